This design comes from an exercise in tuning for small area, a short achievable clock period and few clock cycles per item on the open sky130 flow, not from production work. Where RTL was checked, it was by simulation tests only, not by an equivalence proof against the original. Order is by start time. A run may have started before the one above it ended, and the first run may already hold edits. Not every run is shown, and edits may drop behaviour that the tests do not exercise. The RTL of runs 2, 3, 5 and 6 was laid out without a check of its function. Power and IR drop assume default switching activity.

`flow/config.mk`:
```
export PLATFORM = sky130hd
export DESIGN_NAME = fpu_arith
export DESIGN_NICKNAME = fpu_arith
export VERILOG_FILES = /design/flow/design.v
export SDC_FILE = /design/flow/constraint.sdc
export NUM_CORES = 4
export LEC_CHECK = 0
export CAP_MARGIN = 20
export CORE_MARGIN = 2
export CORE_UTILIZATION = 35
export SLEW_MARGIN = 20
```
`flow/run.sh`:
```
#!/bin/bash
# synth_recipe.tcl (not shown) runs the flow's synth.tcl, then flattens the netlist and writes it again
# the make line also repeats each setting of config.mk as NAME=value (left out here)
make -C /OpenROAD-flow-scripts/flow DESIGN_CONFIG=/design/flow/config.mk WORK_HOME=/design/flow/orfs CLKGATE_MAP_FILE= SYNTH_SCRIPT=/design/flow/synth_recipe.tcl finish
```
`flow/design.v`:
```
module fpu_pre_norm_addsub (
			    clk,
 			    rst,
			    opa_i,		
			    opb_i,		
			    fracta_28_o, 
			    fractb_28_o,
			    exp_o
			    );
   parameter FP_WIDTH = 32;
   parameter MUL_SERIAL = 0;  
   parameter MUL_COUNT = 11;  
   parameter FRAC_WIDTH = 23;
   parameter EXP_WIDTH = 8;
   parameter ZERO_VECTOR = 31'd0;
   parameter INF = 31'b1111111100000000000000000000000;
   parameter QNAN = 31'b1111111110000000000000000000000;
   parameter SNAN = 31'b1111111100000000000000000000001;
   input clk;
   input rst;
   input [FP_WIDTH-1:0] opa_i;
   input [FP_WIDTH-1:0] opb_i;
   output reg [FRAC_WIDTH+4:0] fracta_28_o;
   output reg [FRAC_WIDTH+4:0] fractb_28_o;
   output reg [EXP_WIDTH-1:0]  exp_o;
   reg [EXP_WIDTH-1 : 0]       s_exp_o ;
   wire [FRAC_WIDTH+4 : 0]     s_fracta_28_o, s_fractb_28_o ;
   wire [EXP_WIDTH-1 : 0]      s_expa;
   wire [EXP_WIDTH-1 : 0]      s_expb ;
   wire [FRAC_WIDTH-1 : 0]     s_fracta;
   wire [FRAC_WIDTH-1 : 0]     s_fractb ;
   wire [FRAC_WIDTH+4 : 0]     s_fracta_28;
   wire [FRAC_WIDTH+4 : 0]     s_fractb_28 ;
   wire [FRAC_WIDTH+4 : 0]     s_fract_sm_28;
   wire [FRAC_WIDTH+4 : 0]     s_fract_shr_28 ;
   reg [EXP_WIDTH-1 : 0]       s_exp_diff ;
   reg [5 : 0] 		       s_rzeros ;
   wire 		       s_expa_eq_expb;
   wire 		       s_expa_gt_expb;
   wire 		       s_fracta_1;
   wire 		       s_fractb_1;
   wire 		       s_op_dn,s_opa_dn, s_opb_dn;
   wire [1 : 0] 	       s_mux_diff ;
   wire 		       s_mux_exp;
   wire 		       s_sticky;
   assign s_expa = opa_i[30:23];
   assign s_expb = opb_i[30:23];
   assign s_fracta = opa_i[22:0];
   assign s_fractb = opb_i[22:0];
   always @(posedge clk or posedge rst)
     if (rst)
       begin
	  exp_o <= 'd0;
	  fracta_28_o <= 'd0;
	  fractb_28_o <= 'd0;
       end
     else
       begin
	  exp_o <= s_exp_o;
	  fracta_28_o <= s_fracta_28_o;
	  fractb_28_o <= s_fractb_28_o;	
       end
   assign s_expa_eq_expb = (s_expa == s_expb);
   assign s_expa_gt_expb = (s_expa > s_expb);
   assign s_fracta_1 = |s_fracta;
   assign s_fractb_1 = |s_fractb; 
   assign s_opa_dn = !(|s_expa);
   assign s_opb_dn = !(|s_expb);
   assign s_op_dn = s_opa_dn | s_opb_dn; 
   assign s_mux_exp = s_expa_gt_expb;
   always @(posedge clk or posedge rst)
     if (rst)
       s_exp_o <= 'd0;
     else
       s_exp_o <= s_mux_exp ? s_expa : s_expb;
   assign s_fracta_28 = s_opa_dn ? 
			{2'b00, s_fracta, 3'b000} : {2'b01, s_fracta, 3'b000};
   assign s_fractb_28 = s_opb_dn ? 
			{2'b00, s_fractb, 3'b000} : {2'b01, s_fractb, 3'b000};
   assign s_mux_diff = {s_expa_gt_expb, s_opa_dn ^ s_opb_dn};
   always @(posedge clk or posedge rst)
     if (rst)
       s_exp_diff <= 'd0;
     else
       begin
	  case(s_mux_diff)
	    2'b00: s_exp_diff <= s_expb - s_expa;
	    2'b01: s_exp_diff <= s_expb - (s_expa + 8'd1);
	    2'b10: s_exp_diff <= s_expa - s_expb;
	    2'b11: s_exp_diff <= s_expa - (s_expb + 8'd1);
	  endcase
       end
   assign s_fract_sm_28 =  s_expa_gt_expb ? s_fractb_28 : s_fracta_28;
   assign s_fract_shr_28 = s_fract_sm_28 >> s_exp_diff;
   always @(s_fract_sm_28)
     casez(s_fract_sm_28)
       28'b???????????????????????????1: s_rzeros = 0;
       28'b??????????????????????????10: s_rzeros = 1;
       28'b?????????????????????????100: s_rzeros = 2;
       28'b????????????????????????1000: s_rzeros = 3;
       28'b???????????????????????10000: s_rzeros = 4;
       28'b??????????????????????100000: s_rzeros = 5;
       28'b?????????????????????1000000: s_rzeros = 6;
       28'b????????????????????10000000: s_rzeros = 7;
       28'b???????????????????100000000: s_rzeros = 8;
       28'b??????????????????1000000000: s_rzeros = 9;
       28'b?????????????????10000000000: s_rzeros = 10;
       28'b????????????????100000000000: s_rzeros = 11;
       28'b???????????????1000000000000: s_rzeros = 12;
       28'b??????????????10000000000000: s_rzeros = 13;
       28'b?????????????100000000000000: s_rzeros = 14;
       28'b????????????1000000000000000: s_rzeros = 15;
       28'b???????????10000000000000000: s_rzeros = 16;
       28'b??????????100000000000000000: s_rzeros = 17;
       28'b?????????1000000000000000000: s_rzeros = 18;
       28'b????????10000000000000000000: s_rzeros = 19;
       28'b???????100000000000000000000: s_rzeros = 20;
       28'b??????1000000000000000000000: s_rzeros = 21;
       28'b?????10000000000000000000000: s_rzeros = 22;
       28'b????100000000000000000000000: s_rzeros = 23;
       28'b???1000000000000000000000000: s_rzeros = 24;
       28'b??10000000000000000000000000: s_rzeros = 25;
       28'b?100000000000000000000000000: s_rzeros = 26;
       28'b1000000000000000000000000000: s_rzeros = 27;
       28'b0000000000000000000000000000: s_rzeros = 28;
     endcase  
   assign s_sticky = (s_exp_diff > {2'b00,s_rzeros}) & (|s_fract_sm_28);
   assign s_fracta_28_o = s_expa_gt_expb ?
			  s_fracta_28 :
			  {s_fract_shr_28[27:1],(s_sticky|s_fract_shr_28[0])};
   assign s_fractb_28_o =  s_expa_gt_expb ? 
			   {s_fract_shr_28[27:1],(s_sticky|s_fract_shr_28[0])} :
			   s_fractb_28;
endmodule  
module fpu_addsub(
		  clk,
		  rst,
		  fpu_op_i,
		  fracta_i,
		  fractb_i,
		  signa_i,
		  signb_i,
		  fract_o,
		  sign_o);
   parameter FP_WIDTH = 32;
   parameter MUL_SERIAL = 0;  
   parameter MUL_COUNT = 11;  
   parameter FRAC_WIDTH = 23;
   parameter EXP_WIDTH = 8;
   parameter ZERO_VECTOR = 31'd0;
   parameter INF = 31'b1111111100000000000000000000000;
   parameter QNAN = 31'b1111111110000000000000000000000;
   parameter SNAN = 31'b1111111100000000000000000000001;
   input clk;
   input rst;
   input fpu_op_i;   
   input [FRAC_WIDTH+4:0] fracta_i;
   input [FRAC_WIDTH+4:0] fractb_i;
   input 		  signa_i;
   input 		  signb_i;
   output reg [FRAC_WIDTH+4:0] fract_o;
   output reg 		       sign_o;
   wire [FRAC_WIDTH+4:0]       s_fracta_i;
   wire [FRAC_WIDTH+4:0]       s_fractb_i;
   wire [FRAC_WIDTH+4:0]       s_fract_o;
   wire 		       s_signa_i, s_signb_i, s_sign_o;   
   wire 		       s_fpu_op_i;
   wire 		       fracta_gt_fractb;
   wire 		       s_addop;
   assign s_fracta_i = fracta_i;
   assign s_fractb_i = fractb_i;
   assign s_signa_i  = signa_i;
   assign s_signb_i  = signb_i;
   assign s_fpu_op_i = fpu_op_i;
   always @(posedge clk or posedge rst)
     if (rst)
       begin
	  fract_o <= 'd0;
	  sign_o <= 1'b0;
       end
     else
       begin
	  fract_o <= s_fract_o;
	  sign_o <= s_sign_o;	
       end
   assign fracta_gt_fractb = s_fracta_i > s_fractb_i;
   assign s_addop = ((s_signa_i ^ s_signb_i) & !s_fpu_op_i) |
		    ((s_signa_i ^~ s_signb_i) & s_fpu_op_i);
   assign s_sign_o = ((s_fract_o == 28'd0) & !(s_signa_i & s_signb_i)) ? 1'b0 :
		     (!s_signa_i & (!fracta_gt_fractb & (fpu_op_i^s_signb_i)))|
		     (s_signa_i & (fracta_gt_fractb | (fpu_op_i^s_signb_i)));
   assign s_fract_o = s_addop ?
		      (fracta_gt_fractb ? s_fracta_i - s_fractb_i :
		       s_fractb_i - s_fracta_i) :
		      s_fracta_i + s_fractb_i;
endmodule  
module fpu_post_norm_addsub
  (
   clk,
   rst,
   opa_i,
   opb_i,
   fract_28_i,
   exp_i,
   sign_i,
   fpu_op_i,
   rmode_i,
   output_o,
   ine_o
   );
   parameter FP_WIDTH = 32;
   parameter MUL_SERIAL = 0;  
   parameter MUL_COUNT = 11;  
   parameter FRAC_WIDTH = 23;
   parameter EXP_WIDTH = 8;
   parameter ZERO_VECTOR = 31'd0;
   parameter INF = 31'b1111111100000000000000000000000;
   parameter QNAN = 31'b1111111110000000000000000000000;
   parameter SNAN = 31'b1111111100000000000000000000001;
   input     clk;
   input     rst;
   input [FP_WIDTH-1:0] opa_i;   
   input [FP_WIDTH-1:0] opb_i;
   input [FRAC_WIDTH+4:0] fract_28_i;   
   input [EXP_WIDTH-1:0]  exp_i;
   input 		  sign_i;
   input 		  fpu_op_i;
   input [1:0] 		  rmode_i;
   output reg [FP_WIDTH-1:0] output_o;
   output reg 		     ine_o;
   wire [FP_WIDTH-1:0] 	     s_opa_i;   
   wire [FP_WIDTH-1:0] 	     s_opb_i;
   wire [FRAC_WIDTH+4:0]     s_fract_28_i;	
   wire [EXP_WIDTH-1:0]      s_exp_i;
   wire 		     s_sign_i;
   wire 		     s_fpu_op_i;
   wire [1:0] 		     s_rmode_i;   
   wire [FP_WIDTH-1:0] 	     s_output_o;
   wire 		     s_ine_o;
   wire 		     s_overflow;
   wire [5:0] 		     s_zeros;
   reg [5:0] 		     s_shr1;
   reg [5:0] 		     s_shl1;
   wire 		     s_shr2, s_carry;
   wire [9:0] 		     s_exp10;
   reg [EXP_WIDTH:0] 	     s_expo9_1;
   wire [EXP_WIDTH:0] 	     s_expo9_2;
   wire [EXP_WIDTH:0] 	     s_expo9_3;
   reg [FRAC_WIDTH+4:0]      s_fracto28_1;
   wire [FRAC_WIDTH+4:0]     s_fracto28_2;
   wire [FRAC_WIDTH+4:0]     s_fracto28_rnd;
   wire 		     s_roundup;
   wire 		     s_sticky;
   wire 		     s_zero_fract;	
   wire 		     s_lost;
   wire 		     s_infa, s_infb;
   wire 		     s_nan_in, s_nan_op, s_nan_a, s_nan_b, s_nan_sign;
   assign s_opa_i = opa_i;
   assign s_opb_i = opb_i;
   assign s_fract_28_i = fract_28_i;
   assign s_exp_i = exp_i;
   assign s_sign_i = sign_i;
   assign s_fpu_op_i = fpu_op_i;
   assign s_rmode_i = rmode_i;
   always @(posedge clk or posedge rst)
     if (rst)
       begin
	  output_o <= 'd0;
	  ine_o <= 1'b0;
       end
     else
       begin
	  output_o <= s_output_o;
	  ine_o <= s_ine_o;
       end
   assign s_carry = s_fract_28_i[27];
   reg [5:0] lzeroes;
   always @(s_fract_28_i)
     casez(s_fract_28_i[26:0])
       27'b1??????????????????????????: lzeroes = 0;
       27'b01?????????????????????????: lzeroes = 1;
       27'b001????????????????????????: lzeroes = 2;
       27'b0001???????????????????????: lzeroes = 3;
       27'b00001??????????????????????: lzeroes = 4;
       27'b000001?????????????????????: lzeroes = 5;
       27'b0000001????????????????????: lzeroes = 6;
       27'b00000001???????????????????: lzeroes = 7;
       27'b000000001??????????????????: lzeroes = 8;
       27'b0000000001?????????????????: lzeroes = 9;
       27'b00000000001????????????????: lzeroes = 10;
       27'b000000000001???????????????: lzeroes = 11;
       27'b0000000000001??????????????: lzeroes = 12;
       27'b00000000000001?????????????: lzeroes = 13;
       27'b000000000000001????????????: lzeroes = 14;
       27'b0000000000000001???????????: lzeroes = 15;
       27'b00000000000000001??????????: lzeroes = 16;
       27'b000000000000000001?????????: lzeroes = 17;
       27'b0000000000000000001????????: lzeroes = 18;
       27'b00000000000000000001???????: lzeroes = 19;
       27'b000000000000000000001??????: lzeroes = 20;
       27'b0000000000000000000001?????: lzeroes = 21;
       27'b00000000000000000000001????: lzeroes = 22;
       27'b000000000000000000000001???: lzeroes = 23;
       27'b0000000000000000000000001??: lzeroes = 24;
       27'b00000000000000000000000001?: lzeroes = 25;
       27'b000000000000000000000000001: lzeroes = 26;
       27'b000000000000000000000000000: lzeroes = 27;
     endcase
   assign s_zeros = s_fract_28_i[27] ? 6'd0 : lzeroes;
   assign s_exp10 = {2'd0,s_exp_i} + {9'd0,s_carry} - {4'd0,s_zeros}; 
   always @(posedge clk or posedge rst)
     if (rst)
       begin
	  s_shr1 <= 0;
	  s_shl1 <= 0;
	  s_expo9_1 <= 'd0;
       end
     else
       begin
	  if (s_exp10[9] | !(|s_exp10))
	    begin
	       s_shr1 <= 0;
	       s_expo9_1 <= 9'd1;
	       if (|s_exp_i)
		 s_shl1 <= s_exp_i[5:0] - 6'd1;
	       else
		 s_shl1 <= 0;
	    end
	  else if (s_exp10[8])
	    begin
	       s_shr1 <= 0;
	       s_shl1 <= 0;
	       s_expo9_1 <= 9'b011111111;
	    end
	  else
	    begin
	       s_shr1 <= {5'd0,s_carry};
	       s_shl1 <= s_zeros;
	       s_expo9_1 <= s_exp10[8:0];
	    end  
       end  
   always @(posedge clk or posedge rst)
     if (rst)
       s_fracto28_1 <= 'd0;
     else
       if (|s_shr1)
	 s_fracto28_1 <= s_fract_28_i >> s_shr1;
       else 
	 s_fracto28_1 <= s_fract_28_i << s_shl1; 
   assign s_expo9_2 = (s_fracto28_1[27:26]==2'b00) ? 
		      s_expo9_1 - 9'd1 : s_expo9_1;
   assign s_sticky = s_fracto28_1[0] | (s_fract_28_i[0] & s_fract_28_i[27]); 
   assign s_roundup = s_rmode_i==2'b00 ?
		      s_fracto28_1[2] & ((s_fracto28_1[1] | s_sticky) | 
					 s_fracto28_1[3]) :
		      s_rmode_i==2'b10 ?
		      (s_fracto28_1[2] | s_fracto28_1[1] | s_sticky) & !s_sign_i:
		      s_rmode_i==2'b11 ?
		      (s_fracto28_1[2] | s_fracto28_1[1] | s_sticky) & s_sign_i :
		      1'b0;
   assign s_fracto28_rnd = s_roundup ? 
			   s_fracto28_1+28'b0000_0000_0000_0000_0000_0000_1000 :
			   s_fracto28_1;
   assign s_shr2 = s_fracto28_rnd[27]; 
   assign s_expo9_3 = (s_shr2 &  s_expo9_2!=9'b011111111) ?
		      s_expo9_2 + 9'b000000001 : s_expo9_2;
   assign s_fracto28_2 = s_shr2 ? {1'b0,s_fracto28_rnd[27:1]} : s_fracto28_rnd;
   assign s_infa = &s_opa_i[30:23];
   assign s_infb = &s_opb_i[30:23];
   assign s_nan_a = s_infa &  (|s_opa_i[22:0]);
   assign s_nan_b = s_infb &  (|s_opb_i[22:0]);
   assign s_nan_in = s_nan_a | s_nan_b;
   assign s_nan_op = (s_infa & s_infb) & 
		     (s_opa_i[31] ^ (s_fpu_op_i ^ s_opb_i[31]));
   assign s_nan_sign = (s_nan_a & s_nan_b) ? s_sign_i :
		       s_nan_a ? 
		       s_opa_i[31] : s_opb_i[31];
   assign s_lost = (s_shr1[0] & s_fract_28_i[0]) | 
		   (s_shr2 & s_fracto28_rnd[0]) | (|s_fracto28_2[2:0]);
   assign s_ine_o = (s_lost | s_overflow) & !(s_infa | s_infb);
   assign s_overflow = s_expo9_3==9'b011111111 & !(s_infa | s_infb);
   assign s_zero_fract = s_zeros==27 & !s_fract_28_i[27];
   assign s_output_o = (s_nan_in | s_nan_op) ?
		       {s_nan_sign,QNAN} :
		       (s_infa | s_infb) | s_overflow ?
		       {s_sign_i,INF} :
		       s_zero_fract ?
		       {s_sign_i,ZERO_VECTOR} :
		       {s_sign_i,s_expo9_3[7:0],s_fracto28_2[25:3]};
endmodule  
module fpu_pre_norm_mul (
			 clk,
			 rst,
			 opa_i,
			 opb_i,
			 exp_10_o,
			 fracta_24_o,
			 fractb_24_o
			 );
   parameter FP_WIDTH = 32;
   parameter MUL_SERIAL = 0;  
   parameter MUL_COUNT = 11;  
   parameter FRAC_WIDTH = 23;
   parameter EXP_WIDTH = 8;
   parameter ZERO_VECTOR = 31'd0;
   parameter INF = 31'b1111111100000000000000000000000;
   parameter QNAN = 31'b1111111110000000000000000000000;
   parameter SNAN = 31'b1111111100000000000000000000001;
   input clk;
   input rst;
   input [FP_WIDTH-1:0] opa_i;
   input [FP_WIDTH-1:0] opb_i;
   output reg [EXP_WIDTH+1:0] exp_10_o;
   output [FRAC_WIDTH:0]      fracta_24_o;
   output [FRAC_WIDTH:0]      fractb_24_o; 
   wire [EXP_WIDTH-1:0]       s_expa;
   wire [EXP_WIDTH-1:0]       s_expb;
   wire [FRAC_WIDTH-1:0]      s_fracta;
   wire [FRAC_WIDTH-1:0]      s_fractb;
   wire [EXP_WIDTH+1:0]       s_exp_10_o;
   wire [EXP_WIDTH+1:0]       s_expa_in;
   wire [EXP_WIDTH+1:0]       s_expb_in;
   wire 		      s_opa_dn, s_opb_dn;
   assign s_expa = opa_i[30:23];
   assign s_expb = opb_i[30:23];
   assign s_fracta = opa_i[22:0];
   assign s_fractb = opb_i[22:0];
   always @(posedge clk or posedge rst)
     if (rst)
       exp_10_o <= 'd0;
     else
       exp_10_o <= s_exp_10_o;
   assign s_opa_dn = !(|s_expa);
   assign s_opb_dn = !(|s_expb);
   assign fracta_24_o = {!s_opa_dn, s_fracta};
   assign fractb_24_o = {!s_opb_dn, s_fractb};
   assign s_expa_in = {2'd0, s_expa} + {9'd0, s_opa_dn};
   assign s_expb_in = {2'd0, s_expb} + {9'd0, s_opb_dn};
   assign s_exp_10_o = s_expa_in + s_expb_in - 10'b0001111111;		
endmodule  
module fpu_mul 
  (  
     clk,
     rst,
     fracta_i,
     fractb_i,
     signa_i,
     signb_i,
     start_i,
     fract_o,
     sign_o,
     ready_o
     );
   parameter FP_WIDTH = 32;
   parameter MUL_SERIAL = 0;  
   parameter MUL_COUNT = 11;  
   parameter FRAC_WIDTH = 23;
   parameter EXP_WIDTH = 8;
   parameter ZERO_VECTOR = 31'd0;
   parameter INF = 31'b1111111100000000000000000000000;
   parameter QNAN = 31'b1111111110000000000000000000000;
   parameter SNAN = 31'b1111111100000000000000000000001;
   input clk;
   input rst;
   input [FRAC_WIDTH:0] fracta_i;   
   input [FRAC_WIDTH:0] fractb_i;   
   input 		signa_i;
   input 		signb_i;
   input 		start_i;
   output reg [2*FRAC_WIDTH+1:0] fract_o;
   output reg 			 sign_o;
   output reg 			 ready_o;
   parameter t_state_waiting = 1'b0,
	       t_state_busy = 1'b1;
   reg [47:0] 			 s_fract_o;
   reg [23:0] 			 s_fracta_i;
   reg [23:0] 			 s_fractb_i;
   reg 				 s_signa_i, s_signb_i;
   wire 			 s_sign_o;
   reg 				 s_start_i;
   reg 				 s_ready_o;
   reg 				 s_state;
   reg [4:0] 			 s_count;
   wire [23:0] 			 s_tem_prod;
   always @(posedge clk or posedge rst) 
     if (rst)
       begin 
	  s_fracta_i <= 'd0;
	  s_fractb_i <= 'd0;
	  s_signa_i <= 1'b0;
	  s_signb_i <= 1'b0;
	  s_start_i <= 1'b0;
       end
     else 
       begin
	  s_fracta_i <= fracta_i;
	  s_fractb_i <= fractb_i;
	  s_signa_i<= signa_i;
	  s_signb_i<= signb_i;
	  s_start_i <= start_i;
       end
   always @(posedge clk or posedge rst) 
     if (rst) 
       begin
	  fract_o <= 'd0;
	  sign_o <= 1'b0;
	  ready_o <= 1'b0;
       end
     else 
       begin
	  fract_o <= s_fract_o;
	  sign_o <= s_sign_o;	
	  ready_o <= s_ready_o;
       end
   assign s_sign_o = signa_i ^ signb_i;
   always @(posedge clk or posedge rst) 
     if (rst)
       begin
	  s_state <= t_state_waiting;
	  s_count <= 0;
       end
     else 
       if (s_start_i)
	 begin
	    s_state <= t_state_busy;
	    s_count <= 0;
	 end
       else if (s_count==23)
	 begin
	    s_state <= t_state_waiting;
	    s_ready_o <= 1;
	    s_count <=0;
	 end
       else if (s_state==t_state_busy)
	 s_count <= s_count + 1;
       else
	 begin
	    s_state <= t_state_waiting;
	    s_ready_o <= 0;
	 end
   assign s_tem_prod[0] = s_fracta_i[0] & s_fractb_i[s_count];
   assign s_tem_prod[1] = s_fracta_i[1] & s_fractb_i[s_count];
   assign s_tem_prod[2] = s_fracta_i[2] & s_fractb_i[s_count];
   assign s_tem_prod[3] = s_fracta_i[3] & s_fractb_i[s_count];
   assign s_tem_prod[4] = s_fracta_i[4] & s_fractb_i[s_count];
   assign s_tem_prod[5] = s_fracta_i[5] & s_fractb_i[s_count];
   assign s_tem_prod[6] = s_fracta_i[6] & s_fractb_i[s_count];
   assign s_tem_prod[7] = s_fracta_i[7] & s_fractb_i[s_count];
   assign s_tem_prod[8] = s_fracta_i[8] & s_fractb_i[s_count];
   assign s_tem_prod[9] = s_fracta_i[9] & s_fractb_i[s_count];
   assign s_tem_prod[10] = s_fracta_i[10] & s_fractb_i[s_count];
   assign s_tem_prod[11] = s_fracta_i[11] & s_fractb_i[s_count];
   assign s_tem_prod[12] = s_fracta_i[12] & s_fractb_i[s_count];
   assign s_tem_prod[13] = s_fracta_i[13] & s_fractb_i[s_count];
   assign s_tem_prod[14] = s_fracta_i[14] & s_fractb_i[s_count];
   assign s_tem_prod[15] = s_fracta_i[15] & s_fractb_i[s_count];
   assign s_tem_prod[16] = s_fracta_i[16] & s_fractb_i[s_count];
   assign s_tem_prod[17] = s_fracta_i[17] & s_fractb_i[s_count];
   assign s_tem_prod[18] = s_fracta_i[18] & s_fractb_i[s_count];
   assign s_tem_prod[19] = s_fracta_i[19] & s_fractb_i[s_count];
   assign s_tem_prod[20] = s_fracta_i[20] & s_fractb_i[s_count];
   assign s_tem_prod[21] = s_fracta_i[21] & s_fractb_i[s_count];
   assign s_tem_prod[22] = s_fracta_i[22] & s_fractb_i[s_count];
   assign s_tem_prod[23] = s_fracta_i[23] & s_fractb_i[s_count];
   wire [47:0] v_prod_shl;
   assign v_prod_shl = {24'd0,s_tem_prod} << s_count[4:0];
   always @(posedge clk or posedge rst) 
     if (rst)
       s_fract_o <= 'd0; 
     else
       if (s_state==t_state_busy)
	 begin
	    if (|s_count)
	      s_fract_o <= v_prod_shl + s_fract_o;
	    else
	      s_fract_o <= v_prod_shl;
	 end
endmodule  
module fpu_post_norm_mul(
			 clk,
			 rst,
			 opa_i,
			 opb_i,
			 exp_10_i,
			 fract_48_i,
			 sign_i,
			 rmode_i,
			 output_o,
			 ine_o
			 );
   parameter FP_WIDTH = 32;
   parameter MUL_SERIAL = 0;  
   parameter MUL_COUNT = 11;  
   parameter FRAC_WIDTH = 23;
   parameter EXP_WIDTH = 8;
   parameter ZERO_VECTOR = 31'd0;
   parameter INF = 31'b1111111100000000000000000000000;
   parameter QNAN = 31'b1111111110000000000000000000000;
   parameter SNAN = 31'b1111111100000000000000000000001;
   input clk;
   input rst;
   input [FP_WIDTH-1:0] opa_i;
   input [FP_WIDTH-1:0] opb_i;
   input [EXP_WIDTH+1:0] exp_10_i;
   input [2*FRAC_WIDTH+1:0] fract_48_i;
   input 		    sign_i;
   input [1:0] 		    rmode_i;
   output reg [FP_WIDTH-1:0] output_o;
   output reg 		     ine_o;
   reg [EXP_WIDTH-1:0] 	     s_expa;
   reg [EXP_WIDTH-1:0] 	     s_expb;
   reg [EXP_WIDTH+1:0] 	     s_exp_10_i;
   reg [2*FRAC_WIDTH+1:0]    s_fract_48_i;
   reg 			     s_sign_i;   
   wire [FP_WIDTH-1:0] 	     s_output_o;
   wire 		     s_ine_o;
   wire 		     s_overflow;   
   reg [FP_WIDTH-1:0] 	     s_opa_i;
   reg [FP_WIDTH-1:0] 	     s_opb_i;
   reg [1:0] 		     s_rmode_i;
   reg [5:0] 		     s_zeros;
   wire 		     s_carry;   
   reg [5:0] 		     s_shr2;
   reg [5:0] 		     s_shl2;
   reg [8:0] 		     s_expo1;
   wire [8:0] 		     s_expo2b;
   wire [9:0] 		     s_exp_10a;
   wire [9:0] 		     s_exp_10b;
   reg [47:0] 		     s_frac2a;
   wire 		     s_sticky, s_guard, s_round;   
   wire 		     s_roundup;   
   reg [24:0] 		     s_frac_rnd;
   wire [24:0] 		     s_frac3;
   wire 		     s_shr3;   
   reg [5:0] 		     s_r_zeros;
   wire 		     s_lost;   
   wire 		     s_op_0;   
   wire [8:0] 		     s_expo3;
   wire 		     s_infa, s_infb;   
   wire 		     s_nan_in, s_nan_op, s_nan_a, s_nan_b;   
   always @(posedge clk or posedge rst)
     if (rst)
       begin
	  s_opa_i <= 'd0;
	  s_opb_i <= 'd0;
	  s_expa <= 'd0;
	  s_expb <= 'd0;
	  s_exp_10_i <= 1'b0;
	  s_fract_48_i <= 1'b0;
	  s_sign_i <= 1'b0;
	  s_rmode_i <= 2'b0;
       end
     else
       begin
	  s_opa_i <= opa_i;
	  s_opb_i <= opb_i;	
	  s_expa <= opa_i[30:23];
	  s_expb <= opb_i[30:23];
	  s_exp_10_i <= exp_10_i;
	  s_fract_48_i <= fract_48_i;
	  s_sign_i <= sign_i;
	  s_rmode_i <= rmode_i;
       end
   always @(posedge clk or posedge rst)
     if (rst)
       begin
	  output_o <= 'd0;
	  ine_o <= 1'b0;
       end
     else
       begin
	  output_o <= s_output_o;
	  ine_o	<= s_ine_o;
       end
   assign s_carry = s_fract_48_i[47];
   always @(posedge clk or posedge rst)
     if (rst)
       s_zeros <= 0;
     else
       if (!s_fract_48_i[47])
	 casez(s_fract_48_i[46:1])
	   46'b1?????????????????????????????????????????????: s_zeros <=  0;
	   46'b01????????????????????????????????????????????: s_zeros <=  1;
	   46'b001???????????????????????????????????????????: s_zeros <=  2;
	   46'b0001??????????????????????????????????????????: s_zeros <=  3;
	   46'b00001?????????????????????????????????????????: s_zeros <=  4;
	   46'b000001????????????????????????????????????????: s_zeros <=  5;
	   46'b0000001???????????????????????????????????????: s_zeros <=  6;
	   46'b00000001??????????????????????????????????????: s_zeros <=  7;
	   46'b000000001?????????????????????????????????????: s_zeros <=  8;
	   46'b0000000001????????????????????????????????????: s_zeros <=  9;
	   46'b00000000001???????????????????????????????????: s_zeros <=  10;
	   46'b000000000001??????????????????????????????????: s_zeros <=  11;
	   46'b0000000000001?????????????????????????????????: s_zeros <=  12;
	   46'b00000000000001????????????????????????????????: s_zeros <=  13;
	   46'b000000000000001???????????????????????????????: s_zeros <=  14;
	   46'b0000000000000001??????????????????????????????: s_zeros <=  15;
	   46'b00000000000000001?????????????????????????????: s_zeros <=  16;
	   46'b000000000000000001????????????????????????????: s_zeros <=  17;
	   46'b0000000000000000001???????????????????????????: s_zeros <=  18;
	   46'b00000000000000000001??????????????????????????: s_zeros <=  19;
	   46'b000000000000000000001?????????????????????????: s_zeros <=  20;
	   46'b0000000000000000000001????????????????????????: s_zeros <=  21;
	   46'b00000000000000000000001???????????????????????: s_zeros <=  22;
	   46'b000000000000000000000001??????????????????????: s_zeros <=  23;
	   46'b0000000000000000000000001?????????????????????: s_zeros <=  24;
	   46'b00000000000000000000000001????????????????????: s_zeros <=  25;
	   46'b000000000000000000000000001???????????????????: s_zeros <=  26;
	   46'b0000000000000000000000000001??????????????????: s_zeros <=  27;
	   46'b00000000000000000000000000001?????????????????: s_zeros <=  28;
	   46'b000000000000000000000000000001????????????????: s_zeros <=  29;
	   46'b0000000000000000000000000000001???????????????: s_zeros <=  30;
	   46'b00000000000000000000000000000001??????????????: s_zeros <=  31;
	   46'b000000000000000000000000000000001?????????????: s_zeros <=  32;
	   46'b0000000000000000000000000000000001????????????: s_zeros <=  33;
	   46'b00000000000000000000000000000000001???????????: s_zeros <=  34;
	   46'b000000000000000000000000000000000001??????????: s_zeros <=  35;
	   46'b0000000000000000000000000000000000001?????????: s_zeros <=  36;
	   46'b00000000000000000000000000000000000001????????: s_zeros <=  37;
	   46'b000000000000000000000000000000000000001???????: s_zeros <=  38;
	   46'b0000000000000000000000000000000000000001??????: s_zeros <=  39;
	   46'b00000000000000000000000000000000000000001?????: s_zeros <=  40;
	   46'b000000000000000000000000000000000000000001????: s_zeros <=  41;
	   46'b0000000000000000000000000000000000000000001???: s_zeros <=  42;
	   46'b00000000000000000000000000000000000000000001??: s_zeros <=  43;
	   46'b000000000000000000000000000000000000000000001?: s_zeros <=  44;
	   46'b0000000000000000000000000000000000000000000001: s_zeros <=  45;
	   46'b0000000000000000000000000000000000000000000000: s_zeros <=  46;
	 endcase  
       else
	 s_zeros <= 0;
   always @(posedge clk or posedge rst)
     if (rst)
       s_r_zeros <= 0;
     else
       casez(s_fract_48_i)
	 48'b???????????????????????????????????????????????1: s_r_zeros <=  0;
	 48'b??????????????????????????????????????????????10: s_r_zeros <=  1;
	 48'b?????????????????????????????????????????????100: s_r_zeros <=  2;
	 48'b????????????????????????????????????????????1000: s_r_zeros <=  3;
	 48'b???????????????????????????????????????????10000: s_r_zeros <=  4;
	 48'b??????????????????????????????????????????100000: s_r_zeros <=  5;
	 48'b?????????????????????????????????????????1000000: s_r_zeros <=  6;
	 48'b????????????????????????????????????????10000000: s_r_zeros <=  7;
	 48'b???????????????????????????????????????100000000: s_r_zeros <=  8;
	 48'b??????????????????????????????????????1000000000: s_r_zeros <=  9;
	 48'b?????????????????????????????????????10000000000: s_r_zeros <=  10;
	 48'b????????????????????????????????????100000000000: s_r_zeros <=  11;
	 48'b???????????????????????????????????1000000000000: s_r_zeros <=  12;
	 48'b??????????????????????????????????10000000000000: s_r_zeros <=  13;
	 48'b?????????????????????????????????100000000000000: s_r_zeros <=  14;
	 48'b????????????????????????????????1000000000000000: s_r_zeros <=  15;
	 48'b???????????????????????????????10000000000000000: s_r_zeros <=  16;
	 48'b??????????????????????????????100000000000000000: s_r_zeros <=  17;
	 48'b?????????????????????????????1000000000000000000: s_r_zeros <=  18;
	 48'b????????????????????????????10000000000000000000: s_r_zeros <=  19;
	 48'b???????????????????????????100000000000000000000: s_r_zeros <=  20;
	 48'b??????????????????????????1000000000000000000000: s_r_zeros <=  21;
	 48'b?????????????????????????10000000000000000000000: s_r_zeros <=  22;
	 48'b????????????????????????100000000000000000000000: s_r_zeros <=  23;
	 48'b???????????????????????1000000000000000000000000: s_r_zeros <=  24;
	 48'b??????????????????????10000000000000000000000000: s_r_zeros <=  25;
	 48'b?????????????????????100000000000000000000000000: s_r_zeros <=  26;
	 48'b????????????????????1000000000000000000000000000: s_r_zeros <=  27;
	 48'b???????????????????10000000000000000000000000000: s_r_zeros <=  28;
	 48'b??????????????????100000000000000000000000000000: s_r_zeros <=  29;
	 48'b?????????????????1000000000000000000000000000000: s_r_zeros <=  30;
	 48'b????????????????10000000000000000000000000000000: s_r_zeros <=  31;
	 48'b???????????????100000000000000000000000000000000: s_r_zeros <=  32;
	 48'b??????????????1000000000000000000000000000000000: s_r_zeros <=  33;
	 48'b?????????????10000000000000000000000000000000000: s_r_zeros <=  34;
	 48'b????????????100000000000000000000000000000000000: s_r_zeros <=  35;
	 48'b???????????1000000000000000000000000000000000000: s_r_zeros <=  36;
	 48'b??????????10000000000000000000000000000000000000: s_r_zeros <=  37;
	 48'b?????????100000000000000000000000000000000000000: s_r_zeros <=  38;
	 48'b????????1000000000000000000000000000000000000000: s_r_zeros <=  39;
	 48'b???????10000000000000000000000000000000000000000: s_r_zeros <=  40;
	 48'b??????100000000000000000000000000000000000000000: s_r_zeros <=  41;
	 48'b?????1000000000000000000000000000000000000000000: s_r_zeros <=  42;
	 48'b????10000000000000000000000000000000000000000000: s_r_zeros <=  43;
	 48'b???100000000000000000000000000000000000000000000: s_r_zeros <=  44;
	 48'b??1000000000000000000000000000000000000000000000: s_r_zeros <=  45;
	 48'b?10000000000000000000000000000000000000000000000: s_r_zeros <=  46;
	 48'b100000000000000000000000000000000000000000000000: s_r_zeros <=  47;
	 48'b000000000000000000000000000000000000000000000000: s_r_zeros <=  48;
       endcase  
   assign s_exp_10a = s_exp_10_i + {9'd0,s_carry};		
   assign s_exp_10b = s_exp_10a - {4'd0,s_zeros};
   wire [9:0] v_shr1;
   wire [9:0] v_shl1;
   assign v_shr1 = (s_exp_10a[9] | !(|s_exp_10a)) ?
		   10'd1 - s_exp_10a + {9'd0,s_carry} :
		   (s_exp_10b[9] | !(|s_exp_10b)) ?
		   1'b0 :
		   s_exp_10b[8] ?
		   1'b0 : {9'd0,s_carry};
   assign v_shl1 = (s_exp_10a[9] | !(|s_exp_10a)) ?
		   1'b0 :
		   (s_exp_10b[9] | !(|s_exp_10b)) ?
		   {4'd0,s_zeros} - s_exp_10a :
		   s_exp_10b[8] ?
		   1'b0 : {4'd0,s_zeros};
   always @(posedge clk or posedge rst)
     if (rst)
       s_expo1 <= 'd0;
     else
       begin
	  if ((s_exp_10a[9] | !(|s_exp_10a)))
	    s_expo1 <= 9'd1;
	  else if (s_exp_10b[9] | !(|s_exp_10b))
	    s_expo1 <= 9'd1;
	  else if (s_exp_10b[8])
	    s_expo1 <= 9'b011111111;
	  else
	    s_expo1 <= s_exp_10b[8:0];
	  if (v_shr1[6])
	    s_shr2 <= {6{1'b1}};
	  else
	    s_shr2 <= v_shr1[5:0];
	  s_shl2 <= v_shl1[5:0];
       end  
   always @(posedge clk or posedge rst)
     if (rst)
       s_frac2a <= 'd0;
     else
       if (|s_shr2)
	 s_frac2a <= s_fract_48_i >> s_shr2;
       else 
	 s_frac2a <= s_fract_48_i << s_shl2; 
   assign s_expo2b = s_frac2a[46] ? s_expo1 : s_expo1 - 9'd1;
   assign s_lost = s_shr2 > s_r_zeros;
   assign s_guard = s_frac2a[22];
   assign s_round = s_frac2a[21];
   assign s_sticky = (|s_frac2a[20:0]) | s_lost;
   assign s_roundup = s_rmode_i==2'b00 ?  
		      s_guard & ((s_round | s_sticky) | s_frac2a[23]) :
		      s_rmode_i==2'b10 ?  
		      (s_guard | s_round | s_sticky) & !s_sign_i :
		      s_rmode_i==2'b11 ?  
		      (s_guard | s_round | s_sticky) & s_sign_i : 
		      1'b0;  
   always @(posedge clk or posedge rst)
     if (rst)
       s_frac_rnd <= 'd0;
     else
       if (s_roundup)
	 s_frac_rnd <= s_frac2a[47:23] + 1; 
       else 
	 s_frac_rnd <= s_frac2a[47:23];
   assign s_shr3 = s_frac_rnd[24];
   assign s_expo3 = (s_shr3 & (s_expo2b!=9'b011111111)) ? 
		    s_expo2b + 1'b1 : s_expo2b;
   assign s_frac3 = (s_shr3 & (s_expo2b!=9'b011111111)) ? 
		    {1'b0,s_frac_rnd[24:1]} : s_frac_rnd; 
   assign s_op_0 = !((|s_opa_i[30:0]) & (|s_opb_i[30:0]));
   assign s_infa = &s_expa;
   assign s_infb = &s_expb;
   assign s_nan_a = s_infa & (|s_opa_i[22:0]);
   assign s_nan_b = s_infb & (|s_opb_i[22:0]);
   assign s_nan_in = s_nan_a | s_nan_b;
   assign s_nan_op = (s_infa | s_infb) & s_op_0;  
   assign s_overflow = (s_expo3==9'b011111111) & !(s_infa | s_infb);
   assign s_ine_o = !s_op_0 & (s_lost | (|s_frac2a[22:0]) | s_overflow);
   assign s_output_o = (s_nan_in | s_nan_op) ?
		       {s_sign_i,QNAN} :
		       (s_infa | s_infb) | s_overflow ?
		       {s_sign_i,INF} :
		       s_r_zeros==48 ?
		       {s_sign_i,ZERO_VECTOR} :
		       {s_sign_i,s_expo3[7:0],s_frac3[22:0]};
endmodule  
module fpu_pre_norm_div
  (
   clk,
   rst,
   opa_i,
   opb_i,
   exp_10_o,
   dvdnd_50_o,
   dvsor_27_o
   );
   parameter FP_WIDTH = 32;
   parameter MUL_SERIAL = 0;  
   parameter MUL_COUNT = 11;  
   parameter FRAC_WIDTH = 23;
   parameter EXP_WIDTH = 8;
   parameter ZERO_VECTOR = 31'd0;
   parameter INF = 31'b1111111100000000000000000000000;
   parameter QNAN = 31'b1111111110000000000000000000000;
   parameter SNAN = 31'b1111111100000000000000000000001;
   input clk;
   input rst;
   input [FP_WIDTH-1:0] opa_i;
   input [FP_WIDTH-1:0] opb_i;
   output reg [EXP_WIDTH+1:0] exp_10_o;
   output [2*(FRAC_WIDTH+2)-1:0] dvdnd_50_o;
   output [FRAC_WIDTH+3:0] 	 dvsor_27_o;
   wire [EXP_WIDTH-1:0] 	 s_expa;
   wire [EXP_WIDTH-1:0] 	 s_expb;
   wire [FRAC_WIDTH-1:0] 	 s_fracta;
   wire [FRAC_WIDTH-1:0] 	 s_fractb;
   wire [2*(FRAC_WIDTH+2)-1:0] 	 s_dvdnd_50_o;
   wire [FRAC_WIDTH+3:0] 	 s_dvsor_27_o;
   reg [5:0] 			 s_dvd_zeros;
   reg [5:0] 			 s_div_zeros;
   reg [EXP_WIDTH+1:0] 		 s_exp_10_o;
   reg [EXP_WIDTH+1:0] 		 s_expa_in;
   reg [EXP_WIDTH+1:0] 		 s_expb_in;
   wire 			 s_opa_dn, s_opb_dn;
   wire [FRAC_WIDTH:0] 		 s_fracta_24;
   wire [FRAC_WIDTH:0] 		 s_fractb_24;
   assign s_expa = opa_i[30:23];
   assign s_expb = opb_i[30:23];
   assign s_fracta = opa_i[22:0];
   assign s_fractb = opb_i[22:0];
   assign dvdnd_50_o = s_dvdnd_50_o;
   assign dvsor_27_o	= s_dvsor_27_o;
   always @(posedge clk or posedge rst)
     if (rst)
       exp_10_o <= 'd0;
     else
       exp_10_o <= s_exp_10_o;
   assign s_opa_dn = !(|s_expa);
   assign s_opb_dn = !(|s_expb);
   assign s_fracta_24 = {!s_opa_dn,s_fracta};
   assign s_fractb_24 = {!s_opb_dn,s_fractb};
   always @(s_fracta_24)
     casez(s_fracta_24)
       24'b1???????????????????????: s_dvd_zeros = 0;
       24'b01??????????????????????: s_dvd_zeros = 1;
       24'b001?????????????????????: s_dvd_zeros = 2;
       24'b0001????????????????????: s_dvd_zeros = 3;
       24'b00001???????????????????: s_dvd_zeros = 4;
       24'b000001??????????????????: s_dvd_zeros = 5;
       24'b0000001?????????????????: s_dvd_zeros = 6;
       24'b00000001????????????????: s_dvd_zeros = 7;
       24'b000000001???????????????: s_dvd_zeros = 8;
       24'b0000000001??????????????: s_dvd_zeros = 9;
       24'b00000000001?????????????: s_dvd_zeros = 10;
       24'b000000000001????????????: s_dvd_zeros = 11;
       24'b0000000000001???????????: s_dvd_zeros = 12;
       24'b00000000000001??????????: s_dvd_zeros = 13;
       24'b000000000000001?????????: s_dvd_zeros = 14;
       24'b0000000000000001????????: s_dvd_zeros = 15;
       24'b00000000000000001???????: s_dvd_zeros = 16;
       24'b000000000000000001??????: s_dvd_zeros = 17;
       24'b0000000000000000001?????: s_dvd_zeros = 18;
       24'b00000000000000000001????: s_dvd_zeros = 19;
       24'b000000000000000000001???: s_dvd_zeros = 20;
       24'b0000000000000000000001??: s_dvd_zeros = 21;
       24'b00000000000000000000001?: s_dvd_zeros = 22;
       24'b000000000000000000000001: s_dvd_zeros = 23;
       24'b000000000000000000000000: s_dvd_zeros = 24;
     endcase
   always @(s_fractb_24)
     casez(s_fractb_24)
       24'b1???????????????????????: s_div_zeros = 0;
       24'b01??????????????????????: s_div_zeros = 1;
       24'b001?????????????????????: s_div_zeros = 2;
       24'b0001????????????????????: s_div_zeros = 3;
       24'b00001???????????????????: s_div_zeros = 4;
       24'b000001??????????????????: s_div_zeros = 5;
       24'b0000001?????????????????: s_div_zeros = 6;
       24'b00000001????????????????: s_div_zeros = 7;
       24'b000000001???????????????: s_div_zeros = 8;
       24'b0000000001??????????????: s_div_zeros = 9;
       24'b00000000001?????????????: s_div_zeros = 10;
       24'b000000000001????????????: s_div_zeros = 11;
       24'b0000000000001???????????: s_div_zeros = 12;
       24'b00000000000001??????????: s_div_zeros = 13;
       24'b000000000000001?????????: s_div_zeros = 14;
       24'b0000000000000001????????: s_div_zeros = 15;
       24'b00000000000000001???????: s_div_zeros = 16;
       24'b000000000000000001??????: s_div_zeros = 17;
       24'b0000000000000000001?????: s_div_zeros = 18;
       24'b00000000000000000001????: s_div_zeros = 19;
       24'b000000000000000000001???: s_div_zeros = 20;
       24'b0000000000000000000001??: s_div_zeros = 21;
       24'b00000000000000000000001?: s_div_zeros = 22;
       24'b000000000000000000000001: s_div_zeros = 23;
       24'b000000000000000000000000: s_div_zeros = 24;
     endcase
   wire [FRAC_WIDTH:0] 		 fracta_lshift_intermediate;
   wire [FRAC_WIDTH:0] 		 fractb_lshift_intermediate;
   assign fracta_lshift_intermediate = s_fracta_24 << s_dvd_zeros;
   assign fractb_lshift_intermediate = s_fractb_24 << s_div_zeros;
   assign s_dvdnd_50_o = {fracta_lshift_intermediate,26'd0};
   assign s_dvsor_27_o = {3'd0,fractb_lshift_intermediate};
   always @(posedge clk or posedge rst)
     if (rst)
       begin
	  s_expa_in <= 'd0;
	  s_expb_in <= 'd0;
	  s_exp_10_o <= 'd0;
       end
     else
       begin
	  s_expa_in <= {2'd0,s_expa} + {9'd0,s_opa_dn};
	  s_expb_in <= {2'd0,s_expb} + {9'd0,s_opb_dn};	
	  s_exp_10_o <= s_expa_in - s_expb_in + 10'b0001111111 - 
			{4'd0,s_dvd_zeros} + {4'd0,s_div_zeros};
       end
endmodule  
module fpu_div
  (
   clk,
   rst,
   dvdnd_i,
   dvsor_i,
   sign_dvd_i,
   sign_div_i,
   start_i,
   ready_o,
   qutnt_o,
   rmndr_o,
   sign_o,
   div_zero_o
   );
   parameter FP_WIDTH = 32;
   parameter MUL_SERIAL = 0;  
   parameter MUL_COUNT = 11;  
   parameter FRAC_WIDTH = 23;
   parameter EXP_WIDTH = 8;
   parameter ZERO_VECTOR = 31'd0;
   parameter INF = 31'b1111111100000000000000000000000;
   parameter QNAN = 31'b1111111110000000000000000000000;
   parameter SNAN = 31'b1111111100000000000000000000001;
   input clk;
   input rst;
   input [2*(FRAC_WIDTH+2)-1:0] dvdnd_i;
   input [FRAC_WIDTH+3:0] 	dvsor_i;
   input 			sign_dvd_i;
   input 			sign_div_i;
   input 			start_i;
   output 			ready_o;
   output [FRAC_WIDTH+3:0] 	qutnt_o;
   output [FRAC_WIDTH+3:0] 	rmndr_o;
   output 			sign_o;
   output 			div_zero_o;
   parameter t_state_waiting = 1'b0,
	       t_state_busy = 1'b1;
   reg [FRAC_WIDTH+3:0] 	s_qutnt_o;
   reg [FRAC_WIDTH+3:0] 	s_rmndr_o;   
   reg [2*(FRAC_WIDTH+2)-1:0] 	s_dvdnd_i;   
   reg [FRAC_WIDTH+3:0] 	s_dvsor_i;
   reg 				s_sign_dvd_i, s_sign_div_i;
   wire 			s_sign_o;
   wire 			s_div_zero_o;
   reg 				s_start_i;
   reg 				s_ready_o;
   reg 				s_state;
   reg [4:0] 			s_count;
   reg [FRAC_WIDTH+3:0] 	s_dvd;
   always @(posedge clk or posedge rst)
     if (rst)
       begin
          s_dvdnd_i <= 'd0;
	  s_dvsor_i <= 'd0;
	  s_sign_dvd_i<= 1'b0;
	  s_sign_div_i<= 1'b0;
	  s_start_i <= 1'b0;
       end
     else
       begin
	  s_dvdnd_i <= dvdnd_i;
	  s_dvsor_i <= dvsor_i;
	  s_sign_dvd_i<= sign_dvd_i;
	  s_sign_div_i<= sign_div_i;
	  s_start_i <= start_i;
       end
   assign qutnt_o = s_qutnt_o;
   assign rmndr_o = s_rmndr_o;
   assign sign_o = s_sign_o;	
   assign ready_o = s_ready_o;
   assign div_zero_o = s_div_zero_o;
   assign s_sign_o = sign_dvd_i ^ sign_div_i;
   assign s_div_zero_o = !(|s_dvsor_i) & (|s_dvdnd_i);
   always @(posedge clk or posedge rst)
     if (rst)
       begin
	  s_state <= t_state_waiting;
	  s_count <= 0;
	  s_ready_o <= 0;
       end
     else
       if (s_start_i)
	 begin
	    s_state <= t_state_busy;
	    s_count <= 26;
	 end
       else if (!(|s_count) & s_state==t_state_busy)
	 begin
	    s_state <= t_state_waiting;
	    s_ready_o <= 1;
	    s_count <=26;
	 end
       else if (s_state==t_state_busy)
	 s_count <= s_count - 1;
       else
	 begin
	    s_state <= t_state_waiting;
	    s_ready_o <= 0;
	 end
   wire [26:0] v_div;
   assign v_div = (s_count==26) ? {3'd0,s_dvdnd_i[49:26]} : s_dvd;
   wire [26:0] v_div_minus_s_dvsor_i;
   assign v_div_minus_s_dvsor_i = v_div - s_dvsor_i;
   always @(posedge clk or posedge rst)
     begin
	if (rst)
	  begin
	     s_qutnt_o <= 0;
	     s_rmndr_o <= 0;
	  end
	else
	  if (s_start_i)
	    begin
	       s_qutnt_o <= 0;
	       s_rmndr_o <= 0;
	    end
	  else if (s_state==t_state_busy)
	    begin
	       if (v_div < s_dvsor_i)
		 begin
		    s_qutnt_o[s_count] <= 1'b0;
		    s_dvd <= {v_div[25:0],1'b0};		  
		 end
	       else
		 begin
		    s_qutnt_o[s_count] <= 1'b1;
		    s_dvd <= {v_div_minus_s_dvsor_i[25:0],1'b0};		  
		 end
	       s_rmndr_o <= v_div;
	    end  
     end  
endmodule  
module fpu_post_norm_div
  (
   clk,
   rst,
   opa_i,
   opb_i,
   qutnt_i,
   rmndr_i,
   exp_10_i,
   sign_i,
   rmode_i,
   output_o,
   ine_o
   );
   parameter FP_WIDTH = 32;
   parameter MUL_SERIAL = 0;  
   parameter MUL_COUNT = 11;  
   parameter FRAC_WIDTH = 23;
   parameter EXP_WIDTH = 8;
   parameter ZERO_VECTOR = 31'd0;
   parameter INF = 31'b1111111100000000000000000000000;
   parameter QNAN = 31'b1111111110000000000000000000000;
   parameter SNAN = 31'b1111111100000000000000000000001;
   input clk;
   input rst;
   input [FP_WIDTH-1:0] opa_i;
   input [FP_WIDTH-1:0] opb_i;
   input [FRAC_WIDTH+3:0] qutnt_i;
   input [FRAC_WIDTH+3:0] rmndr_i;
   input [EXP_WIDTH+1:0]  exp_10_i;
   input 		  sign_i;
   input [1:0] 		  rmode_i;
   output reg [FP_WIDTH-1:0] output_o;
   output reg 		     ine_o;
   reg [FP_WIDTH-1:0] 	     s_opa_i;
   reg [FP_WIDTH-1:0] 	     s_opb_i;
   reg [EXP_WIDTH-1:0] 	     s_expa;
   reg [EXP_WIDTH-1:0] 	     s_expb;
   reg [FRAC_WIDTH+3:0]      s_qutnt_i;
   reg [FRAC_WIDTH+3:0]      s_rmndr_i;
   reg [5:0] 		     s_r_zeros;
   reg [EXP_WIDTH+1:0] 	     s_exp_10_i;
   reg 			     s_sign_i;
   reg [1:0] 		     s_rmode_i;
   wire [FP_WIDTH-1:0] 	     s_output_o;
   wire 		     s_ine_o, s_overflow;
   wire 		     s_opa_dn, s_opb_dn;
   wire 		     s_qutdn;
   wire [9:0] 		     s_exp_10b;
   reg [5:0] 		     s_shr1;
   reg [5:0] 		     s_shl1;
   wire 		     s_shr2;
   reg [8:0] 		     s_expo1;
   wire [8:0] 		     s_expo2;
   reg [8:0] 		     s_expo3;
   reg [26:0] 		     s_fraco1;
   wire [24:0] 		     s_frac_rnd;
   reg [24:0] 		     s_fraco2;
   wire 		     s_guard, s_round, s_sticky, s_roundup;
   wire 		     s_lost;
   wire 		     s_op_0, s_opab_0, s_opb_0;
   wire 		     s_infa, s_infb;
   wire 		     s_nan_in, s_nan_op, s_nan_a, s_nan_b;
   wire 		     s_inf_result;
   always @(posedge clk or posedge rst)
     if (rst)
       begin
	  s_opa_i <= 'd0;
	  s_opb_i <= 'd0;
	  s_expa <= 'd0;
	  s_expb <= 'd0;
	  s_qutnt_i <= 1'b0;
	  s_rmndr_i <= 1'b0;
	  s_exp_10_i <= 1'b0;
	  s_sign_i <= 1'b0;
	  s_rmode_i <= 1'b0;
       end
     else
       begin
	  s_opa_i <= opa_i;
	  s_opb_i <= opb_i;	
	  s_expa <= opa_i[30:23];
	  s_expb <= opb_i[30:23];
	  s_qutnt_i <= qutnt_i;
	  s_rmndr_i <= rmndr_i;
	  s_exp_10_i <= exp_10_i;			
	  s_sign_i <= sign_i;
	  s_rmode_i <= rmode_i;
       end
   always @(posedge clk or posedge rst)
     if (rst)
       begin
	  output_o <= 'd0;
	  ine_o <= 1'b0;
       end
     else
       begin
	  output_o <= s_output_o;
	  ine_o	<= s_ine_o;
       end
   assign s_opa_dn = !(|s_expa) & (|opa_i[22:0]);
   assign s_opb_dn = !(|s_expb) & (|opb_i[22:0]);
   assign s_qutdn =  !s_qutnt_i[26];
   assign s_exp_10b = s_exp_10_i - {9'd0,s_qutdn};
   wire [9:0] v_shr;
   wire [9:0] v_shl;
   assign v_shr = (s_exp_10b[9] | !(|s_exp_10b)) ?
		  (10'd1 - s_exp_10b) - {9'd0,s_qutdn} : 6'd0;
   assign v_shl = (s_exp_10b[9] | !(|s_exp_10b)) ?
		  10'd0 :
		  s_exp_10b[8] ?   
		  10'd0 : {9'd0,s_qutdn};
   always @(posedge clk or posedge rst)
     if (rst)
       s_expo1 <= 'd0;
     else
       if (s_exp_10b[9] | !(|s_exp_10b))
	 s_expo1 <= 9'd1;
       else
	 s_expo1 <= s_exp_10b[8:0];
   always @(posedge clk or posedge rst)
     if (rst)
       s_shr1 <= 'd0;
     else
       s_shr1 <= v_shr[6] ? 6'b111111 : v_shr[5:0];
   always @(posedge clk or posedge rst)
     if (rst)
       s_shl1 <= 'd0;
     else
       s_shl1 <= v_shl[5:0];
   always @(posedge clk or posedge rst)
     if (rst)
       s_fraco1 <= 'd0;
     else
       if (|s_shr1)
	 s_fraco1 <= s_qutnt_i >> s_shr1;
       else
	 s_fraco1 <= s_qutnt_i << s_shl1;
   assign s_expo2 = s_fraco1[26] ? s_expo1 : s_expo1 - 9'd1;
   always @(s_qutnt_i)
     casez(s_qutnt_i)
       27'b??????????????????????????1: s_r_zeros = 0;
       27'b?????????????????????????10: s_r_zeros = 1;
       27'b????????????????????????100: s_r_zeros = 2;
       27'b???????????????????????1000: s_r_zeros = 3;
       27'b??????????????????????10000: s_r_zeros = 4;
       27'b?????????????????????100000: s_r_zeros = 5;
       27'b????????????????????1000000: s_r_zeros = 6;
       27'b???????????????????10000000: s_r_zeros = 7;
       27'b??????????????????100000000: s_r_zeros = 8;
       27'b?????????????????1000000000: s_r_zeros = 9;
       27'b????????????????10000000000: s_r_zeros = 10;
       27'b???????????????100000000000: s_r_zeros = 11;
       27'b??????????????1000000000000: s_r_zeros = 12;
       27'b?????????????10000000000000: s_r_zeros = 13;
       27'b????????????100000000000000: s_r_zeros = 14;
       27'b???????????1000000000000000: s_r_zeros = 15;
       27'b??????????10000000000000000: s_r_zeros = 16;
       27'b?????????100000000000000000: s_r_zeros = 17;
       27'b????????1000000000000000000: s_r_zeros = 18;
       27'b???????10000000000000000000: s_r_zeros = 19;
       27'b??????100000000000000000000: s_r_zeros = 20;
       27'b?????1000000000000000000000: s_r_zeros = 21;
       27'b????10000000000000000000000: s_r_zeros = 22;
       27'b???100000000000000000000000: s_r_zeros = 23;
       27'b??1000000000000000000000000: s_r_zeros = 24;
       27'b?10000000000000000000000000: s_r_zeros = 25;
       27'b100000000000000000000000000: s_r_zeros = 26;
       27'b000000000000000000000000000: s_r_zeros = 27;
     endcase  
   assign s_lost = (s_shr1+{5'd0,s_shr2}) > s_r_zeros;
   assign s_guard = s_fraco1[2];
   assign s_round = s_fraco1[1];
   assign s_sticky = s_fraco1[0] | (|s_rmndr_i);
   assign s_roundup = s_rmode_i==2'b00 ?  
		      s_guard & ((s_round | s_sticky) | s_fraco1[3]) :
		      s_rmode_i==2'b10 ?  
		      (s_guard | s_round | s_sticky) & !s_sign_i :
		      s_rmode_i==2'b11 ?  
		      (s_guard | s_round | s_sticky) & s_sign_i : 
		      1'b0;  
   assign s_frac_rnd = s_roundup ?{1'b0,s_fraco1[26:3]} + 25'd1 : 
		       {1'b0,s_fraco1[26:3]};
   assign s_shr2 = s_frac_rnd[24];
   always @(posedge clk or posedge rst)
     if (rst)
       begin
	  s_expo3 <= 1'b0;
	  s_fraco2 <= 'd0;
       end
     else
       begin
	  s_expo3 <= s_shr2 ? s_expo2 + 9'd1 : s_expo2;
	  s_fraco2 <= s_shr2 ? {1'b0,s_frac_rnd[24:1]} : s_frac_rnd;
       end
   assign s_op_0 = !((|s_opa_i[30:0]) & (|s_opb_i[30:0]));
   assign s_opab_0 = !((|s_opa_i[30:0]) | (|s_opb_i[30:0]));
   assign s_opb_0 = !(|s_opb_i[30:0]);
   assign s_infa = &s_expa;
   assign s_infb = &s_expb;
   assign s_nan_a = s_infa & (|s_opa_i[22:0]);
   assign s_nan_b = s_infb & (|s_opb_i[22:0]);
   assign s_nan_in = s_nan_a | s_nan_b;
   assign s_nan_op = (s_infa & s_infb) | s_opab_0;  
   assign s_inf_result = (&s_expo3[7:0]) | s_expo3[8] | s_opb_0;
   assign s_overflow =  s_inf_result & !(s_infa) & !s_opb_0;
   assign s_ine_o =  !s_op_0 & 
		     (s_lost | (|s_fraco1[2:0]) | s_overflow | (|s_rmndr_i));
   assign s_output_o = (s_nan_in | s_nan_op) ?
		       {s_sign_i,QNAN} :
		       s_infa  | s_overflow | s_inf_result ?
		       {s_sign_i,INF} :
		       s_op_0 | s_infb ?
		       {s_sign_i,ZERO_VECTOR} :
		       {s_sign_i,s_expo3[7:0],s_fraco2[22:0]};
endmodule  
module fpu_post_norm_intfloat_conv 
  ( 
    clk, rst, fpu_op, opas, sign, rmode, fract_in, 
    exp_in, opa_dn, opa_nan, opa_inf, opb_dn,  out,
    ine, inv, overflow, underflow, f2i_out_sign
    );
   input		clk;
   input 		rst;
   input [2:0] 		fpu_op;
   input		opas;
   input		sign;
   input [1:0] 		rmode;
   input [47:0] 	fract_in;
   input [7:0] 		exp_in;
   input		opa_dn, opb_dn;
   input 		opa_nan, opa_inf;
   output [30:0] 	out;
   output		ine, inv;
   output		overflow, underflow;
   output		f2i_out_sign;
     reg [22:0] 		fract_out;
    reg [7:0] 		exp_out;
   wire [30:0] 		out;
   wire 		exp_out1_co, overflow, underflow;
   wire [22:0] 		fract_out_final;
   reg [22:0] 		fract_out_rnd;
   wire [8:0] 		exp_next_mi;
   wire 		dn;
   wire 		exp_rnd_adj;
   wire [7:0] 		exp_out_final;
   reg [7:0] 		exp_out_rnd;
   wire 		op_dn = opa_dn | opb_dn;
   wire 		op_mul = fpu_op[2:0]==3'b010;
   wire 		op_div = fpu_op[2:0]==3'b011;
   wire 		op_i2f = fpu_op[2:0]==3'b100;
   wire 		op_f2i = fpu_op[2:0]==3'b101;
   reg [5:0] 		fi_ldz;
   wire 		g, r, s;
   wire 		round, round2, round2a, round2_fasu, round2_fmul;
   wire [7:0] 		exp_out_rnd0, exp_out_rnd1, exp_out_rnd2, exp_out_rnd2a;
   wire [22:0] 		fract_out_rnd0, fract_out_rnd1, fract_out_rnd2, 
			fract_out_rnd2a;
   wire 		exp_rnd_adj0, exp_rnd_adj2a;
   wire 		r_sign;
   wire 		ovf0, ovf1;
   wire [23:0] 		fract_out_pl1;
   wire [7:0] 		exp_out_pl1, exp_out_mi1;
   wire 		exp_out_00, exp_out_fe, exp_out_ff, exp_in_00, 
			exp_in_ff;
   wire 		exp_out_final_ff, fract_out_7fffff;
    reg [24:0] 		fract_trunc;
   wire [7:0] 		exp_out1;
   wire 		grs_sel;
   wire 		fract_out_00;
   reg 			fract_in_00;
   wire 		shft_co;
   wire [8:0] 		exp_in_pl1, exp_in_mi1;
   wire [47:0] 		fract_in_shftr;
   wire [47:0] 		fract_in_shftl;
   wire [7:0] 		shft2;
   wire [7:0] 		exp_out1_mi1;
   wire [6:0] 		fi_ldz_2a;
   wire [7:0] 		fi_ldz_2;
   wire 		left_right;   
   wire [7:0] 		shift_right;
   wire [7:0] 		shift_left;   
   wire [7:0] 		fasu_shift;
   wire [5:0] 		fi_ldz_mi1;
   wire [5:0] 		fi_ldz_mi22;
   wire [6:0] 		ldz_all;
   wire [7:0] 		f2i_shft;
   wire [55:0] 		exp_f2i_1;
   wire 		f2i_zero, f2i_max;
   wire [7:0] 		f2i_emin;
   wire 		f2i_exp_gt_max ,f2i_exp_lt_min;
   wire [7:0] 		conv_shft;
   wire [7:0] 		exp_i2f, exp_f2i, conv_exp;
   wire 		round2_f2i;
   always @(  posedge clk or posedge rst)
     if (rst)
       fi_ldz <= 0;
     else
       casez(fract_in)
	 48'b1???????????????????????????????????????????????: fi_ldz <=  1;
	 48'b01??????????????????????????????????????????????: fi_ldz <=  2;
	 48'b001?????????????????????????????????????????????: fi_ldz <=  3;
	 48'b0001????????????????????????????????????????????: fi_ldz <=  4;
	 48'b00001???????????????????????????????????????????: fi_ldz <=  5;
	 48'b000001??????????????????????????????????????????: fi_ldz <=  6;
	 48'b0000001?????????????????????????????????????????: fi_ldz <=  7;
	 48'b00000001????????????????????????????????????????: fi_ldz <=  8;
	 48'b000000001???????????????????????????????????????: fi_ldz <=  9;
	 48'b0000000001??????????????????????????????????????: fi_ldz <=  10;
	 48'b00000000001?????????????????????????????????????: fi_ldz <=  11;
	 48'b000000000001????????????????????????????????????: fi_ldz <=  12;
	 48'b0000000000001???????????????????????????????????: fi_ldz <=  13;
	 48'b00000000000001??????????????????????????????????: fi_ldz <=  14;
	 48'b000000000000001?????????????????????????????????: fi_ldz <=  15;
	 48'b0000000000000001????????????????????????????????: fi_ldz <=  16;
	 48'b00000000000000001???????????????????????????????: fi_ldz <=  17;
	 48'b000000000000000001??????????????????????????????: fi_ldz <=  18;
	 48'b0000000000000000001?????????????????????????????: fi_ldz <=  19;
	 48'b00000000000000000001????????????????????????????: fi_ldz <=  20;
	 48'b000000000000000000001???????????????????????????: fi_ldz <=  21;
	 48'b0000000000000000000001??????????????????????????: fi_ldz <=  22;
	 48'b00000000000000000000001?????????????????????????: fi_ldz <=  23;
	 48'b000000000000000000000001????????????????????????: fi_ldz <=  24;
	 48'b0000000000000000000000001???????????????????????: fi_ldz <=  25;
	 48'b00000000000000000000000001??????????????????????: fi_ldz <=  26;
	 48'b000000000000000000000000001?????????????????????: fi_ldz <=  27;
	 48'b0000000000000000000000000001????????????????????: fi_ldz <=  28;
	 48'b00000000000000000000000000001???????????????????: fi_ldz <=  29;
	 48'b000000000000000000000000000001??????????????????: fi_ldz <=  30;
	 48'b0000000000000000000000000000001?????????????????: fi_ldz <=  31;
	 48'b00000000000000000000000000000001????????????????: fi_ldz <=  32;
	 48'b000000000000000000000000000000001???????????????: fi_ldz <=  33;
	 48'b0000000000000000000000000000000001??????????????: fi_ldz <=  34;
	 48'b00000000000000000000000000000000001?????????????: fi_ldz <=  35;
	 48'b000000000000000000000000000000000001????????????: fi_ldz <=  36;
	 48'b0000000000000000000000000000000000001???????????: fi_ldz <=  37;
	 48'b00000000000000000000000000000000000001??????????: fi_ldz <=  38;
	 48'b000000000000000000000000000000000000001?????????: fi_ldz <=  39;
	 48'b0000000000000000000000000000000000000001????????: fi_ldz <=  40;
	 48'b00000000000000000000000000000000000000001???????: fi_ldz <=  41;
	 48'b000000000000000000000000000000000000000001??????: fi_ldz <=  42;
	 48'b0000000000000000000000000000000000000000001?????: fi_ldz <=  43;
	 48'b00000000000000000000000000000000000000000001????: fi_ldz <=  44;
	 48'b000000000000000000000000000000000000000000001???: fi_ldz <=  45;
	 48'b0000000000000000000000000000000000000000000001??: fi_ldz <=  46;
	 48'b00000000000000000000000000000000000000000000001?: fi_ldz <=  47;
	 48'b00000000000000000000000000000000000000000000000?: fi_ldz <=  48;
       endcase
   wire 		exp_in_80;
   wire 		rmode_00, rmode_01, rmode_10, rmode_11;
   assign exp_in_ff        = &exp_in;
   assign exp_in_00        = !(|exp_in);
   assign exp_in_80	= exp_in[7] & !(|exp_in[6:0]);
   assign exp_out_ff       = &exp_out;
   assign exp_out_00       = !(|exp_out);
   assign exp_out_fe       = &exp_out[7:1] & !exp_out[0];
   assign exp_out_final_ff = &exp_out_final;
   assign fract_out_7fffff = &fract_out;
   assign fract_out_00     = !(|fract_out);
   always @(posedge clk or posedge rst)
     if (rst)
       fract_in_00 <= 1'b0;
     else
       fract_in_00  <= !(|fract_in);
   assign rmode_00 = (rmode==2'b00);
   assign rmode_01 = (rmode==2'b01);
   assign rmode_10 = (rmode==2'b10);
   assign rmode_11 = (rmode==2'b11);
   assign dn = !op_mul & !op_div & 
	       (exp_in_00 | (exp_next_mi[8] & !fract_in[47]) );
   parameter	f2i_emax = 8'h9d;
   assign f2i_emin = rmode_00 ? 8'h7e : 8'h7f;
   assign f2i_exp_gt_max = (exp_in > f2i_emax);
   assign f2i_exp_lt_min = (exp_in < f2i_emin);
   assign fract_out_pl1 = fract_out + 24'd1;
   assign f2i_zero = (
		      ( (f2i_exp_lt_min & (opas & (!rmode_11 | fract_in_00))) |
			(f2i_exp_lt_min & !opas) |
			(f2i_exp_gt_max & opas) )
		      & !(&exp_in)
		      ) |
		     (opa_inf & opas) |
		       (fract_in_00 & exp_in_00);
   assign f2i_max = (
		     ( ((!opas & f2i_exp_gt_max) | 
			(f2i_exp_lt_min & !fract_in_00 & rmode_11 & opas)) 
		       & !(&exp_in)) |
		     (opa_nan | (opa_inf & !opas))) &
                    !(opas & fract_in_00 & exp_in_00);
   assign f2i_shft  = exp_in-8'h7d;
   assign conv_shft = op_f2i ? f2i_shft : {2'h0, fi_ldz};
   assign fract_in_shftl   = (|conv_shft[7:6] | (f2i_zero & op_f2i)) ? 
			     0 : fract_in<<conv_shft[5:0];
   always @(posedge clk or posedge rst)
     if (rst)
       begin
	  fract_out <= 1'b0;
	  fract_trunc <= 'd0;
       end
     else
       {fract_out,fract_trunc} <= fract_in_shftl;
   assign fi_ldz_mi1    = fi_ldz - 6'd1;
   assign fi_ldz_mi22   = fi_ldz - 6'd22;
   assign exp_out_pl1   = exp_out + 8'd1;
   assign exp_out_mi1   = exp_out - 8'd1;
   assign exp_in_pl1    = exp_in  + 9'd1;	 
   assign exp_in_mi1    = exp_in  - 9'd1;	 
   assign exp_out1_mi1  = exp_out1 - 8'd1;
   assign exp_next_mi  = exp_in_pl1 - 
			 {3'd0,fi_ldz_mi1};  
   assign {exp_out1_co, exp_out1} = fract_in[47] ? exp_in_pl1 : exp_next_mi;
   assign f2i_out_sign = (opas & (exp_in>f2i_emax) & f2i_zero) ?
			 1'b1 : opa_nan | (f2i_zero & !f2i_max & !(opa_inf & opas))
			   | (!(|out) & !f2i_zero)
			     ? 
			 1'b0 :opas;
   assign exp_i2f   = fract_in_00 ? (opas ? 8'h9e : 1'b0) : (8'h9e-{2'd0,fi_ldz});
   assign exp_f2i_1 = {{8{fract_in[47]}}, fract_in }<<f2i_shft;
   assign exp_f2i   = f2i_zero ? 1'b0 : f2i_max ? 8'hff : exp_f2i_1[55:48];
   assign conv_exp  = op_f2i ? exp_f2i : exp_i2f;
   always @(posedge clk or posedge rst)
     if (rst)
       exp_out <= 'd0;
     else
       exp_out <= conv_exp;
   assign ldz_all   = {1'b0,fi_ldz};
   assign fi_ldz_2a = 6'd23 - fi_ldz;
   assign fi_ldz_2  = {fi_ldz_2a[6], fi_ldz_2a[6:0]};
   assign g = fract_out[0];
   assign r = fract_trunc[24];
   assign s = |fract_trunc[23:0];
   assign round = (g & r) | (r & s) ;
   assign {exp_rnd_adj0, fract_out_rnd0} = round ? 
					   fract_out_pl1 : {1'b0, fract_out};
   assign exp_out_rnd0 =  exp_rnd_adj0 ? exp_out_pl1 : exp_out;
   assign ovf0 = exp_out_final_ff & !rmode_01 & !op_f2i;
   assign fract_out_rnd1 = (exp_out_ff  & !dn & !op_f2i) ? 
			   23'h7fffff : 
			   (op_f2i & (|fract_trunc) & opas) ? 
			   fract_out_pl1[22:0] : fract_out ;
   assign exp_out_rnd1 = (g & r & s & exp_in_ff) ? 
			 exp_next_mi[7:0] : (exp_out_ff & !op_f2i) ? 
			 exp_in : 
			 (op_f2i & opas & (|fract_trunc) & fract_out_pl1[23]) ? 
			 exp_out_pl1: exp_out;
   assign ovf1 = exp_out_ff & !dn;
   assign r_sign = sign;
   assign round2a = !exp_out_fe | !fract_out_7fffff | 
		    (exp_out_fe & fract_out_7fffff);
   assign round2_fasu = ((r | s) & !r_sign) & (!exp_out[7] | 
					       (exp_out[7] & round2a));
   assign round2_f2i = rmode_10 & 
		       (( |fract_in[23:0] & !opas & (exp_in<8'h80 )) | 
			(|fract_trunc));
   assign round2 = op_f2i ? round2_f2i : round2_fasu;
   assign {exp_rnd_adj2a, fract_out_rnd2a} = round2 ? fract_out_pl1 : 
					     {1'b0, fract_out};
   assign exp_out_rnd2a  = exp_rnd_adj2a ?  exp_out_pl1 : exp_out;
   assign fract_out_rnd2 = (r_sign & exp_out_ff & !op_div & !dn & !op_f2i) ? 
			   23'h7fffff : fract_out_rnd2a;
   assign exp_out_rnd2   = (r_sign & exp_out_ff & !op_f2i) ? 
			   8'hfe      : exp_out_rnd2a;
   always @(rmode or exp_out_rnd0 or exp_out_rnd1 or exp_out_rnd2)
     case(rmode)
       0: exp_out_rnd = exp_out_rnd0;
       1: exp_out_rnd = exp_out_rnd1;
       2,3: exp_out_rnd = exp_out_rnd2;
     endcase
   always @(rmode or fract_out_rnd0 or fract_out_rnd1 or fract_out_rnd2)
     case(rmode)
       0: fract_out_rnd = fract_out_rnd0;
       1: fract_out_rnd = fract_out_rnd1;
       2,3: fract_out_rnd = fract_out_rnd2;
     endcase
   assign fract_out_final = ovf0 ? 23'h0 :
			    (f2i_max & op_f2i) ? 23'h7fffff :
			    fract_out_rnd;
   assign exp_out_final = (f2i_max & op_f2i) ? 8'hff :  exp_out_rnd;
   assign out = {exp_out_final, fract_out_final};
   assign underflow = (!fract_in[47] & exp_out1_co) & !dn;
   assign overflow  = ovf0 | ovf1;
   wire 		f2i_ine;
   wire 		exp_in_lt_half = (exp_in<8'h80);
   assign f2i_ine = (f2i_zero & !fract_in_00 & !opas) |
		    (|fract_trunc) |
		    (f2i_zero & exp_in_lt_half  & opas & !fract_in_00) |
		    (f2i_max & rmode_11 & (exp_in<8'h80));
   assign ine =	op_f2i ? f2i_ine :
	       op_i2f ? (|fract_trunc) :
	       ((r & !dn) | (s & !dn) );
   assign inv = op_f2i & (exp_in > f2i_emax);
endmodule  
module fpu_intfloat_conv_except
  (	
	clk, rst, opa, opb, inf, ind, qnan, snan, opa_nan, opb_nan,
	opa_00, opb_00, opa_inf, opb_inf, opa_dn, opb_dn
	);
   input		clk;
   input 		rst;
   input [31:0] 	opa, opb;
   output		inf, ind, qnan, snan, opa_nan, opb_nan;
   output		opa_00, opb_00;
   output		opa_inf, opb_inf;
   output		opa_dn;
   output		opb_dn;
   wire [7:0] 		expa, expb;		 
   wire [22:0] 		fracta, fractb;		 
   reg 			expa_ff, infa_f_r, qnan_r_a, snan_r_a;
   reg 			expb_ff, infb_f_r, qnan_r_b, snan_r_b;
   reg 			inf, ind, qnan, snan;	 
   reg 			opa_nan, opb_nan;
   reg 			expa_00, expb_00, fracta_00, fractb_00;
   reg 			opa_00, opb_00;
   reg 			opa_inf, opb_inf;
   reg 			opa_dn, opb_dn;
   assign   expa = opa[30:23];
   assign   expb = opb[30:23];
   assign fracta = opa[22:0];
   assign fractb = opb[22:0];
   always @(posedge clk or posedge rst)
     if (rst)
       expa_ff <= 1'b0;
     else
       expa_ff <=  &expa;
   always @(posedge clk or posedge rst)
     if (rst)     
       expb_ff <= 1'b0;
     else
       expb_ff <=  &expb;
   always @(posedge clk or posedge rst) 
     if (rst) 
       infa_f_r <= 1'b0; 
     else
       infa_f_r <=  !(|fracta);
   always @(posedge clk or posedge rst) 
     if (rst)
       infb_f_r <= 1'b0; 
     else
       infb_f_r <=  !(|fractb);
   always @(posedge clk or posedge rst) 
     if (rst) 
       qnan_r_a <= 1'b0; 
     else
       qnan_r_a <=   fracta[22];
   always @(posedge clk or posedge rst) 
     if (rst) 
       snan_r_a <= 1'b0; 
     else
       snan_r_a <=  !fracta[22] & |fracta[21:0];
   always @(posedge clk or posedge rst) 
     if (rst) 
       qnan_r_b <= 1'b0; 
     else
       qnan_r_b <=   fractb[22];
   always @(posedge clk or posedge rst) 
     if (rst) 
       snan_r_b <= 1'b0; 
     else
       snan_r_b <=  !fractb[22];  
   always @(posedge clk or posedge rst) 
     if (rst) 
       ind <= 1'b0; 
     else
       ind  <=  (expa_ff & infa_f_r);  
   always @(posedge clk or posedge rst) 
     if (rst)
       inf <= 1'b0; 
     else
       inf  <=  (expa_ff & infa_f_r);  
   always @(posedge clk or posedge rst) 
     if (rst) 
       qnan <= 1'b0; 
     else
       qnan <=  (expa_ff & qnan_r_a);  
   always @(posedge clk or posedge rst) 
     if (rst) 
       snan <= 1'b0; 
     else
       snan <=  (expa_ff & snan_r_a);  
   always @(posedge clk or posedge rst) 
     if (rst) 
       opa_nan <= 1'b0; 
     else
       opa_nan <=  &expa & (|fracta[22:0]);
   always @(posedge clk or posedge rst) 
     if (rst) 
       opb_nan <= 1'b0; 
     else
       opb_nan <=  &expb & (|fractb[22:0]);
   always @(posedge clk or posedge rst) 
     if (rst) 
       opa_inf <= 1'b0; 
     else
       opa_inf <=  (expa_ff & infa_f_r);
   always @(posedge clk or posedge rst) 
     if (rst) 
       opb_inf <= 1'b0; 
     else
       opb_inf <=  (expb_ff & infb_f_r);
   always @(posedge clk or posedge rst) 
     if (rst)
       expa_00 <= 1'b0; 
     else
       expa_00 <=  !(|expa);
   always @(posedge clk or posedge rst) 
     if (rst)
       expb_00 <= 1'b0;
     else
       expb_00 <=  !(|expb);
   always @(posedge clk or posedge rst) 
     if (rst)
       fracta_00 <= 1'b0; 
     else
       fracta_00 <=  !(|fracta);
   always @(posedge clk or posedge rst) 
     if (rst) 
       fractb_00 <= 1'b0; 
     else
       fractb_00 <=  !(|fractb);
   always @(posedge clk or posedge rst) 
     if (rst) 
       opa_00 <= 1'b0; 
     else
       opa_00 <=  expa_00 & fracta_00;
   always @(posedge clk or posedge rst) 
     if (rst) 
       opb_00 <= 1'b0; 
     else
       opb_00 <=  expb_00 & fractb_00;
   always @(posedge clk or posedge rst) 
     if (rst)
       opa_dn <= 1'b0; 
     else
       opa_dn <=  expa_00;
   always @(posedge clk or posedge rst) 
     if (rst) 
       opb_dn <= 1'b0; 
     else
       opb_dn <=  expb_00;
endmodule  
module fpu_intfloat_conv
  ( 
    clk, rst, rmode, fpu_op, opa, out, snan, ine, inv,
    overflow, underflow, zero
    );
   input		clk;
   input 		rst;
   input [1:0] 		rmode;
   input [2:0] 		fpu_op;
   input [31:0] 	opa;
   output [31:0] 	out;
   output		snan;   
   output		ine;
   output 		inv;   
   output 		overflow;
   output 		underflow;   
   output		zero;
   parameter	INF  = 31'h7f800000,
		  QNAN = 31'h7fc00001,
		  SNAN = 31'h7f800001;
   reg 			zero;
   reg [31:0] 		opa_r;	 
   reg [31:0] 		out;		 
   reg 			div_by_zero;	 
   wire [7:0] 		exp_fasu;	 
   reg [7:0] 		exp_r;		 
   wire 		co;		 
   wire [30:0] 		out_d;		 
   wire 		overflow_d, underflow_d; 
   reg 			inf, snan, qnan; 
   reg 			ine;		 
   reg [1:0] 		rmode_r1, rmode_r2, 
			rmode_r3;
   reg [2:0] 		fpu_op_r1, fpu_op_r2, 
			fpu_op_r3;
   always @(posedge clk or posedge rst) 
     if (rst) 
       opa_r <= 'd0; 
     else
       opa_r <=  opa;
   always @(posedge clk or posedge rst) 
     if (rst) 
       rmode_r1 <= 'd0; 
     else
       rmode_r1 <=  rmode;
   always @(posedge clk or posedge rst) 
     if (rst) 
       rmode_r2 <= 'd0; 
     else
       rmode_r2 <=  rmode_r1;
   always @(posedge clk or posedge rst) 
     if (rst) 
       rmode_r3 <= 'd0; 
     else
       rmode_r3 <=  rmode_r2;
   always @(posedge clk or posedge rst) 
     if (rst) 
       fpu_op_r1 <= 1'b0; 
     else
       fpu_op_r1 <=  fpu_op;
   always @(posedge clk or posedge rst) 
     if (rst) 
       fpu_op_r2 <= 1'b0; 
     else
       fpu_op_r2 <=  fpu_op_r1;
   always @(posedge clk or posedge rst) 
     if (rst) 
       fpu_op_r3 <= 1'b0; 
     else
       fpu_op_r3 <=  fpu_op_r2;
   wire 		inf_d, ind_d, qnan_d, snan_d, opa_nan;
   wire 		opa_00;   
   wire 		opa_inf;
   wire 		opa_dn;
   fpu_intfloat_conv_except u0
     (	.clk(clk),
	.rst(rst),
	.opa(opa_r), 
	.opb(),
	.inf(inf_d), 
	.ind(ind_d),
	.qnan(qnan_d), 
	.snan(snan_d),
	.opa_nan(opa_nan), 
	.opb_nan(),
	.opa_00(opa_00),   
	.opb_00(),
	.opa_inf(opa_inf), 
	.opb_inf(),
	.opa_dn(opa_dn), 
	.opb_dn()
	);
   wire 		nan_sign_d, result_zero_sign_d;
   reg 			sign_fasu_r;
   wire [1:0] 		exp_ovf;
   reg [1:0] 		exp_ovf_r;
   reg 			opa_sign_r;
   always @(posedge clk or posedge rst) 
     if (rst) 
       opa_sign_r <= 1'b0;
     else
       opa_sign_r <= opa_r[31];
   always @(posedge clk or posedge rst) 
     if (rst) 
       sign_fasu_r <= 1'b0; 
     else
       sign_fasu_r <=  opa_sign_r;  
   wire 		ine_d;
   wire 		inv_d;   
   wire 		sign_d;
   reg 			sign;
   reg [30:0] 		opa_r1;
   reg [47:0] 		fract_i2f;
   reg 			opas_r1, opas_r2;
   wire 		f2i_out_sign;
   wire [47:0] 		fract_denorm;
   always @(posedge clk or posedge rst) 
     if (rst) 
       exp_r <= 'd0; 
     else   
       case(fpu_op_r2)
	 5:	exp_r <=  opa_r1[30:23];
	 default: exp_r <=  0;
       endcase
   always @(posedge clk or posedge rst) 
     if (rst) 
       opa_r1 <= 'd0; 
     else
       opa_r1 <=  opa_r[30:0];
   always @(posedge clk or posedge rst) 
     if (rst) 
       fract_i2f <= 'd0; 
     else
       fract_i2f <=  (fpu_op_r2==5) ?
		     (sign_d ?  1-{24'h00, (|opa_r1[30:23]), opa_r1[22:0]}-1 : 
		      {24'h0, (|opa_r1[30:23]), opa_r1[22:0]})
	 : (sign_d ? 1 - {opa_r1, 17'h01} : {opa_r1, 17'h0});
   assign fract_denorm = fract_i2f;
   always @(posedge clk or posedge rst) 
     if (rst) 
       opas_r1 <= 1'b0;
     else
       opas_r1 <=  opa_r[31];
   always @(posedge clk or posedge rst) 
     if (rst) 
       opas_r2 <= 1'b0; 
     else
       opas_r2 <= opas_r1;
   assign sign_d = opa_sign_r;  
   always @(posedge clk or posedge rst) 
     if (rst)
       sign <= 1'b0;
     else
       sign <=  (rmode_r2==2'h3) ? !sign_d : sign_d;
   wire 		f2i_special_case_no_inv;
   assign f2i_special_case_no_inv = (opa == 32'hcf000000);
   fpu_post_norm_intfloat_conv u4
     (
      .clk(clk),			 
      .rst(rst),
      .fpu_op(fpu_op_r3),		 
      .opas(opas_r2),			 
      .sign(sign),			 
      .rmode(rmode_r3),		 
      .fract_in(fract_denorm),	 
      .exp_in(exp_r),			 
      .opa_dn(opa_dn),		 
      .opa_nan(opa_nan),
      .opa_inf(opa_inf),
      .opb_dn(),		 
      .out(out_d),		 
      .ine(ine_d),		 
      .inv(inv_d),             
      .overflow(overflow_d),	 
      .underflow(underflow_d), 
      .f2i_out_sign(f2i_out_sign)	 
      );
   reg 			fasu_op_r1, fasu_op_r2;
   wire [30:0] 		out_fixed;
   wire 		output_zero_fasu;
   wire 		overflow_fasu;
   wire 		out_d_00;
   wire 		ine_fasu;
   wire 		underflow_fasu;   
   assign out_fixed = (	(qnan_d | snan_d) |
			(ind_d  ))  ? QNAN : INF;
   always @(posedge clk or posedge rst) 
     if (rst)
       out [30:0] <= 'd0; 
     else
       out[30:0] <=  
  out_d;
   assign out_d_00 = !(|out_d);
   always @(posedge clk or posedge rst) 
     if (rst) 
       out[31] <= 1'b0; 
     else
       out[31] <= (fpu_op_r3==3'b101) ? f2i_out_sign : sign_fasu_r; 
   assign ine_fasu = (ine_d | overflow_d | underflow_d) & 
		     !(snan_d | qnan_d | inf_d);
   always @(posedge clk or posedge rst)
     if (rst)
       ine <= 1'b0;
     else
       ine <= fpu_op_r3[2] ? ine_d : ine_fasu;
   assign overflow = overflow_d & !(snan_d | qnan_d | inf_d);
   assign underflow = underflow_d & !(inf_d | snan_d | qnan_d);
   always @(posedge clk or posedge rst) 
     if (rst) 
       snan <= 1'b0; 
     else
       snan <=  snan_d & (fpu_op_r3==3'b101);   
   assign output_zero_fasu = out_d_00 & !(inf_d | snan_d | qnan_d);
   always @(posedge clk or posedge rst) 
     if (rst) 
       zero <= 1'b0; 
     else
       zero <= 	fpu_op_r3==3'b101 ? out_d_00 & !(snan_d | qnan_d) :
	       output_zero_fasu ;
   assign inv = inv_d & !f2i_special_case_no_inv;
endmodule  
module fpu_arith
  (
   clk,
   rst,
   opa_i,
   opb_i,
   fpu_op_i,
   rmode_i,
   output_o,
   start_i,
   ready_o,
   ine_o,
   overflow_o,
   underflow_o,
   div_zero_o,
   inf_o,
   zero_o,
   qnan_o,
   snan_o
   );
   parameter FP_WIDTH = 32;
   parameter MUL_COUNT = 34;  
   parameter FRAC_WIDTH = 23;
   parameter EXP_WIDTH = 8;
   parameter ZERO_VECTOR = 31'd0;
   parameter INF = 31'b1111111100000000000000000000000;
   parameter QNAN = 31'b11111111_10000000000000000000000;
   parameter SNAN = 31'b11111111_00000000000000000000001;
   input  clk;
   input  rst;
   input [FP_WIDTH-1:0] opa_i;
   input [FP_WIDTH-1:0] opb_i;
   input [2:0] 		fpu_op_i;
   input [1:0] 		rmode_i;
   input 		start_i;
   output reg 		ready_o;
   output reg [FP_WIDTH-1:0] output_o;
   output reg 		     ine_o;
   output reg 		     overflow_o;
   output reg 		     underflow_o;
   output reg 		     div_zero_o;
   output reg 		     inf_o;
   output reg 		     zero_o;
   output reg 		     qnan_o;
   output reg 		     snan_o;
   reg [FP_WIDTH-1:0] 	     s_opa_i;
   reg [FP_WIDTH-1:0] 	     s_opb_i;
   reg [2:0] 		     s_fpu_op_i;
   reg [1:0] 		     s_rmode_i;
   reg 			     s_start_i;
   reg [5:0] 		     s_count;  
   reg [FP_WIDTH-1:0] 	     s_output1;   
   reg [FP_WIDTH-1:0] 	     s_output_o;  
   reg 			     s_ine_o;
   wire 		     s_overflow_o, 
			     s_underflow_o, 
			     s_div_zero_o, 
			     s_inf_o, s_zero_o, s_qnan_o, s_snan_o;
   wire 		     s_infa, s_infb;
   parameter t_state_waiting = 0,
	       t_state_busy = 1;
   reg 			     s_state;
   wire [27:0] 		     prenorm_addsub_fracta_28_o;
   wire [27:0] 		     prenorm_addsub_fractb_28_o;
   wire [7:0] 		     prenorm_addsub_exp_o; 
   wire [27:0] 		     addsub_fract_o; 
   wire 		     addsub_sign_o;
   wire [31:0] 		     postnorm_addsub_output_o; 
   wire 		     postnorm_addsub_ine_o;
   wire [9:0] 		     pre_norm_mul_exp_10;
   wire [23:0] 		     pre_norm_mul_fracta_24 ;
   wire [23:0] 		     pre_norm_mul_fractb_24 ;
   wire [47:0] 		     mul_fract_48;
   wire [47:0] 		     mul_24_fract_48;
   wire 		     mul_24_sign;   
   wire [47:0] 		     serial_mul_fract_48;
   wire 		     serial_mul_sign;   
   wire 		     mul_sign;
   wire [31:0] 		     post_norm_mul_output   ;
   wire 		     post_norm_mul_ine;
   wire [49:0] 		     pre_norm_div_dvdnd;
   wire [26:0] 		     pre_norm_div_dvsor;
   wire [EXP_WIDTH+1:0]      pre_norm_div_exp;   
   wire [26:0] 		     serial_div_qutnt;
   wire [26:0] 		     serial_div_rmndr;
   wire 		     serial_div_sign;   
   wire 		     serial_div_div_zero;
   wire [31:0] 		     post_norm_div_output;
   wire 		     post_norm_div_ine;
   wire [51:0] 		     pre_norm_sqrt_fracta_o;   
   wire [7:0] 		     pre_norm_sqrt_exp_o;   
   wire [25:0] 		     sqrt_sqr_o;
   wire 		     sqrt_ine_o;
   wire [31:0] 		     post_norm_sqrt_output  ;
   wire 		     post_norm_sqrt_ine_o;
   wire [31:0] 		     intfloat_conv_output_s;
   wire 		     intfloat_conv_ine_s;
   fpu_pre_norm_addsub fpu_prenorm_addsub
     (
      .clk(clk)  ,
      .rst(rst),
      .opa_i(s_opa_i)  ,
      .opb_i(s_opb_i)  ,
      .fracta_28_o(prenorm_addsub_fracta_28_o)  ,
      .fractb_28_o(prenorm_addsub_fractb_28_o)  ,
      .exp_o(prenorm_addsub_exp_o) );
   fpu_addsub fpu_addsub
     (      
	    .clk(clk)  ,
 	    .rst(rst), 
	    .fpu_op_i(s_fpu_op_i[0]),		 
	    .fracta_i(prenorm_addsub_fracta_28_o)	 ,	
	    .fractb_i(prenorm_addsub_fractb_28_o)	 ,		
	    .signa_i( s_opa_i[31]),			
	    .signb_i( s_opb_i[31]),				
	    .fract_o(addsub_fract_o)  ,			
	    .sign_o(addsub_sign_o)  );	
   fpu_post_norm_addsub fpu_postnorm_addsub
     (
      .clk(clk)  ,
      .rst(rst),
      .opa_i(s_opa_i)  ,
      .opb_i(s_opb_i)  ,	
      .fract_28_i(addsub_fract_o)  ,
      .exp_i(prenorm_addsub_exp_o)  ,
      .sign_i(addsub_sign_o)  ,
      .fpu_op_i(s_fpu_op_i[0]), 
      .rmode_i(s_rmode_i)  ,
      .output_o(postnorm_addsub_output_o)  ,
      .ine_o(postnorm_addsub_ine_o)  
      );
   fpu_pre_norm_mul fpu_pre_norm_mul
     (
      .clk(clk),
      .rst(rst),
      .opa_i(s_opa_i),
      .opb_i(s_opb_i),
      .exp_10_o(pre_norm_mul_exp_10),
      .fracta_24_o(pre_norm_mul_fracta_24),
      .fractb_24_o(pre_norm_mul_fractb_24));
   fpu_mul fpu_mul
     (
      .clk(clk)  ,
      .rst(rst),
      .fracta_i(pre_norm_mul_fracta_24)  ,
      .fractb_i(pre_norm_mul_fractb_24)  ,
      .signa_i(s_opa_i[31]),
      .signb_i(s_opb_i[31]),
      .start_i(s_start_i)  ,
      .fract_o(serial_mul_fract_48)  ,
      .sign_o(serial_mul_sign) 	,
      .ready_o()
      );
   fpu_post_norm_mul fpu_post_norm_mul
     (
      .clk(clk)  ,
      .rst(rst),
      .opa_i(s_opa_i)  ,
      .opb_i(s_opb_i)  ,
      .exp_10_i(pre_norm_mul_exp_10)  ,
      .fract_48_i(serial_mul_fract_48)	 ,  
      .sign_i(serial_mul_sign)	 ,  
      .rmode_i(s_rmode_i)  ,
      .output_o(post_norm_mul_output)  ,
      .ine_o(post_norm_mul_ine)  
      );
   fpu_pre_norm_div fpu_pre_norm_div
     (
      .clk(clk)  ,
      .rst(rst),
      .opa_i(s_opa_i)  ,
      .opb_i(s_opb_i)  ,
      .exp_10_o(pre_norm_div_exp)  ,
      .dvdnd_50_o(pre_norm_div_dvdnd)	 ,
      .dvsor_27_o(pre_norm_div_dvsor)	 );
   fpu_div fpu_div
     (
      .clk(clk) ,
      .rst(rst),
      .dvdnd_i(pre_norm_div_dvdnd)  ,
      .dvsor_i(pre_norm_div_dvsor)  ,
      .sign_dvd_i(s_opa_i[31]),
      .sign_div_i(s_opb_i[31]),
      .start_i(s_start_i)  ,
      .ready_o()  ,
      .qutnt_o(serial_div_qutnt)  ,
      .rmndr_o(serial_div_rmndr)  ,
      .sign_o(serial_div_sign)  ,
      .div_zero_o(serial_div_div_zero)	 );
   fpu_post_norm_div fpu_post_norm_div
     (
      .clk(clk)  ,
      .rst(rst),
      .opa_i(s_opa_i)  ,
      .opb_i(s_opb_i)  ,
      .qutnt_i(serial_div_qutnt) 	,
      .rmndr_i(serial_div_rmndr)  ,
      .exp_10_i(pre_norm_div_exp)  ,
      .sign_i(serial_div_sign)	 ,
      .rmode_i(s_rmode_i) 	,
      .output_o(post_norm_div_output)  ,
      .ine_o(post_norm_div_ine)  );
   fpu_intfloat_conv fpu_intfloat_conv
     (
      .clk(clk),
      .rst(rst),
      .rmode(s_rmode_i),
      .fpu_op(fpu_op_i),
      .opa(opa_i),
      .out(intfloat_conv_output_s),
      .snan(),
      .ine(intfloat_conv_ine_s),
      .inv(),
      .overflow(),
      .underflow(),
      .zero()
      );
   always @(posedge clk or posedge rst)
     if (rst)
       begin
	  s_opa_i <= 'd0;
	  s_opb_i <= 'd0;
	  s_fpu_op_i <= 'd0;
	  s_rmode_i <= 'd0;
	  s_start_i <= 1'b0;
       end
     else
       begin
	  s_opa_i <= opa_i;
	  s_opb_i <= opb_i;
	  s_fpu_op_i <= fpu_op_i;
	  s_rmode_i <= rmode_i;
	  s_start_i <= start_i;
       end
   always @(posedge clk or posedge rst)
     if (rst)
       begin
          output_o <= 'd0;
	  ine_o <= 1'b0;
	  overflow_o <= 1'b0;
	  underflow_o <= 1'b0;
	  div_zero_o <= 1'b0;
	  inf_o <= 1'b0;
	  zero_o <= 1'b0;
	  qnan_o <= 1'b0;
	  snan_o <= 1'b0;
       end
     else
       begin
	  output_o <= s_output_o;
	  ine_o <= s_ine_o;
	  overflow_o <= s_overflow_o;
	  underflow_o <= s_underflow_o;
	  div_zero_o <= s_div_zero_o & !s_infa;
	  inf_o <= s_inf_o;
	  zero_o <= s_zero_o;
	  qnan_o <= s_qnan_o;
	  snan_o <= s_snan_o;
       end
   always @(posedge clk or posedge rst)
     if (rst)
       begin
	  s_state <= t_state_waiting;
	  s_count <= 0;
	  ready_o <= 1'b0;
       end
     else
       begin
	  if (s_start_i)  begin
	     s_state <= t_state_busy;
	     s_count <= 0;
	  end
	  else if (s_state == t_state_busy) begin
	     if (((s_count == 6) & ((fpu_op_i==3'd0) | (fpu_op_i==3'd1))) |
		 ((s_count==MUL_COUNT) & (fpu_op_i==3'd2)) |
		 ((s_count==33) & (fpu_op_i==3'd3)) |
		 ((s_count==5) & (fpu_op_i == 3'd4)) |
		 ((s_count==5) & (fpu_op_i == 3'd5))) 
	       begin
		  s_state <= t_state_waiting;
		  ready_o <= 1;
		  s_count <= 0;
	       end
	     else
	       s_count <= s_count + 1;
	  end  
	  else begin
	     s_state <= t_state_waiting;
	     ready_o <= 0;
	  end  
       end  
   always @(posedge clk or posedge rst)
     if (rst)
       begin
	  s_output1 <= 'd0;
	  s_ine_o <= 1'b0;
       end
     else
       begin
	  case(fpu_op_i)
	    3'd0,
	      3'd1: begin
		 s_output1 <= postnorm_addsub_output_o;
		 s_ine_o <= postnorm_addsub_ine_o;
	      end
	    3'd2: begin
	       s_output1 <= post_norm_mul_output;
	       s_ine_o <= post_norm_mul_ine;
	    end
	    3'd3: begin
	       s_output1 <= post_norm_div_output;
	       s_ine_o <= post_norm_div_ine;
	    end
	    3'd4, 3'd5 : begin
	       s_output1 <= intfloat_conv_output_s;
	       s_ine_o <= intfloat_conv_ine_s;
	    end
	    default: begin
	       s_output1 <= 0;
	       s_ine_o <= 0;
	    end
	  endcase  
       end  
   assign s_infa = &s_opa_i[30:23];
   assign s_infb = &s_opb_i[30:23];
   always @*
     begin
	if (s_rmode_i==2'd0 | s_div_zero_o | s_infa | s_infb | s_qnan_o |
	    s_qnan_o)  
	  s_output_o = s_output1;
	else if (s_rmode_i==2'd1 & (&s_output1[30:23]))
	  s_output_o = {s_output1[31], 31'b1111111_01111111_11111111_11111111};
	else if (s_rmode_i==2'd2 & (&s_output1[31:23]))
	  s_output_o = {32'b11111111_01111111_11111111_11111111};
	else if (s_rmode_i==2'd3) begin
	   if (((s_fpu_op_i==3'd0) | (s_fpu_op_i==3'd1)) & s_zero_o & 
	       (s_opa_i[31] | (s_fpu_op_i[0] ^ s_opb_i[31])))
	     s_output_o = {1'b1,s_output1[30:0]};
	   else if (s_output1[31:23]==9'b0_11111111)
	     s_output_o = 32'b01111111011111111111111111111111;
	   else
	     s_output_o = s_output1;
	end
	else
	  s_output_o = s_output1;
     end  
   assign s_underflow_o = (s_output1[30:23]==8'h00) & s_ine_o;
   assign s_overflow_o = (s_output1[30:23]==8'hff) & s_ine_o;
   assign s_div_zero_o = serial_div_div_zero & fpu_op_i==3'd3;
   assign s_inf_o = s_output1[30:23]==8'hff & !(s_qnan_o | s_snan_o);
   assign s_zero_o = !(|s_output1[30:0]);
   assign s_qnan_o = s_output1[30:0]==QNAN;
   assign s_snan_o = s_output1[30:0]==SNAN;
endmodule  
```
`flow/constraint.sdc`:
```
create_clock -name core_clock -period 9.0 [get_ports {clk}]
set_input_delay 1.8000 -clock core_clock [delete_from_list [all_inputs] [get_ports {clk}]]
set_output_delay 1.8000 -clock core_clock [all_outputs]
set_load 0.01 [all_outputs]
```
==> impl_metrics.py, run 1 <==
metrics = {
    "synth": {
        "synth.distinct_cells": 90,
        "dominantRegCellSynth": "dfrtp_1",
        "synth_enable_flop_cells": 38,
        "synth_cells": 9089,
        "synth_nets": 9481,
        "synth.ff_latch_count": 1226,
        "synth_seq_area_share_pct": 38.4,
        "synth.avg_cell_area_sq_um": 8.85,
        "synth-async-reset-ratio_pct": 96.9,
        "yosysWarningCount": 13,
        "syn_area_sq_mm": 0.0804,
    },
    "setup_path": {
        "crit_top_cell": "o21ai_0",
        "cp.arrival_ns": 6.74,
        "crit_family": "compound AO/OA/AOI/OAI gates",
        "worstPathCellList": "mux4_2 -> nand2_1 -> nand2_1 -> o21ai_0 -> o22a_1 -> buf_4 -> or2_2 -> nor3_1 -> ha_1 -> o21a_1 -> o31a_1 -> o221ai_1 -> o31ai_1 -> o21ai_0 -> a21oi_1 -> o21ai_0 -> a211oi_1 -> o41ai_1 -> o21ai_0 -> xnor2_1 -> o22ai_1",
        "slowest_delay_ns": 0.60,
        "crit_buf_inv": 1,
        "crit_path_start_kind": "flip-flop",
        "required_ns": 9.63,
        "end_kind": "flip-flop",
        "crit_slowest_cell": "o41ai_1",
        "critPathMaxFanout": 21,
        "path_class": "flip-flop to flip-flop",
    },
    "pwr": {
        "leakage_nw": 38.6,
        "power_density_mw_per_mm2": 257,
        "finalPower_mw": 22.9,
        "vdd_drop_max_mv": 0.191,
    },
    "grt": {
        "grt_max_degree": 178,
        "track_usage_pct": 24.1,
        "overflow": 0,
        "grt_antenna_before_repair": 22,
        "grt_pass1_wl_mm": 435,
        "grt_pass1_vias": 67320,
    },
    "clock_tree": {
        "cts_buffers": 141,
        "postCtsSetupRepairBufs": 0,
        "insertion_delay_ns": 0.82,
        "root_buffer": "clkbuf_16",
        "htreeDepth": 4,
        "cts_tree": "done",
        "cts_hold_buf": 0,
        "clock_path_buffers": 3,
        "clk_pin_slew_ns": 0.06,
        "cts.sinks": 1226,
        "cts_resized": 0,
    },
    "die": {
        "dieArea_sq_mm": 0.234,
        "row_count": 175,
        "dieHeight_microns": 483,
        "io_pins": 113,
        "die_x_microns": 483,
        "core_area_sq_mm": 0.228,
        "initial_utilization_pct": 35.3,
    },
    "cells_and_area": {
        "final_cell_area_sq_mm": 0.0892,
        "multi_input_area_sq_mm": 0.0459,
        "utilization_pct": 39.1,
        "layout_common_cells": "1183 x dfrtp_1, 1031 x nand2_1, 891 x nor2_1",
        "nNetsFinal": 9238,
        "n_fill_cell": 22708,
        "final_common_cell": "dfrtp_1",
        "area_growth_pct": 10.9,
        "register_area_sq_mm": 0.0309,
        "final_layout_size_suffix_gt1_share_pct": 7.86,
    },
    "status": {
        "status": "timing/DRC/antenna clean",
    },
    "timing": {
        "finalSetupTns_ns": 0,
        "timing.fmax_ghz": 0.164,
        "slew_viol_final": 0,
        "period_minus_slack_ns": 6.11,
        "hold_violations": 0,
        "finalSetupViolations": 0,
        "finalCritPeriodShare_pct": 67.9,
        "worst_pin_slew_ns": 1.27,
        "setup_slack_ns": 2.89,
        "maxSlewHeadroom_pct": 14.4,
        "clock_skew_ns": 0.0621,
        "rsz0062_at_grt": "false",
    },
    "placed_design": {
        "pre_cts_slack_ns": 3.01,
        "dp_hpwl_mm": 222,
        "placed_cell_area_sq_mm": 0.0842,
        "gp_congestion": 0.984,
        "portBuffers": 112,
    },
    "drt": {
        "avgViaCountPerCell": 5.84,
        "ant_nets": 0,
        "dr_total_vias": 69948,
        "drt-total-wl_mm": 291,
        "drc_errors": 0,
        "first_pass_iters": 6,
        "dr.first_iter.drc_count": 7749,
        "wl_per_cell_microns": 24.3,
    },
    "job": {
        "cap_violations": 0,
    },
    "hold_path": {
        "hold_path.class": "flip-flop to flip-flop",
    },
}
-- cell type report --
class | instances | share of cell area, %
Sequential cell | 1226 | 34.6
Multi-Input combinational cell | 6839 | 51.5
Timing Repair Buffer | 235 | 2.40
Tap cell | 3009 | 4.22
Clock buffer | 183 | 4.43
Clock inverter | 76 | 1.14
Antenna cell | 13 | 0.0365
Inverter | 403 | 1.70
-- cell families (layout without fill, tap and decap cells) --
logic type	count (synthesis)	in the layout	synth area share (%)
xor+xnor	426	426	4.64
compound gates	2186	2186	17.0
fa+ha+maj	320	320	5.19
mux	771	771	11.9
flops	1226	1226	38.4
simple gates	3136	3136	18.0
buf+inv	1024	897	4.79
other cells	0	13	0
-- Yosys cell counts, drive strengths merged, types with 138 or more instances --
master	count	share of area, %
mux2i	557	6.9
o21ai	527	3.3
xnor2	251	2.7
a21oi	643	4.0
dfrtp	1188	37
a211oi	138	1.3
nand2	1031	4.8
ha	297	4.6
nand3	196	1.2
inv	398	1.9
clkbuf	534	2.5
mux4	142	4.0
nor3	232	1.4
xor2	175	1.9
nor2	894	4.2
-- routing by layer --
layer / vias up / global-route usage (%) / part of all wire (%)
met5: - / 0 / 0.017
met4: 8 / 9.88 / 4.2
met3: 518 / 3.68 / 6.7
met2: 2849 / 37.5 / 45
met1: 34643 / 33.5 / 44
li1: 31930 / - / -
-- through the flow --
stage	instances	hold slack [ns]
floorplan	9089	0.331
global placement	11711	0.332
detailed placement	11711	0.335
CTS	11970	0.337
global route	11981	0.350
finish	11984	0.337
-- sequential cells by signal, indices dropped and copies added (netlist names), 28 cells and up --
signal                            flops
fpu_post_norm_mul.s_fract_48_i       48
fpu_post_norm_mul.output_o           32
s_output1                            32
fpu_intfloat_conv.out                32
fpu_mul.s_fract_o                    48
fpu_post_norm_mul.s_frac2a           48
fpu_mul.fract_o                      48
fpu_postnorm_addsub.output_o         32
fpu_intfloat_conv.opa_r              32
fpu_intfloat_conv.fract_i2f          48
fpu_addsub.fract_o                   28
fpu_post_norm_div.output_o           32
output_o                             32
fpu_intfloat_conv.opa_r1             31
fpu_postnorm_addsub.s_fracto28_1     28
s_opb_i                              32
-- path summary, 6_finish.rpt --
kind	start	endpoint	slack [ns]	depth (start not counted)
max	fpu_mul.s_count[1]	fpu_mul.s_fract_o[46]	2.89	21
min	fpu_mul.fract_o[47]	fpu_post_norm_mul.s_fract_48_i[47]	0.34	0
min reg2reg	fpu_mul.fract_o[47]	fpu_post_norm_mul.s_fract_48_i[47]	0.34	0
max in group asynchronous	rst	fpu_div.s_start_i	5.52	4
max reg2reg	fpu_mul.s_count[1]	fpu_mul.s_fract_o[46]	2.89	21
min in group asynchronous	rst	fpu_mul.s_fract_o[16]	1.65	2
-- report_power, final --
group	switching (mW)	internal (mW)
Combinational	5.38	3.29
Sequential	1.55	6.67
Clock	2.51	3.49
Total	9.44	13.4
Testbench counts, summed over its fixed seeds: cycles 295,988, ops 16,000.
==> run 2: changes to the inputs <==
==> flow/design.v (replaced) <==
module fpu_as_s1
  (
   input [31:0]      opa_i,
   input [31:0]      opb_i,
   output [27:0]     fa_o,
   output [27:0]     fb_o,
   output [7:0]      exp_o
   );
   wire [7:0] 	     s_expa = opa_i[30:23];
   wire [7:0] 	     s_expb = opb_i[30:23];
   wire [22:0] 	     s_fracta = opa_i[22:0];
   wire [22:0] 	     s_fractb = opb_i[22:0];
   wire 	     s_expa_gt_expb = s_expa > s_expb;
   wire 	     s_opa_dn = !(|s_expa);
   wire 	     s_opb_dn = !(|s_expb);
   assign exp_o = s_expa_gt_expb ? s_expa : s_expb;
   wire [27:0] 	     s_fracta_28 = {1'b0, !s_opa_dn, s_fracta, 3'b000};
   wire [27:0] 	     s_fractb_28 = {1'b0, !s_opb_dn, s_fractb, 3'b000};
   reg [7:0] 	     s_exp_diff;
   always @*
     case ({s_expa_gt_expb, s_opa_dn ^ s_opb_dn})
       2'b00: s_exp_diff = s_expb - s_expa;
       2'b01: s_exp_diff = s_expb - (s_expa + 8'd1);
       2'b10: s_exp_diff = s_expa - s_expb;
       default: s_exp_diff = s_expa - (s_expb + 8'd1);
     endcase
   wire [27:0] 	     s_fract_sm_28 = s_expa_gt_expb ? s_fractb_28 : s_fracta_28;
   wire [27:0] 	     s_fract_shr_28 = s_fract_sm_28 >> s_exp_diff;
   wire [27:0] 	     s_lost_mask = ~(28'hfffffff << s_exp_diff);
   wire 	     s_sticky = |(s_fract_sm_28 & s_lost_mask);
   wire [27:0] 	     fa = s_expa_gt_expb ? s_fracta_28 :
			  {s_fract_shr_28[27:1], (s_sticky | s_fract_shr_28[0])};
   wire [27:0] 	     fb = s_expa_gt_expb ? {s_fract_shr_28[27:1], (s_sticky | s_fract_shr_28[0])} :
			  s_fractb_28;
   assign fa_o = fa;
   assign fb_o = fb;
endmodule
module fpu_as_add
  (
   input [27:0]      fa,
   input [27:0]      fb,
   input 	     signa,
   input 	     signb,
   input 	     fpu_op_i,
   output [27:0]     fract_o,
   output 	     sign_o
   );
   wire [28:0] 	     d_ab = {1'b0, fa} - {1'b0, fb};
   wire [28:0] 	     d_ba = {1'b0, fb} - {1'b0, fa};
   wire 	     fa_gt_fb = d_ba[28];
   wire 	     fa_eq_fb = fa == fb;
   wire 	     s_addop = ((signa ^ signb) & !fpu_op_i) | ((signa ^~ signb) & fpu_op_i);
   assign fract_o = s_addop ? (fa_gt_fb ? d_ab[27:0] : d_ba[27:0]) : fa + fb;
   wire 	     fract_zero = s_addop ? fa_eq_fb : !(|fa) & !(|fb);
   assign sign_o = (fract_zero & !(signa & signb)) ? 1'b0 :
		   (!signa & (!fa_gt_fb & (fpu_op_i ^ signb))) |
		   (signa & (fa_gt_fb | (fpu_op_i ^ signb)));
endmodule
module fpu_as_s2a
  (
   input [27:0]      fract_28_i,
   input [7:0] 	     exp_i,
   output [27:0]     fracto28_1_o,
   output [8:0]      expo9_1_o,
   output 	     x_sticky_o,  
   output 	     x_lost_o,  
   output 	     zero_fract_o
   );
   wire 	     s_carry = fract_28_i[27];
   reg [5:0] 	     lzeroes;
   integer 	     i;
   always @* begin
      lzeroes = 6'd27;
      for (i = 0; i < 27; i = i + 1)
	if (fract_28_i[i]) lzeroes = 6'd26 - i;
   end
   wire [5:0] 	     s_zeros = s_carry ? 6'd0 : lzeroes;
   wire [9:0] 	     s_exp10 = {2'd0, exp_i} + {9'd0, s_carry} - {4'd0, s_zeros};
   reg [5:0] 	     s_shl1;
   reg 		     s_shr1;
   reg [8:0] 	     s_expo9_1;
   always @* begin
      if (s_exp10[9] | !(|s_exp10)) begin
	 s_shr1 = 1'b0;
	 s_expo9_1 = 9'd1;
	 s_shl1 = (|exp_i) ? exp_i[5:0] - 6'd1 : 6'd0;
      end else if (s_exp10[8]) begin
	 s_shr1 = 1'b0;
	 s_shl1 = 6'd0;
	 s_expo9_1 = 9'b011111111;
      end else begin
	 s_shr1 = s_carry;
	 s_shl1 = s_zeros;
	 s_expo9_1 = s_exp10[8:0];
      end
   end
   assign fracto28_1_o = s_shr1 ? {1'b0, fract_28_i[27:1]} : fract_28_i << s_shl1;
   assign expo9_1_o = s_expo9_1;
   assign x_sticky_o = fract_28_i[0] & fract_28_i[27];
   assign x_lost_o = s_shr1 & fract_28_i[0];
   assign zero_fract_o = s_zeros == 6'd27 & !fract_28_i[27];
endmodule
module fpu_as_s2b
  (
   input [27:0]      s_fracto28_1,
   input [8:0] 	     s_expo9_1,
   input 	     x_sticky,
   input 	     x_lost,
   input 	     s_zero_fract,
   input 	     sign_i,
   input [1:0] 	     rmode_i,
   input 	     nan_in,  
   input 	     nan_op,  
   input 	     nan_sign,
   input 	     inf_in,  
   output [31:0]     output_o,
   output 	     ine_o
   );
   localparam [30:0] INF = 31'b1111111100000000000000000000000;
   localparam [30:0] QNAN = 31'b1111111110000000000000000000000;
   wire [8:0] 	     s_expo9_2 = (s_fracto28_1[27:26] == 2'b00) ? s_expo9_1 - 9'd1 : s_expo9_1;
   wire 	     s_sticky = s_fracto28_1[0] | x_sticky;
   wire 	     s_roundup = rmode_i == 2'b00 ?
				 s_fracto28_1[2] & ((s_fracto28_1[1] | s_sticky) | s_fracto28_1[3]) :
				 rmode_i == 2'b10 ?
				 (s_fracto28_1[2] | s_fracto28_1[1] | s_sticky) & !sign_i :
				 rmode_i == 2'b11 ?
				 (s_fracto28_1[2] | s_fracto28_1[1] | s_sticky) & sign_i :
				 1'b0;
   wire [27:0] 	     s_fracto28_rnd = s_roundup ? s_fracto28_1 + 28'd8 : s_fracto28_1;
   wire 	     s_shr2 = s_fracto28_rnd[27];
   wire [8:0] 	     s_expo9_3 = (s_shr2 & s_expo9_2 != 9'b011111111) ? s_expo9_2 + 9'd1 : s_expo9_2;
   wire [27:0] 	     s_fracto28_2 = s_shr2 ? {1'b0, s_fracto28_rnd[27:1]} : s_fracto28_rnd;
   wire 	     s_lost = x_lost | (s_shr2 & s_fracto28_rnd[0]) | (|s_fracto28_2[2:0]);
   wire 	     s_overflow = s_expo9_3 == 9'b011111111 & !inf_in;
   assign ine_o = (s_lost | s_overflow) & !inf_in;
   assign output_o = (nan_in | nan_op) ? {nan_sign, QNAN} :
		     inf_in | s_overflow ? {sign_i, INF} :
		     s_zero_fract ? {sign_i, 31'd0} :
		     {sign_i, s_expo9_3[7:0], s_fracto28_2[25:3]};
endmodule
module fpu_mul_s1
  (
   input [31:0]      opa_i,
   input [31:0]      opb_i,
   input [35:0]      plo_i,  
   output [35:0]     plo_o,
   output [47:0]     fract_o,
   output [9:0]      exp_10_o
   );
   wire [7:0] 	     s_expa = opa_i[30:23];
   wire [7:0] 	     s_expb = opb_i[30:23];
   wire 	     s_opa_dn = !(|s_expa);
   wire 	     s_opb_dn = !(|s_expb);
   wire [23:0] 	     fracta_24 = {!s_opa_dn, opa_i[22:0]};
   wire [23:0] 	     fractb_24 = {!s_opb_dn, opb_i[22:0]};
   wire [9:0] 	     s_expa_in = {2'd0, s_expa} + {9'd0, s_opa_dn};
   wire [9:0] 	     s_expb_in = {2'd0, s_expb} + {9'd0, s_opb_dn};
   assign exp_10_o = s_expa_in + s_expb_in - 10'b0001111111;
   assign plo_o = fracta_24 * fractb_24[11:0];
   wire [35:0] 	     phi = fracta_24 * fractb_24[23:12] + {12'd0, plo_i[35:12]};
   assign fract_o = {phi, plo_i[11:0]};
endmodule
module fpu_mul_s2
  (
   input [47:0]      fract_48_i,
   input [9:0] 	     exp_10_i,
   output [47:0]     frac2a_o,
   output [8:0]      expo1_o,
   output 	     lost_o
   );
   wire 	     s_carry = fract_48_i[47];
   reg [5:0] 	     s_zeros_l;
   reg [5:0] 	     s_r_zeros;
   integer 	     i;
   always @* begin
      s_zeros_l = 6'd46;
      for (i = 1; i < 47; i = i + 1)
	if (fract_48_i[i]) s_zeros_l = 6'd46 - i;
      s_r_zeros = 6'd48;
      for (i = 47; i >= 0; i = i - 1)
	if (fract_48_i[i]) s_r_zeros = i;
   end
   wire [5:0] 	     s_zeros = s_carry ? 6'd0 : s_zeros_l;
   wire [9:0] 	     s_exp_10a = exp_10_i + {9'd0, s_carry};
   wire [9:0] 	     s_exp_10b = s_exp_10a - {4'd0, s_zeros};
   wire 	     c_a = s_exp_10a[9] | !(|s_exp_10a);
   wire 	     c_b = s_exp_10b[9] | !(|s_exp_10b);
   wire [9:0] 	     v_shr1 = c_a ? 10'd1 - s_exp_10a + {9'd0, s_carry} :
			      c_b ? 10'd0 :
			      s_exp_10b[8] ? 10'd0 : {9'd0, s_carry};
   wire [9:0] 	     v_shl1 = c_a ? 10'd0 :
			      c_b ? {4'd0, s_zeros} - s_exp_10a :
			      s_exp_10b[8] ? 10'd0 : {4'd0, s_zeros};
   assign expo1_o = c_a ? 9'd1 : c_b ? 9'd1 : s_exp_10b[8] ? 9'b011111111 : s_exp_10b[8:0];
   wire [5:0] 	     s_shr2 = v_shr1[6] ? 6'b111111 : v_shr1[5:0];
   wire [5:0] 	     s_shl2 = v_shl1[5:0];
   assign frac2a_o = (|s_shr2) ? fract_48_i >> s_shr2 : fract_48_i << s_shl2;
   assign lost_o = s_shr2 > s_r_zeros;
endmodule
module fpu_mul_s3
  (
   input [47:0]      frac2a_i,
   input [8:0] 	     expo1_i,
   input 	     lost_i,
   input 	     sign_i,
   input [1:0] 	     rmode_i,
   input 	     nan_in,
   input 	     nan_op,
   input 	     inf_in,
   input 	     op_0,
   output [31:0]     output_o,
   output 	     ine_o
   );
   localparam [30:0] INF = 31'b1111111100000000000000000000000;
   localparam [30:0] QNAN = 31'b1111111110000000000000000000000;
   wire [8:0] 	     s_expo2b = frac2a_i[46] ? expo1_i : expo1_i - 9'd1;
   wire 	     s_guard = frac2a_i[22];
   wire 	     s_round = frac2a_i[21];
   wire 	     s_sticky = (|frac2a_i[20:0]) | lost_i;
   wire 	     s_roundup = rmode_i == 2'b00 ?
				 s_guard & ((s_round | s_sticky) | frac2a_i[23]) :
				 rmode_i == 2'b10 ?
				 (s_guard | s_round | s_sticky) & !sign_i :
				 rmode_i == 2'b11 ?
				 (s_guard | s_round | s_sticky) & sign_i :
				 1'b0;
   wire [24:0] 	     s_frac_rnd = frac2a_i[47:23] + {24'd0, s_roundup};
   wire 	     s_shr3 = s_frac_rnd[24];
   wire [8:0] 	     s_expo3 = (s_shr3 & (s_expo2b != 9'b011111111)) ? s_expo2b + 9'd1 : s_expo2b;
   wire [24:0] 	     s_frac3 = (s_shr3 & (s_expo2b != 9'b011111111)) ? {1'b0, s_frac_rnd[24:1]} : s_frac_rnd;
   wire 	     s_overflow = (s_expo3 == 9'b011111111) & !inf_in;
   assign ine_o = !op_0 & (lost_i | (|frac2a_i[22:0]) | s_overflow);
   assign output_o = (nan_in | nan_op) ? {sign_i, QNAN} :
		     inf_in | s_overflow ? {sign_i, INF} :
		     op_0 ? {sign_i, 31'd0} :
		     {sign_i, s_expo3[7:0], s_frac3[22:0]};
endmodule
module fpu_div_s1
  (
   input [31:0]      opa_i,
   input [31:0]      opb_i,
   output [23:0]     dvdnd_o,
   output [23:0]     dvsor_o,
   output [9:0]      exp_10_o
   );
   wire [7:0] 	     s_expa = opa_i[30:23];
   wire [7:0] 	     s_expb = opb_i[30:23];
   wire 	     s_opa_dn = !(|s_expa);
   wire 	     s_opb_dn = !(|s_expb);
   wire [23:0] 	     s_fracta_24 = {!s_opa_dn, opa_i[22:0]};
   wire [23:0] 	     s_fractb_24 = {!s_opb_dn, opb_i[22:0]};
   reg [4:0] 	     s_dvd_zeros;
   reg [4:0] 	     s_div_zeros;
   integer 	     i;
   always @* begin
      s_dvd_zeros = 5'd24;
      s_div_zeros = 5'd24;
      for (i = 0; i < 24; i = i + 1) begin
	 if (s_fracta_24[i]) s_dvd_zeros = 5'd23 - i;
	 if (s_fractb_24[i]) s_div_zeros = 5'd23 - i;
      end
   end
   assign dvdnd_o = s_fracta_24 << s_dvd_zeros;
   assign dvsor_o = s_fractb_24 << s_div_zeros;
   wire [9:0] 	     s_expa_in = {2'd0, s_expa} + {9'd0, s_opa_dn};
   wire [9:0] 	     s_expb_in = {2'd0, s_expb} + {9'd0, s_opb_dn};
   assign exp_10_o = s_expa_in - s_expb_in + 10'b0001111111 -
		     {5'd0, s_dvd_zeros} + {5'd0, s_div_zeros};
endmodule
module fpu_div_step
  (
   input [24:0]      rem_i,
   input [23:0]      dvsor_i,
   output [24:0]     rem_o,
   output 	     q_o
   );
   wire [24:0] 	     b = {1'b0, dvsor_i};
   wire [24:0] 	     g0 = ~rem_i & b;
   wire [24:0] 	     p0 = ~(rem_i ^ b);
   wire [24:0] 	     g1 = g0 | (p0 & {g0[23:0], 1'b0});
   wire [24:0] 	     p1 = p0 & {p0[23:0], 1'b0};
   wire [24:0] 	     g2 = g1 | (p1 & {g1[22:0], 2'b0});
   wire [24:0] 	     p2 = p1 & {p1[22:0], 2'b0};
   wire [24:0] 	     g3 = g2 | (p2 & {g2[20:0], 4'b0});
   wire [24:0] 	     p3 = p2 & {p2[20:0], 4'b0};
   wire [24:0] 	     g4 = g3 | (p3 & {g3[16:0], 8'b0});
   wire [24:0] 	     p4 = p3 & {p3[16:0], 8'b0};
   wire [24:0] 	     g5 = g4 | (p4 & {g4[8:0], 16'b0});
   wire [24:0] 	     bin = {g5[23:0], 1'b0};
   wire [24:0] 	     diff = rem_i ^ b ^ bin;
   assign q_o = !g5[24];
   assign rem_o = q_o ? {diff[23:0], 1'b0} : {rem_i[23:0], 1'b0};
endmodule
module fpu_div_s2a
  (
   input [26:0]      qutnt_i,
   input [9:0] 	     exp_10_i,
   output [26:0]     fraco1_o,
   output [8:0]      expo2_o,
   output 	     lost0_o,  
   output 	     lost1_o  
   );
   wire 	     s_qutdn = !qutnt_i[26];
   wire [9:0] 	     s_exp_10b = exp_10_i - {9'd0, s_qutdn};
   wire 	     c_b = s_exp_10b[9] | !(|s_exp_10b);
   wire [9:0] 	     v_shr = c_b ? (10'd1 - s_exp_10b) - {9'd0, s_qutdn} : 10'd0;
   wire [9:0] 	     v_shl = c_b ? 10'd0 : s_exp_10b[8] ? 10'd0 : {9'd0, s_qutdn};
   wire [8:0] 	     s_expo1 = c_b ? 9'd1 : s_exp_10b[8:0];
   wire [5:0] 	     s_shr1 = v_shr[6] ? 6'b111111 : v_shr[5:0];
   wire [5:0] 	     s_shl1 = v_shl[5:0];
   wire [26:0] 	     s_fraco1 = (|s_shr1) ? qutnt_i >> s_shr1 : qutnt_i << s_shl1;
   assign fraco1_o = s_fraco1;
   assign expo2_o = s_fraco1[26] ? s_expo1 : s_expo1 - 9'd1;
   reg [5:0] 	     s_r_zeros;
   integer 	     i;
   always @* begin
      s_r_zeros = 6'd27;
      for (i = 26; i >= 0; i = i - 1)
	if (qutnt_i[i]) s_r_zeros = i;
   end
   assign lost0_o = s_shr1 > s_r_zeros;
   assign lost1_o = (s_shr1 + 6'd1) > s_r_zeros;
endmodule
module fpu_div_s2b
  (
   input [26:0]      s_fraco1,
   input [8:0] 	     s_expo2,
   input 	     lost0,
   input 	     lost1,
   input 	     rmndr_nz_i,
   input 	     sign_i,
   input [1:0] 	     rmode_i,
   input 	     nan_in,
   input 	     infa,
   input 	     infb,
   input 	     opa_0,
   input 	     opb_0,
   output [31:0]     output_o,
   output 	     ine_o
   );
   localparam [30:0] INF = 31'b1111111100000000000000000000000;
   localparam [30:0] QNAN = 31'b1111111110000000000000000000000;
   wire 	     s_guard = s_fraco1[2];
   wire 	     s_round = s_fraco1[1];
   wire 	     s_sticky = s_fraco1[0] | rmndr_nz_i;
   wire 	     s_roundup = rmode_i == 2'b00 ?
				 s_guard & ((s_round | s_sticky) | s_fraco1[3]) :
				 rmode_i == 2'b10 ?
				 (s_guard | s_round | s_sticky) & !sign_i :
				 rmode_i == 2'b11 ?
				 (s_guard | s_round | s_sticky) & sign_i :
				 1'b0;
   wire [24:0] 	     s_frac_rnd = {1'b0, s_fraco1[26:3]} + {24'd0, s_roundup};
   wire 	     s_shr2 = s_frac_rnd[24];
   wire [8:0] 	     s_expo3 = s_shr2 ? s_expo2 + 9'd1 : s_expo2;
   wire [24:0] 	     s_fraco2 = s_shr2 ? {1'b0, s_frac_rnd[24:1]} : s_frac_rnd;
   wire 	     s_lost = s_shr2 ? lost1 : lost0;
   wire 	     s_op_0 = opa_0 | opb_0;
   wire 	     s_opab_0 = opa_0 & opb_0;
   wire 	     s_nan_op = (infa & infb) | s_opab_0;
   wire 	     s_inf_result = (&s_expo3[7:0]) | s_expo3[8] | opb_0;
   wire 	     s_overflow = s_inf_result & !infa & !opb_0;
   assign ine_o = !s_op_0 & (s_lost | (|s_fraco1[2:0]) | s_overflow | rmndr_nz_i);
   assign output_o = (nan_in | s_nan_op) ? {sign_i, QNAN} :
		     infa | s_overflow | s_inf_result ? {sign_i, INF} :
		     s_op_0 | infb ? {sign_i, 31'd0} :
		     {sign_i, s_expo3[7:0], s_fraco2[22:0]};
endmodule
module fpu_conv_s1
  (
   input [31:0]      opa,
   input 	     op_f2i,  
   input [1:0] 	     rmode,
   output [22:0]     fract_out,
   output 	     r_o,
   output 	     s_o,
   output [7:0]      exp_out,
   output 	     exp_in_lt_half_o,
   output 	     f2i_zero_o,
   output 	     f2i_max_o,
   output 	     fract_in_00_o,
   output 	     fract_in_lo_nz_o,
   output 	     sign_a_o,
   output 	     sign_b_o
   );
   wire 	     opas = opa[31];
   wire [7:0] 	     expa = opa[30:23];
   wire 	     opa_inf = (&expa) & !(|opa[22:0]);
   wire 	     opa_nan = (&expa) & (|opa[22:0]);
   wire [7:0] 	     exp_in = op_f2i ? expa : 8'd0;
   wire [47:0] 	     fract_in = op_f2i ?
			       (opas ? 48'd1 - {24'h00, (|expa), opa[22:0]} - 48'd1 :
				{24'h0, (|expa), opa[22:0]}) :
			       (opas ? 48'd1 - {opa[30:0], 17'h01} : {opa[30:0], 17'h0});
   reg [5:0] 	     fi_ldz;
   integer 	     i;
   always @* begin
      fi_ldz = 6'd48;
      for (i = 1; i < 48; i = i + 1)
	if (fract_in[i]) fi_ldz = 6'd48 - i;
   end
   wire 	     fract_in_00 = !(|fract_in);
   wire 	     rmode_00 = rmode == 2'b00;
   wire 	     rmode_11 = rmode == 2'b11;
   wire 	     exp_in_00 = !(|exp_in);
   wire [7:0] 	     f2i_emin = rmode_00 ? 8'h7e : 8'h7f;
   wire 	     f2i_exp_gt_max = exp_in > 8'h9d;
   wire 	     f2i_exp_lt_min = exp_in < f2i_emin;
   wire 	     f2i_zero = (((f2i_exp_lt_min & (opas & (!rmode_11 | fract_in_00))) |
				  (f2i_exp_lt_min & !opas) |
				  (f2i_exp_gt_max & opas))
				 & !(&exp_in)) |
			        (opa_inf & opas) |
			        (fract_in_00 & exp_in_00);
   wire 	     f2i_max = ((((!opas & f2i_exp_gt_max) |
				  (f2i_exp_lt_min & !fract_in_00 & rmode_11 & opas))
				 & !(&exp_in)) |
				(opa_nan | (opa_inf & !opas))) &
			       !(opas & fract_in_00 & exp_in_00);
   wire [7:0] 	     f2i_shft = exp_in - 8'h7d;
   wire [7:0] 	     conv_shft = op_f2i ? f2i_shft : {2'h0, fi_ldz};
   wire [47:0] 	     fract_in_shftl = (|conv_shft[7:6] | (f2i_zero & op_f2i)) ?
				      48'd0 : fract_in << conv_shft[5:0];
   assign fract_out = fract_in_shftl[47:25];
   assign r_o = fract_in_shftl[24];
   assign s_o = |fract_in_shftl[23:0];
   wire [7:0] 	     exp_i2f = fract_in_00 ? (opas ? 8'h9e : 8'd0) : (8'h9e - {2'd0, fi_ldz});
   wire [55:0] 	     exp_f2i_1 = {{8{fract_in[47]}}, fract_in} << f2i_shft;
   wire [7:0] 	     exp_f2i = f2i_zero ? 8'd0 : f2i_max ? 8'hff : exp_f2i_1[55:48];
   assign exp_out = op_f2i ? exp_f2i : exp_i2f;
   assign exp_in_lt_half_o = exp_in < 8'h80;
   assign f2i_zero_o = f2i_zero;
   assign f2i_max_o = f2i_max;
   assign fract_in_00_o = fract_in_00;
   assign fract_in_lo_nz_o = |fract_in[23:0];
   assign sign_a_o = opas & f2i_exp_gt_max & f2i_zero;
   assign sign_b_o = opa_nan | (f2i_zero & !f2i_max & !(opa_inf & opas));
endmodule
module fpu_conv_s2
  (
   input [22:0]      fract_out,
   input 	     r,
   input 	     s,
   input [7:0] 	     exp_out,
   input 	     exp_in_lt_half,
   input 	     f2i_zero,
   input 	     f2i_max,
   input 	     fract_in_00,
   input 	     fract_in_lo_nz,
   input 	     sign_a,
   input 	     sign_b,
   input 	     opas,
   input 	     op_f2i,
   input [1:0] 	     rmode,
   output [31:0]     out,
   output 	     ine
   );
   wire 	     rmode_01 = rmode == 2'b01;
   wire 	     rmode_10 = rmode == 2'b10;
   wire 	     rmode_11 = rmode == 2'b11;
   wire 	     sign = rmode_11 ? !opas : opas;
   wire 	     exp_out_ff = &exp_out;
   wire 	     exp_out_fe = &exp_out[7:1] & !exp_out[0];
   wire 	     fract_out_7fffff = &fract_out;
   wire [23:0] 	     fract_out_pl1 = fract_out + 24'd1;
   wire [7:0] 	     exp_out_pl1 = exp_out + 8'd1;
   wire 	     g = fract_out[0];
   wire 	     trunc_nz = r | s;
   wire 	     round = (g & r) | (r & s);
   wire 	     exp_rnd_adj0;
   wire [22:0] 	     fract_out_rnd0;
   assign {exp_rnd_adj0, fract_out_rnd0} = round ? fract_out_pl1 : {1'b0, fract_out};
   wire [7:0] 	     exp_out_rnd0 = exp_rnd_adj0 ? exp_out_pl1 : exp_out;
   wire [22:0] 	     fract_out_rnd1 = 1'b0 ? 23'h7fffff :
				      (op_f2i & trunc_nz & opas) ? fract_out_pl1[22:0] : fract_out;
   wire [7:0] 	     exp_out_rnd1 = (exp_out_ff & !op_f2i) ? 8'd0 :
				    (op_f2i & opas & trunc_nz & fract_out_pl1[23]) ? exp_out_pl1 : exp_out;
   wire 	     round2a = !exp_out_fe | !fract_out_7fffff | (exp_out_fe & fract_out_7fffff);
   wire 	     round2_fasu = ((r | s) & !sign) & (!exp_out[7] | (exp_out[7] & round2a));
   wire 	     round2_f2i = rmode_10 & ((fract_in_lo_nz & !opas & exp_in_lt_half) | trunc_nz);
   wire 	     round2 = op_f2i ? round2_f2i : round2_fasu;
   wire 	     exp_rnd_adj2a;
   wire [22:0] 	     fract_out_rnd2a;
   assign {exp_rnd_adj2a, fract_out_rnd2a} = round2 ? fract_out_pl1 : {1'b0, fract_out};
   wire [7:0] 	     exp_out_rnd2a = exp_rnd_adj2a ? exp_out_pl1 : exp_out;
   wire [22:0] 	     fract_out_rnd2 = 1'b0 ? 23'h7fffff : fract_out_rnd2a;
   wire [7:0] 	     exp_out_rnd2 = (sign & exp_out_ff & !op_f2i) ? 8'hfe : exp_out_rnd2a;
   reg [7:0] 	     exp_out_rnd;
   reg [22:0] 	     fract_out_rnd;
   always @* begin
      case (rmode)
	2'd0: begin exp_out_rnd = exp_out_rnd0; fract_out_rnd = fract_out_rnd0; end
	2'd1: begin exp_out_rnd = exp_out_rnd1; fract_out_rnd = fract_out_rnd1; end
	default: begin exp_out_rnd = exp_out_rnd2; fract_out_rnd = fract_out_rnd2; end
      endcase
   end
   wire 	     exp_out_final_ff = &exp_out_final;
   wire 	     ovf0 = exp_out_final_ff & !rmode_01 & !op_f2i;
   wire [22:0] 	     fract_out_final = ovf0 ? 23'h0 : (f2i_max & op_f2i) ? 23'h7fffff : fract_out_rnd;
   wire [7:0] 	     exp_out_final = (f2i_max & op_f2i) ? 8'hff : exp_out_rnd;
   wire [30:0] 	     out_d = {exp_out_final, fract_out_final};
   wire 	     f2i_out_sign = sign_a ? 1'b1 :
				    (sign_b | (!(|out_d) & !f2i_zero)) ? 1'b0 : opas;
   assign out = {op_f2i ? f2i_out_sign : opas, out_d};
   wire 	     f2i_ine = (f2i_zero & !fract_in_00 & !opas) |
			       trunc_nz |
			       (f2i_zero & exp_in_lt_half & opas & !fract_in_00) |
			       (f2i_max & rmode_11 & exp_in_lt_half);
   assign ine = op_f2i ? f2i_ine : trunc_nz;
endmodule
module fpu_arith
  (
   clk,
   rst,
   opa_i,
   opb_i,
   fpu_op_i,
   rmode_i,
   output_o,
   start_i,
   ready_o,
   ine_o,
   overflow_o,
   underflow_o,
   div_zero_o,
   inf_o,
   zero_o,
   qnan_o,
   snan_o
   );
   input  clk;
   input  rst;
   input [31:0] opa_i;
   input [31:0] opb_i;
   input [2:0] 	fpu_op_i;
   input [1:0] 	rmode_i;
   input 	start_i;
   output reg 	ready_o;
   output reg [31:0] output_o;
   output reg 	     ine_o;
   output reg 	     overflow_o;
   output reg 	     underflow_o;
   output reg 	     div_zero_o;
   output reg 	     inf_o;
   output reg 	     zero_o;
   output reg 	     qnan_o;
   output reg 	     snan_o;
   localparam [30:0] QNAN = 31'b11111111_10000000000000000000000;
   localparam [30:0] SNAN = 31'b11111111_00000000000000000000001;
   reg 		     busy;
   reg [3:0] 	     cnt;
   reg [2:0] 	     op_r;
   reg [1:0] 	     rm_r;
   wire 	     op_mul = fpu_op_i == 3'd2;
   wire 	     op_div = fpu_op_i == 3'd3;
   wire 	     op_as = fpu_op_i[2:1] == 2'b00;
   wire 	     op_cv = fpu_op_i[2];
   wire 	     last = busy & (op_as ? cnt == 4'd0 : op_mul ? cnt == 4'd1 : cnt == 4'd7);
   always @(posedge clk or posedge rst)
     if (rst) begin
	busy <= 1'b0;
	ready_o <= 1'b0;
	cnt <= 3'd0;
     end else begin
	if (start_i) begin
	   busy <= !op_cv;
	   ready_o <= op_cv;
	   cnt <= 4'd0;
	end else if (last) begin
	   busy <= 1'b0;
	   ready_o <= 1'b1;
	end else begin
	   ready_o <= 1'b0;
	   cnt <= cnt + 4'd1;
	end
     end
   reg sa, sb, infa, infb, nana, nanb, za, zb;
   always @(posedge clk)
     if (start_i) begin
	op_r <= fpu_op_i;
	rm_r <= rmode_i;
	sa <= opa_i[31];
	sb <= opb_i[31];
	infa <= &opa_i[30:23];
	infb <= &opb_i[30:23];
	nana <= (&opa_i[30:23]) & (|opa_i[22:0]);
	nanb <= (&opb_i[30:23]) & (|opb_i[22:0]);
	za <= !(|opa_i[30:0]);
	zb <= !(|opb_i[30:0]);
     end
   wire [27:0] as_fa_d, as_fb_d;
   wire [7:0]  as_exp_d;
   reg [27:0]  as_fa, as_fb;
   reg [7:0]   as_exp;
   fpu_as_s1 u_as_s1 (.opa_i(opa_i), .opb_i(opb_i), .fa_o(as_fa_d), .fb_o(as_fb_d), .exp_o(as_exp_d));
   always @(posedge clk)
     if (start_i) begin
	as_fa <= as_fa_d;
	as_fb <= as_fb_d;
	as_exp <= as_exp_d;
     end
   wire [27:0] as_fract_d;
   wire        as_sign_d;
   fpu_as_add u_as_add (.fa(as_fa), .fb(as_fb), .signa(sa), .signb(sb), .fpu_op_i(op_r[0]),
			.fract_o(as_fract_d), .sign_o(as_sign_d));
   wire [27:0] as_f1_d;
   wire [8:0]  as_e1_d;
   wire        as_xs_d, as_xl_d, as_zf_d;
   fpu_as_s2a u_as_s2a (.fract_28_i(as_fract_d), .exp_i(as_exp), .fracto28_1_o(as_f1_d),
			.expo9_1_o(as_e1_d), .x_sticky_o(as_xs_d), .x_lost_o(as_xl_d),
			.zero_fract_o(as_zf_d));
   reg [27:0]  as_f1;
   reg [8:0]   as_e1;
   reg 	       as_xs, as_xl, as_zf, as_sign;
   always @(posedge clk)
     if (busy & op_as) begin
	as_f1 <= as_f1_d;
	as_e1 <= as_e1_d;
	as_xs <= as_xs_d;
	as_xl <= as_xl_d;
	as_zf <= as_zf_d;
	as_sign <= as_sign_d;
     end
   wire [31:0] as_out;
   wire        as_ine;
   fpu_as_s2b u_as_s2b
     (.s_fracto28_1(as_f1), .s_expo9_1(as_e1), .x_sticky(as_xs), .x_lost(as_xl),
      .s_zero_fract(as_zf), .sign_i(as_sign), .rmode_i(rm_r),
      .nan_in(nana | nanb),
      .nan_op(infa & infb & (sa ^ (op_r[0] ^ sb))),
      .nan_sign((nana & nanb) ? as_sign : nana ? sa : sb),
      .inf_in(infa | infb),
      .output_o(as_out), .ine_o(as_ine));
   wire [47:0] mul_p_d;
   wire [9:0]  mul_e_d;
   reg [47:0]  mul_m;
   reg [9:0]   mul_e;
   reg 	       mul_lost;
   wire [47:0] mul_frac2a_d;
   wire [8:0]  mul_expo1_d;
   wire        mul_lost_d;
   wire [35:0] mul_plo_d;
   fpu_mul_s1 u_mul_s1 (.opa_i(opa_i), .opb_i(opb_i), .plo_i(mul_m[35:0]), .plo_o(mul_plo_d),
			.fract_o(mul_p_d), .exp_10_o(mul_e_d));
   fpu_mul_s2 u_mul_s2 (.fract_48_i(mul_m), .exp_10_i(mul_e), .frac2a_o(mul_frac2a_d),
			.expo1_o(mul_expo1_d), .lost_o(mul_lost_d));
   always @(posedge clk)
     if (start_i) begin
	mul_m <= {12'd0, mul_plo_d};
	mul_e <= mul_e_d;
     end else if (busy & op_mul & cnt == 4'd0) begin
	mul_m <= mul_p_d;
     end else if (busy & op_mul) begin
	mul_m <= mul_frac2a_d;
	mul_e <= {1'b0, mul_expo1_d};
	mul_lost <= mul_lost_d;
     end
   wire [31:0] mul_out;
   wire        mul_ine;
   fpu_mul_s3 u_mul_s3
     (.frac2a_i(mul_m), .expo1_i(mul_e[8:0]), .lost_i(mul_lost), .sign_i(sa ^ sb),
      .rmode_i(rm_r), .nan_in(nana | nanb), .nan_op((infa | infb) & (za | zb)),
      .inf_in(infa | infb), .op_0(za | zb),
      .output_o(mul_out), .ine_o(mul_ine));
   wire [23:0] div_a_d, div_b_d;
   wire [9:0]  div_e_d;
   reg [24:0]  div_rem;
   reg [23:0]  div_b;
   reg [9:0]   div_e;
   reg [27:0]  div_q;
   fpu_div_s1 u_div_s1 (.opa_i(opa_i), .opb_i(opb_i), .dvdnd_o(div_a_d), .dvsor_o(div_b_d),
			.exp_10_o(div_e_d));
   wire [24:0] r0, r1, r2, r3, r4;
   wire [3:0]  qd;
   assign r0 = div_rem;
   fpu_div_step u_st0 (.rem_i(r0), .dvsor_i(div_b), .rem_o(r1), .q_o(qd[3]));
   fpu_div_step u_st1 (.rem_i(r1), .dvsor_i(div_b), .rem_o(r2), .q_o(qd[2]));
   fpu_div_step u_st2 (.rem_i(r2), .dvsor_i(div_b), .rem_o(r3), .q_o(qd[1]));
   fpu_div_step u_st3 (.rem_i(r3), .dvsor_i(div_b), .rem_o(r4), .q_o(qd[0]));
   always @(posedge clk)
     if (start_i) begin
	div_rem <= {1'b0, div_a_d};
	div_b <= div_b_d;
	div_e <= div_e_d;
     end else if (busy & op_div & !cnt[3] & (cnt != 4'd7)) begin
	div_rem <= r4;
	div_q <= {div_q[23:0], qd};
     end
   wire [26:0] div_f1_d;
   wire [8:0]  div_e2_d;
   wire        div_l0_d, div_l1_d;
   reg [26:0]  div_f1;
   reg [8:0]   div_e2;
   reg 	       div_l0, div_l1;
   fpu_div_s2a u_div_s2a (.qutnt_i(div_q[27:1]), .exp_10_i(div_e), .fraco1_o(div_f1_d),
			  .expo2_o(div_e2_d), .lost0_o(div_l0_d), .lost1_o(div_l1_d));
   always @(posedge clk)
     if (busy & op_div & cnt == 4'd7) begin
	div_f1 <= div_f1_d;
	div_e2 <= div_e2_d;
	div_l0 <= div_l0_d;
	div_l1 <= div_l1_d;
     end
   wire [31:0] div_out;
   wire        div_ine;
   fpu_div_s2b u_div_s2b
     (.s_fraco1(div_f1), .s_expo2(div_e2), .lost0(div_l0), .lost1(div_l1),
      .rmndr_nz_i(|div_rem), .sign_i(sa ^ sb),
      .rmode_i(rm_r), .nan_in(nana | nanb), .infa(infa), .infb(infb), .opa_0(za), .opb_0(zb),
      .output_o(div_out), .ine_o(div_ine));
   wire [22:0] cv_fract_d;
   wire        cv_r_d, cv_s_d;
   wire [7:0]  cv_exp_out_d;
   wire        cv_eh_d, cv_zero_d, cv_max_d, cv_f00_d, cv_lonz_d, cv_sa_d, cv_sb_d;
   reg [22:0]  cv_fract;
   reg 	       cv_r, cv_s;
   reg [7:0]   cv_exp_out;
   reg 	       cv_eh, cv_zero, cv_max, cv_f00, cv_lonz, cv_sa, cv_sb;
   fpu_conv_s1 u_cv_s1
     (.opa(opa_i), .op_f2i(fpu_op_i[0]), .rmode(rmode_i),
      .fract_out(cv_fract_d), .r_o(cv_r_d), .s_o(cv_s_d), .exp_out(cv_exp_out_d),
      .exp_in_lt_half_o(cv_eh_d),
      .f2i_zero_o(cv_zero_d), .f2i_max_o(cv_max_d), .fract_in_00_o(cv_f00_d),
      .fract_in_lo_nz_o(cv_lonz_d), .sign_a_o(cv_sa_d), .sign_b_o(cv_sb_d));
   always @(posedge clk)
     if (start_i) begin
	cv_fract <= cv_fract_d;
	cv_r <= cv_r_d;
	cv_s <= cv_s_d;
	cv_exp_out <= cv_exp_out_d;
	cv_eh <= cv_eh_d;
	cv_zero <= cv_zero_d;
	cv_max <= cv_max_d;
	cv_f00 <= cv_f00_d;
	cv_lonz <= cv_lonz_d;
	cv_sa <= cv_sa_d;
	cv_sb <= cv_sb_d;
     end
   wire [31:0] cv_out;
   wire        cv_ine;
   fpu_conv_s2 u_cv_s2
     (.fract_out(cv_fract), .r(cv_r), .s(cv_s), .exp_out(cv_exp_out), .exp_in_lt_half(cv_eh), .f2i_zero(cv_zero), .f2i_max(cv_max),
      .fract_in_00(cv_f00), .fract_in_lo_nz(cv_lonz), .sign_a(cv_sa), .sign_b(cv_sb),
      .opas(sa), .op_f2i(op_r[0]), .rmode(rm_r), .out(cv_out), .ine(cv_ine));
   reg [31:0]  s_output1;
   reg 	       s_ine_o;
   always @* begin
      case (op_r)
	3'd0, 3'd1: begin s_output1 = as_out; s_ine_o = as_ine; end
	3'd2: begin s_output1 = mul_out; s_ine_o = mul_ine; end
	3'd3: begin s_output1 = div_out; s_ine_o = div_ine; end
	3'd4, 3'd5: begin s_output1 = cv_out; s_ine_o = cv_ine; end
	default: begin s_output1 = 32'd0; s_ine_o = 1'b0; end
      endcase
   end
   wire s_div_zero_o = zb & !za & (op_r == 3'd3);
   wire s_qnan_o = s_output1[30:0] == QNAN;
   wire s_snan_o = s_output1[30:0] == SNAN;
   wire s_zero_o = !(|s_output1[30:0]);
   wire s_exp_ff = &s_output1[30:23];
   wire s_exp_00 = !(|s_output1[30:23]);
   always @* begin
      if (rm_r == 2'd0 | s_div_zero_o | infa | infb | s_qnan_o)
	output_o = s_output1;
      else if (rm_r == 2'd1 & s_exp_ff)
	output_o = {s_output1[31], 31'b1111111_01111111_11111111_11111111};
      else if (rm_r == 2'd2 & s_exp_ff & s_output1[31])
	output_o = 32'b11111111_01111111_11111111_11111111;
      else if (rm_r == 2'd3) begin
	 if (((op_r == 3'd0) | (op_r == 3'd1)) & s_zero_o & (sa | (op_r[0] ^ sb)))
	   output_o = {1'b1, s_output1[30:0]};
	 else if (!s_output1[31] & s_exp_ff)
	   output_o = 32'b01111111011111111111111111111111;
	 else
	   output_o = s_output1;
      end else
	output_o = s_output1;
      ine_o = s_ine_o;
      overflow_o = s_exp_ff & s_ine_o;
      underflow_o = s_exp_00 & s_ine_o;
      div_zero_o = s_div_zero_o & !infa;
      inf_o = s_exp_ff & !(s_qnan_o | s_snan_o);
      zero_o = s_zero_o;
      qnan_o = s_qnan_o;
      snan_o = s_snan_o;
   end
endmodule
==> impl_metrics.py, run 2 <==
metrics = {
    "status": {
        "status": "failed layout checks",
        "so.violations": "setup timing",
    },
    "drt": {
        "first_pass_iters": 7,
        "dr.first_iter.drc_count": 9284,
        "drc_errors": 0,
        "dr_total_vias": 81228,
        "drt-total-wl_mm": 357,
        "wl_per_cell_microns": 26.2,
        "avgViaCountPerCell": 5.95,
        "ant_nets": 0,
    },
    "placed_design": {
        "pre_cts_slack_ns": -4.58,
        "portBuffers": 112,
        "placed_cell_area_sq_mm": 0.0878,
        "dp_hpwl_mm": 289,
        "gp_congestion": 1.02,
    },
    "cells_and_area": {
        "register_area_sq_mm": 0.0102,
        "reg_top3": "mul_m x46, as_f1 x28, div_q x28",
        "final_cell_area_sq_mm": 0.0920,
        "n_fill_cell": 21346,
        "layout_common_cells": "1380 x buf_4, 1271 x nand2_1, 866 x nor2_1",
        "nNetsFinal": 11811,
        "regMostFlops": "mul_m",
        "largest_reg_flops": 46,
        "multi_input_area_sq_mm": 0.0603,
        "final_layout_size_suffix_gt1_share_pct": 19.1,
        "area_growth_pct": 23.7,
        "final_common_cell": "buf_4",
    },
    "setup_path": {
        "critPathMaxFanout": 11,
        "cp-startpoint": "div_rem[1]",
        "regToRegStartpoint": "div_rem[1]",
        "path_class": "flip-flop to flip-flop",
        "crit_slowest_cell": "edfxtp_1",
        "crit_family": "compound AO/OA/AOI/OAI gates",
        "slowest_delay_ns": 0.41,
        "crit_path_start_kind": "flip-flop",
        "end_kind": "flip-flop",
        "required_ns": 9.52,
        "cp.arrival_ns": 13.26,
        "crit_buf_inv": 14,
    },
    "timing": {
        "finalSetupTns_ns": -98.40,
        "worst_pin_slew_ns": 1.25,
        "hold_violations": 0,
        "setup_slack_ns": -3.73,
        "slew_viol_final": 0,
        "finalCritPeriodShare_pct": 141,
        "period_minus_slack_ns": 12.73,
        "rsz0062_at_grt": "true",
        "finalSetupViolations": 52,
        "maxSlewHeadroom_pct": 16.1,
        "clock_skew_ns": 0.0479,
        "timing.fmax_ghz": 0.0785,
    },
    "synth": {
        "synth_enable_flop_cells": 326,
        "syn_area_sq_mm": 0.0743,
        "synth_top_area_share_pct": 13.2,
        "synth.avg_cell_area_sq_um": 7.58,
        "synth.most_common_cell": "nand2_1",
        "netlist_top_cells_count": "1288 x nand2_1, 881 x nor2_1, 805 x inv_1, 639 x a21oi_1, 599 x mux2i_1",
        "synth.distinct_cells": 110,
        "yosys.area.top_type": "edfxtp_1",
        "synth.area.top_cells": "edfxtp_1 13%, fa_1 13%, mux2i_1 8.1%",
        "dominantRegCellSynth": "edfxtp_1",
        "synth_seq_area_share_pct": 13.7,
        "synth_cells": 9802,
        "synth_nets": 10825,
        "synth.ff_latch_count": 345,
        "synth-async-reset-ratio_pct": 1.74,
        "yosysWarningCount": 8,
    },
    "die": {
        "row_count": 169,
        "io_pins": 113,
        "initial_utilization_pct": 35.1,
        "die_x_microns": 465,
        "core_area_sq_mm": 0.212,
        "dieArea_sq_mm": 0.216,
        "dieHeight_microns": 465,
    },
    "clock_tree": {
        "cts_tree": "done",
        "clock_path_buffers": 3,
        "cts_buffers": 48,
        "cts.sinks": 345,
        "clk_pin_slew_ns": 0.05,
        "insertion_delay_ns": 0.72,
        "htreeDepth": 2,
        "root_buffer": "clkbuf_16",
        "cts_hold_buf": 0,
    },
    "hold_path": {
        "hp-start": "busy",
        "hold_path.class": "flip-flop to flip-flop",
    },
    "grt": {
        "grt_pass1_vias": 79159,
        "track_usage_pct": 31.7,
        "grt_max_degree": 60,
        "overflow": 0,
        "grt_antenna_before_repair": 22,
        "grt_pass1_wl_mm": 522,
    },
    "job": {
        "cap_violations": 0,
    },
}
[run 2: timing repair]
item / in CTS / in global routing
setup endpoints to repair: 79 / 90
cloned: 5 / 3
pin swaps: 74 / 93
resized for setup: 302 / 157
setup buffers: 69 / 50
[run 2: cells by family after synthesis]
group                    share of synthesized area (%)
AND/OR/NAND/NOR                                   22.1
multiplexers                                      10.1
buffers and inverters                             7.57
flip-flops                                        13.7
adder cells (fa/ha/maj)                           20.9
AO/OA/AOI/OAI                                     20.7
XOR/XNOR                                          4.88
[run 2: worst reg2reg max path: cells and delay by family, from the launching register on]
kind	cells	cell delay, ns
AOI/OAI and AO/OA	36	6.91
adders and majority gates	4	1.00
buffers and inverters	14	2.06
DFF	1	0.41
muxes	3	0.74
and+or+nand+nor	10	1.43
[run 2: final timing paths]
check	endpoint	slack, ns	cells after the start
max	div_rem[23]	-3.73	67
min	busy	0.54	2
max reg2reg	div_rem[23]	-3.73	67
min reg2reg	busy	0.54	2
max in group asynchronous	cnt[2]	7.53	2
min in group asynchronous	cnt[3]	1.30	2
[run 2: area by class of cell]
| cell class | count | share of cell area (%) |
|---|---|---|
| Inverter | 822 | 3.36 |
| Clock buffer | 61 | 1.43 |
| Sequential cell | 345 | 11.1 |
| Multi-Input combinational cell | 7973 | 65.5 |
| Antenna cell | 3 | 0.00816 |
| Timing Repair Buffer | 1598 | 14.3 |
| Tap cell | 2821 | 3.84 |
| Clock inverter | 28 | 0.393 |
[run 2: per-stage QoR]
| stage | utilization, % | instances | hold slack (ns) |
|---|---|---|---|
| floorplan | - | 9802 | 0.400 |
| global placement | 41.5 | 13446 | 0.541 |
| detailed placement | 41.5 | 13446 | 0.541 |
| CTS | 42.9 | 13608 | 0.548 |
| global route | 43.5 | 13650 | 0.565 |
| finish | 43.5 | 13651 | 0.542 |
[run 2: per-layer routing]
layer  track usage, %  up-vias  part of all wire, %
met3             6.36      790                  9.3
met1             43.1    39718                   42
met5                0        -                0.046
li1                 -    36716                    -
met4             14.1       26                  5.2
met2             48.5     3978                   43
Power of run 2 is not shown: the default activity estimate is doubtful for this run.
==> run 3: changes to the inputs <==
--- a/flow/design.v
+++ b/flow/design.v
@@ -143,9 +143,9 @@
   (
    input [31:0]      opa_i,
    input [31:0]      opb_i,
+   input 	     first,  
    input [35:0]      plo_i,  
-   output [35:0]     plo_o,
-   output [47:0]     fract_o,
+   output [35:0]     prod_o,  
    output [9:0]      exp_10_o
    );
    wire [7:0] 	     s_expa = opa_i[30:23];
@@ -157,9 +157,9 @@
    wire [9:0] 	     s_expa_in = {2'd0, s_expa} + {9'd0, s_opa_dn};
    wire [9:0] 	     s_expb_in = {2'd0, s_expb} + {9'd0, s_opb_dn};
    assign exp_10_o = s_expa_in + s_expb_in - 10'b0001111111;
-   assign plo_o = fracta_24 * fractb_24[11:0];
-   wire [35:0] 	     phi = fracta_24 * fractb_24[23:12] + {12'd0, plo_i[35:12]};
-   assign fract_o = {phi, plo_i[11:0]};
+   wire [11:0] 	     bsel = first ? fractb_24[11:0] : fractb_24[23:12];
+   wire [23:0] 	     addend = first ? 24'd0 : plo_i[35:12];
+   assign prod_o = fracta_24 * bsel + {12'd0, addend};
 endmodule
 module fpu_mul_s2
   (
@@ -270,27 +270,45 @@
 endmodule
 module fpu_div_step
   (
-   input [24:0]      rem_i,
-   input [23:0]      dvsor_i,
-   output [24:0]     rem_o,
-   output 	     q_o
-   );
-   wire [24:0] 	     b = {1'b0, dvsor_i};
-   wire [24:0] 	     g0 = ~rem_i & b;
-   wire [24:0] 	     p0 = ~(rem_i ^ b);
-   wire [24:0] 	     g1 = g0 | (p0 & {g0[23:0], 1'b0});
-   wire [24:0] 	     p1 = p0 & {p0[23:0], 1'b0};
-   wire [24:0] 	     g2 = g1 | (p1 & {g1[22:0], 2'b0});
-   wire [24:0] 	     p2 = p1 & {p1[22:0], 2'b0};
-   wire [24:0] 	     g3 = g2 | (p2 & {g2[20:0], 4'b0});
-   wire [24:0] 	     p3 = p2 & {p2[20:0], 4'b0};
-   wire [24:0] 	     g4 = g3 | (p3 & {g3[16:0], 8'b0});
-   wire [24:0] 	     p4 = p3 & {p3[16:0], 8'b0};
-   wire [24:0] 	     g5 = g4 | (p4 & {g4[8:0], 16'b0});
-   wire [24:0] 	     bin = {g5[23:0], 1'b0};
-   wire [24:0] 	     diff = rem_i ^ b ^ bin;
-   assign q_o = !g5[24];
-   assign rem_o = q_o ? {diff[23:0], 1'b0} : {rem_i[23:0], 1'b0};
+   input [27:0]      s_i,
+   input [27:0]      c_i,
+   input [27:0]      q_i,
+   input [27:0]      qm_i,
+   input [24:0]      d_i,
+   output [27:0]     s_o,
+   output [27:0]     c_o,
+   output [27:0]     q_o,
+   output [27:0]     qm_o
+   );
+   wire [27:0] 	     s2 = {s_i[26:0], 1'b0};
+   wire [27:0] 	     c2 = {c_i[26:0], 1'b0};
+   wire [3:0] 	     y = s2[27:24] + c2[27:24];
+   wire 	     q_pos = !y[3];
+   wire 	     q_zero = y == 4'b1111;
+   wire 	     q_neg = y[3] & !q_zero;
+   wire [27:0] 	     dx = {3'b000, d_i};
+   wire [27:0] 	     t = ({28{q_pos}} & ~dx) | ({28{q_neg}} & dx);
+   assign s_o = s2 ^ c2 ^ t;
+   assign c_o = {(s2[26:0] & c2[26:0]) | (s2[26:0] & t[26:0]) | (c2[26:0] & t[26:0]), q_pos};
+   assign q_o = q_pos ? {q_i[26:0], 1'b1} : q_zero ? {q_i[26:0], 1'b0} : {qm_i[26:0], 1'b1};
+   assign qm_o = q_pos ? {q_i[26:0], 1'b0} : q_zero ? {qm_i[26:0], 1'b1} : {qm_i[26:0], 1'b0};
+endmodule
+module fpu_div_fin
+  (
+   input [27:0]      s_i,
+   input [27:0]      c_i,
+   input [27:0]      q_i,
+   input [27:0]      qm_i,
+   input [24:0]      d_i,
+   output [26:0]     qutnt_o,
+   output 	     rmndr_nz_o
+   );
+   wire [27:0] 	     w = s_i + c_i;
+   wire [27:0] 	     wd = s_i + c_i + {3'b000, d_i};
+   wire 	     neg = w[27];
+   wire [27:0] 	     qf = neg ? qm_i : q_i;
+   assign qutnt_o = qf[27:1];
+   assign rmndr_nz_o = neg ? |wd : |w;
 endmodule
 module fpu_div_s2a
   (
@@ -550,18 +568,16 @@
    localparam [30:0] SNAN = 31'b11111111_00000000000000000000001;
    reg 		     busy;
    reg [3:0] 	     cnt;
-   reg [2:0] 	     op_r;
-   reg [1:0] 	     rm_r;
+   wire 	     op_as = fpu_op_i[2:1] == 2'b00;
    wire 	     op_mul = fpu_op_i == 3'd2;
    wire 	     op_div = fpu_op_i == 3'd3;
-   wire 	     op_as = fpu_op_i[2:1] == 2'b00;
    wire 	     op_cv = fpu_op_i[2];
    wire 	     last = busy & (op_as ? cnt == 4'd0 : op_mul ? cnt == 4'd1 : cnt == 4'd7);
    always @(posedge clk or posedge rst)
      if (rst) begin
 	busy <= 1'b0;
 	ready_o <= 1'b0;
-	cnt <= 3'd0;
+	cnt <= 4'd0;
      end else begin
 	if (start_i) begin
 	   busy <= !op_cv;
@@ -575,13 +591,22 @@
 	   cnt <= cnt + 4'd1;
 	end
      end
-   reg sa, sb, infa, infb, nana, nanb, za, zb;
+   reg sel_as, sel_mul, sel_div, sel_cv;
+   reg op0, rm0, rm1, rm2, rm3, sa, sb, sab, infa, infb, nana, nanb, za, zb;
    always @(posedge clk)
      if (start_i) begin
-	op_r <= fpu_op_i;
-	rm_r <= rmode_i;
+	sel_as <= op_as;
+	sel_mul <= op_mul;
+	sel_div <= op_div;
+	sel_cv <= op_cv;
+	op0 <= fpu_op_i[0];
+	rm0 <= rmode_i == 2'd0;
+	rm1 <= rmode_i == 2'd1;
+	rm2 <= rmode_i == 2'd2;
+	rm3 <= rmode_i == 2'd3;
 	sa <= opa_i[31];
 	sb <= opb_i[31];
+	sab <= opa_i[31] ^ opb_i[31];
 	infa <= &opa_i[30:23];
 	infb <= &opb_i[30:23];
 	nana <= (&opa_i[30:23]) & (|opa_i[22:0]);
@@ -589,6 +614,7 @@
 	za <= !(|opa_i[30:0]);
 	zb <= !(|opb_i[30:0]);
      end
+   wire [1:0] rm_r = {rm2 | rm3, rm1 | rm3};
    wire [27:0] as_fa_d, as_fb_d;
    wire [7:0]  as_exp_d;
    reg [27:0]  as_fa, as_fb;
@@ -602,7 +628,7 @@
      end
    wire [27:0] as_fract_d;
    wire        as_sign_d;
-   fpu_as_add u_as_add (.fa(as_fa), .fb(as_fb), .signa(sa), .signb(sb), .fpu_op_i(op_r[0]),
+   fpu_as_add u_as_add (.fa(as_fa), .fb(as_fb), .signa(sa), .signb(sb), .fpu_op_i(op0),
 			.fract_o(as_fract_d), .sign_o(as_sign_d));
    wire [27:0] as_f1_d;
    wire [8:0]  as_e1_d;
@@ -612,7 +638,7 @@
 			.zero_fract_o(as_zf_d));
    reg [27:0]  as_f1;
    reg [8:0]   as_e1;
-   reg 	       as_xs, as_xl, as_zf, as_sign;
+   reg 	       as_xs, as_xl, as_zf, as_sign, as_nsign;
    always @(posedge clk)
      if (busy & op_as) begin
 	as_f1 <= as_f1_d;
@@ -621,6 +647,7 @@
 	as_xl <= as_xl_d;
 	as_zf <= as_zf_d;
 	as_sign <= as_sign_d;
+	as_nsign <= (nana & nanb) ? as_sign_d : nana ? sa : sb;
      end
    wire [31:0] as_out;
    wire        as_ine;
@@ -628,11 +655,11 @@
      (.s_fracto28_1(as_f1), .s_expo9_1(as_e1), .x_sticky(as_xs), .x_lost(as_xl),
       .s_zero_fract(as_zf), .sign_i(as_sign), .rmode_i(rm_r),
       .nan_in(nana | nanb),
-      .nan_op(infa & infb & (sa ^ (op_r[0] ^ sb))),
-      .nan_sign((nana & nanb) ? as_sign : nana ? sa : sb),
+      .nan_op(infa & infb & (sa ^ (op0 ^ sb))),
+      .nan_sign(as_nsign),
       .inf_in(infa | infb),
       .output_o(as_out), .ine_o(as_ine));
-   wire [47:0] mul_p_d;
+   wire [35:0] mul_prod_d;
    wire [9:0]  mul_e_d;
    reg [47:0]  mul_m;
    reg [9:0]   mul_e;
@@ -640,17 +667,16 @@
    wire [47:0] mul_frac2a_d;
    wire [8:0]  mul_expo1_d;
    wire        mul_lost_d;
-   wire [35:0] mul_plo_d;
-   fpu_mul_s1 u_mul_s1 (.opa_i(opa_i), .opb_i(opb_i), .plo_i(mul_m[35:0]), .plo_o(mul_plo_d),
-			.fract_o(mul_p_d), .exp_10_o(mul_e_d));
+   fpu_mul_s1 u_mul_s1 (.opa_i(opa_i), .opb_i(opb_i), .first(!busy), .plo_i(mul_m[35:0]),
+			.prod_o(mul_prod_d), .exp_10_o(mul_e_d));
    fpu_mul_s2 u_mul_s2 (.fract_48_i(mul_m), .exp_10_i(mul_e), .frac2a_o(mul_frac2a_d),
 			.expo1_o(mul_expo1_d), .lost_o(mul_lost_d));
    always @(posedge clk)
      if (start_i) begin
-	mul_m <= {12'd0, mul_plo_d};
+	mul_m <= {12'd0, mul_prod_d};
 	mul_e <= mul_e_d;
      end else if (busy & op_mul & cnt == 4'd0) begin
-	mul_m <= mul_p_d;
+	mul_m <= {mul_prod_d, mul_m[11:0]};
      end else if (busy & op_mul) begin
 	mul_m <= mul_frac2a_d;
 	mul_e <= {1'b0, mul_expo1_d};
@@ -659,41 +685,52 @@
    wire [31:0] mul_out;
    wire        mul_ine;
    fpu_mul_s3 u_mul_s3
-     (.frac2a_i(mul_m), .expo1_i(mul_e[8:0]), .lost_i(mul_lost), .sign_i(sa ^ sb),
+     (.frac2a_i(mul_m), .expo1_i(mul_e[8:0]), .lost_i(mul_lost), .sign_i(sab),
       .rmode_i(rm_r), .nan_in(nana | nanb), .nan_op((infa | infb) & (za | zb)),
       .inf_in(infa | infb), .op_0(za | zb),
       .output_o(mul_out), .ine_o(mul_ine));
    wire [23:0] div_a_d, div_b_d;
    wire [9:0]  div_e_d;
-   reg [24:0]  div_rem;
+   reg [27:0]  div_s, div_c, div_q, div_qm;
    reg [23:0]  div_b;
    reg [9:0]   div_e;
-   reg [27:0]  div_q;
    fpu_div_s1 u_div_s1 (.opa_i(opa_i), .opb_i(opb_i), .dvdnd_o(div_a_d), .dvsor_o(div_b_d),
 			.exp_10_o(div_e_d));
-   wire [24:0] r0, r1, r2, r3, r4;
-   wire [3:0]  qd;
-   assign r0 = div_rem;
-   fpu_div_step u_st0 (.rem_i(r0), .dvsor_i(div_b), .rem_o(r1), .q_o(qd[3]));
-   fpu_div_step u_st1 (.rem_i(r1), .dvsor_i(div_b), .rem_o(r2), .q_o(qd[2]));
-   fpu_div_step u_st2 (.rem_i(r2), .dvsor_i(div_b), .rem_o(r3), .q_o(qd[1]));
-   fpu_div_step u_st3 (.rem_i(r3), .dvsor_i(div_b), .rem_o(r4), .q_o(qd[0]));
+   wire [24:0] div_d = {div_b, 1'b0};
+   wire [27:0] s1, c1, q1, qm1, s2, c2, q2, qm2, s3, c3, q3, qm3, s4, c4, q4, qm4;
+   fpu_div_step u_st0 (.s_i(div_s), .c_i(div_c), .q_i(div_q), .qm_i(div_qm), .d_i(div_d),
+		       .s_o(s1), .c_o(c1), .q_o(q1), .qm_o(qm1));
+   fpu_div_step u_st1 (.s_i(s1), .c_i(c1), .q_i(q1), .qm_i(qm1), .d_i(div_d),
+		       .s_o(s2), .c_o(c2), .q_o(q2), .qm_o(qm2));
+   fpu_div_step u_st2 (.s_i(s2), .c_i(c2), .q_i(q2), .qm_i(qm2), .d_i(div_d),
+		       .s_o(s3), .c_o(c3), .q_o(q3), .qm_o(qm3));
+   fpu_div_step u_st3 (.s_i(s3), .c_i(c3), .q_i(q3), .qm_i(qm3), .d_i(div_d),
+		       .s_o(s4), .c_o(c4), .q_o(q4), .qm_o(qm4));
    always @(posedge clk)
      if (start_i) begin
-	div_rem <= {1'b0, div_a_d};
+	div_s <= {4'd0, div_a_d};
+	div_c <= 28'd0;
+	div_q <= 28'd0;
+	div_qm <= {28{1'b1}};
 	div_b <= div_b_d;
 	div_e <= div_e_d;
-     end else if (busy & op_div & !cnt[3] & (cnt != 4'd7)) begin
-	div_rem <= r4;
-	div_q <= {div_q[23:0], qd};
+     end else if (busy & op_div & (cnt != 4'd7)) begin
+	div_s <= s4;
+	div_c <= c4;
+	div_q <= q4;
+	div_qm <= qm4;
      end
+   wire [26:0] div_qf;
+   wire        div_rnz_d;
+   fpu_div_fin u_div_fin (.s_i(div_s), .c_i(div_c), .q_i(div_q), .qm_i(div_qm), .d_i(div_d),
+			  .qutnt_o(div_qf), .rmndr_nz_o(div_rnz_d));
    wire [26:0] div_f1_d;
    wire [8:0]  div_e2_d;
    wire        div_l0_d, div_l1_d;
    reg [26:0]  div_f1;
    reg [8:0]   div_e2;
-   reg 	       div_l0, div_l1;
-   fpu_div_s2a u_div_s2a (.qutnt_i(div_q[27:1]), .exp_10_i(div_e), .fraco1_o(div_f1_d),
+   reg 	       div_l0, div_l1, div_rnz;
+   fpu_div_s2a u_div_s2a (.qutnt_i(div_qf), .exp_10_i(div_e), .fraco1_o(div_f1_d),
 			  .expo2_o(div_e2_d), .lost0_o(div_l0_d), .lost1_o(div_l1_d));
    always @(posedge clk)
      if (busy & op_div & cnt == 4'd7) begin
@@ -701,12 +738,13 @@
 	div_e2 <= div_e2_d;
 	div_l0 <= div_l0_d;
 	div_l1 <= div_l1_d;
+	div_rnz <= div_rnz_d;
      end
    wire [31:0] div_out;
    wire        div_ine;
    fpu_div_s2b u_div_s2b
      (.s_fraco1(div_f1), .s_expo2(div_e2), .lost0(div_l0), .lost1(div_l1),
-      .rmndr_nz_i(|div_rem), .sign_i(sa ^ sb),
+      .rmndr_nz_i(div_rnz), .sign_i(sab),
       .rmode_i(rm_r), .nan_in(nana | nanb), .infa(infa), .infb(infb), .opa_0(za), .opb_0(zb),
       .output_o(div_out), .ine_o(div_ine));
    wire [22:0] cv_fract_d;
@@ -740,42 +778,26 @@
    wire [31:0] cv_out;
    wire        cv_ine;
    fpu_conv_s2 u_cv_s2
-     (.fract_out(cv_fract), .r(cv_r), .s(cv_s), .exp_out(cv_exp_out), .exp_in_lt_half(cv_eh), .f2i_zero(cv_zero), .f2i_max(cv_max),
+     (.fract_out(cv_fract), .r(cv_r), .s(cv_s), .exp_out(cv_exp_out),
+      .exp_in_lt_half(cv_eh), .f2i_zero(cv_zero), .f2i_max(cv_max),
       .fract_in_00(cv_f00), .fract_in_lo_nz(cv_lonz), .sign_a(cv_sa), .sign_b(cv_sb),
-      .opas(sa), .op_f2i(op_r[0]), .rmode(rm_r), .out(cv_out), .ine(cv_ine));
-   reg [31:0]  s_output1;
-   reg 	       s_ine_o;
-   always @* begin
-      case (op_r)
-	3'd0, 3'd1: begin s_output1 = as_out; s_ine_o = as_ine; end
-	3'd2: begin s_output1 = mul_out; s_ine_o = mul_ine; end
-	3'd3: begin s_output1 = div_out; s_ine_o = div_ine; end
-	3'd4, 3'd5: begin s_output1 = cv_out; s_ine_o = cv_ine; end
-	default: begin s_output1 = 32'd0; s_ine_o = 1'b0; end
-      endcase
-   end
-   wire s_div_zero_o = zb & !za & (op_r == 3'd3);
+      .opas(sa), .op_f2i(op0), .rmode(rm_r), .out(cv_out), .ine(cv_ine));
+   wire [31:0] s_output1 = ({32{sel_as}} & as_out) | ({32{sel_mul}} & mul_out) |
+		({32{sel_div}} & div_out) | ({32{sel_cv}} & cv_out);
+   wire        s_ine_o = (sel_as & as_ine) | (sel_mul & mul_ine) |
+	       (sel_div & div_ine) | (sel_cv & cv_ine);
+   wire s_div_zero_o = zb & !za & sel_div;
    wire s_qnan_o = s_output1[30:0] == QNAN;
    wire s_snan_o = s_output1[30:0] == SNAN;
    wire s_zero_o = !(|s_output1[30:0]);
    wire s_exp_ff = &s_output1[30:23];
    wire s_exp_00 = !(|s_output1[30:23]);
+   wire keep = rm0 | s_div_zero_o | infa | infb | s_qnan_o;
+   wire sat = !keep & s_exp_ff & (rm1 | (rm2 & s_output1[31]) | (rm3 & !s_output1[31]));
+   wire neg_zero = !keep & rm3 & sel_as & s_zero_o & (sa | (op0 ^ sb));
    always @* begin
-      if (rm_r == 2'd0 | s_div_zero_o | infa | infb | s_qnan_o)
-	output_o = s_output1;
-      else if (rm_r == 2'd1 & s_exp_ff)
-	output_o = {s_output1[31], 31'b1111111_01111111_11111111_11111111};
-      else if (rm_r == 2'd2 & s_exp_ff & s_output1[31])
-	output_o = 32'b11111111_01111111_11111111_11111111;
-      else if (rm_r == 2'd3) begin
-	 if (((op_r == 3'd0) | (op_r == 3'd1)) & s_zero_o & (sa | (op_r[0] ^ sb)))
-	   output_o = {1'b1, s_output1[30:0]};
-	 else if (!s_output1[31] & s_exp_ff)
-	   output_o = 32'b01111111011111111111111111111111;
-	 else
-	   output_o = s_output1;
-      end else
-	output_o = s_output1;
+      output_o = {s_output1[31] | neg_zero,
+		  sat ? 31'b1111111_01111111_11111111_11111111 : s_output1[30:0]};
       ine_o = s_ine_o;
       overflow_o = s_exp_ff & s_ine_o;
       underflow_o = s_exp_00 & s_ine_o;
==> impl_metrics.py, run 3 <==
metrics = {
    "status": {
        "status": "failed layout checks",
        "so.violations": "setup timing",
    },
    "clock_tree": {
        "htreeDepth": 2,
        "cts_buffers": 53,
        "cts_hold_buf": 0,
        "root_buffer": "clkbuf_16",
        "clock_path_buffers": 3,
        "insertion_delay_ns": 0.71,
        "cts.sinks": 410,
        "clk_pin_slew_ns": 0.06,
        "cts_tree": "done",
    },
    "setup_path": {
        "cp.arrival_ns": 7.36,
        "crit_path_start_kind": "flip-flop",
        "crit_top_cell": "buf_4",
        "end_kind": "output port",
        "required_ns": 7.20,
        "critPathMaxFanout": 6,
        "path_class": "flip-flop to output port",
        "crit_slowest_cell": "or4_4",
        "rr_worst_depth": 35,
        "slowest_delay_ns": 0.56,
    },
    "drt": {
        "avgViaCountPerCell": 6.12,
        "dr.first_iter.drc_count": 9029,
        "first_pass_iters": 8,
        "dr_total_vias": 79021,
        "drt-total-wl_mm": 362,
        "ant_nets": 0,
        "drc_errors": 0,
        "wl_per_cell_microns": 28.0,
    },
    "timing": {
        "rsz0062_at_grt": "true",
        "hold_violations": 0,
        "period_minus_slack_ns": 9.16,
        "clock_skew_ns": 0.0575,
        "worst_pin_slew_ns": 1.14,
        "timing.fmax_ghz": 0.109,
        "slew_viol_final": 0,
        "finalCritPeriodShare_pct": 102,
        "setup_slack_ns": -0.163,
        "maxSlewHeadroom_pct": 24.0,
        "finalSetupViolations": 22,
    },
    "grt": {
        "grt_antenna_before_repair": 25,
        "grt_max_degree": 87,
        "grt_pass1_wl_mm": 519,
        "track_usage_pct": 33.1,
        "grt_pass1_vias": 75440,
        "overflow": 0,
    },
    "die": {
        "initial_utilization_pct": 35.2,
        "dieHeight_microns": 458,
        "row_count": 166,
        "dieArea_sq_mm": 0.210,
        "die_x_microns": 458,
        "core_area_sq_mm": 0.205,
        "io_pins": 113,
    },
    "synth": {
        "synth_enable_flop_cells": 305,
        "synth.avg_cell_area_sq_um": 7.53,
        "synth.area.top_cells": "edfxtp_1 13%, fa_1 10%, mux2i_1 9.0%",
        "synth.ff_latch_count": 410,
        "synth-async-reset-ratio_pct": 1.46,
        "synth_seq_area_share_pct": 15.7,
        "synth_nets": 10366,
        "yosys.area.top_type": "edfxtp_1",
        "dominantRegCellSynth": "edfxtp_1",
        "synth_top_area_share_pct": 12.7,
        "synth.distinct_cells": 131,
        "yosysWarningCount": 8,
        "syn_area_sq_mm": 0.0721,
        "netlist_top_cells_count": "1210 x nand2_1, 875 x nor2_1, 653 x a21oi_1, 649 x mux2i_1, 623 x inv_1",
        "synth_cells": 9571,
        "synth.most_common_cell": "nand2_1",
    },
    "hold_path": {
        "min_path_cells": 2,
        "hold_path.class": "flip-flop to flip-flop",
    },
    "placed_design": {
        "dp_hpwl_mm": 293,
        "gp_congestion": 1.05,
        "placed_cell_area_sq_mm": 0.0824,
        "placed_cells": 12725,
        "portBuffers": 112,
    },
    "cells_and_area": {
        "area_growth_pct": 19.4,
        "final_layout_size_suffix_gt1_share_pct": 16.7,
        "layout_common_cells": "1190 x nand2_1, 1063 x buf_4, 854 x nor2_1",
        "largest_reg_flops": 46,
        "nNetsFinal": 10963,
        "regMostFlops": "mul_m",
        "stdcell_count": 12915,
        "final_cell_area_sq_mm": 0.0860,
        "final_common_cell": "nand2_1",
    },
    "job": {
        "cap_violations": 0,
    },
}
[run 3: changes by cell type after synthesis, moves of 34 or more]
cell,previous run,this run
nand2_1,1288,1210
and2_1,197,117
o211ai_1,100,134
nor2b_1,58,93
o21ai_0,441,524
dfxtp_1,13,99
clkbuf_1,564,528
fa_1,487,362
inv_1,805,623
ha_1,464,361
xnor2_1,263,228
mux2i_1,599,649
o22ai_1,118,83
[run 3: critical path: cells and delay by family (launching register included)]
family	cells	cell delay (ns)
AOI/OAI and AO/OA	7	1.37
xor gates and xnor gates	1	0.16
adders and majority gates	2	0.38
buffers and inverters	6	1.04
DFF	1	0.39
and+or+nand+nor	15	3.31
[run 3: logic make-up after synthesis]
group                      synth area share (%)
muxes                                      10.6
AOI/OAI and AO/OA                          22.9
and+or+nand+nor                            22.9
adders and majority gates                  16.3
DFF                                        15.7
xor gates and xnor gates                   4.42
buffers and inverters                      7.11
[run 3: layer usage]
metal | wire length [microns] | vias to the layer above | track usage, %
met2 | 159000 | 3934 | 51.5
li1 | - | 35625 | -
met3 | 30900 | 889 | 6.55
met4 | 24900 | 10 | 19.3
met5 | 111 | - | 0
met1 | 147000 | 38563 | 42.4
[run 3: cell type report]
| cell class | count | area [sq um] |
|---|---|---|
| sequential | 410 | 11300 |
| multi-input combinational | 7846 | 57200 |
| inverter | 639 | 2400 |
| fill | 20793 | 119000 |
| tap | 2688 | 3360 |
| clock inverter | 43 | 470 |
| clock buffer | 56 | 1360 |
| timing repair buffer | 1218 | 9870 |
| antenna | 15 | 37.5 |
[run 3: per-stage QoR]
| stage | utilization, % | worst slack [ns] | hold slack (ns) | TNS (ns) |
|---|---|---|---|---|
| 6_report | 42.1 | -0.163 | 0.464 | -1.62 |
| 5_1_grt | 42.0 | -0.399 | 0.479 | -12.76 |
| 4_1_cts | 41.4 | -0.114 | 0.462 | -1.34 |
| 3_5_place_dp | 40.3 | -0.891 | 0.454 | -24.94 |
| 3_3_place_gp | 40.3 | -0.864 | 0.444 | -15.28 |
| 2_1_floorplan | - | -0.0214 | 0.434 | -0.0632 |
[run 3: what timing repair did]
action                     in CTS  in global routing
buffers inserted               20                 54
cloned                          2                  4
setup endpoints to repair     102                167
pin swaps                      28                 91
resized for setup             194                199
[run 3: worst paths after layout]
| check | start | endpoint | slack, ns |
|---|---|---|---|
| max | mul_m[10] | output_o[19] | -0.16 |
| min | div_qm[0] | div_qm[0] | 0.46 |
| max reg2reg | div_s[23] | div_q[3] | 0.28 |
| min reg2reg | div_qm[0] | div_qm[0] | 0.46 |
| max in group asynchronous | rst | busy | 7.15 |
| min in group asynchronous | rst | ready_o | 1.44 |
Power of run 3 is not shown: the default activity estimate is doubtful for this run.
==> run 4: changes to the inputs <==
--- a/flow/design.v
+++ b/flow/design.v
@@ -200,9 +200,10 @@
 endmodule
 module fpu_mul_s3
   (
-   input [47:0]      frac2a_i,
+   input [47:21]     frac2a_i,  
+   input 	     sticky_i,  
+   input 	     inelow_i,  
    input [8:0] 	     expo1_i,
-   input 	     lost_i,
    input 	     sign_i,
    input [1:0] 	     rmode_i,
    input 	     nan_in,
@@ -217,7 +218,7 @@
    wire [8:0] 	     s_expo2b = frac2a_i[46] ? expo1_i : expo1_i - 9'd1;
    wire 	     s_guard = frac2a_i[22];
    wire 	     s_round = frac2a_i[21];
-   wire 	     s_sticky = (|frac2a_i[20:0]) | lost_i;
+   wire 	     s_sticky = sticky_i;
    wire 	     s_roundup = rmode_i == 2'b00 ?
 				 s_guard & ((s_round | s_sticky) | frac2a_i[23]) :
 				 rmode_i == 2'b10 ?
@@ -225,12 +226,13 @@
 				 rmode_i == 2'b11 ?
 				 (s_guard | s_round | s_sticky) & sign_i :
 				 1'b0;
-   wire [24:0] 	     s_frac_rnd = frac2a_i[47:23] + {24'd0, s_roundup};
+   wire [24:0] 	     s_frac_inc = frac2a_i[47:23] + 25'd1;
+   wire [24:0] 	     s_frac_rnd = s_roundup ? s_frac_inc : frac2a_i[47:23];
    wire 	     s_shr3 = s_frac_rnd[24];
    wire [8:0] 	     s_expo3 = (s_shr3 & (s_expo2b != 9'b011111111)) ? s_expo2b + 9'd1 : s_expo2b;
    wire [24:0] 	     s_frac3 = (s_shr3 & (s_expo2b != 9'b011111111)) ? {1'b0, s_frac_rnd[24:1]} : s_frac_rnd;
    wire 	     s_overflow = (s_expo3 == 9'b011111111) & !inf_in;
-   assign ine_o = !op_0 & (lost_i | (|frac2a_i[22:0]) | s_overflow);
+   assign ine_o = !op_0 & (inelow_i | s_overflow);
    assign output_o = (nan_in | nan_op) ? {sign_i, QNAN} :
 		     inf_in | s_overflow ? {sign_i, INF} :
 		     op_0 ? {sign_i, 31'd0} :
@@ -369,7 +371,8 @@
 				 rmode_i == 2'b11 ?
 				 (s_guard | s_round | s_sticky) & sign_i :
 				 1'b0;
-   wire [24:0] 	     s_frac_rnd = {1'b0, s_fraco1[26:3]} + {24'd0, s_roundup};
+   wire [24:0] 	     s_frac_inc = {1'b0, s_fraco1[26:3]} + 25'd1;
+   wire [24:0] 	     s_frac_rnd = s_roundup ? s_frac_inc : {1'b0, s_fraco1[26:3]};
    wire 	     s_shr2 = s_frac_rnd[24];
    wire [8:0] 	     s_expo3 = s_shr2 ? s_expo2 + 9'd1 : s_expo2;
    wire [24:0] 	     s_fraco2 = s_shr2 ? {1'b0, s_frac_rnd[24:1]} : s_frac_rnd;
@@ -572,7 +575,9 @@
    wire 	     op_mul = fpu_op_i == 3'd2;
    wire 	     op_div = fpu_op_i == 3'd3;
    wire 	     op_cv = fpu_op_i[2];
-   wire 	     last = busy & (op_as ? cnt == 4'd0 : op_mul ? cnt == 4'd1 : cnt == 4'd7);
+   reg 		     mul_fast;
+   wire 	     last = busy & (op_as ? cnt == 4'd0 :
+				    op_mul ? (cnt == 4'd1 | mul_fast) : cnt == 4'd7);
    always @(posedge clk or posedge rst)
      if (rst) begin
 	busy <= 1'b0;
@@ -663,7 +668,7 @@
    wire [9:0]  mul_e_d;
    reg [47:0]  mul_m;
    reg [9:0]   mul_e;
-   reg 	       mul_lost;
+   reg 	       mul_or;
    wire [47:0] mul_frac2a_d;
    wire [8:0]  mul_expo1_d;
    wire        mul_lost_d;
@@ -671,21 +676,32 @@
 			.prod_o(mul_prod_d), .exp_10_o(mul_e_d));
    fpu_mul_s2 u_mul_s2 (.fract_48_i(mul_m), .exp_10_i(mul_e), .frac2a_o(mul_frac2a_d),
 			.expo1_o(mul_expo1_d), .lost_o(mul_lost_d));
+   wire [8:0]  mul_esum = {1'b0, opa_i[30:23]} + {1'b0, opb_i[30:23]};
+   wire        mul_fast_d = (|opa_i[30:23]) & !(&opa_i[30:23]) &
+	       (|opb_i[30:23]) & !(&opb_i[30:23]) &
+	       (mul_esum >= 9'd128) & (mul_esum <= 9'd381);
    always @(posedge clk)
      if (start_i) begin
 	mul_m <= {12'd0, mul_prod_d};
 	mul_e <= mul_e_d;
+	mul_fast <= mul_fast_d;
      end else if (busy & op_mul & cnt == 4'd0) begin
 	mul_m <= {mul_prod_d, mul_m[11:0]};
+	mul_or <= |{mul_prod_d[8:0], mul_m[11:0]};
      end else if (busy & op_mul) begin
 	mul_m <= mul_frac2a_d;
 	mul_e <= {1'b0, mul_expo1_d};
-	mul_lost <= mul_lost_d;
+	mul_or <= (|mul_frac2a_d[20:0]) | mul_lost_d;
      end
+   wire        mul_sh = mul_fast & mul_m[47];
+   wire [47:21] mul_fx = mul_sh ? {1'b0, mul_m[47:22]} : mul_m[47:21];
+   wire [8:0]  mul_ex = mul_e[8:0] + {8'd0, mul_sh};
    wire [31:0] mul_out;
    wire        mul_ine;
    fpu_mul_s3 u_mul_s3
-     (.frac2a_i(mul_m), .expo1_i(mul_e[8:0]), .lost_i(mul_lost), .sign_i(sab),
+     (.frac2a_i(mul_fx), .sticky_i(mul_or | (mul_sh & mul_m[21])),
+      .inelow_i(mul_or | mul_m[21] | mul_m[22] | (mul_sh & mul_m[23])),
+      .expo1_i(mul_ex), .sign_i(sab),
       .rmode_i(rm_r), .nan_in(nana | nanb), .nan_op((infa | infb) & (za | zb)),
       .inf_in(infa | infb), .op_0(za | zb),
       .output_o(mul_out), .ine_o(mul_ine));
==> impl_metrics.py, run 4 <==
metrics = {
    "grt": {
        "met1_usage_pct": 43.7,
        "grt_antenna_before_repair": 21,
        "busiest_layer": "met2",
        "grt_use_met2_pct": 44.5,
        "track_usage_pct": 30.8,
        "grt_use_met3_pct": 6.50,
        "overflow": 0,
        "grt_pass1_vias": 76085,
        "grt_max_degree": 79,
        "grt_pass1_wl_mm": 511,
    },
    "die": {
        "core_area_sq_mm": 0.212,
        "die_x_microns": 465,
        "row_count": 169,
        "initial_utilization_pct": 35.2,
        "dieHeight_microns": 465,
        "dieArea_sq_mm": 0.216,
        "io_pins": 113,
    },
    "synth": {
        "synth-async-reset-ratio_pct": 1.46,
        "synth_cells": 10098,
        "yosysWarningCount": 8,
        "synth.ff_latch_count": 410,
        "synth.area.top_cells": "edfxtp_1 12%, fa_1 9.8%, mux2i_1 6.8%",
        "synth.distinct_cells": 118,
        "syn_area_sq_mm": 0.0744,
        "synth_seq_area_share_pct": 15.2,
        "synth_enable_flop_cells": 305,
        "netlist_top_cells_count": "1282 x nand2_1, 994 x nor2_1, 711 x a21oi_1, 638 x inv_1, 614 x o21ai_0",
        "dominantRegCellSynth": "edfxtp_1",
        "synth_top_area_share_pct": 12.3,
        "synth_nets": 10896,
        "yosys.area.top_type": "edfxtp_1",
        "synth.avg_cell_area_sq_um": 7.37,
        "synth.most_common_cell": "nand2_1",
    },
    "clock_tree": {
        "cts.sinks": 410,
        "root_buffer": "clkbuf_16",
        "cts_buffers": 52,
        "insertion_delay_ns": 0.73,
        "htreeDepth": 2,
        "cts_hold_buf": 0,
        "clock_path_buffers": 3,
        "clk_pin_slew_ns": 0.06,
        "cts_tree": "done",
    },
    "cells_and_area": {
        "largest_reg_flops": 48,
        "final_layout_size_suffix_gt1_share_pct": 12.9,
        "regMostFlops": "mul_m",
        "multi_input_area_sq_mm": 0.0589,
        "layout_common_cells": "1276 x nand2_1, 985 x nor2_1, 768 x buf_4",
        "final_common_cell": "nand2_1",
        "area_growth_pct": 15.1,
        "stdcell_count": 13218,
        "register_area_sq_mm": 0.0113,
        "nNetsFinal": 11139,
        "n_fill_cell": 21743,
    },
    "placed_design": {
        "gp_congestion": 1.07,
        "placed_cells": 13051,
        "dp_hpwl_mm": 280,
        "portBuffers": 112,
    },
    "timing": {
        "maxSlewHeadroom_pct": 26.1,
        "hold_violations": 0,
        "clock_skew_ns": 0.0694,
        "worst_pin_slew_ns": 1.10,
        "finalCritPeriodShare_pct": 98.5,
        "finalSetupViolations": 0,
        "period_minus_slack_ns": 8.87,
        "slew_viol_final": 0,
        "timing.fmax_ghz": 0.113,
    },
    "drt": {
        "drt-total-wl_mm": 349,
        "dr_total_vias": 82175,
        "first_pass_iters": 9,
        "wl_per_cell_microns": 26.4,
        "ant_nets": 0,
        "avgViaCountPerCell": 6.22,
        "dr.first_iter.drc_count": 11042,
        "drc_errors": 0,
    },
    "setup_path": {
        "slowest_delay_ns": 0.62,
        "critPathMaxFanout": 23,
        "crit_slowest_cell": "or4_4",
        "crit_family": "simple AND/OR/NAND/NOR gates",
        "required_ns": 7.20,
        "cp.arrival_ns": 7.07,
        "path_class": "flip-flop to output port",
        "crit_path_start_kind": "flip-flop",
        "end_kind": "output port",
        "crit_buf_inv": 5,
    },
    "job": {
        "cap_violations": 0,
    },
    "status": {
        "status": "timing/DRC/antenna clean",
    },
    "hold_path": {
        "hold_path.class": "flip-flop to flip-flop",
    },
}
==> run 4: changes by cell type after synthesis, moves of 21 or more <==
cell      delta
nor4_1      -21
o211ai_1    +45
nand4_1     +26
a211oi_1    +46
a21o_1      +27
nor2_1     +119
a21oi_1     +58
mux2i_1    -142
clkbuf_1    +67
nand2_1     +72
o22ai_1     +24
o21ai_0     +90
==> run 4: cell families after synthesis <==
family                     share of synthesized area (%)
DFF                                                 15.2
muxes                                               9.03
xor gates and xnor gates                            4.19
adders and majority gates                           15.9
buffers and inverters                               7.19
and+or+nand+nor                                     23.2
AOI/OAI and AO/OA                                   25.3
==> run 4: what timing repair did <==
action / 4_1_cts / 5_1_grt
resized for setup: 22 / 160
buffers inserted: 5 / 49
pin swaps: 6 / 62
gates cloned: 1 / 2
endpoints found under the setup margin: 88 / 164
==> run 4: layout make-up <==
cell class,instances,area share [%]
Antenna cell,12,0.0351
Tap cell,2821,4.12
Sequential cell,410,13.2
Clock buffer,54,1.53
Multi-Input combinational cell,8302,68.8
Clock inverter,44,0.549
Timing Repair Buffer,916,8.91
Inverter,659,2.89
==> run 4: through the flow <==
stage          util [%]  hold WS, ns  setup WS (ns)  instance area [sq um]  setup TNS, ns
5_1_grt            40.4        0.487         -0.121                  85600          -4.13
3_3_place_gp       39.1        0.446         -0.503                  82700          -3.89
4_1_cts            40.0        0.463         0.0157                  84600              0
2_1_floorplan         -        0.434        -0.0178                  74700        -0.0357
3_5_place_dp       39.1        0.455         -0.561                  82700          -5.77
6_report           40.5        0.465          0.134                  85600              0
==> run 4: path summary, 6_finish.rpt <==
kind                                 from            to  slack [ns]  cells after the start
worst min-delay path            div_c[25]     div_c[25]        0.47                      2
max in group asynchronous             rst          busy        7.18                      2
worst min register to register  div_c[25]     div_c[25]        0.47                      2
worst max-delay path             mul_fast  output_o[12]        0.13                     28
min in group asynchronous             rst       ready_o        1.43                      2
worst max register to register  div_s[23]      div_s[6]        0.21                     38
==> run 4: metal layers <==
layer	wire [microns]	part of all wire, %	vias to the layer above
li1	-	-	36936
met1	151000	43	39757
met2	143000	41	4720
met3	36300	10	744
met4	18400	5.3	18
met5	126	0.036	-
==> run 4: tightest hold or removal path, stage by stage (launching register included) <==
cell and delay [ns]:
dfxtp_1 0.31, nand2_1 0.05, a21oi_1 0.05
Testbench counts for the RTL of run 4, summed over its fixed seeds: cycles 40,382, ops 16,000.
Power of run 4 is not shown: the default activity estimate is doubtful for this run.
==> run 5: changes to the inputs <==
--- a/flow/design.v
+++ b/flow/design.v
@@ -108,25 +108,23 @@
    input 	     x_lost,
    input 	     s_zero_fract,
    input 	     sign_i,
-   input [1:0] 	     rmode_i,
+   input [3:0] 	     rm_i,  
    input 	     nan_in,  
    input 	     nan_op,  
    input 	     nan_sign,
    input 	     inf_in,  
    output [31:0]     output_o,
-   output 	     ine_o
+   output 	     ine_o,
+   output 	     sp_nan_o,  
+   output 	     sp_inf_o  
    );
    localparam [30:0] INF = 31'b1111111100000000000000000000000;
    localparam [30:0] QNAN = 31'b1111111110000000000000000000000;
    wire [8:0] 	     s_expo9_2 = (s_fracto28_1[27:26] == 2'b00) ? s_expo9_1 - 9'd1 : s_expo9_1;
    wire 	     s_sticky = s_fracto28_1[0] | x_sticky;
-   wire 	     s_roundup = rmode_i == 2'b00 ?
-				 s_fracto28_1[2] & ((s_fracto28_1[1] | s_sticky) | s_fracto28_1[3]) :
-				 rmode_i == 2'b10 ?
-				 (s_fracto28_1[2] | s_fracto28_1[1] | s_sticky) & !sign_i :
-				 rmode_i == 2'b11 ?
-				 (s_fracto28_1[2] | s_fracto28_1[1] | s_sticky) & sign_i :
-				 1'b0;
+   wire 	     s_roundup = (rm_i[0] & (s_fracto28_1[2] & ((s_fracto28_1[1] | s_sticky) | s_fracto28_1[3]))) |
+				 (rm_i[2] & ((s_fracto28_1[2] | s_fracto28_1[1] | s_sticky) & !sign_i)) |
+				 (rm_i[3] & ((s_fracto28_1[2] | s_fracto28_1[1] | s_sticky) & sign_i));
    wire [27:0] 	     s_fracto28_rnd = s_roundup ? s_fracto28_1 + 28'd8 : s_fracto28_1;
    wire 	     s_shr2 = s_fracto28_rnd[27];
    wire [8:0] 	     s_expo9_3 = (s_shr2 & s_expo9_2 != 9'b011111111) ? s_expo9_2 + 9'd1 : s_expo9_2;
@@ -134,6 +132,8 @@
    wire 	     s_lost = x_lost | (s_shr2 & s_fracto28_rnd[0]) | (|s_fracto28_2[2:0]);
    wire 	     s_overflow = s_expo9_3 == 9'b011111111 & !inf_in;
    assign ine_o = (s_lost | s_overflow) & !inf_in;
+   assign sp_nan_o = nan_in | nan_op;
+   assign sp_inf_o = !(nan_in | nan_op) & (inf_in | s_overflow);
    assign output_o = (nan_in | nan_op) ? {nan_sign, QNAN} :
 		     inf_in | s_overflow ? {sign_i, INF} :
 		     s_zero_fract ? {sign_i, 31'd0} :
@@ -205,13 +205,15 @@
    input 	     inelow_i,  
    input [8:0] 	     expo1_i,
    input 	     sign_i,
-   input [1:0] 	     rmode_i,
+   input [3:0] 	     rm_i,  
    input 	     nan_in,
    input 	     nan_op,
    input 	     inf_in,
    input 	     op_0,
    output [31:0]     output_o,
-   output 	     ine_o
+   output 	     ine_o,
+   output 	     sp_nan_o,  
+   output 	     sp_inf_o  
    );
    localparam [30:0] INF = 31'b1111111100000000000000000000000;
    localparam [30:0] QNAN = 31'b1111111110000000000000000000000;
@@ -219,13 +221,9 @@
    wire 	     s_guard = frac2a_i[22];
    wire 	     s_round = frac2a_i[21];
    wire 	     s_sticky = sticky_i;
-   wire 	     s_roundup = rmode_i == 2'b00 ?
-				 s_guard & ((s_round | s_sticky) | frac2a_i[23]) :
-				 rmode_i == 2'b10 ?
-				 (s_guard | s_round | s_sticky) & !sign_i :
-				 rmode_i == 2'b11 ?
-				 (s_guard | s_round | s_sticky) & sign_i :
-				 1'b0;
+   wire 	     s_roundup = (rm_i[0] & (s_guard & ((s_round | s_sticky) | frac2a_i[23]))) |
+				 (rm_i[2] & ((s_guard | s_round | s_sticky) & !sign_i)) |
+				 (rm_i[3] & ((s_guard | s_round | s_sticky) & sign_i));
    wire [24:0] 	     s_frac_inc = frac2a_i[47:23] + 25'd1;
    wire [24:0] 	     s_frac_rnd = s_roundup ? s_frac_inc : frac2a_i[47:23];
    wire 	     s_shr3 = s_frac_rnd[24];
@@ -233,6 +231,8 @@
    wire [24:0] 	     s_frac3 = (s_shr3 & (s_expo2b != 9'b011111111)) ? {1'b0, s_frac_rnd[24:1]} : s_frac_rnd;
    wire 	     s_overflow = (s_expo3 == 9'b011111111) & !inf_in;
    assign ine_o = !op_0 & (inelow_i | s_overflow);
+   assign sp_nan_o = nan_in | nan_op;
+   assign sp_inf_o = !(nan_in | nan_op) & (inf_in | s_overflow);
    assign output_o = (nan_in | nan_op) ? {sign_i, QNAN} :
 		     inf_in | s_overflow ? {sign_i, INF} :
 		     op_0 ? {sign_i, 31'd0} :
@@ -274,33 +274,36 @@
   (
    input [27:0]      s_i,
    input [27:0]      c_i,
-   input [27:0]      q_i,
-   input [27:0]      qm_i,
    input [24:0]      d_i,
    output [27:0]     s_o,
    output [27:0]     c_o,
-   output [27:0]     q_o,
-   output [27:0]     qm_o
+   output 	     qpos_o,
+   output 	     qneg_o
    );
    wire [27:0] 	     s2 = {s_i[26:0], 1'b0};
    wire [27:0] 	     c2 = {c_i[26:0], 1'b0};
-   wire [3:0] 	     y = s2[27:24] + c2[27:24];
-   wire 	     q_pos = !y[3];
-   wire 	     q_zero = y == 4'b1111;
-   wire 	     q_neg = y[3] & !q_zero;
+   wire [3:0] 	     ya = s2[27:24];
+   wire [3:0] 	     yb = c2[27:24];
+   wire [3:0] 	     yg = ya & yb;
+   wire [3:0] 	     yp = ya ^ yb;
+   wire 	     yc3 = yg[2] | (yp[2] & yg[1]) | (yp[2] & yp[1] & yg[0]);
+   wire 	     ysign = yp[3] ^ yc3;
+   wire 	     yall1 = &yp;
+   wire 	     q_pos = !ysign;
+   wire 	     q_neg = ysign & !yall1;
    wire [27:0] 	     dx = {3'b000, d_i};
    wire [27:0] 	     t = ({28{q_pos}} & ~dx) | ({28{q_neg}} & dx);
    assign s_o = s2 ^ c2 ^ t;
    assign c_o = {(s2[26:0] & c2[26:0]) | (s2[26:0] & t[26:0]) | (c2[26:0] & t[26:0]), q_pos};
-   assign q_o = q_pos ? {q_i[26:0], 1'b1} : q_zero ? {q_i[26:0], 1'b0} : {qm_i[26:0], 1'b1};
-   assign qm_o = q_pos ? {q_i[26:0], 1'b0} : q_zero ? {qm_i[26:0], 1'b1} : {qm_i[26:0], 1'b0};
+   assign qpos_o = q_pos;
+   assign qneg_o = q_neg;
 endmodule
 module fpu_div_fin
   (
    input [27:0]      s_i,
    input [27:0]      c_i,
-   input [27:0]      q_i,
-   input [27:0]      qm_i,
+   input [27:0]      qp_i,
+   input [27:0]      qn_i,
    input [24:0]      d_i,
    output [26:0]     qutnt_o,
    output 	     rmndr_nz_o
@@ -308,7 +311,9 @@
    wire [27:0] 	     w = s_i + c_i;
    wire [27:0] 	     wd = s_i + c_i + {3'b000, d_i};
    wire 	     neg = w[27];
-   wire [27:0] 	     qf = neg ? qm_i : q_i;
+   wire [27:0] 	     q_0 = qp_i - qn_i;
+   wire [27:0] 	     q_m = qp_i + ~qn_i;
+   wire [27:0] 	     qf = neg ? q_m : q_0;
    assign qutnt_o = qf[27:1];
    assign rmndr_nz_o = neg ? |wd : |w;
 endmodule
@@ -350,27 +355,25 @@
    input 	     lost1,
    input 	     rmndr_nz_i,
    input 	     sign_i,
-   input [1:0] 	     rmode_i,
+   input [3:0] 	     rm_i,  
    input 	     nan_in,
    input 	     infa,
    input 	     infb,
    input 	     opa_0,
    input 	     opb_0,
    output [31:0]     output_o,
-   output 	     ine_o
+   output 	     ine_o,
+   output 	     sp_nan_o,  
+   output 	     sp_inf_o  
    );
    localparam [30:0] INF = 31'b1111111100000000000000000000000;
    localparam [30:0] QNAN = 31'b1111111110000000000000000000000;
    wire 	     s_guard = s_fraco1[2];
    wire 	     s_round = s_fraco1[1];
    wire 	     s_sticky = s_fraco1[0] | rmndr_nz_i;
-   wire 	     s_roundup = rmode_i == 2'b00 ?
-				 s_guard & ((s_round | s_sticky) | s_fraco1[3]) :
-				 rmode_i == 2'b10 ?
-				 (s_guard | s_round | s_sticky) & !sign_i :
-				 rmode_i == 2'b11 ?
-				 (s_guard | s_round | s_sticky) & sign_i :
-				 1'b0;
+   wire 	     s_roundup = (rm_i[0] & (s_guard & ((s_round | s_sticky) | s_fraco1[3]))) |
+				 (rm_i[2] & ((s_guard | s_round | s_sticky) & !sign_i)) |
+				 (rm_i[3] & ((s_guard | s_round | s_sticky) & sign_i));
    wire [24:0] 	     s_frac_inc = {1'b0, s_fraco1[26:3]} + 25'd1;
    wire [24:0] 	     s_frac_rnd = s_roundup ? s_frac_inc : {1'b0, s_fraco1[26:3]};
    wire 	     s_shr2 = s_frac_rnd[24];
@@ -383,6 +386,8 @@
    wire 	     s_inf_result = (&s_expo3[7:0]) | s_expo3[8] | opb_0;
    wire 	     s_overflow = s_inf_result & !infa & !opb_0;
    assign ine_o = !s_op_0 & (s_lost | (|s_fraco1[2:0]) | s_overflow | rmndr_nz_i);
+   assign sp_nan_o = nan_in | s_nan_op;
+   assign sp_inf_o = !(nan_in | s_nan_op) & (infa | s_overflow | s_inf_result);
    assign output_o = (nan_in | s_nan_op) ? {sign_i, QNAN} :
 		     infa | s_overflow | s_inf_result ? {sign_i, INF} :
 		     s_op_0 | infb ? {sign_i, 31'd0} :
@@ -473,13 +478,13 @@
    input 	     sign_b,
    input 	     opas,
    input 	     op_f2i,
-   input [1:0] 	     rmode,
+   input [3:0] 	     rm,  
    output [31:0]     out,
    output 	     ine
    );
-   wire 	     rmode_01 = rmode == 2'b01;
-   wire 	     rmode_10 = rmode == 2'b10;
-   wire 	     rmode_11 = rmode == 2'b11;
+   wire 	     rmode_01 = rm[1];
+   wire 	     rmode_10 = rm[2];
+   wire 	     rmode_11 = rm[3];
    wire 	     sign = rmode_11 ? !opas : opas;
    wire 	     exp_out_ff = &exp_out;
    wire 	     exp_out_fe = &exp_out[7:1] & !exp_out[0];
@@ -507,15 +512,10 @@
    wire [7:0] 	     exp_out_rnd2a = exp_rnd_adj2a ? exp_out_pl1 : exp_out;
    wire [22:0] 	     fract_out_rnd2 = 1'b0 ? 23'h7fffff : fract_out_rnd2a;
    wire [7:0] 	     exp_out_rnd2 = (sign & exp_out_ff & !op_f2i) ? 8'hfe : exp_out_rnd2a;
-   reg [7:0] 	     exp_out_rnd;
-   reg [22:0] 	     fract_out_rnd;
-   always @* begin
-      case (rmode)
-	2'd0: begin exp_out_rnd = exp_out_rnd0; fract_out_rnd = fract_out_rnd0; end
-	2'd1: begin exp_out_rnd = exp_out_rnd1; fract_out_rnd = fract_out_rnd1; end
-	default: begin exp_out_rnd = exp_out_rnd2; fract_out_rnd = fract_out_rnd2; end
-      endcase
-   end
+   wire [7:0] 	     exp_out_rnd = ({8{rm[0]}} & exp_out_rnd0) | ({8{rm[1]}} & exp_out_rnd1) |
+				   ({8{rm[2] | rm[3]}} & exp_out_rnd2);
+   wire [22:0] 	     fract_out_rnd = ({23{rm[0]}} & fract_out_rnd0) | ({23{rm[1]}} & fract_out_rnd1) |
+				     ({23{rm[2] | rm[3]}} & fract_out_rnd2);
    wire 	     exp_out_final_ff = &exp_out_final;
    wire 	     ovf0 = exp_out_final_ff & !rmode_01 & !op_f2i;
    wire [22:0] 	     fract_out_final = ovf0 ? 23'h0 : (f2i_max & op_f2i) ? 23'h7fffff : fract_out_rnd;
@@ -598,8 +598,7 @@
      end
    reg sel_as, sel_mul, sel_div, sel_cv;
    reg op0, rm0, rm1, rm2, rm3, sa, sb, sab, infa, infb, nana, nanb, za, zb;
-   always @(posedge clk)
-     if (start_i) begin
+   always @(posedge clk) begin
 	sel_as <= op_as;
 	sel_mul <= op_mul;
 	sel_div <= op_div;
@@ -619,14 +618,13 @@
 	za <= !(|opa_i[30:0]);
 	zb <= !(|opb_i[30:0]);
      end
-   wire [1:0] rm_r = {rm2 | rm3, rm1 | rm3};
+   wire [3:0] rm_oh = {rm3, rm2, rm1, rm0};
    wire [27:0] as_fa_d, as_fb_d;
    wire [7:0]  as_exp_d;
    reg [27:0]  as_fa, as_fb;
    reg [7:0]   as_exp;
    fpu_as_s1 u_as_s1 (.opa_i(opa_i), .opb_i(opb_i), .fa_o(as_fa_d), .fb_o(as_fb_d), .exp_o(as_exp_d));
-   always @(posedge clk)
-     if (start_i) begin
+   always @(posedge clk) begin
 	as_fa <= as_fa_d;
 	as_fb <= as_fb_d;
 	as_exp <= as_exp_d;
@@ -644,8 +642,7 @@
    reg [27:0]  as_f1;
    reg [8:0]   as_e1;
    reg 	       as_xs, as_xl, as_zf, as_sign, as_nsign;
-   always @(posedge clk)
-     if (busy & op_as) begin
+   always @(posedge clk) begin
 	as_f1 <= as_f1_d;
 	as_e1 <= as_e1_d;
 	as_xs <= as_xs_d;
@@ -655,15 +652,15 @@
 	as_nsign <= (nana & nanb) ? as_sign_d : nana ? sa : sb;
      end
    wire [31:0] as_out;
-   wire        as_ine;
+   wire        as_ine, as_spn, as_spi;
    fpu_as_s2b u_as_s2b
      (.s_fracto28_1(as_f1), .s_expo9_1(as_e1), .x_sticky(as_xs), .x_lost(as_xl),
-      .s_zero_fract(as_zf), .sign_i(as_sign), .rmode_i(rm_r),
+      .s_zero_fract(as_zf), .sign_i(as_sign), .rm_i(rm_oh),
       .nan_in(nana | nanb),
       .nan_op(infa & infb & (sa ^ (op0 ^ sb))),
       .nan_sign(as_nsign),
       .inf_in(infa | infb),
-      .output_o(as_out), .ine_o(as_ine));
+      .output_o(as_out), .ine_o(as_ine), .sp_nan_o(as_spn), .sp_inf_o(as_spi));
    wire [35:0] mul_prod_d;
    wire [9:0]  mul_e_d;
    reg [47:0]  mul_m;
@@ -680,65 +677,74 @@
    wire        mul_fast_d = (|opa_i[30:23]) & !(&opa_i[30:23]) &
 	       (|opb_i[30:23]) & !(&opb_i[30:23]) &
 	       (mul_esum >= 9'd128) & (mul_esum <= 9'd381);
-   always @(posedge clk)
-     if (start_i) begin
+   always @(posedge clk) begin
+      mul_fast <= mul_fast_d;
+      if (!busy)
 	mul_m <= {12'd0, mul_prod_d};
-	mul_e <= mul_e_d;
-	mul_fast <= mul_fast_d;
-     end else if (busy & op_mul & cnt == 4'd0) begin
+      else if (cnt == 4'd0)
 	mul_m <= {mul_prod_d, mul_m[11:0]};
-	mul_or <= |{mul_prod_d[8:0], mul_m[11:0]};
-     end else if (busy & op_mul) begin
+      else
 	mul_m <= mul_frac2a_d;
+      if (busy & cnt != 4'd0)
 	mul_e <= {1'b0, mul_expo1_d};
+      else
+	mul_e <= mul_e_d;
+      if (cnt == 4'd0)
+	mul_or <= |{mul_prod_d[8:0], mul_m[11:0]};
+      else
 	mul_or <= (|mul_frac2a_d[20:0]) | mul_lost_d;
-     end
+   end
    wire        mul_sh = mul_fast & mul_m[47];
    wire [47:21] mul_fx = mul_sh ? {1'b0, mul_m[47:22]} : mul_m[47:21];
    wire [8:0]  mul_ex = mul_e[8:0] + {8'd0, mul_sh};
    wire [31:0] mul_out;
-   wire        mul_ine;
+   wire        mul_ine, mul_spn, mul_spi;
    fpu_mul_s3 u_mul_s3
      (.frac2a_i(mul_fx), .sticky_i(mul_or | (mul_sh & mul_m[21])),
       .inelow_i(mul_or | mul_m[21] | mul_m[22] | (mul_sh & mul_m[23])),
       .expo1_i(mul_ex), .sign_i(sab),
-      .rmode_i(rm_r), .nan_in(nana | nanb), .nan_op((infa | infb) & (za | zb)),
+      .rm_i(rm_oh), .nan_in(nana | nanb), .nan_op((infa | infb) & (za | zb)),
       .inf_in(infa | infb), .op_0(za | zb),
-      .output_o(mul_out), .ine_o(mul_ine));
+      .output_o(mul_out), .ine_o(mul_ine), .sp_nan_o(mul_spn), .sp_inf_o(mul_spi));
    wire [23:0] div_a_d, div_b_d;
    wire [9:0]  div_e_d;
-   reg [27:0]  div_s, div_c, div_q, div_qm;
+   reg [27:0]  div_s, div_c, div_dp, div_dn;
    reg [23:0]  div_b;
    reg [9:0]   div_e;
    fpu_div_s1 u_div_s1 (.opa_i(opa_i), .opb_i(opb_i), .dvdnd_o(div_a_d), .dvsor_o(div_b_d),
 			.exp_10_o(div_e_d));
    wire [24:0] div_d = {div_b, 1'b0};
-   wire [27:0] s1, c1, q1, qm1, s2, c2, q2, qm2, s3, c3, q3, qm3, s4, c4, q4, qm4;
-   fpu_div_step u_st0 (.s_i(div_s), .c_i(div_c), .q_i(div_q), .qm_i(div_qm), .d_i(div_d),
-		       .s_o(s1), .c_o(c1), .q_o(q1), .qm_o(qm1));
-   fpu_div_step u_st1 (.s_i(s1), .c_i(c1), .q_i(q1), .qm_i(qm1), .d_i(div_d),
-		       .s_o(s2), .c_o(c2), .q_o(q2), .qm_o(qm2));
-   fpu_div_step u_st2 (.s_i(s2), .c_i(c2), .q_i(q2), .qm_i(qm2), .d_i(div_d),
-		       .s_o(s3), .c_o(c3), .q_o(q3), .qm_o(qm3));
-   fpu_div_step u_st3 (.s_i(s3), .c_i(c3), .q_i(q3), .qm_i(qm3), .d_i(div_d),
-		       .s_o(s4), .c_o(c4), .q_o(q4), .qm_o(qm4));
-   always @(posedge clk)
-     if (start_i) begin
-	div_s <= {4'd0, div_a_d};
-	div_c <= 28'd0;
-	div_q <= 28'd0;
-	div_qm <= {28{1'b1}};
-	div_b <= div_b_d;
-	div_e <= div_e_d;
-     end else if (busy & op_div & (cnt != 4'd7)) begin
-	div_s <= s4;
-	div_c <= c4;
-	div_q <= q4;
-	div_qm <= qm4;
-     end
+   wire [27:0] st_s [0:4];
+   wire [27:0] st_c [0:4];
+   wire [3:0]  st_qp, st_qn;
+   assign st_s[0] = div_s;
+   assign st_c[0] = div_c;
+   genvar      gi;
+   generate
+      for (gi = 0; gi < 4; gi = gi + 1) begin : g_st
+	 fpu_div_step u_st
+	      (.s_i(st_s[gi]), .c_i(st_c[gi]), .d_i(div_d),
+	       .s_o(st_s[gi+1]), .c_o(st_c[gi+1]), .qpos_o(st_qp[3-gi]), .qneg_o(st_qn[3-gi]));
+      end
+   endgenerate
+   always @(posedge clk) begin
+      div_b <= div_b_d;
+      div_e <= div_e_d;
+      if (!busy) begin
+	 div_s <= {4'd0, div_a_d};
+	 div_c <= 28'd0;
+	 div_dp <= 28'd0;
+	 div_dn <= 28'd0;
+      end else begin
+	 div_s <= st_s[4];
+	 div_c <= st_c[4];
+	 div_dp <= {div_dp[23:0], st_qp};
+	 div_dn <= {div_dn[23:0], st_qn};
+      end
+   end
    wire [26:0] div_qf;
    wire        div_rnz_d;
-   fpu_div_fin u_div_fin (.s_i(div_s), .c_i(div_c), .q_i(div_q), .qm_i(div_qm), .d_i(div_d),
+   fpu_div_fin u_div_fin (.s_i(div_s), .c_i(div_c), .qp_i(div_dp), .qn_i(div_dn), .d_i(div_d),
 			  .qutnt_o(div_qf), .rmndr_nz_o(div_rnz_d));
    wire [26:0] div_f1_d;
    wire [8:0]  div_e2_d;
@@ -748,8 +754,7 @@
    reg 	       div_l0, div_l1, div_rnz;
    fpu_div_s2a u_div_s2a (.qutnt_i(div_qf), .exp_10_i(div_e), .fraco1_o(div_f1_d),
 			  .expo2_o(div_e2_d), .lost0_o(div_l0_d), .lost1_o(div_l1_d));
-   always @(posedge clk)
-     if (busy & op_div & cnt == 4'd7) begin
+   always @(posedge clk) begin
 	div_f1 <= div_f1_d;
 	div_e2 <= div_e2_d;
 	div_l0 <= div_l0_d;
@@ -757,12 +762,12 @@
 	div_rnz <= div_rnz_d;
      end
    wire [31:0] div_out;
-   wire        div_ine;
+   wire        div_ine, div_spn, div_spi;
    fpu_div_s2b u_div_s2b
      (.s_fraco1(div_f1), .s_expo2(div_e2), .lost0(div_l0), .lost1(div_l1),
       .rmndr_nz_i(div_rnz), .sign_i(sab),
-      .rmode_i(rm_r), .nan_in(nana | nanb), .infa(infa), .infb(infb), .opa_0(za), .opb_0(zb),
-      .output_o(div_out), .ine_o(div_ine));
+      .rm_i(rm_oh), .nan_in(nana | nanb), .infa(infa), .infb(infb), .opa_0(za), .opb_0(zb),
+      .output_o(div_out), .ine_o(div_ine), .sp_nan_o(div_spn), .sp_inf_o(div_spi));
    wire [22:0] cv_fract_d;
    wire        cv_r_d, cv_s_d;
    wire [7:0]  cv_exp_out_d;
@@ -777,8 +782,7 @@
       .exp_in_lt_half_o(cv_eh_d),
       .f2i_zero_o(cv_zero_d), .f2i_max_o(cv_max_d), .fract_in_00_o(cv_f00_d),
       .fract_in_lo_nz_o(cv_lonz_d), .sign_a_o(cv_sa_d), .sign_b_o(cv_sb_d));
-   always @(posedge clk)
-     if (start_i) begin
+   always @(posedge clk) begin
 	cv_fract <= cv_fract_d;
 	cv_r <= cv_r_d;
 	cv_s <= cv_s_d;
@@ -797,30 +801,49 @@
      (.fract_out(cv_fract), .r(cv_r), .s(cv_s), .exp_out(cv_exp_out),
       .exp_in_lt_half(cv_eh), .f2i_zero(cv_zero), .f2i_max(cv_max),
       .fract_in_00(cv_f00), .fract_in_lo_nz(cv_lonz), .sign_a(cv_sa), .sign_b(cv_sb),
-      .opas(sa), .op_f2i(op0), .rmode(rm_r), .out(cv_out), .ine(cv_ine));
-   wire [31:0] s_output1 = ({32{sel_as}} & as_out) | ({32{sel_mul}} & mul_out) |
-		({32{sel_div}} & div_out) | ({32{sel_cv}} & cv_out);
-   wire        s_ine_o = (sel_as & as_ine) | (sel_mul & mul_ine) |
-	       (sel_div & div_ine) | (sel_cv & cv_ine);
-   wire s_div_zero_o = zb & !za & sel_div;
-   wire s_qnan_o = s_output1[30:0] == QNAN;
-   wire s_snan_o = s_output1[30:0] == SNAN;
-   wire s_zero_o = !(|s_output1[30:0]);
-   wire s_exp_ff = &s_output1[30:23];
-   wire s_exp_00 = !(|s_output1[30:23]);
-   wire keep = rm0 | s_div_zero_o | infa | infb | s_qnan_o;
-   wire sat = !keep & s_exp_ff & (rm1 | (rm2 & s_output1[31]) | (rm3 & !s_output1[31]));
-   wire neg_zero = !keep & rm3 & sel_as & s_zero_o & (sa | (op0 ^ sb));
+      .opas(sa), .op_f2i(op0), .rm(rm_oh), .out(cv_out), .ine(cv_ine));
+   localparam [30:0] MAXF = 31'b1111111_01111111_11111111_11111111;
+   wire dz = zb & !za;
+   wire as_z = !(|as_out[30:0]);
+   wire as_e0 = !(|as_out[30:23]);
+   wire as_ff = as_spn | as_spi;
+   wire as_keep = rm0 | infa | infb | as_spn;
+   wire as_sat = !as_keep & as_ff & (rm1 | (rm2 & as_out[31]) | (rm3 & !as_out[31]));
+   wire as_negz = !as_keep & rm3 & as_z & (sa | (op0 ^ sb));
+   wire [31:0] as_fo = {as_out[31] | as_negz, as_sat ? MAXF : as_out[30:0]};
+   wire mul_z = !(|mul_out[30:0]);
+   wire mul_e0 = !(|mul_out[30:23]);
+   wire mul_ff = mul_spn | mul_spi;
+   wire mul_keep = rm0 | infa | infb | mul_spn;
+   wire mul_sat = !mul_keep & mul_ff & (rm1 | (rm2 & mul_out[31]) | (rm3 & !mul_out[31]));
+   wire [31:0] mul_fo = {mul_out[31], mul_sat ? MAXF : mul_out[30:0]};
+   wire div_z = !(|div_out[30:0]);
+   wire div_e0 = !(|div_out[30:23]);
+   wire div_ff = div_spn | div_spi;
+   wire div_keep = rm0 | dz | infa | infb | div_spn;
+   wire div_sat = !div_keep & div_ff & (rm1 | (rm2 & div_out[31]) | (rm3 & !div_out[31]));
+   wire [31:0] div_fo = {div_out[31], div_sat ? MAXF : div_out[30:0]};
+   wire cv_z = !(|cv_out[30:0]);
+   wire cv_e0 = !(|cv_out[30:23]);
+   wire cv_ff = &cv_out[30:23];
+   wire cv_qn = cv_out[30:0] == QNAN;
+   wire cv_sn = cv_out[30:0] == SNAN;
+   wire cv_keep = rm0 | infa | infb | cv_qn;
+   wire cv_sat = !cv_keep & cv_ff & (rm1 | (rm2 & cv_out[31]) | (rm3 & !cv_out[31]));
+   wire [31:0] cv_fo = {cv_out[31], cv_sat ? MAXF : cv_out[30:0]};
    always @* begin
-      output_o = {s_output1[31] | neg_zero,
-		  sat ? 31'b1111111_01111111_11111111_11111111 : s_output1[30:0]};
-      ine_o = s_ine_o;
-      overflow_o = s_exp_ff & s_ine_o;
-      underflow_o = s_exp_00 & s_ine_o;
-      div_zero_o = s_div_zero_o & !infa;
-      inf_o = s_exp_ff & !(s_qnan_o | s_snan_o);
-      zero_o = s_zero_o;
-      qnan_o = s_qnan_o;
-      snan_o = s_snan_o;
+      output_o = ({32{sel_as}} & as_fo) | ({32{sel_mul}} & mul_fo) |
+		 ({32{sel_div}} & div_fo) | ({32{sel_cv}} & cv_fo);
+      ine_o = (sel_as & as_ine) | (sel_mul & mul_ine) | (sel_div & div_ine) | (sel_cv & cv_ine);
+      overflow_o = (sel_as & as_ff & as_ine) | (sel_mul & mul_ff & mul_ine) |
+		   (sel_div & div_ff & div_ine) | (sel_cv & cv_ff & cv_ine);
+      underflow_o = (sel_as & as_e0 & as_ine) | (sel_mul & mul_e0 & mul_ine) |
+		    (sel_div & div_e0 & div_ine) | (sel_cv & cv_e0 & cv_ine);
+      div_zero_o = sel_div & dz & !infa;
+      inf_o = (sel_as & as_spi) | (sel_mul & mul_spi) | (sel_div & div_spi) |
+	      (sel_cv & cv_ff & !(cv_qn | cv_sn));
+      zero_o = (sel_as & as_z) | (sel_mul & mul_z) | (sel_div & div_z) | (sel_cv & cv_z);
+      qnan_o = (sel_as & as_spn) | (sel_mul & mul_spn) | (sel_div & div_spn) | (sel_cv & cv_qn);
+      snan_o = sel_cv & cv_sn;
    end
 endmodule
==> impl_metrics.py, run 5 <==
metrics = {
    "status": {
        "status": "failed layout checks",
        "so.violations": "setup timing",
    },
    "synth": {
        "yosys.area.top_type": "dfxtp_1",
        "synth.distinct_cells": 114,
        "synth_cells": 9919,
        "synth.ff_latch_count": 408,
        "synth.most_common_cell": "nand2_1",
        "netlist_top_cells_count": "1227 x nand2_1, 997 x nor2_1, 728 x a21oi_1, 641 x inv_1, 587 x o21ai_0",
        "synth_nets": 10741,
        "synth_top_area_share_pct": 11.1,
        "yosysWarningCount": 7,
        "dominantRegCellSynth": "dfxtp_1",
        "synth_enable_flop_cells": 12,
        "synth-async-reset-ratio_pct": 1.47,
        "syn_area_sq_mm": 0.0704,
        "synth.avg_cell_area_sq_um": 7.10,
        "synth.area.top_cells": "dfxtp_1 11%, fa_1 10%, mux2i_1 7.9%",
        "synth_seq_area_share_pct": 11.8,
    },
    "cells_and_area": {
        "nNetsFinal": 11247,
        "area_growth_pct": 18.9,
        "regMostFlops": "mul_m",
        "final_layout_size_suffix_gt1_share_pct": 15.1,
        "utilization_pct": 41.9,
        "stdcell_count": 13138,
        "final_common_cell": "nand2_1",
        "final_cell_area_sq_mm": 0.0837,
        "largest_reg_flops": 48,
        "n_fill_cell": 20744,
        "layout_common_cells": "1214 x nand2_1, 986 x nor2_1, 982 x buf_4",
    },
    "grt": {
        "overflow": 0,
        "grt_pass1_wl_mm": 512,
        "grt_max_degree": 76,
        "grt_pass1_vias": 75215,
        "grt_antenna_before_repair": 28,
        "track_usage_pct": 33.0,
    },
    "clock_tree": {
        "cts.sinks": 408,
        "clk_pin_slew_ns": 0.07,
        "cts_tree": "done",
        "clock_path_buffers": 3,
        "htreeDepth": 2,
        "cts_buffers": 52,
        "insertion_delay_ns": 0.71,
        "root_buffer": "clkbuf_16",
        "cts_hold_buf": 0,
    },
    "setup_path": {
        "rrSetupSlack_ns": -0.12,
        "slowest_delay_ns": 0.80,
        "path_class": "flip-flop to flip-flop",
        "end_kind": "flip-flop",
        "cp.arrival_ns": 9.68,
        "required_ns": 9.56,
        "crit_path_start_kind": "flip-flop",
        "r2r-end": "div_f1[4]",
        "rr_worst_depth": 43,
        "critPathMaxFanout": 6,
        "regToRegStartpoint": "div_c[3]",
        "crit_top_cell": "buf_4",
        "crit_slowest_cell": "o311ai_1",
    },
    "hold_path": {
        "min_to": "div_dp[10]",
        "hold_path.class": "flip-flop to flip-flop",
        "hp-start": "div_dp[6]",
        "min_path_cells": 1,
    },
    "timing": {
        "period_minus_slack_ns": 9.12,
        "finalCritPeriodShare_pct": 101,
        "timing.fmax_ghz": 0.110,
        "clock_skew_ns": 0.0590,
        "rsz0062_at_grt": "true",
        "slew_viol_final": 0,
        "setup_slack_ns": -0.122,
        "finalSetupViolations": 13,
        "maxSlewHeadroom_pct": 20.0,
        "worst_pin_slew_ns": 1.20,
        "hold_violations": 0,
    },
    "drt": {
        "wl_per_cell_microns": 26.9,
        "dr.first_iter.drc_count": 10010,
        "ant_nets": 0,
        "drt-total-wl_mm": 353,
        "drc_errors": 0,
        "avgViaCountPerCell": 6.09,
        "first_pass_iters": 8,
        "dr_total_vias": 80070,
    },
    "placed_design": {
        "placed_cells": 12965,
        "dp_hpwl_mm": 290,
        "portBuffers": 112,
        "gp_congestion": 1.04,
        "placed_cell_area_sq_mm": 0.0803,
    },
    "die": {
        "row_count": 164,
        "initial_utilization_pct": 35.2,
        "core_area_sq_mm": 0.200,
        "dieArea_sq_mm": 0.205,
        "io_pins": 113,
        "dieHeight_microns": 453,
        "die_x_microns": 453,
    },
    "job": {
        "cap_violations": 0,
    },
}
==> run 5: cell count changes after synthesis, sizes merged, moves of 30 or more <==
cell / previous run / this run
clkbuf: 596 / 555
nand2: 1284 / 1228
and2: 129 / 166
o211ai: 180 / 115
edfxtp: 305 / 12
mux2i: 507 / 559
a211oi: 193 / 134
dfxtp: 99 / 390
o21ai: 636 / 606
a31oi: 130 / 90
xnor2: 224 / 275
==> run 5: cell families (layout without fill, tap and decap cells) <==
family | count (synthesis) | after routing | share of synthesized area, %
DFF | 408 | 408 | 11.8
AOI/OAI and AO/OA | 2592 | 2592 | 23.9
adders and majority gates | 750 | 750 | 17.2
and+or+nand+nor | 3743 | 3743 | 24.9
buffers and inverters | 1344 | 1894 | 7.31
xor gates and xnor gates | 420 | 420 | 5.22
muxes | 662 | 662 | 9.70
other | 0 | 13 | 0
==> run 5: layout make-up <==
class | instances | area, sq um | share of cell area, %
Multi-Input combinational cell | 8167 | 58600 | 70.0
Timing Repair Buffer | 1130 | 9060 | 10.8
Sequential cell | 408 | 8330 | 9.95
Tap cell | 2656 | 3320 | 3.97
Inverter | 666 | 2500 | 2.99
Clock buffer | 62 | 1410 | 1.68
Clock inverter | 36 | 469 | 0.560
Antenna cell | 13 | 32.5 | 0.0389
==> run 5: stage by stage <==
stage          hold WS, ns  setup slack (ns)  setup TNS (ns)
2_1_floorplan        0.439           -0.0954          -0.570
3_3_place_gp         0.452            -0.948          -12.39
3_5_place_dp         0.452            -0.798          -17.17
4_1_cts              0.463          0.000237               0
5_1_grt              0.485            -0.629          -16.68
6_report             0.458            -0.122          -0.810
==> run 5: timing repair <==
| item | 4_1_cts | 5_1_grt |
|---|---|---|
| setup buffers | 27 | 34 |
| endpoints found under the setup margin | 74 | 143 |
| pin swaps | 43 | 68 |
| endpoints found under the hold margin | 0 | 0 |
| gates resized for setup | 62 | 168 |
| gates cloned | 1 | 1 |
==> run 5: routing by layer <==
metal  wire, microns  vias up  track usage (%)
met4           19500       10             15.4
met5              92        -                0
li1                -    36247                -
met3           32500      675             5.20
met2          145000     4311             48.6
met1          155000    38827             46.8
==> run 5: how the worst max path moves through the flow <==
stage,to,from
2_1_floorplan,div_e2[5],div_s[3]
3_3_place_gp,mul_m[34],opb_i[25]
3_5_place_dp,mul_m[34],opb_i[25]
4_1_cts,as_f1[24],as_fb[0]
5_1_grt,div_f1[0],div_c[3]
6_report,div_f1[4],div_c[3]
==> run 5: critical path, delay by kind of cell (launching register included) <==
kind            cells  cell delay (ns)
simple gates       13             2.70
buf+inv            10             1.13
xor+xnor            2             0.34
fa+ha+maj           4             0.91
flops               1             0.36
compound gates     14             3.52
Power of run 5 is left out: the tool's default activity adds up to more than one toggle a clock period on the data nets, which glitch-free logic cannot reach.
==> run 6: changes to the inputs <==
--- a/flow/config.mk
+++ b/flow/config.mk
@@ -8,4 +8,5 @@
 export CAP_MARGIN = 20
 export CORE_MARGIN = 2
 export CORE_UTILIZATION = 35
+export GPL_TIMING_DRIVEN = 0
 export SLEW_MARGIN = 20
==> impl_metrics.py, run 6 <==
metrics = {
    "cells_and_area": {
        "regMostFlops": "mul_m",
        "largest_reg_flops": 48,
        "layout_common_cells": "1198 x nand2_1, 971 x nor2_1, 684 x a21oi_1",
        "nNetsFinal": 11085,
        "final_common_cell": "nand2_1",
        "n_fill_cell": 20906,
        "stdcell_count": 12995,
        "area_growth_pct": 16.7,
        "utilization_pct": 41.1,
        "final_layout_size_suffix_gt1_share_pct": 12.1,
    },
    "synth": {
        "netlist_top_cells_count": "1227 x nand2_1, 997 x nor2_1, 728 x a21oi_1, 641 x inv_1, 587 x o21ai_0",
        "synth_top_area_share_pct": 11.1,
        "synth_enable_flop_cells": 12,
        "synth.avg_cell_area_sq_um": 7.10,
        "yosysWarningCount": 7,
        "synth.distinct_cells": 114,
        "yosys.area.top_type": "dfxtp_1",
        "dominantRegCellSynth": "dfxtp_1",
        "synth_seq_area_share_pct": 11.8,
        "synth.area.top_cells": "dfxtp_1 11%, fa_1 10%, mux2i_1 7.9%",
        "synth.most_common_cell": "nand2_1",
        "synth_cells": 9919,
        "synth_nets": 10741,
        "syn_area_sq_mm": 0.0704,
        "synth-async-reset-ratio_pct": 1.47,
        "synth.ff_latch_count": 408,
    },
    "grt": {
        "grt_max_degree": 20,
        "grt_antenna_before_repair": 38,
        "grt_pass1_wl_mm": 540,
        "met1_usage_pct": 46.0,
        "track_usage_pct": 35.2,
        "busiest_layer": "met2",
        "overflow": 0,
        "grt_use_met3_pct": 7.96,
        "grt_pass1_vias": 77146,
        "grt_use_met2_pct": 53.9,
    },
    "drt": {
        "first_pass_iters": 14,
        "dr_total_vias": 81662,
        "dr.first_iter.drc_count": 9946,
        "ant_nets": 0,
        "drt-total-wl_mm": 379,
        "drc_errors": 0,
        "wl_per_cell_microns": 29.1,
        "avgViaCountPerCell": 6.28,
    },
    "timing": {
        "worst_pin_slew_ns": 1.28,
        "timing.fmax_ghz": 0.0992,
        "hold_violations": 0,
        "finalCritPeriodShare_pct": 112,
        "period_minus_slack_ns": 10.08,
        "setup_slack_ns": -1.08,
        "timing.hold.ws_ns": 0.462,
        "rsz0062_at_grt": "true",
        "slew_viol_final": 0,
        "maxSlewHeadroom_pct": 14.3,
        "clock_skew_ns": 0.0663,
        "finalSetupViolations": 37,
    },
    "setup_path": {
        "rrSetupSlack_ns": -1.08,
        "crit_slowest_cell": "or3_4",
        "crit_top_cell": "buf_4",
        "required_ns": 9.53,
        "crit_path_start_kind": "flip-flop",
        "cp.arrival_ns": 10.61,
        "path_class": "flip-flop to flip-flop",
        "critPathMaxFanout": 3,
        "crit_buf_inv": 28,
        "slowest_delay_ns": 0.48,
        "crit_family": "buffers and inverters",
        "end_kind": "flip-flop",
    },
    "placed_design": {
        "gp_congestion": 1.08,
        "placed_cells": 12671,
        "dp_hpwl_mm": 306,
        "portBuffers": 90,
    },
    "clock_tree": {
        "cts_buffers": 53,
        "htreeDepth": 2,
        "cts.sinks": 408,
        "clk_pin_slew_ns": 0.06,
        "cts_tree": "done",
        "root_buffer": "clkbuf_16",
        "insertion_delay_ns": 0.73,
        "clock_path_buffers": 3,
    },
    "die": {
        "initial_utilization_pct": 35.2,
        "core_area_sq_mm": 0.200,
        "row_count": 164,
        "dieHeight_microns": 453,
        "io_pins": 113,
        "dieArea_sq_mm": 0.205,
        "die_x_microns": 453,
    },
    "job": {
        "cap_violations": 0,
    },
    "status": {
        "so.violations": "setup timing",
        "status": "failed layout checks",
    },
    "hold_path": {
        "hold_path.class": "flip-flop to flip-flop",
    },
}
-- run 6: changes by cell type in the layout (fill, tap and decap cells not counted), sizes merged --
cell	previous run	this run
diode	13	32
clkdlybuf4s15	0	2
clkdlybuf4s18	0	3
nand2	1228	1229
clkinvlp	5	8
buf	1020	377
dlymetal6s2s	0	17
bufinv	5	3
clkinv	35	32
dlygate4sd2	0	4
inv	657	655
clkdlybuf4s50	110	59
clkbuf	62	571
-- run 6: what timing repair did --
item                       CTS  global route
pin swaps                   81           130
gates cloned                 1             1
setup endpoints to repair  231           187
gates resized for setup    581           442
setup buffers              134            93
hold buffers                 0             0
-- run 6: metrics by stage --
stage / setup TNS, ns / cell area [sq um] / setup slack, ns
2_1_floorplan: -0.570 / 70900 / -0.0954
3_3_place_gp: -501.21 / 75100 / -3.37
3_5_place_dp: -478.80 / 75300 / -3.41
4_1_cts: -24.71 / 80100 / -0.875
5_1_grt: -40.80 / 82100 / -1.36
6_report: -27.69 / 82200 / -1.08
-- run 6: layout make-up --
type	instances	area (sq um)	area share, %
multi-input cells	8168	60100	73.2
flip-flops and latches	408	8350	10.2
well taps	2656	3320	4.04
plain buffers	642	3180	3.87
repair buffers	324	2750	3.35
inverters	666	2530	3.08
clock buffers	67	1500	1.83
clock inverters	32	340	0.414
diodes	32	80.1	0.0975
-- run 6: logic make-up (layout without fill, tap and decap cells) --
family	count (synthesis)	in the layout	synth area share, %
other	0	32	0
AOI/OAI and AO/OA	2592	2592	23.9
adders and majority gates	750	750	17.2
muxes	662	662	9.70
buffers and inverters	1344	1731	7.31
xor gates and xnor gates	420	420	5.22
DFF	408	408	11.8
and+or+nand+nor	3743	3744	24.9
-- run 6: worst paths after layout --
check / start / cells past startpoint / endpoint
max reg2reg: div_dp[1] / 62 / div_l0
min reg2reg: div_dp[10] / 1 / div_dp[14]
max in group asynchronous: rst / 2 / busy
min in group asynchronous: rst / 2 / cnt[2]
min: div_dp[10] / 1 / div_dp[14]
max: div_dp[1] / 62 / div_l0
-- run 6: layer usage --
layer	routed length (microns)	vias to the layer above
met5	111	-
met2	162000	4843
met1	155000	39757
met3	37900	1026
li1	-	36018
met4	23200	18
Power of run 6 is left out for the same reason.
==> run 7: changes to the inputs <==
--- a/flow/design.v
+++ b/flow/design.v
@@ -327,16 +327,27 @@
    output 	     lost1_o  
    );
    wire 	     s_qutdn = !qutnt_i[26];
-   wire [9:0] 	     s_exp_10b = exp_10_i - {9'd0, s_qutdn};
-   wire 	     c_b = s_exp_10b[9] | !(|s_exp_10b);
-   wire [9:0] 	     v_shr = c_b ? (10'd1 - s_exp_10b) - {9'd0, s_qutdn} : 10'd0;
-   wire [9:0] 	     v_shl = c_b ? 10'd0 : s_exp_10b[8] ? 10'd0 : {9'd0, s_qutdn};
-   wire [8:0] 	     s_expo1 = c_b ? 9'd1 : s_exp_10b[8:0];
-   wire [5:0] 	     s_shr1 = v_shr[6] ? 6'b111111 : v_shr[5:0];
-   wire [5:0] 	     s_shl1 = v_shl[5:0];
-   wire [26:0] 	     s_fraco1 = (|s_shr1) ? qutnt_i >> s_shr1 : qutnt_i << s_shl1;
+   wire [9:0] 	     eb0 = exp_10_i;
+   wire [9:0] 	     eb1 = exp_10_i - 10'd1;
+   wire 	     cb0 = eb0[9] | !(|eb0);
+   wire 	     cb1 = eb1[9] | !(|eb1);
+   wire [9:0] 	     vr0 = cb0 ? 10'd1 - eb0 : 10'd0;
+   wire [9:0] 	     vr1 = cb1 ? (10'd1 - eb1) - 10'd1 : 10'd0;
+   wire [9:0] 	     vl1 = cb1 ? 10'd0 : eb1[8] ? 10'd0 : 10'd1;
+   wire [8:0] 	     e1_0 = cb0 ? 9'd1 : eb0[8:0];
+   wire [8:0] 	     e1_1 = cb1 ? 9'd1 : eb1[8:0];
+   wire [5:0] 	     sr0 = vr0[6] ? 6'b111111 : vr0[5:0];
+   wire [5:0] 	     sr1 = vr1[6] ? 6'b111111 : vr1[5:0];
+   wire [8:0] 	     e1m_0 = e1_0 - 9'd1;
+   wire [8:0] 	     e1m_1 = e1_1 - 9'd1;
+   wire [5:0] 	     s_shr1 = s_qutdn ? sr1 : sr0;
+   wire [5:0] 	     s_shl1 = s_qutdn ? vl1[5:0] : 6'd0;
+   wire 	     s_right = s_qutdn ? (|sr1) : (|sr0);
+   wire [8:0] 	     s_expo1 = s_qutdn ? e1_1 : e1_0;
+   wire [8:0] 	     s_expo1m = s_qutdn ? e1m_1 : e1m_0;
+   wire [26:0] 	     s_fraco1 = s_right ? qutnt_i >> s_shr1 : qutnt_i << s_shl1;
    assign fraco1_o = s_fraco1;
-   assign expo2_o = s_fraco1[26] ? s_expo1 : s_expo1 - 9'd1;
+   assign expo2_o = s_fraco1[26] ? s_expo1 : s_expo1m;
    reg [5:0] 	     s_r_zeros;
    integer 	     i;
    always @* begin
--- a/flow/config.mk
+++ b/flow/config.mk
@@ -8,5 +8,4 @@
 export CAP_MARGIN = 20
 export CORE_MARGIN = 2
 export CORE_UTILIZATION = 35
-export GPL_TIMING_DRIVEN = 0
 export SLEW_MARGIN = 20
==> impl_metrics.py, run 7 <==
metrics = {
    "placed_design": {
        "dp_hpwl_mm": 284,
        "placed_cell_area_sq_mm": 0.0785,
        "portBuffers": 112,
        "gp_congestion": 1.04,
    },
    "setup_path": {
        "cp.arrival_ns": 9.28,
        "worst-path-stages": 28,
        "rrSetupSlack_ns": 0.33,
        "slowest_delay_ns": 0.68,
        "crit_top_cell": "buf_4",
        "rr_worst_depth": 29,
        "end_kind": "flip-flop",
        "critPathMaxFanout": 11,
        "crit_slowest_cell": "a2111oi_0",
        "crit_buf_inv": 10,
        "path_class": "primary input to flip-flop",
        "required_ns": 9.53,
        "crit_family": "compound AO/OA/AOI/OAI gates",
        "crit_path_start_kind": "primary input",
    },
    "timing": {
        "finalSetupViolations": 0,
        "timing.fmax_ghz": 0.114,
        "finalCritPeriodShare_pct": 97.2,
        "finalSetupTns_ns": 0,
        "slew_viol_final": 0,
        "clock_skew_ns": 0.0149,
        "hold_violations": 0,
        "worst_pin_slew_ns": 1.37,
        "timing.hold.ws_ns": 0.467,
        "period_minus_slack_ns": 8.75,
        "maxSlewHeadroom_pct": 7.77,
    },
    "die": {
        "dieHeight_microns": 449,
        "dieArea_sq_mm": 0.202,
        "initial_utilization_pct": 35.2,
        "core_area_sq_mm": 0.197,
        "io_pins": 113,
        "row_count": 163,
        "die_x_microns": 449,
    },
    "cells_and_area": {
        "nNetsFinal": 10961,
        "utilization_pct": 41.0,
        "layout_common_cells": "1160 x nand2_1, 959 x nor2_1, 884 x buf_4",
        "regMostFlops": "mul_m",
        "multi_input_area_sq_mm": 0.0567,
        "register_area_sq_mm": 0.00833,
        "area_growth_pct": 16.4,
        "largest_reg_flops": 48,
        "final_common_cell": "nand2_1",
        "final_layout_size_suffix_gt1_share_pct": 13.2,
        "n_fill_cell": 20777,
        "final_cell_area_sq_mm": 0.0807,
    },
    "grt": {
        "grt_max_degree": 78,
        "grt_antenna_before_repair": 28,
        "busiest_layer": "met2",
        "track_usage_pct": 32.9,
        "grt_use_met2_pct": 48.3,
        "grt_pass1_wl_mm": 504,
        "overflow": 0,
        "met1_usage_pct": 46.4,
        "grt_use_met3_pct": 5.54,
        "grt_pass1_vias": 73908,
    },
    "synth": {
        "synth.most_common_cell": "nand2_1",
        "synth.avg_cell_area_sq_um": 7.12,
        "syn_area_sq_mm": 0.0693,
        "netlist_top_cells_count": "1161 x nand2_1, 963 x nor2_1, 721 x o21ai_0, 678 x a21oi_1, 631 x inv_1",
        "synth_seq_area_share_pct": 12.0,
        "yosys.area.top_type": "dfxtp_1",
        "synth_top_area_share_pct": 11.3,
        "synth_enable_flop_cells": 12,
        "synth.area.top_cells": "dfxtp_1 11%, fa_1 10%, mux2i_1 8.0%",
        "synth-async-reset-ratio_pct": 1.47,
        "dominantRegCellSynth": "dfxtp_1",
        "synth.distinct_cells": 121,
        "synth.ff_latch_count": 408,
        "synth_cells": 9733,
        "synth_nets": 10545,
        "yosysWarningCount": 7,
    },
    "drt": {
        "dr_total_vias": 77639,
        "avgViaCountPerCell": 6.04,
        "wl_per_cell_microns": 26.9,
        "ant_nets": 0,
        "first_pass_iters": 7,
        "drt-total-wl_mm": 346,
        "dr.first_iter.drc_count": 9298,
        "drc_errors": 0,
    },
    "clock_tree": {
        "cts_buffers": 49,
        "cts_tree": "done",
        "insertion_delay_ns": 0.67,
        "root_buffer": "clkbuf_16",
        "clk_pin_slew_ns": 0.06,
        "cts_hold_buf": 0,
        "htreeDepth": 2,
        "clock_path_buffers": 3,
        "cts.sinks": 408,
    },
    "status": {
        "status": "timing/DRC/antenna clean",
    },
    "job": {
        "cap_violations": 0,
    },
    "hold_path": {
        "min_path_cells": 1,
        "hold_path.class": "flip-flop to flip-flop",
    },
}
run 7: cell types whose count changed after synthesis, moves of 32 or more:
cell / previous run / this run
nand3_1: 308 / 241
buf_2: 34 / 71
clkbuf_1: 539 / 507
a21oi_1: 728 / 678
nand2_1: 1227 / 1161
o21ai_0: 587 / 721
nor2_1: 997 / 963
run 7: worst reg2reg max path, delay by kind of cell (launching register included):
kind,cells,cell delay (ns)
xor+xnor,1,0.13
simple gates,15,4.61
compound gates,7,1.65
fa+ha+maj,1,0.39
flops,1,0.59
mux,2,0.73
buf+inv,3,0.38
run 7: path summary, 6_finish.rpt:
kind	start	endpoint
setup / recovery	opa_i[1]	cv_fract[11]
hold / removal	div_dp[2]	div_dp[6]
setup reg to reg	mul_m[3]	mul_or
hold reg to reg	div_dp[2]	div_dp[6]
max in group asynchronous	rst	busy
min in group asynchronous	rst	ready_o
run 7: kinds of logic (layout without fill, tap and decap cells):
logic type / after synthesis / count (layout) / synth area share [%]
muxes: 654 / 654 / 9.70
xor gates and xnor gates: 427 / 427 / 5.43
other: 0 / 21 / 0
buffers and inverters: 1308 / 1765 / 7.26
adders and majority gates: 740 / 740 / 17.3
and+or+nand+nor: 3562 / 3562 / 24.2
DFF: 408 / 408 / 12.0
AOI/OAI and AO/OA: 2634 / 2634 / 24.2
run 7: cell type report:
type                    count  share of cell area [%]
repair buffers           1019                    10.1
clock buffers              58                    1.62
inverters                 654                    3.04
clock inverters            34                   0.426
well taps                2640                    4.09
diodes                     21                  0.0651
multi-input cells        8017                    70.3
flip-flops and latches    408                    10.3
run 7: per-layer routing:
metal / part of all wire [%] / up-vias
li1: - / 35322
met1: 44 / 37789
met2: 41 / 3922
met3: 9.3 / 600
met4: 5.7 / 6
met5: 0.011 / -
run 7: what timing repair did:
item | CTS | global route
setup endpoints to repair | 19 | 110
hold endpoints to repair | 0 | 0
setup buffers | 0 | 11
resized for setup | 9 | 99
cloned | 0 | 1
pin swaps | 0 | 18
run 7: through the flow:
stage | setup WS [ns] | std cells
6_report | 0.252 | 12851
5_1_grt | -0.0692 | 12844
4_1_cts | 0.00613 | 12818
3_5_place_dp | -0.428 | 12726
3_3_place_gp | -0.311 | 12726
2_1_floorplan | 0.0325 | 9733
Testbench counts for the RTL of run 7, summed over its fixed seeds: cycles 40,382, ops 16,000.
Power of run 7 is left out for the same reason.
==> run 8: changes to the inputs <==
--- a/flow/config.mk
+++ b/flow/config.mk
@@ -8,4 +8,5 @@
 export CAP_MARGIN = 20
 export CORE_MARGIN = 2
 export CORE_UTILIZATION = 35
+export SETUP_SLACK_MARGIN = 0.3
 export SLEW_MARGIN = 20
==> impl_metrics.py, run 8 <==
metrics = {
    "status": {
        "status": "timing/DRC/antenna clean",
    },
    "placed_design": {
        "placed_cell_area_sq_mm": 0.0782,
        "dp_hpwl_mm": 282,
        "gp_congestion": 1.06,
        "pre_cts_slack_ns": -0.252,
        "placed_cells": 12684,
        "portBuffers": 112,
    },
    "hold_path": {
        "hold_path.class": "flip-flop to flip-flop",
        "min_to": "div_dp[12]",
        "hp-start": "div_dp[8]",
        "min_path_cells": 1,
    },
    "drt": {
        "drt-total-wl_mm": 346,
        "avgViaCountPerCell": 6.02,
        "dr_total_vias": 77290,
        "dr.first_iter.drc_count": 8596,
        "ant_nets": 0,
        "wl_per_cell_microns": 26.9,
        "first_pass_iters": 6,
        "drc_errors": 0,
    },
    "cells_and_area": {
        "register_area_sq_mm": 0.00836,
        "multi_input_area_sq_mm": 0.0573,
        "largest_reg_flops": 48,
        "regMostFlops": "mul_m",
        "final_cell_area_sq_mm": 0.0815,
        "nNetsFinal": 10957,
        "stdcell_count": 12835,
        "final_layout_size_suffix_gt1_share_pct": 14.2,
        "n_fill_cell": 20576,
        "layout_common_cells": "1160 x nand2_1, 954 x nor2_1, 858 x buf_4",
        "utilization_pct": 41.4,
        "final_common_cell": "nand2_1",
        "area_growth_pct": 17.5,
    },
    "timing": {
        "clock_skew_ns": 0.0258,
        "slew_viol_final": 0,
        "timing.fmax_ghz": 0.118,
        "rsz0062_at_grt": "true",
        "maxSlewHeadroom_pct": 19.0,
        "finalCritPeriodShare_pct": 94.5,
        "period_minus_slack_ns": 8.50,
        "setup_slack_ns": 0.497,
        "hold_violations": 0,
        "finalSetupViolations": 0,
        "worst_pin_slew_ns": 1.20,
    },
    "synth": {
        "synth_top_area_share_pct": 11.3,
        "synth_top_family_by_area": "compound AO/OA/AOI/OAI gates",
        "synth_enable_flop_cells": 12,
        "yosysWarningCount": 7,
        "synth.ff_latch_count": 408,
        "synth_cells": 9733,
        "synth-async-reset-ratio_pct": 1.47,
        "synth_mux_area_share_pct": 9.70,
        "synth.most_common_cell": "nand2_1",
        "dominantRegCellSynth": "dfxtp_1",
        "netlist_top_cells_count": "1161 x nand2_1, 963 x nor2_1, 721 x o21ai_0, 678 x a21oi_1, 631 x inv_1",
        "synth.avg_cell_area_sq_um": 7.12,
        "synth.distinct_cells": 121,
        "synth_fa_ha_area_share_pct": 17.3,
        "synthSimpleGateAreaFrac_pct": 24.2,
        "synth.area.top_cells": "dfxtp_1 11%, fa_1 10%, mux2i_1 8.0%",
        "yosys.area.top_type": "dfxtp_1",
        "synth_nets": 10545,
        "yosys.area_share.xor_xnor_pct": 5.43,
        "synth-compound-area-share_pct": 24.2,
        "synth_seq_area_share_pct": 12.0,
        "syn_area_sq_mm": 0.0693,
    },
    "clock_tree": {
        "insertion_delay_ns": 0.69,
        "htreeDepth": 2,
        "clk_pin_slew_ns": 0.06,
        "root_buffer": "clkbuf_16",
        "cts.sinks": 408,
        "cts_hold_buf": 0,
        "clock_path_buffers": 3,
        "cts_buffers": 50,
        "cts_tree": "done",
    },
    "grt": {
        "grt_antenna_before_repair": 21,
        "track_usage_pct": 32.8,
        "grt_pass1_vias": 73722,
        "grt_max_degree": 69,
        "overflow": 0,
        "grt_pass1_wl_mm": 502,
    },
    "setup_path": {
        "required_ns": 9.55,
        "end_kind": "flip-flop",
        "path_class": "flip-flop to flip-flop",
        "regToRegStartpoint": "as_fa[0]",
        "rr_worst_depth": 46,
        "crit_path_start_kind": "flip-flop",
        "rrSetupSlack_ns": 0.50,
        "r2r-end": "as_f1[7]",
        "crit_buf_inv": 11,
        "cp.arrival_ns": 9.05,
        "critPathMaxFanout": 9,
        "crit_top_cell": "buf_4",
        "crit_slowest_cell": "or3b_4",
        "crit_family": "compound AO/OA/AOI/OAI gates",
        "slowest_delay_ns": 0.42,
    },
    "die": {
        "row_count": 163,
        "die_x_microns": 449,
        "initial_utilization_pct": 35.2,
        "io_pins": 113,
        "dieHeight_microns": 449,
        "core_area_sq_mm": 0.197,
        "dieArea_sq_mm": 0.202,
    },
    "job": {
        "cap_violations": 0,
    },
}
run 8: logic make-up (layout without fill, tap and decap cells):
group / Yosys count / in the layout
AND/OR/NAND/NOR: 3562 / 3562
AO/OA/AOI/OAI: 2634 / 2634
buffers and inverters: 1308 / 1761
adder cells (fa/ha/maj): 740 / 740
multiplexers: 654 / 654
XOR/XNOR: 427 / 427
flip-flops: 408 / 408
other: 0 / 9
run 8: final cells by class:
cell class / instances / area share [%]
clock inverter: 27 / 0.393
clock buffer: 66 / 1.68
inverter: 654 / 3.03
tap: 2640 / 4.05
sequential: 408 / 10.3
multi-input combinational: 8017 / 70.4
antenna: 9 / 0.0276
timing repair buffer: 1014 / 10.2
run 8: timing repair:
item / CTS / global route
cloned: 0 / 4
buffers inserted: 5 / 40
pin swaps: 4 / 66
gates resized for setup: 34 / 254
setup endpoints to repair: 69 / 118
run 8: how the worst max path moves through the flow:
stage,startpoint,end,depth (start not counted)
floorplan,div_s[24],div_s[19],39
global placement,opb_i[13],mul_m[47],32
detailed placement,opb_i[2],mul_m[47],29
CTS,mul_fast,zero_o,26
global route,as_fb[0],as_f1[7],47
finish,as_fa[0],as_f1[7],46
run 8: stage by stage:
step                      TNS, ns  hold WS, ns
after floorplan                 0        0.441
after global placement      -1.30        0.454
after detailed placement   -0.995        0.452
after CTS                       0        0.465
after global routing            0        0.490
final                           0        0.462
run 8: layer usage:
layer | global-route usage [%] | wire [microns] | up-vias | share of wire [%]
met5 | 0.0947 | 61 | - | 0.018
met4 | 16.0 | 20300 | 8 | 5.9
met3 | 6.20 | 31800 | 658 | 9.2
met2 | 48.0 | 142000 | 3788 | 41
met1 | 45.8 | 151000 | 37532 | 44
li1 | - | - | 35304 | -
Power of run 8 is left out for the same reason.
==> run 9: changes to the inputs <==
--- a/flow/config.mk
+++ b/flow/config.mk
@@ -5,8 +5,8 @@
 export SDC_FILE = /design/flow/constraint.sdc
 export NUM_CORES = 4
 export LEC_CHECK = 0
+export ABC_AREA = 1
 export CAP_MARGIN = 20
 export CORE_MARGIN = 2
 export CORE_UTILIZATION = 35
-export SETUP_SLACK_MARGIN = 0.3
 export SLEW_MARGIN = 20
==> impl_metrics.py, run 9 <==
metrics = {
    "status": {
        "status": "timing/DRC/antenna clean",
    },
    "timing": {
        "maxSlewHeadroom_pct": 11.8,
        "finalCritPeriodShare_pct": 96.0,
        "worst_pin_slew_ns": 1.32,
        "timing.fmax_ghz": 0.116,
        "timing.hold.ws_ns": 0.439,
        "finalSetupViolations": 0,
        "rsz0062_at_grt": "true",
        "slew_viol_final": 0,
        "hold_violations": 0,
        "period_minus_slack_ns": 8.64,
        "clock_skew_ns": 0.0413,
    },
    "drt": {
        "drc_errors": 0,
        "top_layer": "met5",
        "route.met3.wl_mm": 27.7,
        "dr.first_iter.drc_count": 8742,
        "wl_met2_mm": 139,
        "avgViaCountPerCell": 5.62,
        "ant_nets": 0,
        "wl_per_cell_microns": 23.1,
        "first_pass_iters": 8,
        "drt-total-wl_mm": 326,
        "wl_met1_mm": 143,
        "dr_total_vias": 79266,
    },
    "clock_tree": {
        "cts_tree": "done",
        "clock_path_buffers": 3,
        "insertion_delay_ns": 0.71,
        "cts.sinks": 408,
        "cts_buffers": 52,
        "clk_pin_slew_ns": 0.06,
        "root_buffer": "clkbuf_16",
        "htreeDepth": 2,
    },
    "cells_and_area": {
        "nNetsFinal": 12345,
        "largest_reg_flops": 48,
        "regMostFlops": "mul_m",
        "final_layout_size_suffix_gt1_share_pct": 8.79,
        "stdcell_count": 14107,
        "final_common_cell": "nand2_1",
        "utilization_pct": 40.3,
        "area_growth_pct": 14.5,
        "layout_common_cells": "2924 x nand2_1, 1479 x inv_1, 1045 x o21ai_0",
        "final_cell_area_sq_mm": 0.0776,
    },
    "setup_path": {
        "crit_path_start_kind": "primary input",
        "rr_worst_depth": 41,
        "critPathMaxFanout": 11,
        "end_kind": "flip-flop",
        "crit_slowest_cell": "clkdlybuf4s50_1",
        "r2r-end": "mul_m[47]",
        "path_class": "primary input to flip-flop",
        "regToRegStartpoint": "busy",
        "cp.arrival_ns": 9.25,
        "rrSetupSlack_ns": 0.53,
        "crit_top_cell": "a21oi_2",
        "required_ns": 9.61,
        "slowest_delay_ns": 0.69,
    },
    "synth": {
        "synth.ff_latch_count": 408,
        "synth.most_common_cell": "nand2_1",
        "synth_cells": 11284,
        "synth_top_area_share_pct": 16.3,
        "synth_seq_area_share_pct": 12.3,
        "dominantRegCellSynth": "dfxtp_1",
        "synth_enable_flop_cells": 12,
        "yosysWarningCount": 7,
        "synth_nets": 12096,
        "synth-async-reset-ratio_pct": 1.47,
        "synth.distinct_cells": 88,
        "synth.area.top_cells": "nand2_1 16%, dfxtp_1 12%, fa_1 11%",
        "synth.avg_cell_area_sq_um": 6.00,
        "syn_area_sq_mm": 0.0677,
        "netlist_top_cells_count": "2942 x nand2_1, 1493 x inv_1, 1098 x o21ai_0, 898 x nand3_1, 871 x nor2_1",
        "yosys.area.top_type": "nand2_1",
    },
    "die": {
        "dieHeight_microns": 444,
        "row_count": 161,
        "dieArea_sq_mm": 0.197,
        "core_area_sq_mm": 0.192,
        "die_x_microns": 444,
        "io_pins": 113,
        "initial_utilization_pct": 35.2,
    },
    "job": {
        "cap_violations": 0,
    },
    "placed_design": {
        "dp_hpwl_mm": 273,
        "placed_cell_area_sq_mm": 0.0747,
        "gp_congestion": 1.10,
        "placed_cells": 13970,
        "portBuffers": 112,
    },
    "grt": {
        "track_usage_pct": 31.9,
        "grt_pass1_wl_mm": 480,
        "grt_antenna_before_repair": 21,
        "overflow": 0,
        "grt_pass1_vias": 74719,
        "grt_max_degree": 66,
    },
    "hold_path": {
        "hold_path.class": "flip-flop to flip-flop",
        "hp-start": "div_dp[13]",
        "min_path_cells": 2,
        "min_to": "div_dp[17]",
    },
}
[run 9: cell count changes in the layout (fill, tap and decap cells not counted), sizes merged, moves of 139 or more]
cell,previous run,this run
inv,645,1533
buf,902,633
o21ai,739,1213
xnor2,280,73
xor2,147,331
and2,170,6
nand3,244,906
nand2,1161,2954
a21oi,678,539
mux2i,554,37
[run 9: kinds of logic after synthesis]
| family | synth area share (%) |
|---|---|
| AO/OA/AOI/OAI | 19.6 |
| XOR/XNOR | 5.22 |
| adder cells (fa/ha/maj) | 17.7 |
| buffers and inverters | 11.9 |
| flip-flops | 12.3 |
| multiplexers | 0.563 |
| AND/OR/NAND/NOR | 32.8 |
[run 9: timing repair]
action | 4_1_cts | 5_1_grt
resized for setup | 19 | 243
pin swaps | 2 | 88
hold buffers | 0 | 0
cloned | 2 | 3
setup endpoints to repair | 36 | 161
buffers inserted | 1 | 29
[run 9: through the flow]
stage | setup TNS, ns | worst slack [ns]
finish | 0 | 0.359
global route | -0.351 | -0.268
CTS | 0 | 0.00111
detailed placement | -13.61 | -1.06
global placement | -11.53 | -0.985
floorplan | 0 | 0.0336
[run 9: how the worst max path moves through the flow]
stage,end,start,slack (ns),depth (start not counted)
final,mul_m[47],opa_i[3],0.36,40
after global routing,div_l0,div_s[4],-0.27,73
after CTS,mul_m[46],opb_i[1],0.001,44
after detailed placement,mul_m[33],opb_i[2],-1.06,49
after global placement,mul_m[33],opb_i[2],-0.98,49
after floorplan,mul_m[33],opb_i[1],0.03,49
[run 9: routing by layer]
layer	GRT usage, %	vias to the layer above
li1	-	37518
met1	44.0	37565
met2	48.7	3559
met3	5.39	608
met4	13.9	16
met5	0	-
[run 9: area by class of cell]
| cell class | instances | area (sq um) |
|---|---|---|
| antenna | 7 | 17.5 |
| inverter | 1558 | 5870 |
| timing repair buffer | 743 | 6260 |
| clock buffer | 62 | 1400 |
| multi-input combinational | 8770 | 52100 |
| fill | 20834 | 115000 |
| sequential | 408 | 8330 |
| tap | 2526 | 3160 |
| clock inverter | 33 | 459 |
[run 9: critical path, delay by kind of cell]
kind	cells	cell delay [ns]
AO/OA/AOI/OAI	18	2.57
AND/OR/NAND/NOR	7	0.65
XOR/XNOR	1	0.21
adder cells (fa/ha/maj)	6	2.62
buffers and inverters	8	1.39
Power of run 9 is left out for the same reason.
==> run 10: changes to the inputs <==
--- a/flow/design.v
+++ b/flow/design.v
@@ -457,14 +457,15 @@
 			       !(opas & fract_in_00 & exp_in_00);
    wire [7:0] 	     f2i_shft = exp_in - 8'h7d;
    wire [7:0] 	     conv_shft = op_f2i ? f2i_shft : {2'h0, fi_ldz};
+   wire [55:0] 	     fract_in_shft56 = {{8{fract_in[47]}}, fract_in} << conv_shft[5:0];
    wire [47:0] 	     fract_in_shftl = (|conv_shft[7:6] | (f2i_zero & op_f2i)) ?
-				      48'd0 : fract_in << conv_shft[5:0];
+				      48'd0 : fract_in_shft56[47:0];
    assign fract_out = fract_in_shftl[47:25];
    assign r_o = fract_in_shftl[24];
    assign s_o = |fract_in_shftl[23:0];
    wire [7:0] 	     exp_i2f = fract_in_00 ? (opas ? 8'h9e : 8'd0) : (8'h9e - {2'd0, fi_ldz});
-   wire [55:0] 	     exp_f2i_1 = {{8{fract_in[47]}}, fract_in} << f2i_shft;
-   wire [7:0] 	     exp_f2i = f2i_zero ? 8'd0 : f2i_max ? 8'hff : exp_f2i_1[55:48];
+   wire [7:0] 	     exp_f2i_1 = (|f2i_shft[7:6]) ? 8'd0 : fract_in_shft56[55:48];
+   wire [7:0] 	     exp_f2i = f2i_zero ? 8'd0 : f2i_max ? 8'hff : exp_f2i_1;
    assign exp_out = op_f2i ? exp_f2i : exp_i2f;
    assign exp_in_lt_half_o = exp_in < 8'h80;
    assign f2i_zero_o = f2i_zero;
--- a/flow/config.mk
+++ b/flow/config.mk
@@ -9,4 +9,5 @@
 export CAP_MARGIN = 20
 export CORE_MARGIN = 2
 export CORE_UTILIZATION = 35
+export SETUP_SLACK_MARGIN = 0.5
 export SLEW_MARGIN = 20
==> impl_metrics.py, run 10 <==
metrics = {
    "drt": {
        "drc_errors": 0,
        "first_pass_iters": 6,
        "dr.first_iter.drc_count": 8511,
        "dr_total_vias": 79218,
        "drt-total-wl_mm": 330,
        "ant_nets": 0,
        "avgViaCountPerCell": 5.54,
        "wl_per_cell_microns": 23.1,
    },
    "clock_tree": {
        "cts_hold_buf": 0,
        "cts.sinks": 408,
        "insertion_delay_ns": 0.68,
        "clock_path_buffers": 3,
        "clk_pin_slew_ns": 0.07,
        "cts_buffers": 50,
        "cts_tree": "done",
        "htreeDepth": 2,
        "root_buffer": "clkbuf_16",
    },
    "grt": {
        "grt_pass1_vias": 75250,
        "met1_usage_pct": 43.5,
        "busiest_layer": "met2",
        "track_usage_pct": 32.4,
        "grt_antenna_before_repair": 13,
        "overflow": 0,
        "grt_max_degree": 64,
        "grt_use_met3_pct": 4.69,
        "grt_pass1_wl_mm": 485,
        "grt_use_met2_pct": 50.2,
    },
    "setup_path": {
        "critPathMaxFanout": 4,
        "slowest_delay_ns": 0.54,
        "end_kind": "flip-flop",
        "cp.arrival_ns": 9.06,
        "rrSetupSlack_ns": 0.67,
        "crit_path_start_kind": "primary input",
        "path_class": "primary input to flip-flop",
        "crit_family": "buffers and inverters",
        "crit_slowest_cell": "fa_1",
        "crit_top_cell": "buf_4",
        "required_ns": 9.53,
        "crit_buf_inv": 26,
    },
    "timing": {
        "hold_violations": 0,
        "timing.hold.ws_ns": 0.428,
        "slew_viol_final": 0,
        "rsz0062_at_grt": "true",
        "clock_skew_ns": 0.0589,
        "period_minus_slack_ns": 8.52,
        "worst_pin_slew_ns": 1.19,
        "setup_slack_ns": 0.476,
        "maxSlewHeadroom_pct": 20.7,
        "timing.fmax_ghz": 0.117,
        "finalSetupViolations": 0,
        "finalCritPeriodShare_pct": 94.7,
    },
    "cells_and_area": {
        "final_layout_size_suffix_gt1_share_pct": 13.4,
        "layout_common_cells": "2879 x nand2_1, 1400 x inv_1, 994 x nand3_1",
        "utilization_pct": 41.9,
        "area_growth_pct": 19.4,
        "largest_reg_flops": 48,
        "regMostFlops": "mul_m",
        "final_common_cell": "nand2_1",
        "stdcell_count": 14292,
        "nNetsFinal": 12532,
    },
    "synth": {
        "synth.most_common_cell": "nand2_1",
        "synth_enable_flop_cells": 12,
        "synth_seq_area_share_pct": 12.3,
        "synth_top_area_share_pct": 16.3,
        "synth.distinct_cells": 102,
        "synth-async-reset-ratio_pct": 1.47,
        "dominantRegCellSynth": "dfxtp_1",
        "synth_nets": 11993,
        "synth.avg_cell_area_sq_um": 6.04,
        "synth.ff_latch_count": 408,
        "synth.area.top_cells": "nand2_1 16%, dfxtp_1 12%, fa_1 11%",
        "yosysWarningCount": 7,
        "syn_area_sq_mm": 0.0675,
        "synth_cells": 11181,
        "netlist_top_cells_count": "2932 x nand2_1, 1435 x inv_1, 1025 x nand3_1, 897 x o21ai_0, 880 x nor2_1",
        "yosys.area.top_type": "nand2_1",
    },
    "die": {
        "row_count": 161,
        "die_x_microns": 443,
        "dieHeight_microns": 443,
        "initial_utilization_pct": 35.1,
        "dieArea_sq_mm": 0.196,
        "core_area_sq_mm": 0.192,
        "io_pins": 113,
    },
    "placed_design": {
        "portBuffers": 112,
        "pre_cts_slack_ns": -1.01,
        "placed_cells": 14044,
        "dp_hpwl_mm": 275,
        "gp_congestion": 1.06,
    },
    "status": {
        "status": "timing/DRC/antenna clean",
    },
    "job": {
        "cap_violations": 0,
    },
    "hold_path": {
        "hold_path.class": "flip-flop to flip-flop",
    },
}
==> run 10: cell count changes after synthesis, moves of 17 or more <==
cell | before | now
a21oi_1 | 536 | 603
buf_2 | 52 | 77
clkbuf_1 | 445 | 401
inv_1 | 1493 | 1435
inv_2 | 33 | 50
nand3_1 | 898 | 1025
nand4_1 | 182 | 160
nor3_1 | 157 | 126
o21ai_0 | 1098 | 897
==> run 10: final cells by class <==
cell class | count | area (sq um)
fillers | 20704 | 112000
multi-input cells | 8704 | 52900
well taps | 2526 | 3160
flip-flops and latches | 408 | 8360
clock inverters | 31 | 358
diodes | 6 | 15.0
repair inverters | 1 | 7.51
inverters | 1517 | 5770
clock buffers | 61 | 1370
repair buffers | 1038 | 8650
==> run 10: worst paths after layout <==
path,startpoint,to,depth (start not counted)
max reg2reg,busy,mul_m[28],46
min in group asynchronous,rst,busy,2
max,opb_i[0],mul_m[28],48
max in group asynchronous,rst,busy,2
min,div_dp[19],div_dp[23],2
min reg2reg,div_dp[19],div_dp[23],2
==> run 10: logic make-up (layout without fill, tap and decap cells) <==
kind of cell    count (synthesis)  count (layout)  share of synthesized area (%)
simple gates                 5358            5360                           33.9
other cells                     0               6                              0
mux                            31              31                          0.465
flops                         408             408                           12.3
xor+xnor                      400             400                           5.25
buf+inv                      2071            2648                           12.0
fa+ha+maj                     740             740                           17.7
compound gates               2173            2173                           18.4
==> run 10: layer usage <==
layer	vias up	share of wire, %	wire, microns
met5	-	0.0079	26
met4	4	6.5	21400
met3	708	7.7	25300
met2	3374	43	142000
met1	37446	43	142000
li1	37686	-	-
==> run 10: timing repair <==
action / CTS / global route
endpoints found under the hold margin: 0 / 0
setup buffers: 74 / 72
gates resized for setup: 145 / 487
pin swaps: 53 / 158
gates cloned: 3 / 1
endpoints found under the setup margin: 74 / 218
==> run 10: through the flow <==
step / instance area [sq um] / setup TNS [ns]
finish: 80600 / 0
global placement: 75900 / -10.35
floorplan: 67700 / 0
global route: 80600 / 0
CTS: 78600 / 0
detailed placement: 75900 / -10.82
==> run 10: tightest hold or removal path: stages, from the launching register on <==
cell     delay (ns)
dfxtp_1        0.31
nand2_1        0.06
inv_1          0.03
Testbench counts for the RTL of run 10, summed over its fixed seeds: cycles 40,382, ops 16,000.
Power of run 10 is left out for the same reason.
==> run 11: changes to the inputs <==
--- a/flow/config.mk
+++ b/flow/config.mk
@@ -9,5 +9,5 @@
 export CAP_MARGIN = 20
 export CORE_MARGIN = 2
 export CORE_UTILIZATION = 35
-export SETUP_SLACK_MARGIN = 0.5
+export SETUP_SLACK_MARGIN = 1.0
 export SLEW_MARGIN = 20
==> impl_metrics.py, run 11 <==
metrics = {
    "synth": {
        "synth_mux_area_share_pct": 0.465,
        "synth_seq_area_share_pct": 12.3,
        "synth.ff_latch_count": 408,
        "yosys.area_share.xor_xnor_pct": 5.25,
        "synth-compound-area-share_pct": 18.4,
        "synth.most_common_cell": "nand2_1",
        "synth.distinct_cells": 102,
        "yosysWarningCount": 7,
        "netlist_top_cells_count": "2932 x nand2_1, 1435 x inv_1, 1025 x nand3_1, 897 x o21ai_0, 880 x nor2_1",
        "synth_top_family_by_area": "simple AND/OR/NAND/NOR gates",
        "synth_nets": 11993,
        "synth-async-reset-ratio_pct": 1.47,
        "synth.area.top_cells": "nand2_1 16%, dfxtp_1 12%, fa_1 11%",
        "synthSimpleGateAreaFrac_pct": 33.9,
        "synth_fa_ha_area_share_pct": 17.7,
        "synth_enable_flop_cells": 12,
        "synth_top_area_share_pct": 16.3,
        "synth.avg_cell_area_sq_um": 6.04,
        "yosys.area.top_type": "nand2_1",
        "dominantRegCellSynth": "dfxtp_1",
        "syn_area_sq_mm": 0.0675,
        "synth_cells": 11181,
    },
    "cells_and_area": {
        "regMostFlops": "mul_m",
        "layout_common_cells": "2819 x nand2_1, 1379 x inv_1, 1043 x buf_4",
        "nNetsFinal": 12770,
        "largest_reg_flops": 48,
        "final_common_cell": "nand2_1",
        "area_growth_pct": 24.5,
        "final_layout_size_suffix_gt1_share_pct": 17.2,
    },
    "setup_path": {
        "cp.arrival_ns": 8.92,
        "path_class": "primary input to flip-flop",
        "required_ns": 9.56,
        "end_kind": "flip-flop",
        "slowest_delay_ns": 0.54,
        "crit_path_start_kind": "primary input",
        "critPathMaxFanout": 4,
        "crit_slowest_cell": "fa_1",
    },
    "drt": {
        "drt-total-wl_mm": 337,
        "wl_per_cell_microns": 23.2,
        "wl_met1_mm": 142,
        "dr.first_iter.drc_count": 8688,
        "top_layer": "met5",
        "route.met3.wl_mm": 28.7,
        "wl_met2_mm": 144,
        "dr_total_vias": 81102,
        "first_pass_iters": 8,
        "ant_nets": 0,
        "drc_errors": 0,
        "avgViaCountPerCell": 5.58,
    },
    "die": {
        "io_pins": 113,
        "die_x_microns": 443,
        "initial_utilization_pct": 35.1,
        "row_count": 161,
        "core_area_sq_mm": 0.192,
        "dieArea_sq_mm": 0.196,
        "dieHeight_microns": 443,
    },
    "timing": {
        "clock_skew_ns": 0.0357,
        "hold_violations": 0,
        "slew_viol_final": 0,
        "rsz0062_at_grt": "true",
        "finalCritPeriodShare_pct": 92.9,
        "finalSetupTns_ns": 0,
        "timing.hold.ws_ns": 0.436,
        "setup_slack_ns": 0.641,
        "maxSlewHeadroom_pct": 25.5,
        "period_minus_slack_ns": 8.36,
        "worst_pin_slew_ns": 1.12,
        "finalSetupViolations": 0,
        "timing.fmax_ghz": 0.120,
    },
    "clock_tree": {
        "cts.sinks": 408,
        "cts_buffers": 51,
        "clock_path_buffers": 3,
        "root_buffer": "clkbuf_16",
        "cts_tree": "done",
        "insertion_delay_ns": 0.67,
        "clk_pin_slew_ns": 0.06,
        "htreeDepth": 2,
    },
    "status": {
        "status": "timing/DRC/antenna clean",
    },
    "hold_path": {
        "hold_path.class": "flip-flop to flip-flop",
    },
    "placed_design": {
        "dp_hpwl_mm": 272,
        "pre_cts_slack_ns": -1.09,
        "gp_congestion": 1.07,
        "portBuffers": 112,
    },
    "grt": {
        "track_usage_pct": 32.7,
        "grt_antenna_before_repair": 21,
        "grt_pass1_wl_mm": 490,
        "grt_max_degree": 68,
        "overflow": 0,
        "grt_pass1_vias": 76445,
    },
    "job": {
        "cap_violations": 0,
    },
}
run 11: changes by cell type in the layout (fill, tap and decap cells not counted), sizes merged, moves of 4 or more:
| cell | before | now |
|---|---|---|
| clkinv | 43 | 47 |
| buf | 940 | 1182 |
| clkdlybuf4s50 | 50 | 46 |
| dlygate4sd2 | 1 | 22 |
| clkdlybuf4s15 | 0 | 4 |
| clkbuf | 80 | 72 |
| dlymetal6s2s | 28 | 4 |
| clkinvlp | 8 | 14 |
| inv | 1494 | 1485 |
run 11: worst paths after layout:
| check | startpoint | end | slack [ns] | depth (start not counted) |
|---|---|---|---|---|
| setup / recovery | opb_i[0] | mul_m[46] | 0.64 | 45 |
| hold / removal | div_dp[7] | div_dp[11] | 0.44 | 2 |
| max in group asynchronous | rst | busy | 7.13 | 2 |
| setup reg to reg | busy | mul_m[46] | 0.86 | 43 |
| min in group asynchronous | rst | ready_o | 1.61 | 2 |
| hold reg to reg | div_dp[7] | div_dp[11] | 0.44 | 2 |
run 11: layer usage:
| layer | vias up | global-route usage, % |
|---|---|---|
| met4 | 12 | 17.6 |
| li1 | 38180 | - |
| met3 | 798 | 5.64 |
| met5 | - | 0 |
| met2 | 3791 | 50.3 |
| met1 | 38321 | 43.4 |
run 11: timing repair:
item | CTS | global route
buffers inserted | 287 | 132
pin swaps | 153 | 284
resized for setup | 498 | 566
hold buffers | 0 | 0
cloned | 6 | 13
endpoints found under the setup margin | 142 | 281
run 11: stage by stage:
stage | instance area (sq um) | cells | utilization (%)
floorplan | 67700 | 11181 | -
global placement | 75500 | 13992 | 39.3
detailed placement | 75500 | 13992 | 39.3
CTS | 80700 | 14378 | 42.0
global route | 84000 | 14526 | 43.7
finish | 84000 | 14532 | 43.7
run 11: critical path: cells and delay by family:
kind                     cells  cell delay [ns]
AO/OA/AOI/OAI               20             2.71
buffers and inverters        7             0.51
adder cells (fa/ha/maj)      6             2.67
XOR/XNOR                     1             0.29
AND/OR/NAND/NOR             11             0.91
run 11: layout make-up:
cell class / instances / area [sq um]
multi-input combinational: 8707 / 54200
clock buffer: 61 / 1370
fill: 20313 / 108000
inverter: 1517 / 5810
tap: 2526 / 3160
clock inverter: 32 / 397
timing repair inverter: 3 / 20.0
antenna: 8 / 20.0
sequential: 408 / 8380
timing repair buffer: 1270 / 10700
run 11: cells by family after synthesis:
group | Yosys count
xor+xnor | 400
flops | 408
compound gates | 2173
fa+ha+maj | 740
simple gates | 5358
buf+inv | 2071
mux | 31
Power of run 11 is left out for the same reason.
==> run 12: changes to the inputs <==
--- a/flow/config.mk
+++ b/flow/config.mk
@@ -9,5 +9,4 @@
 export CAP_MARGIN = 20
 export CORE_MARGIN = 2
 export CORE_UTILIZATION = 35
-export SETUP_SLACK_MARGIN = 1.0
 export SLEW_MARGIN = 20
==> impl_metrics.py, run 12 <==
metrics = {
    "die": {
        "die_x_microns": 443,
        "core_area_sq_mm": 0.192,
        "dieHeight_microns": 443,
        "row_count": 161,
        "initial_utilization_pct": 35.1,
        "io_pins": 113,
        "dieArea_sq_mm": 0.196,
    },
    "setup_path": {
        "setup.worst_path.end": "zero_o",
        "crit_path_start_kind": "flip-flop",
        "rr_worst_depth": 42,
        "regToRegStartpoint": "busy",
        "end_kind": "output port",
        "required_ns": 7.20,
        "crit_buf_inv": 7,
        "crit_family": "simple AND/OR/NAND/NOR gates",
        "critPathMaxFanout": 27,
        "path_class": "flip-flop to output port",
        "worst-path-stages": 31,
        "rrSetupSlack_ns": 0.57,
        "cp-startpoint": "mul_m[47]",
        "cp.arrival_ns": 6.88,
        "slowest_delay_ns": 0.62,
        "crit_slowest_cell": "clkdlybuf4s50_1",
        "r2r-end": "mul_m[46]",
    },
    "placed_design": {
        "portBuffers": 112,
        "dp_hpwl_mm": 270,
        "placed_cells": 13906,
        "placed_cell_area_sq_mm": 0.0746,
        "gp_congestion": 1.07,
    },
    "timing": {
        "rsz0062_at_grt": "true",
        "clock_skew_ns": 0.0601,
        "finalSetupTns_ns": 0,
        "period_minus_slack_ns": 8.68,
        "worst_pin_slew_ns": 1.14,
        "slew_viol_final": 0,
        "maxSlewHeadroom_pct": 23.6,
        "finalCritPeriodShare_pct": 96.5,
        "hold_violations": 0,
        "timing.fmax_ghz": 0.115,
        "finalSetupViolations": 0,
    },
    "clock_tree": {
        "clock_path_buffers": 3,
        "cts_buffers": 52,
        "clk_pin_slew_ns": 0.06,
        "cts_tree": "done",
        "cts.sinks": 408,
        "htreeDepth": 2,
        "cts_hold_buf": 0,
        "insertion_delay_ns": 0.71,
        "root_buffer": "clkbuf_16",
    },
    "drt": {
        "dr.first_iter.drc_count": 8837,
        "ant_nets": 0,
        "wl_per_cell_microns": 23.1,
        "dr_total_vias": 78174,
        "drc_errors": 0,
        "first_pass_iters": 7,
        "avgViaCountPerCell": 5.57,
        "drt-total-wl_mm": 324,
    },
    "synth": {
        "dominantRegCellSynth": "dfxtp_1",
        "synth_seq_area_share_pct": 12.3,
        "synth.distinct_cells": 102,
        "synth_top_area_share_pct": 16.3,
        "synth_cells": 11181,
        "syn_area_sq_mm": 0.0675,
        "yosys.area_share.xor_xnor_pct": 5.25,
        "synthSimpleGateAreaFrac_pct": 33.9,
        "synth_nets": 11993,
        "yosys.area.top_type": "nand2_1",
        "synth_fa_ha_area_share_pct": 17.7,
        "synth_mux_area_share_pct": 0.465,
        "synth.ff_latch_count": 408,
        "synth_top_family_by_area": "simple AND/OR/NAND/NOR gates",
        "netlist_top_cells_count": "2932 x nand2_1, 1435 x inv_1, 1025 x nand3_1, 897 x o21ai_0, 880 x nor2_1",
        "synth.area.top_cells": "nand2_1 16%, dfxtp_1 12%, fa_1 11%",
        "synth-async-reset-ratio_pct": 1.47,
        "synth.most_common_cell": "nand2_1",
        "synth_enable_flop_cells": 12,
        "synth.avg_cell_area_sq_um": 6.04,
        "yosysWarningCount": 7,
        "synth-compound-area-share_pct": 18.4,
    },
    "grt": {
        "overflow": 0,
        "grt_pass1_vias": 74387,
        "grt_antenna_before_repair": 16,
        "grt_pass1_wl_mm": 476,
        "track_usage_pct": 31.8,
        "grt_max_degree": 64,
    },
    "cells_and_area": {
        "nNetsFinal": 12274,
        "layout_common_cells": "2916 x nand2_1, 1419 x inv_1, 1022 x nand3_1",
        "multi_input_area_sq_mm": 0.0518,
        "area_growth_pct": 14.7,
        "n_fill_cell": 21048,
        "stdcell_count": 14036,
        "final_cell_area_sq_mm": 0.0774,
        "regMostFlops": "mul_m",
        "utilization_pct": 40.3,
        "final_layout_size_suffix_gt1_share_pct": 9.40,
        "largest_reg_flops": 48,
        "register_area_sq_mm": 0.00833,
        "final_common_cell": "nand2_1",
    },
    "job": {
        "cap_violations": 0,
    },
    "status": {
        "status": "timing/DRC/antenna clean",
    },
    "hold_path": {
        "hold_path.class": "flip-flop to flip-flop",
    },
}
run 12: stage by stage:
| step | hold WS (ns) | setup slack, ns |
|---|---|---|
| after CTS | 0.436 | 0.000310 |
| after global routing | 0.456 | -0.198 |
| after floorplan | 0.420 | 0.0254 |
| final | 0.435 | 0.319 |
| after detailed placement | 0.431 | -1.02 |
| after global placement | 0.435 | -0.963 |
run 12: logic make-up after synthesis:
| family | Yosys count |
|---|---|
| buffers and inverters | 2071 |
| xor gates and xnor gates | 400 |
| and+or+nand+nor | 5358 |
| AOI/OAI and AO/OA | 2173 |
| DFF | 408 |
| adders and majority gates | 740 |
| muxes | 31 |
run 12: repair_timing:
action / 4_1_cts / 5_1_grt
gates cloned: 1 / 2
hold endpoints to repair: 0 / 0
endpoints found under the setup margin: 32 / 130
pin swaps: 2 / 53
buffers inserted: 4 / 21
resized for setup: 18 / 211
run 12: layer usage:
metal	GRT usage (%)	part of all wire, %	up-vias
met2	48.8	43	3689
li1	-	-	37108
met5	0	0.016	-
met4	17.1	6.4	8
met3	6.62	9.1	710
met1	41.7	42	36659
run 12: worst min-delay path by stage:
stage	startpoint	end	cells past startpoint
2_1_floorplan	div_dp[6]	div_dp[10]	2
6_report	div_dp[7]	div_dp[11]	2
3_5_place_dp	div_dp[15]	div_dp[19]	2
3_3_place_gp	div_dp[17]	div_dp[21]	2
5_1_grt	div_dp[5]	div_dp[9]	2
4_1_cts	div_dp[7]	div_dp[11]	2
run 12: cell type report:
| class | instances | share of cell area, % |
|---|---|---|
| diodes | 5 | 0.0162 |
| repair buffers | 779 | 8.46 |
| well taps | 2526 | 4.08 |
| clock inverters | 33 | 0.574 |
| clock buffers | 64 | 1.83 |
| flip-flops and latches | 408 | 10.8 |
| multi-input cells | 8704 | 66.9 |
| inverters | 1517 | 7.39 |
run 12: worst register-to-register path, delay by kind of cell, from the launching register on:
family                     cells  cell delay [ns]
AOI/OAI and AO/OA             18             2.62
xor gates and xnor gates       1             0.28
adders and majority gates      6             2.59
buffers and inverters          7             1.19
DFF                            1             0.64
and+or+nand+nor               10             1.00
Power of run 12 is left out for the same reason.
==> run 13: changes to the inputs <==
--- a/flow/config.mk
+++ b/flow/config.mk
@@ -9,4 +9,5 @@
 export CAP_MARGIN = 20
 export CORE_MARGIN = 2
 export CORE_UTILIZATION = 35
+export GPL_TIMING_DRIVEN = 0
 export SLEW_MARGIN = 20
==> impl_metrics.py, run 13 <==
metrics = {
    "clock_tree": {
        "cts.sinks": 408,
        "cts_tree": "done",
        "root_buffer": "clkbuf_16",
        "htreeDepth": 2,
        "cts_hold_buf": 0,
        "insertion_delay_ns": 0.71,
        "clk_pin_slew_ns": 0.07,
        "clock_path_buffers": 3,
        "cts_buffers": 52,
    },
    "grt": {
        "grt_pass1_vias": 74771,
        "overflow": 0,
        "grt_antenna_before_repair": 30,
        "track_usage_pct": 35.5,
        "grt_pass1_wl_mm": 518,
        "grt_max_degree": 22,
    },
    "drt": {
        "drc_errors": 0,
        "wl_per_cell_microns": 26.0,
        "first_pass_iters": 9,
        "drt-total-wl_mm": 364,
        "avgViaCountPerCell": 5.72,
        "ant_nets": 0,
        "dr.first_iter.drc_count": 8978,
        "dr_total_vias": 80268,
    },
    "timing": {
        "period_minus_slack_ns": 9.09,
        "finalSetupViolations": 1,
        "slew_viol_final": 0,
        "clock_skew_ns": 0.0382,
        "maxSlewHeadroom_pct": 21.2,
        "rsz0062_at_grt": "true",
        "hold_violations": 0,
        "setup_slack_ns": -0.0897,
        "worst_pin_slew_ns": 1.18,
        "finalCritPeriodShare_pct": 101,
        "timing.fmax_ghz": 0.110,
    },
    "hold_path": {
        "hold_path.class": "flip-flop to flip-flop",
        "hp-start": "div_dp[10]",
    },
    "placed_design": {
        "dp_hpwl_mm": 306,
        "pre_cts_slack_ns": -3.27,
        "gp_congestion": 1.03,
        "portBuffers": 93,
    },
    "synth": {
        "synth_seq_area_share_pct": 12.3,
        "synth.most_common_cell": "nand2_1",
        "synth_enable_flop_cells": 12,
        "synth.ff_latch_count": 408,
        "yosysWarningCount": 7,
        "synth_cells": 11181,
        "synth.avg_cell_area_sq_um": 6.04,
        "synth-async-reset-ratio_pct": 1.47,
        "synth.distinct_cells": 102,
        "netlist_top_cells_count": "2932 x nand2_1, 1435 x inv_1, 1025 x nand3_1, 897 x o21ai_0, 880 x nor2_1",
        "yosys.area.top_type": "nand2_1",
        "synth_nets": 11993,
        "syn_area_sq_mm": 0.0675,
        "synth.area.top_cells": "nand2_1 16%, dfxtp_1 12%, fa_1 11%",
        "synth_top_area_share_pct": 16.3,
        "dominantRegCellSynth": "dfxtp_1",
    },
    "setup_path": {
        "slowest_delay_ns": 0.57,
        "crit_path_start_kind": "primary input",
        "required_ns": 9.58,
        "crit_top_cell": "a21oi_2",
        "path_class": "primary input to flip-flop",
        "cp.arrival_ns": 9.67,
        "cp-startpoint": "opb_i[15]",
        "critPathMaxFanout": 10,
        "crit_buf_inv": 8,
        "crit_slowest_cell": "fa_1",
        "end_kind": "flip-flop",
        "crit_family": "compound AO/OA/AOI/OAI gates",
        "regToRegStartpoint": "busy",
    },
    "die": {
        "core_area_sq_mm": 0.192,
        "io_pins": 113,
        "initial_utilization_pct": 35.1,
        "dieArea_sq_mm": 0.196,
        "die_x_microns": 443,
        "dieHeight_microns": 443,
        "row_count": 161,
    },
    "cells_and_area": {
        "nNetsFinal": 12258,
        "largest_reg_flops": 48,
        "area_growth_pct": 13.3,
        "regMostFlops": "mul_m",
        "final_common_cell": "nand2_1",
        "layout_common_cells": "2886 x nand2_1, 1392 x inv_1, 1010 x nand3_1",
        "final_layout_size_suffix_gt1_share_pct": 8.05,
    },
    "status": {
        "so.violations": "setup timing",
        "status": "failed layout checks",
    },
    "job": {
        "cap_violations": 0,
    },
}
==> run 13: cell counts after synthesis <==
No cell type changed its count.
==> run 13: what timing repair did <==
| action | in CTS | in global routing |
|---|---|---|
| setup endpoints to repair | 160 | 212 |
| gates cloned | 0 | 0 |
| pin swaps | 35 | 95 |
| setup buffers | 54 | 80 |
| resized for setup | 333 | 377 |
==> run 13: area by class of cell <==
type	count	area (sq um)
diodes	20	50.0
plain buffers	535	2580
flip-flops and latches	408	8360
clock inverters	39	562
inverters	1517	5770
clock buffers	57	1370
fillers	21191	116000
repair buffers	230	1980
well taps	2526	3160
multi-input cells	8702	52600
==> run 13: metal layers <==
| layer | part of all wire, % | wire length, microns | track usage (%) | up-vias |
|---|---|---|---|---|
| met1 | 43 | 158000 | 48.6 | 38543 |
| met2 | 43 | 155000 | 54.3 | 3880 |
| met4 | 5.0 | 18300 | 15.1 | 14 |
| met5 | 0.027 | 100 | 0 | - |
| met3 | 8.9 | 32500 | 6.74 | 678 |
| li1 | - | - | - | 37153 |
==> run 13: cell families after synthesis <==
kind of cell | count (synthesis) | synth area share [%]
xor gates and xnor gates | 400 | 5.25
adders and majority gates | 740 | 17.7
buffers and inverters | 2071 | 12.0
muxes | 31 | 0.465
and+or+nand+nor | 5358 | 33.9
DFF | 408 | 12.3
AOI/OAI and AO/OA | 2173 | 18.4
==> run 13: stage by stage <==
step / TNS (ns) / instance area, sq um / cells / util [%] / hold WS (ns)
2_1_floorplan: 0 / 67500 / 11181 / - / 0.420
3_3_place_gp: -197.67 / 71600 / 13800 / 37.3 / 0.433
3_5_place_dp: -203.29 / 71700 / 13807 / 37.3 / 0.431
4_1_cts: -0.165 / 74800 / 13946 / 38.9 / 0.431
5_1_grt: -1.90 / 76400 / 14017 / 39.8 / 0.460
6_report: -0.0897 / 76500 / 14034 / 39.8 / 0.431
==> run 13: worst reg2reg max path: cells and delay by family (launching register included) <==
family,cells,cell delay [ns]
fa+ha+maj,6,2.90
compound gates,20,2.85
simple gates,11,1.17
buf+inv,8,1.15
flops,1,0.62
xor+xnor,1,0.22
==> run 13: final timing paths <==
kind	to	slack, ns	depth (start not counted)
setup / recovery	mul_m[46]	-0.09	46
hold / removal	div_dp[14]	0.43	2
setup reg to reg	mul_m[46]	-0.04	46
hold reg to reg	div_dp[14]	0.43	2
max in group asynchronous	busy	7.08	2
min in group asynchronous	ready_o	1.59	2
Power of run 13 is left out for the same reason.
==> run 14: changes to the inputs <==
--- a/flow/config.mk
+++ b/flow/config.mk
@@ -8,6 +8,5 @@
 export ABC_AREA = 1
 export CAP_MARGIN = 20
 export CORE_MARGIN = 2
-export CORE_UTILIZATION = 35
-export GPL_TIMING_DRIVEN = 0
+export CORE_UTILIZATION = 50
 export SLEW_MARGIN = 20
==> impl_metrics.py, run 14 <==
metrics = {
    "cells_and_area": {
        "final_common_cell": "nand2_1",
        "n_fill_cell": 13557,
        "final_layout_size_suffix_gt1_share_pct": 9.13,
        "regMostFlops": "mul_m",
        "nNetsFinal": 12199,
        "layout_common_cells": "2907 x nand2_1, 1417 x inv_1, 1022 x nand3_1",
        "stdcell_count": 13200,
        "utilization_pct": 56.7,
        "area_growth_pct": 12.3,
        "largest_reg_flops": 48,
    },
    "synth": {
        "synth_fa_ha_area_share_pct": 17.7,
        "synth.avg_cell_area_sq_um": 6.04,
        "synth-async-reset-ratio_pct": 1.47,
        "synth.distinct_cells": 102,
        "netlist_top_cells_count": "2932 x nand2_1, 1435 x inv_1, 1025 x nand3_1, 897 x o21ai_0, 880 x nor2_1",
        "yosysWarningCount": 7,
        "synthSimpleGateAreaFrac_pct": 33.9,
        "synth.most_common_cell": "nand2_1",
        "dominantRegCellSynth": "dfxtp_1",
        "synth_cells": 11181,
        "synth.area.top_cells": "nand2_1 16%, dfxtp_1 12%, fa_1 11%",
        "yosys.area.top_type": "nand2_1",
        "yosys.area_share.xor_xnor_pct": 5.25,
        "synth_top_family_by_area": "simple AND/OR/NAND/NOR gates",
        "synth_mux_area_share_pct": 0.465,
        "synth_nets": 11993,
        "synth_top_area_share_pct": 16.3,
        "synth_seq_area_share_pct": 12.3,
        "synth_enable_flop_cells": 12,
        "synth.ff_latch_count": 408,
        "synth-compound-area-share_pct": 18.4,
        "syn_area_sq_mm": 0.0675,
    },
    "setup_path": {
        "critPathMaxFanout": 7,
        "crit_path_start_kind": "flip-flop",
        "cp.arrival_ns": 6.93,
        "end_kind": "output port",
        "required_ns": 7.20,
        "path_class": "flip-flop to output port",
        "slowest_delay_ns": 0.49,
        "crit_slowest_cell": "clkdlybuf4s50_1",
    },
    "placed_design": {
        "portBuffers": 112,
        "gp_congestion": 1.10,
        "dp_hpwl_mm": 251,
        "placed_cells": 13060,
    },
    "die": {
        "die_x_microns": 371,
        "io_pins": 113,
        "row_count": 134,
        "dieArea_sq_mm": 0.138,
        "initial_utilization_pct": 50.5,
        "dieHeight_microns": 371,
        "core_area_sq_mm": 0.134,
    },
    "grt": {
        "overflow": 0,
        "grt_antenna_before_repair": 17,
        "grt_pass1_vias": 74338,
        "grt_max_degree": 99,
        "track_usage_pct": 43.0,
        "grt_pass1_wl_mm": 453,
    },
    "drt": {
        "dr_total_vias": 79877,
        "dr.first_iter.drc_count": 10307,
        "wl_per_cell_microns": 23.3,
        "ant_nets": 0,
        "avgViaCountPerCell": 6.05,
        "drc_errors": 0,
        "first_pass_iters": 9,
        "drt-total-wl_mm": 307,
    },
    "timing": {
        "slew_viol_final": 0,
        "hold_violations": 0,
        "worst_pin_slew_ns": 1.06,
        "finalSetupTns_ns": 0,
        "finalCritPeriodShare_pct": 97.0,
        "maxSlewHeadroom_pct": 28.1,
        "timing.fmax_ghz": 0.115,
        "clock_skew_ns": 0.0386,
        "finalSetupViolations": 0,
        "period_minus_slack_ns": 8.73,
    },
    "status": {
        "status": "timing/DRC/antenna clean",
    },
    "clock_tree": {
        "root_buffer": "clkbuf_16",
        "cts_hold_buf": 0,
        "clk_pin_slew_ns": 0.07,
        "insertion_delay_ns": 0.66,
        "htreeDepth": 2,
        "cts.sinks": 408,
        "cts_buffers": 48,
        "clock_path_buffers": 3,
        "cts_tree": "done",
    },
    "hold_path": {
        "hold_path.class": "flip-flop to flip-flop",
    },
    "job": {
        "cap_violations": 0,
    },
}
[run 14: cell counts after synthesis]
Identical to the previous run, type by type.
[run 14: final cells by class]
type | instances | area (sq um) | share of cell area (%)
Clock buffer | 64 | 1400 | 1.85
Antenna cell | 7 | 17.5 | 0.0231
Clock inverter | 24 | 319 | 0.421
Timing Repair inverter | 1 | 7.51 | 0.00990
Inverter | 1517 | 5730 | 7.55
Sequential cell | 408 | 8340 | 11.0
Multi-Input combinational cell | 8709 | 52000 | 68.5
Tap cell | 1768 | 2210 | 2.92
Timing Repair Buffer | 702 | 5840 | 7.70
[run 14: per-stage QoR]
step / area [sq um] / hold WS [ns] / setup slack (ns)
after CTS: 74700 / 0.425 / -0.0463
after detailed placement: 72900 / 0.429 / -1.01
final: 75800 / 0.421 / 0.271
after global placement: 72900 / 0.426 / -0.878
after global routing: 75800 / 0.448 / -0.201
after floorplan: 67500 / 0.420 / 0.0254
[run 14: final timing paths]
path	from	to	slack, ns	depth (start not counted)
max	cv_fract[0]	output_o[2]	0.27	38
min	div_dp[17]	div_dp[21]	0.42	2
max reg2reg	as_fb[0]	as_f1[16]	0.52	61
min reg2reg	div_dp[17]	div_dp[21]	0.42	2
max in group asynchronous	rst	busy	7.37	2
min in group asynchronous	rst	ready_o	1.40	2
[run 14: cell families (layout without fill, tap and decap cells)]
kind of cell,count (synthesis),in the layout
and+or+nand+nor,5358,5361
adders and majority gates,740,740
DFF,408,408
AOI/OAI and AO/OA,2173,2177
other,0,7
muxes,31,31
buffers and inverters,2071,2308
xor gates and xnor gates,400,400
[run 14: what timing repair did]
action / 4_1_cts / 5_1_grt
setup buffers: 3 / 34
pin swaps: 3 / 90
resized for setup: 12 / 244
gates cloned: 1 / 7
endpoints found under the setup margin: 10 / 138
[run 14: critical path: cells and delay by family (launching register included)]
| kind | cells | cell delay, ns |
|---|---|---|
| buf+inv | 5 | 0.91 |
| simple gates | 28 | 4.26 |
| flops | 1 | 0.39 |
| compound gates | 5 | 0.72 |
[run 14: metal layers]
| metal | global-route usage (%) | vias up | share of wire, % | routed length [microns] |
|---|---|---|---|---|
| met5 | 0 | - | 0.010 | 32 |
| met4 | 22.6 | 6 | 6.5 | 19900 |
| met3 | 11.4 | 975 | 12 | 36800 |
| met2 | 65.8 | 4814 | 42 | 130000 |
| met1 | 55.2 | 37046 | 39 | 121000 |
| li1 | - | 37036 | - | - |
Power of run 14 is left out for the same reason.

[what the ideal ports hide]
The flow's constraints put no driver on any port. The routed layouts listed below were extracted and timed again, unchanged, in two steps.
Step 1, drivers: a clkbuf_16 drives clk and a buf_2 each remaining input, both assumed.
Step 2 also shifts input and output timing later by t, the mid clock arrival at the registers, as if the neighbouring blocks saw the same clock.
a / b / c = ideal / step 1 / step 2; a / b = the first two.
| run | t, ns | setup slack, ns | worst setup path after step 2 | clock arrival spread, ns |
|---|---|---|---|---|
| run 1 | 0.885 | 2.888 / 2.888 / 2.888 | register to register | 0.071 / 0.071 |
| run 2 | 0.792 | -3.734 / -3.734 / -3.734 | register to register | 0.069 / 0.070 |
| run 3 | 0.778 | -0.163 / -0.257 / -0.439 | input to register | 0.059 / 0.059 |
| run 4 | 0.789 | 0.134 / 0.038 / -0.400 | input to register | 0.076 / 0.076 |
| run 5 | 0.784 | -0.122 / -0.122 / -0.412 | input to register | 0.071 / 0.071 |
| run 6 | 0.780 | -1.078 / -1.078 / -1.078 | register to register | 0.069 / 0.069 |
| run 7 | 0.754 | 0.252 / 0.182 / -0.477 | input to register | 0.019 / 0.020 |
| run 8 | 0.764 | 0.497 / 0.414 / -0.172 | input to register | 0.028 / 0.028 |
| run 9 | 0.771 | 0.359 / 0.382 / -0.389 | input to register | 0.047 / 0.048 |
| run 10 | 0.743 | 0.476 / 0.468 / -0.215 | input to register | 0.064 / 0.064 |
| run 11 | 0.742 | 0.641 / 0.653 / -0.048 | input to register | 0.039 / 0.039 |
| run 12 | 0.770 | 0.319 / 0.230 / -0.312 | input to register | 0.065 / 0.065 |
| run 13 | 0.792 | -0.090 / -0.066 / -0.859 | input to register | 0.040 / 0.041 |
| run 14 | 0.735 | 0.271 / 0.173 / -0.322 | input to register | 0.040 / 0.040 |
With both steps, setup timing fails in 8 of these runs, where it was met with ideal ports. For run 13, which loses most, drivers alone change the setup slack by +0.024 ns; drivers and shift together by -0.769 ns.
